Background: an optimization exercise with open tools, aiming at small area. Do not read the settings as production practice.
RTL that was checked went through simulation tests only; none was proved equivalent to the original.
Runs are listed by start time; runs that overlapped did not see each other's results, and the first one shown may already differ from the original design.
Some runs may be left out. An edit can pass the tests and still lose a function that they never use.
No functional check of the RTL was part of runs 3 to 9.
Power is estimated from default activity; no workload was simulated.

`flow/design.v`:
```
module ktoi(Ncbps,k,i);
	input wire [6:0]Ncbps;  
	input wire [6:0]k;
	output reg [7:0]i;
	always@(*)
	begin
		if (Ncbps == 7'd48)
		begin
			i = (4'd3)*(k%(5'd16)) + (k >> 4);
		end
		else if (Ncbps == 7'd96)
		begin
			i = (4'd6)*(k%(5'd16)) + (k >> 4);
		end
		else  
			i = 8'b0;
	end
endmodule
module itok(Ncbps,i,k);
	input wire [6:0]Ncbps;  
	input wire [6:0]i;
	output reg [6:0]k;  
	always@(*)
	begin
		if (Ncbps == 7'd48)
		begin
			k = (i<<4) - 47*((i<<4)/48);
		end
		else if (Ncbps == 7'd96)
		begin
			k = (i<<4) - 95*((i<<4)/96);
		end
		else  
			k = 8'b0;
	end
endmodule
`timescale 1ns / 1ps
module interleaver(
    input wire clk,
    input wire reset,
    input wire in,
    output reg out
    );
	reg [6:0]k;
	wire [7:0]i;
	reg [6:0]Ncbps;
ktoi ktoi (
    .Ncbps(Ncbps), 
    .k(k), 
    .i(i)
    );
	reg flag; 
	always@(posedge clk or negedge reset)
	begin
		if (!reset)
		begin
			k <= 0;
			Ncbps <= 7'd48;
			flag <= 0;
		end	
		else if (Ncbps == 7'd48 && k == 7'd47)  
		begin												 
			k <= 0;
			Ncbps <= 7'd96;
			flag <= 1;  
		end	
		else if (k == 7'd95)  
		begin
			k <= 0;
			flag <= ~flag;
		end	
		else
			k <= k+1;  
	end	
	reg [0:47]signal;  
	always@(posedge clk or negedge reset)
	begin
		if (!reset)
			signal <= 0;
		else if(Ncbps == 7'd48)
			signal[i] <= in;
	end
	reg [0:95]a,b;  
	always@(posedge clk or negedge reset)
	begin
		if (!reset)
		begin
			a <= 0; b <= 0;
		end
		else if (Ncbps == 7'd96 && flag == 1)	
			a[i] <= in;
		else if (Ncbps == 7'd96 && flag == 0)	
			b[i] <= in;
	end
	reg [7:0]counter;
	always@(posedge clk or negedge reset)
	begin
		if (!reset)
			counter <= 0;
		else if (counter < 8'd143)
			counter <= counter +1;
		else if (counter == 8'd143)
			counter <= 8'd255;  
	end	
	always@(posedge clk)  
	begin
		if (!reset)
		begin
		end
		else if (counter <= 143)
		begin
			if (counter >= 96)
			begin
				out <= signal[counter - 96];  
			end
		end
		else if (counter == 255 && flag == 0)  
			out <= a[k];
		else if (counter == 255 && flag == 1)
			out <= b[k];	
	end
endmodule
`timescale 1ns / 1ps
module deinterleaver(
    input wire clk,
    input wire reset,
    input wire in,
    output reg out
    );
	reg [6:0]i;
	wire [6:0]k;
	reg [6:0]Ncbps;
itok itok (
    .Ncbps(Ncbps), 
    .i(i), 
    .k(k)
    );
	reg flag;
	always@(posedge clk or negedge reset)
	begin
		if (!reset)
		begin
			i <= 0;
			Ncbps <= 7'd48;
			flag <= 0;
		end	
		else if (Ncbps == 7'd48 && i == 7'd47)
		begin
			i <= 0;
			Ncbps <= 7'd96;
			flag <= 1;
		end	
		else if (i == 7'd95)
		begin
			i <= 0;
			flag <= ~flag;
		end	
		else
			i <= i+1;
	end	
	reg [0:47]signal;
	always@(posedge clk or negedge reset)
	begin
		if (!reset)
			signal <= 0;
		else if(Ncbps == 7'd48)
			signal[k] <= in;
	end
	reg [0:95]a,b;
	always@(posedge clk or negedge reset)
	begin
		if (!reset)
		begin
			a <= 0; b <= 0;
		end
		else if (Ncbps == 7'd96 && flag == 1)	
			a[k] <= in;
		else if (Ncbps == 7'd96 && flag == 0)	
			b[k] <= in;
	end
	reg [7:0]counter;
	always@(posedge clk or negedge reset)
	begin
		if (!reset)
			counter <= 0;
		else if (counter < 8'd143)
			counter <= counter +1;
		else if (counter == 8'd143)
			counter <= 8'd255;  
	end	
	always@(posedge clk)  
	begin
		if (!reset)
		begin
		end
		else if (counter <= 143)
		begin
			if (counter >= 96)
			begin
				out <= signal[counter - 96];
			end
		end
		else if (counter == 255 && flag == 0)
			out <= a[i];
		else if (counter == 255 && flag == 1)
			out <= b[i];	
	end
endmodule
module wlan_interleaver_top(
    input wire clk,
    input wire reset,
    input wire il_in,
    output wire il_out,
    input wire dil_in,
    output wire dil_out
    );
	interleaver u_il (
		.clk(clk),
		.reset(reset),
		.in(il_in),
		.out(il_out)
	);
	deinterleaver u_dil (
		.clk(clk),
		.reset(reset),
		.in(dil_in),
		.out(dil_out)
	);
endmodule
```
`flow/run.sh`:
```
#!/bin/bash
# synth_recipe.tcl (not shown) runs the flow's synth.tcl, then flattens the netlist and writes it again
# the make line also repeats each setting of config.mk as NAME=value (left out here)
make -C /OpenROAD-flow-scripts/flow DESIGN_CONFIG=/design/flow/config.mk WORK_HOME=/design/flow/orfs CLKGATE_MAP_FILE= SYNTH_SCRIPT=/design/flow/synth_recipe.tcl finish
```
`flow/config.mk`:
```
export PLATFORM = sky130hd
export DESIGN_NAME = wlan_interleaver_top
export DESIGN_NICKNAME = wlan_interleaver_top
export VERILOG_FILES = /design/flow/design.v
export SDC_FILE = /design/flow/constraint.sdc
export NUM_CORES = 4
export LEC_CHECK = 0
export CAP_MARGIN = 20
export CORE_MARGIN = 2
export CORE_UTILIZATION = 40
export SLEW_MARGIN = 20
```
`flow/constraint.sdc`:
```
create_clock -name core_clock -period 25.0 [get_ports {clk}]
set_input_delay 5.0000 -clock core_clock [delete_from_list [all_inputs] [get_ports {clk}]]
set_output_delay 5.0000 -clock core_clock [all_outputs]
set_load 0.01 [all_outputs]
```
==> run notes, run 1 <==
CTS clk-pin slew, worst paths=70 ps; CP arrival=17120 ps; drt first-iter violations=1640; Synth-to-Final Area Change=8.857%; peak supply drop=0.04662 mV; pins over their slew limit=0; Max Fclk=60.11 MHz; Post-CTS Resized=0; largest net degree at the start of global routing=168; gr usage total=20.57%; Port Buf Inserts=5; register area share after synthesis=38.85%; die width=292.9 um; hold-fix buffer count after cts=0; initial antenna violation count=0; Sequential Power Share=47.8%; CP max-delay cell=dfrtp_1; worst endpoint required time=25490 ps; CP Launch Type=register; Post-Route Utilization=44.13%; Hold Crit Class=reg2reg; Pwr Total=1.842 mW; # Post-CTS Setup Buffers=0; Post-Syn Area per Cell=10.63 um2; Crit Path Max Fanout=33; # IOs=6; most common cell after layout, fill and taps aside=dfrtp_1; Setup violations, final=0; cells after synthesis=3142; area of the die=0.08582 mm2; most frequent cells in the layout=dfrtp_1 (512), nand2_1 (447), mux2_2 (420); GP Congestion=0.9014; DP HPWL=58320 um; CP bufs+invs=9; CTS Buf Count=56; Int Power=1.421 mW; clock root cell=clkbuf_16; via/cell ratio=5.880; H-Tree Depth=2; EDFF count, synth=2; initial core utilization=40.54%; final hold violation count=0; vias=24420; CTS tree=done; Setup TNS=0 ps; synthesized net count=3279; Rows=105; CP delay by family, top=simple AND/OR/NAND/NOR gates; filler cell count=7664; ANT cells=0; Synth Cell Area=0.03340 mm2; DRC Markers=0; first-pass GRT wire length=142600 um; Worst Skew=47.00 ps; share of layout cells above drive strength 1=25.16%; RSZ-0062 raised after global routing=false; clock buffer depth=3; final period utilization=66.55%; status=finished clean; max incr delay on CP=1020 ps; Worst Max-Slew Pin Slew=1160 ps; hold slack=486.8 ps; Seq cells post-synth=518; Worst Setup End Kind=register; Comb pwr share=4.0%; vias in the first global route=24610; Switching Share=22.83%; most used cell along the critical path=ha_1; Routed Wire Length=88410 um; antenna-violating nets left=0; Pre-antenna DRT Iters=5; Clk Latency, worst-skew pair=640 ps; WS Path Type=reg2reg; most common flop cell mapped by yosys=dfrtp_1; Die H=292.9 um; Leakage Power=14.42 nW; Core ar.=0.08237 mm2; Worst slew margin=22.42%; Switching Power=420.5 uW; gr ovfl total=0; Avg WL per Cell=21.28 um; count of cell types in the netlist=118; maxcap violations=0; post-route minimum period=16640 ps; clock network power share=48.2%; Layout Nets=3175; PwrDens=50.66 mW/mm2; clock sink total=518; Synthesis Warnings=4; async set-reset flop share out of synthesis=99.61%
==> power by group through the flow <==
stage | sequential, mW | clock, mW | combinational (mW)
5_1_grt | 0.882 | 0.941 | 0.0813
6_report | 0.880 | 0.889 | 0.0733
3_5_place_dp | 0.895 | 0 | 0.0750
2_1_floorplan | 0.890 | 0 | 0.0461
3_3_place_gp | 0.894 | 0 | 0.0737
4_1_cts | 0.879 | 0.907 | 0.0750
==> stage by stage <==
stage | setup slack (ps) | cells | area, um2
after floorplan | 11330 | 3142 | 33400
after global placement | 8621 | 4050 | 34350
after detailed placement | 8320 | 4050 | 34360
after CTS | 8216 | 4154 | 36330
after global routing | 7214 | 4154 | 36350
final | 8363 | 4154 | 36350
==> sequential cells by signal (all words and copies together) (netlist names) <==
register,count
u_dil.b,96
u_dil.counter,8
u_il.signal,48
u_dil.i,7
u_il.b,96
u_il.counter,8
u_dil.Ncbps,2
u_il.Ncbps,2
u_il.a,96
u_dil.a,96
u_dil.out,1
u_dil.flag,1
u_il.out,1
u_il.flag,1
u_dil.signal,48
u_il.k,7
==> layout make-up <==
| type | instances | area (um2) | area share (%) |
|---|---|---|---|
| clock buffer | 82 | 1649 | 4.536 |
| clock inverter | 22 | 327.8 | 0.9017 |
| inverter | 90 | 342.8 | 0.9430 |
| multi-input combinational | 2326 | 19320 | 53.15 |
| sequential | 518 | 12980 | 35.71 |
| tap | 1070 | 1339 | 3.683 |
| timing repair buffer | 46 | 390.4 | 1.074 |
==> kinds of logic after synthesis <==
group | synth area share (%)
mux | 25.80
compound gates | 7.917
fa+ha+maj | 5.455
xor+xnor | 2.278
flops | 38.85
buf+inv | 3.563
simple gates | 16.13
==> layer usage <==
metal | vias to the layer above | routed length (um) | global-route usage (%) | share of wire (%)
met3 | 144 | 3592 | 2.519 | 4.1
met4 | 0 | 2129 | 5.604 | 2.4
met1 | 12470 | 40050 | 28.13 | 45
met5 | - | 0 | 0 | 0
li1 | 11250 | - | - | -
met2 | 566 | 42640 | 34.50 | 48
==> synth_stat cells (20+ instances only) <==
library cell  count  area share (%)
a21oi_1          66            0.99
and3_1           25            0.47
buf_1            27            0.30
buf_2            25            0.37
clkbuf_1        149             1.7
dfrtp_1         514              39
fa_1             21             1.3
ha_1            112             4.2
inv_1            83            0.93
mux2_1           47             1.6
mux2_2          420              14
mux2i_1          37             1.1
mux4_2          132             8.9
nand2_1         447             5.0
nand2b_1         47            0.88
nand3_1          77             1.2
nand4_1          37            0.69
nor2_1          174             2.0
nor3_1          134             2.0
nor4_1           28            0.52
o21ai_0          56            0.84
o31ai_1          25            0.56
or3_1            20            0.37
xnor2_1          69             1.8
==> path summary, 6_finish.rpt <==
path / from / end / slack (ps) / depth (start not counted)
worst min-delay path: u_dil.a[18]$_DFFE_PN0P_ / u_dil.a[18]$_DFFE_PN0P_ / 490 / 1
min in group asynchronous: reset / u_dil.signal[47]$_DFFE_PN0P_ / 4350 / 1
worst max-delay path: u_dil.i[1]$_DFF_PN0_ / u_dil.a[80]$_DFFE_PN0P_ / 8360 / 52
worst min register to register: u_dil.a[18]$_DFFE_PN0P_ / u_dil.a[18]$_DFFE_PN0P_ / 490 / 1
worst max register to register: u_dil.i[1]$_DFF_PN0_ / u_dil.a[80]$_DFFE_PN0P_ / 8360 / 52
max in group asynchronous: reset / u_il.b[10]$_DFFE_PN0P_ / 18550 / 3
==> inputs of run 2 (changes only) <==
==> flow/design.v (replaced) <==
module ktoi(Ncbps,k,i);
	input wire [6:0]Ncbps;  
	input wire [6:0]k;
	output reg [7:0]i;
	always@(*)
	begin
		if (Ncbps == 7'd48)
		begin
			i = (4'd3)*(k%(5'd16)) + (k >> 4);
		end
		else if (Ncbps == 7'd96)
		begin
			i = (4'd6)*(k%(5'd16)) + (k >> 4);
		end
		else  
			i = 8'b0;
	end
endmodule
module itok(Ncbps,i,k);
	input wire [6:0]Ncbps;  
	input wire [6:0]i;
	output reg [6:0]k;  
	always@(*)
	begin
		if (Ncbps == 7'd48)
		begin
			k = (i<<4) - 47*((i<<4)/48);
		end
		else if (Ncbps == 7'd96)
		begin
			k = (i<<4) - 95*((i<<4)/96);
		end
		else  
			k = 8'b0;
	end
endmodule
module interleaver(
    input wire clk,
    input wire reset,
    input wire [7:0] cnt,
    input wire in,
    output reg out
    );
	reg [11:0] m;
	always @(*) begin
		case (cnt)
			8'd0: m = 12'b111101011010;
			8'd1: m = 12'b111110101010;
			8'd2: m = 12'b111101101010;
			8'd3: m = 12'b111110101010;
			8'd4: m = 12'b111110101010;
			8'd5: m = 12'b111100000000;
			8'd6: m = 12'b111101000000;
			8'd7: m = 12'b111110010000;
			8'd8: m = 12'b111101010000;
			8'd9: m = 12'b111110100100;
			8'd10: m = 12'b111110100100;
			8'd11: m = 12'b111100010100;
			8'd12: m = 12'b111101010100;
			8'd13: m = 12'b111110101001;
			8'd14: m = 12'b111101101001;
			8'd15: m = 12'b111110101001;
			8'd16: m = 12'b111110101001;
			8'd17: m = 12'b111100000101;
			8'd18: m = 12'b111101000101;
			8'd19: m = 12'b111110010101;
			8'd20: m = 12'b111101010101;
			8'd21: m = 12'b111110101010;
			8'd22: m = 12'b111110101010;
			8'd23: m = 12'b111100011010;
			8'd24: m = 12'b111101011010;
			8'd25: m = 12'b111110101010;
			8'd26: m = 12'b111101101010;
			8'd27: m = 12'b111110101010;
			8'd28: m = 12'b111110101010;
			8'd29: m = 12'b111100000001;
			8'd30: m = 12'b111101000001;
			8'd31: m = 12'b111110010001;
			8'd32: m = 12'b111101010001;
			8'd33: m = 12'b111110100101;
			8'd34: m = 12'b111110100101;
			8'd35: m = 12'b111100010101;
			8'd36: m = 12'b111101010101;
			8'd37: m = 12'b111110101010;
			8'd38: m = 12'b111101101010;
			8'd39: m = 12'b111110101010;
			8'd40: m = 12'b111110101010;
			8'd41: m = 12'b111100000110;
			8'd42: m = 12'b111101000110;
			8'd43: m = 12'b111110010110;
			8'd44: m = 12'b111101010110;
			8'd45: m = 12'b111110101010;
			8'd46: m = 12'b111110101010;
			8'd47: m = 12'b111100011010;
			8'd48: m = 12'b111101011010;
			8'd49: m = 12'b111110101010;
			8'd50: m = 12'b111101101010;
			8'd51: m = 12'b111110101010;
			8'd52: m = 12'b111110101010;
			8'd53: m = 12'b111100000000;
			8'd54: m = 12'b111101000000;
			8'd55: m = 12'b111110010000;
			8'd56: m = 12'b111101010000;
			8'd57: m = 12'b111110100100;
			8'd58: m = 12'b111110100100;
			8'd59: m = 12'b111100010100;
			8'd60: m = 12'b111101010100;
			8'd61: m = 12'b111110101001;
			8'd62: m = 12'b111101101001;
			8'd63: m = 12'b111110101001;
			8'd64: m = 12'b111110101001;
			8'd65: m = 12'b111100000101;
			8'd66: m = 12'b111101000101;
			8'd67: m = 12'b111110010101;
			8'd68: m = 12'b111101010101;
			8'd69: m = 12'b111110101010;
			8'd70: m = 12'b111110101010;
			8'd71: m = 12'b111100011010;
			8'd72: m = 12'b111101011010;
			8'd73: m = 12'b111110101010;
			8'd74: m = 12'b111101101010;
			8'd75: m = 12'b111110101010;
			8'd76: m = 12'b111110101010;
			8'd77: m = 12'b111100000001;
			8'd78: m = 12'b111101000001;
			8'd79: m = 12'b111110010001;
			8'd80: m = 12'b111101010001;
			8'd81: m = 12'b111110100101;
			8'd82: m = 12'b111110100101;
			8'd83: m = 12'b111100010101;
			8'd84: m = 12'b111101010101;
			8'd85: m = 12'b111110101010;
			8'd86: m = 12'b111101101010;
			8'd87: m = 12'b111110101010;
			8'd88: m = 12'b111110101010;
			8'd89: m = 12'b111100000110;
			8'd90: m = 12'b111101000110;
			8'd91: m = 12'b111110010110;
			8'd92: m = 12'b111101010110;
			8'd93: m = 12'b111110101010;
			8'd94: m = 12'b111110101010;
			8'd95: m = 12'b111100011010;
			8'd96: m = 12'b111101011010;
			8'd97: m = 12'b111110101010;
			8'd98: m = 12'b111101101010;
			8'd99: m = 12'b111110101010;
			8'd100: m = 12'b111110101010;
			8'd101: m = 12'b111100000000;
			8'd102: m = 12'b111101000000;
			8'd103: m = 12'b111110010000;
			8'd104: m = 12'b111101010000;
			8'd105: m = 12'b111110100100;
			8'd106: m = 12'b111110100100;
			8'd107: m = 12'b111100010100;
			8'd108: m = 12'b111101010100;
			8'd109: m = 12'b111110101001;
			8'd110: m = 12'b111101101001;
			8'd111: m = 12'b111110101001;
			8'd112: m = 12'b111110101001;
			8'd113: m = 12'b111100000101;
			8'd114: m = 12'b111101000101;
			8'd115: m = 12'b111110010101;
			8'd116: m = 12'b111101010101;
			8'd117: m = 12'b111110101010;
			8'd118: m = 12'b111110101010;
			8'd119: m = 12'b111100011010;
			8'd120: m = 12'b111101011010;
			8'd121: m = 12'b111110101010;
			8'd122: m = 12'b111101101010;
			8'd123: m = 12'b111110101010;
			8'd124: m = 12'b111110101010;
			8'd125: m = 12'b111100000001;
			8'd126: m = 12'b111101000001;
			8'd127: m = 12'b111110010001;
			8'd128: m = 12'b111101010001;
			8'd129: m = 12'b111110100101;
			8'd130: m = 12'b111110100101;
			8'd131: m = 12'b111100010101;
			8'd132: m = 12'b111101010101;
			8'd133: m = 12'b111110101010;
			8'd134: m = 12'b111101101010;
			8'd135: m = 12'b111110101010;
			8'd136: m = 12'b111110101010;
			8'd137: m = 12'b111100000110;
			8'd138: m = 12'b111101000110;
			8'd139: m = 12'b111110010110;
			8'd140: m = 12'b111101010110;
			8'd141: m = 12'b111110101010;
			8'd142: m = 12'b111110101010;
			8'd143: m = 12'b111100011010;
			8'd144: m = 12'b111101011010;
			8'd145: m = 12'b111110101010;
			8'd146: m = 12'b111101101010;
			8'd147: m = 12'b000010101010;
			8'd148: m = 12'b000010101010;
			8'd149: m = 12'b000000000000;
			8'd150: m = 12'b100001000000;
			8'd151: m = 12'b100010010000;
			8'd152: m = 12'b100001010000;
			8'd153: m = 12'b110010100100;
			8'd154: m = 12'b110010100100;
			8'd155: m = 12'b110000010100;
			8'd156: m = 12'b110001010100;
			8'd157: m = 12'b110010101001;
			8'd158: m = 12'b110001101001;
			8'd159: m = 12'b011010101001;
			8'd160: m = 12'b011010101001;
			8'd161: m = 12'b011000000101;
			8'd162: m = 12'b111001000101;
			8'd163: m = 12'b111010010101;
			8'd164: m = 12'b111001010101;
			8'd165: m = 12'b111010101010;
			8'd166: m = 12'b111010101010;
			8'd167: m = 12'b111000011010;
			8'd168: m = 12'b111001011010;
			8'd169: m = 12'b111010101010;
			8'd170: m = 12'b111001101010;
			8'd171: m = 12'b001110101010;
			8'd172: m = 12'b001110101010;
			8'd173: m = 12'b001100000001;
			8'd174: m = 12'b101101000001;
			8'd175: m = 12'b101110010001;
			8'd176: m = 12'b101101010001;
			8'd177: m = 12'b111110100101;
			8'd178: m = 12'b111110100101;
			8'd179: m = 12'b111100010101;
			8'd180: m = 12'b111101010101;
			8'd181: m = 12'b111110101010;
			8'd182: m = 12'b111101101010;
			8'd183: m = 12'b011110101010;
			8'd184: m = 12'b011110101010;
			8'd185: m = 12'b011100000110;
			8'd186: m = 12'b111101000110;
			8'd187: m = 12'b111110010110;
			8'd188: m = 12'b111101010110;
			8'd189: m = 12'b111110101010;
			8'd190: m = 12'b111110101010;
			8'd191: m = 12'b111100011010;
			8'd192: m = 12'b111101011010;
			8'd193: m = 12'b111110101010;
			8'd194: m = 12'b111101101010;
			8'd195: m = 12'b000110101010;
			8'd196: m = 12'b000110101010;
			8'd197: m = 12'b000100000000;
			8'd198: m = 12'b100101000000;
			8'd199: m = 12'b100110010000;
			8'd200: m = 12'b100101010000;
			8'd201: m = 12'b110110100100;
			8'd202: m = 12'b110110100100;
			8'd203: m = 12'b110100010100;
			8'd204: m = 12'b110101010100;
			8'd205: m = 12'b110110101001;
			8'd206: m = 12'b110101101001;
			8'd207: m = 12'b011110101001;
			8'd208: m = 12'b011110101001;
			8'd209: m = 12'b011100000101;
			8'd210: m = 12'b111101000101;
			8'd211: m = 12'b111110010101;
			8'd212: m = 12'b111101010101;
			8'd213: m = 12'b111110101010;
			8'd214: m = 12'b111110101010;
			8'd215: m = 12'b111100011010;
			8'd216: m = 12'b111101011010;
			8'd217: m = 12'b111110101010;
			8'd218: m = 12'b111101101010;
			8'd219: m = 12'b001110101010;
			8'd220: m = 12'b001110101010;
			8'd221: m = 12'b001100000001;
			8'd222: m = 12'b101101000001;
			8'd223: m = 12'b101110010001;
			8'd224: m = 12'b101101010001;
			8'd225: m = 12'b111110100101;
			8'd226: m = 12'b111110100101;
			8'd227: m = 12'b111100010101;
			8'd228: m = 12'b111101010101;
			8'd229: m = 12'b111110101010;
			8'd230: m = 12'b111101101010;
			8'd231: m = 12'b011110101010;
			8'd232: m = 12'b011110101010;
			8'd233: m = 12'b011100000110;
			8'd234: m = 12'b111101000110;
			8'd235: m = 12'b111110010110;
			8'd236: m = 12'b111101010110;
			8'd237: m = 12'b111110101010;
			8'd238: m = 12'b111110101010;
			8'd239: m = 12'b111100011010;
			default: m = 12'bx;
		endcase
	end
	reg [20:0] pad;
	always @(posedge clk) pad <= {pad[19:0], in};
	reg [7:0] s0_1;
	reg [7:0] s0_2;
	wire s0_o1 = s0_1[7];
	wire s0_o2 = s0_2[7];
	wire s0_i1 = m[0] ? pad[20] : s0_o1;
	wire s0_i2 = m[1] ? pad[20] : s0_o2;
	wire s0_y = m[0] ? s0_o1 : m[1] ? s0_o2 : pad[20];
	always @(posedge clk) s0_1 <= {s0_1[6:0], s0_i1};
	always @(posedge clk) s0_2 <= {s0_2[6:0], s0_i2};
	reg [3:0] s1_1;
	reg [3:0] s1_2;
	wire s1_o1 = s1_1[3];
	wire s1_o2 = s1_2[3];
	wire s1_i1 = m[2] ? s0_y : s1_o1;
	wire s1_i2 = m[3] ? s0_y : s1_o2;
	wire s1_y = m[2] ? s1_o1 : m[3] ? s1_o2 : s0_y;
	always @(posedge clk) s1_1 <= {s1_1[2:0], s1_i1};
	always @(posedge clk) s1_2 <= {s1_2[2:0], s1_i2};
	reg [1:0] s2_1;
	reg [1:0] s2_2;
	wire s2_o1 = s2_1[1];
	wire s2_o2 = s2_2[1];
	wire s2_i1 = m[4] ? s1_y : s2_o1;
	wire s2_i2 = m[5] ? s1_y : s2_o2;
	wire s2_y = m[4] ? s2_o1 : m[5] ? s2_o2 : s1_y;
	always @(posedge clk) s2_1 <= {s2_1[0:0], s2_i1};
	always @(posedge clk) s2_2 <= {s2_2[0:0], s2_i2};
	reg [0:0] s3_1;
	reg [0:0] s3_2;
	wire s3_o1 = s3_1[0];
	wire s3_o2 = s3_2[0];
	wire s3_i1 = m[6] ? s2_y : s3_o1;
	wire s3_i2 = m[7] ? s2_y : s3_o2;
	wire s3_y = m[6] ? s3_o1 : m[7] ? s3_o2 : s2_y;
	always @(posedge clk) s3_1 <= s3_i1;
	always @(posedge clk) s3_2 <= s3_i2;
	reg [23:0] s4_1;
	wire s4_o1 = s4_1[23];
	wire s4_i1 = m[8] ? s3_y : s4_o1;
	wire s4_y = m[8] ? s4_o1 : s3_y;
	always @(posedge clk) s4_1 <= {s4_1[22:0], s4_i1};
	reg [11:0] s5_1;
	wire s5_o1 = s5_1[11];
	wire s5_i1 = m[9] ? s4_y : s5_o1;
	wire s5_y = m[9] ? s5_o1 : s4_y;
	always @(posedge clk) s5_1 <= {s5_1[10:0], s5_i1};
	reg [5:0] s6_1;
	wire s6_o1 = s6_1[5];
	wire s6_i1 = m[10] ? s5_y : s6_o1;
	wire s6_y = m[10] ? s6_o1 : s5_y;
	always @(posedge clk) s6_1 <= {s6_1[4:0], s6_i1};
	reg [2:0] s7_1;
	wire s7_o1 = s7_1[2];
	wire s7_i1 = m[11] ? s6_y : s7_o1;
	wire s7_y = m[11] ? s7_o1 : s6_y;
	always @(posedge clk) s7_1 <= {s7_1[1:0], s7_i1};
	always @(posedge clk) out <= s7_y;
endmodule
module deinterleaver(
    input wire clk,
    input wire reset,
    input wire [7:0] cnt,
    input wire in,
    output reg out
    );
	reg [11:0] m;
	always @(*) begin
		case (cnt)
			8'd0: m = 12'b101010101111;
			8'd1: m = 12'b101010011111;
			8'd2: m = 12'b101000101111;
			8'd3: m = 12'b101000001111;
			8'd4: m = 12'b100101011111;
			8'd5: m = 12'b100101011111;
			8'd6: m = 12'b100101101111;
			8'd7: m = 12'b100101011111;
			8'd8: m = 12'b001010101111;
			8'd9: m = 12'b001010001111;
			8'd10: m = 12'b001001011111;
			8'd11: m = 12'b001001011111;
			8'd12: m = 12'b000010101111;
			8'd13: m = 12'b000010011111;
			8'd14: m = 12'b000000101111;
			8'd15: m = 12'b000000001111;
			8'd16: m = 12'b010101011111;
			8'd17: m = 12'b010101011111;
			8'd18: m = 12'b010101101111;
			8'd19: m = 12'b010101011111;
			8'd20: m = 12'b010110101111;
			8'd21: m = 12'b010110001111;
			8'd22: m = 12'b010101011111;
			8'd23: m = 12'b010101011111;
			8'd24: m = 12'b011010101111;
			8'd25: m = 12'b011010011111;
			8'd26: m = 12'b011000101111;
			8'd27: m = 12'b011000001111;
			8'd28: m = 12'b010101011111;
			8'd29: m = 12'b010101011111;
			8'd30: m = 12'b010101101111;
			8'd31: m = 12'b010101011111;
			8'd32: m = 12'b101010101111;
			8'd33: m = 12'b101010001111;
			8'd34: m = 12'b101001011111;
			8'd35: m = 12'b101001011111;
			8'd36: m = 12'b100010101111;
			8'd37: m = 12'b100010011111;
			8'd38: m = 12'b100000101111;
			8'd39: m = 12'b100000001111;
			8'd40: m = 12'b010101011111;
			8'd41: m = 12'b010101011111;
			8'd42: m = 12'b010101101111;
			8'd43: m = 12'b010101011111;
			8'd44: m = 12'b010110101111;
			8'd45: m = 12'b010110001111;
			8'd46: m = 12'b010101011111;
			8'd47: m = 12'b010101011111;
			8'd48: m = 12'b101010101111;
			8'd49: m = 12'b101010011111;
			8'd50: m = 12'b101000101111;
			8'd51: m = 12'b101000001111;
			8'd52: m = 12'b100101011111;
			8'd53: m = 12'b100101011111;
			8'd54: m = 12'b100101101111;
			8'd55: m = 12'b100101011111;
			8'd56: m = 12'b001010101111;
			8'd57: m = 12'b001010001111;
			8'd58: m = 12'b001001011111;
			8'd59: m = 12'b001001011111;
			8'd60: m = 12'b000010101111;
			8'd61: m = 12'b000010011111;
			8'd62: m = 12'b000000101111;
			8'd63: m = 12'b000000001111;
			8'd64: m = 12'b010101011111;
			8'd65: m = 12'b010101011111;
			8'd66: m = 12'b010101101111;
			8'd67: m = 12'b010101011111;
			8'd68: m = 12'b010110101111;
			8'd69: m = 12'b010110001111;
			8'd70: m = 12'b010101011111;
			8'd71: m = 12'b010101011111;
			8'd72: m = 12'b011010101111;
			8'd73: m = 12'b011010011111;
			8'd74: m = 12'b011000101111;
			8'd75: m = 12'b011000001110;
			8'd76: m = 12'b010101011110;
			8'd77: m = 12'b010101011110;
			8'd78: m = 12'b010101101111;
			8'd79: m = 12'b010101011111;
			8'd80: m = 12'b101010101111;
			8'd81: m = 12'b101010001111;
			8'd82: m = 12'b101001011111;
			8'd83: m = 12'b101001011111;
			8'd84: m = 12'b100010101101;
			8'd85: m = 12'b100010011101;
			8'd86: m = 12'b100000101101;
			8'd87: m = 12'b100000001100;
			8'd88: m = 12'b010101011100;
			8'd89: m = 12'b010101011100;
			8'd90: m = 12'b010101101111;
			8'd91: m = 12'b010101011111;
			8'd92: m = 12'b010110101111;
			8'd93: m = 12'b010110001111;
			8'd94: m = 12'b010101011111;
			8'd95: m = 12'b010101011111;
			8'd96: m = 12'b101010101111;
			8'd97: m = 12'b101010011111;
			8'd98: m = 12'b101000101111;
			8'd99: m = 12'b101000001110;
			8'd100: m = 12'b100101011110;
			8'd101: m = 12'b100101011110;
			8'd102: m = 12'b100101101011;
			8'd103: m = 12'b100101011011;
			8'd104: m = 12'b001010101011;
			8'd105: m = 12'b001010001011;
			8'd106: m = 12'b001001011011;
			8'd107: m = 12'b001001011011;
			8'd108: m = 12'b000010101001;
			8'd109: m = 12'b000010011001;
			8'd110: m = 12'b000000101001;
			8'd111: m = 12'b000000001000;
			8'd112: m = 12'b010101011000;
			8'd113: m = 12'b010101011000;
			8'd114: m = 12'b010101101111;
			8'd115: m = 12'b010101011111;
			8'd116: m = 12'b010110101111;
			8'd117: m = 12'b010110001111;
			8'd118: m = 12'b010101011111;
			8'd119: m = 12'b010101011111;
			8'd120: m = 12'b011010101111;
			8'd121: m = 12'b011010011111;
			8'd122: m = 12'b011000101111;
			8'd123: m = 12'b011000001110;
			8'd124: m = 12'b010101011110;
			8'd125: m = 12'b010101011110;
			8'd126: m = 12'b010101101111;
			8'd127: m = 12'b010101011111;
			8'd128: m = 12'b101010101111;
			8'd129: m = 12'b101010001111;
			8'd130: m = 12'b101001011111;
			8'd131: m = 12'b101001011111;
			8'd132: m = 12'b100010101101;
			8'd133: m = 12'b100010011101;
			8'd134: m = 12'b100000101101;
			8'd135: m = 12'b100000001100;
			8'd136: m = 12'b010101011100;
			8'd137: m = 12'b010101011100;
			8'd138: m = 12'b010101100111;
			8'd139: m = 12'b010101010111;
			8'd140: m = 12'b010110100111;
			8'd141: m = 12'b010110000111;
			8'd142: m = 12'b010101010111;
			8'd143: m = 12'b010101010111;
			8'd144: m = 12'b101010100111;
			8'd145: m = 12'b101010010111;
			8'd146: m = 12'b101000100111;
			8'd147: m = 12'b101000000110;
			8'd148: m = 12'b100101010110;
			8'd149: m = 12'b100101010110;
			8'd150: m = 12'b100101100011;
			8'd151: m = 12'b100101010011;
			8'd152: m = 12'b001010100011;
			8'd153: m = 12'b001010000011;
			8'd154: m = 12'b001001010011;
			8'd155: m = 12'b001001010011;
			8'd156: m = 12'b000010100001;
			8'd157: m = 12'b000010010001;
			8'd158: m = 12'b000000100001;
			8'd159: m = 12'b000000000000;
			8'd160: m = 12'b010101010000;
			8'd161: m = 12'b010101010000;
			8'd162: m = 12'b010101101111;
			8'd163: m = 12'b010101011111;
			8'd164: m = 12'b010110101111;
			8'd165: m = 12'b010110001111;
			8'd166: m = 12'b010101011111;
			8'd167: m = 12'b010101011111;
			8'd168: m = 12'b011010101111;
			8'd169: m = 12'b011010011111;
			8'd170: m = 12'b011000101111;
			8'd171: m = 12'b011000001110;
			8'd172: m = 12'b010101011110;
			8'd173: m = 12'b010101011110;
			8'd174: m = 12'b010101101111;
			8'd175: m = 12'b010101011111;
			8'd176: m = 12'b101010101111;
			8'd177: m = 12'b101010001111;
			8'd178: m = 12'b101001011111;
			8'd179: m = 12'b101001011111;
			8'd180: m = 12'b100010101101;
			8'd181: m = 12'b100010011101;
			8'd182: m = 12'b100000101101;
			8'd183: m = 12'b100000001100;
			8'd184: m = 12'b010101011100;
			8'd185: m = 12'b010101011100;
			8'd186: m = 12'b010101101111;
			8'd187: m = 12'b010101011111;
			8'd188: m = 12'b010110101111;
			8'd189: m = 12'b010110001111;
			8'd190: m = 12'b010101011111;
			8'd191: m = 12'b010101011111;
			8'd192: m = 12'b101010101111;
			8'd193: m = 12'b101010011111;
			8'd194: m = 12'b101000101111;
			8'd195: m = 12'b101000001110;
			8'd196: m = 12'b100101011110;
			8'd197: m = 12'b100101011110;
			8'd198: m = 12'b100101101011;
			8'd199: m = 12'b100101011011;
			8'd200: m = 12'b001010101011;
			8'd201: m = 12'b001010001011;
			8'd202: m = 12'b001001011011;
			8'd203: m = 12'b001001011011;
			8'd204: m = 12'b000010101001;
			8'd205: m = 12'b000010011001;
			8'd206: m = 12'b000000101001;
			8'd207: m = 12'b000000001000;
			8'd208: m = 12'b010101011000;
			8'd209: m = 12'b010101011000;
			8'd210: m = 12'b010101101111;
			8'd211: m = 12'b010101011111;
			8'd212: m = 12'b010110101111;
			8'd213: m = 12'b010110001111;
			8'd214: m = 12'b010101011111;
			8'd215: m = 12'b010101011111;
			8'd216: m = 12'b011010101111;
			8'd217: m = 12'b011010011111;
			8'd218: m = 12'b011000101111;
			8'd219: m = 12'b011000001110;
			8'd220: m = 12'b010101011110;
			8'd221: m = 12'b010101011110;
			8'd222: m = 12'b010101101111;
			8'd223: m = 12'b010101011111;
			8'd224: m = 12'b101010101111;
			8'd225: m = 12'b101010001111;
			8'd226: m = 12'b101001011111;
			8'd227: m = 12'b101001011111;
			8'd228: m = 12'b100010101101;
			8'd229: m = 12'b100010011101;
			8'd230: m = 12'b100000101101;
			8'd231: m = 12'b100000001100;
			8'd232: m = 12'b010101011100;
			8'd233: m = 12'b010101011100;
			8'd234: m = 12'b010101100111;
			8'd235: m = 12'b010101010111;
			8'd236: m = 12'b010110100111;
			8'd237: m = 12'b010110000111;
			8'd238: m = 12'b010101010111;
			8'd239: m = 12'b010101010111;
			default: m = 12'bx;
		endcase
	end
	reg [20:0] pad;
	always @(posedge clk) pad <= {pad[19:0], in};
	reg [2:0] s0_1;
	wire s0_o1 = s0_1[2];
	wire s0_i1 = m[0] ? pad[20] : s0_o1;
	wire s0_y = m[0] ? s0_o1 : pad[20];
	always @(posedge clk) s0_1 <= {s0_1[1:0], s0_i1};
	reg [5:0] s1_1;
	wire s1_o1 = s1_1[5];
	wire s1_i1 = m[1] ? s0_y : s1_o1;
	wire s1_y = m[1] ? s1_o1 : s0_y;
	always @(posedge clk) s1_1 <= {s1_1[4:0], s1_i1};
	reg [11:0] s2_1;
	wire s2_o1 = s2_1[11];
	wire s2_i1 = m[2] ? s1_y : s2_o1;
	wire s2_y = m[2] ? s2_o1 : s1_y;
	always @(posedge clk) s2_1 <= {s2_1[10:0], s2_i1};
	reg [23:0] s3_1;
	wire s3_o1 = s3_1[23];
	wire s3_i1 = m[3] ? s2_y : s3_o1;
	wire s3_y = m[3] ? s3_o1 : s2_y;
	always @(posedge clk) s3_1 <= {s3_1[22:0], s3_i1};
	reg [0:0] s4_1;
	reg [0:0] s4_2;
	wire s4_o1 = s4_1[0];
	wire s4_o2 = s4_2[0];
	wire s4_i1 = m[4] ? s3_y : s4_o1;
	wire s4_i2 = m[5] ? s3_y : s4_o2;
	wire s4_y = m[4] ? s4_o1 : m[5] ? s4_o2 : s3_y;
	always @(posedge clk) s4_1 <= s4_i1;
	always @(posedge clk) s4_2 <= s4_i2;
	reg [1:0] s5_1;
	reg [1:0] s5_2;
	wire s5_o1 = s5_1[1];
	wire s5_o2 = s5_2[1];
	wire s5_i1 = m[6] ? s4_y : s5_o1;
	wire s5_i2 = m[7] ? s4_y : s5_o2;
	wire s5_y = m[6] ? s5_o1 : m[7] ? s5_o2 : s4_y;
	always @(posedge clk) s5_1 <= {s5_1[0:0], s5_i1};
	always @(posedge clk) s5_2 <= {s5_2[0:0], s5_i2};
	reg [3:0] s6_1;
	reg [3:0] s6_2;
	wire s6_o1 = s6_1[3];
	wire s6_o2 = s6_2[3];
	wire s6_i1 = m[8] ? s5_y : s6_o1;
	wire s6_i2 = m[9] ? s5_y : s6_o2;
	wire s6_y = m[8] ? s6_o1 : m[9] ? s6_o2 : s5_y;
	always @(posedge clk) s6_1 <= {s6_1[2:0], s6_i1};
	always @(posedge clk) s6_2 <= {s6_2[2:0], s6_i2};
	reg [7:0] s7_1;
	reg [7:0] s7_2;
	wire s7_o1 = s7_1[7];
	wire s7_o2 = s7_2[7];
	wire s7_i1 = m[10] ? s6_y : s7_o1;
	wire s7_i2 = m[11] ? s6_y : s7_o2;
	wire s7_y = m[10] ? s7_o1 : m[11] ? s7_o2 : s6_y;
	always @(posedge clk) s7_1 <= {s7_1[6:0], s7_i1};
	always @(posedge clk) s7_2 <= {s7_2[6:0], s7_i2};
	always @(posedge clk) out <= s7_y;
endmodule
module wlan_interleaver_top(
    input wire clk,
    input wire reset,
    input wire il_in,
    output wire il_out,
    input wire dil_in,
    output wire dil_out
    );
	reg [7:0] cnt;
	always @(posedge clk or negedge reset)
	begin
		if (!reset)
			cnt <= 8'd0;
		else if (cnt == 8'd239)
			cnt <= 8'd144;
		else
			cnt <= cnt + 8'd1;
	end
	interleaver u_il (
		.clk(clk),
		.reset(reset),
		.cnt(cnt),
		.in(il_in),
		.out(il_out)
	);
	deinterleaver u_dil (
		.clk(clk),
		.reset(reset),
		.cnt(cnt),
		.in(dil_in),
		.out(dil_out)
	);
endmodule
==> run notes, run 2 <==
Worst slew margin=27.27% (was 22.42%); Worst Skew=19.28 ps (was 47.00 ps); largest net degree at the start of global routing=79 (was 168); final period utilization=25.32% (was 66.55%); pre-CTS setup slack=19180 ps (was 8320 ps); # Post-CTS Setup Buffers=0 (unchanged); most frequent cells in the layout=dfxtp_1 (190), nand2_1 (65), nor2_1 (48) (was dfrtp_1 (512), nand2_1 (447), mux2_2 (420)); worst endpoint required time=20000 ps (was 25490 ps); vias=6207 (was 24420); vias in the first global route=5682 (was 24610); max incr delay on CP=530 ps (was 1020 ps); GP Congestion=0.9444 (was 0.9014); Synthesis Warnings=3 (was 4); most common cell after layout, fill and taps aside=dfxtp_1 (was dfrtp_1); filler cell count=1922 (was 7664); Pre-antenna DRT Iters=5 (unchanged); initial core utilization=40.94% (was 40.54%); Worst Max-Slew Pin Slew=1087 ps (was 1160 ps); die width=145.4 um (was 292.9 um); Rows=51 (was 105); clock root cell=clkbuf_16 (unchanged); register area share after synthesis=51.59% (was 38.85%); Setup TNS=0 ps (unchanged); post-route minimum period=6331 ps (was 16640 ps); Port Buf Inserts=5 (unchanged); most common flop cell mapped by yosys=dfxtp_1 (was dfrtp_1); Synth top cells by count=dfxtp_1 (190), nand2_1 (65), nor2_1 (48) (was dfrtp_1 (514), nand2_1 (447), mux2_2 (420)); Avg WL per Cell=18.59 um (was 21.28 um); async set-reset flop share out of synthesis=3.960% (was 99.61%); Storage cell area=0.004128 mm2 (was 0.01298 mm2); area of the die=0.02113 mm2 (was 0.08582 mm2); pins over their slew limit=0 (unchanged); first-pass GRT wire length=31820 um (was 142600 um); gr ovfl total=0 (unchanged); Register-to-Register Path Depth=11 (was 52); Seq cells post-synth=202 (was 518); CP max-delay cell=clkdlybuf4s50_1 (was dfrtp_1); share of layout cells above drive strength 1=9.348% (was 25.16%); Yosys top cell area share=47.58% (was 38.51%); CTS clk-pin slew, worst paths=60 ps (was 70 ps); post-synth top area cell=dfxtp_1 (was dfrtp_1); Core ar.=0.01953 mm2 (was 0.08237 mm2); WS Path Type=reg2out (was reg2reg); FF-to-FF End=u_dil.s7_2[0]$_DFF_P_ (was u_dil.a[80]$_DFFE_PN0P_); Die H=145.4 um (was 292.9 um); Routed Wire Length=20040 um (was 88410 um); ANT cells=0 (unchanged); area of the multi-input gates=0.003475 mm2 (was 0.01932 mm2); CP delay by family, top=buffers and inverters (was simple AND/OR/NAND/NOR gates); H-Tree Depth=1 (was 2); metal2 WL=8391 um (was 42640 um); R2R Setup Slk=20820 ps (was 8360 ps); drt first-iter violations=789 (was 1640); clock sink total=202 (was 518); initial antenna violation count=0 (unchanged); CP arrival=1330 ps (was 17120 ps); Critical Path Start=u_il.out$_DFF_P_ (was u_dil.i[1]$_DFF_PN0_); RR Startpoint=cnt[4]$_DFF_PN0_ (was u_dil.i[1]$_DFF_PN0_); EDFF count, synth=4 (was 2); Synth-to-Final Area Change=10.03% (was 8.857%); DR WL met3=1848 um (was 3592 um); Worst Setup End Kind=primary output (was register); Post-CTS Resized=0 (unchanged); status=finished clean (unchanged); worst-path cell chain=clkdlybuf4s50_1; Synth Cell Area=0.007994 mm2 (was 0.03340 mm2); CTS tree=done (unchanged); topmost layer with routed signal wires=met4 (unchanged); antenna-violating nets left=0 (unchanged); Crit Path Max Fanout=1 (was 33); final hold violation count=0 (unchanged); # IOs=6 (unchanged); CTS Buf Count=21 (was 56); maxcap violations=0 (unchanged); hold slack=309.1 ps (was 486.8 ps); RSZ-0062 raised after global routing=false (unchanged); top-count cell post-synth=dfxtp_1 (was dfrtp_1); DP HPWL=13070 um (was 58320 um); Crit. path cell count=1 (was 52); Post-Syn Area per Cell=9.749 um2 (was 10.63 um2); Layout Nets=810 (was 3175); count of cell types in the netlist=84 (was 118); Setup violations, final=0 (unchanged); Hold Crit Class=reg2reg (unchanged); CP Launch Type=register (unchanged); via/cell ratio=5.758 (was 5.880); CP bufs+invs=1 (was 9); Max Fclk=157.9 MHz (was 60.11 MHz); clock buffer depth=3 (unchanged); cells after synthesis=820 (was 3142); gr usage total=18.54% (was 20.57%); Regs by FF count=u_dil.s3_1: 24 flops, u_il.s4_1: 24 flops; DRC Markers=0 (unchanged); Critical path destination=il_out (was u_dil.a[80]$_DFFE_PN0P_); synthesized net count=832 (was 3279); M1 WL=8858 um (was 40050 um); hold-fix buffer count after cts=0 (unchanged); largest cells by area after synthesis=dfxtp_1 (48%), nand2_1 (3.1%), o21ai_0 (2.9%) (was dfrtp_1 (39%), mux2_2 (14%), mux4_2 (8.9%)); Setup WS post-layout=18670 ps (was 8363 ps); Clk Latency, worst-skew pair=500 ps (was 640 ps)
## run 2: changes by cell type in the layout (fill, tap and decap cells not counted), moves of 47 or more
cell,previous run,this run
dfrtp_1,512,5
mux2_2,420,11
nand2_1,447,65
dfxtp_1,0,190
mux4_2,132,0
nor2_1,170,48
nor3_1,130,17
ha_1,112,8
inv_1,83,22
nand3_1,77,16
xnor2_1,68,9
mux2_1,47,0
## run 2: final cells by class
type,instances,share of cell area (%)
clock buffers,31,6.743
clock inverters,7,0.6543
inverters,25,1.067
multi-input cells,534,39.50
flip-flops and latches,202,46.93
well taps,265,3.770
repair buffers,14,1.337
## run 2: routing by layer
layer,up-vias,global-route usage (%)
li1,2933,-
met1,2863,25.92
met2,338,26.94
met3,73,4.232
met4,0,9.216
met5,-,0
## run 2: cell families (layout without fill, tap and decap cells)
group | Yosys count | in the layout | synth area share (%)
AOI/OAI and AO/OA | 253 | 253 | 22.21
and+or+nand+nor | 234 | 234 | 14.99
DFF | 202 | 202 | 51.59
buffers and inverters | 84 | 77 | 4.946
muxes | 24 | 24 | 3.177
xor gates and xnor gates | 15 | 15 | 1.831
adders and majority gates | 8 | 8 | 1.252
## run 2: worst min-delay path by stage
stage	start	end	slack, ps	cells past startpoint
detailed placement	u_il.s4_1[4]$_DFF_P_	u_il.s4_1[5]$_DFF_P_	310	0
global placement	u_dil.s1_1[4]$_DFF_P_	u_dil.s1_1[5]$_DFF_P_	310	0
global route	u_il.pad[17]$_DFF_P_	u_il.pad[18]$_DFF_P_	330	0
finish	u_il.s2_1[0]$_DFF_P_	u_il.s2_1[1]$_DFF_P_	310	0
CTS	u_dil.pad[13]$_DFF_P_	u_dil.pad[14]$_DFF_P_	320	0
floorplan	u_dil.pad[9]$_DFF_P_	u_dil.pad[10]$_DFF_P_	310	0
## run 2: through the flow
stage	util, %	instances	area [um2]
detailed placement	41.71	1040	8145
CTS	45.05	1078	8796
global placement	41.71	1040	8145
finish	45.05	1078	8796
global route	45.05	1078	8796
floorplan	-	820	7994
Power of run 2 is not shown: the default activity estimate is doubtful for this run.
==> inputs of run 3 (changes only) <==
==> flow/design.v (replaced) <==
module ktoi(Ncbps,k,i);
	input wire [6:0]Ncbps;  
	input wire [6:0]k;
	output reg [7:0]i;
	always@(*)
	begin
		if (Ncbps == 7'd48)
		begin
			i = (4'd3)*(k%(5'd16)) + (k >> 4);
		end
		else if (Ncbps == 7'd96)
		begin
			i = (4'd6)*(k%(5'd16)) + (k >> 4);
		end
		else  
			i = 8'b0;
	end
endmodule
module itok(Ncbps,i,k);
	input wire [6:0]Ncbps;  
	input wire [6:0]i;
	output reg [6:0]k;  
	always@(*)
	begin
		if (Ncbps == 7'd48)
		begin
			k = (i<<4) - 47*((i<<4)/48);
		end
		else if (Ncbps == 7'd96)
		begin
			k = (i<<4) - 95*((i<<4)/96);
		end
		else  
			k = 8'b0;
	end
endmodule
module interleaver(
    input wire clk,
    input wire [4:0] B,
    input wire [1:0] e,
    input wire sig,
    input wire in,
    output reg out
    );
	reg a0;
	always @(*) begin
		case ({e[1], e[0], B[3], B[2], B[1], B[0]})
			6'b000100: a0 = 1'b1;
			6'b100100: a0 = 1'b1;
			6'b010100: a0 = 1'b1;
			6'b001100: a0 = 1'b1;
			6'b101100: a0 = 1'b1;
			6'b011100: a0 = 1'b1;
			6'b001010: a0 = 1'b1;
			6'b101010: a0 = 1'b1;
			6'b011010: a0 = 1'b1;
			6'b000110: a0 = 1'b1;
			6'b010110: a0 = 1'b1;
			6'b001110: a0 = 1'b1;
			6'b011110: a0 = 1'b1;
			6'b101001: a0 = 1'b1;
			6'b011001: a0 = 1'b1;
			6'b000101: a0 = 1'b1;
			6'b100101: a0 = 1'b1;
			6'b010101: a0 = 1'b1;
			6'b001101: a0 = 1'b1;
			6'b101101: a0 = 1'b1;
			6'b011101: a0 = 1'b1;
			6'b001011: a0 = 1'b1;
			6'b101011: a0 = 1'b1;
			6'b011011: a0 = 1'b1;
			default: a0 = 1'b0;
		endcase
	end
	reg b0;
	always @(*) begin
		case ({e[1], e[0], B[3], B[2], B[1], B[0]})
			6'b001000: b0 = 1'b1;
			6'b101000: b0 = 1'b1;
			6'b011000: b0 = 1'b1;
			6'b000010: b0 = 1'b1;
			6'b100010: b0 = 1'b1;
			6'b010010: b0 = 1'b1;
			6'b100110: b0 = 1'b1;
			6'b100001: b0 = 1'b1;
			6'b010001: b0 = 1'b1;
			6'b001001: b0 = 1'b1;
			6'b000011: b0 = 1'b1;
			6'b100011: b0 = 1'b1;
			6'b010011: b0 = 1'b1;
			6'b000111: b0 = 1'b1;
			6'b100111: b0 = 1'b1;
			6'b010111: b0 = 1'b1;
			default: b0 = 1'b0;
		endcase
	end
	reg [7:0] s0_1;
	reg [7:0] s0_2;
	wire s0_o1 = s0_1[7];
	wire s0_o2 = s0_2[7];
	wire s0_i1 = a0 ? in : s0_o1;
	wire s0_i2 = b0 ? in : s0_o2;
	wire s0_y = a0 ? s0_o1 : b0 ? s0_o2 : in;
	always @(posedge clk) s0_1 <= {s0_1[6:0], s0_i1};
	always @(posedge clk) s0_2 <= {s0_2[6:0], s0_i2};
	reg a1;
	always @(*) begin
		case ({e[1], e[0], B[2], B[1], B[0]})
			5'b00100: a1 = 1'b1;
			5'b10100: a1 = 1'b1;
			5'b01100: a1 = 1'b1;
			5'b00010: a1 = 1'b1;
			5'b01010: a1 = 1'b1;
			5'b00110: a1 = 1'b1;
			5'b01110: a1 = 1'b1;
			5'b10001: a1 = 1'b1;
			5'b01001: a1 = 1'b1;
			5'b00101: a1 = 1'b1;
			5'b10101: a1 = 1'b1;
			5'b01101: a1 = 1'b1;
			default: a1 = 1'b0;
		endcase
	end
	reg b1;
	always @(*) begin
		case ({e[1], e[0], B[2], B[1], B[0]})
			5'b00000: b1 = 1'b1;
			5'b10000: b1 = 1'b1;
			5'b01000: b1 = 1'b1;
			5'b10010: b1 = 1'b1;
			5'b00001: b1 = 1'b1;
			5'b00011: b1 = 1'b1;
			5'b10011: b1 = 1'b1;
			5'b01011: b1 = 1'b1;
			default: b1 = 1'b0;
		endcase
	end
	reg [3:0] s1_1;
	reg [3:0] s1_2;
	wire s1_o1 = s1_1[3];
	wire s1_o2 = s1_2[3];
	wire s1_i1 = a1 ? s0_y : s1_o1;
	wire s1_i2 = b1 ? s0_y : s1_o2;
	wire s1_y = a1 ? s1_o1 : b1 ? s1_o2 : s0_y;
	always @(posedge clk) s1_1 <= {s1_1[2:0], s1_i1};
	always @(posedge clk) s1_2 <= {s1_2[2:0], s1_i2};
	reg a2;
	always @(*) begin
		case ({e[1], e[0], B[1], B[0]})
			4'b0000: a2 = 1'b1;
			4'b0100: a2 = 1'b1;
			4'b0010: a2 = 1'b1;
			4'b0110: a2 = 1'b1;
			4'b1001: a2 = 1'b1;
			4'b0101: a2 = 1'b1;
			default: a2 = 1'b0;
		endcase
	end
	reg b2;
	always @(*) begin
		case ({e[1], e[0], B[1], B[0]})
			4'b1000: b2 = 1'b1;
			4'b0001: b2 = 1'b1;
			4'b1011: b2 = 1'b1;
			4'b0111: b2 = 1'b1;
			default: b2 = 1'b0;
		endcase
	end
	reg [1:0] s2_1;
	reg [1:0] s2_2;
	wire s2_o1 = s2_1[1];
	wire s2_o2 = s2_2[1];
	wire s2_i1 = a2 ? s1_y : s2_o1;
	wire s2_i2 = b2 ? s1_y : s2_o2;
	wire s2_y = a2 ? s2_o1 : b2 ? s2_o2 : s1_y;
	always @(posedge clk) s2_1 <= {s2_1[0:0], s2_i1};
	always @(posedge clk) s2_2 <= {s2_2[0:0], s2_i2};
	reg a3;
	always @(*) begin
		case ({e[1], e[0], B[0]})
			3'b000: a3 = 1'b1;
			3'b010: a3 = 1'b1;
			3'b011: a3 = 1'b1;
			default: a3 = 1'b0;
		endcase
	end
	reg b3;
	always @(*) begin
		case ({e[0], B[0]})
			2'b01: b3 = 1'b1;
			default: b3 = 1'b0;
		endcase
	end
	reg [0:0] s3_1;
	reg [0:0] s3_2;
	wire s3_o1 = s3_1[0];
	wire s3_o2 = s3_2[0];
	wire s3_i1 = a3 ? s2_y : s3_o1;
	wire s3_i2 = b3 ? s2_y : s3_o2;
	wire s3_y = a3 ? s3_o1 : b3 ? s3_o2 : s2_y;
	always @(posedge clk) s3_1 <= s3_i1;
	always @(posedge clk) s3_2 <= s3_i2;
	reg w4;
	always @(*) begin
		case ({B[4], B[3], B[2], B[1]})
			4'b0000: w4 = 1'b1;
			4'b0010: w4 = 1'b1;
			4'b0001: w4 = 1'b1;
			4'b1111: w4 = 1'b1;
			default: w4 = 1'b0;
		endcase
	end
	wire g4 = w4 & ~sig;
	reg [23:0] s4_1;
	wire s4_o1 = s4_1[23];
	wire s4_i1 = g4 ? s4_o1 : s3_y;
	wire s4_y = g4 ? s3_y : s4_o1;
	always @(posedge clk) s4_1 <= {s4_1[22:0], s4_i1};
	reg w5;
	always @(*) begin
		case ({B[3], B[2], B[1]})
			3'b000: w5 = 1'b1;
			3'b111: w5 = 1'b1;
			default: w5 = 1'b0;
		endcase
	end
	wire g5 = w5 & ~sig;
	reg [11:0] s5_1;
	wire s5_o1 = s5_1[11];
	wire s5_i1 = g5 ? s5_o1 : s4_y;
	wire s5_y = g5 ? s4_y : s5_o1;
	always @(posedge clk) s5_1 <= {s5_1[10:0], s5_i1};
	reg w6;
	always @(*) begin
		case ({B[2], B[1]})
			2'b11: w6 = 1'b1;
			default: w6 = 1'b0;
		endcase
	end
	wire g6 = w6 & ~sig;
	reg [5:0] s6_1;
	wire s6_o1 = s6_1[5];
	wire s6_i1 = g6 ? s6_o1 : s5_y;
	wire s6_y = g6 ? s5_y : s6_o1;
	always @(posedge clk) s6_1 <= {s6_1[4:0], s6_i1};
	reg w7;
	always @(*) begin
		case ({B[1], B[0]})
			2'b10: w7 = 1'b1;
			default: w7 = 1'b0;
		endcase
	end
	wire g7 = w7 & ~sig;
	reg [2:0] s7_1;
	wire s7_o1 = s7_1[2];
	wire s7_i1 = g7 ? s7_o1 : s6_y;
	wire s7_y = g7 ? s6_y : s7_o1;
	always @(posedge clk) s7_1 <= {s7_1[1:0], s7_i1};
	reg [20:0] p8;
	always @(posedge clk) p8 <= {p8[19:0], s7_y};
	always @(posedge clk) out <= p8[20];
endmodule
module deinterleaver(
    input wire clk,
    input wire [4:0] B,
    input wire [1:0] e,
    input wire sig,
    input wire in,
    output reg out
    );
	reg [20:0] p0;
	always @(posedge clk) p0 <= {p0[19:0], in};
	reg w1;
	always @(*) begin
		case ({B[1], B[0]})
			2'b01: w1 = 1'b1;
			default: w1 = 1'b0;
		endcase
	end
	wire g1 = w1 & ~sig;
	reg [2:0] s1_1;
	wire s1_o1 = s1_1[2];
	wire s1_i1 = g1 ? s1_o1 : p0[20];
	wire s1_y = g1 ? p0[20] : s1_o1;
	always @(posedge clk) s1_1 <= {s1_1[1:0], s1_i1};
	reg w2;
	always @(*) begin
		case ({B[2], B[1]})
			2'b00: w2 = 1'b1;
			default: w2 = 1'b0;
		endcase
	end
	wire g2 = w2 & ~sig;
	reg [5:0] s2_1;
	wire s2_o1 = s2_1[5];
	wire s2_i1 = g2 ? s2_o1 : s1_y;
	wire s2_y = g2 ? s1_y : s2_o1;
	always @(posedge clk) s2_1 <= {s2_1[4:0], s2_i1};
	reg w3;
	always @(*) begin
		case ({B[3], B[2], B[1]})
			3'b100: w3 = 1'b1;
			3'b011: w3 = 1'b1;
			default: w3 = 1'b0;
		endcase
	end
	wire g3 = w3 & ~sig;
	reg [11:0] s3_1;
	wire s3_o1 = s3_1[11];
	wire s3_i1 = g3 ? s3_o1 : s2_y;
	wire s3_y = g3 ? s2_y : s3_o1;
	always @(posedge clk) s3_1 <= {s3_1[10:0], s3_i1};
	reg w4;
	always @(*) begin
		case ({B[4], B[3], B[2], B[1]})
			4'b0100: w4 = 1'b1;
			4'b0010: w4 = 1'b1;
			4'b0001: w4 = 1'b1;
			4'b0011: w4 = 1'b1;
			default: w4 = 1'b0;
		endcase
	end
	wire g4 = w4 & ~sig;
	reg [23:0] s4_1;
	wire s4_o1 = s4_1[23];
	wire s4_i1 = g4 ? s4_o1 : s3_y;
	wire s4_y = g4 ? s3_y : s4_o1;
	always @(posedge clk) s4_1 <= {s4_1[22:0], s4_i1};
	reg a5;
	always @(*) begin
		case ({e[0], B[0]})
			2'b00: a5 = 1'b1;
			default: a5 = 1'b0;
		endcase
	end
	reg b5;
	always @(*) begin
		case ({e[1], e[0], B[0]})
			3'b010: b5 = 1'b1;
			3'b101: b5 = 1'b1;
			3'b011: b5 = 1'b1;
			default: b5 = 1'b0;
		endcase
	end
	reg [0:0] s5_1;
	reg [0:0] s5_2;
	wire s5_o1 = s5_1[0];
	wire s5_o2 = s5_2[0];
	wire s5_i1 = a5 ? s4_y : s5_o1;
	wire s5_i2 = b5 ? s4_y : s5_o2;
	wire s5_y = a5 ? s5_o1 : b5 ? s5_o2 : s4_y;
	always @(posedge clk) s5_1 <= s5_i1;
	always @(posedge clk) s5_2 <= s5_i2;
	reg a6;
	always @(*) begin
		case ({e[1], e[0], B[1], B[0]})
			4'b0000: a6 = 1'b1;
			4'b0100: a6 = 1'b1;
			4'b1010: a6 = 1'b1;
			4'b0011: a6 = 1'b1;
			default: a6 = 1'b0;
		endcase
	end
	reg b6;
	always @(*) begin
		case ({e[1], e[0], B[1], B[0]})
			4'b0010: b6 = 1'b1;
			4'b0110: b6 = 1'b1;
			4'b1001: b6 = 1'b1;
			4'b0101: b6 = 1'b1;
			4'b1011: b6 = 1'b1;
			4'b0111: b6 = 1'b1;
			default: b6 = 1'b0;
		endcase
	end
	reg [1:0] s6_1;
	reg [1:0] s6_2;
	wire s6_o1 = s6_1[1];
	wire s6_o2 = s6_2[1];
	wire s6_i1 = a6 ? s5_y : s6_o1;
	wire s6_i2 = b6 ? s5_y : s6_o2;
	wire s6_y = a6 ? s6_o1 : b6 ? s6_o2 : s5_y;
	always @(posedge clk) s6_1 <= {s6_1[0:0], s6_i1};
	always @(posedge clk) s6_2 <= {s6_2[0:0], s6_i2};
	reg a7;
	always @(*) begin
		case ({e[1], e[0], B[2], B[1], B[0]})
			5'b00100: a7 = 1'b1;
			5'b10100: a7 = 1'b1;
			5'b01100: a7 = 1'b1;
			5'b10110: a7 = 1'b1;
			5'b00101: a7 = 1'b1;
			5'b00111: a7 = 1'b1;
			5'b10111: a7 = 1'b1;
			5'b01111: a7 = 1'b1;
			default: a7 = 1'b0;
		endcase
	end
	reg b7;
	always @(*) begin
		case ({e[1], e[0], B[2], B[1], B[0]})
			5'b00010: b7 = 1'b1;
			5'b10010: b7 = 1'b1;
			5'b01010: b7 = 1'b1;
			5'b00110: b7 = 1'b1;
			5'b01110: b7 = 1'b1;
			5'b10001: b7 = 1'b1;
			5'b01001: b7 = 1'b1;
			5'b10101: b7 = 1'b1;
			5'b01101: b7 = 1'b1;
			5'b00011: b7 = 1'b1;
			5'b10011: b7 = 1'b1;
			5'b01011: b7 = 1'b1;
			default: b7 = 1'b0;
		endcase
	end
	reg [3:0] s7_1;
	reg [3:0] s7_2;
	wire s7_o1 = s7_1[3];
	wire s7_o2 = s7_2[3];
	wire s7_i1 = a7 ? s6_y : s7_o1;
	wire s7_i2 = b7 ? s6_y : s7_o2;
	wire s7_y = a7 ? s7_o1 : b7 ? s7_o2 : s6_y;
	always @(posedge clk) s7_1 <= {s7_1[2:0], s7_i1};
	always @(posedge clk) s7_2 <= {s7_2[2:0], s7_i2};
	reg a8;
	always @(*) begin
		case ({e[1], e[0], B[3], B[2], B[1], B[0]})
			6'b000000: a8 = 1'b1;
			6'b100000: a8 = 1'b1;
			6'b010000: a8 = 1'b1;
			6'b000100: a8 = 1'b1;
			6'b100100: a8 = 1'b1;
			6'b010100: a8 = 1'b1;
			6'b000110: a8 = 1'b1;
			6'b010110: a8 = 1'b1;
			6'b101110: a8 = 1'b1;
			6'b000001: a8 = 1'b1;
			6'b000101: a8 = 1'b1;
			6'b100101: a8 = 1'b1;
			6'b010101: a8 = 1'b1;
			6'b001111: a8 = 1'b1;
			6'b101111: a8 = 1'b1;
			6'b011111: a8 = 1'b1;
			default: a8 = 1'b0;
		endcase
	end
	reg b8;
	always @(*) begin
		case ({e[1], e[0], B[3], B[2], B[1], B[0]})
			6'b001100: b8 = 1'b1;
			6'b101100: b8 = 1'b1;
			6'b011100: b8 = 1'b1;
			6'b000010: b8 = 1'b1;
			6'b100010: b8 = 1'b1;
			6'b010010: b8 = 1'b1;
			6'b001010: b8 = 1'b1;
			6'b101010: b8 = 1'b1;
			6'b011010: b8 = 1'b1;
			6'b001110: b8 = 1'b1;
			6'b011110: b8 = 1'b1;
			6'b100001: b8 = 1'b1;
			6'b010001: b8 = 1'b1;
			6'b101001: b8 = 1'b1;
			6'b011001: b8 = 1'b1;
			6'b001101: b8 = 1'b1;
			6'b101101: b8 = 1'b1;
			6'b011101: b8 = 1'b1;
			6'b000011: b8 = 1'b1;
			6'b100011: b8 = 1'b1;
			6'b010011: b8 = 1'b1;
			6'b001011: b8 = 1'b1;
			6'b101011: b8 = 1'b1;
			6'b011011: b8 = 1'b1;
			default: b8 = 1'b0;
		endcase
	end
	reg [7:0] s8_1;
	reg [7:0] s8_2;
	wire s8_o1 = s8_1[7];
	wire s8_o2 = s8_2[7];
	wire s8_i1 = a8 ? s7_y : s8_o1;
	wire s8_i2 = b8 ? s7_y : s8_o2;
	wire s8_y = a8 ? s8_o1 : b8 ? s8_o2 : s7_y;
	always @(posedge clk) s8_1 <= {s8_1[6:0], s8_i1};
	always @(posedge clk) s8_2 <= {s8_2[6:0], s8_i2};
	always @(posedge clk) out <= s8_y;
endmodule
module wlan_interleaver_top(
    input wire clk,
    input wire reset,
    input wire il_in,
    output wire il_out,
    input wire dil_in,
    output wire dil_out
    );
	reg [4:0] B;
	reg [1:0] e;
	always @(posedge clk or negedge reset)
	begin
		if (!reset)
		begin
			B <= 5'd20;
			e <= 2'd0;
		end
		else if (e == 2'd2)
		begin
			B <= B + 5'd1;
			e <= 2'd0;
		end
		else
			e <= e + 2'd1;
	end
	reg sig_dl, sig_il;
	always @(posedge clk or negedge reset)
	begin
		if (!reset)
		begin
			sig_dl <= 1'b1;
			sig_il <= 1'b1;
		end
		else
		begin
			if ({B, e} == {5'd9, 2'd2})
				sig_dl <= 1'b0;
			if (!sig_dl && {B, e} == {5'd26, 2'd2})
				sig_il <= 1'b0;
		end
	end
	interleaver u_il (
		.clk(clk),
		.B(B),
		.e(e),
		.sig(sig_il),
		.in(il_in),
		.out(il_out)
	);
	deinterleaver u_dil (
		.clk(clk),
		.B(B),
		.e(e),
		.sig(sig_dl),
		.in(dil_in),
		.out(dil_out)
	);
endmodule
--- a/flow/config.mk
+++ b/flow/config.mk
@@ -5,6 +5,7 @@
 export SDC_FILE = /design/flow/constraint.sdc
 export NUM_CORES = 4
 export LEC_CHECK = 0
+export ABC_AREA = 1
 export CAP_MARGIN = 20
 export CORE_MARGIN = 2
 export CORE_UTILIZATION = 40
==> run notes, run 3 <==
Worst Max-Slew Pin Slew=562.6 ps (was 1087 ps); Synthesis Warnings=3 (unchanged); async set-reset flop share out of synthesis=4.433% (was 3.960%); CTS tree=done (unchanged); H-Tree Depth=1 (unchanged); Yosys top cell area share=68.97% (was 47.58%); register area share after synthesis=75.32% (was 51.59%); CP delay by family, top=buffers and inverters (unchanged); die width=121.4 um (was 145.4 um); placed cells=627 (was 1040); initial core utilization=41.32% (was 40.94%); Seq cells post-synth=203 (was 202); # Post-CTS Setup Buffers=0 (unchanged); gr ovfl total=0 (unchanged); most frequent cells in the layout=dfxtp_1 (190), nand2_1 (58), inv_1 (36) (was dfxtp_1 (190), nand2_1 (65), nor2_1 (48)); CP arrival=1280 ps (was 1330 ps); Switching Power=113.3 uW; most common flop cell mapped by yosys=dfxtp_1 (unchanged); drt first-iter violations=177 (was 789); CP max-delay cell=clkdlybuf4s50_1 (unchanged); Port Buf Inserts=5 (unchanged); clock network power share=45.7%; Core ar.=0.01335 mm2 (was 0.01953 mm2); antenna-violating nets left=0 (unchanged); final hold violation count=0 (unchanged); GRT busiest layer=met2 (unchanged); Int Power=505.2 uW; cells after synthesis=453 (was 820); Post-CTS Resized=0 (unchanged); synthesized net count=463 (was 832); clock root cell=clkbuf_16 (unchanged); Crit Path Max Fanout=1 (unchanged); area of the die=0.01474 mm2 (was 0.02113 mm2); Layout Nets=482 (was 810); Leakage Power=2.731 nW; filler cell count=1222 (was 1922); met2 track demand over resource=18.15% (was 26.94%); Setup WS post-layout=18720 ps (was 18670 ps); CP bufs+invs=1 (unchanged); max incr delay on CP=520 ps (was 530 ps); worst endpoint required time=20000 ps (about the same); Rows=42 (was 51); via/cell ratio=4.383 (was 5.758); Routed Wire Length=8197 um (was 20040 um); vias in the first global route=2951 (was 5682); EDFF count, synth=4 (unchanged); Die H=121.4 um (was 145.4 um); met1 Use GR=16.69% (was 25.92%); GP Congestion=0.8489 (was 0.9444); PwrDens=97.73 mW/mm2; final period utilization=25.12% (was 25.32%); status=finished clean (unchanged); clock buffer depth=3 (unchanged); RSZ-0062 raised after global routing=false (unchanged); DP HPWL=5183 um (was 13070 um); peak supply drop=0.04934 mV; Worst slew margin=62.49% (was 27.27%); largest net degree at the start of global routing=16 (was 79); Switching Share=18.32%; Post-Syn Area per Cell=12.18 um2 (was 9.749 um2); M3 GR Usage=2.679% (was 4.232%); Hold Crit Class=reg2reg (unchanged); CTS clk-pin slew, worst paths=60 ps (about the same); Avg WL per Cell=12.50 um (was 18.59 um); Setup violations, final=0 (unchanged); Regs by FF count=u_dil.s4_1: 24 flops, u_il.s4_1: 24 flops (was u_dil.s3_1: 24 flops, u_il.s4_1: 24 flops); top-count cell post-synth=dfxtp_1 (unchanged); Worst Setup End Kind=primary output (unchanged); Pre-antenna DRT Iters=4 (was 5); Worst Skew=14.64 ps (was 19.28 ps); post-route minimum period=6281 ps (was 6331 ps); first-pass GRT wire length=14120 um (was 31820 um); Sequential Power Share=53.9%; area of the multi-input gates=0.001109 mm2 (was 0.003475 mm2); largest cells by area after synthesis=dfxtp_1 (69%), nand2_1 (3.9%), inv_1 (2.5%) (was dfxtp_1 (48%), nand2_1 (3.1%), o21ai_0 (2.9%)); hold-fix buffer count after cts=0 (unchanged); gr usage total=11.95% (was 18.54%); share of layout cells above drive strength 1=16.04% (was 9.348%); Storage cell area=0.004154 mm2 (was 0.004128 mm2); maxcap violations=0 (unchanged); ANT cells=0 (unchanged); Synth top cells by count=dfxtp_1 (190), nand2_1 (58), inv_1 (36) (was dfxtp_1 (190), nand2_1 (65), nor2_1 (48)); pre-CTS setup slack=18450 ps (was 19180 ps); worst-path cell chain=clkdlybuf4s50_1 (unchanged); final non-filler cell total=656 (was 1078); most common cell after layout, fill and taps aside=dfxtp_1 (unchanged); count of cell types in the netlist=42 (was 84); DRC Markers=0 (unchanged); # IOs=6 (unchanged); clock sink total=203 (was 202); Setup TNS=0 ps (unchanged); Clk Latency, worst-skew pair=470 ps (was 500 ps); WS Path Type=reg2out (unchanged); Comb pwr share=0.4%; pins over their slew limit=0 (unchanged); Max Fclk=159.2 MHz (was 157.9 MHz); vias=2875 (was 6207); post-synth top area cell=dfxtp_1 (unchanged); initial antenna violation count=0 (unchanged); Synth-to-Final Area Change=14.75% (was 10.03%); CP Launch Type=register (unchanged); Synth Cell Area=0.005515 mm2 (was 0.007994 mm2); CTS Buf Count=19 (was 21)
-- run 3: logic make-up (layout without fill, tap and decap cells) --
logic type,after synthesis,in the layout,synth area share [%]
flip-flops,203,203,75.32
multiplexers,1,1,0.2042
AO/OA/AOI/OAI,57,57,6.216
adder cells (fa/ha/maj),6,6,1.361
AND/OR/NAND/NOR,133,133,11.84
buffers and inverters,50,77,4.582
XOR/XNOR,3,3,0.4765
-- run 3: path summary, 6_finish.rpt --
kind	start	slack (ps)	cells after the start	endpoint
hold / removal	u_dil.s7_1[0]$_DFF_P_	320	0	u_dil.s7_1[1]$_DFF_P_
hold reg to reg	u_dil.s7_1[0]$_DFF_P_	320	0	u_dil.s7_1[1]$_DFF_P_
max in group asynchronous	reset	19820	1	sig_il$_DFFE_PN1P_
setup reg to reg	B[1]$_DFFE_PN0P_	22060	20	u_il.s7_1[0]$_DFF_P_
min in group asynchronous	reset	4830	1	B[0]$_DFFE_PN0P_
setup / recovery	u_il.out$_DFF_P_	18720	1	il_out
-- run 3: power groups by stage --
stage	logic [mW]	registers [mW]	clock network, mW
2_1_floorplan	0.00162	0.340	0
3_3_place_gp	0.00251	0.340	0
3_5_place_dp	0.00266	0.340	0
4_1_cts	0.00269	0.333	0.289
5_1_grt	0.00310	0.334	0.304
6_report	0.00265	0.333	0.283
-- run 3: final cells by class --
class                   count  area share, %
flip-flops and latches    203          65.64
multi-input cells         200          17.52
clock buffers              26          9.233
well taps                 176          3.480
inverters                  43          2.689
repair buffers              5         0.7908
clock inverters             3         0.6524
-- run 3: metrics by stage --
stage / power [mW] / util [%] / instance area, um2 / hold slack [ps]
after floorplan: 0.3413 / - / 5515 / 309.6
after global placement: 0.3429 / 42.73 / 5703 / 309.8
after detailed placement: 0.3431 / 42.73 / 5703 / 312.1
after CTS: 0.6254 / 47.41 / 6329 / 320.8
after global routing: 0.6409 / 47.41 / 6329 / 327.5
final: 0.6185 / 47.41 / 6329 / 320.6
-- run 3: per-layer routing --
metal,routed length (um),share of wire (%)
met5,0,0
met2,3454,42
met4,265,3.2
met1,4037,49
met3,439,5.4
==> inputs of run 4 (changes only) <==
--- a/flow/config.mk
+++ b/flow/config.mk
@@ -9,4 +9,5 @@
 export CAP_MARGIN = 20
 export CORE_MARGIN = 2
 export CORE_UTILIZATION = 40
+export CTS_BUF_LIST = sky130_fd_sc_hd__clkbuf_4
 export SLEW_MARGIN = 20
==> run notes, run 4 <==
Regs by FF count=u_dil.s4_1: 24 flops, u_il.s4_1: 24 flops (unchanged); Layout Nets=509 (was 482); clock sink total=203 (unchanged); gr ovfl total=0 (unchanged); largest cells by area after synthesis=dfxtp_1 (69%), nand2_1 (3.9%), inv_1 (2.5%) (unchanged); peak supply drop=0.04880 mV (was 0.04934 mV); CP delay by family, top=buffers and inverters (unchanged); most frequent cells in the layout=dfxtp_1 (190), clkbuf_4 (69), nand2_1 (58) (was dfxtp_1 (190), nand2_1 (58), inv_1 (36)); # Post-CTS Setup Buffers=0 (unchanged); CP arrival=1380 ps (was 1280 ps); DP HPWL=5183 um (unchanged); clock root cell=clkbuf_4 (was clkbuf_16); CP bufs+invs=1 (unchanged); async set-reset flop share out of synthesis=4.433% (unchanged); Core ar.=0.01335 mm2 (unchanged); Rows=42 (unchanged); Register-to-Register Path Depth=20 (unchanged); initial core utilization=41.32% (unchanged); Crit. path cell count=1 (unchanged); CP max-delay cell=clkdlybuf4s50_1 (unchanged); CTS tree=done (unchanged); post-synth top area cell=dfxtp_1 (unchanged); RSZ-0062 raised after global routing=false (unchanged); worst hold stages=0 (unchanged); Yosys top cell area share=68.97% (unchanged); Leakage Power=2.767 nW (was 2.731 nW); count of cell types in the netlist=42 (unchanged); cells after synthesis=453 (unchanged); Setup TNS=0 ps (unchanged); GP Congestion=0.8489 (unchanged); Pre-antenna DRT Iters=4 (unchanged); Die H=121.4 um (unchanged); Setup violations, final=0 (unchanged); status=finished clean (unchanged); final period utilization=25.52% (was 25.12%); Synthesis Warnings=3 (unchanged); antenna-violating nets left=0 (unchanged); Synth-to-Final Area Change=14.16% (was 14.75%); largest net degree at the start of global routing=14 (was 16); gr usage total=12.44% (was 11.95%); synthesized net count=463 (unchanged); Worst Setup End Kind=primary output (unchanged); Clk Latency, worst-skew pair=560 ps (was 470 ps); EDFF count, synth=4 (unchanged); Post-Syn Area per Cell=12.18 um2 (unchanged); register area share after synthesis=75.32% (unchanged); DRC Markers=0 (unchanged); first-pass GRT wire length=14640 um (was 14120 um); most common flop cell mapped by yosys=dfxtp_1 (unchanged); CP Launch Type=register (unchanged); CTS Buf Count=46 (was 19); Seq cells post-synth=203 (unchanged); worst endpoint required time=20000 ps (about the same); area of the die=0.01474 mm2 (unchanged); Synth top cells by count=dfxtp_1 (190), nand2_1 (58), inv_1 (36) (unchanged); Crit Path Max Fanout=1 (unchanged); vias in the first global route=3211 (was 2951); drt first-iter violations=130 (was 177); Max Fclk=156.8 MHz (was 159.2 MHz); ANT cells=0 (unchanged); clock buffer depth=3 (unchanged); Synth Cell Area=0.005515 mm2 (unchanged); worst-path cell chain=clkdlybuf4s50_1 (unchanged); PwrDens=92.90 mW/mm2 (was 97.73 mW/mm2); share of layout cells above drive strength 1=22.56% (was 16.04%); hold-fix buffer count after cts=0 (unchanged); Worst slew margin=62.38% (was 62.49%); maxcap violations=0 (unchanged); top-count cell post-synth=dfxtp_1 (unchanged); pins over their slew limit=0 (unchanged); CTS clk-pin slew, worst paths=60 ps (about the same); post-route minimum period=6379 ps (was 6281 ps); vias=3053 (was 2875); placed cells=627 (unchanged); initial antenna violation count=0 (unchanged); Post-CTS Resized=0 (unchanged); # IOs=6 (unchanged); H-Tree Depth=2 (was 1); Hold Crit Class=reg2reg (unchanged); WS Path Type=reg2out (unchanged); Routed Wire Length=8363 um (was 8197 um); Worst Max-Slew Pin Slew=564.3 ps (was 562.6 ps); via/cell ratio=4.312 (was 4.383); Placed Area=0.005703 mm2 (unchanged); Post-Route Utilization=47.17% (was 47.41%); Avg WL per Cell=11.81 um (was 12.50 um); post-route design area=0.006296 mm2 (was 0.006329 mm2); final non-filler cell total=708 (was 656); most common cell after layout, fill and taps aside=dfxtp_1 (unchanged); Worst Skew=16.42 ps (was 14.64 ps); final hold violation count=0 (unchanged); die width=121.4 um (unchanged); max incr delay on CP=520 ps (about the same); Port Buf Inserts=5 (unchanged)
[run 4: cell counts after synthesis]
Identical to the previous run, type by type.
[run 4: cell families after synthesis]
group	count (synthesis)	share of synthesized area (%)
AO/OA/AOI/OAI	57	6.216
XOR/XNOR	3	0.4765
buffers and inverters	50	4.582
flip-flops	203	75.32
multiplexers	1	0.2042
adder cells (fa/ha/maj)	6	1.361
AND/OR/NAND/NOR	133	11.84
[run 4: stage by stage]
step	hold slack (ps)	total power [mW]	worst slack, ps
5_1_grt	321.0	0.6164	18520
2_1_floorplan	309.6	0.3413	19020
3_3_place_gp	309.8	0.3429	18520
4_1_cts	308.6	0.5973	18560
3_5_place_dp	312.1	0.3431	18450
6_report	321.6	0.5849	18620
[run 4: power breakdown]
| part | internal [mW] | total, mW | switching [mW] |
|---|---|---|---|
| Clock | 0.136 | 0.249 | 0.113 |
| Combinational | 0.00122 | 0.00264 | 0.00142 |
| Sequential | 0.331 | 0.333 | 0.00177 |
[run 4: layer usage]
metal / wire (um) / global-route usage [%] / up-vias / part of all wire, %
li1: - / - / 1563 / -
met1: 4183 / 16.43 / 1424 / 50
met2: 3686 / 18.61 / 56 / 44
met3: 382 / 4.229 / 10 / 4.6
met4: 112 / 5.316 / 0 / 1.3
met5: 0 / 0 / - / 0
[run 4: worst paths after layout]
| path | to | slack, ps | startpoint |
|---|---|---|---|
| max | il_out | 18620 | u_il.out$_DFF_P_ |
| min | u_dil.s3_1[1]$_DFF_P_ | 320 | u_dil.s3_1[0]$_DFF_P_ |
| max reg2reg | u_il.s7_1[0]$_DFF_P_ | 22060 | B[1]$_DFFE_PN0P_ |
| min reg2reg | u_dil.s3_1[1]$_DFF_P_ | 320 | u_dil.s3_1[0]$_DFF_P_ |
| max in group asynchronous | B[2]$_DFFE_PN1P_ | 19950 | reset |
| min in group asynchronous | B[3]$_DFFE_PN0P_ | 4730 | reset |
[run 4: area by class of cell]
cell class                      instances  area (um2)
Clock inverter                         12       75.07
Tap cell                              176       220.2
Inverter                               43       170.2
Clock buffer                           69       518.0
Timing Repair Buffer                    5       50.05
Fill cell                            1234        7052
Sequential cell                       203        4154
Multi-Input combinational cell        200        1109
==> inputs of run 5 (changes only) <==
--- a/flow/config.mk
+++ b/flow/config.mk
@@ -9,5 +9,7 @@
 export CAP_MARGIN = 20
 export CORE_MARGIN = 2
 export CORE_UTILIZATION = 40
-export CTS_BUF_LIST = sky130_fd_sc_hd__clkbuf_4
+export CTS_BUF_LIST = sky130_fd_sc_hd__clkbuf_16
+export CTS_CLUSTER_DIAMETER = 60
+export CTS_CLUSTER_SIZE = 16
 export SLEW_MARGIN = 20
==> run notes, run 5 <==
status=finished clean (unchanged); CP delay by family, top=buffers and inverters (unchanged); CP max-delay cell=clkdlybuf4s50_1 (unchanged); Avg WL per Cell=12.33 um (was 11.81 um); first-pass GRT wire length=13790 um (was 14640 um); post-route minimum period=6272 ps (was 6379 ps); Worst Skew=25.58 ps (was 16.42 ps); Setup TNS=0 ps (unchanged); maxcap violations=0 (unchanged); Worst Max-Slew Pin Slew=554.2 ps (was 564.3 ps); clock root cell=clkbuf_16 (was clkbuf_4); Placed Area=0.005703 mm2 (unchanged); Rows=42 (unchanged); CTS Buf Count=16 (was 46); most common cell after layout, fill and taps aside=dfxtp_1 (unchanged); count of cell types in the netlist=42 (unchanged); most frequent cells in the layout=dfxtp_1 (190), nand2_1 (58), inv_1 (40) (was dfxtp_1 (190), clkbuf_4 (69), nand2_1 (58)); via/cell ratio=4.398 (was 4.312); largest cells by area after synthesis=dfxtp_1 (69%), nand2_1 (3.9%), inv_1 (2.5%) (unchanged); initial antenna violation count=0 (unchanged); Hold Crit Class=reg2reg (unchanged); Seq cells post-synth=203 (unchanged); clock network power share=39.7% (was 42.6%); Worst slew margin=63.05% (was 62.38%); Routed Wire Length=7999 um (was 8363 um); Setup WS post-layout=18730 ps (was 18620 ps); Max Fclk=159.4 MHz (was 156.8 MHz); final hold violation count=0 (unchanged); CP arrival=1270 ps (was 1380 ps); Switching Share=18.52% (was 19.80%); post-route design area=0.006151 mm2 (was 0.006296 mm2); Synth-to-Final Area Change=11.52% (was 14.16%); gr usage total=11.63% (was 12.44%); ANT cells=0 (unchanged); Switching Power=103.2 uW (was 115.8 uW); cells after synthesis=453 (unchanged); DRC Markers=0 (unchanged); peak supply drop=0.04907 mV (was 0.04880 mV); share of layout cells above drive strength 1=14.16% (was 22.56%); Yosys top cell area share=68.97% (unchanged); Port Buf Inserts=5 (unchanged); most common flop cell mapped by yosys=dfxtp_1 (unchanged); # IOs=6 (unchanged); antenna-violating nets left=0 (unchanged); DP HPWL=5183 um (unchanged); worst endpoint required time=20000 ps (about the same); WS Path Type=reg2out (unchanged); filler cell count=1232 (was 1234); top-count cell post-synth=dfxtp_1 (unchanged); Setup violations, final=0 (unchanged); final period utilization=25.09% (was 25.52%); Post-CTS Resized=0 (unchanged); GP Congestion=0.8489 (unchanged); Comb pwr share=0.5% (about the same); pre-CTS setup slack=18450 ps (unchanged); Synthesis Warnings=3 (unchanged); Synth Cell Area=0.005515 mm2 (unchanged); area of the die=0.01474 mm2 (unchanged); vias=2854 (was 3053); largest net degree at the start of global routing=18 (was 14); Layout Nets=479 (was 509); async set-reset flop share out of synthesis=4.433% (unchanged); Pre-antenna DRT Iters=4 (unchanged); gr ovfl total=0 (unchanged); placed cells=627 (unchanged); Worst Setup End Kind=primary output (unchanged); Sequential Power Share=59.8% (was 57.0%); Leakage Power=2.650 nW (was 2.767 nW); die width=121.4 um (unchanged); max incr delay on CP=520 ps (about the same); CP bufs+invs=1 (unchanged); final non-filler cell total=649 (was 708); clock buffer depth=3 (unchanged); Crit Path Max Fanout=1 (unchanged); worst-path cell chain=clkdlybuf4s50_1 (unchanged); Int Power=453.7 uW (was 469.1 uW); hold-fix buffer count after cts=0 (unchanged); H-Tree Depth=1 (was 2); drt first-iter violations=141 (was 130); CTS clk-pin slew, worst paths=70 ps (was 60 ps); Core ar.=0.01335 mm2 (unchanged); Clk Latency, worst-skew pair=470 ps (was 560 ps); post-synth top area cell=dfxtp_1 (unchanged); clock sink total=203 (unchanged); EDFF count, synth=4 (unchanged); pins over their slew limit=0 (unchanged); # Post-CTS Setup Buffers=0 (unchanged); vias in the first global route=2900 (was 3211); RSZ-0062 raised after global routing=false (unchanged); PwrDens=90.54 mW/mm2 (was 92.90 mW/mm2); Die H=121.4 um (unchanged); Post-Syn Area per Cell=12.18 um2 (unchanged); Synth top cells by count=dfxtp_1 (190), nand2_1 (58), inv_1 (36) (unchanged); CP Launch Type=register (unchanged); synthesized net count=463 (unchanged); register area share after synthesis=75.32% (unchanged); initial core utilization=41.32% (unchanged); CTS tree=done (unchanged); Regs by FF count=u_dil.s4_1: 24 flops, u_il.s4_1: 24 flops (unchanged)
## run 5: cell counts after synthesis
No cell type changed its count.
## run 5: layout make-up
cell class	count	area [um2]	area share (%)
clock buffers	17	425.4	6.916
clock inverters	5	22.52	0.3662
inverters	43	170.2	2.766
multi-input cells	200	1109	18.02
flip-flops and latches	203	4154	67.53
well taps	176	220.2	3.580
repair buffers	5	50.05	0.8137
## run 5: through the flow
step	power (mW)	hold slack (ps)	util, %
6_report	0.5569	315.6	46.08
5_1_grt	0.5775	320.8	46.08
4_1_cts	0.5646	320.1	46.08
3_5_place_dp	0.3431	312.1	42.73
3_3_place_gp	0.3429	309.8	42.73
2_1_floorplan	0.3413	309.6	-
## run 5: worst paths after layout
check / start / endpoint / slack, ps / depth (start not counted)
max reg2reg: B[1]$_DFFE_PN0P_ / u_il.s7_1[0]$_DFF_P_ / 22070 / 20
max in group asynchronous: reset / sig_il$_DFFE_PN1P_ / 19840 / 1
min in group asynchronous: reset / B[3]$_DFFE_PN0P_ / 4830 / 1
min: u_dil.s4_1[5]$_DFF_P_ / u_dil.s4_1[6]$_DFF_P_ / 320 / 0
min reg2reg: u_dil.s4_1[5]$_DFF_P_ / u_dil.s4_1[6]$_DFF_P_ / 320 / 0
max: u_dil.out$_DFF_P_ / dil_out / 18730 / 1
## run 5: kinds of logic (layout without fill, tap and decap cells)
logic type / count (synthesis) / in the layout / share of synthesized area, %
mux: 1 / 1 / 0.2042
flops: 203 / 203 / 75.32
xor+xnor: 3 / 3 / 0.4765
simple gates: 133 / 133 / 11.84
fa+ha+maj: 6 / 6 / 1.361
buf+inv: 50 / 70 / 4.582
compound gates: 57 / 57 / 6.216
## run 5: layer usage
layer	track usage (%)	routed length (um)
met1	16.20	4068
met2	17.94	3390
met3	2.961	365
met4	3.376	175
met5	0	0
## run 5: power groups by stage
stage	logic (mW)	clock network, mW	registers [mW]
floorplan	0.00162	0	0.340
global placement	0.00251	0	0.340
detailed placement	0.00266	0	0.340
CTS	0.00269	0.229	0.333
global route	0.00310	0.241	0.334
finish	0.00266	0.221	0.333
==> inputs of run 6 (changes only) <==
--- a/flow/config.mk
+++ b/flow/config.mk
@@ -9,7 +9,7 @@
 export CAP_MARGIN = 20
 export CORE_MARGIN = 2
 export CORE_UTILIZATION = 40
-export CTS_BUF_LIST = sky130_fd_sc_hd__clkbuf_16
+export CTS_BUF_LIST = sky130_fd_sc_hd__clkbuf_8
 export CTS_CLUSTER_DIAMETER = 60
 export CTS_CLUSTER_SIZE = 16
 export SLEW_MARGIN = 20
==> run notes, run 6 <==
RSZ-0062 raised after global routing=false (unchanged); post-synth top area cell=dfxtp_1 (unchanged); Hold Crit Class=reg2reg (unchanged); peak supply drop=0.05101 mV (was 0.04907 mV); Setup WS post-layout=18700 ps (was 18730 ps); pre-CTS setup slack=18450 ps (unchanged); mux contribution to synthesized area=0.2042% (unchanged); EDFF count, synth=4 (unchanged); Simple-Gate Fraction of Synth Area=11.84% (unchanged); async set-reset flop share out of synthesis=4.433% (unchanged); Worst slew margin=63.24% (was 63.05%); Layout Nets=479 (unchanged); H-Tree Depth=1 (unchanged); via/cell ratio=4.402 (was 4.398); Synth Cell Area=0.005515 mm2 (unchanged); Leakage Power=2.563 nW (was 2.650 nW); final period utilization=25.18% (was 25.09%); Synth top cells by count=dfxtp_1 (190), nand2_1 (58), inv_1 (36) (unchanged); top-count cell post-synth=dfxtp_1 (unchanged); initial antenna violation count=0 (unchanged); count of cell types in the netlist=42 (unchanged); worst-path cell chain=clkdlybuf4s50_1 (unchanged); Seq cells post-synth=203 (unchanged); met1 Use GR=16.14% (was 16.20%); largest net degree at the start of global routing=18 (unchanged); CTS tree=done (unchanged); register area share after synthesis=75.32% (unchanged); most common flop cell mapped by yosys=dfxtp_1 (unchanged); most frequent cells in the layout=dfxtp_1 (190), nand2_1 (58), inv_1 (40) (unchanged); most common cell after layout, fill and taps aside=dfxtp_1 (unchanged); Post-CTS Resized=0 (unchanged); synthesized net count=463 (unchanged); CTS clk-pin slew, worst paths=100 ps (was 70 ps); CP arrival=1300 ps (was 1270 ps); hold slack=318.3 ps (was 315.6 ps); gr ovfl total=0 (unchanged); Post-Syn Area per Cell=12.18 um2 (unchanged); Worst Max-Slew Pin Slew=551.5 ps (was 554.2 ps); clock sink total=203 (unchanged); GRT busiest layer=met2 (unchanged); Max Fclk=158.8 MHz (was 159.4 MHz); met2 track demand over resource=17.66% (was 17.94%); post-route minimum period=6296 ps (was 6272 ps); CP bufs+invs=1 (unchanged); Placed Area=0.005703 mm2 (unchanged); CP max-delay cell=clkdlybuf4s50_1 (unchanged); clock root cell=clkbuf_8 (was clkbuf_16); final non-filler cell total=649 (unchanged); Worst Skew=30.84 ps (was 25.58 ps); WS Path Type=reg2out (unchanged); share of layout cells above drive strength 1=14.16% (unchanged); largest cells by area after synthesis=dfxtp_1 (69%), nand2_1 (3.9%), inv_1 (2.5%) (unchanged); CP delay by family, top=buffers and inverters (unchanged); adder-cell share of the synthesized area=1.361% (unchanged); CP Launch Type=register (unchanged); Port Buf Inserts=5 (unchanged); hold-fix buffer count after cts=0 (unchanged); Yosys top cell area share=68.97% (unchanged); Pre-antenna DRT Iters=4 (unchanged); # Post-CTS Setup Buffers=0 (unchanged); first-pass GRT wire length=13650 um (was 13790 um); initial core utilization=41.32% (unchanged); Clk Latency, worst-skew pair=480 ps (was 470 ps); area of the die=0.01474 mm2 (unchanged); clock buffer depth=3 (unchanged); Synthesis Warnings=3 (unchanged); Crit Path Max Fanout=1 (unchanged); Regs by FF count=u_dil.s4_1: 24 flops, u_il.s4_1: 24 flops (unchanged); maxcap violations=0 (unchanged); drt first-iter violations=139 (was 141); max incr delay on CP=520 ps (about the same); # IOs=6 (unchanged); Worst Setup End Kind=primary output (unchanged); Avg WL per Cell=12.30 um (was 12.33 um); vias=2857 (was 2854); post-synthesis compound-gate area fraction=6.216% (unchanged); DP HPWL=5183 um (unchanged); Routed Wire Length=7981 um (was 7999 um); Rows=42 (unchanged); ANT cells=0 (unchanged); DRC Markers=0 (unchanged); filler cell count=1256 (was 1232); gr usage total=11.54% (was 11.63%); post-route design area=0.005959 mm2 (was 0.006151 mm2); PwrDens=82.04 mW/mm2 (was 90.54 mW/mm2); Synth Area in XOR/XNOR=0.4764% (unchanged); M3 GR Usage=2.914% (was 2.961%); cells after synthesis=453 (unchanged); CTS Buf Count=16 (unchanged); Setup TNS=0 ps (unchanged); worst endpoint required time=20000 ps (about the same); vias in the first global route=2883 (was 2900); pins over their slew limit=0 (unchanged); antenna-violating nets left=0 (unchanged); Setup violations, final=0 (unchanged); Die H=121.4 um (unchanged); GP Congestion=0.8489 (unchanged); final hold violation count=0 (unchanged); status=finished clean (unchanged); placed cells=627 (unchanged); largest family of logic cells by synthesized area=simple AND/OR/NAND/NOR gates (unchanged); Synth-to-Final Area Change=8.054% (was 11.52%); die width=121.4 um (unchanged); Core ar.=0.01335 mm2 (unchanged)
-- run 6: layout make-up --
cell class	instances	area (um2)	area share, %
Clock buffer	17	234.0	3.926
Clock inverter	5	22.52	0.3779
Inverter	43	170.2	2.855
Multi-Input combinational cell	200	1109	18.60
Sequential cell	203	4154	69.70
Tap cell	176	220.2	3.695
Timing Repair Buffer	5	50.05	0.8398
-- run 6: path summary, 6_finish.rpt --
kind	startpoint	slack (ps)	end	depth (start not counted)
worst max-delay path	u_dil.out$_DFF_P_	18700	dil_out	1
worst min-delay path	u_dil.s4_1[5]$_DFF_P_	320	u_dil.s4_1[6]$_DFF_P_	0
worst max register to register	B[1]$_DFFE_PN0P_	22070	u_il.s7_1[0]$_DFF_P_	20
worst min register to register	u_dil.s4_1[5]$_DFF_P_	320	u_dil.s4_1[6]$_DFF_P_	0
max in group asynchronous	reset	19860	sig_il$_DFFE_PN1P_	1
min in group asynchronous	reset	4810	B[3]$_DFFE_PN0P_	1
-- run 6: cell families (layout without fill, tap and decap cells) --
group / after synthesis / count (layout)
DFF: 203 / 203
and+or+nand+nor: 133 / 133
AOI/OAI and AO/OA: 57 / 57
buffers and inverters: 50 / 70
adders and majority gates: 6 / 6
xor gates and xnor gates: 3 / 3
muxes: 1 / 1
-- run 6: power by group --
part / switching (mW) / internal (mW)
Sequential: 0.00176 / 0.331
Clock: 0.0910 / 0.0624
Combinational: 0.00146 / 0.00122
-- run 6: through the flow --
step	power (mW)	utilization, %
global placement	0.3429	42.73
floorplan	0.3413	-
CTS	0.4964	44.65
global route	0.5106	44.65
detailed placement	0.3431	42.73
finish	0.4889	44.65
-- run 6: routing by layer --
| layer | wire length [um] | up-vias |
|---|---|---|
| met2 | 3393 | 45 |
| met1 | 4069 | 1333 |
| li1 | - | 1467 |
| met5 | 0 | - |
| met3 | 350 | 12 |
| met4 | 167 | 0 |
==> inputs of run 7 (changes only) <==
--- a/flow/config.mk
+++ b/flow/config.mk
@@ -9,7 +9,7 @@
 export CAP_MARGIN = 20
 export CORE_MARGIN = 2
 export CORE_UTILIZATION = 40
-export CTS_BUF_LIST = sky130_fd_sc_hd__clkbuf_8
-export CTS_CLUSTER_DIAMETER = 60
-export CTS_CLUSTER_SIZE = 16
+export CTS_BUF_LIST = sky130_fd_sc_hd__clkbuf_4
+export CTS_CLUSTER_DIAMETER = 50
+export CTS_CLUSTER_SIZE = 10
 export SLEW_MARGIN = 20
==> run notes, run 7 <==
status=finished clean (unchanged); CTS clk-pin slew, worst paths=100 ps (about the same); DP HPWL=5183 um (unchanged); Crit. path cell count=1 (unchanged); Synthesis Warnings=3 (unchanged); CTS tree=done (unchanged); Leakage Power=2.555 nW (was 2.563 nW); clock sink total=203 (unchanged); most common cell after layout, fill and taps aside=dfxtp_1 (unchanged); Worst slew margin=63.38% (was 63.24%); max incr delay on CP=520 ps (about the same); worst hold stages=0 (unchanged); largest net degree at the start of global routing=14 (was 18); most frequent cells in the layout=dfxtp_1 (190), nand2_1 (58), inv_1 (36) (was dfxtp_1 (190), nand2_1 (58), inv_1 (40)); Storage cell area=0.004154 mm2 (unchanged); share of layout cells above drive strength 1=16.39% (was 14.16%); Clk Latency, worst-skew pair=590 ps (was 480 ps); Critical Path Start=u_il.out$_DFF_P_ (was u_dil.out$_DFF_P_); EDFF count, synth=4 (unchanged); async set-reset flop share out of synthesis=4.433% (unchanged); area of the multi-input gates=0.001109 mm2 (unchanged); PwrDens=81.02 mW/mm2 (was 82.04 mW/mm2); Crit Path Max Fanout=1 (unchanged); DRC Markers=0 (unchanged); cells after synthesis=453 (unchanged); post-route design area=0.005932 mm2 (was 0.005959 mm2); drt first-iter violations=127 (was 139); GP Congestion=0.8489 (unchanged); initial antenna violation count=0 (unchanged); synthesized net count=463 (unchanged); Pre-antenna DRT Iters=4 (unchanged); ANT cells=0 (unchanged); register area share after synthesis=75.32% (unchanged); Placed Area=0.005703 mm2 (unchanged); worst-path cell chain=clkdlybuf4s50_1 (unchanged); Setup violations, final=0 (unchanged); CP arrival=1390 ps (was 1300 ps); gr ovfl total=0 (unchanged); final hold violation count=0 (unchanged); maxcap violations=0 (unchanged); die width=121.4 um (unchanged); vias in the first global route=2948 (was 2883); Rows=42 (unchanged); WS Path Type=reg2out (unchanged); count of cell types in the netlist=42 (unchanged); # Post-CTS Setup Buffers=0 (unchanged); clock root cell=clkbuf_4 (was clkbuf_8); Synth top cells by count=dfxtp_1 (190), nand2_1 (58), inv_1 (36) (unchanged); Hold Crit Class=reg2reg (unchanged); Yosys top cell area share=68.97% (unchanged); CTS Buf Count=24 (was 16); Synth Cell Area=0.005515 mm2 (unchanged); area of the die=0.01474 mm2 (unchanged); Routed Wire Length=8014 um (was 7981 um); Worst Setup End Kind=primary output (unchanged); # IOs=6 (unchanged); Layout Nets=487 (was 479); R2R Setup Slk=22060 ps (was 22070 ps); Register-to-Register Path Depth=20 (unchanged); post-synth top area cell=dfxtp_1 (unchanged); Worst Skew=43.63 ps (was 30.84 ps); CP bufs+invs=1 (unchanged); Max Fclk=156.5 MHz (was 158.8 MHz); antenna-violating nets left=0 (unchanged); CP Launch Type=register (unchanged); Die H=121.4 um (unchanged); worst endpoint required time=20000 ps (about the same); HP Start=u_il.p8[2]$_DFF_P_ (was u_dil.s4_1[5]$_DFF_P_); via/cell ratio=4.397 (was 4.402); vias=2893 (was 2857); Regs by FF count=u_dil.s4_1: 24 flops, u_il.s4_1: 24 flops (unchanged); post-route minimum period=6388 ps (was 6296 ps); pins over their slew limit=0 (unchanged); Seq cells post-synth=203 (unchanged); Core ar.=0.01335 mm2 (unchanged); RSZ-0062 raised after global routing=false (unchanged); Synth-to-Final Area Change=7.554% (was 8.054%); filler cell count=1255 (was 1256); Post-Syn Area per Cell=12.18 um2 (unchanged); Port Buf Inserts=5 (unchanged); Pwr Total=480.6 uW (was 488.9 uW); gr usage total=11.78% (was 11.54%); RR Startpoint=B[1]$_DFFE_PN0P_ (unchanged); most common flop cell mapped by yosys=dfxtp_1 (unchanged); final period utilization=25.55% (was 25.18%); CP delay by family, top=buffers and inverters (unchanged); Avg WL per Cell=12.18 um (was 12.30 um); top-count cell post-synth=dfxtp_1 (unchanged); H-Tree Depth=1 (unchanged); Setup TNS=0 ps (unchanged); largest cells by area after synthesis=dfxtp_1 (69%), nand2_1 (3.9%), inv_1 (2.5%) (unchanged); hold slack=313.2 ps (was 318.3 ps); first-pass GRT wire length=13850 um (was 13650 um); Post-CTS Resized=0 (unchanged); initial core utilization=41.32% (unchanged); Worst Max-Slew Pin Slew=549.3 ps (was 551.5 ps); clock buffer depth=3 (unchanged); hold-fix buffer count after cts=0 (unchanged); peak supply drop=0.04915 mV (was 0.05101 mV); CP max-delay cell=clkdlybuf4s50_1 (unchanged)
[run 7: cell counts after synthesis]
No cell type changed its count.
[run 7: worst register-to-register path: stages (launching register included)]
cell,delay [ps]
dfrtp_1,710
clkinv_2,200
ha_1,350
nor2_2,200
inv_1,110
nand2_1,80
nand2_1,90
nand2_2,90
nand4_1,120
nand3_2,130
nand3_2,80
nand2_2,90
nand3_2,70
nand2_2,70
nand2_2,70
nand2_2,70
nand3_2,70
nand3_2,80
nand3_2,70
nand3_1,80
nand2_1,50
[run 7: layout make-up]
| class | count | share of cell area (%) |
|---|---|---|
| Sequential cell | 203 | 70.03 |
| Inverter | 43 | 2.869 |
| Multi-Input combinational cell | 200 | 18.69 |
| Clock inverter | 2 | 0.1898 |
| Clock buffer | 29 | 3.670 |
| Timing Repair Buffer | 5 | 0.8437 |
| Tap cell | 176 | 3.712 |
[run 7: path summary, 6_finish.rpt]
kind / end
setup / recovery: il_out
hold / removal: u_il.p8[3]$_DFF_P_
setup reg to reg: u_il.s7_1[0]$_DFF_P_
hold reg to reg: u_il.p8[3]$_DFF_P_
max in group asynchronous: sig_il$_DFFE_PN1P_
min in group asynchronous: e[1]$_DFF_PN0_
[run 7: report_power, final]
part | switching (mW) | total (mW) | internal (mW) | leakage, nW
Clock | 0.0915 | 0.145 | 0.0535 | 0.135
Combinational | 0.00144 | 0.00266 | 0.00122 | 0.685
Sequential | 0.00174 | 0.333 | 0.331 | 1.73
Total | 0.0947 | 0.481 | 0.386 | 2.55
[run 7: cell families after synthesis]
group,Yosys count,synth area share [%]
xor gates and xnor gates,3,0.4765
muxes,1,0.2042
buffers and inverters,50,4.582
AOI/OAI and AO/OA,57,6.216
and+or+nand+nor,133,11.84
DFF,203,75.32
adders and majority gates,6,1.361
[run 7: per-stage QoR]
| step | worst slack (ps) | utilization [%] | std cells |
|---|---|---|---|
| after floorplan | 19020 | - | 453 |
| after global placement | 18520 | 42.73 | 627 |
| after detailed placement | 18450 | 42.73 | 627 |
| after CTS | 18550 | 44.44 | 658 |
| after global routing | 18470 | 44.44 | 658 |
| final | 18610 | 44.44 | 658 |
[run 7: routing by layer]
layer,track usage (%),wire length [um],up-vias,part of all wire (%)
met5,0,0,-,0
met4,4.167,150,0,1.9
met3,3.336,435,15,5.4
met2,17.77,3377,53,42
met1,16.21,4052,1332,51
li1,-,-,1493,-
==> inputs of run 8 (changes only) <==
--- a/flow/config.mk
+++ b/flow/config.mk
@@ -9,7 +9,7 @@
 export CAP_MARGIN = 20
 export CORE_MARGIN = 2
 export CORE_UTILIZATION = 40
-export CTS_BUF_LIST = sky130_fd_sc_hd__clkbuf_4
-export CTS_CLUSTER_DIAMETER = 50
-export CTS_CLUSTER_SIZE = 10
+export CTS_BUF_LIST = sky130_fd_sc_hd__clkbuf_16
+export CTS_CLUSTER_DIAMETER = 80
+export CTS_CLUSTER_SIZE = 25
 export SLEW_MARGIN = 20
==> run notes, run 8 <==
Setup WS post-layout=18720 ps (was 18610 ps); clock sink total=203 (unchanged); CP arrival=1280 ps (was 1390 ps); Routed Wire Length=7965 um (was 8014 um); most common flop cell mapped by yosys=dfxtp_1 (unchanged); final period utilization=25.13% (was 25.55%); hold-fix buffer count after cts=0 (unchanged); RSZ-0062 raised after global routing=false (unchanged); H-Tree Depth=1 (unchanged); Crit Path Max Fanout=1 (unchanged); peak supply drop=0.05517 mV (was 0.04915 mV); clock buffer depth=3 (unchanged); Port Buf Inserts=5 (unchanged); ANT cells=0 (unchanged); Seq cells post-synth=203 (unchanged); drt first-iter violations=157 (was 127); Worst Max-Slew Pin Slew=544.9 ps (was 549.3 ps); cells after synthesis=453 (unchanged); via/cell ratio=4.420 (was 4.397); Crit. path cell count=1 (unchanged); CP Launch Type=register (unchanged); WS Path Type=reg2out (unchanged); filler cell count=1239 (was 1255); initial antenna violation count=0 (unchanged); Synth top cells by count=dfxtp_1 (190), nand2_1 (58), inv_1 (36) (unchanged); async set-reset flop share out of synthesis=4.433% (unchanged); worst endpoint required time=20000 ps (about the same); Setup violations, final=0 (unchanged); Worst Setup End Kind=primary output (unchanged); clock root cell=clkbuf_16 (was clkbuf_4); HP Start=u_dil.p0[10]$_DFF_P_ (was u_il.p8[2]$_DFF_P_); vias=2855 (was 2893); CTS Buf Count=12 (was 24); count of cell types in the netlist=42 (unchanged); worst-path cell chain=clkdlybuf4s50_1 (unchanged); Rows=42 (unchanged); largest net degree at the start of global routing=27 (was 14); synthesized net count=463 (unchanged); most common cell after layout, fill and taps aside=dfxtp_1 (unchanged); gr usage total=11.58% (was 11.78%); most frequent cells in the layout=dfxtp_1 (190), nand2_1 (58), inv_1 (40) (was dfxtp_1 (190), nand2_1 (58), inv_1 (36)); share of layout cells above drive strength 1=13.62% (was 16.39%); die width=121.4 um (unchanged); worst hold stages=0 (unchanged); # Post-CTS Setup Buffers=0 (unchanged); Synthesis Warnings=3 (unchanged); CP delay by family, top=buffers and inverters (unchanged); final hold violation count=0 (unchanged); Regs by FF count=u_dil.s4_1: 24 flops, u_il.s4_1: 24 flops (unchanged); Post-Syn Area per Cell=12.18 um2 (unchanged); Yosys top cell area share=68.97% (unchanged); Setup TNS=0 ps (unchanged); Post-CTS Resized=0 (unchanged); Core ar.=0.01335 mm2 (unchanged); initial core utilization=41.32% (unchanged); register area share after synthesis=75.32% (unchanged); top-count cell post-synth=dfxtp_1 (unchanged); DRC Markers=0 (unchanged); post-synth top area cell=dfxtp_1 (unchanged); Pre-antenna DRT Iters=4 (unchanged); post-route minimum period=6284 ps (was 6388 ps); EDFF count, synth=4 (unchanged); maxcap violations=0 (unchanged); gr ovfl total=0 (unchanged); Max Fclk=159.1 MHz (was 156.5 MHz); Critical Path Start=u_il.out$_DFF_P_ (unchanged); GP Congestion=0.8489 (unchanged); pins over their slew limit=0 (unchanged); Hold Crit Class=reg2reg (unchanged); DP HPWL=5183 um (unchanged); PwrDens=87.50 mW/mm2 (was 81.02 mW/mm2); Synth-to-Final Area Change=10.03% (was 7.554%); Synth Cell Area=0.005515 mm2 (unchanged); CP bufs+invs=1 (unchanged); Die H=121.4 um (unchanged); CTS clk-pin slew, worst paths=90 ps (was 100 ps); vias in the first global route=2847 (was 2948); largest cells by area after synthesis=dfxtp_1 (69%), nand2_1 (3.9%), inv_1 (2.5%) (unchanged); Avg WL per Cell=12.33 um (was 12.18 um); area of the die=0.01474 mm2 (unchanged); Leakage Power=2.615 nW (was 2.555 nW); first-pass GRT wire length=13630 um (was 13850 um); CP max-delay cell=clkdlybuf4s50_1 (unchanged); max incr delay on CP=520 ps (about the same); antenna-violating nets left=0 (unchanged); RR Startpoint=B[1]$_DFFE_PN0P_ (unchanged); Clk Latency, worst-skew pair=460 ps (was 590 ps); pre-CTS setup slack=18450 ps (unchanged); Worst slew margin=63.67% (was 63.38%); Register-to-Register Path Depth=20 (unchanged); Worst Skew=14.80 ps (was 43.63 ps); # IOs=6 (unchanged); CTS tree=done (unchanged); Layout Nets=475 (was 487); status=finished clean (unchanged)
run 8: cell counts after synthesis:
No cell type changed its count.
run 8: layout make-up:
cell class / instances / area (um2) / share of cell area [%]
clock buffer: 13 / 325.3 / 5.361
clock inverter: 6 / 40.04 / 0.6598
inverter: 43 / 170.2 / 2.804
multi-input combinational: 200 / 1109 / 18.27
sequential: 203 / 4154 / 68.45
tap: 176 / 220.2 / 3.629
timing repair buffer: 5 / 50.05 / 0.8247
run 8: cell families (layout without fill, tap and decap cells):
group           count (synthesis)  count (layout)  share of synthesized area, %
compound gates                 57              57                         6.216
simple gates                  133             133                         11.84
mux                             1               1                        0.2042
fa+ha+maj                       6               6                         1.361
buf+inv                        50              67                         4.582
xor+xnor                        3               3                        0.4765
flops                         203             203                         75.32
run 8: worst paths after layout:
| kind | to | slack [ps] |
|---|---|---|
| min reg2reg | u_dil.p0[11]$_DFF_P_ | 330 |
| min | u_dil.p0[11]$_DFF_P_ | 330 |
| min in group asynchronous | e[1]$_DFF_PN0_ | 4830 |
| max | il_out | 18720 |
| max in group asynchronous | sig_dl$_DFFE_PN1N_ | 19840 |
| max reg2reg | u_il.s7_1[0]$_DFF_P_ | 22070 |
run 8: per-stage QoR:
stage	util [%]	total power, mW	cell area [um2]	hold slack (ps)	instances
global placement	42.73	0.3429	5703	309.8	627
CTS	45.46	0.5375	6068	323.9	646
finish	45.46	0.5310	6068	325.8	646
floorplan	-	0.3413	5515	309.6	453
detailed placement	42.73	0.3431	5703	312.1	627
global route	45.46	0.5511	6068	322.9	646
run 8: layer usage:
| metal | vias to the layer above | wire length, um | track usage [%] |
|---|---|---|---|
| met5 | - | 0 | 0 |
| met4 | 0 | 245 | 4.454 |
| met3 | 13 | 413 | 2.585 |
| met2 | 47 | 3370 | 17.70 |
| met1 | 1332 | 3936 | 16.05 |
| li1 | 1463 | - | - |
run 8: power breakdown:
part	internal, mW	total (mW)	switching [mW]
Clock	0.0962	0.195	0.0992
Combinational	0.00122	0.00266	0.00144
Sequential	0.331	0.333	0.00176
==> inputs of run 9 (changes only) <==
--- a/flow/config.mk
+++ b/flow/config.mk
@@ -9,7 +9,7 @@
 export CAP_MARGIN = 20
 export CORE_MARGIN = 2
 export CORE_UTILIZATION = 40
-export CTS_BUF_LIST = sky130_fd_sc_hd__clkbuf_16
-export CTS_CLUSTER_DIAMETER = 80
-export CTS_CLUSTER_SIZE = 25
+export CTS_BUF_LIST = sky130_fd_sc_hd__clkbuf_2 sky130_fd_sc_hd__clkbuf_4
+export CTS_CLUSTER_DIAMETER = 40
+export CTS_CLUSTER_SIZE = 8
 export SLEW_MARGIN = 20
==> run notes, run 9 <==
largest cells by area after synthesis=dfxtp_1 (69%), nand2_1 (3.9%), inv_1 (2.5%) (unchanged); M1 WL=4056 um (was 3936 um); pins over their slew limit=0 (unchanged); Die H=121.4 um (unchanged); RR Startpoint=B[1]$_DFFE_PN0P_ (unchanged); vias in the first global route=3003 (was 2847); max incr delay on CP=520 ps (about the same); DP HPWL=5183 um (unchanged); FF-to-FF End=u_il.s7_1[0]$_DFF_P_ (unchanged); CP Launch Type=register (unchanged); count of cell types in the netlist=42 (unchanged); # Post-CTS Setup Buffers=0 (unchanged); Seq cells post-synth=203 (unchanged); largest net degree at the start of global routing=14 (was 27); final period utilization=25.63% (was 25.13%); Worst Setup End Kind=primary output (unchanged); DRC Markers=0 (unchanged); CP max-delay cell=clkdlybuf4s50_1 (unchanged); EDFF count, synth=4 (unchanged); CTS tree=done (unchanged); clock root cell=clkbuf_4 (was clkbuf_16); Synth Area in XOR/XNOR=0.4764% (unchanged); PwrDens=81.71 mW/mm2 (was 87.50 mW/mm2); Hold Crit Class=reg2reg (unchanged); drt first-iter violations=151 (was 157); gr usage total=11.91% (was 11.58%); ANT cells=0 (unchanged); async set-reset flop share out of synthesis=4.433% (unchanged); CP bufs+invs=1 (unchanged); Yosys top cell area share=68.97% (unchanged); DR WL met3=425 um (was 413 um); synthesized net count=463 (unchanged); post-synth top area cell=dfxtp_1 (unchanged); RSZ-0062 raised after global routing=false (unchanged); Setup TNS=0 ps (unchanged); maxcap violations=0 (unchanged); post-route minimum period=6408 ps (was 6284 ps); CTS clk-pin slew, worst paths=100 ps (was 90 ps); Synth top cells by count=dfxtp_1 (190), nand2_1 (58), inv_1 (36) (unchanged); status=finished clean (unchanged); Simple-Gate Fraction of Synth Area=11.84% (unchanged); CTS Buf Count=29 (was 12); Post-Syn Area per Cell=12.18 um2 (unchanged); via/cell ratio=4.449 (was 4.420); vias=2941 (was 2855); share of layout cells above drive strength 1=16.91% (was 13.62%); metal2 WL=3420 um (was 3370 um); Critical path destination=il_out (unchanged); post-synthesis compound-gate area fraction=6.216% (unchanged); placed cells=627 (unchanged); Leakage Power=2.572 nW (was 2.615 nW); hold-fix buffer count after cts=0 (unchanged); Core ar.=0.01335 mm2 (unchanged); final non-filler cell total=661 (was 646); gr ovfl total=0 (unchanged); first-pass GRT wire length=14040 um (was 13630 um); Layout Nets=492 (was 475); Crit. path cell count=1 (unchanged); Regs by FF count=u_dil.s4_1: 24 flops, u_il.s4_1: 24 flops (unchanged); Setup violations, final=0 (unchanged); register area share after synthesis=75.32% (unchanged); Synth Cell Area=0.005515 mm2 (unchanged); CP delay by family, top=buffers and inverters (unchanged); Worst Skew=16.99 ps (was 14.80 ps); most common cell after layout, fill and taps aside=dfxtp_1 (unchanged); Worst slew margin=63.01% (was 63.67%); Pre-antenna DRT Iters=4 (unchanged); die width=121.4 um (unchanged); CP arrival=1410 ps (was 1280 ps); top-count cell post-synth=dfxtp_1 (unchanged); Rows=42 (unchanged); Post-CTS Resized=0 (unchanged); mux contribution to synthesized area=0.2042% (unchanged); cells after synthesis=453 (unchanged); worst endpoint required time=20000 ps (about the same); hold slack=318.0 ps (was 325.8 ps); most frequent cells in the layout=dfxtp_1 (190), nand2_1 (58), inv_1 (36) (was dfxtp_1 (190), nand2_1 (58), inv_1 (40)); most common flop cell mapped by yosys=dfxtp_1 (unchanged); Port Buf Inserts=5 (unchanged); GP Congestion=0.8489 (unchanged); Crit Path Max Fanout=1 (unchanged); largest family of logic cells by synthesized area=simple AND/OR/NAND/NOR gates (unchanged); Clk Latency, worst-skew pair=590 ps (was 460 ps); peak supply drop=0.04732 mV (was 0.05517 mV); R2R Setup Slk=22080 ps (was 22070 ps); final hold violation count=0 (unchanged); initial antenna violation count=0 (unchanged); worst-path cell chain=clkdlybuf4s50_1 (unchanged); Synthesis Warnings=3 (unchanged); area of the die=0.01474 mm2 (unchanged); Routed Wire Length=8049 um (was 7965 um); clock sink total=203 (unchanged); Critical Path Start=u_il.out$_DFF_P_ (unchanged); WS Path Type=reg2out (unchanged); antenna-violating nets left=0 (unchanged); initial core utilization=41.32% (unchanged); H-Tree Depth=1 (unchanged); Register-to-Register Path Depth=20 (unchanged); Max Fclk=156.1 MHz (was 159.1 MHz); # IOs=6 (unchanged); topmost layer with routed signal wires=met4 (unchanged); Worst Max-Slew Pin Slew=554.9 ps (was 544.9 ps); Avg WL per Cell=12.18 um (was 12.33 um); Synth-to-Final Area Change=7.917% (was 10.03%); clock buffer depth=3 (unchanged); adder-cell share of the synthesized area=1.361% (unchanged); Pwr Total=486.3 uW (was 531.0 uW)
==> run 9: cell families (layout without fill, tap and decap cells) <==
logic type      count (synthesis)  count (layout)
xor+xnor                        3               3
fa+ha+maj                       6               6
buf+inv                        50              82
mux                             1               1
compound gates                 57              57
simple gates                  133             133
flops                         203             203
==> run 9: cell type report <==
cell class              count  area, um2
clock buffers              32      240.2
inverters                  43      170.2
repair buffers              5      50.05
multi-input cells         200       1109
flip-flops and latches    203       4154
fillers                  1271       7396
clock inverters             2      8.758
well taps                 176      220.2
==> run 9: power breakdown <==
part | internal [mW] | leakage (nW) | switching (mW)
combinational | 0.00122 | 0.685 | 0.00145
clock | 0.0588 | 0.153 | 0.0920
sequential | 0.331 | 1.73 | 0.00175
==> run 9: per-stage QoR <==
stage	util, %	worst slack, ps	instance area [um2]
floorplan	-	19020	5515
global placement	42.73	18520	5703
detailed placement	42.73	18450	5703
CTS	44.59	18520	5952
global route	44.59	18460	5952
finish	44.59	18590	5952
==> run 9: worst min-delay path by stage <==
stage / start / to / slack, ps / cells past startpoint
final: u_il.s2_2[0]$_DFF_P_ / u_il.s2_2[1]$_DFF_P_ / 320 / 0
after global routing: u_dil.s3_1[9]$_DFF_P_ / u_dil.s3_1[10]$_DFF_P_ / 320 / 0
after CTS: u_il.s2_2[0]$_DFF_P_ / u_il.s2_2[1]$_DFF_P_ / 310 / 0
after detailed placement: u_il.p8[11]$_DFF_P_ / u_il.p8[12]$_DFF_P_ / 310 / 0
after global placement: u_dil.s3_1[0]$_DFF_P_ / u_dil.s3_1[1]$_DFF_P_ / 310 / 0
after floorplan: u_dil.p0[9]$_DFF_P_ / u_dil.p0[10]$_DFF_P_ / 310 / 0
==> run 9: per-layer routing <==
metal | vias up | track usage [%]
li1 | 1503 | -
met1 | 1378 | 16.43
met2 | 48 | 17.91
met3 | 12 | 3.759
met4 | 0 | 3.664
met5 | - | 0
==> inputs of run 10 (changes only) <==
==> flow/design.v (replaced) <==
module ktoi(Ncbps,k,i);
	input wire [6:0]Ncbps;  
	input wire [6:0]k;
	output reg [7:0]i;
	always@(*)
	begin
		if (Ncbps == 7'd48)
		begin
			i = (4'd3)*(k%(5'd16)) + (k >> 4);
		end
		else if (Ncbps == 7'd96)
		begin
			i = (4'd6)*(k%(5'd16)) + (k >> 4);
		end
		else  
			i = 8'b0;
	end
endmodule
module itok(Ncbps,i,k);
	input wire [6:0]Ncbps;  
	input wire [6:0]i;
	output reg [6:0]k;  
	always@(*)
	begin
		if (Ncbps == 7'd48)
		begin
			k = (i<<4) - 47*((i<<4)/48);
		end
		else if (Ncbps == 7'd96)
		begin
			k = (i<<4) - 95*((i<<4)/96);
		end
		else  
			k = 8'b0;
	end
endmodule
module interleaver(
    input wire clk,
    input wire [4:0] B,
    input wire [1:0] e,
    input wire sig,
    input wire in,
    output reg out
    );
	wire a0 = ({e[1], e[0], B[3], B[2], B[1], B[0]} == 6'b000000) | ({e[1], e[0], B[3], B[2], B[1], B[0]} == 6'b100000) | ({e[1], e[0], B[3], B[2], B[1], B[0]} == 6'b110000) | ({e[1], e[0], B[3], B[2], B[1], B[0]} == 6'b001000) | ({e[1], e[0], B[3], B[2], B[1], B[0]} == 6'b101000) | ({e[1], e[0], B[3], B[2], B[1], B[0]} == 6'b111000) | ({e[1], e[0], B[3], B[2], B[1], B[0]} == 6'b000010) | ({e[1], e[0], B[3], B[2], B[1], B[0]} == 6'b100010) | ({e[1], e[0], B[3], B[2], B[1], B[0]} == 6'b001010) | ({e[1], e[0], B[3], B[2], B[1], B[0]} == 6'b101010) | ({e[1], e[0], B[3], B[2], B[1], B[0]} == 6'b001110) | ({e[1], e[0], B[3], B[2], B[1], B[0]} == 6'b101110) | ({e[1], e[0], B[3], B[2], B[1], B[0]} == 6'b111110) | ({e[1], e[0], B[3], B[2], B[1], B[0]} == 6'b000001) | ({e[1], e[0], B[3], B[2], B[1], B[0]} == 6'b100001) | ({e[1], e[0], B[3], B[2], B[1], B[0]} == 6'b110001) | ({e[1], e[0], B[3], B[2], B[1], B[0]} == 6'b001001) | ({e[1], e[0], B[3], B[2], B[1], B[0]} == 6'b101001) | ({e[1], e[0], B[3], B[2], B[1], B[0]} == 6'b111001) | ({e[1], e[0], B[3], B[2], B[1], B[0]} == 6'b101101) | ({e[1], e[0], B[3], B[2], B[1], B[0]} == 6'b111101) | ({e[1], e[0], B[3], B[2], B[1], B[0]} == 6'b001111) | ({e[1], e[0], B[3], B[2], B[1], B[0]} == 6'b101111) | ({e[1], e[0], B[3], B[2], B[1], B[0]} == 6'b111111);
	wire b0 = ({e[1], e[0], B[3], B[2], B[1], B[0]} == 6'b001100) | ({e[1], e[0], B[3], B[2], B[1], B[0]} == 6'b101100) | ({e[1], e[0], B[3], B[2], B[1], B[0]} == 6'b111100) | ({e[1], e[0], B[3], B[2], B[1], B[0]} == 6'b111010) | ({e[1], e[0], B[3], B[2], B[1], B[0]} == 6'b000110) | ({e[1], e[0], B[3], B[2], B[1], B[0]} == 6'b100110) | ({e[1], e[0], B[3], B[2], B[1], B[0]} == 6'b110110) | ({e[1], e[0], B[3], B[2], B[1], B[0]} == 6'b100101) | ({e[1], e[0], B[3], B[2], B[1], B[0]} == 6'b110101) | ({e[1], e[0], B[3], B[2], B[1], B[0]} == 6'b001101) | ({e[1], e[0], B[3], B[2], B[1], B[0]} == 6'b001011) | ({e[1], e[0], B[3], B[2], B[1], B[0]} == 6'b101011) | ({e[1], e[0], B[3], B[2], B[1], B[0]} == 6'b111011) | ({e[1], e[0], B[3], B[2], B[1], B[0]} == 6'b000111) | ({e[1], e[0], B[3], B[2], B[1], B[0]} == 6'b100111) | ({e[1], e[0], B[3], B[2], B[1], B[0]} == 6'b110111);
	reg [7:0] s0_1;
	reg [7:0] s0_2;
	wire s0_o1 = s0_1[7];
	wire s0_o2 = s0_2[7];
	wire s0_i1 = a0 ? in : s0_o1;
	wire s0_i2 = b0 ? in : s0_o2;
	wire s0_y = a0 ? s0_o1 : b0 ? s0_o2 : in;
	always @(posedge clk) s0_1 <= {s0_1[6:0], s0_i1};
	always @(posedge clk) s0_2 <= {s0_2[6:0], s0_i2};
	wire a1 = ({e[1], e[0], B[2], B[1], B[0]} == 5'b00000) | ({e[1], e[0], B[2], B[1], B[0]} == 5'b10000) | ({e[1], e[0], B[2], B[1], B[0]} == 5'b11000) | ({e[1], e[0], B[2], B[1], B[0]} == 5'b00010) | ({e[1], e[0], B[2], B[1], B[0]} == 5'b10010) | ({e[1], e[0], B[2], B[1], B[0]} == 5'b00110) | ({e[1], e[0], B[2], B[1], B[0]} == 5'b10110) | ({e[1], e[0], B[2], B[1], B[0]} == 5'b00001) | ({e[1], e[0], B[2], B[1], B[0]} == 5'b10001) | ({e[1], e[0], B[2], B[1], B[0]} == 5'b11001) | ({e[1], e[0], B[2], B[1], B[0]} == 5'b10101) | ({e[1], e[0], B[2], B[1], B[0]} == 5'b11101);
	wire b1 = ({e[1], e[0], B[2], B[1], B[0]} == 5'b00100) | ({e[1], e[0], B[2], B[1], B[0]} == 5'b10100) | ({e[1], e[0], B[2], B[1], B[0]} == 5'b11100) | ({e[1], e[0], B[2], B[1], B[0]} == 5'b11110) | ({e[1], e[0], B[2], B[1], B[0]} == 5'b00101) | ({e[1], e[0], B[2], B[1], B[0]} == 5'b00111) | ({e[1], e[0], B[2], B[1], B[0]} == 5'b10111) | ({e[1], e[0], B[2], B[1], B[0]} == 5'b11111);
	reg [3:0] s1_1;
	reg [3:0] s1_2;
	wire s1_o1 = s1_1[3];
	wire s1_o2 = s1_2[3];
	wire s1_i1 = a1 ? s0_y : s1_o1;
	wire s1_i2 = b1 ? s0_y : s1_o2;
	wire s1_y = a1 ? s1_o1 : b1 ? s1_o2 : s0_y;
	always @(posedge clk) s1_1 <= {s1_1[2:0], s1_i1};
	always @(posedge clk) s1_2 <= {s1_2[2:0], s1_i2};
	wire a2 = ({e[1], e[0], B[1], B[0]} == 4'b0000) | ({e[1], e[0], B[1], B[0]} == 4'b1000) | ({e[1], e[0], B[1], B[0]} == 4'b0010) | ({e[1], e[0], B[1], B[0]} == 4'b1010) | ({e[1], e[0], B[1], B[0]} == 4'b1001) | ({e[1], e[0], B[1], B[0]} == 4'b1101);
	wire b2 = ({e[1], e[0], B[1], B[0]} == 4'b1100) | ({e[1], e[0], B[1], B[0]} == 4'b0001) | ({e[1], e[0], B[1], B[0]} == 4'b1011) | ({e[1], e[0], B[1], B[0]} == 4'b1111);
	reg [1:0] s2_1;
	reg [1:0] s2_2;
	wire s2_o1 = s2_1[1];
	wire s2_o2 = s2_2[1];
	wire s2_i1 = a2 ? s1_y : s2_o1;
	wire s2_i2 = b2 ? s1_y : s2_o2;
	wire s2_y = a2 ? s2_o1 : b2 ? s2_o2 : s1_y;
	always @(posedge clk) s2_1 <= {s2_1[0:0], s2_i1};
	always @(posedge clk) s2_2 <= {s2_2[0:0], s2_i2};
	wire a3 = ({e[1], e[0], B[0]} == 3'b000) | ({e[1], e[0], B[0]} == 3'b100) | ({e[1], e[0], B[0]} == 3'b101);
	wire b3 = ({e[1], e[0], B[0]} == 3'b001) | ({e[1], e[0], B[0]} == 3'b111);
	reg [0:0] s3_1;
	reg [0:0] s3_2;
	wire s3_o1 = s3_1[0];
	wire s3_o2 = s3_2[0];
	wire s3_i1 = a3 ? s2_y : s3_o1;
	wire s3_i2 = b3 ? s2_y : s3_o2;
	wire s3_y = a3 ? s3_o1 : b3 ? s3_o2 : s2_y;
	always @(posedge clk) s3_1 <= s3_i1;
	always @(posedge clk) s3_2 <= s3_i2;
	reg [17:0] p4;
	always @(posedge clk) p4 <= {p4[16:0], s3_y};
	wire w5 = ({e[1], e[0], B[4], B[3]} == 4'b0011) | ({e[1], e[0], B[4], B[3]} == 4'b1011) | ({e[1], e[0], B[4], B[3]} == 4'b1111);
	wire g5 = w5 & ~sig;
	reg [23:0] s5_1;
	wire s5_o1 = s5_1[23];
	wire s5_i1 = g5 ? s5_o1 : p4[17];
	wire s5_y = g5 ? p4[17] : s5_o1;
	always @(posedge clk) s5_1 <= {s5_1[22:0], s5_i1};
	wire w6 = ({e[1], e[0], B[3], B[2]} == 4'b0010) | ({e[1], e[0], B[3], B[2]} == 4'b1010) | ({e[1], e[0], B[3], B[2]} == 4'b1110);
	wire g6 = w6 & ~sig;
	reg [11:0] s6_1;
	wire s6_o1 = s6_1[11];
	wire s6_i1 = g6 ? s6_o1 : s5_y;
	wire s6_y = g6 ? s5_y : s6_o1;
	always @(posedge clk) s6_1 <= {s6_1[10:0], s6_i1};
	wire w7 = ({e[1], e[0], B[2], B[1]} == 4'b0000) | ({e[1], e[0], B[2], B[1]} == 4'b1000) | ({e[1], e[0], B[2], B[1]} == 4'b1100);
	wire g7 = w7 & ~sig;
	reg [5:0] s7_1;
	wire s7_o1 = s7_1[5];
	wire s7_i1 = g7 ? s7_o1 : s6_y;
	wire s7_y = g7 ? s6_y : s7_o1;
	always @(posedge clk) s7_1 <= {s7_1[4:0], s7_i1};
	wire w8 = ({e[1], e[0], B[1], B[0]} == 4'b0000) | ({e[1], e[0], B[1], B[0]} == 4'b1000) | ({e[1], e[0], B[1], B[0]} == 4'b1100);
	wire g8 = w8 & ~sig;
	reg [2:0] s8_1;
	wire s8_o1 = s8_1[2];
	wire s8_i1 = g8 ? s8_o1 : s7_y;
	wire s8_y = g8 ? s7_y : s8_o1;
	always @(posedge clk) s8_1 <= {s8_1[1:0], s8_i1};
	reg [2:0] p9;
	always @(posedge clk) p9 <= {p9[1:0], s8_y};
	always @(posedge clk) out <= p9[2];
endmodule
module deinterleaver(
    input wire clk,
    input wire [4:0] B,
    input wire [1:0] e,
    input wire sig,
    input wire in,
    output reg out
    );
	reg [2:0] p0;
	always @(posedge clk) p0 <= {p0[1:0], in};
	wire w1 = ({e[1], e[0], B[1], B[0]} == 4'b0011) | ({e[1], e[0], B[1], B[0]} == 4'b1011) | ({e[1], e[0], B[1], B[0]} == 4'b1111);
	wire g1 = w1 & ~sig;
	reg [2:0] s1_1;
	wire s1_o1 = s1_1[2];
	wire s1_i1 = g1 ? s1_o1 : p0[2];
	wire s1_y = g1 ? p0[2] : s1_o1;
	always @(posedge clk) s1_1 <= {s1_1[1:0], s1_i1};
	wire w2 = ({e[1], e[0], B[2], B[1]} == 4'b0011) | ({e[1], e[0], B[2], B[1]} == 4'b1011) | ({e[1], e[0], B[2], B[1]} == 4'b1111);
	wire g2 = w2 & ~sig;
	reg [5:0] s2_1;
	wire s2_o1 = s2_1[5];
	wire s2_i1 = g2 ? s2_o1 : s1_y;
	wire s2_y = g2 ? s1_y : s2_o1;
	always @(posedge clk) s2_1 <= {s2_1[4:0], s2_i1};
	wire w3 = ({e[1], e[0], B[3], B[2]} == 4'b0001) | ({e[1], e[0], B[3], B[2]} == 4'b1001) | ({e[1], e[0], B[3], B[2]} == 4'b1101);
	wire g3 = w3 & ~sig;
	reg [11:0] s3_1;
	wire s3_o1 = s3_1[11];
	wire s3_i1 = g3 ? s3_o1 : s2_y;
	wire s3_y = g3 ? s2_y : s3_o1;
	always @(posedge clk) s3_1 <= {s3_1[10:0], s3_i1};
	wire w4 = ({e[1], e[0], B[4], B[3]} == 4'b0010) | ({e[1], e[0], B[4], B[3]} == 4'b1010) | ({e[1], e[0], B[4], B[3]} == 4'b1110);
	wire g4 = w4 & ~sig;
	reg [23:0] s4_1;
	wire s4_o1 = s4_1[23];
	wire s4_i1 = g4 ? s4_o1 : s3_y;
	wire s4_y = g4 ? s3_y : s4_o1;
	always @(posedge clk) s4_1 <= {s4_1[22:0], s4_i1};
	reg [13:0] p5;
	always @(posedge clk) p5 <= {p5[12:0], s4_y};
	wire a6 = ({e[1], e[0], B[0]} == 3'b010) | ({e[1], e[0], B[0]} == 3'b110) | ({e[1], e[0], B[0]} == 3'b101);
	wire b6 = ({e[1], e[0], B[0]} == 3'b000) | ({e[1], e[0], B[0]} == 3'b100) | ({e[1], e[0], B[0]} == 3'b001);
	reg [0:0] s6_1;
	reg [0:0] s6_2;
	wire s6_o1 = s6_1[0];
	wire s6_o2 = s6_2[0];
	wire s6_i1 = a6 ? p5[13] : s6_o1;
	wire s6_i2 = b6 ? p5[13] : s6_o2;
	wire s6_y = a6 ? s6_o1 : b6 ? s6_o2 : p5[13];
	always @(posedge clk) s6_1 <= s6_i1;
	always @(posedge clk) s6_2 <= s6_i2;
	wire a7 = ({e[1], e[0], B[1], B[0]} == 4'b0110) | ({e[1], e[0], B[1], B[0]} == 4'b1110) | ({e[1], e[0], B[1], B[0]} == 4'b1001) | ({e[1], e[0], B[1], B[0]} == 4'b0101) | ({e[1], e[0], B[1], B[0]} == 4'b1101) | ({e[1], e[0], B[1], B[0]} == 4'b0011);
	wire b7 = ({e[1], e[0], B[1], B[0]} == 4'b0000) | ({e[1], e[0], B[1], B[0]} == 4'b1000) | ({e[1], e[0], B[1], B[0]} == 4'b0100) | ({e[1], e[0], B[1], B[0]} == 4'b1100) | ({e[1], e[0], B[1], B[0]} == 4'b0010) | ({e[1], e[0], B[1], B[0]} == 4'b1010) | ({e[1], e[0], B[1], B[0]} == 4'b0001);
	reg [1:0] s7_1;
	reg [1:0] s7_2;
	wire s7_o1 = s7_1[1];
	wire s7_o2 = s7_2[1];
	wire s7_i1 = a7 ? s6_y : s7_o1;
	wire s7_i2 = b7 ? s6_y : s7_o2;
	wire s7_y = a7 ? s7_o1 : b7 ? s7_o2 : s6_y;
	always @(posedge clk) s7_1 <= {s7_1[0:0], s7_i1};
	always @(posedge clk) s7_2 <= {s7_2[0:0], s7_i2};
	wire a8 = ({e[1], e[0], B[2], B[1], B[0]} == 5'b00010) | ({e[1], e[0], B[2], B[1], B[0]} == 5'b10010) | ({e[1], e[0], B[2], B[1], B[0]} == 5'b01110) | ({e[1], e[0], B[2], B[1], B[0]} == 5'b11110) | ({e[1], e[0], B[2], B[1], B[0]} == 5'b10001) | ({e[1], e[0], B[2], B[1], B[0]} == 5'b01001) | ({e[1], e[0], B[2], B[1], B[0]} == 5'b11001) | ({e[1], e[0], B[2], B[1], B[0]} == 5'b00111) | ({e[1], e[0], B[2], B[1], B[0]} == 5'b10111) | ({e[1], e[0], B[2], B[1], B[0]} == 5'b01111) | ({e[1], e[0], B[2], B[1], B[0]} == 5'b11111);
	wire b8 = ({e[1], e[0], B[2], B[1], B[0]} == 5'b00000) | ({e[1], e[0], B[2], B[1], B[0]} == 5'b10000) | ({e[1], e[0], B[2], B[1], B[0]} == 5'b01000) | ({e[1], e[0], B[2], B[1], B[0]} == 5'b11000) | ({e[1], e[0], B[2], B[1], B[0]} == 5'b00100) | ({e[1], e[0], B[2], B[1], B[0]} == 5'b10100) | ({e[1], e[0], B[2], B[1], B[0]} == 5'b01100) | ({e[1], e[0], B[2], B[1], B[0]} == 5'b11100) | ({e[1], e[0], B[2], B[1], B[0]} == 5'b00110) | ({e[1], e[0], B[2], B[1], B[0]} == 5'b10110) | ({e[1], e[0], B[2], B[1], B[0]} == 5'b00001) | ({e[1], e[0], B[2], B[1], B[0]} == 5'b00101) | ({e[1], e[0], B[2], B[1], B[0]} == 5'b10101) | ({e[1], e[0], B[2], B[1], B[0]} == 5'b01101) | ({e[1], e[0], B[2], B[1], B[0]} == 5'b11101);
	reg [3:0] s8_1;
	reg [3:0] s8_2;
	wire s8_o1 = s8_1[3];
	wire s8_o2 = s8_2[3];
	wire s8_i1 = a8 ? s7_y : s8_o1;
	wire s8_i2 = b8 ? s7_y : s8_o2;
	wire s8_y = a8 ? s8_o1 : b8 ? s8_o2 : s7_y;
	always @(posedge clk) s8_1 <= {s8_1[2:0], s8_i1};
	always @(posedge clk) s8_2 <= {s8_2[2:0], s8_i2};
	wire a9 = ({e[1], e[0], B[3], B[2], B[1], B[0]} == 6'b001000) | ({e[1], e[0], B[3], B[2], B[1], B[0]} == 6'b101000) | ({e[1], e[0], B[3], B[2], B[1], B[0]} == 6'b011000) | ({e[1], e[0], B[3], B[2], B[1], B[0]} == 6'b111000) | ({e[1], e[0], B[3], B[2], B[1], B[0]} == 6'b000010) | ({e[1], e[0], B[3], B[2], B[1], B[0]} == 6'b100010) | ({e[1], e[0], B[3], B[2], B[1], B[0]} == 6'b010010) | ({e[1], e[0], B[3], B[2], B[1], B[0]} == 6'b110010) | ({e[1], e[0], B[3], B[2], B[1], B[0]} == 6'b010110) | ({e[1], e[0], B[3], B[2], B[1], B[0]} == 6'b110110) | ({e[1], e[0], B[3], B[2], B[1], B[0]} == 6'b100001) | ({e[1], e[0], B[3], B[2], B[1], B[0]} == 6'b010001) | ({e[1], e[0], B[3], B[2], B[1], B[0]} == 6'b110001) | ({e[1], e[0], B[3], B[2], B[1], B[0]} == 6'b001001) | ({e[1], e[0], B[3], B[2], B[1], B[0]} == 6'b000011) | ({e[1], e[0], B[3], B[2], B[1], B[0]} == 6'b100011) | ({e[1], e[0], B[3], B[2], B[1], B[0]} == 6'b010011) | ({e[1], e[0], B[3], B[2], B[1], B[0]} == 6'b110011) | ({e[1], e[0], B[3], B[2], B[1], B[0]} == 6'b000111) | ({e[1], e[0], B[3], B[2], B[1], B[0]} == 6'b100111) | ({e[1], e[0], B[3], B[2], B[1], B[0]} == 6'b010111) | ({e[1], e[0], B[3], B[2], B[1], B[0]} == 6'b110111);
	wire b9 = ({e[1], e[0], B[3], B[2], B[1], B[0]} == 6'b000000) | ({e[1], e[0], B[3], B[2], B[1], B[0]} == 6'b100000) | ({e[1], e[0], B[3], B[2], B[1], B[0]} == 6'b010000) | ({e[1], e[0], B[3], B[2], B[1], B[0]} == 6'b110000) | ({e[1], e[0], B[3], B[2], B[1], B[0]} == 6'b000100) | ({e[1], e[0], B[3], B[2], B[1], B[0]} == 6'b100100) | ({e[1], e[0], B[3], B[2], B[1], B[0]} == 6'b010100) | ({e[1], e[0], B[3], B[2], B[1], B[0]} == 6'b110100) | ({e[1], e[0], B[3], B[2], B[1], B[0]} == 6'b001100) | ({e[1], e[0], B[3], B[2], B[1], B[0]} == 6'b101100) | ({e[1], e[0], B[3], B[2], B[1], B[0]} == 6'b011100) | ({e[1], e[0], B[3], B[2], B[1], B[0]} == 6'b111100) | ({e[1], e[0], B[3], B[2], B[1], B[0]} == 6'b000110) | ({e[1], e[0], B[3], B[2], B[1], B[0]} == 6'b100110) | ({e[1], e[0], B[3], B[2], B[1], B[0]} == 6'b001110) | ({e[1], e[0], B[3], B[2], B[1], B[0]} == 6'b101110) | ({e[1], e[0], B[3], B[2], B[1], B[0]} == 6'b011110) | ({e[1], e[0], B[3], B[2], B[1], B[0]} == 6'b111110) | ({e[1], e[0], B[3], B[2], B[1], B[0]} == 6'b000001) | ({e[1], e[0], B[3], B[2], B[1], B[0]} == 6'b000101) | ({e[1], e[0], B[3], B[2], B[1], B[0]} == 6'b100101) | ({e[1], e[0], B[3], B[2], B[1], B[0]} == 6'b010101) | ({e[1], e[0], B[3], B[2], B[1], B[0]} == 6'b110101) | ({e[1], e[0], B[3], B[2], B[1], B[0]} == 6'b001101) | ({e[1], e[0], B[3], B[2], B[1], B[0]} == 6'b101101) | ({e[1], e[0], B[3], B[2], B[1], B[0]} == 6'b011101) | ({e[1], e[0], B[3], B[2], B[1], B[0]} == 6'b111101) | ({e[1], e[0], B[3], B[2], B[1], B[0]} == 6'b001111) | ({e[1], e[0], B[3], B[2], B[1], B[0]} == 6'b101111) | ({e[1], e[0], B[3], B[2], B[1], B[0]} == 6'b011111) | ({e[1], e[0], B[3], B[2], B[1], B[0]} == 6'b111111);
	reg [7:0] s9_1;
	reg [7:0] s9_2;
	wire s9_o1 = s9_1[7];
	wire s9_o2 = s9_2[7];
	wire s9_i1 = a9 ? s8_y : s9_o1;
	wire s9_i2 = b9 ? s8_y : s9_o2;
	wire s9_y = a9 ? s9_o1 : b9 ? s9_o2 : s8_y;
	always @(posedge clk) s9_1 <= {s9_1[6:0], s9_i1};
	always @(posedge clk) s9_2 <= {s9_2[6:0], s9_i2};
	reg [3:0] p10;
	always @(posedge clk) p10 <= {p10[2:0], s9_y};
	always @(posedge clk) out <= p10[3];
endmodule
module wlan_interleaver_top(
    input wire clk,
    input wire reset,
    input wire il_in,
    output wire il_out,
    input wire dil_in,
    output wire dil_out
    );
	reg [4:0] B;
	reg [1:0] e;
	always @(posedge clk or negedge reset)
	begin
		if (!reset)
		begin
			B <= 5'd8;
			e <= 2'd0;
		end
		else if (e == 2'd3)
		begin
			B <= B + 5'd1;
			e <= 2'd0;
		end
		else if (e == 2'd0)
			e <= 2'd2;
		else
			e <= 2'd3;
	end
	reg sig_dl, sig_il;
	always @(posedge clk or negedge reset)
	begin
		if (!reset)
		begin
			sig_dl <= 1'b1;
			sig_il <= 1'b1;
		end
		else
		begin
			if (B[3] && B[4])
				sig_dl <= 1'b0;
			if (!sig_dl && B[0] && B[2] && !B[3] && B[4])
				sig_il <= 1'b0;
		end
	end
	interleaver u_il (
		.clk(clk),
		.B(B),
		.e(e),
		.sig(sig_il),
		.in(il_in),
		.out(il_out)
	);
	deinterleaver u_dil (
		.clk(clk),
		.B(B),
		.e(e),
		.sig(sig_dl),
		.in(dil_in),
		.out(dil_out)
	);
endmodule
--- a/flow/config.mk
+++ b/flow/config.mk
@@ -9,7 +9,7 @@
 export CAP_MARGIN = 20
 export CORE_MARGIN = 2
 export CORE_UTILIZATION = 40
-export CTS_BUF_LIST = sky130_fd_sc_hd__clkbuf_2 sky130_fd_sc_hd__clkbuf_4
-export CTS_CLUSTER_DIAMETER = 40
-export CTS_CLUSTER_SIZE = 8
+export CTS_BUF_LIST = sky130_fd_sc_hd__clkbuf_4
+export CTS_CLUSTER_DIAMETER = 50
+export CTS_CLUSTER_SIZE = 10
 export SLEW_MARGIN = 20
==> run notes, run 10 <==
metal2 WL=3344 um (was 3420 um); hold-fix buffer count after cts=0 (unchanged); final non-filler cell total=694 (was 661); DP HPWL=5181 um (was 5183 um); Setup TNS=0 ps (unchanged); Leakage Power=2.692 nW (was 2.572 nW); pre-CTS setup slack=18670 ps (was 18450 ps); Synth Cell Area=0.005550 mm2 (was 0.005515 mm2); H-Tree Depth=1 (unchanged); CTS Buf Count=25 (was 29); Post-Syn Area per Cell=11.47 um2 (was 12.18 um2); maxcap violations=0 (unchanged); Crit Path Max Fanout=1 (unchanged); placed cells=661 (was 627); WS Path Type=reg2out (unchanged); Int Power=389.6 uW (was 391.1 uW); peak supply drop=0.05384 mV (was 0.04732 mV); Switching Share=20.35% (was 19.58%); post-synth top area cell=dfxtp_1 (unchanged); largest cells by area after synthesis=dfxtp_1 (69%), nand2_1 (5.3%), inv_1 (2.8%) (was dfxtp_1 (69%), nand2_1 (3.9%), inv_1 (2.5%)); EDFF count, synth=4 (unchanged); post-route design area=0.006012 mm2 (was 0.005952 mm2); CP arrival=1430 ps (was 1410 ps); post-route minimum period=6427 ps (was 6408 ps); max incr delay on CP=520 ps (about the same); Storage cell area=0.004153 mm2 (was 0.004154 mm2); Post-Route Utilization=43.82% (was 44.59%); gr ovfl total=0 (unchanged); Rows=43 (was 42); clock sink total=203 (unchanged); largest net degree at the start of global routing=17 (was 14); Switching Power=99.53 uW (was 95.22 uW); count of cell types in the netlist=35 (was 42); Routed Wire Length=8070 um (was 8049 um); Avg WL per Cell=11.63 um (was 12.18 um); clock buffer depth=3 (unchanged); DRC Markers=0 (unchanged); Pre-antenna DRT Iters=5 (was 4); CP delay by family, top=buffers and inverters (unchanged); area of the die=0.01483 mm2 (was 0.01474 mm2); Worst Setup End Kind=primary output (unchanged); ANT cells=0 (unchanged); Comb pwr share=0.5% (was 0.6%); RSZ-0062 raised after global routing=false (unchanged); Layout Nets=520 (was 492); filler cell count=1345 (was 1271); gr usage total=11.39% (was 11.91%); CP bufs+invs=1 (unchanged); # Post-CTS Setup Buffers=0 (unchanged); final period utilization=25.71% (was 25.63%); pins over their slew limit=0 (unchanged); Placed Area=0.005766 mm2 (was 0.005703 mm2); CTS clk-pin slew, worst paths=100 ps (about the same); Port Buf Inserts=5 (unchanged); clock root cell=clkbuf_4 (unchanged); clock network power share=31.3% (was 31.0%); Synth top cells by count=dfxtp_1 (190), nand2_1 (79), inv_1 (41), nor2_1 (41), o21ai_0 (25) (was dfxtp_1 (190), nand2_1 (58), inv_1 (36)); Worst Skew=14.21 ps (was 16.99 ps); Setup violations, final=0 (unchanged); # IOs=6 (unchanged); CTS tree=done (unchanged); Worst slew margin=58.00% (was 63.01%); Hold Crit Class=reg2reg (unchanged); top-count cell post-synth=dfxtp_1 (unchanged); die width=121.8 um (was 121.4 um); initial antenna violation count=0 (unchanged); Post-CTS Resized=0 (unchanged); Seq cells post-synth=203 (unchanged); initial core utilization=40.46% (was 41.32%); most common flop cell mapped by yosys=dfxtp_1 (unchanged); status=finished clean (unchanged); Regs by FF count=u_dil.s4_1: 24 flops, u_il.s5_1: 24 flops, u_il.p4: 18 flops (was u_dil.s4_1: 24 flops, u_il.s4_1: 24 flops); register area share after synthesis=74.82% (was 75.32%); worst endpoint required time=20000 ps (about the same); share of layout cells above drive strength 1=11.48% (was 16.91%); CP max-delay cell=clkdlybuf4s50_1 (unchanged); async set-reset flop share out of synthesis=4.433% (unchanged); synthesized net count=496 (was 463); topmost layer with routed signal wires=met4 (unchanged); Sequential Power Share=68.3% (was 68.4%); CP Launch Type=register (unchanged); Worst Max-Slew Pin Slew=630.0 ps (was 554.9 ps); GP Congestion=0.8814 (was 0.8489); drt first-iter violations=144 (was 151); Synthesis Warnings=3 (unchanged); hold slack=322.5 ps (was 318.0 ps); Pwr Total=489.1 uW (was 486.3 uW); DR WL met3=441 um (was 425 um); Synth-to-Final Area Change=8.318% (was 7.917%); cells after synthesis=484 (was 453); Yosys top cell area share=68.53% (was 68.97%); vias in the first global route=2952 (was 3003); first-pass GRT wire length=13720 um (was 14040 um); Die H=121.8 um (was 121.4 um); Setup WS post-layout=18570 ps (was 18590 ps); via/cell ratio=4.467 (was 4.449); area of the multi-input gates=0.001164 mm2 (was 0.001109 mm2); most frequent cells in the layout=dfxtp_1 (190), nand2_1 (79), inv_1 (41), nor2_1 (41), clkbuf_4 (30) (was dfxtp_1 (190), nand2_1 (58), inv_1 (36)); Clk Latency, worst-skew pair=590 ps (about the same); final hold violation count=0 (unchanged); most common cell after layout, fill and taps aside=dfxtp_1 (unchanged); vias=3100 (was 2941); M1 WL=4026 um (was 4056 um); worst-path cell chain=clkdlybuf4s50_1 (unchanged); PwrDens=81.36 mW/mm2 (was 81.71 mW/mm2); Max Fclk=155.6 MHz (was 156.1 MHz); Core ar.=0.01372 mm2 (was 0.01335 mm2); antenna-violating nets left=0 (unchanged)
-- run 10: cell type report --
type                            count  area share (%)
Clock buffer                       30           3.746
Timing Repair Buffer                5          0.8325
Inverter                           45           2.893
Sequential cell                   203           69.07
Clock inverter                      3          0.3538
Multi-Input combinational cell    228           19.35
Tap cell                          180           3.746
-- run 10: logic make-up after synthesis --
family	count (synthesis)	synth area share, %
compound gates	61	6.470
xor+xnor	3	0.4735
fa+ha+maj	8	1.803
buf+inv	53	4.215
flops	203	74.82
simple gates	156	12.22
-- run 10: worst paths after layout --
| check | slack (ps) | from | endpoint | cells after the start |
|---|---|---|---|---|
| setup reg to reg | 22370 | e[1]$_DFF_PN0_ | u_il.p9[0]$_DFF_P_ | 13 |
| min in group asynchronous | 4680 | reset | B[2]$_DFFE_PN0P_ | 1 |
| hold reg to reg | 320 | u_dil.s3_1[8]$_DFF_P_ | u_dil.s3_1[9]$_DFF_P_ | 0 |
| setup / recovery | 18570 | u_il.out$_DFF_P_ | il_out | 1 |
| hold / removal | 320 | u_dil.s3_1[8]$_DFF_P_ | u_dil.s3_1[9]$_DFF_P_ | 0 |
| max in group asynchronous | 20030 | reset | B[3]$_DFFE_PN1P_ | 1 |
-- run 10: metal layers --
| layer | global-route usage (%) | up-vias |
|---|---|---|
| li1 | - | 1582 |
| met1 | 16.43 | 1421 |
| met2 | 16.41 | 72 |
| met3 | 3.043 | 25 |
| met4 | 4.167 | 0 |
| met5 | 0 | - |
-- run 10: power groups by stage --
stage	combinational [mW]	clock [mW]	sequential, mW
6_report	0.00240	0.153	0.334
5_1_grt	0.00280	0.176	0.335
4_1_cts	0.00246	0.162	0.334
3_5_place_dp	0.00243	0	0.341
3_3_place_gp	0.00235	0	0.341
2_1_floorplan	0.00147	0	0.341
==> inputs of run 11 (changes only) <==
==> flow/flow/run.sh (new file) <==
#!/bin/bash
# Own layout flow: the standard layout (standard.sh), run with a copy of
# the ORFS scripts in which only the ABC area script differs (pure area
# mapping, no buffering or gate upsizing for ABC's picosecond-read clock
# period); port buffers are the smallest buffer, and CTS uses clkbuf_4 and
# no dummy loads. Each step's full output goes to a log file here.
set -euo pipefail
W=$(pwd)
rm -rf "$W/own_scripts"
cp -r "$FLOW_HOME/scripts" "$W/own_scripts"
cp "$W/flow/abc_area.script" "$W/own_scripts/abc_area.script"
ARGS=(
  "SCRIPTS_DIR=$W/own_scripts"
  "BUFFER_PORTS_ARGS=-buffer_cell sky130_fd_sc_hd__buf_1"
  "CTS_ARGS=-sink_clustering_enable -repair_clock_nets -sink_clustering_size 10 -sink_clustering_max_diameter 50 -buf_list sky130_fd_sc_hd__clkbuf_4 -dont_use_dummy_load"
)
bash standard.sh "${ARGS[@]}" synth > "$W/log_synth.txt" 2>&1
bash standard.sh "${ARGS[@]}" finish > "$W/log_layout.txt" 2>&1
test -f "$W/out/final.def"
==> flow/flow/abc_area.script (new file) <==
strash
ifraig
scorr
dc2
strash
dch -f
amap
topo
==> flow/standard.sh (new file) <==
#!/bin/bash
# synth_recipe.tcl (not shown) runs the flow's synth.tcl, then flattens the netlist and writes it again
# the make line also repeats each setting of config.mk as NAME=value (left out here)
make -C /OpenROAD-flow-scripts/flow DESIGN_CONFIG=/design/flow/config.mk WORK_HOME=/design/flow/orfs CLKGATE_MAP_FILE= SYNTH_SCRIPT=/design/flow/synth_recipe.tcl "${@:-finish}"
removed: flow/run.sh
==> run notes, run 11 <==
Synth top cells by count=dfxtp_1 (190), nor2_1 (46), clkinv_1 (44) (was dfxtp_1 (190), nand2_1 (79), inv_1 (41), nor2_1 (41), o21ai_0 (25)); worst-path cell chain=buf_1 -> clkinv_1 -> nor2_1 -> a21oi_1 -> o22ai_1 -> o221ai_1 -> o21ai_0 -> nor2_1 -> o32ai_1 -> o221ai_1 -> o21ai_0 (was clkdlybuf4s50_1); Hold Crit Class=reg2reg (unchanged); # IOs=6 (unchanged); Routed Wire Length=7786 um (was 8070 um); Synth-to-Final Area Change=7.881% (was 8.318%); first-pass GRT wire length=13480 um (was 13720 um); area of the die=0.01407 mm2 (was 0.01483 mm2); worst hold stages=0 (unchanged); Hold EP=u_dil.p0[1]$_DFF_P_ (was u_dil.s3_1[9]$_DFF_P_); FF-to-FF End=u_il.p4[0]$_DFF_P_ (was u_il.p9[0]$_DFF_P_); Rows=41 (was 43); post-route design area=0.005669 mm2 (was 0.006012 mm2); Crit Path Max Fanout=3 (was 1); Setup TNS=0 ps (unchanged); count of cell types in the netlist=27 (was 35); share of layout cells above drive strength 1=6.081% (was 11.48%); clock root cell=clkbuf_4 (unchanged); CP Launch Type=input pin (was register); Synthesis Warnings=3 (unchanged); Placed Area=0.005489 mm2 (was 0.005766 mm2); Register-to-Register Path Depth=14 (was 13); largest cells by area after synthesis=dfxtp_1 (72%), nor2_1 (3.3%), clkinv_1 (3.1%) (was dfxtp_1 (69%), nand2_1 (5.3%), inv_1 (2.8%)); maxcap violations=0 (unchanged); CP max-delay cell=o32ai_1 (was clkdlybuf4s50_1); Regs by FF count=u_dil.s4_1: 24 flops, u_il.s5_1: 24 flops, u_il.p4: 18 flops (unchanged); Worst Setup End Kind=register (was primary output); RR Startpoint=B[2]$_DFFE_PN0P_ (was e[1]$_DFF_PN0_); pins over their slew limit=0 (unchanged); DRC Markers=0 (unchanged); top-count cell post-synth=dfxtp_1 (unchanged); hold-fix buffer count after cts=0 (unchanged); Storage cell area=0.004153 mm2 (unchanged); RSZ-0062 raised after global routing=false (unchanged); Leakage Power=2.235 nW (was 2.692 nW); Core ar.=0.01272 mm2 (was 0.01372 mm2); HP Start=u_dil.p0[0]$_DFF_P_ (was u_dil.s3_1[8]$_DFF_P_); final hold violation count=0 (unchanged); vias=2830 (was 3100); filler cell count=1222 (was 1345); Setup violations, final=0 (unchanged); vias in the first global route=2836 (was 2952); gr usage total=11.75% (was 11.39%); Die H=118.6 um (was 121.8 um); Post-CTS Resized=0 (unchanged); most common cell after layout, fill and taps aside=dfxtp_1 (unchanged); Yosys top cell area share=72.38% (was 68.53%); ANT cells=0 (unchanged); R2R Setup Slk=21260 ps (was 22370 ps); initial antenna violation count=0 (unchanged); DP HPWL=5151 um (was 5181 um); CP arrival=6620 ps (was 1430 ps); register area share after synthesis=79.02% (was 74.82%); status=finished clean (unchanged); initial core utilization=41.31% (was 40.46%); # Post-CTS Setup Buffers=0 (unchanged); Worst Skew=53.98 ps (was 14.21 ps); area of the multi-input gates=937.1 um2 (was 0.001164 mm2); async set-reset flop share out of synthesis=4.433% (unchanged); final period utilization=24.39% (was 25.71%); peak supply drop=0.04948 mV (was 0.05384 mV); via/cell ratio=4.594 (was 4.467); largest net degree at the start of global routing=14 (was 17); post-route minimum period=6096 ps (was 6427 ps); synthesized net count=427 (was 496); max incr delay on CP=370 ps (was 520 ps); Max Fclk=164.0 MHz (was 155.6 MHz); Pre-antenna DRT Iters=4 (was 5); most common flop cell mapped by yosys=dfxtp_1 (unchanged); gr ovfl total=0 (unchanged); CTS Buf Count=24 (was 25); clock sink total=203 (unchanged); Layout Nets=458 (was 520); Clk Latency, worst-skew pair=590 ps (about the same); cells after synthesis=415 (was 484); PwrDens=82.57 mW/mm2 (was 81.36 mW/mm2); Seq cells post-synth=203 (unchanged); clock buffer depth=3 (unchanged); Worst slew margin=47.77% (was 58.00%); CTS clk-pin slew, worst paths=100 ps (about the same); Port Buf Inserts=5 (unchanged); post-synth top area cell=dfxtp_1 (unchanged); GP Congestion=0.9069 (was 0.8814); Avg WL per Cell=12.64 um (was 11.63 um); EDFF count, synth=4 (unchanged); Synth Cell Area=0.005255 mm2 (was 0.005550 mm2); antenna-violating nets left=0 (unchanged); WS Path Type=in2reg (was reg2out); CTS tree=done (unchanged); drt first-iter violations=215 (was 144); Worst Max-Slew Pin Slew=773.7 ps (was 630.0 ps); die width=118.6 um (was 121.8 um); worst endpoint required time=25520 ps (was 20000 ps); H-Tree Depth=1 (unchanged); most frequent cells in the layout=dfxtp_1 (190), nor2_1 (46), clkinv_1 (44) (was dfxtp_1 (190), nand2_1 (79), inv_1 (41), nor2_1 (41), clkbuf_4 (30)); Post-Syn Area per Cell=12.66 um2 (was 11.47 um2)
==> run 11: worst max-delay path by stage <==
stage / from / to / slack (ps)
2_1_floorplan: il_in / u_il.p4[0]$_DFF_P_ / 18670
5_1_grt: il_in / u_il.p4[0]$_DFF_P_ / 18780
4_1_cts: u_dil.out$_DFF_P_ / dil_out / 18930
3_5_place_dp: il_in / u_il.p4[0]$_DFF_P_ / 18290
3_3_place_gp: il_in / u_il.p4[0]$_DFF_P_ / 18420
6_report: il_in / u_il.p4[0]$_DFF_P_ / 18900
==> run 11: stage by stage <==
stage,setup WS (ps),power [mW],utilization (%),std cells,hold slack [ps]
floorplan,18670,0.3420,-,415,309.6
global placement,18420,0.3433,43.15,592,309.7
detailed placement,18290,0.3436,43.15,592,312.1
CTS,18930,0.4773,44.56,616,278.8
global route,18780,0.4937,44.56,616,274.8
finish,18900,0.4681,44.56,616,279.0
==> run 11: power breakdown <==
part	total, mW	switching (mW)	internal, mW
clock network	0.132	0.0877	0.0443
registers	0.334	0.00197	0.332
logic	0.00214	0.00123	0.000912
total	0.468	0.0909	0.377
==> run 11: layer usage <==
metal	part of all wire, %	wire length, um	track usage (%)	vias to the layer above
met5	0	0	0	-
met4	2.9	229	4.613	0
met3	4.9	379	3.475	20
met2	42	3262	17.31	57
met1	50	3914	16.21	1310
li1	-	-	-	1443
==> run 11: worst max-delay path, delay by kind of cell <==
family / cells / cell delay, ps
buffers and inverters: 2 / 160
AOI/OAI and AO/OA: 7 / 1250
and+or+nand+nor: 2 / 200
==> run 11: kinds of logic (layout without fill, tap and decap cells) <==
kind of cell	after synthesis	after routing	synth area share [%]
flip-flops	203	203	79.02
buffers and inverters	44	73	3.143
AND/OR/NAND/NOR	76	76	5.905
adder cells (fa/ha/maj)	8	8	1.905
AO/OA/AOI/OAI	84	84	10.02
==> run 11: cell type report <==
type / count / share of cell area (%)
well taps: 172 / 3.796
multi-input cells: 168 / 16.53
clock buffers: 24 / 3.178
flip-flops and latches: 203 / 73.25
inverters: 44 / 2.913
repair buffers: 5 / 0.3311
==> inputs of run 12 (changes only) <==
==> flow/design.v (replaced) <==
module ktoi(Ncbps,k,i);
	input wire [6:0]Ncbps;  
	input wire [6:0]k;
	output reg [7:0]i;
	always@(*)
	begin
		if (Ncbps == 7'd48)
		begin
			i = (4'd3)*(k%(5'd16)) + (k >> 4);
		end
		else if (Ncbps == 7'd96)
		begin
			i = (4'd6)*(k%(5'd16)) + (k >> 4);
		end
		else  
			i = 8'b0;
	end
endmodule
module itok(Ncbps,i,k);
	input wire [6:0]Ncbps;  
	input wire [6:0]i;
	output reg [6:0]k;  
	always@(*)
	begin
		if (Ncbps == 7'd48)
		begin
			k = (i<<4) - 47*((i<<4)/48);
		end
		else if (Ncbps == 7'd96)
		begin
			k = (i<<4) - 95*((i<<4)/96);
		end
		else  
			k = 8'b0;
	end
endmodule
module interleaver(
    input wire clk,
    input wire [11:0] c,
    input wire in,
    output reg out
    );
	reg [7:0] s0_1;
	reg [7:0] s0_2;
	wire s0_o1 = s0_1[7];
	wire s0_o2 = s0_2[7];
	wire s0_i1 = c[0] ? in : s0_o1;
	wire s0_i2 = c[1] ? in : s0_o2;
	wire s0_y = c[0] ? s0_o1 : c[1] ? s0_o2 : in;
	always @(posedge clk) s0_1 <= {s0_1[6:0], s0_i1};
	always @(posedge clk) s0_2 <= {s0_2[6:0], s0_i2};
	reg [3:0] s1_1;
	reg [3:0] s1_2;
	wire s1_o1 = s1_1[3];
	wire s1_o2 = s1_2[3];
	wire s1_i1 = c[2] ? s0_y : s1_o1;
	wire s1_i2 = c[3] ? s0_y : s1_o2;
	wire s1_y = c[2] ? s1_o1 : c[3] ? s1_o2 : s0_y;
	always @(posedge clk) s1_1 <= {s1_1[2:0], s1_i1};
	always @(posedge clk) s1_2 <= {s1_2[2:0], s1_i2};
	reg [1:0] s2_1;
	reg [1:0] s2_2;
	wire s2_o1 = s2_1[1];
	wire s2_o2 = s2_2[1];
	wire s2_i1 = c[4] ? s1_y : s2_o1;
	wire s2_i2 = c[5] ? s1_y : s2_o2;
	wire s2_y = c[4] ? s2_o1 : c[5] ? s2_o2 : s1_y;
	always @(posedge clk) s2_1 <= {s2_1[0:0], s2_i1};
	always @(posedge clk) s2_2 <= {s2_2[0:0], s2_i2};
	reg [0:0] s3_1;
	reg [0:0] s3_2;
	wire s3_o1 = s3_1[0];
	wire s3_o2 = s3_2[0];
	wire s3_i1 = c[6] ? s2_y : s3_o1;
	wire s3_i2 = c[7] ? s2_y : s3_o2;
	wire s3_y = c[6] ? s3_o1 : c[7] ? s3_o2 : s2_y;
	always @(posedge clk) s3_1 <= s3_i1;
	always @(posedge clk) s3_2 <= s3_i2;
	reg [17:0] p4;
	always @(posedge clk) p4 <= {p4[16:0], s3_y};
	reg [23:0] s5_1;
	wire s5_o1 = s5_1[23];
	wire s5_i1 = c[8] ? s5_o1 : p4[17];
	wire s5_y = c[8] ? p4[17] : s5_o1;
	always @(posedge clk) s5_1 <= {s5_1[22:0], s5_i1};
	reg [11:0] s6_1;
	wire s6_o1 = s6_1[11];
	wire s6_i1 = c[9] ? s6_o1 : s5_y;
	wire s6_y = c[9] ? s5_y : s6_o1;
	always @(posedge clk) s6_1 <= {s6_1[10:0], s6_i1};
	reg [5:0] s7_1;
	wire s7_o1 = s7_1[5];
	wire s7_i1 = c[10] ? s7_o1 : s6_y;
	wire s7_y = c[10] ? s6_y : s7_o1;
	always @(posedge clk) s7_1 <= {s7_1[4:0], s7_i1};
	reg [2:0] s8_1;
	wire s8_o1 = s8_1[2];
	wire s8_i1 = c[11] ? s8_o1 : s7_y;
	wire s8_y = c[11] ? s7_y : s8_o1;
	always @(posedge clk) s8_1 <= {s8_1[1:0], s8_i1};
	reg [2:0] p9;
	always @(posedge clk) p9 <= {p9[1:0], s8_y};
	always @(posedge clk) out <= p9[2];
endmodule
module deinterleaver(
    input wire clk,
    input wire [11:0] c,
    input wire in,
    output reg out
    );
	reg [2:0] p0;
	always @(posedge clk) p0 <= {p0[1:0], in};
	reg [2:0] s1_1;
	wire s1_o1 = s1_1[2];
	wire s1_i1 = c[0] ? s1_o1 : p0[2];
	wire s1_y = c[0] ? p0[2] : s1_o1;
	always @(posedge clk) s1_1 <= {s1_1[1:0], s1_i1};
	reg [5:0] s2_1;
	wire s2_o1 = s2_1[5];
	wire s2_i1 = c[1] ? s2_o1 : s1_y;
	wire s2_y = c[1] ? s1_y : s2_o1;
	always @(posedge clk) s2_1 <= {s2_1[4:0], s2_i1};
	reg [11:0] s3_1;
	wire s3_o1 = s3_1[11];
	wire s3_i1 = c[2] ? s3_o1 : s2_y;
	wire s3_y = c[2] ? s2_y : s3_o1;
	always @(posedge clk) s3_1 <= {s3_1[10:0], s3_i1};
	reg [23:0] s4_1;
	wire s4_o1 = s4_1[23];
	wire s4_i1 = c[3] ? s4_o1 : s3_y;
	wire s4_y = c[3] ? s3_y : s4_o1;
	always @(posedge clk) s4_1 <= {s4_1[22:0], s4_i1};
	reg [5:0] p5;
	always @(posedge clk) p5 <= {p5[4:0], s4_y};
	reg [0:0] s6_1;
	reg [0:0] s6_2;
	wire s6_o1 = s6_1[0];
	wire s6_o2 = s6_2[0];
	wire s6_i1 = c[4] ? p5[5] : s6_o1;
	wire s6_i2 = c[5] ? p5[5] : s6_o2;
	wire s6_y = c[4] ? s6_o1 : c[5] ? s6_o2 : p5[5];
	always @(posedge clk) s6_1 <= s6_i1;
	always @(posedge clk) s6_2 <= s6_i2;
	reg [1:0] s7_1;
	reg [1:0] s7_2;
	wire s7_o1 = s7_1[1];
	wire s7_o2 = s7_2[1];
	wire s7_i1 = c[6] ? s6_y : s7_o1;
	wire s7_i2 = c[7] ? s6_y : s7_o2;
	wire s7_y = c[6] ? s7_o1 : c[7] ? s7_o2 : s6_y;
	always @(posedge clk) s7_1 <= {s7_1[0:0], s7_i1};
	always @(posedge clk) s7_2 <= {s7_2[0:0], s7_i2};
	reg [3:0] s8_1;
	reg [3:0] s8_2;
	wire s8_o1 = s8_1[3];
	wire s8_o2 = s8_2[3];
	wire s8_i1 = c[8] ? s7_y : s8_o1;
	wire s8_i2 = c[9] ? s7_y : s8_o2;
	wire s8_y = c[8] ? s8_o1 : c[9] ? s8_o2 : s7_y;
	always @(posedge clk) s8_1 <= {s8_1[2:0], s8_i1};
	always @(posedge clk) s8_2 <= {s8_2[2:0], s8_i2};
	reg [7:0] s9_1;
	reg [7:0] s9_2;
	wire s9_o1 = s9_1[7];
	wire s9_o2 = s9_2[7];
	wire s9_i1 = c[10] ? s8_y : s9_o1;
	wire s9_i2 = c[11] ? s8_y : s9_o2;
	wire s9_y = c[10] ? s9_o1 : c[11] ? s9_o2 : s8_y;
	always @(posedge clk) s9_1 <= {s9_1[6:0], s9_i1};
	always @(posedge clk) s9_2 <= {s9_2[6:0], s9_i2};
	reg [11:0] p10;
	always @(posedge clk) p10 <= {p10[10:0], s9_y};
	always @(posedge clk) out <= p10[11];
endmodule
module wlan_interleaver_top(
    input wire clk,
    input wire reset,
    input wire il_in,
    output wire il_out,
    input wire dil_in,
    output wire dil_out
    );
	reg [4:0] B;
	reg [1:0] e;
	always @(posedge clk or negedge reset)
	begin
		if (!reset)
		begin
			B <= 5'd0;
			e <= 2'd1;
		end
		else if (e == 2'd3)
		begin
			B <= B ^ {&B[3:0], &B[2:0], &B[1:0], B[0], 1'b1};
			e <= 2'd1;
		end
		else if (e == 2'd1)
			e <= 2'd2;
		else
			e <= 2'd3;
	end
	reg sig_dl, sig_il;
	always @(posedge clk or negedge reset)
	begin
		if (!reset)
		begin
			sig_dl <= 1'b1;
			sig_il <= 1'b1;
		end
		else
		begin
			if (B[4])
				sig_dl <= 1'b0;
			if (!sig_dl && B[0] && B[2] && B[3] && !B[4])
				sig_il <= 1'b0;
		end
	end
	wire il_a0 = ({e[1], e[0], B[3], B[2], B[1], B[0]} == 6'b000000) | ({e[1], e[0], B[3], B[2], B[1], B[0]} == 6'b100000) | ({e[1], e[0], B[3], B[2], B[1], B[0]} == 6'b010000) | ({e[1], e[0], B[3], B[2], B[1], B[0]} == 6'b110000) | ({e[1], e[0], B[3], B[2], B[1], B[0]} == 6'b001000) | ({e[1], e[0], B[3], B[2], B[1], B[0]} == 6'b101000) | ({e[1], e[0], B[3], B[2], B[1], B[0]} == 6'b011000) | ({e[1], e[0], B[3], B[2], B[1], B[0]} == 6'b111000) | ({e[1], e[0], B[3], B[2], B[1], B[0]} == 6'b000010) | ({e[1], e[0], B[3], B[2], B[1], B[0]} == 6'b100010) | ({e[1], e[0], B[3], B[2], B[1], B[0]} == 6'b010010) | ({e[1], e[0], B[3], B[2], B[1], B[0]} == 6'b001010) | ({e[1], e[0], B[3], B[2], B[1], B[0]} == 6'b101010) | ({e[1], e[0], B[3], B[2], B[1], B[0]} == 6'b011010) | ({e[1], e[0], B[3], B[2], B[1], B[0]} == 6'b000110) | ({e[1], e[0], B[3], B[2], B[1], B[0]} == 6'b100110) | ({e[1], e[0], B[3], B[2], B[1], B[0]} == 6'b010110) | ({e[1], e[0], B[3], B[2], B[1], B[0]} == 6'b110110) | ({e[1], e[0], B[3], B[2], B[1], B[0]} == 6'b000001) | ({e[1], e[0], B[3], B[2], B[1], B[0]} == 6'b100001) | ({e[1], e[0], B[3], B[2], B[1], B[0]} == 6'b010001) | ({e[1], e[0], B[3], B[2], B[1], B[0]} == 6'b110001) | ({e[1], e[0], B[3], B[2], B[1], B[0]} == 6'b001001) | ({e[1], e[0], B[3], B[2], B[1], B[0]} == 6'b101001) | ({e[1], e[0], B[3], B[2], B[1], B[0]} == 6'b011001) | ({e[1], e[0], B[3], B[2], B[1], B[0]} == 6'b111001) | ({e[1], e[0], B[3], B[2], B[1], B[0]} == 6'b100101) | ({e[1], e[0], B[3], B[2], B[1], B[0]} == 6'b110101) | ({e[1], e[0], B[3], B[2], B[1], B[0]} == 6'b000111) | ({e[1], e[0], B[3], B[2], B[1], B[0]} == 6'b100111) | ({e[1], e[0], B[3], B[2], B[1], B[0]} == 6'b010111) | ({e[1], e[0], B[3], B[2], B[1], B[0]} == 6'b110111);
	wire il_b0 = ({e[1], e[0], B[3], B[2], B[1], B[0]} == 6'b000100) | ({e[1], e[0], B[3], B[2], B[1], B[0]} == 6'b100100) | ({e[1], e[0], B[3], B[2], B[1], B[0]} == 6'b010100) | ({e[1], e[0], B[3], B[2], B[1], B[0]} == 6'b110100) | ({e[1], e[0], B[3], B[2], B[1], B[0]} == 6'b110010) | ({e[1], e[0], B[3], B[2], B[1], B[0]} == 6'b001110) | ({e[1], e[0], B[3], B[2], B[1], B[0]} == 6'b101110) | ({e[1], e[0], B[3], B[2], B[1], B[0]} == 6'b011110) | ({e[1], e[0], B[3], B[2], B[1], B[0]} == 6'b111110) | ({e[1], e[0], B[3], B[2], B[1], B[0]} == 6'b000101) | ({e[1], e[0], B[3], B[2], B[1], B[0]} == 6'b010101) | ({e[1], e[0], B[3], B[2], B[1], B[0]} == 6'b101101) | ({e[1], e[0], B[3], B[2], B[1], B[0]} == 6'b111101) | ({e[1], e[0], B[3], B[2], B[1], B[0]} == 6'b000011) | ({e[1], e[0], B[3], B[2], B[1], B[0]} == 6'b100011) | ({e[1], e[0], B[3], B[2], B[1], B[0]} == 6'b010011) | ({e[1], e[0], B[3], B[2], B[1], B[0]} == 6'b110011) | ({e[1], e[0], B[3], B[2], B[1], B[0]} == 6'b001111) | ({e[1], e[0], B[3], B[2], B[1], B[0]} == 6'b101111) | ({e[1], e[0], B[3], B[2], B[1], B[0]} == 6'b011111) | ({e[1], e[0], B[3], B[2], B[1], B[0]} == 6'b111111);
	wire il_a1 = ({e[1], e[0], B[2], B[1], B[0]} == 5'b00000) | ({e[1], e[0], B[2], B[1], B[0]} == 5'b10000) | ({e[1], e[0], B[2], B[1], B[0]} == 5'b01000) | ({e[1], e[0], B[2], B[1], B[0]} == 5'b11000) | ({e[1], e[0], B[2], B[1], B[0]} == 5'b00010) | ({e[1], e[0], B[2], B[1], B[0]} == 5'b10010) | ({e[1], e[0], B[2], B[1], B[0]} == 5'b01010) | ({e[1], e[0], B[2], B[1], B[0]} == 5'b00110) | ({e[1], e[0], B[2], B[1], B[0]} == 5'b10110) | ({e[1], e[0], B[2], B[1], B[0]} == 5'b01110) | ({e[1], e[0], B[2], B[1], B[0]} == 5'b00001) | ({e[1], e[0], B[2], B[1], B[0]} == 5'b10001) | ({e[1], e[0], B[2], B[1], B[0]} == 5'b01001) | ({e[1], e[0], B[2], B[1], B[0]} == 5'b11001) | ({e[1], e[0], B[2], B[1], B[0]} == 5'b10101) | ({e[1], e[0], B[2], B[1], B[0]} == 5'b11101);
	wire il_b1 = ({e[1], e[0], B[2], B[1], B[0]} == 5'b00100) | ({e[1], e[0], B[2], B[1], B[0]} == 5'b10100) | ({e[1], e[0], B[2], B[1], B[0]} == 5'b01100) | ({e[1], e[0], B[2], B[1], B[0]} == 5'b11100) | ({e[1], e[0], B[2], B[1], B[0]} == 5'b11110) | ({e[1], e[0], B[2], B[1], B[0]} == 5'b00101) | ({e[1], e[0], B[2], B[1], B[0]} == 5'b01101) | ({e[1], e[0], B[2], B[1], B[0]} == 5'b00111) | ({e[1], e[0], B[2], B[1], B[0]} == 5'b10111) | ({e[1], e[0], B[2], B[1], B[0]} == 5'b01111) | ({e[1], e[0], B[2], B[1], B[0]} == 5'b11111);
	wire il_a2 = ({e[1], e[0], B[1], B[0]} == 4'b0000) | ({e[1], e[0], B[1], B[0]} == 4'b1000) | ({e[1], e[0], B[1], B[0]} == 4'b0100) | ({e[1], e[0], B[1], B[0]} == 4'b0010) | ({e[1], e[0], B[1], B[0]} == 4'b1010) | ({e[1], e[0], B[1], B[0]} == 4'b0110) | ({e[1], e[0], B[1], B[0]} == 4'b1001) | ({e[1], e[0], B[1], B[0]} == 4'b1101);
	wire il_b2 = ({e[1], e[0], B[1], B[0]} == 4'b1100) | ({e[1], e[0], B[1], B[0]} == 4'b0001) | ({e[1], e[0], B[1], B[0]} == 4'b0101) | ({e[1], e[0], B[1], B[0]} == 4'b1011) | ({e[1], e[0], B[1], B[0]} == 4'b1111);
	wire il_a3 = ({e[1], e[0], B[0]} == 3'b000) | ({e[1], e[0], B[0]} == 3'b100) | ({e[1], e[0], B[0]} == 3'b010) | ({e[1], e[0], B[0]} == 3'b101);
	wire il_b3 = ({e[1], e[0], B[0]} == 3'b001) | ({e[1], e[0], B[0]} == 3'b011) | ({e[1], e[0], B[0]} == 3'b111);
	wire il_w5 = ({B[4], B[3]} == 2'b10);
	wire il_g5 = il_w5 & ~sig_il;
	wire il_w6 = ({B[3], B[2]} == 2'b00);
	wire il_g6 = il_w6 & ~sig_il;
	wire il_w7 = ({B[2], B[1]} == 2'b00);
	wire il_g7 = il_w7 & ~sig_il;
	wire il_w8 = ({B[1], B[0]} == 2'b00);
	wire il_g8 = il_w8 & ~sig_il;
	wire dl_w1 = ({B[1], B[0]} == 2'b11);
	wire dl_g1 = dl_w1 & ~sig_dl;
	wire dl_w2 = ({B[2], B[1]} == 2'b11);
	wire dl_g2 = dl_w2 & ~sig_dl;
	wire dl_w3 = ({B[3], B[2]} == 2'b11);
	wire dl_g3 = dl_w3 & ~sig_dl;
	wire dl_w4 = ({B[4], B[3]} == 2'b01);
	wire dl_g4 = dl_w4 & ~sig_dl;
	wire dl_a6 = ({e[1], e[0], B[0]} == 3'b000) | ({e[1], e[0], B[0]} == 3'b010) | ({e[1], e[0], B[0]} == 3'b110);
	wire dl_b6 = ({e[1], e[0], B[0]} == 3'b100) | ({e[1], e[0], B[0]} == 3'b101) | ({e[1], e[0], B[0]} == 3'b111);
	wire dl_a7 = ({e[1], e[0], B[1], B[0]} == 4'b0000) | ({e[1], e[0], B[1], B[0]} == 4'b1000) | ({e[1], e[0], B[1], B[0]} == 4'b0100) | ({e[1], e[0], B[1], B[0]} == 4'b1110) | ({e[1], e[0], B[1], B[0]} == 4'b0011) | ({e[1], e[0], B[1], B[0]} == 4'b0111);
	wire dl_b7 = ({e[1], e[0], B[1], B[0]} == 4'b0010) | ({e[1], e[0], B[1], B[0]} == 4'b1010) | ({e[1], e[0], B[1], B[0]} == 4'b0110) | ({e[1], e[0], B[1], B[0]} == 4'b1001) | ({e[1], e[0], B[1], B[0]} == 4'b1101) | ({e[1], e[0], B[1], B[0]} == 4'b1011) | ({e[1], e[0], B[1], B[0]} == 4'b1111);
	wire dl_a8 = ({e[1], e[0], B[2], B[1], B[0]} == 5'b00100) | ({e[1], e[0], B[2], B[1], B[0]} == 5'b10100) | ({e[1], e[0], B[2], B[1], B[0]} == 5'b01100) | ({e[1], e[0], B[2], B[1], B[0]} == 5'b11100) | ({e[1], e[0], B[2], B[1], B[0]} == 5'b11110) | ({e[1], e[0], B[2], B[1], B[0]} == 5'b00101) | ({e[1], e[0], B[2], B[1], B[0]} == 5'b01101) | ({e[1], e[0], B[2], B[1], B[0]} == 5'b00111) | ({e[1], e[0], B[2], B[1], B[0]} == 5'b10111) | ({e[1], e[0], B[2], B[1], B[0]} == 5'b01111) | ({e[1], e[0], B[2], B[1], B[0]} == 5'b11111);
	wire dl_b8 = ({e[1], e[0], B[2], B[1], B[0]} == 5'b00010) | ({e[1], e[0], B[2], B[1], B[0]} == 5'b10010) | ({e[1], e[0], B[2], B[1], B[0]} == 5'b01010) | ({e[1], e[0], B[2], B[1], B[0]} == 5'b11010) | ({e[1], e[0], B[2], B[1], B[0]} == 5'b00110) | ({e[1], e[0], B[2], B[1], B[0]} == 5'b10110) | ({e[1], e[0], B[2], B[1], B[0]} == 5'b01110) | ({e[1], e[0], B[2], B[1], B[0]} == 5'b10001) | ({e[1], e[0], B[2], B[1], B[0]} == 5'b11001) | ({e[1], e[0], B[2], B[1], B[0]} == 5'b10101) | ({e[1], e[0], B[2], B[1], B[0]} == 5'b11101) | ({e[1], e[0], B[2], B[1], B[0]} == 5'b00011) | ({e[1], e[0], B[2], B[1], B[0]} == 5'b10011) | ({e[1], e[0], B[2], B[1], B[0]} == 5'b01011) | ({e[1], e[0], B[2], B[1], B[0]} == 5'b11011);
	wire dl_a9 = ({e[1], e[0], B[3], B[2], B[1], B[0]} == 6'b001000) | ({e[1], e[0], B[3], B[2], B[1], B[0]} == 6'b101000) | ({e[1], e[0], B[3], B[2], B[1], B[0]} == 6'b011000) | ({e[1], e[0], B[3], B[2], B[1], B[0]} == 6'b111000) | ({e[1], e[0], B[3], B[2], B[1], B[0]} == 6'b001100) | ({e[1], e[0], B[3], B[2], B[1], B[0]} == 6'b101100) | ({e[1], e[0], B[3], B[2], B[1], B[0]} == 6'b011100) | ({e[1], e[0], B[3], B[2], B[1], B[0]} == 6'b111100) | ({e[1], e[0], B[3], B[2], B[1], B[0]} == 6'b110110) | ({e[1], e[0], B[3], B[2], B[1], B[0]} == 6'b001110) | ({e[1], e[0], B[3], B[2], B[1], B[0]} == 6'b101110) | ({e[1], e[0], B[3], B[2], B[1], B[0]} == 6'b011110) | ({e[1], e[0], B[3], B[2], B[1], B[0]} == 6'b001001) | ({e[1], e[0], B[3], B[2], B[1], B[0]} == 6'b011001) | ({e[1], e[0], B[3], B[2], B[1], B[0]} == 6'b001101) | ({e[1], e[0], B[3], B[2], B[1], B[0]} == 6'b101101) | ({e[1], e[0], B[3], B[2], B[1], B[0]} == 6'b011101) | ({e[1], e[0], B[3], B[2], B[1], B[0]} == 6'b111101) | ({e[1], e[0], B[3], B[2], B[1], B[0]} == 6'b000111) | ({e[1], e[0], B[3], B[2], B[1], B[0]} == 6'b100111) | ({e[1], e[0], B[3], B[2], B[1], B[0]} == 6'b010111) | ({e[1], e[0], B[3], B[2], B[1], B[0]} == 6'b110111);
	wire dl_b9 = ({e[1], e[0], B[3], B[2], B[1], B[0]} == 6'b000100) | ({e[1], e[0], B[3], B[2], B[1], B[0]} == 6'b100100) | ({e[1], e[0], B[3], B[2], B[1], B[0]} == 6'b010100) | ({e[1], e[0], B[3], B[2], B[1], B[0]} == 6'b110100) | ({e[1], e[0], B[3], B[2], B[1], B[0]} == 6'b000010) | ({e[1], e[0], B[3], B[2], B[1], B[0]} == 6'b100010) | ({e[1], e[0], B[3], B[2], B[1], B[0]} == 6'b010010) | ({e[1], e[0], B[3], B[2], B[1], B[0]} == 6'b110010) | ({e[1], e[0], B[3], B[2], B[1], B[0]} == 6'b001010) | ({e[1], e[0], B[3], B[2], B[1], B[0]} == 6'b101010) | ({e[1], e[0], B[3], B[2], B[1], B[0]} == 6'b011010) | ({e[1], e[0], B[3], B[2], B[1], B[0]} == 6'b111010) | ({e[1], e[0], B[3], B[2], B[1], B[0]} == 6'b000110) | ({e[1], e[0], B[3], B[2], B[1], B[0]} == 6'b100110) | ({e[1], e[0], B[3], B[2], B[1], B[0]} == 6'b010110) | ({e[1], e[0], B[3], B[2], B[1], B[0]} == 6'b100001) | ({e[1], e[0], B[3], B[2], B[1], B[0]} == 6'b110001) | ({e[1], e[0], B[3], B[2], B[1], B[0]} == 6'b101001) | ({e[1], e[0], B[3], B[2], B[1], B[0]} == 6'b111001) | ({e[1], e[0], B[3], B[2], B[1], B[0]} == 6'b000101) | ({e[1], e[0], B[3], B[2], B[1], B[0]} == 6'b100101) | ({e[1], e[0], B[3], B[2], B[1], B[0]} == 6'b010101) | ({e[1], e[0], B[3], B[2], B[1], B[0]} == 6'b110101) | ({e[1], e[0], B[3], B[2], B[1], B[0]} == 6'b000011) | ({e[1], e[0], B[3], B[2], B[1], B[0]} == 6'b100011) | ({e[1], e[0], B[3], B[2], B[1], B[0]} == 6'b010011) | ({e[1], e[0], B[3], B[2], B[1], B[0]} == 6'b110011) | ({e[1], e[0], B[3], B[2], B[1], B[0]} == 6'b001011) | ({e[1], e[0], B[3], B[2], B[1], B[0]} == 6'b101011) | ({e[1], e[0], B[3], B[2], B[1], B[0]} == 6'b011011) | ({e[1], e[0], B[3], B[2], B[1], B[0]} == 6'b111011);
	interleaver u_il (
		.clk(clk),
		.c({il_g8, il_g7, il_g6, il_g5, il_b3, il_a3, il_b2, il_a2, il_b1, il_a1, il_b0, il_a0}),
		.in(il_in),
		.out(il_out)
	);
	deinterleaver u_dil (
		.clk(clk),
		.c({dl_b9, dl_a9, dl_b8, dl_a8, dl_b7, dl_a7, dl_b6, dl_a6, dl_g4, dl_g3, dl_g2, dl_g1}),
		.in(dil_in),
		.out(dil_out)
	);
endmodule
==> run notes, run 12 <==
RSZ-0062 raised after global routing=false (unchanged); antenna-violating nets left=0 (unchanged); Int Power=375.9 uW (was 377.2 uW); DP HPWL=3780 um (was 5151 um); worst hold stages=0 (unchanged); Core ar.=0.01206 mm2 (was 0.01272 mm2); worst endpoint required time=25470 ps (was 25520 ps); DRC Markers=0 (unchanged); Port Buf Inserts=5 (unchanged); Switching Power=89.92 uW (was 90.88 uW); gr usage total=10.07% (was 11.75%); final period utilization=24.53% (was 24.39%); Layout Nets=402 (was 458); final hold violation count=0 (unchanged); RR Startpoint=B[0]$_DFFE_PN0P_ (was B[2]$_DFFE_PN0P_); Placed Area=0.005184 mm2 (was 0.005489 mm2); Routed Wire Length=6087 um (was 7786 um); Avg WL per Cell=10.87 um (was 12.64 um); Comb pwr share=0.5% (about the same); Die H=115.3 um (was 118.6 um); async set-reset flop share out of synthesis=4.433% (unchanged); Setup violations, final=0 (unchanged); via/cell ratio=4.288 (was 4.594); clock sink total=203 (unchanged); Storage cell area=0.004153 mm2 (unchanged); Clk Latency, worst-skew pair=580 ps (was 590 ps); most used cell along the critical path=nor2_1; # IOs=6 (unchanged); Regs by FF count=u_dil.s4_1: 24 flops, u_il.s5_1: 24 flops, u_il.p4: 18 flops (unchanged); top-count cell post-synth=dfxtp_1 (unchanged); Setup TNS=0 ps (unchanged); FF-to-FF End=u_il.p4[0]$_DFF_P_ (unchanged); filler cell count=1099 (was 1222); post-route minimum period=6133 ps (was 6096 ps); register area share after synthesis=83.81% (was 79.02%); post-synth top area cell=dfxtp_1 (unchanged); area of the die=0.01329 mm2 (was 0.01407 mm2); Switching Share=19.31% (was 19.42%); clock buffer depth=3 (unchanged); post-route design area=0.005366 mm2 (was 0.005669 mm2); max incr delay on CP=360 ps (was 370 ps); Worst Skew=38.15 ps (was 53.98 ps); die width=115.3 um (was 118.6 um); Max Fclk=163.0 MHz (was 164.0 MHz); PwrDens=86.80 mW/mm2 (was 82.57 mW/mm2); Sequential Power Share=71.3% (about the same); Hold Crit Class=reg2reg (unchanged); initial core utilization=41.08% (was 41.31%); largest net degree at the start of global routing=12 (was 14); R2R Setup Slk=21600 ps (was 21260 ps); area of the multi-input gates=696.9 um2 (was 937.1 um2); Pre-antenna DRT Iters=4 (unchanged); drt first-iter violations=83 (was 215); Synth top cells by count=dfxtp_1 (190), nor2_1 (38), clkinv_1 (28) (was dfxtp_1 (190), nor2_1 (46), clkinv_1 (44)); worst-path cell chain=buf_1 -> clkinv_1 -> nor2_1 -> a21oi_1 -> nor2_1 -> a21oi_1 -> nor2_1 -> o32ai_1 -> nand2_1 -> o211ai_1 -> o21ai_0 -> o22ai_1 -> o21ai_0 (was buf_1 -> clkinv_1 -> nor2_1 -> a21oi_1 -> o22ai_1 -> o221ai_1 -> o21ai_0 -> nor2_1 -> o32ai_1 -> o221ai_1 -> o21ai_0); first-pass GRT wire length=10680 um (was 13480 um); synthesized net count=371 (was 427); CP Launch Type=input pin (unchanged); cells after synthesis=362 (was 415); Synth-to-Final Area Change=8.308% (was 7.881%); GP Congestion=0.8461 (was 0.9069); CTS Buf Count=24 (unchanged); pins over their slew limit=0 (unchanged); Critical Path Start=il_in (unchanged); CP bufs+invs=2 (unchanged); clock root cell=clkbuf_4 (unchanged); share of layout cells above drive strength 1=6.905% (was 6.081%); status=finished clean (unchanged); Post-CTS Resized=0 (unchanged); most frequent cells in the layout=dfxtp_1 (190), nor2_1 (38), clkinv_1 (28) (was dfxtp_1 (190), nor2_1 (46), clkinv_1 (44)); CP delay by family, top=compound AO/OA/AOI/OAI gates (unchanged); gr ovfl total=0 (unchanged); CP arrival=6600 ps (was 6620 ps); Synth Cell Area=0.004955 mm2 (was 0.005255 mm2); most common cell after layout, fill and taps aside=dfxtp_1 (unchanged); count of cell types in the netlist=24 (was 27); Worst slew margin=62.38% (was 47.77%); initial antenna violation count=1 (was 0); Yosys top cell area share=76.77% (was 72.38%); Hold EP=u_dil.s4_1[21]$_DFF_P_ (was u_dil.p0[1]$_DFF_P_); CTS tree=done (unchanged); Post-Syn Area per Cell=13.69 um2 (was 12.66 um2); clock network power share=28.2% (about the same); Register-to-Register Path Depth=15 (was 14); peak supply drop=0.02991 mV (was 0.04948 mV); CP max-delay cell=o32ai_1 (unchanged); # Post-CTS Setup Buffers=0 (unchanged); largest cells by area after synthesis=dfxtp_1 (77%), dfrtp_1 (3.0%), nor2_1 (2.9%) (was dfxtp_1 (72%), nor2_1 (3.3%), clkinv_1 (3.1%)); Worst Max-Slew Pin Slew=564.4 ps (was 773.7 ps); Synthesis Warnings=3 (unchanged); vias in the first global route=2298 (was 2836); CTS clk-pin slew, worst paths=100 ps (about the same); WS Path Type=in2reg (unchanged); hold-fix buffer count after cts=0 (unchanged); vias=2401 (was 2830); H-Tree Depth=1 (unchanged); maxcap violations=0 (unchanged); Leakage Power=2.136 nW (was 2.235 nW); HP Start=u_dil.s4_1[20]$_DFF_P_ (was u_dil.p0[0]$_DFF_P_); Rows=40 (was 41); Crit Path Max Fanout=3 (unchanged); Worst Setup End Kind=register (unchanged); Seq cells post-synth=203 (unchanged); most common flop cell mapped by yosys=dfxtp_1 (unchanged); EDFF count, synth=4 (unchanged)
==> run 12: through the flow <==
step | utilization [%] | hold slack [ps] | setup slack (ps) | cells | power (mW)
2_1_floorplan | - | 309.6 | 18580 | 362 | 0.3406
3_3_place_gp | 42.98 | 309.5 | 18330 | 535 | 0.3418
3_5_place_dp | 42.98 | 312.1 | 18260 | 535 | 0.3421
4_1_cts | 44.47 | 287.8 | 18900 | 559 | 0.4751
5_1_grt | 44.49 | 290.4 | 18550 | 560 | 0.4891
6_report | 44.49 | 287.4 | 18870 | 560 | 0.4658
==> run 12: worst register-to-register path, stage by stage, from the launching register on <==
cell	delay (ps)
dfrtp_1	500
clkinv_1	280
ha_1	320
nor3_1	340
o32a_1	180
o21ai_0	180
a21oi_1	200
nor2_1	60
a21oi_1	210
nor2_1	60
o32ai_1	360
nand2_1	90
o211ai_1	90
o21ai_0	150
o22ai_1	180
o21ai_0	90
==> run 12: kinds of logic (layout without fill, tap and decap cells) <==
logic type	after synthesis	count (layout)	synth area share, %
and+or+nand+nor	63	63	5.227
buffers and inverters	28	57	2.121
adders and majority gates	5	5	1.263
DFF	203	203	83.81
other	0	1	0
AOI/OAI and AO/OA	63	63	7.576
==> run 12: power by group through the flow <==
| stage | logic (mW) | registers [mW] | clock network (mW) |
|---|---|---|---|
| 2_1_floorplan | 0.00150 | 0.339 | 0 |
| 3_3_place_gp | 0.00220 | 0.340 | 0 |
| 3_5_place_dp | 0.00228 | 0.340 | 0 |
| 4_1_cts | 0.00230 | 0.332 | 0.140 |
| 5_1_grt | 0.00269 | 0.333 | 0.153 |
| 6_report | 0.00225 | 0.332 | 0.131 |
==> run 12: how the worst max path moves through the flow <==
stage / end / slack [ps] / depth (start not counted)
after floorplan: u_il.p4[0]$_DFF_P_ / 18580 / 12
after global placement: u_il.p4[0]$_DFF_P_ / 18330 / 13
after detailed placement: u_il.p4[0]$_DFF_P_ / 18260 / 13
after CTS: u_il.p4[0]$_DFF_P_ / 18900 / 13
after global routing: u_il.p4[0]$_DFF_P_ / 18550 / 13
final: u_il.p4[0]$_DFF_P_ / 18870 / 13
==> run 12: layout make-up <==
| cell class | count | area share, % |
|---|---|---|
| Multi-Input combinational cell | 131 | 12.99 |
| Timing Repair Buffer | 5 | 0.3497 |
| Tap cell | 168 | 3.917 |
| Sequential cell | 203 | 77.38 |
| Clock buffer | 24 | 3.357 |
| Antenna cell | 1 | 0.04663 |
| Inverter | 28 | 1.959 |
==> run 12: layer usage <==
metal,vias to the layer above,routed length [um],global-route usage [%]
met1,1079,3203,14.21
met4,0,255,5.382
met3,21,281,3.163
met5,-,0,0
li1,1259,-,-
met2,42,2345,13.76
==> inputs of run 13 (changes only) <==
--- a/flow/flow/run.sh
+++ b/flow/flow/run.sh
@@ -12,7 +12,7 @@
 ARGS=(
   "SCRIPTS_DIR=$W/own_scripts"
   "BUFFER_PORTS_ARGS=-buffer_cell sky130_fd_sc_hd__buf_1"
-  "CTS_ARGS=-sink_clustering_enable -repair_clock_nets -sink_clustering_size 10 -sink_clustering_max_diameter 50 -buf_list sky130_fd_sc_hd__clkbuf_4 -dont_use_dummy_load"
+  "CTS_ARGS=-sink_clustering_enable -repair_clock_nets -sink_clustering_size 12 -sink_clustering_max_diameter 40 -buf_list sky130_fd_sc_hd__clkbuf_4 -dont_use_dummy_load"
 )
 bash standard.sh "${ARGS[@]}" synth > "$W/log_synth.txt" 2>&1
 bash standard.sh "${ARGS[@]}" finish > "$W/log_layout.txt" 2>&1
--- a/flow/config.mk
+++ b/flow/config.mk
@@ -8,7 +8,7 @@
 export ABC_AREA = 1
 export CAP_MARGIN = 20
 export CORE_MARGIN = 2
-export CORE_UTILIZATION = 40
+export CORE_UTILIZATION = 60
 export CTS_BUF_LIST = sky130_fd_sc_hd__clkbuf_4
 export CTS_CLUSTER_DIAMETER = 50
 export CTS_CLUSTER_SIZE = 10
==> run notes, run 13 <==
status=finished clean (unchanged); R2R Setup Slk=21640 ps (was 21600 ps); vias in the first global route=2253 (was 2298); Yosys top cell area share=76.77% (unchanged); Placed Area=0.005105 mm2 (was 0.005184 mm2); # IOs=6 (unchanged); RSZ-0062 raised after global routing=false (unchanged); gr ovfl total=0 (unchanged); pre-CTS setup slack=18240 ps (was 18260 ps); Die H=94.88 um (was 115.3 um); CTS Buf Count=21 (was 24); Critical Path Start=il_in (unchanged); Avg WL per Cell=12.75 um (was 10.87 um); CP Launch Type=input pin (unchanged); Pre-antenna DRT Iters=4 (unchanged); drt first-iter violations=59 (was 83); Worst Setup End Kind=register (unchanged); gr usage total=15.20% (was 10.07%); clock sink total=203 (unchanged); Setup TNS=0 ps (unchanged); synthesized net count=371 (unchanged); Port Buf Inserts=5 (unchanged); mux contribution to synthesized area=0% (unchanged); Worst Skew=36.55 ps (was 38.15 ps); post-synth top area cell=dfxtp_1 (unchanged); Core ar.=0.008093 mm2 (was 0.01206 mm2); Synth-to-Final Area Change=6.212% (was 8.308%); Synth Area in XOR/XNOR=0% (unchanged); Seq cells post-synth=203 (unchanged); EDFF count, synth=4 (unchanged); FF-to-FF End=u_il.p4[0]$_DFF_P_ (unchanged); largest family of logic cells by synthesized area=compound AO/OA/AOI/OAI gates (unchanged); Regs by FF count=u_dil.s4_1: 24 flops, u_il.s5_1: 24 flops, u_il.p4: 18 flops (unchanged); vias=2371 (was 2401); Routed Wire Length=6286 um (was 6087 um); post-synthesis compound-gate area fraction=7.576% (unchanged); peak supply drop=0.05614 mV (was 0.02991 mV); adder-cell share of the synthesized area=1.263% (unchanged); Synthesis Warnings=3 (unchanged); HP Start=u_dil.s7_2[0]$_DFF_P_ (was u_dil.s4_1[20]$_DFF_P_); CTS clk-pin slew, worst paths=110 ps (was 100 ps); clock root cell=clkbuf_4 (unchanged); RR Startpoint=B[0]$_DFFE_PN0P_ (unchanged); H-Tree Depth=1 (unchanged); first-pass GRT wire length=10630 um (was 10680 um); CP arrival=6640 ps (was 6600 ps); most common flop cell mapped by yosys=dfxtp_1 (unchanged); most common cell after layout, fill and taps aside=dfxtp_1 (unchanged); WS Path Type=in2reg (unchanged); via/cell ratio=4.809 (was 4.288); Simple-Gate Fraction of Synth Area=5.227% (unchanged); Setup violations, final=0 (unchanged); Worst Max-Slew Pin Slew=549.8 ps (was 564.4 ps); post-route minimum period=6215 ps (was 6133 ps); Synth top cells by count=dfxtp_1 (190), nor2_1 (38), clkinv_1 (28) (unchanged); worst hold stages=0 (unchanged); largest cells by area after synthesis=dfxtp_1 (77%), dfrtp_1 (3.0%), nor2_1 (2.9%) (unchanged); CTS tree=done (unchanged); Setup WS post-layout=18790 ps (was 18870 ps); Max Fclk=160.9 MHz (was 163.0 MHz); post-route design area=0.005263 mm2 (was 0.005366 mm2); die width=94.88 um (was 115.3 um); cells after synthesis=362 (unchanged); ANT cells=0 (was 1); async set-reset flop share out of synthesis=4.433% (unchanged); Layout Nets=399 (was 402); final non-filler cell total=493 (was 560); Post-Syn Area per Cell=13.69 um2 (unchanged); Post-CTS Resized=0 (unchanged); clock buffer depth=3 (unchanged); Hold Crit Class=reg2reg (unchanged); DRC Markers=0 (unchanged); share of layout cells above drive strength 1=6.186% (was 6.905%); Crit Path Max Fanout=3 (unchanged); largest net degree at the start of global routing=13 (was 12); Rows=33 (was 40); most frequent cells in the layout=dfxtp_1 (190), nor2_1 (38), clkinv_1 (28) (unchanged); DP HPWL=3964 um (was 3780 um); Synth Cell Area=0.004955 mm2 (unchanged); register area share after synthesis=83.81% (unchanged); count of cell types in the netlist=24 (unchanged); Register-to-Register Path Depth=15 (unchanged); Worst slew margin=63.34% (was 62.38%); pins over their slew limit=0 (unchanged); initial core utilization=61.22% (was 41.08%); placed cells=472 (was 535); Pwr Total=460.7 uW (was 465.8 uW); final hold violation count=0 (unchanged); Hold EP=u_dil.s7_2[1]$_DFF_P_ (was u_dil.s4_1[21]$_DFF_P_); top-count cell post-synth=dfxtp_1 (unchanged); hold-fix buffer count after cts=0 (unchanged); filler cell count=637 (was 1099); final period utilization=24.86% (was 24.53%); PwrDens=87.54 mW/mm2 (was 86.80 mW/mm2); worst endpoint required time=25430 ps (was 25470 ps); initial antenna violation count=0 (was 1); GP Congestion=0.8333 (was 0.8461); area of the die=0.009001 mm2 (was 0.01329 mm2); antenna-violating nets left=0 (unchanged); # Post-CTS Setup Buffers=0 (unchanged); Leakage Power=2.122 nW (was 2.136 nW); maxcap violations=0 (unchanged); Clk Latency, worst-skew pair=560 ps (was 580 ps)
[run 13: cell counts after synthesis]
No cell type changed its count.
[run 13: power by group]
group | switching, mW | total [mW] | internal (mW)
Sequential | 0.00168 | 0.332 | 0.331
Combinational | 0.00130 | 0.00222 | 0.000922
Clock | 0.0870 | 0.126 | 0.0390
Total | 0.0900 | 0.461 | 0.371
[run 13: routing by layer]
layer	global-route usage (%)	vias up	share of wire [%]
met5	0	-	0
met4	6.280	0	3.4
met3	3.990	15	3.6
met2	21.99	45	40
met1	21.81	1071	53
li1	-	1240	-
[run 13: worst max-delay path, stage by stage]
cell and delay, ps:
buf_1 80, clkinv_1 70, nor2_1 50, a21oi_1 130, nor2_1 50, a21oi_1 210
nor2_1 70, o32ai_1 350, nand2_1 100, o211ai_1 90, o21ai_0 160, o22ai_1 200
o21ai_0 90
[run 13: kinds of logic (layout without fill, tap and decap cells)]
logic type / after synthesis / in the layout
buffers and inverters: 28 / 54
flip-flops: 203 / 203
AND/OR/NAND/NOR: 63 / 63
AO/OA/AOI/OAI: 63 / 63
adder cells (fa/ha/maj): 5 / 5
[run 13: metrics by stage]
| step | util, % | hold slack, ps |
|---|---|---|
| 2_1_floorplan | - | 309.6 |
| 3_3_place_gp | 63.08 | 309.8 |
| 3_5_place_dp | 63.08 | 312.1 |
| 4_1_cts | 65.03 | 288.6 |
| 5_1_grt | 65.03 | 281.6 |
| 6_report | 65.03 | 298.9 |
[run 13: area by class of cell]
cell class,instances,area [um2],area share [%]
clock buffer,21,157.7,2.996
inverter,28,105.1,1.997
multi-input combinational,131,696.9,13.24
sequential,203,4153,78.91
tap,105,131.4,2.496
timing repair buffer,5,18.77,0.3566
[run 13: how the worst max path moves through the flow]
stage,end,slack (ps),cells after the start
2_1_floorplan,u_il.p4[0]$_DFF_P_,18580,12
4_1_cts,u_il.p4[0]$_DFF_P_,18840,13
3_5_place_dp,u_il.p4[0]$_DFF_P_,18240,13
3_3_place_gp,u_il.p4[0]$_DFF_P_,18320,13
5_1_grt,u_il.p4[0]$_DFF_P_,18640,13
6_report,u_il.p4[0]$_DFF_P_,18790,13
==> inputs of run 14 (changes only) <==
==> flow/flow/abc_area.script (replaced) <==
strash
dch -f
if -K 4 -a
strash
dch -f
amap
topo
==> run notes, run 14 <==
status=finished clean (unchanged); Sequential Power Share=72.7% (was 72.2%); register area share after synthesis=82.87% (was 83.81%); Switching Share=18.90% (was 19.54%); Post-Syn Area per Cell=13.33 um2 (was 13.69 um2); DR WL met3=320 um (was 226 um); Max Fclk=166.2 MHz (was 160.9 MHz); Register-to-Register Path Depth=17 (was 15); WS Path Type=in2reg (unchanged); Leakage Power=2.169 nW (was 2.122 nW); EDFF count, synth=4 (unchanged); Worst slew margin=43.73% (was 63.34%); first-pass GRT wire length=10540 um (was 10630 um); GP Congestion=0.8887 (was 0.8333); worst endpoint required time=25430 ps (about the same); Synth Cell Area=0.005011 mm2 (was 0.004955 mm2); CP Launch Type=input pin (unchanged); area of the die=0.009098 mm2 (was 0.009001 mm2); share of layout cells above drive strength 1=5.970% (was 6.186%); metal2 WL=2468 um (was 2525 um); Hold Crit Class=reg2reg (unchanged); final hold violation count=0 (unchanged); CTS clk-pin slew, worst paths=110 ps (about the same); clock buffer depth=3 (unchanged); Setup WS post-layout=18980 ps (was 18790 ps); gr usage total=14.78% (was 15.20%); clock root cell=clkbuf_4 (unchanged); pins over their slew limit=0 (unchanged); largest cells by area after synthesis=dfxtp_1 (76%), nor2_1 (3.2%), dfrtp_1 (3.0%) (was dfxtp_1 (77%), dfrtp_1 (3.0%), nor2_1 (2.9%)); Synth-to-Final Area Change=6.167% (was 6.212%); Comb pwr share=0.5% (about the same); most common cell after layout, fill and taps aside=dfxtp_1 (unchanged); CP bufs+invs=2 (unchanged); clock sink total=203 (unchanged); top-count cell post-synth=dfxtp_1 (unchanged); Synthesis Warnings=3 (unchanged); max incr delay on CP=240 ps (was 350 ps); Routed Wire Length=6166 um (was 6286 um); Hold EP=u_il.s1_2[3]$_DFF_P_ (was u_dil.s7_2[1]$_DFF_P_); Setup violations, final=0 (unchanged); post-synth top area cell=dfxtp_1 (unchanged); CTS Buf Count=21 (unchanged); DRC Markers=0 (unchanged); Synth top cells by count=dfxtp_1 (190), nor2_1 (43), clkinv_1 (33) (was dfxtp_1 (190), nor2_1 (38), clkinv_1 (28)); M1 WL=3264 um (was 3317 um); # IOs=6 (unchanged); Worst Setup End Kind=register (unchanged); DP HPWL=3882 um (was 3964 um); most common flop cell mapped by yosys=dfxtp_1 (unchanged); synthesized net count=385 (was 371); CP delay by family, top=compound AO/OA/AOI/OAI gates (unchanged); clock network power share=26.8% (was 27.4%); post-route design area=0.005320 mm2 (was 0.005263 mm2); Core ar.=0.008175 mm2 (was 0.008093 mm2); topmost layer with routed signal wires=met4 (unchanged); final period utilization=24.07% (was 24.86%); Crit Path Max Fanout=3 (unchanged); Clk Latency, worst-skew pair=540 ps (was 560 ps); pre-CTS setup slack=18460 ps (was 18240 ps); post-route minimum period=6017 ps (was 6215 ps); Int Power=370.7 uW (was 370.6 uW); Yosys top cell area share=75.91% (was 76.77%); H-Tree Depth=1 (unchanged); count of cell types in the netlist=24 (unchanged); FF-to-FF End=u_il.p4[0]$_DFF_P_ (unchanged); CP max-delay cell=o22ai_1 (was o32ai_1); Worst Max-Slew Pin Slew=841.9 ps (was 549.8 ps); ANT cells=0 (unchanged); CP arrival=6450 ps (was 6640 ps); PwrDens=85.93 mW/mm2 (was 87.54 mW/mm2); die width=95.39 um (was 94.88 um); R2R Setup Slk=21400 ps (was 21640 ps); Worst Skew=40.13 ps (was 36.55 ps); peak supply drop=0.05853 mV (was 0.05614 mV); Post-CTS Resized=0 (unchanged); Regs by FF count=u_dil.s4_1: 24 flops, u_il.s5_1: 24 flops, u_il.p4: 18 flops (unchanged); Rows=33 (unchanged); gr ovfl total=0 (unchanged); # Post-CTS Setup Buffers=0 (unchanged); Layout Nets=413 (was 399); hold-fix buffer count after cts=0 (unchanged); CTS tree=done (unchanged); RR Startpoint=e[1]$_DFF_PN0_ (was B[0]$_DFFE_PN0P_); via/cell ratio=4.850 (was 4.809); antenna-violating nets left=0 (unchanged); largest net degree at the start of global routing=13 (unchanged); most used cell along the critical path=nor2_1 (unchanged); vias in the first global route=2329 (was 2253); drt first-iter violations=60 (was 59); Seq cells post-synth=203 (unchanged); Placed Area=0.005161 mm2 (was 0.005105 mm2); most frequent cells in the layout=dfxtp_1 (190), nor2_1 (43), clkinv_1 (33) (was dfxtp_1 (190), nor2_1 (38), clkinv_1 (28)); initial core utilization=61.29% (was 61.22%); HP Start=u_il.s1_2[2]$_DFF_P_ (was u_dil.s7_2[0]$_DFF_P_); cells after synthesis=376 (was 362); Die H=95.39 um (was 94.88 um); Pre-antenna DRT Iters=4 (unchanged); worst-path cell chain=buf_1 -> clkinv_1 -> nor2_1 -> a21oi_1 -> nor2_1 -> a21oi_1 -> nor2_1 -> a21oi_1 -> o22ai_1 -> a22oi_1 -> o22ai_1 -> nor2_1 -> o21ai_0 (was buf_1 -> clkinv_1 -> nor2_1 -> a21oi_1 -> nor2_1 -> a21oi_1 -> nor2_1 -> o32ai_1 -> nand2_1 -> o211ai_1 -> o21ai_0 -> o22ai_1 -> o21ai_0); maxcap violations=0 (unchanged); Switching Power=86.42 uW (was 90.02 uW); Port Buf Inserts=5 (unchanged); async set-reset flop share out of synthesis=4.433% (unchanged); RSZ-0062 raised after global routing=false (unchanged); vias=2459 (was 2371); Avg WL per Cell=12.16 um (was 12.75 um); initial antenna violation count=0 (unchanged); worst hold stages=0 (unchanged); Setup TNS=0 ps (unchanged)
[run 14: cells by family after synthesis]
kind of cell	Yosys count	share of synthesized area, %
AO/OA/AOI/OAI	69	8.140
adder cells (fa/ha/maj)	5	1.248
flip-flops	203	82.87
buffers and inverters	33	2.472
AND/OR/NAND/NOR	66	5.268
[run 14: worst max path at each step]
stage	startpoint	endpoint	cells after the start
CTS	u_il.out$_DFF_P_	il_out	1
detailed placement	il_in	u_il.p4[0]$_DFF_P_	13
global placement	il_in	u_il.p4[0]$_DFF_P_	13
global route	il_in	u_il.p4[0]$_DFF_P_	13
finish	il_in	u_il.p4[0]$_DFF_P_	13
floorplan	il_in	u_il.p4[0]$_DFF_P_	12
[run 14: metrics by stage]
| stage | power [mW] | hold slack, ps | util [%] | instances |
|---|---|---|---|---|
| 2_1_floorplan | 0.3407 | 309.6 | - | 376 |
| 3_3_place_gp | 0.3421 | 310.1 | 63.13 | 486 |
| 3_5_place_dp | 0.3422 | 312.1 | 63.13 | 486 |
| 4_1_cts | 0.4654 | 288.1 | 65.06 | 507 |
| 5_1_grt | 0.4782 | 262.2 | 65.08 | 507 |
| 6_report | 0.4572 | 286.3 | 65.08 | 507 |
[run 14: final cells by class]
class | count | area (um2)
repair buffers | 5 | 18.77
inverters | 33 | 123.9
flip-flops and latches | 203 | 4153
fillers | 646 | 2855
multi-input cells | 140 | 735.7
clock buffers | 21 | 157.7
well taps | 105 | 131.4
[run 14: power by group through the flow]
stage / sequential, mW / clock [mW] / combinational [mW]
floorplan: 0.339 / 0 / 0.00165
global placement: 0.340 / 0 / 0.00233
detailed placement: 0.340 / 0 / 0.00242
CTS: 0.333 / 0.130 / 0.00245
global route: 0.333 / 0.142 / 0.00286
finish: 0.332 / 0.122 / 0.00239
[run 14: per-layer routing]
layer	track usage [%]	vias up
met1	21.25	1106
met2	21.42	56
met3	4.032	10
met4	5.714	0
li1	-	1287
met5	0	-
==> inputs of run 15 (changes only) <==
--- a/flow/flow/run.sh
+++ b/flow/flow/run.sh
@@ -12,7 +12,7 @@
 ARGS=(
   "SCRIPTS_DIR=$W/own_scripts"
   "BUFFER_PORTS_ARGS=-buffer_cell sky130_fd_sc_hd__buf_1"
-  "CTS_ARGS=-sink_clustering_enable -repair_clock_nets -sink_clustering_size 12 -sink_clustering_max_diameter 40 -buf_list sky130_fd_sc_hd__clkbuf_4 -dont_use_dummy_load"
+  "CTS_ARGS=-sink_clustering_enable -repair_clock_nets -sink_clustering_size 22 -sink_clustering_max_diameter 50 -buf_list sky130_fd_sc_hd__clkbuf_8 -dont_use_dummy_load"
 )
 bash standard.sh "${ARGS[@]}" synth > "$W/log_synth.txt" 2>&1
 bash standard.sh "${ARGS[@]}" finish > "$W/log_layout.txt" 2>&1
==> run notes, run 15 <==
CP arrival=6440 ps (was 6450 ps); Die H=95.39 um (unchanged); area of the die=0.009098 mm2 (unchanged); peak supply drop=0.06672 mV (was 0.05853 mV); Pre-antenna DRT Iters=4 (unchanged); Int Power=382.6 uW (was 370.7 uW); count of cell types in the netlist=24 (unchanged); H-Tree Depth=1 (unchanged); clock network power share=28.8% (was 26.8%); CTS clk-pin slew, worst paths=110 ps (about the same); pre-CTS setup slack=18460 ps (unchanged); GP Congestion=0.8887 (unchanged); Worst Setup End Kind=register (unchanged); Synthesis Warnings=3 (unchanged); die width=95.39 um (unchanged); gr ovfl total=0 (unchanged); Setup WS post-layout=18910 ps (was 18980 ps); CP Launch Type=input pin (unchanged); post-route minimum period=6089 ps (was 6017 ps); Switching Power=87.80 uW (was 86.42 uW); met1 Use GR=21.51% (was 21.25%); final period utilization=24.36% (was 24.07%); gr usage total=14.70% (was 14.78%); Synth top cells by count=dfxtp_1 (190), nor2_1 (43), clkinv_1 (33) (unchanged); Post-Syn Area per Cell=13.33 um2 (unchanged); Setup TNS=0 ps (unchanged); first-pass GRT wire length=10400 um (was 10540 um); via/cell ratio=4.864 (was 4.850); pins over their slew limit=0 (unchanged); register area share after synthesis=82.87% (unchanged); Routed Wire Length=6165 um (was 6166 um); clock root cell=clkbuf_8 (was clkbuf_4); worst hold stages=0 (unchanged); EDFF count, synth=4 (unchanged); Regs by FF count=u_dil.s4_1: 24 flops, u_il.s5_1: 24 flops, u_il.p4: 18 flops (unchanged); Rows=33 (unchanged); Post-CTS Resized=0 (unchanged); Worst slew margin=44.23% (was 43.73%); maxcap violations=0 (unchanged); Synth-to-Final Area Change=6.866% (was 6.167%); async set-reset flop share out of synthesis=4.433% (unchanged); Hold Crit Class=reg2reg (unchanged); Core ar.=0.008175 mm2 (unchanged); post-synth top area cell=dfxtp_1 (unchanged); DRC Markers=0 (unchanged); Avg WL per Cell=12.33 um (was 12.16 um); CTS Buf Count=14 (was 21); initial antenna violation count=0 (unchanged); final hold violation count=0 (unchanged); # Post-CTS Setup Buffers=0 (unchanged); clock buffer depth=3 (unchanged); Switching Share=18.67% (was 18.90%); worst endpoint required time=25350 ps (was 25430 ps); Comb pwr share=0.5% (about the same); cells after synthesis=376 (unchanged); antenna-violating nets left=0 (unchanged); RSZ-0062 raised after global routing=false (unchanged); Pwr Total=470.4 uW (was 457.2 uW); ANT cells=0 (unchanged); share of layout cells above drive strength 1=4.304% (was 5.970%); top-count cell post-synth=dfxtp_1 (unchanged); most common flop cell mapped by yosys=dfxtp_1 (unchanged); Layout Nets=406 (was 413); synthesized net count=385 (unchanged); WS Path Type=in2reg (unchanged); Sequential Power Share=70.7% (was 72.7%); status=finished clean (unchanged); vias in the first global route=2240 (was 2329); largest cells by area after synthesis=dfxtp_1 (76%), nor2_1 (3.2%), dfrtp_1 (3.0%) (unchanged); Worst Skew=46.66 ps (was 40.13 ps); Max Fclk=164.2 MHz (was 166.2 MHz); largest net degree at the start of global routing=23 (was 13); Register-to-Register Path Depth=17 (unchanged); most common cell after layout, fill and taps aside=dfxtp_1 (unchanged); drt first-iter violations=68 (was 60); CTS tree=done (unchanged); Post-Route Utilization=65.50% (was 65.08%); filler cell count=645 (was 646); vias=2432 (was 2459); met2 track demand over resource=21.13% (was 21.42%); Clk Latency, worst-skew pair=470 ps (was 540 ps); Leakage Power=2.173 nW (was 2.169 nW); Crit Path Max Fanout=3 (unchanged); Seq cells post-synth=203 (unchanged); Worst Max-Slew Pin Slew=834.4 ps (was 841.9 ps); Yosys top cell area share=75.91% (unchanged); PwrDens=87.84 mW/mm2 (was 85.93 mW/mm2); # IOs=6 (unchanged); DP HPWL=3882 um (unchanged); clock sink total=203 (unchanged); Synth Cell Area=0.005011 mm2 (unchanged); hold-fix buffer count after cts=0 (unchanged); Port Buf Inserts=5 (unchanged); GRT busiest layer=met1 (was met2); Setup violations, final=0 (unchanged); M3 GR Usage=3.399% (was 4.032%); most frequent cells in the layout=dfxtp_1 (190), nor2_1 (43), clkinv_1 (33) (unchanged); initial core utilization=61.29% (unchanged)
## run 15: changes by cell type in the layout (fill, tap and decap cells not counted), sizes merged
cell and change:
clkbuf -7
## run 15: metrics by stage
step	hold slack, ps	cells	instance area [um2]
floorplan	309.6	376	5011
global placement	310.1	486	5161
detailed placement	312.1	486	5161
CTS	295.2	500	5354
global route	291.2	500	5355
finish	292.9	500	5355
## run 15: cell type report
type | instances | area (um2) | share of cell area (%)
inverter | 33 | 123.9 | 2.313
multi-input combinational | 140 | 735.7 | 13.74
clock buffer | 14 | 192.7 | 3.598
timing repair buffer | 5 | 18.77 | 0.3505
tap | 105 | 131.4 | 2.453
sequential | 203 | 4153 | 77.55
## run 15: path summary, 6_finish.rpt
| check | slack (ps) | start | end |
|---|---|---|---|
| max in group asynchronous | 20140 | reset | sig_il$_DFFE_PN1P_ |
| worst min-delay path | 290 | u_dil.s8_2[0]$_DFF_P_ | u_dil.s8_2[1]$_DFF_P_ |
| min in group asynchronous | 4460 | reset | B[1]$_DFFE_PN0P_ |
| worst max-delay path | 18910 | il_in | u_il.p4[0]$_DFF_P_ |
| worst max register to register | 21430 | e[1]$_DFF_PN0_ | u_il.p4[0]$_DFF_P_ |
| worst min register to register | 290 | u_dil.s8_2[0]$_DFF_P_ | u_dil.s8_2[1]$_DFF_P_ |
## run 15: kinds of logic (layout without fill, tap and decap cells)
| kind of cell | after synthesis | after routing | synth area share, % |
|---|---|---|---|
| flops | 203 | 203 | 82.87 |
| simple gates | 66 | 66 | 5.268 |
| buf+inv | 33 | 52 | 2.472 |
| compound gates | 69 | 69 | 8.140 |
| fa+ha+maj | 5 | 5 | 1.248 |
## run 15: power groups by stage
stage                     clock [mW]  sequential, mW  combinational (mW)
after global placement             0           0.340             0.00233
final                          0.136           0.332             0.00240
after CTS                      0.141           0.333             0.00245
after global routing           0.153           0.333             0.00286
after detailed placement           0           0.340             0.00242
after floorplan                    0           0.339             0.00165
## run 15: layer usage
metal	vias to the layer above	wire length, um
met3	17	288
met4	0	175
met1	1104	3293
met5	-	0
met2	50	2406
li1	1261	-
## run 15: worst max-delay path, cell delays in order
cell and delay (ps):
buf_1 70, clkinv_1 90, nor2_1 110, a21oi_1 50, nor2_1 100, a21oi_1 70, nor2_1 120, a21oi_1 50
o22ai_1 200, a22oi_1 120, o22ai_1 240, nor2_1 70, o21ai_0 150
==> inputs of run 16 (changes only) <==
--- a/flow/flow/run.sh
+++ b/flow/flow/run.sh
@@ -12,7 +12,7 @@
 ARGS=(
   "SCRIPTS_DIR=$W/own_scripts"
   "BUFFER_PORTS_ARGS=-buffer_cell sky130_fd_sc_hd__buf_1"
-  "CTS_ARGS=-sink_clustering_enable -repair_clock_nets -sink_clustering_size 22 -sink_clustering_max_diameter 50 -buf_list sky130_fd_sc_hd__clkbuf_8 -dont_use_dummy_load"
+  "CTS_ARGS=-sink_clustering_enable -repair_clock_nets -sink_clustering_size 40 -sink_clustering_max_diameter 80 -buf_list sky130_fd_sc_hd__clkbuf_16 -root_buf sky130_fd_sc_hd__clkbuf_4 -tree_buf sky130_fd_sc_hd__clkbuf_4 -dont_use_dummy_load"
 )
 bash standard.sh "${ARGS[@]}" synth > "$W/log_synth.txt" 2>&1
 bash standard.sh "${ARGS[@]}" finish > "$W/log_layout.txt" 2>&1
==> run notes, run 16 <==
gr ovfl total=0 (unchanged); WS Path Type=reg2out (was in2reg); Setup violations, final=0 (unchanged); CTS clk-pin slew, worst paths=130 ps (was 110 ps); hold-fix buffer count after cts=0 (unchanged); synthesized net count=385 (unchanged); Avg WL per Cell=12.36 um (was 12.33 um); area of the multi-input gates=735.7 um2 (unchanged); final period utilization=24.02% (was 24.36%); clock sink total=203 (unchanged); Post-CTS Resized=0 (unchanged); Max Fclk=166.5 MHz (was 164.2 MHz); # IOs=6 (unchanged); placed cells=486 (unchanged); vias in the first global route=2203 (was 2240); Placed Area=0.005161 mm2 (unchanged); pre-CTS setup slack=18460 ps (unchanged); Synth-to-Final Area Change=6.467% (was 6.866%); H-Tree Depth=1 (unchanged); Leakage Power=2.160 nW (was 2.173 nW); gr usage total=14.37% (was 14.70%); Synthesis Warnings=3 (unchanged); Core ar.=0.008175 mm2 (unchanged); filler cell count=643 (was 645); Worst Skew=84.16 ps (was 46.66 ps); share of layout cells above drive strength 1=3.077% (was 4.304%); Routed Wire Length=6116 um (was 6165 um); Post-Syn Area per Cell=13.33 um2 (unchanged); max incr delay on CP=330 ps (was 240 ps); DRC Markers=0 (unchanged); initial core utilization=61.29% (unchanged); Crit Path Max Fanout=1 (was 3); async set-reset flop share out of synthesis=4.433% (unchanged); Setup TNS=0 ps (unchanged); post-route design area=0.005335 mm2 (was 0.005355 mm2); Synth top cells by count=dfxtp_1 (190), nor2_1 (43), clkinv_1 (33) (unchanged); Setup WS post-layout=19000 ps (was 18910 ps); Hold Crit Class=reg2reg (unchanged); antenna-violating nets left=0 (unchanged); via/cell ratio=4.836 (was 4.864); PwrDens=87.56 mW/mm2 (was 87.84 mW/mm2); largest net degree at the start of global routing=41 (was 23); count of cell types in the netlist=24 (unchanged); initial antenna violation count=0 (unchanged); Worst slew margin=43.78% (was 44.23%); largest cells by area after synthesis=dfxtp_1 (76%), nor2_1 (3.2%), dfrtp_1 (3.0%) (unchanged); CP Launch Type=register (was input pin); Clk Latency, worst-skew pair=540 ps (was 470 ps); die width=95.39 um (unchanged); Pre-antenna DRT Iters=4 (unchanged); CP max-delay cell=dfxtp_1 (was o22ai_1); ANT cells=0 (unchanged); peak supply drop=0.07062 mV (was 0.06672 mV); clock root cell=clkbuf_4 (was clkbuf_8); drt first-iter violations=93 (was 68); maxcap violations=0 (unchanged); Seq cells post-synth=203 (unchanged); # Post-CTS Setup Buffers=0 (unchanged); Port Buf Inserts=5 (unchanged); Layout Nets=401 (was 406); post-synth top area cell=dfxtp_1 (unchanged); status=finished clean (unchanged); Worst Max-Slew Pin Slew=841.1 ps (was 834.4 ps); Rows=33 (unchanged); worst endpoint required time=20000 ps (was 25350 ps); final hold violation count=0 (unchanged); CP bufs+invs=1 (was 2); CTS tree=done (unchanged); CP arrival=1000 ps (was 6440 ps); vias=2394 (was 2432); area of the die=0.009098 mm2 (unchanged); clock buffer depth=3 (unchanged); CTS Buf Count=9 (was 14); Regs by FF count=u_dil.s4_1: 24 flops, u_il.s5_1: 24 flops, u_il.p4: 18 flops (unchanged); GP Congestion=0.8887 (unchanged); register area share after synthesis=82.87% (unchanged); cells after synthesis=376 (unchanged); pins over their slew limit=0 (unchanged); EDFF count, synth=4 (unchanged); Worst Setup End Kind=primary output (was register); most frequent cells in the layout=dfxtp_1 (190), nor2_1 (43), clkinv_1 (33) (unchanged); first-pass GRT wire length=10230 um (was 10400 um); post-route minimum period=6005 ps (was 6089 ps); final non-filler cell total=495 (was 500); most common cell after layout, fill and taps aside=dfxtp_1 (unchanged); worst-path cell chain=buf_1 (was buf_1 -> clkinv_1 -> nor2_1 -> a21oi_1 -> nor2_1 -> a21oi_1 -> nor2_1 -> a21oi_1 -> o22ai_1 -> a22oi_1 -> o22ai_1 -> nor2_1 -> o21ai_0); DP HPWL=3882 um (unchanged); RSZ-0062 raised after global routing=false (unchanged); Yosys top cell area share=75.91% (unchanged); Die H=95.39 um (unchanged); most common flop cell mapped by yosys=dfxtp_1 (unchanged); CP delay by family, top=flip-flops (was compound AO/OA/AOI/OAI gates); Storage cell area=0.004153 mm2 (unchanged); Synth Cell Area=0.005011 mm2 (unchanged); top-count cell post-synth=dfxtp_1 (unchanged)
==> run 16: cell counts after synthesis <==
Identical to the previous run, type by type.
==> run 16: area by class of cell <==
type                            count  area share, %
Inverter                           33          2.322
Timing Repair Buffer                5         0.3518
Tap cell                          105          2.462
Sequential cell                   203          77.84
Clock buffer                        9          3.236
Multi-Input combinational cell    140          13.79
==> run 16: worst paths after layout <==
check / from / to / slack (ps) / cells after the start
min in group asynchronous: reset / B[1]$_DFFE_PN0P_ / 4390 / 1
worst min-delay path: u_dil.p0[0]$_DFF_P_ / u_dil.p0[1]$_DFF_P_ / 250 / 0
worst max-delay path: u_il.out$_DFF_P_ / il_out / 19000 / 1
worst max register to register: e[1]$_DFF_PN0_ / u_il.p4[0]$_DFF_P_ / 21450 / 17
worst min register to register: u_dil.p0[0]$_DFF_P_ / u_dil.p0[1]$_DFF_P_ / 250 / 0
max in group asynchronous: reset / e[0]$_DFF_PN1_ / 20160 / 1
==> run 16: where the power goes <==
| group | internal [mW] | switching, mW |
|---|---|---|
| clock network | 0.0491 | 0.0829 |
| logic | 0.000999 | 0.00140 |
| registers | 0.331 | 0.00174 |
| total | 0.381 | 0.0861 |
==> run 16: cells by family (layout without fill, tap and decap cells) <==
kind of cell | after synthesis | in the layout | share of synthesized area, %
flip-flops | 203 | 203 | 82.87
AO/OA/AOI/OAI | 69 | 69 | 8.140
AND/OR/NAND/NOR | 66 | 66 | 5.268
buffers and inverters | 33 | 47 | 2.472
adder cells (fa/ha/maj) | 5 | 5 | 1.248
==> run 16: routing by layer <==
metal	up-vias	track usage [%]	wire length, um	share of wire, %
li1	1259	-	-	-
met1	1086	21.29	3317	54
met2	38	21.36	2438	40
met3	11	3.162	223	3.6
met4	0	4.167	138	2.3
met5	-	0	0	0
==> run 16: stage by stage <==
stage,power [mW],util (%),hold WS (ps)
CTS,0.4721,65.24,241.5
global placement,0.3421,63.13,310.1
floorplan,0.3407,-,309.6
detailed placement,0.3422,63.13,312.1
global route,0.4832,65.26,229.5
finish,0.4671,65.26,245.1
==> inputs of run 17 (changes only) <==
--- a/flow/flow/run.sh
+++ b/flow/flow/run.sh
@@ -12,7 +12,7 @@
 ARGS=(
   "SCRIPTS_DIR=$W/own_scripts"
   "BUFFER_PORTS_ARGS=-buffer_cell sky130_fd_sc_hd__buf_1"
-  "CTS_ARGS=-sink_clustering_enable -repair_clock_nets -sink_clustering_size 40 -sink_clustering_max_diameter 80 -buf_list sky130_fd_sc_hd__clkbuf_16 -root_buf sky130_fd_sc_hd__clkbuf_4 -tree_buf sky130_fd_sc_hd__clkbuf_4 -dont_use_dummy_load"
+  "CTS_ARGS=-sink_clustering_enable -repair_clock_nets -sink_clustering_size 13 -sink_clustering_max_diameter 40 -buf_list sky130_fd_sc_hd__clkbuf_4 -dont_use_dummy_load"
 )
 bash standard.sh "${ARGS[@]}" synth > "$W/log_synth.txt" 2>&1
 bash standard.sh "${ARGS[@]}" finish > "$W/log_layout.txt" 2>&1
==> flow/flow/abc_area.script (replaced) <==
strash
ifraig
scorr
dc2
strash
dch -f
amap
topo
==> run notes, run 17 <==
H-Tree Depth=1 (unchanged); DRC Markers=0 (unchanged); die width=94.88 um (was 95.39 um); initial antenna violation count=0 (unchanged); worst-path cell chain=buf_1 -> clkinv_1 -> nor2_1 -> a21oi_1 -> nor2_1 -> a21oi_1 -> nor2_1 -> o32ai_1 -> nand2_1 -> o211ai_1 -> o21ai_0 -> o22ai_1 -> o21ai_0 (was buf_1); Post-Route Utilization=64.94% (was 65.26%); most common cell after layout, fill and taps aside=dfxtp_1 (unchanged); max incr delay on CP=350 ps (was 330 ps); Seq cells post-synth=203 (unchanged); Avg WL per Cell=12.65 um (was 12.36 um); peak supply drop=0.05651 mV (was 0.07062 mV); Pre-antenna DRT Iters=4 (unchanged); CTS tree=done (unchanged); hold slack=238.3 ps (was 245.1 ps); worst hold stages=0 (unchanged); Synth top cells by count=dfxtp_1 (190), nor2_1 (38), clkinv_1 (28) (was dfxtp_1 (190), nor2_1 (43), clkinv_1 (33)); Setup TNS=0 ps (unchanged); RSZ-0062 raised after global routing=false (unchanged); post-synth top area cell=dfxtp_1 (unchanged); Post-Syn Area per Cell=13.69 um2 (was 13.33 um2); Clk Latency, worst-skew pair=580 ps (was 540 ps); cells after synthesis=362 (was 376); Synthesis Warnings=3 (unchanged); drt first-iter violations=92 (was 93); Layout Nets=398 (was 401); CP max-delay cell=o32ai_1 (was dfxtp_1); Regs by FF count=u_dil.s4_1: 24 flops, u_il.s5_1: 24 flops, u_il.p4: 18 flops (unchanged); CTS clk-pin slew, worst paths=120 ps (was 130 ps); PwrDens=87.18 mW/mm2 (was 87.56 mW/mm2); Core ar.=0.008093 mm2 (was 0.008175 mm2); Rows=33 (unchanged); worst endpoint required time=25450 ps (was 20000 ps); Routed Wire Length=6222 um (was 6116 um); Int Power=368.9 uW (was 381.0 uW); async set-reset flop share out of synthesis=4.433% (unchanged); Worst Setup End Kind=register (was primary output); most used cell along the critical path=nor2_1; initial core utilization=61.22% (was 61.29%); Synth Cell Area=0.004955 mm2 (was 0.005011 mm2); Yosys top cell area share=76.77% (was 75.91%); Worst Skew=85.27 ps (was 84.16 ps); Worst slew margin=64.54% (was 43.78%); clock network power share=26.9% (was 28.3%); GP Congestion=0.8333 (was 0.8887); Worst Max-Slew Pin Slew=526.3 ps (was 841.1 ps); antenna-violating nets left=0 (unchanged); Comb pwr share=0.5% (about the same); clock sink total=203 (unchanged); Register-to-Register Path Depth=15 (was 17); Crit Path Max Fanout=3 (was 1); Max Fclk=161.3 MHz (was 166.5 MHz); CP Launch Type=input pin (was register); register area share after synthesis=83.81% (was 82.87%); maxcap violations=0 (unchanged); clock root cell=clkbuf_4 (unchanged); EDFF count, synth=4 (unchanged); vias=2346 (was 2394); synthesized net count=371 (was 385); Die H=94.88 um (was 95.39 um); DP HPWL=3964 um (was 3882 um); # IOs=6 (unchanged); Setup violations, final=0 (unchanged); final hold violation count=0 (unchanged); most frequent cells in the layout=dfxtp_1 (190), nor2_1 (38), clkinv_1 (28) (was dfxtp_1 (190), nor2_1 (43), clkinv_1 (33)); Switching Share=19.47% (was 18.43%); Port Buf Inserts=5 (unchanged); pins over their slew limit=0 (unchanged); # Post-CTS Setup Buffers=0 (unchanged); CTS Buf Count=20 (was 9); status=finished clean (unchanged); Sequential Power Share=72.6% (was 71.2%); Pwr Total=458.2 uW (was 467.1 uW); CP arrival=6650 ps (was 1000 ps); Hold Crit Class=reg2reg (unchanged); clock buffer depth=3 (unchanged); largest cells by area after synthesis=dfxtp_1 (77%), dfrtp_1 (3.0%), nor2_1 (2.9%) (was dfxtp_1 (76%), nor2_1 (3.2%), dfrtp_1 (3.0%)); area of the die=0.009001 mm2 (was 0.009098 mm2); share of layout cells above drive strength 1=5.943% (was 3.077%); Synth-to-Final Area Change=6.061% (was 6.467%); ANT cells=0 (unchanged); count of cell types in the netlist=24 (unchanged); post-route minimum period=6201 ps (was 6005 ps); Leakage Power=2.117 nW (was 2.160 nW); Switching Power=89.21 uW (was 86.08 uW); first-pass GRT wire length=10520 um (was 10230 um); vias in the first global route=2209 (was 2203); final period utilization=24.81% (was 24.02%); hold-fix buffer count after cts=0 (unchanged); via/cell ratio=4.768 (was 4.836); gr ovfl total=0 (unchanged); gr usage total=15.08% (was 14.37%); Post-CTS Resized=0 (unchanged); top-count cell post-synth=dfxtp_1 (unchanged); WS Path Type=in2reg (was reg2out); largest net degree at the start of global routing=14 (was 41); most common flop cell mapped by yosys=dfxtp_1 (unchanged)
[run 17: changes by cell type after synthesis, moves of 2 or more]
cell	before	now
a211oi_1	4	0
clkinv_1	33	28
nor3_1	2	4
a21oi_1	20	22
nor2_1	43	38
a221oi_1	0	2
o21ai_0	20	15
[run 17: power by group through the flow]
stage	clock network [mW]	registers [mW]	logic [mW]
finish	0.123	0.332	0.00225
floorplan	0	0.339	0.00150
global placement	0	0.340	0.00214
detailed placement	0	0.340	0.00224
CTS	0.128	0.333	0.00225
global route	0.141	0.333	0.00259
[run 17: per-layer routing]
layer	routed length (um)	up-vias	part of all wire, %	global-route usage (%)
met5	0	-	0	0
li1	-	1242	-	-
met2	2498	32	40	21.87
met4	200	0	3.2	6.039
met1	3301	1052	53	21.81
met3	222	20	3.6	3.751
[run 17: worst max-delay path, delay by kind of cell]
family	cells	cell delay [ps]
AO/OA/AOI/OAI	7	1240
AND/OR/NAND/NOR	4	270
buffers and inverters	2	150
[run 17: kinds of logic after synthesis]
family / synth area share [%]
and+or+nand+nor: 5.227
DFF: 83.81
adders and majority gates: 1.263
AOI/OAI and AO/OA: 7.576
buffers and inverters: 2.121
[run 17: metrics by stage]
stage | instance area, um2 | setup slack (ps) | cells
finish | 5255 | 18800 | 492
global route | 5255 | 18670 | 492
CTS | 5255 | 18850 | 492
detailed placement | 5105 | 18240 | 472
global placement | 5105 | 18320 | 472
floorplan | 4955 | 18580 | 362
[run 17: layout make-up]
| cell class | count | area [um2] |
|---|---|---|
| inverters | 28 | 105.1 |
| repair buffers | 5 | 18.77 |
| fillers | 639 | 2838 |
| multi-input cells | 131 | 696.9 |
| flip-flops and latches | 203 | 4153 |
| clock buffers | 20 | 150.1 |
| well taps | 105 | 131.4 |
[run 17: final timing paths]
check	from	endpoint	slack [ps]
min in group asynchronous	reset	B[2]$_DFFE_PN0P_	4420
setup / recovery	il_in	u_il.p4[0]$_DFF_P_	18800
hold reg to reg	u_dil.s7_2[0]$_DFF_P_	u_dil.s7_2[1]$_DFF_P_	240
hold / removal	u_dil.s7_2[0]$_DFF_P_	u_dil.s7_2[1]$_DFF_P_	240
setup reg to reg	B[0]$_DFFE_PN0P_	u_il.p4[0]$_DFF_P_	21700
max in group asynchronous	reset	e[0]$_DFF_PN1_	20230
==> inputs of run 18 (changes only) <==
--- a/flow/flow/run.sh
+++ b/flow/flow/run.sh
@@ -12,7 +12,7 @@
 ARGS=(
   "SCRIPTS_DIR=$W/own_scripts"
   "BUFFER_PORTS_ARGS=-buffer_cell sky130_fd_sc_hd__buf_1"
-  "CTS_ARGS=-sink_clustering_enable -repair_clock_nets -sink_clustering_size 13 -sink_clustering_max_diameter 40 -buf_list sky130_fd_sc_hd__clkbuf_4 -dont_use_dummy_load"
+  "CTS_ARGS=-sink_clustering_enable -repair_clock_nets -sink_clustering_size 13 -sink_clustering_max_diameter 35 -buf_list sky130_fd_sc_hd__clkbuf_4 -dont_use_dummy_load"
 )
 bash standard.sh "${ARGS[@]}" synth > "$W/log_synth.txt" 2>&1
 bash standard.sh "${ARGS[@]}" finish > "$W/log_layout.txt" 2>&1
--- a/flow/config.mk
+++ b/flow/config.mk
@@ -8,7 +8,7 @@
 export ABC_AREA = 1
 export CAP_MARGIN = 20
 export CORE_MARGIN = 2
-export CORE_UTILIZATION = 60
+export CORE_UTILIZATION = 65
 export CTS_BUF_LIST = sky130_fd_sc_hd__clkbuf_4
 export CTS_CLUSTER_DIAMETER = 50
 export CTS_CLUSTER_SIZE = 10
==> run notes, run 18 <==
Hold Crit Class=reg2reg (unchanged); Port Buf Inserts=5 (unchanged); post-route minimum period=6283 ps (was 6201 ps); CTS tree=done (unchanged); most frequent cells in the layout=dfxtp_1 (190), nor2_1 (38), clkinv_1 (28) (unchanged); Regs by FF count=u_dil.s4_1: 24 flops, u_il.s5_1: 24 flops, u_il.p4: 18 flops (unchanged); most common cell after layout, fill and taps aside=dfxtp_1 (unchanged); Layout Nets=399 (was 398); initial core utilization=67.59% (was 61.22%); peak supply drop=0.05833 mV (was 0.05651 mV); largest cells by area after synthesis=dfxtp_1 (77%), dfrtp_1 (3.0%), nor2_1 (2.9%) (unchanged); Switching Share=18.92% (was 19.47%); status=finished clean (unchanged); Worst Skew=46.08 ps (was 85.27 ps); register area share after synthesis=83.81% (unchanged); Synth top cells by count=dfxtp_1 (190), nor2_1 (38), clkinv_1 (28) (unchanged); Avg WL per Cell=12.43 um (was 12.65 um); vias in the first global route=2403 (was 2209); max incr delay on CP=360 ps (was 350 ps); hold-fix buffer count after cts=0 (unchanged); final period utilization=25.13% (was 24.81%); post-synth top area cell=dfxtp_1 (unchanged); most common flop cell mapped by yosys=dfxtp_1 (unchanged); CP bufs+invs=2 (unchanged); H-Tree Depth=1 (unchanged); Pwr Total=457.2 uW (was 458.2 uW); Core ar.=0.007331 mm2 (was 0.008093 mm2); Switching Power=86.48 uW (was 89.21 uW); Post-CTS Resized=0 (unchanged); Setup violations, final=0 (unchanged); Comb pwr share=0.5% (about the same); count of cell types in the netlist=24 (unchanged); # IOs=6 (unchanged); maxcap violations=0 (unchanged); share of layout cells above drive strength 1=6.186% (was 5.943%); Max Fclk=159.2 MHz (was 161.3 MHz); Synthesis Warnings=3 (unchanged); drt first-iter violations=87 (was 92); Worst slew margin=63.88% (was 64.54%); Die H=91.31 um (was 94.88 um); PwrDens=87.00 mW/mm2 (was 87.18 mW/mm2); CP delay by family, top=compound AO/OA/AOI/OAI gates (unchanged); Crit Path Max Fanout=3 (unchanged); CTS clk-pin slew, worst paths=110 ps (was 120 ps); clock buffer depth=3 (unchanged); Routed Wire Length=6053 um (was 6222 um); CP Launch Type=input pin (unchanged); via/cell ratio=4.873 (was 4.768); CP max-delay cell=o32ai_1 (unchanged); Setup TNS=0 ps (unchanged); ANT cells=0 (unchanged); DRC Markers=0 (unchanged); GP Congestion=0.8945 (was 0.8333); EDFF count, synth=4 (unchanged); Rows=31 (was 33); vias=2373 (was 2346); CP arrival=6660 ps (was 6650 ps); worst-path cell chain=buf_1 -> clkinv_1 -> nor2_1 -> a21oi_1 -> nor2_1 -> a21oi_1 -> nor2_1 -> o32ai_1 -> nand2_1 -> o211ai_1 -> o21ai_0 -> o22ai_1 -> o21ai_0 (unchanged); async set-reset flop share out of synthesis=4.433% (unchanged); Synth-to-Final Area Change=6.061% (unchanged); clock sink total=203 (unchanged); cells after synthesis=362 (unchanged); Yosys top cell area share=76.77% (unchanged); Worst Max-Slew Pin Slew=541.9 ps (was 526.3 ps); DP HPWL=3814 um (was 3964 um); pins over their slew limit=0 (unchanged); Int Power=370.7 uW (was 368.9 uW); Post-Syn Area per Cell=13.69 um2 (unchanged); area of the die=0.008338 mm2 (was 0.009001 mm2); Seq cells post-synth=203 (unchanged); Pre-antenna DRT Iters=4 (unchanged); die width=91.31 um (was 94.88 um); worst endpoint required time=25380 ps (was 25450 ps); Post-Route Utilization=71.68% (was 64.94%); Sequential Power Share=72.7% (was 72.6%); # Post-CTS Setup Buffers=0 (unchanged); synthesized net count=371 (unchanged); first-pass GRT wire length=10820 um (was 10520 um); WS Path Type=in2reg (unchanged); final hold violation count=0 (unchanged); initial antenna violation count=0 (unchanged); top-count cell post-synth=dfxtp_1 (unchanged); gr usage total=16.03% (was 15.08%); most used cell along the critical path=nor2_1 (unchanged); largest net degree at the start of global routing=14 (unchanged); gr ovfl total=0 (unchanged); Worst Setup End Kind=register (unchanged); RSZ-0062 raised after global routing=false (unchanged); clock network power share=26.8% (was 26.9%); Leakage Power=2.122 nW (was 2.117 nW); CTS Buf Count=21 (was 20); Clk Latency, worst-skew pair=540 ps (was 580 ps); Synth Cell Area=0.004955 mm2 (unchanged); antenna-violating nets left=0 (unchanged); hold slack=291.8 ps (was 238.3 ps); clock root cell=clkbuf_4 (unchanged)
run 18: power by group through the flow:
stage / registers (mW) / logic, mW / clock network, mW
finish: 0.332 / 0.00222 / 0.123
global route: 0.333 / 0.00261 / 0.142
CTS: 0.333 / 0.00224 / 0.130
detailed placement: 0.340 / 0.00219 / 0
global placement: 0.340 / 0.00215 / 0
floorplan: 0.339 / 0.00150 / 0
run 18: cells by family (layout without fill, tap and decap cells):
logic type,Yosys count,in the layout,share of synthesized area [%]
AOI/OAI and AO/OA,63,63,7.576
buffers and inverters,28,54,2.121
DFF,203,203,83.81
and+or+nand+nor,63,63,5.227
adders and majority gates,5,5,1.263
run 18: final timing paths:
kind                                      start                    to  slack (ps)  cells after the start
max                                       il_in    u_il.p4[0]$_DFF_P_       18720                     13
min                        u_il.s6_1[1]$_DFF_P_  u_il.s6_1[2]$_DFF_P_         290                      0
max reg2reg                    B[0]$_DFFE_PN0P_    u_il.p4[0]$_DFF_P_       21650                     15
min reg2reg                u_il.s6_1[1]$_DFF_P_  u_il.s6_1[2]$_DFF_P_         290                      0
max in group asynchronous                 reset        e[0]$_DFF_PN1_       20250                      1
min in group asynchronous                 reset      B[4]$_DFFE_PN0P_        4360                      1
run 18: through the flow:
stage | std cells | cell area, um2 | setup slack (ps)
after floorplan | 362 | 4955 | 18580
after global placement | 466 | 5097 | 18350
after detailed placement | 466 | 5097 | 18280
after CTS | 487 | 5255 | 18780
after global routing | 487 | 5255 | 18510
final | 487 | 5255 | 18720
run 18: cell type report:
| class | count | area (um2) |
|---|---|---|
| Fill cell | 516 | 2076 |
| Clock buffer | 21 | 157.7 |
| Inverter | 28 | 105.1 |
| Multi-Input combinational cell | 131 | 696.9 |
| Sequential cell | 203 | 4153 |
| Timing Repair Buffer | 5 | 18.77 |
| Tap cell | 99 | 123.9 |
run 18: metal layers:
layer  vias to the layer above  wire length (um)  GRT usage [%]
li1                       1243                 -              -
met1                      1088              3198          23.31
met2                        36              2534          24.01
met3                         6               262          3.983
met4                         0                58          4.798
met5                         -                 0              0
==> inputs of run 19 (changes only) <==
--- a/flow/flow/run.sh
+++ b/flow/flow/run.sh
@@ -12,7 +12,7 @@
 ARGS=(
   "SCRIPTS_DIR=$W/own_scripts"
   "BUFFER_PORTS_ARGS=-buffer_cell sky130_fd_sc_hd__buf_1"
-  "CTS_ARGS=-sink_clustering_enable -repair_clock_nets -sink_clustering_size 13 -sink_clustering_max_diameter 35 -buf_list sky130_fd_sc_hd__clkbuf_4 -dont_use_dummy_load"
+  "CTS_ARGS=-sink_clustering_enable -repair_clock_nets -sink_clustering_size 12 -sink_clustering_max_diameter 30 -buf_list sky130_fd_sc_hd__clkbuf_4 -dont_use_dummy_load"
 )
 bash standard.sh "${ARGS[@]}" synth > "$W/log_synth.txt" 2>&1
 bash standard.sh "${ARGS[@]}" finish > "$W/log_layout.txt" 2>&1
--- a/flow/config.mk
+++ b/flow/config.mk
@@ -8,7 +8,7 @@
 export ABC_AREA = 1
 export CAP_MARGIN = 20
 export CORE_MARGIN = 2
-export CORE_UTILIZATION = 65
+export CORE_UTILIZATION = 70
 export CTS_BUF_LIST = sky130_fd_sc_hd__clkbuf_4
 export CTS_CLUSTER_DIAMETER = 50
 export CTS_CLUSTER_SIZE = 10
==> run notes, run 19 <==
Port Buf Inserts=5 (unchanged); # IOs=6 (unchanged); most common flop cell mapped by yosys=dfxtp_1 (unchanged); ANT cells=0 (unchanged); CTS tree=done (unchanged); EDFF count, synth=4 (unchanged); clock root cell=clkbuf_4 (unchanged); peak supply drop=0.06573 mV (was 0.05833 mV); H-Tree Depth=1 (unchanged); largest net degree at the start of global routing=14 (unchanged); filler cell count=440 (was 516); final non-filler cell total=488 (was 487); Regs by FF count=u_dil.s4_1: 24 flops, u_il.s5_1: 24 flops, u_il.p4: 18 flops (unchanged); Pwr Total=467.6 uW (was 457.2 uW); largest family of logic cells by synthesized area=compound AO/OA/AOI/OAI gates (unchanged); Setup TNS=0 ps (unchanged); Post-CTS Resized=0 (unchanged); Post-Syn Area per Cell=13.69 um2 (unchanged); placed cells=463 (was 466); CP max-delay cell=o32ai_1 (unchanged); HP Start=u_il.p4[1]$_DFF_P_ (was u_il.s6_1[1]$_DFF_P_); CTS Buf Count=25 (was 21); final period utilization=24.66% (was 25.13%); clock buffer depth=3 (unchanged); maxcap violations=0 (unchanged); Synth Cell Area=0.004955 mm2 (unchanged); die width=88.13 um (was 91.31 um); area of the multi-input gates=696.9 um2 (unchanged); DRC Markers=0 (unchanged); Critical Path Start=il_in (unchanged); Storage cell area=0.004153 mm2 (unchanged); initial antenna violation count=0 (unchanged); post-route minimum period=6166 ps (was 6283 ps); Worst Max-Slew Pin Slew=585.3 ps (was 541.9 ps); Yosys top cell area share=76.77% (unchanged); Routed Wire Length=6839 um (was 6053 um); worst-path cell chain=buf_1 -> clkinv_1 -> nor2_1 -> a21oi_1 -> nor2_1 -> a21oi_1 -> nor2_1 -> o32ai_1 -> nand2_1 -> o211ai_1 -> o21ai_0 -> o22ai_1 -> o21ai_0 (unchanged); initial core utilization=72.53% (was 67.59%); post-synthesis compound-gate area fraction=7.576% (unchanged); Worst Skew=86.25 ps (was 46.08 ps); CP arrival=6640 ps (was 6660 ps); Rows=30 (was 31); Crit Path Max Fanout=3 (unchanged); mux contribution to synthesized area=0% (unchanged); drt first-iter violations=86 (was 87); gr usage total=18.41% (was 16.03%); most used cell along the critical path=nor2_1 (unchanged); vias in the first global route=2426 (was 2403); Synth top cells by count=dfxtp_1 (190), nor2_1 (38), clkinv_1 (28) (unchanged); final hold violation count=0 (unchanged); register area share after synthesis=83.81% (unchanged); area of the die=0.007767 mm2 (was 0.008338 mm2); Max Fclk=162.2 MHz (was 159.2 MHz); Worst slew margin=60.57% (was 63.88%); cells after synthesis=362 (unchanged); Worst Setup End Kind=register (unchanged); post-synth top area cell=dfxtp_1 (unchanged); count of cell types in the netlist=24 (unchanged); via/cell ratio=5.078 (was 4.873); Core ar.=0.006832 mm2 (was 0.007331 mm2); top-count cell post-synth=dfxtp_1 (unchanged); adder-cell share of the synthesized area=1.263% (unchanged); antenna-violating nets left=0 (unchanged); Pre-antenna DRT Iters=6 (was 4); pins over their slew limit=0 (unchanged); DP HPWL=4434 um (was 3814 um); max incr delay on CP=380 ps (was 360 ps); Seq cells post-synth=203 (unchanged); # Post-CTS Setup Buffers=0 (unchanged); Clk Latency, worst-skew pair=600 ps (was 540 ps); vias=2478 (was 2373); Simple-Gate Fraction of Synth Area=5.227% (unchanged); GP Congestion=0.8817 (was 0.8945); RR Startpoint=B[0]$_DFFE_PN0P_ (unchanged); Die H=88.13 um (was 91.31 um); worst endpoint required time=25470 ps (was 25380 ps); Hold Crit Class=reg2reg (unchanged); Setup violations, final=0 (unchanged); WS Path Type=in2reg (unchanged); first-pass GRT wire length=10960 um (was 10820 um); Leakage Power=2.140 nW (was 2.122 nW); most common cell after layout, fill and taps aside=dfxtp_1 (unchanged); PwrDens=88.54 mW/mm2 (was 87.00 mW/mm2); synthesized net count=371 (unchanged); async set-reset flop share out of synthesis=4.433% (unchanged); RSZ-0062 raised after global routing=false (unchanged); clock sink total=203 (unchanged); Synthesis Warnings=3 (unchanged); Layout Nets=403 (was 399); hold-fix buffer count after cts=0 (unchanged); share of layout cells above drive strength 1=7.143% (was 6.186%); CTS clk-pin slew, worst paths=100 ps (was 110 ps); Synth Area in XOR/XNOR=0% (unchanged); largest cells by area after synthesis=dfxtp_1 (77%), dfrtp_1 (3.0%), nor2_1 (2.9%) (unchanged); CP Launch Type=input pin (unchanged); Synth-to-Final Area Change=6.591% (was 6.061%); Avg WL per Cell=14.01 um (was 12.43 um); status=finished clean (unchanged); most frequent cells in the layout=dfxtp_1 (190), nor2_1 (38), clkinv_1 (28) (unchanged); gr ovfl total=0 (unchanged)
## run 19: changes by cell type in the layout (fill, tap and decap cells not counted)
cell	previous run	this run
clkbuf_4	21	25
## run 19: final timing paths
path | to | slack [ps] | cells after the start
worst min register to register | u_il.p4[2]$_DFF_P_ | 250 | 0
worst max register to register | u_il.p4[0]$_DFF_P_ | 21720 | 15
worst max-delay path | u_il.p4[0]$_DFF_P_ | 18830 | 13
worst min-delay path | u_il.p4[2]$_DFF_P_ | 250 | 0
min in group asynchronous | B[3]$_DFFE_PN0P_ | 4370 | 1
max in group asynchronous | e[0]$_DFF_PN1_ | 20260 | 1
## run 19: area by class of cell
class | instances | share of cell area, %
clock buffer | 25 | 3.554
timing repair buffer | 5 | 0.3554
inverter | 28 | 1.990
tap | 96 | 2.274
sequential | 203 | 78.63
multi-input combinational | 131 | 13.20
## run 19: logic make-up (layout without fill, tap and decap cells)
group / count (synthesis) / count (layout)
AOI/OAI and AO/OA: 63 / 63
adders and majority gates: 5 / 5
buffers and inverters: 28 / 58
DFF: 203 / 203
and+or+nand+nor: 63 / 63
## run 19: layer usage
layer / share of wire, % / up-vias / wire [um] / track usage, %
met5: 0 / - / 0 / 0
met1: 48 / 1162 / 3278 / 24.51
met4: 2.2 / 0 / 152 / 7.713
li1: - / 1252 / - / -
met3: 3.9 / 16 / 267 / 4.713
met2: 46 / 48 / 3141 / 29.06
## run 19: critical path, delay by kind of cell
family | cells | cell delay (ps)
buffers and inverters | 2 | 150
AND/OR/NAND/NOR | 4 | 270
AO/OA/AOI/OAI | 7 | 1220
## run 19: per-stage QoR
stage / cell area (um2) / util, % / setup WS [ps] / hold slack, ps
floorplan: 4955 / - / 18580 / 309.6
global placement: 5094 / 74.56 / 18340 / 309.7
detailed placement: 5094 / 74.56 / 18260 / 312.1
CTS: 5281 / 77.31 / 18900 / 255.4
global route: 5281 / 77.31 / 18680 / 250.2
finish: 5281 / 77.31 / 18830 / 246.6
## run 19: where the power goes
| group | total (mW) | switching, mW | leakage, nW | internal [mW] |
|---|---|---|---|---|
| logic | 0.00229 | 0.00136 | 0.299 | 0.000923 |
| clock network | 0.133 | 0.0869 | 0.115 | 0.0460 |
| registers | 0.333 | 0.00183 | 1.73 | 0.331 |
==> inputs of run 20 (changes only) <==
--- a/flow/flow/run.sh
+++ b/flow/flow/run.sh
@@ -12,7 +12,7 @@
 ARGS=(
   "SCRIPTS_DIR=$W/own_scripts"
   "BUFFER_PORTS_ARGS=-buffer_cell sky130_fd_sc_hd__buf_1"
-  "CTS_ARGS=-sink_clustering_enable -repair_clock_nets -sink_clustering_size 12 -sink_clustering_max_diameter 30 -buf_list sky130_fd_sc_hd__clkbuf_4 -dont_use_dummy_load"
+  "CTS_ARGS=-sink_clustering_enable -repair_clock_nets -sink_clustering_size 12 -sink_clustering_max_diameter 40 -buf_list sky130_fd_sc_hd__clkbuf_4 -dont_use_dummy_load -root_buf sky130_fd_sc_hd__clkbuf_8 -tree_buf sky130_fd_sc_hd__clkbuf_8"
 )
 bash standard.sh "${ARGS[@]}" synth > "$W/log_synth.txt" 2>&1
 bash standard.sh "${ARGS[@]}" finish > "$W/log_layout.txt" 2>&1
--- a/flow/config.mk
+++ b/flow/config.mk
@@ -8,7 +8,7 @@
 export ABC_AREA = 1
 export CAP_MARGIN = 20
 export CORE_MARGIN = 2
-export CORE_UTILIZATION = 70
+export CORE_UTILIZATION = 60
 export CTS_BUF_LIST = sky130_fd_sc_hd__clkbuf_4
 export CTS_CLUSTER_DIAMETER = 50
 export CTS_CLUSTER_SIZE = 10
==> run notes, run 20 <==
status=finished clean (unchanged); Routed Wire Length=6325 um (was 6839 um); Max Fclk=158.9 MHz (was 162.2 MHz); pins over their slew limit=0 (unchanged); async set-reset flop share out of synthesis=4.433% (unchanged); Worst Skew=35.07 ps (was 86.25 ps); cells after synthesis=362 (unchanged); # IOs=6 (unchanged); CTS tree=done (unchanged); drt first-iter violations=74 (was 86); share of layout cells above drive strength 1=6.186% (was 7.143%); hold-fix buffer count after cts=0 (unchanged); Die H=94.88 um (was 88.13 um); worst endpoint required time=25350 ps (was 25470 ps); Worst slew margin=63.51% (was 60.57%); RSZ-0062 raised after global routing=false (unchanged); DP HPWL=3964 um (was 4434 um); GP Congestion=0.8333 (was 0.8817); WS Path Type=in2reg (unchanged); Hold Crit Class=reg2reg (unchanged); clock buffer depth=3 (unchanged); Pwr Total=466.9 uW (was 467.6 uW); Synth Cell Area=0.004955 mm2 (unchanged); Critical path destination=u_il.p4[0]$_DFF_P_ (unchanged); Register-to-Register Path Depth=15 (unchanged); final non-filler cell total=493 (was 488); final period utilization=25.17% (was 24.66%); M1 WL=3318 um (was 3278 um); Post-CTS Resized=0 (unchanged); top-count cell post-synth=dfxtp_1 (unchanged); CTS Buf Count=21 (was 25); Setup TNS=0 ps (unchanged); gr usage total=15.31% (was 18.41%); CP arrival=6650 ps (was 6640 ps); Clk Latency, worst-skew pair=480 ps (was 600 ps); Synth top cells by count=dfxtp_1 (190), nor2_1 (38), clkinv_1 (28) (unchanged); Post-Syn Area per Cell=13.69 um2 (unchanged); vias in the first global route=2251 (was 2426); DR WL met3=263 um (was 267 um); largest cells by area after synthesis=dfxtp_1 (77%), dfrtp_1 (3.0%), nor2_1 (2.9%) (unchanged); Synthesis Warnings=3 (unchanged); largest net degree at the start of global routing=13 (was 14); Layout Nets=399 (was 403); Core ar.=0.008093 mm2 (was 0.006832 mm2); FF-to-FF End=u_il.p4[0]$_DFF_P_ (unchanged); Post-Route Utilization=65.26% (was 77.31%); area of the die=0.009001 mm2 (was 0.007767 mm2); clock sink total=203 (unchanged); Worst Max-Slew Pin Slew=547.4 ps (was 585.3 ps); Port Buf Inserts=5 (unchanged); via/cell ratio=4.773 (was 5.078); antenna-violating nets left=0 (unchanged); Setup violations, final=0 (unchanged); Avg WL per Cell=12.83 um (was 14.01 um); Leakage Power=2.130 nW (was 2.140 nW); maxcap violations=0 (unchanged); post-route minimum period=6293 ps (was 6166 ps); most common flop cell mapped by yosys=dfxtp_1 (unchanged); initial antenna violation count=0 (unchanged); peak supply drop=0.05621 mV (was 0.06573 mV); gr ovfl total=0 (unchanged); CP Launch Type=input pin (unchanged); H-Tree Depth=1 (unchanged); post-synth top area cell=dfxtp_1 (unchanged); Placed Area=0.005105 mm2 (was 0.005094 mm2); first-pass GRT wire length=10650 um (was 10960 um); final hold violation count=0 (unchanged); initial core utilization=61.22% (was 72.53%); vias=2353 (was 2478); worst hold stages=0 (unchanged); ANT cells=0 (unchanged); RR Startpoint=B[0]$_DFFE_PN0P_ (unchanged); most frequent cells in the layout=dfxtp_1 (190), nor2_1 (38), clkinv_1 (28) (unchanged); count of cell types in the netlist=24 (unchanged); Worst Setup End Kind=register (unchanged); PwrDens=88.40 mW/mm2 (was 88.54 mW/mm2); Crit Path Max Fanout=3 (unchanged); die width=94.88 um (was 88.13 um); Critical Path Start=il_in (unchanged); EDFF count, synth=4 (unchanged); R2R Setup Slk=21630 ps (was 21720 ps); Regs by FF count=u_dil.s4_1: 24 flops, u_il.s5_1: 24 flops, u_il.p4: 18 flops (unchanged); Synth-to-Final Area Change=6.591% (unchanged); DRC Markers=0 (unchanged); clock root cell=clkbuf_8 (was clkbuf_4); Rows=33 (was 30); Yosys top cell area share=76.77% (unchanged); metal2 WL=2580 um (was 3141 um); Seq cells post-synth=203 (unchanged); placed cells=472 (was 463); topmost layer with routed signal wires=met4 (unchanged); register area share after synthesis=83.81% (unchanged); # Post-CTS Setup Buffers=0 (unchanged); CTS clk-pin slew, worst paths=110 ps (was 100 ps); most common cell after layout, fill and taps aside=dfxtp_1 (unchanged); Pre-antenna DRT Iters=4 (was 6); synthesized net count=371 (unchanged); post-route design area=0.005281 mm2 (unchanged)
run 20: cell counts after synthesis:
No cell type changed its count.
run 20: area by class of cell:
type | count | area [um2]
multi-input combinational | 131 | 696.9
sequential | 203 | 4153
timing repair buffer | 5 | 18.77
fill | 638 | 2811
tap | 105 | 131.4
clock buffer | 21 | 176.4
inverter | 28 | 105.1
run 20: through the flow:
stage                     setup slack (ps)  hold WS (ps)
after detailed placement             18240         312.1
after global placement               18320         309.8
after CTS                            18740         299.0
after global routing                 18550         287.0
after floorplan                      18580         309.6
final                                18710         302.1
run 20: kinds of logic (layout without fill, tap and decap cells):
| group | count (synthesis) | after routing | share of synthesized area, % |
|---|---|---|---|
| flops | 203 | 203 | 83.81 |
| compound gates | 63 | 63 | 7.576 |
| simple gates | 63 | 63 | 5.227 |
| buf+inv | 28 | 54 | 2.121 |
| fa+ha+maj | 5 | 5 | 1.263 |
run 20: worst min-delay path by stage:
stage	from	to	slack [ps]
after floorplan	u_dil.p10[11]$_DFF_P_	u_dil.out$_DFF_P_	310
after global placement	u_dil.s9_1[0]$_DFF_P_	u_dil.s9_1[1]$_DFF_P_	310
after detailed placement	u_dil.s1_1[1]$_DFF_P_	u_dil.s1_1[2]$_DFF_P_	310
after CTS	u_dil.s7_2[0]$_DFF_P_	u_dil.s7_2[1]$_DFF_P_	300
after global routing	u_dil.s7_2[0]$_DFF_P_	u_dil.s7_2[1]$_DFF_P_	290
final	u_dil.p5[0]$_DFF_P_	u_dil.p5[1]$_DFF_P_	300
run 20: worst max-delay path: stages:
cell and delay [ps]:
buf_1 80, clkinv_1 70, nor2_1 50, a21oi_1 130, nor2_1 50, a21oi_1 210, nor2_1 70, o32ai_1 350
nand2_1 100, o211ai_1 90, o21ai_0 170, o22ai_1 200, o21ai_0 90
run 20: layer usage:
layer | GRT usage [%] | vias up
met3 | 4.230 | 13
met5 | 0 | -
li1 | - | 1237
met2 | 22.16 | 45
met1 | 21.82 | 1058
met4 | 6.280 | 0
run 20: power breakdown:
part           internal [mW]  switching (mW)  total (mW)
Clock                 0.0445          0.0877       0.132
Sequential             0.331         0.00168       0.332
Combinational       0.000922         0.00131     0.00224
==> inputs of run 21 (changes only) <==
--- a/flow/flow/run.sh
+++ b/flow/flow/run.sh
@@ -12,7 +12,7 @@
 ARGS=(
   "SCRIPTS_DIR=$W/own_scripts"
   "BUFFER_PORTS_ARGS=-buffer_cell sky130_fd_sc_hd__buf_1"
-  "CTS_ARGS=-sink_clustering_enable -repair_clock_nets -sink_clustering_size 12 -sink_clustering_max_diameter 40 -buf_list sky130_fd_sc_hd__clkbuf_4 -dont_use_dummy_load -root_buf sky130_fd_sc_hd__clkbuf_8 -tree_buf sky130_fd_sc_hd__clkbuf_8"
+  "CTS_ARGS=-sink_clustering_enable -repair_clock_nets -sink_clustering_size 12 -sink_clustering_max_diameter 40 -buf_list sky130_fd_sc_hd__clkbuf_4 -dont_use_dummy_load -distance_between_buffers 200"
 )
 bash standard.sh "${ARGS[@]}" synth > "$W/log_synth.txt" 2>&1
 bash standard.sh "${ARGS[@]}" finish > "$W/log_layout.txt" 2>&1
==> run notes, run 21 <==
status=finished clean (unchanged); antenna-violating nets left=0 (unchanged); FF-to-FF End=u_il.p4[0]$_DFF_P_ (unchanged); GP Congestion=0.8333 (unchanged); adder-cell share of the synthesized area=1.263% (unchanged); CP arrival=6640 ps (was 6650 ps); Seq cells post-synth=203 (unchanged); synthesized net count=371 (unchanged); gr ovfl total=0 (unchanged); CTS clk-pin slew, worst paths=110 ps (about the same); most common flop cell mapped by yosys=dfxtp_1 (unchanged); Register-to-Register Path Depth=15 (unchanged); via/cell ratio=4.809 (was 4.773); post-synthesis compound-gate area fraction=7.576% (unchanged); # Post-CTS Setup Buffers=0 (unchanged); largest family of logic cells by synthesized area=compound AO/OA/AOI/OAI gates (unchanged); register area share after synthesis=83.81% (unchanged); drt first-iter violations=59 (was 74); Yosys top cell area share=76.77% (unchanged); topmost layer with routed signal wires=met4 (unchanged); post-route design area=0.005263 mm2 (was 0.005281 mm2); Synth top cells by count=dfxtp_1 (190), nor2_1 (38), clkinv_1 (28) (unchanged); Worst Setup End Kind=register (unchanged); Core ar.=0.008093 mm2 (unchanged); most frequent cells in the layout=dfxtp_1 (190), nor2_1 (38), clkinv_1 (28) (unchanged); initial core utilization=61.22% (unchanged); CP max-delay cell=o32ai_1 (unchanged); final period utilization=24.86% (was 25.17%); EDFF count, synth=4 (unchanged); Layout Nets=399 (unchanged); Max Fclk=160.9 MHz (was 158.9 MHz); metal2 WL=2525 um (was 2580 um); initial antenna violation count=0 (unchanged); max incr delay on CP=350 ps (about the same); clock sink total=203 (unchanged); most used cell along the critical path=nor2_1 (unchanged); count of cell types in the netlist=24 (unchanged); largest net degree at the start of global routing=13 (unchanged); worst endpoint required time=25430 ps (was 25350 ps); first-pass GRT wire length=10630 um (was 10650 um); share of layout cells above drive strength 1=6.186% (unchanged); worst hold stages=0 (unchanged); clock buffer depth=3 (unchanged); Placed Area=0.005105 mm2 (unchanged); mux contribution to synthesized area=0% (unchanged); clock root cell=clkbuf_4 (was clkbuf_8); Synth Area in XOR/XNOR=0% (unchanged); Worst Skew=36.55 ps (was 35.07 ps); Post-Syn Area per Cell=13.69 um2 (unchanged); CTS tree=done (unchanged); ANT cells=0 (unchanged); Post-CTS Resized=0 (unchanged); HP Start=u_dil.s7_2[0]$_DFF_P_ (was u_dil.p5[0]$_DFF_P_); Setup TNS=0 ps (unchanged); Die H=94.88 um (unchanged); cells after synthesis=362 (unchanged); PwrDens=87.54 mW/mm2 (was 88.40 mW/mm2); area of the multi-input gates=696.9 um2 (unchanged); Synth Cell Area=0.004955 mm2 (unchanged); post-synth top area cell=dfxtp_1 (unchanged); placed cells=472 (unchanged); pins over their slew limit=0 (unchanged); CP delay by family, top=compound AO/OA/AOI/OAI gates (unchanged); hold-fix buffer count after cts=0 (unchanged); CP bufs+invs=2 (unchanged); DR WL met3=226 um (was 263 um); Simple-Gate Fraction of Synth Area=5.227% (unchanged); post-route minimum period=6215 ps (was 6293 ps); R2R Setup Slk=21640 ps (was 21630 ps); die width=94.88 um (unchanged); Setup violations, final=0 (unchanged); maxcap violations=0 (unchanged); M1 WL=3317 um (was 3318 um); Pre-antenna DRT Iters=4 (unchanged); gr usage total=15.20% (was 15.31%); Pwr Total=460.7 uW (was 466.9 uW); Avg WL per Cell=12.75 um (was 12.83 um); Worst Max-Slew Pin Slew=549.8 ps (was 547.4 ps); DP HPWL=3964 um (unchanged); RSZ-0062 raised after global routing=false (unchanged); CP Launch Type=input pin (unchanged); vias=2371 (was 2353); area of the die=0.009001 mm2 (unchanged); WS Path Type=in2reg (unchanged); final non-filler cell total=493 (unchanged); Hold Crit Class=reg2reg (unchanged); # IOs=6 (unchanged); CTS Buf Count=21 (unchanged); top-count cell post-synth=dfxtp_1 (unchanged); worst-path cell chain=buf_1 -> clkinv_1 -> nor2_1 -> a21oi_1 -> nor2_1 -> a21oi_1 -> nor2_1 -> o32ai_1 -> nand2_1 -> o211ai_1 -> o21ai_0 -> o22ai_1 -> o21ai_0 (unchanged); Port Buf Inserts=5 (unchanged); Storage cell area=0.004153 mm2 (unchanged); Worst slew margin=63.34% (was 63.51%); Routed Wire Length=6286 um (was 6325 um); final hold violation count=0 (unchanged); largest cells by area after synthesis=dfxtp_1 (77%), dfrtp_1 (3.0%), nor2_1 (2.9%) (unchanged); filler cell count=637 (was 638); hold slack=298.9 ps (was 302.1 ps); DRC Markers=0 (unchanged); Crit Path Max Fanout=3 (unchanged); Synthesis Warnings=3 (unchanged); Hold EP=u_dil.s7_2[1]$_DFF_P_ (was u_dil.p5[1]$_DFF_P_); Rows=33 (unchanged); RR Startpoint=B[0]$_DFFE_PN0P_ (unchanged); async set-reset flop share out of synthesis=4.433% (unchanged); H-Tree Depth=1 (unchanged); peak supply drop=0.05614 mV (was 0.05621 mV); Regs by FF count=u_dil.s4_1: 24 flops, u_il.s5_1: 24 flops, u_il.p4: 18 flops (unchanged); Synth-to-Final Area Change=6.212% (was 6.591%); vias in the first global route=2253 (was 2251); most common cell after layout, fill and taps aside=dfxtp_1 (unchanged); Leakage Power=2.122 nW (was 2.130 nW); Clk Latency, worst-skew pair=560 ps (was 480 ps)
## run 21: changes by cell type in the layout (fill, tap and decap cells not counted)
cell      previous run  this run
clkbuf_4            18        21
clkbuf_8             3         0
## run 21: cell families after synthesis
group,after synthesis
flip-flops,203
AO/OA/AOI/OAI,63
AND/OR/NAND/NOR,63
buffers and inverters,28
adder cells (fa/ha/maj),5
## run 21: final cells by class
cell class	instances	share of cell area, %
Inverter	28	1.997
Timing Repair Buffer	5	0.3566
Clock buffer	21	2.996
Tap cell	105	2.496
Sequential cell	203	78.91
Multi-Input combinational cell	131	13.24
## run 21: power breakdown
| group | total [mW] | switching (mW) | internal, mW |
|---|---|---|---|
| clock network | 0.126 | 0.0870 | 0.0390 |
| registers | 0.332 | 0.00168 | 0.331 |
| logic | 0.00222 | 0.00130 | 0.000922 |
| total | 0.461 | 0.0900 | 0.371 |
## run 21: stage by stage
| stage | setup WS (ps) | util [%] |
|---|---|---|
| after floorplan | 18580 | - |
| after global placement | 18320 | 63.08 |
| after detailed placement | 18240 | 63.08 |
| after CTS | 18840 | 65.03 |
| after global routing | 18640 | 65.03 |
| final | 18790 | 65.03 |
## run 21: how the worst max path moves through the flow
stage	slack (ps)	end	start	cells past startpoint
global placement	18320	u_il.p4[0]$_DFF_P_	il_in	13
detailed placement	18240	u_il.p4[0]$_DFF_P_	il_in	13
CTS	18840	u_il.p4[0]$_DFF_P_	il_in	13
finish	18790	u_il.p4[0]$_DFF_P_	il_in	13
floorplan	18580	u_il.p4[0]$_DFF_P_	il_in	12
global route	18640	u_il.p4[0]$_DFF_P_	il_in	13
## run 21: per-layer routing
metal / vias to the layer above / GRT usage (%)
met5: - / 0
met4: 0 / 6.280
met3: 15 / 3.990
met2: 45 / 21.99
met1: 1071 / 21.81
li1: 1240 / -
==> inputs of run 22 (changes only) <==
--- a/flow/flow/run.sh
+++ b/flow/flow/run.sh
@@ -12,7 +12,7 @@
 ARGS=(
   "SCRIPTS_DIR=$W/own_scripts"
   "BUFFER_PORTS_ARGS=-buffer_cell sky130_fd_sc_hd__buf_1"
-  "CTS_ARGS=-sink_clustering_enable -repair_clock_nets -sink_clustering_size 12 -sink_clustering_max_diameter 40 -buf_list sky130_fd_sc_hd__clkbuf_4 -dont_use_dummy_load -distance_between_buffers 200"
+  "CTS_ARGS=-sink_clustering_enable -repair_clock_nets -sink_clustering_size 12 -sink_clustering_max_diameter 40 -buf_list sky130_fd_sc_hd__clkbuf_4 -dont_use_dummy_load -sink_clustering_levels 1"
 )
 bash standard.sh "${ARGS[@]}" synth > "$W/log_synth.txt" 2>&1
 bash standard.sh "${ARGS[@]}" finish > "$W/log_layout.txt" 2>&1
==> run notes, run 22 <==
Setup violations, final=0 (unchanged); RSZ-0062 raised after global routing=false (unchanged); Synth Cell Area=0.004955 mm2 (unchanged); # IOs=6 (unchanged); initial core utilization=61.22% (unchanged); Die H=94.88 um (unchanged); Rows=33 (unchanged); Setup WS post-layout=18790 ps (unchanged); post-route minimum period=6215 ps (unchanged); synthesized net count=371 (unchanged); Pwr Total=460.7 uW (unchanged); Crit Path Max Fanout=3 (unchanged); vias in the first global route=2253 (unchanged); cells after synthesis=362 (unchanged); clock root cell=clkbuf_4 (unchanged); Yosys top cell area share=76.77% (unchanged); GP Congestion=0.8333 (unchanged); post-route design area=0.005263 mm2 (unchanged); die width=94.88 um (unchanged); Max Fclk=160.9 MHz (unchanged); Worst Setup End Kind=register (unchanged); # Post-CTS Setup Buffers=0 (unchanged); most common flop cell mapped by yosys=dfxtp_1 (unchanged); Worst Skew=36.55 ps (unchanged); status=finished clean (unchanged); Routed Wire Length=6286 um (unchanged); area of the multi-input gates=696.9 um2 (unchanged); CTS Buf Count=21 (unchanged); area of the die=0.009001 mm2 (unchanged); CTS clk-pin slew, worst paths=110 ps (about the same); Setup TNS=0 ps (unchanged); count of cell types in the netlist=24 (unchanged); Pre-antenna DRT Iters=4 (unchanged); peak supply drop=0.05614 mV (unchanged); Post-CTS Resized=0 (unchanged); Worst Max-Slew Pin Slew=549.8 ps (unchanged); pins over their slew limit=0 (unchanged); CP arrival=6640 ps (about the same); largest net degree at the start of global routing=13 (unchanged); top-count cell post-synth=dfxtp_1 (unchanged); hold slack=298.9 ps (unchanged); Layout Nets=399 (unchanged); Post-Route Utilization=65.03% (unchanged); clock sink total=203 (unchanged); Port Buf Inserts=5 (unchanged); gr usage total=15.20% (unchanged); Core ar.=0.008093 mm2 (unchanged); share of layout cells above drive strength 1=6.186% (unchanged); filler cell count=637 (unchanged); WS Path Type=in2reg (unchanged); Worst slew margin=63.34% (unchanged); Avg WL per Cell=12.75 um (unchanged); most common cell after layout, fill and taps aside=dfxtp_1 (unchanged); post-synth top area cell=dfxtp_1 (unchanged); drt first-iter violations=59 (unchanged); most frequent cells in the layout=dfxtp_1 (190), nor2_1 (38), clkinv_1 (28) (unchanged); final period utilization=24.86% (unchanged); Seq cells post-synth=203 (unchanged); largest cells by area after synthesis=dfxtp_1 (77%), dfrtp_1 (3.0%), nor2_1 (2.9%) (unchanged); Leakage Power=2.122 nW (unchanged); worst endpoint required time=25430 ps (about the same); final hold violation count=0 (unchanged); DP HPWL=3964 um (unchanged); Regs by FF count=u_dil.s4_1: 24 flops, u_il.s5_1: 24 flops, u_il.p4: 18 flops (unchanged); register area share after synthesis=83.81% (unchanged); Post-Syn Area per Cell=13.69 um2 (unchanged); Clk Latency, worst-skew pair=560 ps (about the same); antenna-violating nets left=0 (unchanged); Synth-to-Final Area Change=6.212% (unchanged); placed cells=472 (unchanged); final non-filler cell total=493 (unchanged); Synthesis Warnings=3 (unchanged); PwrDens=87.54 mW/mm2 (unchanged); gr ovfl total=0 (unchanged); CTS tree=done (unchanged); first-pass GRT wire length=10630 um (unchanged); Placed Area=0.005105 mm2 (unchanged); clock buffer depth=3 (unchanged); initial antenna violation count=0 (unchanged); CP Launch Type=input pin (unchanged); async set-reset flop share out of synthesis=4.433% (unchanged); DRC Markers=0 (unchanged); Storage cell area=0.004153 mm2 (unchanged); maxcap violations=0 (unchanged); Synth top cells by count=dfxtp_1 (190), nor2_1 (38), clkinv_1 (28) (unchanged); pre-CTS setup slack=18240 ps (unchanged); ANT cells=0 (unchanged); Hold Crit Class=reg2reg (unchanged); H-Tree Depth=1 (unchanged); vias=2371 (unchanged); hold-fix buffer count after cts=0 (unchanged); via/cell ratio=4.809 (unchanged); EDFF count, synth=4 (unchanged)
-- run 22: cell counts in the layout (fill, tap and decap cells not counted) --
No cell type changed its count.
-- run 22: final cells by class --
cell class,count,share of cell area [%]
repair buffers,5,0.3566
flip-flops and latches,203,78.91
clock buffers,21,2.996
inverters,28,1.997
multi-input cells,131,13.24
well taps,105,2.496
-- run 22: critical path, cell delays in order --
cell      delay, ps
buf_1            80
clkinv_1         70
nor2_1           50
a21oi_1         130
nor2_1           50
a21oi_1         210
nor2_1           70
o32ai_1         350
nand2_1         100
o211ai_1         90
o21ai_0         160
o22ai_1         200
o21ai_0          90
-- run 22: power breakdown --
group | switching [mW] | total (mW) | leakage, nW | internal (mW)
clock | 0.0870 | 0.126 | 0.0966 | 0.0390
sequential | 0.00168 | 0.332 | 1.73 | 0.331
combinational | 0.00130 | 0.00222 | 0.299 | 0.000922
total | 0.0900 | 0.461 | 2.12 | 0.371
-- run 22: final timing paths --
path                                        from                     to  slack, ps  cells past startpoint
max reg2reg                     B[0]$_DFFE_PN0P_     u_il.p4[0]$_DFF_P_      21640                     15
min in group asynchronous                  reset       B[2]$_DFFE_PN0P_       4370                      1
max                                        il_in     u_il.p4[0]$_DFF_P_      18790                     13
max in group asynchronous                  reset         e[0]$_DFF_PN1_      20270                      1
min reg2reg                u_dil.s7_2[0]$_DFF_P_  u_dil.s7_2[1]$_DFF_P_        300                      0
min                        u_dil.s7_2[0]$_DFF_P_  u_dil.s7_2[1]$_DFF_P_        300                      0
-- run 22: logic make-up (layout without fill, tap and decap cells) --
| kind of cell | after synthesis | count (layout) | synth area share (%) |
|---|---|---|---|
| fa+ha+maj | 5 | 5 | 1.263 |
| buf+inv | 28 | 54 | 2.121 |
| simple gates | 63 | 63 | 5.227 |
| flops | 203 | 203 | 83.81 |
| compound gates | 63 | 63 | 7.576 |
-- run 22: routing by layer --
layer | global-route usage, % | routed length (um)
met2 | 21.99 | 2525
met3 | 3.990 | 226
met5 | 0 | 0
met4 | 6.280 | 216
met1 | 21.81 | 3317
==> inputs of run 23 (changes only) <==
==> flow/design.v (replaced) <==
module ktoi(Ncbps,k,i);
	input wire [6:0]Ncbps;  
	input wire [6:0]k;
	output reg [7:0]i;
	always@(*)
	begin
		if (Ncbps == 7'd48)
		begin
			i = (4'd3)*(k%(5'd16)) + (k >> 4);
		end
		else if (Ncbps == 7'd96)
		begin
			i = (4'd6)*(k%(5'd16)) + (k >> 4);
		end
		else  
			i = 8'b0;
	end
endmodule
module itok(Ncbps,i,k);
	input wire [6:0]Ncbps;  
	input wire [6:0]i;
	output reg [6:0]k;  
	always@(*)
	begin
		if (Ncbps == 7'd48)
		begin
			k = (i<<4) - 47*((i<<4)/48);
		end
		else if (Ncbps == 7'd96)
		begin
			k = (i<<4) - 95*((i<<4)/96);
		end
		else  
			k = 8'b0;
	end
endmodule
module interleaver(
    input wire clk,
    input wire [11:0] c,
    input wire in,
    output reg out
    );
	reg [18:0] p0;
	always @(posedge clk) p0 <= {p0[17:0], in};
	reg [7:0] s1_1;
	reg [7:0] s1_2;
	wire s1_o1 = s1_1[7];
	wire s1_o2 = s1_2[7];
	wire s1_i1 = c[0] ? p0[18] : s1_o1;
	wire s1_i2 = c[1] ? p0[18] : s1_o2;
	wire s1_y = c[0] ? s1_o1 : c[1] ? s1_o2 : p0[18];
	always @(posedge clk) s1_1 <= {s1_1[6:0], s1_i1};
	always @(posedge clk) s1_2 <= {s1_2[6:0], s1_i2};
	reg [3:0] s2_1;
	reg [3:0] s2_2;
	wire s2_o1 = s2_1[3];
	wire s2_o2 = s2_2[3];
	wire s2_i1 = c[2] ? s1_y : s2_o1;
	wire s2_i2 = c[3] ? s1_y : s2_o2;
	wire s2_y = c[2] ? s2_o1 : c[3] ? s2_o2 : s1_y;
	always @(posedge clk) s2_1 <= {s2_1[2:0], s2_i1};
	always @(posedge clk) s2_2 <= {s2_2[2:0], s2_i2};
	reg [1:0] s3_1;
	reg [1:0] s3_2;
	wire s3_o1 = s3_1[1];
	wire s3_o2 = s3_2[1];
	wire s3_i1 = c[4] ? s2_y : s3_o1;
	wire s3_i2 = c[5] ? s2_y : s3_o2;
	wire s3_y = c[4] ? s3_o1 : c[5] ? s3_o2 : s2_y;
	always @(posedge clk) s3_1 <= {s3_1[0:0], s3_i1};
	always @(posedge clk) s3_2 <= {s3_2[0:0], s3_i2};
	reg [0:0] s4_1;
	reg [0:0] s4_2;
	wire s4_o1 = s4_1[0];
	wire s4_o2 = s4_2[0];
	wire s4_i1 = c[6] ? s3_y : s4_o1;
	wire s4_i2 = c[7] ? s3_y : s4_o2;
	wire s4_y = c[6] ? s4_o1 : c[7] ? s4_o2 : s3_y;
	always @(posedge clk) s4_1 <= s4_i1;
	always @(posedge clk) s4_2 <= s4_i2;
	reg [1:0] p5;
	always @(posedge clk) p5 <= {p5[0:0], s4_y};
	reg [23:0] s6_1;
	wire s6_o1 = s6_1[23];
	wire s6_i1 = c[8] ? s6_o1 : p5[1];
	wire s6_y = c[8] ? p5[1] : s6_o1;
	always @(posedge clk) s6_1 <= {s6_1[22:0], s6_i1};
	reg [11:0] s7_1;
	wire s7_o1 = s7_1[11];
	wire s7_i1 = c[9] ? s7_o1 : s6_y;
	wire s7_y = c[9] ? s6_y : s7_o1;
	always @(posedge clk) s7_1 <= {s7_1[10:0], s7_i1};
	reg [5:0] s8_1;
	wire s8_o1 = s8_1[5];
	wire s8_i1 = c[10] ? s8_o1 : s7_y;
	wire s8_y = c[10] ? s7_y : s8_o1;
	always @(posedge clk) s8_1 <= {s8_1[4:0], s8_i1};
	reg [2:0] s9_1;
	wire s9_o1 = s9_1[2];
	wire s9_i1 = c[11] ? s9_o1 : s8_y;
	wire s9_y = c[11] ? s8_y : s9_o1;
	always @(posedge clk) s9_1 <= {s9_1[1:0], s9_i1};
	always @(posedge clk) out <= s9_y;
endmodule
module deinterleaver(
    input wire clk,
    input wire [11:0] c,
    input wire in,
    output reg out
    );
	reg [5:0] p0;
	always @(posedge clk) p0 <= {p0[4:0], in};
	reg [2:0] s1_1;
	wire s1_o1 = s1_1[2];
	wire s1_i1 = c[0] ? s1_o1 : p0[5];
	wire s1_y = c[0] ? p0[5] : s1_o1;
	always @(posedge clk) s1_1 <= {s1_1[1:0], s1_i1};
	reg [5:0] s2_1;
	wire s2_o1 = s2_1[5];
	wire s2_i1 = c[1] ? s2_o1 : s1_y;
	wire s2_y = c[1] ? s1_y : s2_o1;
	always @(posedge clk) s2_1 <= {s2_1[4:0], s2_i1};
	reg [11:0] s3_1;
	wire s3_o1 = s3_1[11];
	wire s3_i1 = c[2] ? s3_o1 : s2_y;
	wire s3_y = c[2] ? s2_y : s3_o1;
	always @(posedge clk) s3_1 <= {s3_1[10:0], s3_i1};
	reg [23:0] s4_1;
	wire s4_o1 = s4_1[23];
	wire s4_i1 = c[3] ? s4_o1 : s3_y;
	wire s4_y = c[3] ? s3_y : s4_o1;
	always @(posedge clk) s4_1 <= {s4_1[22:0], s4_i1};
	reg [1:0] p5;
	always @(posedge clk) p5 <= {p5[0:0], s4_y};
	reg [0:0] s6_1;
	reg [0:0] s6_2;
	wire s6_o1 = s6_1[0];
	wire s6_o2 = s6_2[0];
	wire s6_i1 = c[4] ? p5[1] : s6_o1;
	wire s6_i2 = c[5] ? p5[1] : s6_o2;
	wire s6_y = c[4] ? s6_o1 : c[5] ? s6_o2 : p5[1];
	always @(posedge clk) s6_1 <= s6_i1;
	always @(posedge clk) s6_2 <= s6_i2;
	reg [1:0] s7_1;
	reg [1:0] s7_2;
	wire s7_o1 = s7_1[1];
	wire s7_o2 = s7_2[1];
	wire s7_i1 = c[6] ? s6_y : s7_o1;
	wire s7_i2 = c[7] ? s6_y : s7_o2;
	wire s7_y = c[6] ? s7_o1 : c[7] ? s7_o2 : s6_y;
	always @(posedge clk) s7_1 <= {s7_1[0:0], s7_i1};
	always @(posedge clk) s7_2 <= {s7_2[0:0], s7_i2};
	reg [3:0] s8_1;
	reg [3:0] s8_2;
	wire s8_o1 = s8_1[3];
	wire s8_o2 = s8_2[3];
	wire s8_i1 = c[8] ? s7_y : s8_o1;
	wire s8_i2 = c[9] ? s7_y : s8_o2;
	wire s8_y = c[8] ? s8_o1 : c[9] ? s8_o2 : s7_y;
	always @(posedge clk) s8_1 <= {s8_1[2:0], s8_i1};
	always @(posedge clk) s8_2 <= {s8_2[2:0], s8_i2};
	reg [7:0] s9_1;
	reg [7:0] s9_2;
	wire s9_o1 = s9_1[7];
	wire s9_o2 = s9_2[7];
	wire s9_i1 = c[10] ? s8_y : s9_o1;
	wire s9_i2 = c[11] ? s8_y : s9_o2;
	wire s9_y = c[10] ? s9_o1 : c[11] ? s9_o2 : s8_y;
	always @(posedge clk) s9_1 <= {s9_1[6:0], s9_i1};
	always @(posedge clk) s9_2 <= {s9_2[6:0], s9_i2};
	reg [12:0] p10;
	always @(posedge clk) p10 <= {p10[11:0], s9_y};
	always @(posedge clk) out <= p10[12];
endmodule
module wlan_interleaver_top(
    input wire clk,
    input wire reset,
    input wire il_in,
    output wire il_out,
    input wire dil_in,
    output wire dil_out
    );
	reg [4:0] B;
	reg [1:0] e;
	always @(posedge clk or negedge reset)
	begin
		if (!reset)
		begin
			B <= 5'd7;
			e <= 2'd1;
		end
		else if (e == 2'd3)
		begin
			B <= B ^ {&B[3:0], &B[2:0], &B[1:0], B[0], 1'b1};
			e <= 2'd1;
		end
		else if (e == 2'd1)
			e <= 2'd2;
		else
			e <= 2'd3;
	end
	reg sig_dl, sig_il;
	always @(posedge clk or negedge reset)
	begin
		if (!reset)
		begin
			sig_dl <= 1'b1;
			sig_il <= 1'b1;
		end
		else
		begin
			if (B[3] && B[4])
				sig_dl <= 1'b0;
			if (!sig_dl && B[0] && B[2] && !B[3] && B[4])
				sig_il <= 1'b0;
		end
	end
	wire [23:0] cy;
	wlan_ctl u_ctl (.B(B), .e(e), .sig_il(sig_il), .sig_dl(sig_dl), .y(cy));
	wire il_a1 = cy[0];
	wire il_b1 = cy[1];
	wire il_a2 = cy[2];
	wire il_b2 = cy[3];
	wire il_a3 = cy[4];
	wire il_b3 = cy[5];
	wire il_a4 = cy[6];
	wire il_b4 = cy[7];
	wire il_g6 = cy[8];
	wire il_g7 = cy[9];
	wire il_g8 = cy[10];
	wire il_g9 = cy[11];
	wire dl_g1 = cy[12];
	wire dl_g2 = cy[13];
	wire dl_g3 = cy[14];
	wire dl_g4 = cy[15];
	wire dl_a6 = cy[16];
	wire dl_b6 = cy[17];
	wire dl_a7 = cy[18];
	wire dl_b7 = cy[19];
	wire dl_a8 = cy[20];
	wire dl_b8 = cy[21];
	wire dl_a9 = cy[22];
	wire dl_b9 = cy[23];
	interleaver u_il (
		.clk(clk),
		.c({il_g9, il_g8, il_g7, il_g6, il_b4, il_a4, il_b3, il_a3, il_b2, il_a2, il_b1, il_a1}),
		.in(il_in),
		.out(il_out)
	);
	deinterleaver u_dil (
		.clk(clk),
		.c({dl_b9, dl_a9, dl_b8, dl_a8, dl_b7, dl_a7, dl_b6, dl_a6, dl_g4, dl_g3, dl_g2, dl_g1}),
		.in(dil_in),
		.out(dil_out)
	);
endmodule
module wlan_ctl(B, e, sig_il, sig_dl, y);
  input [4:0] B;
  wire [4:0] B;
  input [1:0] e;
  wire [1:0] e;
  input sig_il;
  wire sig_il;
  input sig_dl;
  wire sig_dl;
  output [23:0] y;
  wire [23:0] y;
  wire dl_a6;
  wire dl_a7;
  wire dl_a8;
  wire dl_a9;
  wire dl_b6;
  wire dl_b7;
  wire dl_b8;
  wire dl_b9;
  wire dl_g1;
  wire dl_g2;
  wire dl_g3;
  wire dl_g4;
  wire il_a1;
  wire il_a2;
  wire il_a3;
  wire il_a4;
  wire il_b1;
  wire il_b2;
  wire il_b3;
  wire il_b4;
  wire il_g6;
  wire il_g7;
  wire il_g8;
  wire il_g9;
  wire n0;
  wire n1;
  wire n10;
  wire n11;
  wire n12;
  wire n13;
  wire n14;
  wire n15;
  wire n16;
  wire n17;
  wire n18;
  wire n19;
  wire n2;
  wire n20;
  wire n3;
  wire n4;
  wire n5;
  wire n6;
  wire n7;
  wire n8;
  wire n9;
  assign n8 = ~B[1];
  assign n7 = B[0] & e[1];
  assign n6 = n8 & ~(n7);
  assign n5 = B[2] & ~(n6);
  assign n4 = ~B[0];
  assign n3 = e[0] & e[1];
  assign n2 = n4 & ~(n3);
  assign n1 = B[1] & ~(n2);
  assign dl_b8 = ~(n5 | n1);
  assign n0 = B[1] ? n2 : n7;
  assign n20 = ~B[2];
  assign dl_a8 = n20 ? n1 : n0;
  assign dl_b7 = n6 | n2;
  assign dl_a7 = n7 ? n8 : n1;
  assign dl_b6 = ~(n7 | n3);
  assign n19 = e[1] & ~(e[0]);
  assign dl_a6 = n4 ? n3 : n19;
  assign n18 = B[3] | sig_dl;
  assign dl_g4 = B[4] & ~(n18);
  assign dl_g3 = B[2] & ~(n18);
  assign n17 = ~n1;
  assign n16 = ~((n17 & n20) | B[3]);
  assign dl_b9 = ~(n16 | n5);
  assign n15 = sig_dl | ~(B[1]);
  assign dl_g2 = B[2] & ~(n15);
  assign dl_g1 = B[0] & ~(n15);
  assign n14 = sig_il | B[1];
  assign il_g9 = n4 & ~(n14);
  assign il_g8 = n20 & ~(n14);
  assign n13 = sig_il | ~(B[3]);
  assign il_g7 = n20 & ~(n13);
  assign il_g6 = B[4] & ~(n13);
  assign n12 = ~e[1];
  assign il_b4 = B[0] ? n12 : n19;
  assign il_a4 = ~dl_b6;
  assign il_b3 = n2 ? B[1] : n6;
  assign il_a3 = ~dl_b7;
  assign il_b2 = B[2] ? n6 : n0;
  assign il_a2 = ~dl_b8;
  assign n11 = n1 | B[3];
  assign n10 = n20 ? n1 : n6;
  assign n9 = ~(n10 & B[3]);
  assign il_b1 = ~((n11 | B[2]) & n9);
  assign il_a1 = ~dl_b9;
  assign dl_a9 = B[3] ? n5 : n10;
  assign y = { dl_b9, dl_a9, dl_b8, dl_a8, dl_b7, dl_a7, dl_b6, dl_a6, dl_g4, dl_g3, dl_g2, dl_g1, il_g9, il_g8, il_g7, il_g6, il_b4, il_a4, il_b3, il_a3, il_b2, il_a2, il_b1, il_a1 };
endmodule
--- a/flow/flow/run.sh
+++ b/flow/flow/run.sh
@@ -12,7 +12,7 @@
 ARGS=(
   "SCRIPTS_DIR=$W/own_scripts"
   "BUFFER_PORTS_ARGS=-buffer_cell sky130_fd_sc_hd__buf_1"
-  "CTS_ARGS=-sink_clustering_enable -repair_clock_nets -sink_clustering_size 12 -sink_clustering_max_diameter 40 -buf_list sky130_fd_sc_hd__clkbuf_4 -dont_use_dummy_load -sink_clustering_levels 1"
+  "CTS_ARGS=-sink_clustering_enable -repair_clock_nets -sink_clustering_size 10 -sink_clustering_max_diameter 40 -buf_list sky130_fd_sc_hd__clkbuf_4 -dont_use_dummy_load"
 )
 bash standard.sh "${ARGS[@]}" synth > "$W/log_synth.txt" 2>&1
 bash standard.sh "${ARGS[@]}" finish > "$W/log_layout.txt" 2>&1
==> run notes, run 23 <==
status=finished clean (unchanged); Max Fclk=165.9 MHz (was 160.9 MHz); post-route minimum period=6029 ps (was 6215 ps); # Post-CTS Setup Buffers=0 (unchanged); drt first-iter violations=78 (was 59); gr ovfl total=0 (unchanged); vias in the first global route=2214 (was 2253); CP max-delay cell=dfxtp_1 (was o32ai_1); largest net degree at the start of global routing=12 (was 13); Core ar.=0.007767 mm2 (was 0.008093 mm2); register area share after synthesis=86.00% (was 83.81%); synthesized net count=344 (was 371); CP arrival=1030 ps (was 6640 ps); Seq cells post-synth=203 (unchanged); HP Start=u_dil.s4_1[13]$_DFF_P_ (was u_dil.s7_2[0]$_DFF_P_); CTS clk-pin slew, worst paths=100 ps (was 110 ps); RSZ-0062 raised after global routing=false (unchanged); Post-Syn Area per Cell=14.30 um2 (was 13.69 um2); Avg WL per Cell=11.97 um (was 12.75 um); final hold violation count=0 (unchanged); Die H=93.76 um (was 94.88 um); Critical Path Start=u_il.out$_DFF_P_ (was il_in); via/cell ratio=4.721 (was 4.809); most frequent cells in the layout=dfxtp_1 (190), clkinv_1 (26), nor2_1 (26) (was dfxtp_1 (190), nor2_1 (38), clkinv_1 (28)); CTS Buf Count=24 (was 21); antenna-violating nets left=0 (unchanged); die width=93.76 um (was 94.88 um); PwrDens=90.50 mW/mm2 (was 87.54 mW/mm2); initial antenna violation count=0 (unchanged); Switching Power=89.59 uW (was 90.02 uW); first-pass GRT wire length=9970 um (was 10630 um); WS Path Type=reg2out (was in2reg); CTS tree=done (unchanged); Clk Latency, worst-skew pair=550 ps (was 560 ps); Worst Skew=28.03 ps (was 36.55 ps); Comb pwr share=0.4% (was 0.5%); clock buffer depth=3 (unchanged); H-Tree Depth=1 (unchanged); Sequential Power Share=71.6% (was 72.2%); clock root cell=clkbuf_4 (unchanged); count of cell types in the netlist=24 (unchanged); async set-reset flop share out of synthesis=4.433% (unchanged); Pwr Total=467.0 uW (was 460.7 uW); max incr delay on CP=330 ps (was 350 ps); gr usage total=14.38% (was 15.20%); largest cells by area after synthesis=dfxtp_1 (79%), dfstp_2 (3.3%), edfxtp_1 (2.5%) (was dfxtp_1 (77%), dfrtp_1 (3.0%), nor2_1 (2.9%)); Synth top cells by count=dfxtp_1 (190), clkinv_1 (26), nor2_1 (26) (was dfxtp_1 (190), nor2_1 (38), clkinv_1 (28)); post-synth top area cell=dfxtp_1 (unchanged); Setup TNS=0 ps (unchanged); Layout Nets=375 (was 399); clock sink total=203 (unchanged); Int Power=377.4 uW (was 370.6 uW); Synth Cell Area=0.004833 mm2 (was 0.004955 mm2); Hold Crit Class=reg2reg (unchanged); DP HPWL=3440 um (was 3964 um); Worst Setup End Kind=primary output (was register); final period utilization=24.12% (was 24.86%); DRC Markers=0 (unchanged); Yosys top cell area share=78.70% (was 76.77%); GP Congestion=0.7531 (was 0.8333); area of the die=0.008790 mm2 (was 0.009001 mm2); Crit Path Max Fanout=1 (was 3); top-count cell post-synth=dfxtp_1 (unchanged); EDFF count, synth=4 (unchanged); worst endpoint required time=20000 ps (was 25430 ps); Rows=32 (was 33); Regs by FF count=u_dil.s4_1: 24 flops, u_il.s6_1: 24 flops, u_il.p0: 19 flops (was u_dil.s4_1: 24 flops, u_il.s5_1: 24 flops, u_il.p4: 18 flops); most common cell after layout, fill and taps aside=dfxtp_1 (unchanged); Worst slew margin=70.63% (was 63.34%); Setup violations, final=0 (unchanged); peak supply drop=0.05447 mV (was 0.05614 mV); hold-fix buffer count after cts=0 (unchanged); worst-path cell chain=buf_1 (was buf_1 -> clkinv_1 -> nor2_1 -> a21oi_1 -> nor2_1 -> a21oi_1 -> nor2_1 -> o32ai_1 -> nand2_1 -> o211ai_1 -> o21ai_0 -> o22ai_1 -> o21ai_0); clock network power share=28.1% (was 27.4%); CP Launch Type=register (was input pin); maxcap violations=0 (unchanged); RR Startpoint=e[0]$_DFF_PN1_ (was B[0]$_DFFE_PN0P_); most common flop cell mapped by yosys=dfxtp_1 (unchanged); Pre-antenna DRT Iters=4 (unchanged); Routed Wire Length=5612 um (was 6286 um); cells after synthesis=338 (was 362); CP bufs+invs=1 (was 2); pins over their slew limit=0 (unchanged); Port Buf Inserts=5 (unchanged); # IOs=6 (unchanged); CP delay by family, top=flip-flops (was compound AO/OA/AOI/OAI gates); R2R Setup Slk=21810 ps (was 21640 ps); share of layout cells above drive strength 1=8.174% (was 6.186%); Worst Max-Slew Pin Slew=438.9 ps (was 549.8 ps); vias=2214 (was 2371); Post-CTS Resized=0 (unchanged); Synthesis Warnings=3 (unchanged); filler cell count=595 (was 637); Switching Share=19.18% (was 19.54%); ANT cells=0 (unchanged); Synth-to-Final Area Change=6.756% (was 6.212%); Leakage Power=2.104 nW (was 2.122 nW); initial core utilization=62.23% (was 61.22%)
run 23: area by class of cell:
type / count / area [um2] / share of cell area, %
inverters: 26 / 97.59 / 1.891
flip-flops and latches: 203 / 4156 / 80.55
repair buffers: 5 / 18.77 / 0.3637
well taps: 102 / 127.6 / 2.473
multi-input cells: 109 / 579.3 / 11.23
clock buffers: 24 / 180.2 / 3.492
run 23: cells by family (layout without fill, tap and decap cells):
group	Yosys count	after routing	share of synthesized area, %
AOI/OAI and AO/OA	50	50	6.549
DFF	203	203	86.00
buffers and inverters	26	55	2.019
adders and majority gates	2	2	0.5176
and+or+nand+nor	57	57	4.918
run 23: final timing paths:
| path | cells past startpoint | to |
|---|---|---|
| hold / removal | 0 | u_dil.s4_1[14]$_DFF_P_ |
| min in group asynchronous | 1 | e[1]$_DFF_PN0_ |
| setup reg to reg | 13 | u_il.p5[0]$_DFF_P_ |
| max in group asynchronous | 1 | B[0]$_DFFE_PN1P_ |
| setup / recovery | 1 | il_out |
| hold reg to reg | 0 | u_dil.s4_1[14]$_DFF_P_ |
run 23: layer usage:
layer | part of all wire [%] | global-route usage (%)
met1 | 53 | 20.71
met4 | 2.5 | 6.522
met5 | 0 | 0
met2 | 41 | 20.60
met3 | 3.7 | 3.612
run 23: metrics by stage:
step	util (%)	area, um2	worst slack [ps]	hold WS (ps)	std cells
after floorplan	-	4833	19670	309.6	338
after global placement	64.11	4980	19570	310.2	445
after detailed placement	64.11	4980	19560	312.1	445
after CTS	66.43	5160	18920	299.6	469
after global routing	66.43	5160	18870	307.8	469
final	66.43	5160	18970	299.1	469
run 23: power by group through the flow:
stage	logic, mW	clock network, mW	registers [mW]
after floorplan	0.00120	0	0.341
after global placement	0.00184	0	0.341
after detailed placement	0.00185	0	0.342
after CTS	0.00187	0.138	0.334
after global routing	0.00211	0.152	0.335
final	0.00183	0.131	0.334
==> inputs of run 24 (changes only) <==
--- a/flow/flow/run.sh
+++ b/flow/flow/run.sh
@@ -12,7 +12,7 @@
 ARGS=(
   "SCRIPTS_DIR=$W/own_scripts"
   "BUFFER_PORTS_ARGS=-buffer_cell sky130_fd_sc_hd__buf_1"
-  "CTS_ARGS=-sink_clustering_enable -repair_clock_nets -sink_clustering_size 10 -sink_clustering_max_diameter 40 -buf_list sky130_fd_sc_hd__clkbuf_4 -dont_use_dummy_load"
+  "CTS_ARGS=-sink_clustering_enable -repair_clock_nets -sink_clustering_size 12 -sink_clustering_max_diameter 30 -buf_list sky130_fd_sc_hd__clkbuf_4 -dont_use_dummy_load"
 )
 bash standard.sh "${ARGS[@]}" synth > "$W/log_synth.txt" 2>&1
 bash standard.sh "${ARGS[@]}" finish > "$W/log_layout.txt" 2>&1
==> run notes, run 24 <==
post-synth top area cell=dfxtp_1 (unchanged); Synth top cells by count=dfxtp_1 (190), clkinv_1 (26), nor2_1 (26) (unchanged); Hold EP=u_il.s1_1[1]$_DFF_P_ (was u_dil.s4_1[14]$_DFF_P_); Regs by FF count=u_dil.s4_1: 24 flops, u_il.s6_1: 24 flops, u_il.p0: 19 flops (unchanged); initial core utilization=62.23% (unchanged); final period utilization=24.05% (was 24.12%); H-Tree Depth=1 (unchanged); CP Launch Type=register (unchanged); Crit Path Max Fanout=1 (unchanged); hold-fix buffer count after cts=0 (unchanged); maxcap violations=0 (unchanged); largest net degree at the start of global routing=13 (was 12); RR Startpoint=e[0]$_DFF_PN1_ (unchanged); largest cells by area after synthesis=dfxtp_1 (79%), dfstp_2 (3.3%), edfxtp_1 (2.5%) (unchanged); pins over their slew limit=0 (unchanged); Core ar.=0.007767 mm2 (unchanged); CTS Buf Count=26 (was 24); clock buffer depth=3 (unchanged); EDFF count, synth=4 (unchanged); FF-to-FF End=u_il.p5[0]$_DFF_P_ (unchanged); status=finished clean (unchanged); Post-Syn Area per Cell=14.30 um2 (unchanged); Avg WL per Cell=11.88 um (was 11.97 um); async set-reset flop share out of synthesis=4.433% (unchanged); Die H=93.76 um (unchanged); worst endpoint required time=20000 ps (about the same); Worst slew margin=69.15% (was 70.63%); WS Path Type=reg2out (unchanged); clock root cell=clkbuf_4 (unchanged); vias=2229 (was 2214); area of the multi-input gates=579.3 um2 (unchanged); Layout Nets=377 (was 375); Placed Area=0.004980 mm2 (unchanged); cells after synthesis=338 (unchanged); Hold Crit Class=reg2reg (unchanged); Worst Max-Slew Pin Slew=462.7 ps (was 438.9 ps); Pre-antenna DRT Iters=4 (unchanged); Storage cell area=0.004156 mm2 (unchanged); Rows=32 (unchanged); peak supply drop=0.05261 mV (was 0.05447 mV); top-count cell post-synth=dfxtp_1 (unchanged); most common cell after layout, fill and taps aside=dfxtp_1 (unchanged); share of layout cells above drive strength 1=8.672% (was 8.174%); R2R Setup Slk=21760 ps (was 21810 ps); # IOs=6 (unchanged); Synth Cell Area=0.004833 mm2 (unchanged); drt first-iter violations=68 (was 78); post-route design area=0.005175 mm2 (was 0.005160 mm2); Max Fclk=166.3 MHz (was 165.9 MHz); initial antenna violation count=0 (unchanged); Routed Wire Length=5594 um (was 5612 um); filler cell count=593 (was 595); ANT cells=0 (unchanged); worst-path cell chain=buf_1 (unchanged); Port Buf Inserts=5 (unchanged); most common flop cell mapped by yosys=dfxtp_1 (unchanged); Post-CTS Resized=0 (unchanged); gr ovfl total=0 (unchanged); synthesized net count=344 (unchanged); via/cell ratio=4.732 (was 4.721); most frequent cells in the layout=dfxtp_1 (190), clkinv_1 (26), nor2_1 (26), clkbuf_4 (26), nand2_1 (17) (was dfxtp_1 (190), clkinv_1 (26), nor2_1 (26)); post-route minimum period=6013 ps (was 6029 ps); # Post-CTS Setup Buffers=0 (unchanged); CTS clk-pin slew, worst paths=110 ps (was 100 ps); DP HPWL=3440 um (unchanged); die width=93.76 um (unchanged); worst hold stages=0 (unchanged); RSZ-0062 raised after global routing=false (unchanged); first-pass GRT wire length=9936 um (was 9970 um); register area share after synthesis=86.00% (unchanged); Leakage Power=2.113 nW (was 2.104 nW); CP max-delay cell=dfxtp_1 (unchanged); Synth-to-Final Area Change=7.067% (was 6.756%); CP delay by family, top=flip-flops (unchanged); Clk Latency, worst-skew pair=580 ps (was 550 ps); HP Start=u_il.s1_1[0]$_DFF_P_ (was u_dil.s4_1[13]$_DFF_P_); vias in the first global route=2206 (was 2214); Worst Setup End Kind=primary output (unchanged); CTS tree=done (unchanged); count of cell types in the netlist=24 (unchanged); CP arrival=1010 ps (was 1030 ps); Setup violations, final=0 (unchanged); clock sink total=203 (unchanged); antenna-violating nets left=0 (unchanged); Setup TNS=0 ps (unchanged); PwrDens=90.81 mW/mm2 (was 90.50 mW/mm2); area of the die=0.008790 mm2 (unchanged); max incr delay on CP=330 ps (about the same); hold slack=257.0 ps (was 299.1 ps); Post-Route Utilization=66.62% (was 66.43%); GP Congestion=0.7531 (unchanged); CP bufs+invs=1 (unchanged); Worst Skew=86.86 ps (was 28.03 ps); gr usage total=14.30% (was 14.38%); final hold violation count=0 (unchanged); Synthesis Warnings=3 (unchanged); Seq cells post-synth=203 (unchanged); Register-to-Register Path Depth=13 (unchanged); Yosys top cell area share=78.70% (unchanged); DRC Markers=0 (unchanged)
[run 24: worst max-delay path by stage]
stage,from,to,slack [ps],cells past startpoint
after detailed placement,u_il.out$_DFF_P_,il_out,19560,1
after CTS,u_dil.out$_DFF_P_,dil_out,18930,1
after global routing,u_dil.out$_DFF_P_,dil_out,18880,1
after global placement,u_il.out$_DFF_P_,il_out,19570,1
after floorplan,u_dil.out$_DFF_P_,dil_out,19670,0
final,u_dil.out$_DFF_P_,dil_out,18990,1
[run 24: layer usage]
metal	part of all wire (%)	global-route usage (%)	up-vias
met2	42	20.71	39
li1	-	-	1173
met1	52	20.19	1009
met5	0	0	-
met3	4.6	4.093	8
met4	1.1	6.159	0
[run 24: report_power, final]
part	leakage (nW)	internal (mW)	total, mW	switching, mW
clock network	0.120	0.0479	0.134	0.0860
registers	1.72	0.332	0.334	0.00192
logic	0.271	0.000826	0.00184	0.00101
total	2.11	0.381	0.470	0.0889
[run 24: final cells by class]
type,count,area share (%)
Sequential cell,203,80.32
Clock buffer,26,3.772
Inverter,26,1.886
Timing Repair Buffer,5,0.3627
Multi-Input combinational cell,109,11.19
Tap cell,102,2.466
[run 24: cell families (layout without fill, tap and decap cells)]
family / Yosys count / after routing / synth area share (%)
AO/OA/AOI/OAI: 50 / 50 / 6.549
buffers and inverters: 26 / 57 / 2.019
adder cells (fa/ha/maj): 2 / 2 / 0.5176
flip-flops: 203 / 203 / 86.00
AND/OR/NAND/NOR: 57 / 57 / 4.918
[run 24: through the flow]
step	worst slack [ps]	power, mW	cells
floorplan	19670	0.3420	338
global placement	19570	0.3432	445
detailed placement	19560	0.3435	445
CTS	18930	0.4783	471
global route	18880	0.4919	471
finish	18990	0.4699	471
==> inputs of run 25 (changes only) <==
--- a/flow/flow/run.sh
+++ b/flow/flow/run.sh
@@ -12,7 +12,7 @@
 ARGS=(
   "SCRIPTS_DIR=$W/own_scripts"
   "BUFFER_PORTS_ARGS=-buffer_cell sky130_fd_sc_hd__buf_1"
-  "CTS_ARGS=-sink_clustering_enable -repair_clock_nets -sink_clustering_size 12 -sink_clustering_max_diameter 30 -buf_list sky130_fd_sc_hd__clkbuf_4 -dont_use_dummy_load"
+  "CTS_ARGS=-sink_clustering_enable -repair_clock_nets -sink_clustering_size 12 -sink_clustering_max_diameter 40 -buf_list sky130_fd_sc_hd__clkbuf_4 -dont_use_dummy_load"
 )
 bash standard.sh "${ARGS[@]}" synth > "$W/log_synth.txt" 2>&1
 bash standard.sh "${ARGS[@]}" finish > "$W/log_layout.txt" 2>&1
==> run notes, run 25 <==
status=finished clean (unchanged); Post-Route Utilization=66.04% (was 66.62%); via/cell ratio=4.699 (was 4.732); Core ar.=0.007767 mm2 (unchanged); Pre-antenna DRT Iters=5 (was 4); M3 GR Usage=3.371% (was 4.093%); Avg WL per Cell=12.04 um (was 11.88 um); CP Launch Type=register (unchanged); first-pass GRT wire length=9756 um (was 9936 um); CP bufs+invs=1 (unchanged); HP Start=u_dil.s4_1[14]$_DFF_P_ (was u_il.s1_1[0]$_DFF_P_); Post-Syn Area per Cell=14.30 um2 (unchanged); Worst Max-Slew Pin Slew=464.3 ps (was 462.7 ps); Worst Setup End Kind=primary output (unchanged); CP max-delay cell=dfxtp_1 (unchanged); final hold violation count=0 (unchanged); WS Path Type=reg2out (unchanged); Seq cells post-synth=203 (unchanged); initial core utilization=62.23% (unchanged); Hold EP=u_dil.s4_1[15]$_DFF_P_ (was u_il.s1_1[1]$_DFF_P_); top-count cell post-synth=dfxtp_1 (unchanged); DP HPWL=3440 um (unchanged); post-route design area=0.005130 mm2 (was 0.005175 mm2); # IOs=6 (unchanged); Synth top cells by count=dfxtp_1 (190), clkinv_1 (26), nor2_1 (26) (unchanged); Max Fclk=165.9 MHz (was 166.3 MHz); Hold Crit Class=reg2reg (unchanged); Leakage Power=2.086 nW (was 2.113 nW); Crit. path cell count=1 (unchanged); gr ovfl total=0 (unchanged); GP Congestion=0.7531 (unchanged); Regs by FF count=u_dil.s4_1: 24 flops, u_il.s6_1: 24 flops, u_il.p0: 19 flops (unchanged); Routed Wire Length=5598 um (was 5594 um); clock buffer depth=3 (unchanged); CTS Buf Count=20 (was 26); H-Tree Depth=1 (unchanged); worst endpoint required time=20000 ps (about the same); clock sink total=203 (unchanged); CP delay by family, top=flip-flops (unchanged); CTS clk-pin slew, worst paths=120 ps (was 110 ps); Layout Nets=371 (was 377); Clk Latency, worst-skew pair=550 ps (was 580 ps); Worst slew margin=69.05% (was 69.15%); count of cell types in the netlist=24 (unchanged); clock root cell=clkbuf_4 (unchanged); Die H=93.76 um (unchanged); R2R Setup Slk=21780 ps (was 21760 ps); Synth-to-Final Area Change=6.135% (was 7.067%); Post-CTS Resized=0 (unchanged); post-route minimum period=6027 ps (was 6013 ps); largest cells by area after synthesis=dfxtp_1 (79%), dfstp_2 (3.3%), edfxtp_1 (2.5%) (unchanged); GRT busiest layer=met2 (unchanged); share of layout cells above drive strength 1=7.163% (was 8.672%); Placed Area=0.004980 mm2 (unchanged); vias in the first global route=2157 (was 2206); gr usage total=14.12% (was 14.30%); peak supply drop=0.05029 mV (was 0.05261 mV); post-synth top area cell=dfxtp_1 (unchanged); CP arrival=1030 ps (was 1010 ps); most common flop cell mapped by yosys=dfxtp_1 (unchanged); pins over their slew limit=0 (unchanged); Setup violations, final=0 (unchanged); met1 Use GR=20.06% (was 20.19%); register area share after synthesis=86.00% (unchanged); final period utilization=24.11% (was 24.05%); Register-to-Register Path Depth=13 (unchanged); die width=93.76 um (unchanged); Yosys top cell area share=78.70% (unchanged); hold-fix buffer count after cts=0 (unchanged); largest net degree at the start of global routing=13 (unchanged); worst-path cell chain=buf_1 (unchanged); ANT cells=0 (unchanged); Synth Cell Area=0.004833 mm2 (unchanged); # Post-CTS Setup Buffers=0 (unchanged); PwrDens=89.33 mW/mm2 (was 90.81 mW/mm2); RSZ-0062 raised after global routing=false (unchanged); Port Buf Inserts=5 (unchanged); drt first-iter violations=50 (was 68); DRC Markers=0 (unchanged); area of the die=0.008790 mm2 (unchanged); CTS tree=done (unchanged); antenna-violating nets left=0 (unchanged); RR Startpoint=e[0]$_DFF_PN1_ (unchanged); initial antenna violation count=0 (unchanged); met2 track demand over resource=20.60% (was 20.71%); synthesized net count=344 (unchanged); max incr delay on CP=340 ps (was 330 ps); async set-reset flop share out of synthesis=4.433% (unchanged); cells after synthesis=338 (unchanged); Setup TNS=0 ps (unchanged); FF-to-FF End=u_il.p5[0]$_DFF_P_ (unchanged); filler cell count=593 (unchanged); maxcap violations=0 (unchanged); Rows=32 (unchanged); vias=2185 (was 2229); Crit Path Max Fanout=1 (unchanged); most common cell after layout, fill and taps aside=dfxtp_1 (unchanged); Synthesis Warnings=3 (unchanged); most frequent cells in the layout=dfxtp_1 (190), clkinv_1 (26), nor2_1 (26) (was dfxtp_1 (190), clkinv_1 (26), nor2_1 (26), clkbuf_4 (26), nand2_1 (17)); Worst Skew=16.37 ps (was 86.86 ps); EDFF count, synth=4 (unchanged); worst hold stages=0 (unchanged)
run 25: cell families (layout without fill, tap and decap cells):
kind of cell / Yosys count / in the layout / share of synthesized area, %
and+or+nand+nor: 57 / 57 / 4.918
buffers and inverters: 26 / 51 / 2.019
adders and majority gates: 2 / 2 / 0.5176
AOI/OAI and AO/OA: 50 / 50 / 6.549
DFF: 203 / 203 / 86.00
run 25: how the worst max path moves through the flow:
| stage | end | slack (ps) | from |
|---|---|---|---|
| after floorplan | dil_out | 19670 | u_dil.out$_DFF_P_ |
| after detailed placement | il_out | 19560 | u_il.out$_DFF_P_ |
| after CTS | il_out | 18920 | u_il.out$_DFF_P_ |
| after global routing | il_out | 18900 | u_il.out$_DFF_P_ |
| after global placement | il_out | 19570 | u_il.out$_DFF_P_ |
| final | il_out | 18970 | u_il.out$_DFF_P_ |
run 25: final cells by class:
class	count	area, um2	area share (%)
Timing Repair Buffer	5	18.77	0.3659
Inverter	26	97.59	1.902
Multi-Input combinational cell	109	579.3	11.29
Tap cell	102	127.6	2.488
Clock buffer	20	150.1	2.927
Sequential cell	203	4156	81.02
run 25: power breakdown:
| part | switching [mW] | total, mW | leakage (nW) | internal, mW |
|---|---|---|---|---|
| clock network | 0.0849 | 0.122 | 0.0920 | 0.0373 |
| registers | 0.00194 | 0.334 | 1.72 | 0.332 |
| logic | 0.00101 | 0.00184 | 0.271 | 0.000826 |
run 25: through the flow:
| step | worst slack (ps) | total power [mW] | std cells | hold slack [ps] |
|---|---|---|---|---|
| detailed placement | 19560 | 0.3435 | 445 | 312.1 |
| finish | 18970 | 0.4583 | 465 | 326.3 |
| CTS | 18920 | 0.4650 | 465 | 328.6 |
| global placement | 19570 | 0.3432 | 445 | 310.2 |
| global route | 18900 | 0.4770 | 465 | 328.6 |
| floorplan | 19670 | 0.3420 | 338 | 309.6 |
run 25: metal layers:
metal	share of wire [%]	wire, um
met1	53	2985
met2	41	2277
met3	3.1	174
met4	2.9	161
met5	0	0
==> inputs of run 26 (changes only) <==
--- a/flow/flow/run.sh
+++ b/flow/flow/run.sh
@@ -12,7 +12,7 @@
 ARGS=(
   "SCRIPTS_DIR=$W/own_scripts"
   "BUFFER_PORTS_ARGS=-buffer_cell sky130_fd_sc_hd__buf_1"
-  "CTS_ARGS=-sink_clustering_enable -repair_clock_nets -sink_clustering_size 12 -sink_clustering_max_diameter 40 -buf_list sky130_fd_sc_hd__clkbuf_4 -dont_use_dummy_load"
+  "CTS_ARGS=-sink_clustering_enable -repair_clock_nets -sink_clustering_size 11 -sink_clustering_max_diameter 40 -buf_list sky130_fd_sc_hd__clkbuf_4 -dont_use_dummy_load"
 )
 bash standard.sh "${ARGS[@]}" synth > "$W/log_synth.txt" 2>&1
 bash standard.sh "${ARGS[@]}" finish > "$W/log_layout.txt" 2>&1
==> run notes, run 26 <==
share of layout cells above drive strength 1=7.671% (was 7.163%); final hold violation count=0 (unchanged); Register-to-Register Path Depth=13 (unchanged); Hold Crit Class=reg2reg (unchanged); final period utilization=24.18% (was 24.11%); Post-Syn Area per Cell=14.30 um2 (unchanged); peak supply drop=0.05293 mV (was 0.05029 mV); top-count cell post-synth=dfxtp_1 (unchanged); Setup TNS=0 ps (unchanged); maxcap violations=0 (unchanged); WS Path Type=reg2out (unchanged); # IOs=6 (unchanged); largest net degree at the start of global routing=12 (was 13); CP max-delay cell=dfxtp_1 (unchanged); CTS clk-pin slew, worst paths=110 ps (was 120 ps); post-route design area=0.005145 mm2 (was 0.005130 mm2); area of the die=0.008790 mm2 (unchanged); Leakage Power=2.095 nW (was 2.086 nW); H-Tree Depth=1 (unchanged); Setup violations, final=0 (unchanged); initial antenna violation count=0 (unchanged); RSZ-0062 raised after global routing=false (unchanged); status=finished clean (unchanged); DP HPWL=3440 um (unchanged); largest cells by area after synthesis=dfxtp_1 (79%), dfstp_2 (3.3%), edfxtp_1 (2.5%) (unchanged); Worst Setup End Kind=primary output (unchanged); CP Launch Type=register (unchanged); Post-CTS Resized=0 (unchanged); Die H=93.76 um (unchanged); # Post-CTS Setup Buffers=0 (unchanged); Synthesis Warnings=3 (unchanged); synthesized net count=344 (unchanged); CP delay by family, top=flip-flops (unchanged); GP Congestion=0.7531 (unchanged); vias=2207 (was 2185); most common cell after layout, fill and taps aside=dfxtp_1 (unchanged); post-synth top area cell=dfxtp_1 (unchanged); Placed Area=0.004980 mm2 (unchanged); Critical path destination=il_out (unchanged); ANT cells=0 (unchanged); Seq cells post-synth=203 (unchanged); vias in the first global route=2212 (was 2157); worst-path cell chain=buf_1 (unchanged); via/cell ratio=4.726 (was 4.699); most common flop cell mapped by yosys=dfxtp_1 (unchanged); gr ovfl total=0 (unchanged); CP arrival=1040 ps (was 1030 ps); CP bufs+invs=1 (unchanged); Clk Latency, worst-skew pair=570 ps (was 550 ps); Post-Route Utilization=66.24% (was 66.04%); DRC Markers=0 (unchanged); Core ar.=0.007767 mm2 (unchanged); Routed Wire Length=5621 um (was 5598 um); Rows=32 (unchanged); Synth top cells by count=dfxtp_1 (190), clkinv_1 (26), nor2_1 (26) (unchanged); drt first-iter violations=47 (was 50); antenna-violating nets left=0 (unchanged); CTS tree=done (unchanged); clock buffer depth=3 (unchanged); Yosys top cell area share=78.70% (unchanged); PwrDens=89.91 mW/mm2 (was 89.33 mW/mm2); Worst Max-Slew Pin Slew=464.1 ps (was 464.3 ps); Worst slew margin=69.06% (was 69.05%); cells after synthesis=338 (unchanged); RR Startpoint=e[0]$_DFF_PN1_ (unchanged); gr usage total=14.31% (was 14.12%); clock sink total=203 (unchanged); Pre-antenna DRT Iters=5 (unchanged); R2R Setup Slk=21810 ps (was 21780 ps); worst endpoint required time=20000 ps (about the same); pins over their slew limit=0 (unchanged); Pwr Total=462.6 uW (was 458.3 uW); initial core utilization=62.23% (unchanged); Crit. path cell count=1 (unchanged); hold slack=300.9 ps (was 326.3 ps); Synth Cell Area=0.004833 mm2 (unchanged); max incr delay on CP=330 ps (was 340 ps); CTS Buf Count=22 (was 20); post-route minimum period=6044 ps (was 6027 ps); first-pass GRT wire length=9915 um (was 9756 um); async set-reset flop share out of synthesis=4.433% (unchanged); count of cell types in the netlist=24 (unchanged); EDFF count, synth=4 (unchanged); die width=93.76 um (unchanged); hold-fix buffer count after cts=0 (unchanged); filler cell count=601 (was 593); Avg WL per Cell=12.04 um (about the same); clock root cell=clkbuf_4 (unchanged); Max Fclk=165.4 MHz (was 165.9 MHz); most frequent cells in the layout=dfxtp_1 (190), clkinv_1 (26), nor2_1 (26) (unchanged); Crit Path Max Fanout=1 (unchanged); register area share after synthesis=86.00% (unchanged); Synth-to-Final Area Change=6.446% (was 6.135%); Regs by FF count=u_dil.s4_1: 24 flops, u_il.s6_1: 24 flops, u_il.p0: 19 flops (unchanged); FF-to-FF End=u_il.p5[0]$_DFF_P_ (unchanged); Worst Skew=46.96 ps (was 16.37 ps); Port Buf Inserts=5 (unchanged); Layout Nets=373 (was 371); Critical Path Start=u_il.out$_DFF_P_ (unchanged)
[run 26: area by class of cell]
type / count / area, um2 / share of cell area, %
flip-flops and latches: 203 / 4156 / 80.79
well taps: 102 / 127.6 / 2.481
multi-input cells: 109 / 579.3 / 11.26
inverters: 26 / 97.59 / 1.897
repair buffers: 5 / 18.77 / 0.3648
clock buffers: 22 / 165.2 / 3.210
[run 26: power breakdown]
group	internal, mW	switching [mW]
registers	0.332	0.00194
clock network	0.0408	0.0857
logic	0.000826	0.00102
total	0.374	0.0887
[run 26: metrics by stage]
| stage | instances | worst slack [ps] |
|---|---|---|
| after global placement | 445 | 19570 |
| after detailed placement | 445 | 19560 |
| after global routing | 467 | 18880 |
| after floorplan | 338 | 19670 |
| after CTS | 467 | 18900 |
| final | 467 | 18960 |
[run 26: logic make-up (layout without fill, tap and decap cells)]
kind of cell | after synthesis | after routing | share of synthesized area, %
flops | 203 | 203 | 86.00
buf+inv | 26 | 53 | 2.019
compound gates | 50 | 50 | 6.549
simple gates | 57 | 57 | 4.918
fa+ha+maj | 2 | 2 | 0.5176
[run 26: worst min-delay path by stage]
stage,endpoint,startpoint,depth (start not counted)
4_1_cts,u_dil.s8_2[1]$_DFF_P_,u_dil.s8_2[0]$_DFF_P_,0
3_5_place_dp,u_dil.p10[9]$_DFF_P_,u_dil.p10[8]$_DFF_P_,0
6_report,u_dil.s8_2[1]$_DFF_P_,u_dil.s8_2[0]$_DFF_P_,0
2_1_floorplan,u_dil.out$_DFF_P_,u_dil.p10[12]$_DFF_P_,0
3_3_place_gp,u_il.s2_1[1]$_DFF_P_,u_il.s2_1[0]$_DFF_P_,0
5_1_grt,u_dil.s4_1[13]$_DFF_P_,u_dil.s4_1[12]$_DFF_P_,0
[run 26: layer usage]
layer  up-vias  global-route usage (%)  part of all wire, %
met5         -                       0                    0
met4         0                   6.401                  2.1
met3        12                   3.772                  2.9
met2        28                   20.77                   42
met1      1001                   20.27                   53
li1       1166                       -                    -
==> inputs of run 27 (changes only) <==
--- a/flow/flow/run.sh
+++ b/flow/flow/run.sh
@@ -12,7 +12,7 @@
 ARGS=(
   "SCRIPTS_DIR=$W/own_scripts"
   "BUFFER_PORTS_ARGS=-buffer_cell sky130_fd_sc_hd__buf_1"
-  "CTS_ARGS=-sink_clustering_enable -repair_clock_nets -sink_clustering_size 11 -sink_clustering_max_diameter 40 -buf_list sky130_fd_sc_hd__clkbuf_4 -dont_use_dummy_load"
+  "CTS_ARGS=-sink_clustering_enable -repair_clock_nets -sink_clustering_size 12 -sink_clustering_max_diameter 40 -buf_list sky130_fd_sc_hd__clkbuf_4 -dont_use_dummy_load"
 )
 bash standard.sh "${ARGS[@]}" synth > "$W/log_synth.txt" 2>&1
 bash standard.sh "${ARGS[@]}" finish > "$W/log_layout.txt" 2>&1
--- a/flow/config.mk
+++ b/flow/config.mk
@@ -8,7 +8,7 @@
 export ABC_AREA = 1
 export CAP_MARGIN = 20
 export CORE_MARGIN = 2
-export CORE_UTILIZATION = 60
+export CORE_UTILIZATION = 50
 export CTS_BUF_LIST = sky130_fd_sc_hd__clkbuf_4
 export CTS_CLUSTER_DIAMETER = 50
 export CTS_CLUSTER_SIZE = 10
==> run notes, run 27 <==
CP arrival=1020 ps (was 1040 ps); Worst Setup End Kind=primary output (unchanged); most common flop cell mapped by yosys=dfxtp_1 (unchanged); Core ar.=0.009328 mm2 (was 0.007767 mm2); Crit Path Max Fanout=1 (unchanged); Hold EP=u_dil.s8_2[1]$_DFF_P_ (unchanged); Rows=35 (was 32); CP bufs+invs=1 (unchanged); initial core utilization=51.82% (was 62.23%); Die H=102.3 um (was 93.76 um); gr ovfl total=0 (unchanged); placed cells=472 (was 445); area of the die=0.01047 mm2 (was 0.008790 mm2); drt first-iter violations=72 (was 47); FF-to-FF End=u_il.p5[0]$_DFF_P_ (unchanged); count of cell types in the netlist=24 (unchanged); Regs by FF count=u_dil.s4_1: 24 flops, u_il.s6_1: 24 flops, u_il.p0: 19 flops (unchanged); CP delay by family, top=flip-flops (unchanged); first-pass GRT wire length=9984 um (was 9915 um); post-route minimum period=6024 ps (was 6044 ps); RR Startpoint=B[0]$_DFFE_PN1P_ (was e[0]$_DFF_PN1_); largest cells by area after synthesis=dfxtp_1 (79%), dfstp_2 (3.3%), edfxtp_1 (2.5%) (unchanged); Pre-antenna DRT Iters=4 (was 5); Setup WS post-layout=18980 ps (was 18960 ps); Pwr Total=461.2 uW (was 462.6 uW); final non-filler cell total=493 (was 467); Synthesis Warnings=3 (unchanged); largest net degree at the start of global routing=13 (was 12); EDFF count, synth=4 (unchanged); HP Start=u_dil.s8_2[0]$_DFF_P_ (unchanged); status=finished clean (unchanged); die width=102.3 um (was 93.76 um); worst-path cell chain=buf_1 (unchanged); # Post-CTS Setup Buffers=0 (unchanged); synthesized net count=344 (unchanged); Worst Skew=29.34 ps (was 46.96 ps); H-Tree Depth=1 (unchanged); via/cell ratio=4.538 (was 4.726); async set-reset flop share out of synthesis=4.433% (unchanged); CP max-delay cell=dfxtp_1 (unchanged); cells after synthesis=338 (unchanged); antenna-violating nets left=0 (unchanged); Port Buf Inserts=5 (unchanged); initial antenna violation count=0 (unchanged); maxcap violations=0 (unchanged); Worst slew margin=64.10% (was 69.06%); vias in the first global route=2202 (was 2212); Layout Nets=372 (was 373); Post-Syn Area per Cell=14.30 um2 (unchanged); Hold Crit Class=reg2reg (unchanged); hold slack=298.2 ps (was 300.9 ps); worst endpoint required time=20000 ps (about the same); register area share after synthesis=86.00% (unchanged); clock sink total=203 (unchanged); clock buffer depth=3 (unchanged); final hold violation count=0 (unchanged); share of layout cells above drive strength 1=7.418% (was 7.671%); CTS clk-pin slew, worst paths=110 ps (about the same); Seq cells post-synth=203 (unchanged); WS Path Type=reg2out (unchanged); hold-fix buffer count after cts=0 (unchanged); Post-Route Utilization=55.44% (was 66.24%); DP HPWL=3429 um (was 3440 um); GP Congestion=0.7823 (was 0.7531); ANT cells=0 (unchanged); most common cell after layout, fill and taps aside=dfxtp_1 (unchanged); clock root cell=clkbuf_4 (unchanged); CP Launch Type=register (unchanged); post-synth top area cell=dfxtp_1 (unchanged); worst hold stages=0 (unchanged); DRC Markers=0 (unchanged); RSZ-0062 raised after global routing=false (unchanged); max incr delay on CP=320 ps (was 330 ps); Leakage Power=2.090 nW (was 2.095 nW); Max Fclk=166.0 MHz (was 165.4 MHz); Synth top cells by count=dfxtp_1 (190), clkinv_1 (26), nor2_1 (26) (unchanged); final period utilization=24.09% (was 24.18%); PwrDens=89.18 mW/mm2 (was 89.91 mW/mm2); gr usage total=12.20% (was 14.31%); Avg WL per Cell=11.53 um (was 12.04 um); Setup TNS=0 ps (unchanged); R2R Setup Slk=21750 ps (was 21810 ps); CTS Buf Count=21 (was 22); Synth Cell Area=0.004833 mm2 (unchanged); Placed Area=0.005014 mm2 (was 0.004980 mm2); vias=2237 (was 2207); Worst Max-Slew Pin Slew=538.4 ps (was 464.1 ps); Clk Latency, worst-skew pair=560 ps (was 570 ps); most frequent cells in the layout=dfxtp_1 (190), clkinv_1 (26), nor2_1 (26) (unchanged); post-route design area=0.005171 mm2 (was 0.005145 mm2); top-count cell post-synth=dfxtp_1 (unchanged); Synth-to-Final Area Change=6.989% (was 6.446%); # IOs=6 (unchanged); pins over their slew limit=0 (unchanged); Yosys top cell area share=78.70% (unchanged); pre-CTS setup slack=19570 ps (was 19560 ps); peak supply drop=0.04623 mV (was 0.05293 mV); Register-to-Register Path Depth=14 (was 13); CTS tree=done (unchanged); Setup violations, final=0 (unchanged); Routed Wire Length=5684 um (was 5621 um); Post-CTS Resized=0 (unchanged)
==> run 27: logic make-up (layout without fill, tap and decap cells) <==
group	after synthesis	count (layout)	share of synthesized area (%)
DFF	203	203	86.00
and+or+nand+nor	57	57	4.918
AOI/OAI and AO/OA	50	50	6.549
buffers and inverters	26	52	2.019
adders and majority gates	2	2	0.5176
==> run 27: final cells by class <==
| cell class | count | area [um2] |
|---|---|---|
| Sequential cell | 203 | 4156 |
| Fill cell | 797 | 4156 |
| Multi-Input combinational cell | 109 | 579.3 |
| Tap cell | 129 | 161.4 |
| Clock buffer | 21 | 157.7 |
| Inverter | 26 | 97.59 |
| Timing Repair Buffer | 5 | 18.77 |
==> run 27: report_power, final <==
part / internal, mW / switching, mW / total [mW]
registers: 0.332 / 0.00189 / 0.334
clock network: 0.0390 / 0.0861 / 0.125
logic: 0.000829 / 0.00107 / 0.00190
==> run 27: how the worst max path moves through the flow <==
| stage | start | cells after the start | to |
|---|---|---|---|
| after floorplan | u_dil.out$_DFF_P_ | 0 | dil_out |
| after global placement | u_il.out$_DFF_P_ | 1 | il_out |
| after detailed placement | u_il.out$_DFF_P_ | 1 | il_out |
| after CTS | u_dil.out$_DFF_P_ | 1 | dil_out |
| after global routing | u_dil.out$_DFF_P_ | 1 | dil_out |
| final | u_dil.out$_DFF_P_ | 1 | dil_out |
==> run 27: routing by layer <==
layer | share of wire [%] | global-route usage [%] | up-vias
li1 | - | - | 1165
met1 | 51 | 16.77 | 1011
met2 | 40 | 17.76 | 42
met3 | 5.2 | 3.830 | 19
met4 | 3.6 | 5.538 | 0
met5 | 0 | 0 | -
==> inputs of run 28 (changes only) <==
--- a/flow/config.mk
+++ b/flow/config.mk
@@ -8,7 +8,7 @@
 export ABC_AREA = 1
 export CAP_MARGIN = 20
 export CORE_MARGIN = 2
-export CORE_UTILIZATION = 50
+export CORE_UTILIZATION = 55
 export CTS_BUF_LIST = sky130_fd_sc_hd__clkbuf_4
 export CTS_CLUSTER_DIAMETER = 50
 export CTS_CLUSTER_SIZE = 10
==> run notes, run 28 <==
initial core utilization=55.97% (was 51.82%); Crit Path Max Fanout=1 (unchanged); Layout Nets=372 (unchanged); Hold Crit Class=reg2reg (unchanged); Synthesis Warnings=3 (unchanged); Die H=97.75 um (was 102.3 um); clock sink total=203 (unchanged); CTS clk-pin slew, worst paths=110 ps (about the same); antenna-violating nets left=0 (unchanged); Register-to-Register Path Depth=13 (was 14); most common flop cell mapped by yosys=dfxtp_1 (unchanged); cells after synthesis=338 (unchanged); CP arrival=1010 ps (was 1020 ps); Pre-antenna DRT Iters=4 (unchanged); Synth-to-Final Area Change=6.446% (was 6.989%); Leakage Power=2.090 nW (unchanged); post-route minimum period=6008 ps (was 6024 ps); Rows=34 (was 35); R2R Setup Slk=21730 ps (was 21750 ps); CP delay by family, top=flip-flops (unchanged); post-synthesis compound-gate area fraction=6.549% (unchanged); largest net degree at the start of global routing=13 (unchanged); # Post-CTS Setup Buffers=0 (unchanged); post-synth top area cell=dfxtp_1 (unchanged); pins over their slew limit=0 (unchanged); WS Path Type=reg2out (unchanged); Post-Route Utilization=59.58% (was 55.44%); Seq cells post-synth=203 (unchanged); placed cells=451 (was 472); gr ovfl total=0 (unchanged); top-count cell post-synth=dfxtp_1 (unchanged); Synth Area in XOR/XNOR=0% (unchanged); peak supply drop=0.06231 mV (was 0.04623 mV); Worst slew margin=66.05% (was 64.10%); Simple-Gate Fraction of Synth Area=4.918% (unchanged); FF-to-FF End=u_il.p5[0]$_DFF_P_ (unchanged); gr usage total=12.51% (was 12.20%); vias in the first global route=2130 (was 2202); mux contribution to synthesized area=0% (unchanged); max incr delay on CP=320 ps (about the same); hold-fix buffer count after cts=0 (unchanged); drt first-iter violations=78 (was 72); Hold EP=u_dil.p5[1]$_DFF_P_ (was u_dil.s8_2[1]$_DFF_P_); worst hold stages=0 (unchanged); final non-filler cell total=472 (was 493); Regs by FF count=u_dil.s4_1: 24 flops, u_il.s6_1: 24 flops, u_il.p0: 19 flops (unchanged); Clk Latency, worst-skew pair=550 ps (was 560 ps); CP max-delay cell=dfxtp_1 (unchanged); Crit. path cell count=1 (unchanged); HP Start=u_dil.p5[0]$_DFF_P_ (was u_dil.s8_2[0]$_DFF_P_); Yosys top cell area share=78.70% (unchanged); Post-CTS Resized=0 (unchanged); CP bufs+invs=1 (unchanged); Post-Syn Area per Cell=14.30 um2 (unchanged); GP Congestion=0.7767 (was 0.7823); Avg WL per Cell=11.82 um (was 11.53 um); Synth Cell Area=0.004833 mm2 (unchanged); clock root cell=clkbuf_4 (unchanged); share of layout cells above drive strength 1=7.418% (unchanged); initial antenna violation count=0 (unchanged); Port Buf Inserts=5 (unchanged); Routed Wire Length=5581 um (was 5684 um); Max Fclk=166.4 MHz (was 166.0 MHz); register area share after synthesis=86.00% (unchanged); ANT cells=0 (unchanged); Worst Skew=24.71 ps (was 29.34 ps); maxcap violations=0 (unchanged); DRC Markers=0 (unchanged); synthesized net count=344 (unchanged); worst-path cell chain=buf_1 (unchanged); Worst Max-Slew Pin Slew=509.2 ps (was 538.4 ps); most frequent cells in the layout=dfxtp_1 (190), clkinv_1 (26), nor2_1 (26) (unchanged); pre-CTS setup slack=19580 ps (was 19570 ps); Core ar.=0.008636 mm2 (was 0.009328 mm2); adder-cell share of the synthesized area=0.5177% (unchanged); hold slack=310.7 ps (was 298.2 ps); vias=2240 (was 2237); Setup WS post-layout=18990 ps (was 18980 ps); final hold violation count=0 (unchanged); die width=97.75 um (was 102.3 um); CTS Buf Count=21 (unchanged); area of the die=0.009554 mm2 (was 0.01047 mm2); via/cell ratio=4.746 (was 4.538); count of cell types in the netlist=24 (unchanged); most common cell after layout, fill and taps aside=dfxtp_1 (unchanged); RSZ-0062 raised after global routing=false (unchanged); final period utilization=24.03% (was 24.09%); worst endpoint required time=20000 ps (about the same); CP Launch Type=register (unchanged); CTS tree=done (unchanged); largest family of logic cells by synthesized area=compound AO/OA/AOI/OAI gates (unchanged); largest cells by area after synthesis=dfxtp_1 (79%), dfstp_2 (3.3%), edfxtp_1 (2.5%) (unchanged); DP HPWL=3395 um (was 3429 um); Setup TNS=0 ps (unchanged); RR Startpoint=e[0]$_DFF_PN1_ (was B[0]$_DFFE_PN1P_); clock buffer depth=3 (unchanged); H-Tree Depth=1 (unchanged); async set-reset flop share out of synthesis=4.433% (unchanged); Worst Setup End Kind=primary output (unchanged); status=finished clean (unchanged); Synth top cells by count=dfxtp_1 (190), clkinv_1 (26), nor2_1 (26) (unchanged); Setup violations, final=0 (unchanged); EDFF count, synth=4 (unchanged); PwrDens=89.59 mW/mm2 (was 89.18 mW/mm2); first-pass GRT wire length=9839 um (was 9984 um); # IOs=6 (unchanged)
==> run 28: stage by stage <==
| stage | area, um2 | power [mW] |
|---|---|---|
| 6_report | 5145 | 0.4610 |
| 4_1_cts | 5145 | 0.4686 |
| 3_3_place_gp | 4987 | 0.3433 |
| 2_1_floorplan | 4833 | 0.3420 |
| 3_5_place_dp | 4987 | 0.3436 |
| 5_1_grt | 5145 | 0.4824 |
==> run 28: worst max path at each step <==
stage / from / to / slack, ps
final: u_dil.out$_DFF_P_ / dil_out / 18990
after floorplan: u_dil.out$_DFF_P_ / dil_out / 19670
after global routing: u_dil.out$_DFF_P_ / dil_out / 18910
after global placement: u_il.out$_DFF_P_ / il_out / 19570
after detailed placement: u_dil.out$_DFF_P_ / dil_out / 19580
after CTS: u_il.out$_DFF_P_ / il_out / 18950
==> run 28: report_power, final <==
group	switching (mW)	internal [mW]
clock network	0.0859	0.0390
logic	0.00104	0.000829
registers	0.00190	0.332
==> run 28: logic make-up (layout without fill, tap and decap cells) <==
logic type      after synthesis  count (layout)
fa+ha+maj                     2               2
flops                       203             203
buf+inv                      26              52
compound gates               50              50
simple gates                 57              57
==> run 28: final cells by class <==
class | count | area [um2]
Clock buffer | 21 | 157.7
Fill cell | 728 | 3491
Sequential cell | 203 | 4156
Inverter | 26 | 97.59
Tap cell | 108 | 135.1
Multi-Input combinational cell | 109 | 579.3
Timing Repair Buffer | 5 | 18.77
==> run 28: layer usage <==
metal	GRT usage (%)	routed length, um
met4	4.915	173
met2	16.92	2136
met5	0	0
met3	3.722	269
met1	18.99	3002
==> inputs of run 29 (changes only) <==
--- a/flow/flow/run.sh
+++ b/flow/flow/run.sh
@@ -12,7 +12,7 @@
 ARGS=(
   "SCRIPTS_DIR=$W/own_scripts"
   "BUFFER_PORTS_ARGS=-buffer_cell sky130_fd_sc_hd__buf_1"
-  "CTS_ARGS=-sink_clustering_enable -repair_clock_nets -sink_clustering_size 12 -sink_clustering_max_diameter 40 -buf_list sky130_fd_sc_hd__clkbuf_4 -dont_use_dummy_load"
+  "CTS_ARGS=-sink_clustering_enable -repair_clock_nets -sink_clustering_size 12 -sink_clustering_max_diameter 50 -buf_list sky130_fd_sc_hd__clkbuf_4 -dont_use_dummy_load"
 )
 bash standard.sh "${ARGS[@]}" synth > "$W/log_synth.txt" 2>&1
 bash standard.sh "${ARGS[@]}" finish > "$W/log_layout.txt" 2>&1
--- a/flow/config.mk
+++ b/flow/config.mk
@@ -8,7 +8,7 @@
 export ABC_AREA = 1
 export CAP_MARGIN = 20
 export CORE_MARGIN = 2
-export CORE_UTILIZATION = 55
+export CORE_UTILIZATION = 60
 export CTS_BUF_LIST = sky130_fd_sc_hd__clkbuf_4
 export CTS_CLUSTER_DIAMETER = 50
 export CTS_CLUSTER_SIZE = 10
==> run notes, run 29 <==
CTS Buf Count=20 (was 21); CP bufs+invs=1 (unchanged); cells after synthesis=338 (unchanged); Avg WL per Cell=11.94 um (was 11.82 um); GP Congestion=0.7531 (was 0.7767); worst-path cell chain=buf_1 (unchanged); CTS clk-pin slew, worst paths=120 ps (was 110 ps); Die H=93.76 um (was 97.75 um); Placed Area=0.004980 mm2 (was 0.004987 mm2); Synth top cells by count=dfxtp_1 (190), clkinv_1 (26), nor2_1 (26) (unchanged); RSZ-0062 raised after global routing=false (unchanged); GRT busiest layer=met2 (was met1); WS Path Type=reg2out (unchanged); CP max-delay cell=dfxtp_1 (unchanged); CTS tree=done (unchanged); Core ar.=0.007767 mm2 (was 0.008636 mm2); share of layout cells above drive strength 1=7.163% (was 7.418%); Crit Path Max Fanout=1 (unchanged); vias=2186 (was 2240); status=finished clean (unchanged); clock root cell=clkbuf_4 (unchanged); Post-Syn Area per Cell=14.30 um2 (unchanged); PwrDens=88.97 mW/mm2 (was 89.59 mW/mm2); Synth Cell Area=0.004833 mm2 (unchanged); met2 track demand over resource=20.89% (was 16.92%); worst endpoint required time=20000 ps (about the same); antenna-violating nets left=0 (unchanged); pins over their slew limit=0 (unchanged); synthesized net count=344 (unchanged); Synthesis Warnings=3 (unchanged); met1 Use GR=20.55% (was 18.99%); Hold Crit Class=reg2reg (unchanged); Setup TNS=0 ps (unchanged); post-synth top area cell=dfxtp_1 (unchanged); via/cell ratio=4.701 (was 4.746); Setup violations, final=0 (unchanged); pre-CTS setup slack=19560 ps (was 19580 ps); Leakage Power=2.086 nW (was 2.090 nW); final period utilization=24.03% (about the same); # Post-CTS Setup Buffers=0 (unchanged); drt first-iter violations=56 (was 78); maxcap violations=0 (unchanged); CP arrival=1010 ps (about the same); H-Tree Depth=1 (unchanged); vias in the first global route=2193 (was 2130); Setup WS post-layout=18990 ps (about the same); initial antenna violation count=0 (unchanged); post-route design area=0.005130 mm2 (was 0.005145 mm2); die width=93.76 um (was 97.75 um); Worst Setup End Kind=primary output (unchanged); Synth-to-Final Area Change=6.135% (was 6.446%); DP HPWL=3440 um (was 3395 um); Max Fclk=166.5 MHz (was 166.4 MHz); initial core utilization=62.23% (was 55.97%); most common cell after layout, fill and taps aside=dfxtp_1 (unchanged); clock sink total=203 (unchanged); Port Buf Inserts=5 (unchanged); register area share after synthesis=86.00% (unchanged); M3 GR Usage=3.612% (was 3.722%); DRC Markers=0 (unchanged); Post-CTS Resized=0 (unchanged); hold-fix buffer count after cts=0 (unchanged); # IOs=6 (unchanged); Regs by FF count=u_dil.s4_1: 24 flops, u_il.s6_1: 24 flops, u_il.p0: 19 flops (unchanged); Worst Skew=16.06 ps (was 24.71 ps); Clk Latency, worst-skew pair=530 ps (was 550 ps); count of cell types in the netlist=24 (unchanged); post-route minimum period=6007 ps (was 6008 ps); gr ovfl total=0 (unchanged); CP Launch Type=register (unchanged); Worst Max-Slew Pin Slew=453.2 ps (was 509.2 ps); Routed Wire Length=5551 um (was 5581 um); Yosys top cell area share=78.70% (unchanged); peak supply drop=0.05585 mV (was 0.06231 mV); final hold violation count=0 (unchanged); most frequent cells in the layout=dfxtp_1 (190), clkinv_1 (26), nor2_1 (26) (unchanged); Rows=32 (was 34); max incr delay on CP=330 ps (was 320 ps); Seq cells post-synth=203 (unchanged); first-pass GRT wire length=9956 um (was 9839 um); ANT cells=0 (unchanged); Pre-antenna DRT Iters=4 (unchanged); most common flop cell mapped by yosys=dfxtp_1 (unchanged); top-count cell post-synth=dfxtp_1 (unchanged); clock buffer depth=3 (unchanged); CP delay by family, top=flip-flops (unchanged); largest cells by area after synthesis=dfxtp_1 (79%), dfstp_2 (3.3%), edfxtp_1 (2.5%) (unchanged); area of the die=0.008790 mm2 (was 0.009554 mm2); Worst slew margin=69.67% (was 66.05%); EDFF count, synth=4 (unchanged); async set-reset flop share out of synthesis=4.433% (unchanged); gr usage total=14.33% (was 12.51%); Layout Nets=371 (was 372); largest net degree at the start of global routing=13 (unchanged)
## run 29: cell counts after synthesis
Identical to the previous run, type by type.
## run 29: metrics by stage
step	std cells	utilization (%)	hold slack (ps)	total power, mW
after floorplan	338	-	309.6	0.3420
after CTS	465	66.04	328.6	0.4647
final	465	66.04	325.5	0.4564
after detailed placement	445	64.11	312.1	0.3435
after global placement	445	64.11	310.2	0.3432
after global routing	465	66.04	328.5	0.4790
## run 29: logic make-up (layout without fill, tap and decap cells)
kind of cell | after synthesis | after routing | share of synthesized area, %
flops | 203 | 203 | 86.00
compound gates | 50 | 50 | 6.549
fa+ha+maj | 2 | 2 | 0.5176
simple gates | 57 | 57 | 4.918
buf+inv | 26 | 51 | 2.019
## run 29: area by class of cell
cell class,instances,area (um2)
fill,589,2638
sequential,203,4156
clock buffer,20,150.1
inverter,26,97.59
timing repair buffer,5,18.77
multi-input combinational,109,579.3
tap,102,127.6
## run 29: power breakdown
group          internal [mW]  switching, mW
sequential             0.332        0.00193
clock                 0.0372         0.0831
combinational       0.000827        0.00101
## run 29: worst paths after layout
check | from | to | slack (ps) | cells after the start
hold / removal | u_dil.s9_2[0]$_DFF_P_ | u_dil.s9_2[1]$_DFF_P_ | 330 | 0
setup / recovery | u_il.out$_DFF_P_ | il_out | 18990 | 1
min in group asynchronous | reset | e[1]$_DFF_PN0_ | 4370 | 1
setup reg to reg | e[0]$_DFF_PN1_ | u_il.p5[0]$_DFF_P_ | 21800 | 13
hold reg to reg | u_dil.s9_2[0]$_DFF_P_ | u_dil.s9_2[1]$_DFF_P_ | 330 | 0
max in group asynchronous | reset | sig_il$_DFFE_PN1P_ | 20290 | 1
## run 29: metal layers
layer / up-vias / share of wire [%] / wire, um
met5: - / 0 / 0
met4: 0 / 2.3 / 126
met3: 12 / 3.6 / 199
met2: 23 / 42 / 2318
met1: 993 / 52 / 2906
li1: 1158 / - / -

[static timing again, ports no longer ideal]
The results above use ideal ports. As a check the final layouts listed here were re-extracted and re-timed, cells and wires unchanged. Step 1 assumes that a clkbuf_16 drives the clock port and a buf_2 every other input. Step 2 moves the port delays by t, midway between the first and last clock arrival at a register: inputs arrive t later, outputs are due t later. That takes back most of the time a late clock gives input paths. Three values: no drivers, after step 1, after step 2; two values: the first two.
run	t, ns	setup WS [ns]	worst setup path at the end	slew at the worst register clock pin (ns)	worst data-port slew with drivers (ns)
run 1	0.697	8.363 / 8.363 / 8.363	register to register	0.07 / 0.07	0.07
run 2	0.530	18.669 / 18.626 / 19.156	register to output	0.06 / 0.06	0.03
run 3	0.500	18.719 / 18.683 / 18.457	input to register	0.06 / 0.06	0.03
run 4	0.587	18.621 / 18.588 / 18.462	input to register	0.07 / 0.07	0.03
run 5	0.489	18.728 / 18.692 / 18.468	input to register	0.07 / 0.07	0.03
run 6	0.499	18.704 / 18.673 / 18.477	input to register	0.10 / 0.10	0.03
run 7	0.604	18.612 / 18.578 / 18.490	input to register	0.11 / 0.11	0.03
run 8	0.493	18.716 / 18.675 / 18.471	input to register	0.09 / 0.09	0.03
run 9	0.610	18.592 / 18.563 / 18.465	input to register	0.10 / 0.10	0.03
run 10	0.612	18.572 / 18.541 / 18.680	input to register	0.10 / 0.10	0.03
run 11	0.599	18.904 / 18.911 / 18.312	input to register	0.11 / 0.11	0.03
run 12	0.588	18.867 / 18.885 / 18.297	input to register	0.10 / 0.10	0.04
run 13	0.575	18.785 / 18.798 / 18.223	input to register	0.11 / 0.11	0.03
run 14	0.554	18.983 / 18.963 / 18.439	input to register	0.12 / 0.12	0.03
run 15	0.483	18.911 / 18.922 / 18.440	input to register	0.12 / 0.12	0.03
run 16	0.525	18.995 / 18.965 / 18.510	input to register	0.13 / 0.13	0.03
run 17	0.566	18.799 / 18.810 / 18.244	input to register	0.12 / 0.12	0.03
run 18	0.550	18.717 / 18.726 / 18.175	input to register	0.12 / 0.12	0.03
run 19	0.574	18.834 / 18.842 / 18.268	input to register	0.11 / 0.11	0.03
run 20	0.498	18.708 / 18.721 / 18.223	input to register	0.11 / 0.11	0.03
run 21	0.575	18.785 / 18.798 / 18.223	input to register	0.11 / 0.11	0.03
run 22	0.575	18.785 / 18.798 / 18.223	input to register	0.11 / 0.11	0.03
run 23	0.571	18.971 / 18.942 / 19.513	register to output	0.10 / 0.10	0.03
run 24	0.560	18.987 / 18.958 / 19.519	register to output	0.11 / 0.11	0.03
run 25	0.567	18.973 / 18.945 / 19.512	register to output	0.12 / 0.12	0.03
run 26	0.574	18.956 / 18.928 / 19.501	register to output	0.11 / 0.11	0.03
run 27	0.575	18.976 / 18.946 / 19.521	register to output	0.11 / 0.11	0.04
run 28	0.569	18.992 / 18.964 / 19.532	register to output	0.11 / 0.11	0.03
run 29	0.556	18.993 / 18.962 / 19.519	register to output	0.12 / 0.12	0.03
After both steps every run listed still meets setup and hold. The setup slack of run 11, which loses most, moves by +0.007 ns with the drivers and by -0.592 ns with both steps.
